From an optimization exercise on the open Yosys and OpenROAD flow, aimed at small area; shortcuts taken in it are not production practice.
RTL that was checked went through simulation tests only; none was proved equivalent to the original.
Order is by start time. A run may have started before the one above it ended, and the first run may already hold edits.
Some runs may be left out. An edit can pass the tests and still lose a function that they never use.
Only the layout flow was run in runs 2, 7 and 21 to 23; the RTL was not checked for function there.
The clock port is modelled as an ideal driver; clocking choices that lean on that would not hold on a real chip.

==> flow/run.sh <==
#!/bin/bash
# synth_recipe.tcl (not shown) runs the flow's synth.tcl, then flattens the netlist and writes it again
# the make line also repeats each setting of config.mk as NAME=value (left out here)
make -C /OpenROAD-flow-scripts/flow DESIGN_CONFIG=/design/flow/config.mk WORK_HOME=/design/flow/orfs CLKGATE_MAP_FILE= SYNTH_SCRIPT=/design/flow/synth_recipe.tcl finish
==> flow/config.mk <==
export PLATFORM = sky130hd
export DESIGN_NAME = hyper_bus
export DESIGN_NICKNAME = hyper_bus
export VERILOG_FILES = /design/flow/design.v
export SDC_FILE = /design/flow/constraint.sdc
export NUM_CORES = 4
export LEC_CHECK = 0
export CAP_MARGIN = 20
export CORE_MARGIN = 2
export CORE_UTILIZATION = 40
export PLACE_DENSITY = 0.6
export SLEW_MARGIN = 20
==> flow/constraint.sdc <==
create_clock -name core_clock -period 5.0 [get_ports {ram_clock}]
set_input_delay 1.0000 -clock core_clock [delete_from_list [all_inputs] [get_ports {ram_clock}]]
set_output_delay 1.0000 -clock core_clock [all_outputs]
set_load 0.01 [all_outputs]
==> flow/design.v <==
`timescale 1 ns / 1 ns
module hyper_bus #(
    parameter HBRAM_FRE   = 200_000_000,
    parameter BIT_WIDTH   = 16,
    parameter INIT_NUM    = 256,
    parameter LATENCY     = 7,
    parameter STRENGTH    = "34_ohms",
    parameter BURST_MODE  = "legacy",
    parameter BURST_LEN   = 16,
    parameter REFRESH     = "Full_Array",
    parameter CLOCK_TYPE  = "Single_Ended",
    parameter MASK_WIDTH  = 4
) (
    input                              ram_clock,
    input                              ram_reset,
    input                              ram_en,
    input                              rw_ctrl,
    input      [31:0]                  ram_addr,
    input      [31:0]                  ram_burst_len,
    output                             ram_wr_valid,
    input      [BIT_WIDTH * 2 - 1 : 0] ram_wr_data,
    output reg                         ram_rd_valid,
    output reg [BIT_WIDTH * 2 - 1 : 0] ram_rd_data,
    input      [MASK_WIDTH - 1 : 0]    ram_data_mask,
    output  reg                        hbc_cal_pass,
    output  reg                        ctrl_idle,
    output  reg                        hbc_ck_p_hi,
    output                             hbc_ck_p_lo,
    output                             hbc_ck_n_hi,
    output                             hbc_ck_n_lo,
    output  reg                        hbc_cs_n,
    output  reg                        hbc_rst_n,
    output reg [BIT_WIDTH - 1 : 0]     hbc_dq_en,
    output reg [BIT_WIDTH - 1 : 0]     hbc_dq_out_hi,
    output reg [BIT_WIDTH - 1 : 0]     hbc_dq_out_lo,
    input      [BIT_WIDTH - 1 : 0]     hbc_dq_in_hi,
    input      [BIT_WIDTH - 1 : 0]     hbc_dq_in_lo,
    output reg [BIT_WIDTH/8 - 1 : 0]   hbc_rwds_en,
    output reg [BIT_WIDTH/8 - 1 : 0]   hbc_rwds_out_hi,
    output reg [BIT_WIDTH/8 - 1 : 0]   hbc_rwds_out_lo,
    input      [BIT_WIDTH/8 - 1 : 0]   hbc_rwds_in_hi,
    input      [BIT_WIDTH/8 - 1 : 0]   hbc_rwds_in_lo
);
localparam                TVCS = ((HBRAM_FRE / 1000) * 160) / 1000;             
localparam                TRP  = (((HBRAM_FRE / 1000) / 1000) * 200) / 1000;    
localparam                TRPH = (((HBRAM_FRE / 1000) / 1000) * 400) / 1000;    
localparam                TRST = ((HBRAM_FRE / 1000) * 3) / 1000;               
localparam                TCPH = ((HBRAM_FRE / 1000) * 2) / 1000;               
localparam                IDLE        = 4'd0;
localparam                RESET       = 4'd1;
localparam                RESET_WAIT  = 4'd2;
localparam                CONFIG_PRE  = 4'd3;
localparam                CONFIG      = 4'd4;
localparam                CONFIG_DONE = 4'd5;
localparam                CONFIG_WAIT = 4'd6;
localparam                WAIT        = 4'd7;
localparam                INIT_PRE    = 4'd8;
localparam                INIT        = 4'd9;
localparam                WRITE       = 4'd10;
localparam                READ        = 4'd11;
localparam                DONE        = 4'd12;
reg                       flag;                
reg  [15:0]               init_cnt;            
reg  [6:0]                rst_cnt;             
reg  [15:0]               rst_wait_cnt;        
reg  [3:0]                clk_cnt;             
reg  [9:0]                cph_cnt;             
reg  [1:0]                cr_cnt;              
reg  [31:0]               data_cnt;            
wire [3:0]                latency_config;      
wire [2:0]                str_config;          
wire                      mode_config;         
wire [1:0]                len_config;          
wire [2:0]                refresh_config;      
wire                      clock_config;        
wire [7:0]                command_config;
wire [15:0]               cr0_config;          
wire [15:0]               cr1_config;          
reg  [31:0]               r_ram_addr;
reg                       r_rw_ctrl;
reg  [MASK_WIDTH - 1 : 0] r_data_mask;
wire [MASK_WIDTH - 1 : 0] read_data_mask;
reg  [BIT_WIDTH/8 - 1 : 0]r_hbc_rwds_in_hi;
reg  [BIT_WIDTH - 1 : 0]  r_hbc_dq_in_hi;
reg  [3:0]                state_now;
reg  [3:0]                state_next;
assign                    command_config = {r_rw_ctrl,1'b0,mode_config,r_ram_addr[31:27]};
assign                    cr0_config     = {1'b1,str_config,4'hf,latency_config,1'b1,mode_config,len_config};
assign                    cr1_config     = {8'hff,1'b1,clock_config,1'b0,refresh_config,2'b01};
assign                    read_data_mask = ~r_data_mask;
always @(posedge ram_clock or posedge ram_reset) begin
    if(ram_reset == 1'b1)begin
        flag <= 1'b0;
    end
    else if(state_now == DONE)begin
        flag <= 1'b1;
    end
    else begin
        flag <= flag;
    end
end
always @(posedge ram_clock or posedge ram_reset) begin
    if(ram_reset == 1'b1)begin
        r_rw_ctrl <= 1'b0;
    end
    else if(ram_en)begin
        r_rw_ctrl <= rw_ctrl;
    end
    else begin
        r_rw_ctrl <= r_rw_ctrl;
    end
end
always @(posedge ram_clock or posedge ram_reset) begin
    if(ram_reset == 1'b1)begin
        r_ram_addr <= 1'b0;
    end
    else if(ram_en)begin
        r_ram_addr <= ram_addr;
    end
    else begin
        r_ram_addr <= r_ram_addr;
    end
end
generate
    case (LATENCY)
        3 : begin : three_delay
            assign latency_config = 4'b1110;
        end
        4 : begin : four_delay
            assign latency_config = 4'b1111;
        end
        5 : begin : five_delay
            assign latency_config = 4'b0000;
        end
        6 : begin : six_delay
            assign latency_config = 4'b0001;
        end
        7 : begin : seven_delay
            assign latency_config = 4'b0010;
        end
        default : begin
            assign latency_config = 4'b0010;
        end
endcase
endgenerate
generate
    case (STRENGTH)
        "34_ohms"  : begin : Drive_34_ohms
            assign str_config = 3'b000;
        end
        "115_ohms" : begin : Drive_115_ohms
            assign str_config = 3'b001;
        end
        "67_ohms"  : begin : Drive_67_ohms
            assign str_config = 3'b010;
        end
        "46_ohms"  : begin : Drive_46_ohms
            assign str_config = 3'b011;
        end
        "27_ohms"  : begin : Drive_27_ohms
            assign str_config = 3'b101;
        end
        "22_ohms"  : begin : Drive_22_ohms
            assign str_config = 3'b110;
        end
        "19_ohms"  : begin : Drive_19_ohms
            assign str_config = 3'b111;
        end
        default    : begin
            assign str_config = 3'b000;
        end
endcase
endgenerate
generate
    case (BURST_MODE)
        "legacy" : begin : legacy_burst_mode
            assign mode_config = 1'b1;
        end
        "hybrid" : begin : hybrid_burst_mode
            assign mode_config = 1'b0;
        end
        default : begin
            assign mode_config = 1'b1;
        end
    endcase
endgenerate
generate
    case (BURST_LEN)
        16  : begin : length_16
            assign len_config = 2'b10;
        end
        32  : begin : length_32
            assign len_config = 2'b11;
        end
        64  : begin : length_64
            assign len_config = 2'b01;
        end
        128 : begin : length_128
            assign len_config = 2'b00;
        end
        default : begin : NOP end
endcase
endgenerate
generate
    case (REFRESH)
        "Full_Array" : begin : FULL_ARRAY
            assign refresh_config = 3'b000;
        end
        "Bottom_1_2_Array" : begin : BOTTOM_1_2_ARRAY
            assign refresh_config = 3'b001;
        end
        "Bottom_1_4_Array" : begin : BOTTOM_1_4_ARRAY
            assign refresh_config = 3'b010;
        end
        "Bottom_1_8_Arrray" : begin : BOTTOM_1_8_ARRAY
            assign refresh_config = 3'b011;
        end
        "None" : begin : NONE
            assign refresh_config = 3'b100;
        end
        "Top_1_2_Array" : begin : TOP_1_2_ARRAY
            assign refresh_config = 3'b101;
        end
        "Top_1_4_Array" : begin : TOP_1_4_ARRAY
            assign refresh_config = 3'b110;
        end
        "Top_1_8_Array" : begin : TOP_1_8_ARRAY
            assign refresh_config = 3'b111;
        end
        default : begin
            assign refresh_config = 3'b000;
        end
endcase
endgenerate
generate
    case (CLOCK_TYPE)
        "legacy" : begin : Singal_Ended_Config
            assign clock_config = 1'b1;
        end
        "hybrid" : begin : Different_Config
            assign clock_config = 1'b0;
        end
        default : begin
            assign clock_config = 1'b1;
        end
    endcase
endgenerate
always @(posedge ram_clock or posedge ram_reset) begin
    if(ram_reset == 1'b1)begin
        init_cnt <= 16'd0;
    end
    else if(init_cnt < 16'd1000)begin
        init_cnt <= init_cnt + 1'b1;
    end
    else begin
        init_cnt <= init_cnt;
    end
end
always @(posedge ram_clock or posedge ram_reset) begin
    if(ram_reset == 1'b1)begin
        rst_cnt <= 7'd0;
    end
    else if(state_now == RESET)begin
        if(rst_cnt < TRPH - 1)begin
            rst_cnt <= rst_cnt + 1'b1;
        end
        else begin
            rst_cnt <= rst_cnt;
        end
    end
    else begin
        rst_cnt <= rst_cnt;
    end
end
always @(posedge ram_clock or posedge ram_reset) begin
    if(ram_reset == 1'b1)begin
        rst_wait_cnt <= 10'd0;
    end
    else if(state_now == RESET_WAIT)begin
        if(rst_wait_cnt < TVCS - 1)begin
            rst_wait_cnt <= rst_wait_cnt + 1'b1;
        end
        else begin
            rst_wait_cnt <= rst_wait_cnt;
        end
    end
    else begin
        rst_wait_cnt <= rst_wait_cnt;
    end
end
always @(posedge ram_clock or posedge ram_reset) begin
    if(ram_reset == 1'b1)begin
        clk_cnt <= 4'd0;
    end
    else if(state_now == CONFIG || state_now == INIT)begin
        clk_cnt <= clk_cnt + 1'b1;
    end
    else begin
        clk_cnt <= 4'd0;
    end
end
always @(posedge ram_clock or posedge ram_reset) begin
    if(ram_reset == 1'b1)begin
        cph_cnt <= 4'd0;
    end
    else if(state_now == CONFIG_WAIT || state_now == DONE)begin
        if(cph_cnt < TCPH - 1'b1)begin
            cph_cnt <= cph_cnt + 1'b1;
        end
        else begin
            cph_cnt <= cph_cnt;
        end
    end
    else begin
        cph_cnt <= 3'd0;
    end
end
always @(posedge ram_clock or posedge ram_reset) begin
    if(ram_reset == 1'b1)begin
        cr_cnt <= 2'd0;
    end
    else if(state_now == CONFIG_DONE)begin
        cr_cnt <= cr_cnt + 1'b1;
    end
    else begin
        cr_cnt <= cr_cnt;
    end
end
always @(posedge ram_clock or posedge ram_reset) begin
    if(ram_reset == 1'b1)begin
        data_cnt <= 12'd0;
    end
    else if(state_now == WRITE)begin
        data_cnt <= data_cnt + 2'd2;
    end
    else if(state_now == READ)begin
        if(r_hbc_rwds_in_hi[0] ^ hbc_rwds_in_lo[0])begin
            data_cnt <= data_cnt + 2'd2;
        end
        else begin
            data_cnt <= data_cnt;
        end
    end
    else begin
        data_cnt <= 12'd0;
    end
end
always @(posedge ram_clock or posedge ram_reset) begin
    if(ram_reset == 1'b1)begin
        state_now <= IDLE;
    end
    else begin
        state_now <= state_next;
    end
end
always @(*) begin
    if(ram_reset == 1'b1)begin
        state_next <= IDLE;
    end
    else begin
        case(state_now)
            IDLE:begin
                if(init_cnt == 16'd1000)begin
                    state_next <= RESET;
                end
                else begin
                    state_next <= IDLE;
                end
            end
            RESET:begin
                if(rst_cnt == TRPH - 1)begin
                    state_next <= RESET_WAIT;
                end
                else begin
                    state_next <= RESET;
                end
            end
            RESET_WAIT:begin
                if(rst_wait_cnt == TVCS - 1)begin
                    state_next <= CONFIG_PRE;
                end
                else begin
                    state_next <= RESET_WAIT;
                end
            end
            CONFIG_PRE:begin
                state_next <= CONFIG;
            end
            CONFIG:begin
                if(clk_cnt == 4'd3)begin
                    state_next <= CONFIG_DONE;
                end
                else begin
                    state_next <= CONFIG;
                end
            end
            CONFIG_DONE:begin
                state_next <= CONFIG_WAIT;
            end
            CONFIG_WAIT:begin
                if(cr_cnt == 2'd2)begin
                    if(cph_cnt == TCPH - 1)begin
                        state_next <= WAIT;
                    end
                    else begin
                        state_next <= CONFIG_WAIT;
                    end
                end
                else begin
                    if(cph_cnt == TCPH - 1)begin
                        state_next <= CONFIG_PRE;
                    end
                    else begin
                        state_next <= CONFIG_WAIT;
                    end
                end
            end
            WAIT:begin
                if(flag == 1'b0)begin
                    state_next <= INIT_PRE;
                end
                else begin
                    if(ram_en)begin
                        state_next <= INIT_PRE;
                    end
                    else begin
                        state_next <= WAIT;
                    end
                end
            end
            INIT_PRE:begin
                state_next <= INIT;
            end
            INIT:begin
                if(flag == 1'b0)begin
                    if(clk_cnt == LATENCY * 2 + 1)begin
                        state_next <= WRITE;
                    end
                    else begin
                        state_next <= INIT;
                    end
                end
                else begin
                    if(clk_cnt == LATENCY * 2 + 1)begin
                        if(r_rw_ctrl)begin
                            state_next <= READ;
                        end
                        else begin
                            state_next <= WRITE;
                        end
                    end
                    else begin
                        state_next <= INIT;
                    end
                end
            end
            WRITE:begin
                if(flag == 1'b0)begin
                    if(data_cnt == INIT_NUM - 2)begin
                        state_next <= DONE;
                    end
                    else begin
                        state_next <= WRITE;
                    end
                end
                else begin
                    if(data_cnt == ram_burst_len - 2)begin
                        state_next <= DONE;
                    end
                    else begin
                        state_next <= WRITE;
                    end
                end
            end
            READ:begin
                if(data_cnt == ram_burst_len - 2)begin
                    state_next <= DONE;
                end
                else begin
                    state_next <= READ;
                end
            end
            DONE:begin
                if(cph_cnt == TCPH - 1'b1)begin
                    state_next <= WAIT;
                end
                else begin
                    state_next <= DONE;
                end
            end
            default:begin
                state_next <= IDLE;
            end
        endcase
    end
end
assign hbc_ck_p_lo = 1'b0;
assign hbc_ck_n_lo = 1'b0;
always @(posedge ram_clock or posedge ram_reset) begin
        if(ram_reset == 1'b1)begin
            hbc_ck_p_hi <= 1'b0;
        end
        else begin
            case(state_now)
                IDLE:begin
                    hbc_ck_p_hi <= 1'b0;
                end
                RESET:begin
                    hbc_ck_p_hi <= 1'b0;
                end
                RESET_WAIT:begin
                    hbc_ck_p_hi <= 1'b0;
                end
                CONFIG_PRE:begin
                    hbc_ck_p_hi <= 1'b0;
                end
                CONFIG_DONE:begin
                    hbc_ck_p_hi <= 1'b0;
                end
                CONFIG_WAIT:begin
                    hbc_ck_p_hi <= 1'b0;
                end
                WAIT:begin
                    hbc_ck_p_hi <= 1'b0;
                end
                INIT_PRE:begin
                    hbc_ck_p_hi <= 1'b0;
                end
                DONE:begin
                    hbc_ck_p_hi <= 1'b0;
                end
                default:begin
                    hbc_ck_p_hi <= 1'b1;
                end
            endcase
        end
    end
generate if(CLOCK_TYPE == "Single_Ended") begin : Single_Ended_Clock
    assign hbc_ck_n_hi = 1'b0;
end
endgenerate
generate if(CLOCK_TYPE == "Different") begin : Different_Clock
    assign hbc_ck_n_hi = ~hbc_ck_p_hi;
end
endgenerate
always @(posedge ram_clock or posedge ram_reset) begin
    if(ram_reset == 1'b1)begin
        hbc_cs_n <= 1'b1;
    end
    else begin
        case(state_now)
            IDLE:begin
                hbc_cs_n <= 1'b1;
            end
            RESET:begin
                hbc_cs_n <= 1'b1;
            end
            RESET_WAIT:begin
                hbc_cs_n <= 1'b1;
            end
            CONFIG_PRE:begin
                hbc_cs_n <= 1'b0;
            end
            CONFIG:begin
                hbc_cs_n <= 1'b0;
            end
            CONFIG_DONE:begin
                hbc_cs_n <= 1'b1;
            end
            CONFIG_WAIT:begin
                hbc_cs_n <= 1'b1;
            end
            WAIT:begin
                hbc_cs_n <= 1'b1;
            end
            INIT_PRE:begin
                hbc_cs_n <= 1'b0;
            end
            INIT:begin
                hbc_cs_n <= 1'b0;
            end
            WRITE:begin
                hbc_cs_n <= 1'b0;
            end
            READ:begin
                hbc_cs_n <= 1'b0;
            end
            DONE:begin
                hbc_cs_n <= 1'b1;
            end
            default:begin
                hbc_cs_n <= 1'b1;
            end
        endcase
    end
end
always @(posedge ram_clock or posedge ram_reset) begin
    if(ram_reset == 1'b1)begin
        hbc_rst_n <= 1'b1;
    end
    else if(state_now == RESET)begin
        if(rst_cnt <= TRP - 1)begin
            hbc_rst_n <= 1'b0;
        end
        else begin
            hbc_rst_n <= 1'b1;
        end
    end
    else begin
        hbc_rst_n <= 1'b1;
    end
end
always @(posedge ram_clock or posedge ram_reset) begin
    if(ram_reset == 1'b1)begin
        hbc_dq_en <= {(BIT_WIDTH){1'b0}};
    end
    else begin
        case(state_now)
            RESET:begin
                if(rst_cnt <= TRP - 1)begin
                    hbc_dq_en <= {(BIT_WIDTH){1'b0}};
                end
                else begin
                    hbc_dq_en <= {(BIT_WIDTH){1'b1}};
                end
            end
            INIT:begin
                if(clk_cnt <= 4'd2)begin
                    hbc_dq_en <= {(BIT_WIDTH){1'b1}};
                end
                else begin
                    hbc_dq_en <= {(BIT_WIDTH){1'b0}};
                end
            end
            READ:begin
                hbc_dq_en <= {(BIT_WIDTH){1'b0}};
            end
            DONE:begin
                hbc_dq_en <= {(BIT_WIDTH){1'b0}};
            end
            default:begin
                hbc_dq_en <= {(BIT_WIDTH){1'b1}};
            end
        endcase
    end
end
always @(posedge ram_clock or posedge ram_reset) begin
    if(ram_reset == 1'b1)begin
        hbc_dq_out_hi <= 0;
        hbc_dq_out_lo <= 0;
    end
    else begin
        case(state_now)
            IDLE:begin
                hbc_dq_out_hi <= 0;
                hbc_dq_out_lo <= 0;
            end
            RESET:begin
                hbc_dq_out_hi <= 0;
                hbc_dq_out_lo <= 0;
            end
            RESET_WAIT:begin
                hbc_dq_out_hi <= 0;
                hbc_dq_out_lo <= 0;
            end
            CONFIG:begin
                case(clk_cnt)
                    4'd0:begin
                        hbc_dq_out_hi <= (BIT_WIDTH == 16) ? 16'h6060 : 8'h60;
                        hbc_dq_out_lo <= 0;
                    end
                    4'd1:begin
                        hbc_dq_out_hi <= (BIT_WIDTH == 16) ? 16'h0101 : 8'h01;
                        hbc_dq_out_lo <= 0;
                    end
                    4'd2:begin
                        hbc_dq_out_hi <= 0;
                        case(cr_cnt)
                            2'd0:begin
                                hbc_dq_out_lo <= 0;
                            end
                            2'd1:begin
                                hbc_dq_out_lo <= (BIT_WIDTH == 16) ? 16'h0101 : 8'h01;
                            end
                            default:begin
                                hbc_dq_out_lo <= 0;
                            end
                        endcase
                    end
                    4'd3:begin
                        case(cr_cnt)
                            2'd0:begin
                                hbc_dq_out_hi <= (BIT_WIDTH == 16) ? {cr0_config[15:8],cr0_config[15:8]} : cr0_config[15:8];
                                hbc_dq_out_lo <= (BIT_WIDTH == 16) ? {cr0_config[7:0],cr0_config[7:0]}  : cr0_config[7:0];
                            end
                            2'd1:begin
                                hbc_dq_out_hi <= (BIT_WIDTH == 16) ? {cr1_config[15:8],cr1_config[15:8]} : cr1_config[15:8];
                                hbc_dq_out_lo <= (BIT_WIDTH == 16) ? {cr1_config[7:0],cr1_config[7:0]}  : cr1_config[7:0];
                            end
                            default:begin
                                hbc_dq_out_lo <= 0;
                            end
                        endcase
                    end
                    default:begin
                        hbc_dq_out_hi <= 0;
                        hbc_dq_out_lo <= 0;
                    end
                endcase
            end
            CONFIG_DONE:begin
                hbc_dq_out_hi <= 0;
                hbc_dq_out_lo <= 0;
            end
            CONFIG_WAIT:begin
                hbc_dq_out_hi <= 0;
                hbc_dq_out_lo <= 0;
            end
            WAIT:begin
                hbc_dq_out_hi <= 0;
                hbc_dq_out_lo <= 0;
            end
            INIT:begin
                case(clk_cnt)
                    4'd0:begin
                        hbc_dq_out_hi <= (BIT_WIDTH == 16) ? {command_config,command_config}       : command_config;
                        hbc_dq_out_lo <= (BIT_WIDTH == 16) ? {r_ram_addr[26:19],r_ram_addr[26:19]} : r_ram_addr[26:19];
                    end
                    4'd1:begin
                        hbc_dq_out_hi <= (BIT_WIDTH == 16) ? {r_ram_addr[18:11],r_ram_addr[18:11]} : r_ram_addr[18:11];
                        hbc_dq_out_lo <= (BIT_WIDTH == 16) ? {r_ram_addr[10:3],r_ram_addr[10:3]}   : r_ram_addr[10:3];
                    end
                    4'd2:begin
                        hbc_dq_out_hi <= (BIT_WIDTH == 16) ? 16'h0000 : 8'h00;
                        hbc_dq_out_lo <= (BIT_WIDTH == 16) ? {5'd0,r_ram_addr[2:0],5'd0,r_ram_addr[2:0]} : {5'd0,r_ram_addr[2:0]};
                    end
                    default:begin
                        hbc_dq_out_hi <= 0;
                        hbc_dq_out_lo <= 0;
                    end
                endcase
            end
            WRITE:begin
                if(flag == 1'b0)begin
                    hbc_dq_out_hi <= 0;
                    hbc_dq_out_lo <= 0;
                end
                else begin
                    hbc_dq_out_hi <= ram_wr_data[BIT_WIDTH * 2 - 1 : BIT_WIDTH];
                    hbc_dq_out_lo <= ram_wr_data[BIT_WIDTH - 1 : 0];
                end
            end
            READ:begin
                hbc_dq_out_hi <= 0;
                hbc_dq_out_lo <= 0;
            end
            DONE:begin
                hbc_dq_out_hi <= 0;
                hbc_dq_out_lo <= 0;
            end
            default:begin
                hbc_dq_out_hi <= 0;
                hbc_dq_out_lo <= 0;
            end
        endcase
    end
end
always @(posedge ram_clock or posedge ram_reset) begin
    if(ram_reset == 1'b1)begin
        hbc_rwds_en <= 0;
    end
    else begin
        case(state_now)
            CONFIG_PRE:begin
                hbc_rwds_en <= (BIT_WIDTH == 16) ? 2'b11 : 1'b1;
            end
            CONFIG:begin
                hbc_rwds_en <= (BIT_WIDTH == 16) ? 2'b11 : 1'b1;
            end
            INIT_PRE:begin
                hbc_rwds_en <= (BIT_WIDTH == 16) ? 2'b11 : 1'b1;
            end
            INIT:begin
                if(clk_cnt <= 4'd2)begin
                    hbc_rwds_en <= (BIT_WIDTH == 16) ? 2'b11 : 1'b1;
                end
                else if(clk_cnt == LATENCY * 2 + 1)begin
                    if(r_rw_ctrl)begin
                        hbc_rwds_en <= (BIT_WIDTH == 16) ? 2'b00 : 1'b0;
                    end
                    else begin
                        hbc_rwds_en <= (BIT_WIDTH == 16) ? 2'b11 : 1'b1;
                    end
                end
                else begin
                    hbc_rwds_en <= 0;
                end
            end
            WRITE:begin
                hbc_rwds_en <= (BIT_WIDTH == 16) ? 2'b11 : 1'b1;
            end
            default:begin
                hbc_rwds_en <= 0;
            end
        endcase
    end
end
generate if(MASK_WIDTH >= 4) begin : BIG_TO_SMALL
    case(BIT_WIDTH)
        8 : begin
            always @(posedge ram_clock or posedge ram_reset) begin
                if(ram_reset == 1'b1)begin
                    r_data_mask <= 0;
                end
                else if(ram_en)begin
                    r_data_mask <= ram_data_mask;
                end
                else if(state_now == WRITE)begin
                    r_data_mask <= {r_data_mask[MASK_WIDTH - 3 : 0],r_data_mask[MASK_WIDTH - 1 : MASK_WIDTH - 2]};
                end
                else begin
                    r_data_mask <= r_data_mask;
                end
            end
            always @(posedge ram_clock or posedge ram_reset) begin
                if(ram_reset == 1'b1)begin
                    hbc_rwds_out_hi <= 1'b0;
                    hbc_rwds_out_lo <= 1'b0;
                end
                else if(state_now == INIT)begin
                    if(clk_cnt <= 4'd3)begin
                        hbc_rwds_out_hi <= 1'b1;
                        hbc_rwds_out_lo <= 1'b1;
                    end
                    else begin
                        hbc_rwds_out_hi <= 1'b0;
                        hbc_rwds_out_lo <= 1'b0;
                    end
                end
                else if(state_now == CONFIG_PRE || state_now == CONFIG || state_now == INIT_PRE)begin
                    hbc_rwds_out_hi <= 1'b1;
                    hbc_rwds_out_lo <= 1'b1;
                end
                else if(state_now == WRITE)begin
                    if(flag == 1'b0)begin
                        hbc_rwds_out_hi <= 1'b0;
                        hbc_rwds_out_lo <= 1'b0;
                    end
                    else begin
                        hbc_rwds_out_hi <= ~r_data_mask[MASK_WIDTH - 1];
                        hbc_rwds_out_lo <= ~r_data_mask[MASK_WIDTH - 2];
                    end
                end
                else begin
                    hbc_rwds_out_hi <= 1'b0;
                    hbc_rwds_out_lo <= 1'b0;
                end
            end
        end
        16 : begin
            if(MASK_WIDTH == 4)begin
                always @(posedge ram_clock or posedge ram_reset) begin
                    if(ram_reset == 1'b1)begin
                        r_data_mask <= 0;
                    end
                    else if(ram_en)begin
                        r_data_mask <= ram_data_mask;
                    end
                    else begin
                        r_data_mask <= r_data_mask;
                    end
                end
            end
            else begin
                always @(posedge ram_clock or posedge ram_reset) begin
                    if(ram_reset == 1'b1)begin
                        r_data_mask <= 0;
                    end
                    else if(ram_en)begin
                        r_data_mask <= ram_data_mask;
                    end
                    else if(state_now == WRITE)begin
                        r_data_mask <= {r_data_mask[MASK_WIDTH - 5 : 0],r_data_mask[MASK_WIDTH - 1 : MASK_WIDTH - 4]};
                    end
                    else begin
                        r_data_mask <= r_data_mask;
                    end
                end
            end
            always @(posedge ram_clock or posedge ram_reset) begin
                if(ram_reset == 1'b1)begin
                    hbc_rwds_out_hi <= 2'b00;
                    hbc_rwds_out_lo <= 2'b00;
                end
                else if(state_now == INIT)begin
                    if(clk_cnt <= 4'd3)begin
                        hbc_rwds_out_hi <= 2'b11;
                        hbc_rwds_out_lo <= 2'b11;
                    end
                    else begin
                        hbc_rwds_out_hi <= 2'b00;
                        hbc_rwds_out_lo <= 2'b00;
                    end
                end
                else if(state_now == CONFIG_PRE || state_now == CONFIG || state_now == INIT_PRE)begin
                    hbc_rwds_out_hi <= 2'b11;
                    hbc_rwds_out_lo <= 2'b11;
                end
                else if(state_now == WRITE)begin
                    if(flag == 1'b0)begin
                        hbc_rwds_out_hi <= 2'b00;
                        hbc_rwds_out_lo <= 2'b00;
                    end
                    else begin
                        hbc_rwds_out_hi <= ~r_data_mask[MASK_WIDTH - 3 : MASK_WIDTH - 4];
                        hbc_rwds_out_lo <= ~r_data_mask[MASK_WIDTH - 1 : MASK_WIDTH - 2];
                    end
                end
                else begin
                    hbc_rwds_out_hi <= 2'b00;
                    hbc_rwds_out_lo <= 2'b00;
                end
            end
        end
        default : begin
            always @(posedge ram_clock) begin
                hbc_rwds_out_hi <= 0;
                hbc_rwds_out_lo <= 0;
            end
        end
    endcase
end
endgenerate
generate if(MASK_WIDTH < 4) begin : SMALL_TO_BIG
    always @(posedge ram_clock or posedge ram_reset) begin
        if(ram_reset == 1'b1)begin
            r_data_mask <= 0;
        end
        else if(ram_en)begin
            r_data_mask <= ram_data_mask;
        end
        else begin
            r_data_mask <= r_data_mask;
        end
    end
    if(MASK_WIDTH <= 1)begin
        always @(posedge ram_clock or posedge ram_reset) begin
            if(ram_reset == 1'b1)begin
                hbc_rwds_out_hi <= 0;
                hbc_rwds_out_lo <= 0;
            end
            else if(state_now == INIT)begin
                if(clk_cnt <= 4'd3)begin
                    hbc_rwds_out_hi <= (BIT_WIDTH == 16) ? 2'b11 : 1'b1;
                    hbc_rwds_out_lo <= (BIT_WIDTH == 16) ? 2'b11 : 1'b1;
                end
                else begin
                    hbc_rwds_out_hi <= 0;
                    hbc_rwds_out_lo <= 0;
                end
            end
            else if(state_now == CONFIG_PRE || state_now == CONFIG || state_now == INIT_PRE)begin
                hbc_rwds_out_hi <= (BIT_WIDTH == 16) ? 2'b11 : 1'b1;
                hbc_rwds_out_lo <= (BIT_WIDTH == 16) ? 2'b11 : 1'b1;
            end
            else if(state_now == WRITE)begin
                if(flag == 1'b0)begin
                    hbc_rwds_out_hi <= 0;
                    hbc_rwds_out_lo <= 0;
                end
                else begin
                    hbc_rwds_out_hi <= ~r_data_mask;
                    hbc_rwds_out_lo <= ~r_data_mask;
                end
            end
            else begin
                hbc_rwds_out_hi <= 0;
                hbc_rwds_out_lo <= 0;
            end
        end
    end
    else begin
        always @(posedge ram_clock or posedge ram_reset) begin
            if(ram_reset == 1'b1)begin
                hbc_rwds_out_hi <= 0;
                hbc_rwds_out_lo <= 0;
            end
            else if(state_now == INIT)begin
                if(clk_cnt <= 4'd3)begin
                    hbc_rwds_out_hi <= (BIT_WIDTH == 16) ? 2'b11 : 1'b1;
                    hbc_rwds_out_lo <= (BIT_WIDTH == 16) ? 2'b11 : 1'b1;
                end
                else begin
                    hbc_rwds_out_hi <= 0;
                    hbc_rwds_out_lo <= 0;
                end
            end
            else if(state_now == CONFIG_PRE || state_now == CONFIG || state_now == INIT_PRE)begin
                hbc_rwds_out_hi <= (BIT_WIDTH == 16) ? 2'b11 : 1'b1;
                hbc_rwds_out_lo <= (BIT_WIDTH == 16) ? 2'b11 : 1'b1;
            end
            else if(state_now == WRITE)begin
                if(flag == 1'b0)begin
                    hbc_rwds_out_hi <= 0;
                    hbc_rwds_out_lo <= 0;
                end
                else begin
                    hbc_rwds_out_hi <= (BIT_WIDTH == 16) ? ~r_data_mask : ~r_data_mask[MASK_WIDTH - 1];
                    hbc_rwds_out_lo <= (BIT_WIDTH == 16) ? ~r_data_mask : ~r_data_mask[MASK_WIDTH - 2];
                end
            end
            else begin
                hbc_rwds_out_hi <= 0;
                hbc_rwds_out_lo <= 0;
            end
        end
    end
end
endgenerate
always @(posedge ram_clock or posedge ram_reset) begin
    if(ram_reset == 1'b1)begin
        hbc_cal_pass <= 1'b0;
    end
    else if(state_now == WAIT && flag)begin
        hbc_cal_pass <= 1'b1;
    end
    else begin
        hbc_cal_pass <= hbc_cal_pass;
    end
end
always @(posedge ram_clock or posedge ram_reset) begin
    if(ram_reset == 1'b1)begin
        r_hbc_rwds_in_hi <= 0;
    end
    else begin
        r_hbc_rwds_in_hi <= hbc_rwds_in_hi;
    end
end
always @(posedge ram_clock or posedge ram_reset) begin
    if(ram_reset == 1'b1)begin
        ram_rd_valid <= 1'b0;
    end
    else if(state_now == READ)begin
        if(r_hbc_rwds_in_hi[0] ^ hbc_rwds_in_lo[0])begin
            ram_rd_valid <= 1'b1;
        end
        else begin
            ram_rd_valid <= 1'b0;
        end
    end
    else begin
        ram_rd_valid <= 1'b0;
    end
end
always @(posedge ram_clock or posedge ram_reset) begin
    if(ram_reset == 1'b1)begin
        r_hbc_dq_in_hi <= 0;
    end
    else begin
        r_hbc_dq_in_hi <= hbc_dq_in_hi;
    end
end
always @(posedge ram_clock or posedge ram_reset) begin
    if(ram_reset == 1'b1)begin
        ram_rd_data <= 0;
    end
    else if(state_now == READ)begin
        if(r_hbc_rwds_in_hi[0] ^ hbc_rwds_in_lo[0])begin
            ram_rd_data <= {r_hbc_dq_in_hi,hbc_dq_in_lo};
        end
        else begin
            ram_rd_data <= ram_rd_data;
        end
    end
    else begin
        ram_rd_data <= ram_rd_data;
    end
end
assign ram_wr_valid = (state_now == WRITE && flag) ? 1'b1 : 1'b0;
always @(posedge ram_clock or posedge ram_reset) begin
    if(ram_reset == 1'b1)begin
        ctrl_idle <= 1'b1;
    end
    else if(flag && (state_now == INIT || state_now == WRITE || state_now == READ || state_now == DONE))begin
        ctrl_idle <= 1'b0;
    end
    else begin
        ctrl_idle <= 1'b1;
    end
end
endmodule   
==> impl_metrics.json, run 1 <==
{
  "cts-resized-gates": 0,
  "clockBufferDepth": 3,
  "worst-slew-pin-transition_ns": 0.8426,
  "maxSlewHeadroom_pct": 43.35,
  "final-hold-violation-count": 0,
  "dp_hpwl_um": 19050,
  "antenna_found_initial": 0,
  "start_util_pct": 40.48,
  "post_synth.cell_area_avg_um2": 10.46,
  "layout_common_cells": "sky130_fd_sc_hd__clkdlybuf4s50_1, sky130_fd_sc_hd__dfrtp_1, sky130_fd_sc_hd__nor2_1, sky130_fd_sc_hd__nand2_1, sky130_fd_sc_hd__mux2_2",
  "fillCellCount": 2430,
  "drv_slew": 0,
  "hold_path_class": "register to register",
  "antenna_left": 0,
  "max_stage_delay_ns": 0.72,
  "routed_via_density": 5.273,
  "dpl_cell_area_mm2": 0.01333,
  "clk_root_buffer_cell": "sky130_fd_sc_hd__clkbuf_16",
  "cts-htree-levels": 1,
  "startpoint_type": "register",
  "num_io_pins": 236,
  "grt_max_degree": 139,
  "area_growth_syn_to_layout_pct": 30.50,
  "portBuffers": 230,
  "cp_num_buf_inv": 2,
  "num_vias": 8426,
  "grt_setup_unrepaired": "no",
  "synth_ff_type": "sky130_fd_sc_hd__dfrtp_1",
  "drt-pass1-iter-count": 8,
  "design_area_mm2": 0.01416,
  "worstSetupPathType": "register to primary output",
  "grt_use_total_pct": 18.61,
  "required_ns": 4.00,
  "critPathMaxFanout": 19,
  "ys.warnings.count": 1,
  "gp_routability_congestion": 0.8734,
  "drc": 0,
  "synthDistinctLibCells": 76,
  "finalNetCount": 1393,
  "row_cnt": 60,
  "worst_clock_skew_ns": 0.01800,
  "final_common_cell": "sky130_fd_sc_hd__clkdlybuf4s50_1",
  "timing.critical_path.max_delay_family": "simple AND/OR/NAND/NOR gates",
  "timing.critical_path.arrival_ns": 2.93,
  "cap_violations": 0,
  "grt_overflow": 0,
  "synth_sequential_area_ratio_pct": 51.01,
  "detail_route.wl_per_cell_um": 16.55,
  "finalWirelength_um": 26450,
  "worstPathCellList": "nor2b_1 > nand2_1 > nor2_1 > nand2_1 > clkinv_1 > clkdlybuf4s50_1",
  "fp.dieArea_mm2": 0.02846,
  "die_h_um": 168.7,
  "post_cts_buffers": 0,
  "diodes": 0,
  "drive_gt1_share_pct": 11.46,
  "cts_buffers": 25,
  "synth-edff-count": 0,
  "core_region_area_mm2": 0.02680,
  "crit_slowest_cell": "sky130_fd_sc_hd__dfrtp_1",
  "post_cts_hold_buffer_count": 0,
  "worstSetupEndpointType": "primary output",
  "drt_iter0_markers": 477,
  "layout_min_cycle_time_ns": 3.935,
  "worst_skew_pair.late_latency_ns": 0.52,
  "cts_tree": "yes",
  "fp.dieW_um": 168.7,
  "clock-sinks": 221,
  "grt_first_pass_wirelength_um": 43640,
  "ys_ff_latch": 221,
  "max_freq_mhz": 254.1,
  "setup-violations-final": 0,
  "outcome": "finished clean",
  "post_synth_instance_area_mm2": 0.01085,
  "first_global_vias": 8436,
  "min_period_over_period_pct": 78.69,
  "asyncSetResetFlopFracSynth_pct": 100.0,
  "syn_inst_count": 1037,
  "cpMostUsedCell": "sky130_fd_sc_hd__nand2_1",
  "cts.reportedPaths.clkPinSlew_ns": 0.06
}
==> per-layer routing <==
metal | vias up | wire length [µm] | global-route usage [%]
met3 | 37 | 1536 | 3.718
met1 | 4092 | 12220 | 26.03
met4 | 0 | 524 | 4.648
met5 | - | 0 | 0
met2 | 237 | 12160 | 29.83
li1 | 4060 | - | -
==> sequential cells by signal (all words and copies together), names as in the netlist, 4 cells and up <==
signal,cells
r_ram_addr,32
ram_rd_data,32
data_cnt,31
hbc_dq_out_hi,16
hbc_dq_out_lo,16
init_cnt,16
r_hbc_dq_in_hi,16
rst_wait_cnt,16
cph_cnt,10
rst_cnt,7
clk_cnt,4
r_data_mask,4
state_now,4
==> stage by stage <==
stage               setup TNS (ns)  cells  hold WS, ns  util (%)  setup slack [ns]
floorplan                 -0.03596   1039       0.4276         -          -0.03596
global placement                 0   1553       0.3651     49.75            0.7720
detailed placement               0   1553       0.3659     49.75            0.7001
CTS                              0   1598       0.3807     52.82            0.9987
global route                     0   1598       0.3984     52.83            0.8456
finish                           0   1598       0.3763     52.83             1.065
==> worst register-to-register path, cell delays in order (launching register included) <==
cell and delay [ns]:
sky130_fd_sc_hd__dfrtp_1 0.71, sky130_fd_sc_hd__nand2b_1 0.32, sky130_fd_sc_hd__or2_2 0.42, sky130_fd_sc_hd__nor3_2 0.24, sky130_fd_sc_hd__nand2_1 0.27, sky130_fd_sc_hd__nor3_2 0.18
sky130_fd_sc_hd__buf_4 0.26, sky130_fd_sc_hd__nand2b_1 0.46, sky130_fd_sc_hd__a21oi_1 0.10, sky130_fd_sc_hd__a21o_1 0.17
==> synthesized netlist by cell type (3+ instances only) <==
| cell type | count | share of area (%) |
|---|---|---|
| sky130_fd_sc_hd__nand2b_1 | 12 | 0.69 |
| sky130_fd_sc_hd__xnor2_1 | 62 | 5.0 |
| sky130_fd_sc_hd__buf_4 | 19 | 1.3 |
| sky130_fd_sc_hd__nand3_1 | 43 | 2.0 |
| sky130_fd_sc_hd__a21o_1 | 22 | 1.5 |
| sky130_fd_sc_hd__a21oi_1 | 34 | 1.6 |
| sky130_fd_sc_hd__and2_1 | 5 | 0.29 |
| sky130_fd_sc_hd__xor2_1 | 34 | 2.7 |
| sky130_fd_sc_hd__nand4_1 | 20 | 1.2 |
| sky130_fd_sc_hd__or3_1 | 8 | 0.46 |
| sky130_fd_sc_hd__dfstp_2 | 3 | 0.73 |
| sky130_fd_sc_hd__o2111ai_1 | 3 | 0.24 |
| sky130_fd_sc_hd__nor2_1 | 94 | 3.3 |
| sky130_fd_sc_hd__o21ai_0 | 46 | 2.1 |
| sky130_fd_sc_hd__nor4_1 | 21 | 1.2 |
| sky130_fd_sc_hd__o31ai_1 | 4 | 0.28 |
| sky130_fd_sc_hd__mux2_2 | 73 | 7.6 |
| sky130_fd_sc_hd__and4b_1 | 3 | 0.28 |
| sky130_fd_sc_hd__and4_1 | 6 | 0.48 |
| sky130_fd_sc_hd__nand3b_1 | 6 | 0.42 |
| sky130_fd_sc_hd__and3_1 | 8 | 0.46 |
| sky130_fd_sc_hd__clkbuf_1 | 39 | 1.3 |
| sky130_fd_sc_hd__nor3_2 | 3 | 0.28 |
| sky130_fd_sc_hd__or2_2 | 4 | 0.23 |
| sky130_fd_sc_hd__nand2_1 | 81 | 2.8 |
| sky130_fd_sc_hd__ha_1 | 14 | 1.6 |
| sky130_fd_sc_hd__a211oi_1 | 4 | 0.28 |
| sky130_fd_sc_hd__nor4b_1 | 3 | 0.24 |
| sky130_fd_sc_hd__or4_1 | 4 | 0.28 |
| sky130_fd_sc_hd__a22oi_1 | 13 | 0.90 |
| sky130_fd_sc_hd__inv_1 | 26 | 0.90 |
| sky130_fd_sc_hd__nor2b_1 | 4 | 0.23 |
| sky130_fd_sc_hd__dfrtp_1 | 218 | 50 |
| sky130_fd_sc_hd__a31oi_1 | 8 | 0.46 |
| sky130_fd_sc_hd__nor3_1 | 33 | 1.5 |
==> worst paths after layout <==
path | start | end | slack (ns) | cells past startpoint
min in group asynchronous | ram_reset | rst_wait_cnt[10] | 1.17 | 3
max in group asynchronous | ram_reset | data_cnt[24] | 3.23 | 3
hold reg to reg | init_cnt[13] | init_cnt[13] | 0.38 | 0
hold / removal | init_cnt[13] | init_cnt[13] | 0.38 | 0
setup / recovery | state_now[3] | ram_wr_valid | 1.07 | 6
setup reg to reg | state_now[2] | hbc_dq_out_hi[13] | 1.77 | 9
==> cell families (layout without fill, tap and decap cells) <==
family | count (synthesis) | after routing | synth area share, %
AO/OA/AOI/OAI | 164 | 164 | 9.803
XOR/XNOR | 96 | 96 | 7.750
adder cells (fa/ha/maj) | 14 | 14 | 1.615
buffers and inverters | 92 | 310 | 3.956
flip-flops | 221 | 221 | 51.01
multiplexers | 76 | 76 | 7.865
other | 1 | 3 | 0.03456
AND/OR/NAND/NOR | 373 | 373 | 17.97
==> layout make-up <==
class | count | area, µm² | area share, %
flip-flops and latches | 221 | 5534 | 39.09
multi-input cells | 726 | 4898 | 34.60
repair buffers | 238 | 2374 | 16.76
clock buffers | 40 | 742.0 | 5.240
well taps | 341 | 426.7 | 3.013
inverters | 27 | 105.1 | 0.7423
clock inverters | 5 | 78.83 | 0.5567
Power of run 1 is not shown: the default activity estimate is doubtful for this run.
==> run 2, diff against run 1 <==
==> flow/design.v (replaced) <==
`timescale 1 ns / 1 ns
module hyper_bus #(
    parameter HBRAM_FRE   = 200_000_000,
    parameter BIT_WIDTH   = 16,
    parameter INIT_NUM    = 256,
    parameter LATENCY     = 7,
    parameter STRENGTH    = "34_ohms",
    parameter BURST_MODE  = "legacy",
    parameter BURST_LEN   = 16,
    parameter REFRESH     = "Full_Array",
    parameter CLOCK_TYPE  = "Single_Ended",
    parameter MASK_WIDTH  = 4
) (
    input                              ram_clock,
    input                              ram_reset,
    input                              ram_en,
    input                              rw_ctrl,
    input      [31:0]                  ram_addr,
    input      [31:0]                  ram_burst_len,
    output                             ram_wr_valid,
    input      [BIT_WIDTH * 2 - 1 : 0] ram_wr_data,
    output reg                         ram_rd_valid,
    output reg [BIT_WIDTH * 2 - 1 : 0] ram_rd_data,
    input      [MASK_WIDTH - 1 : 0]    ram_data_mask,
    output reg                         hbc_cal_pass,
    output reg                         ctrl_idle,
    output reg                         hbc_ck_p_hi,
    output                             hbc_ck_p_lo,
    output                             hbc_ck_n_hi,
    output                             hbc_ck_n_lo,
    output reg                         hbc_cs_n,
    output reg                         hbc_rst_n,
    output     [BIT_WIDTH - 1 : 0]     hbc_dq_en,
    output     [BIT_WIDTH - 1 : 0]     hbc_dq_out_hi,
    output     [BIT_WIDTH - 1 : 0]     hbc_dq_out_lo,
    input      [BIT_WIDTH - 1 : 0]     hbc_dq_in_hi,
    input      [BIT_WIDTH - 1 : 0]     hbc_dq_in_lo,
    output     [BIT_WIDTH/8 - 1 : 0]   hbc_rwds_en,
    output     [BIT_WIDTH/8 - 1 : 0]   hbc_rwds_out_hi,
    output     [BIT_WIDTH/8 - 1 : 0]   hbc_rwds_out_lo,
    input      [BIT_WIDTH/8 - 1 : 0]   hbc_rwds_in_hi,
    input      [BIT_WIDTH/8 - 1 : 0]   hbc_rwds_in_lo
);
localparam IDLE        = 4'd0;
localparam RESET       = 4'd1;
localparam RESET_WAIT  = 4'd2;
localparam CONFIG_PRE  = 4'd3;
localparam CONFIG      = 4'd4;
localparam CONFIG_DONE = 4'd5;
localparam CONFIG_WAIT = 4'd6;
localparam WAIT        = 4'd7;
localparam INIT_PRE    = 4'd8;
localparam INIT        = 4'd9;
localparam WRITE       = 4'd10;
localparam READ        = 4'd11;
localparam DONE        = 4'd12;
reg  [3:0]  state;
reg  [3:0]  state_next;
reg  [14:0] cnt;             
reg         flag;            
reg         cr_sel;          
reg         dq_en_r;
reg         rwds_en_r;
reg         r_rw_ctrl;
reg  [3:0]  r_data_mask;
reg  [2:0]  r_addr_lo;       
reg         r_rwds_hi0;
reg  [15:0] r_dq_in_hi;
reg  [15:0] dq_hi;           
reg  [15:0] dq_lo;           
reg         dq_on;           
reg         dq_dup;          
reg         rwds_wr;         
reg         rwds_one;        
wire strobe = r_rwds_hi0 ^ hbc_rwds_in_lo[0];
wire rw_rd  = r_rw_ctrl & flag;
wire [14:0] cnt_inc = cnt + 1'b1;
wire t1000  = cnt[9] & cnt[8] & cnt[7] & cnt[6] & cnt[5] & cnt[3];
wire t79    = cnt[6] & cnt[3] & cnt[2] & cnt[1] & cnt[0];
wire t31999 = cnt[14] & cnt[13] & cnt[12] & cnt[11] & cnt[10] & cnt[7] & cnt[6] &
              cnt[5] & cnt[4] & cnt[3] & cnt[2] & cnt[1] & cnt[0];
wire t3     = cnt[1] & cnt[0];
wire t399   = cnt[8] & cnt[7] & cnt[3] & cnt[2] & cnt[1] & cnt[0];
wire t15    = cnt[3] & cnt[2] & cnt[1] & cnt[0];
wire t127   = cnt[6] & cnt[5] & cnt[4] & cnt[3] & cnt[2] & cnt[1] & cnt[0];
wire tlen   = (cnt_inc[10:0] == ram_burst_len[11:1]);
wire ge40   = cnt[6] | (cnt[5] & (cnt[4] | cnt[3]));    
wire le2    = !(cnt[3] | cnt[2] | (cnt[1] & cnt[0]));    
always @(*) begin
    case (state)
        IDLE:        state_next = t1000 ? RESET : IDLE;
        RESET:       state_next = t79 ? RESET_WAIT : RESET;
        RESET_WAIT:  state_next = t31999 ? CONFIG_PRE : RESET_WAIT;
        CONFIG_PRE:  state_next = CONFIG;
        CONFIG:      state_next = t3 ? CONFIG_DONE : CONFIG;
        CONFIG_DONE: state_next = CONFIG_WAIT;
        CONFIG_WAIT: state_next = t399 ? (cr_sel ? CONFIG_PRE : WAIT) : CONFIG_WAIT;
        WAIT:        state_next = (!flag || ram_en) ? INIT_PRE : WAIT;
        INIT_PRE:    state_next = INIT;
        INIT:        state_next = t15 ? (rw_rd ? READ : WRITE) : INIT;
        WRITE:       state_next = (flag ? tlen : t127) ? DONE : WRITE;
        READ:        state_next = tlen ? DONE : READ;
        DONE:        state_next = t399 ? WAIT : DONE;
        default:     state_next = IDLE;
    endcase
end
always @(posedge ram_clock or posedge ram_reset) begin
    if (ram_reset) begin
        state <= IDLE;
        cnt   <= 15'd0;
    end else begin
        state <= state_next;
        if (state_next != state)
            cnt <= 15'd0;
        else if (state != READ || strobe)
            cnt <= cnt_inc;
    end
end
always @(posedge ram_clock or posedge ram_reset) begin
    if (ram_reset) begin
        flag   <= 1'b0;
        cr_sel <= 1'b0;
    end else begin
        if (state == DONE)
            flag <= 1'b1;
        if (state == CONFIG_DONE)
            cr_sel <= ~cr_sel;
    end
end
always @(posedge ram_clock) begin
    if (ram_en) begin
        r_rw_ctrl   <= rw_ctrl;
        r_data_mask <= ram_data_mask;
    end
    r_rwds_hi0 <= hbc_rwds_in_hi[0];
    r_dq_in_hi <= hbc_dq_in_hi;
end
always @(posedge ram_clock) begin
    case (state)
        WAIT: begin
            dq_hi     <= {ram_addr[18:11] & {8{flag}}, rw_ctrl & flag, 1'b0, 1'b1, ram_addr[31:27] & {5{flag}}};
            dq_lo     <= {ram_addr[10:3] & {8{flag}}, ram_addr[26:19] & {8{flag}}};
            r_addr_lo <= ram_addr[2:0] & {3{flag}};
        end
        INIT: case (cnt[1:0])
            2'd0: ;
            2'd1: begin
                dq_hi[7:0] <= dq_hi[15:8];
                dq_lo[7:0] <= dq_lo[15:8];
            end
            2'd2: begin
                dq_hi[7:0] <= 8'd0;
                dq_lo[7:0] <= {5'd0, r_addr_lo};
            end
            default: ;
        endcase
        INIT_PRE: ;
        CONFIG: case (cnt[1:0])
            2'd0: begin dq_hi[7:0] <= 8'h60; dq_lo[7:0] <= 8'h00; end
            2'd1: begin dq_hi[7:0] <= 8'h01; dq_lo[7:0] <= 8'h00; end
            2'd2: begin dq_hi[7:0] <= 8'h00; dq_lo[7:0] <= cr_sel ? 8'h01 : 8'h00; end
            2'd3: begin
                dq_hi[7:0] <= cr_sel ? 8'hff : 8'h8f;
                dq_lo[7:0] <= cr_sel ? 8'hc1 : 8'h2e;
            end
        endcase
        default: begin
            dq_hi <= ram_wr_data[31:16];
            dq_lo <= ram_wr_data[15:0];
        end
    endcase
end
assign hbc_dq_out_hi = {dq_dup ? dq_hi[7:0] : dq_hi[15:8], dq_hi[7:0]} & {16{dq_on}};
assign hbc_dq_out_lo = {dq_dup ? dq_lo[7:0] : dq_lo[15:8], dq_lo[7:0]} & {16{dq_on}};
assign hbc_rwds_out_hi = ({2{rwds_wr}} & ~r_data_mask[1:0]) | {2{rwds_one}};
assign hbc_rwds_out_lo = ({2{rwds_wr}} & ~r_data_mask[3:2]) | {2{rwds_one}};
assign hbc_ck_p_lo = 1'b0;
assign hbc_ck_n_lo = 1'b0;
assign hbc_ck_n_hi = 1'b0;
assign hbc_dq_en   = {BIT_WIDTH{dq_en_r}};
assign hbc_rwds_en = {2{rwds_en_r}};
assign ram_wr_valid = (state == WRITE) & flag;
always @(posedge ram_clock or posedge ram_reset) begin
    if (ram_reset) begin
        hbc_ck_p_hi     <= 1'b0;
        hbc_cs_n        <= 1'b1;
        hbc_rst_n       <= 1'b1;
        dq_en_r         <= 1'b0;
        rwds_en_r       <= 1'b0;
        dq_on           <= 1'b0;
        dq_dup          <= 1'b0;
        rwds_wr         <= 1'b0;
        rwds_one        <= 1'b0;
        hbc_cal_pass    <= 1'b0;
        ctrl_idle       <= 1'b1;
        ram_rd_valid    <= 1'b0;
        ram_rd_data     <= 32'd0;
    end else begin
        hbc_ck_p_hi <= (state == CONFIG) | (state == INIT) | (state == WRITE) | (state == READ);
        hbc_cs_n    <= !((state == CONFIG_PRE) | (state == CONFIG) | (state == INIT_PRE) |
                         (state == INIT) | (state == WRITE) | (state == READ));
        hbc_rst_n   <= !((state == RESET) & !ge40);
        case (state)
            RESET:   dq_en_r <= ge40;
            INIT:    dq_en_r <= le2;
            READ:    dq_en_r <= 1'b0;
            DONE:    dq_en_r <= 1'b0;
            default: dq_en_r <= 1'b1;
        endcase
        case (state)
            CONFIG_PRE, CONFIG, INIT_PRE: rwds_en_r <= 1'b1;
            INIT:    rwds_en_r <= le2 | (t15 & !rw_rd);
            WRITE:   rwds_en_r <= 1'b1;
            default: rwds_en_r <= 1'b0;
        endcase
        rwds_one <= (state == CONFIG_PRE) | (state == CONFIG) | (state == INIT_PRE) |
                    ((state == INIT) & !(cnt[3] | cnt[2]));
        rwds_wr  <= (state == WRITE) & flag;
        dq_on    <= (state == CONFIG) | ((state == INIT) & le2) | ((state == WRITE) & flag);
        dq_dup   <= (state == CONFIG) | (state == INIT);
        if (state == WAIT && flag)
            hbc_cal_pass <= 1'b1;
        ctrl_idle    <= !(flag & ((state == INIT) | (state == WRITE) | (state == READ) | (state == DONE)));
        ram_rd_valid <= (state == READ) & strobe;
        if ((state == READ) & strobe)
            ram_rd_data <= {r_dq_in_hi, hbc_dq_in_lo};
    end
end
endmodule
==> flow/flow/run.sh (new file) <==
#!/bin/bash
# Standard ORFS layout (standard.sh, unchanged synthesis) with two
# area-related overrides:
#  - port buffers use the smallest buffer cell (every port still gets one)
#  - clock tree synthesis uses small clock buffers and no dummy loads
set -uo pipefail
export BUFFER_PORTS_ARGS="-buffer_cell sky130_fd_sc_hd__buf_1"
export CTS_ARGS="-sink_clustering_enable -repair_clock_nets -dont_use_dummy_load -buf_list {sky130_fd_sc_hd__clkbuf_2 sky130_fd_sc_hd__clkbuf_4 sky130_fd_sc_hd__clkbuf_8}"
bash standard.sh > make_finish.log 2>&1
st=$?
cp -r orfs/logs orfs_logs 2>/dev/null || true
exit $st
==> flow/standard.sh (new file) <==
#!/bin/bash
# synth_recipe.tcl (not shown) runs the flow's synth.tcl, then flattens the netlist and writes it again
# the make line also repeats each setting of config.mk as NAME=value (left out here)
make -C /OpenROAD-flow-scripts/flow DESIGN_CONFIG=/design/flow/config.mk WORK_HOME=/design/flow/orfs CLKGATE_MAP_FILE= SYNTH_SCRIPT=/design/flow/synth_recipe.tcl "${@:-finish}"
--- a/flow/config.mk
+++ b/flow/config.mk
@@ -7,2 +7,3 @@
 export LEC_CHECK = 0
+export ABC_AREA = 1
 export CAP_MARGIN = 20
removed: flow/run.sh
==> impl_metrics.json, run 2 <==
{
  "clock-sinks": 122,
  "syn_inst_count": 731,
  "largest_reg_flops": 32,
  "finalWirelength_um": 15910,
  "drive_gt1_share_pct": 7.367,
  "setup-violations-final": 0,
  "layout_common_cells": "sky130_fd_sc_hd__nand2_1, sky130_fd_sc_hd__buf_1, sky130_fd_sc_hd__nor2_1, sky130_fd_sc_hd__inv_1, sky130_fd_sc_hd__dfrtp_1",
  "grt_overflow": 0,
  "startpoint_type": "register",
  "synth_sequential_area_ratio_pct": 51.40,
  "drc": 0,
  "post_cts_buffers": 0,
  "grt_setup_unrepaired": "no",
  "ys.warnings.count": 1,
  "required_ns": 4.00,
  "hold_path_class": "register to register",
  "antenna_left": 0,
  "min_period_over_period_pct": 61.10,
  "outcome": "finished clean",
  "post_synth.cell_area_avg_um2": 8.442,
  "worst-slew-pin-transition_ns": 0.9819,
  "synth.area.top_cells": "sky130_fd_sc_hd__dfrtp_1, sky130_fd_sc_hd__edfxtp_1, sky130_fd_sc_hd__nand2_1",
  "fp.dieArea_mm2": 0.01644,
  "portBuffers": 209,
  "fp.dieW_um": 128.2,
  "worstSetupPathType": "register to primary output",
  "tns_ns": 0,
  "yosysTopAreaCell": "sky130_fd_sc_hd__dfrtp_1",
  "grt_max_degree": 35,
  "dp_hpwl_um": 12000,
  "post_cts_hold_buffer_count": 0,
  "routed_via_density": 4.847,
  "critPathMaxFanout": 17,
  "num_io_pins": 236,
  "clk_root_buffer_cell": "sky130_fd_sc_hd__clkbuf_8",
  "first_global_vias": 4999,
  "ff2ff_setup_slack_ns": 2.19,
  "cts-resized-gates": 0,
  "cts.reportedPaths.clkPinSlew_ns": 0.08,
  "fillCellCount": 1533,
  "synth-edff-count": 40,
  "ys_top_cells_by_count": "sky130_fd_sc_hd__nand2_1, sky130_fd_sc_hd__nor2_1, sky130_fd_sc_hd__inv_1",
  "maxSlewHeadroom_pct": 34.30,
  "grt_first_pass_wirelength_um": 24920,
  "worst_skew_pair.late_latency_ns": 0.44,
  "core_region_area_mm2": 0.01515,
  "drt-pass1-iter-count": 5,
  "synth_ff_type": "sky130_fd_sc_hd__dfrtp_1",
  "gp_routability_congestion": 0.9098,
  "layout_min_cycle_time_ns": 3.055,
  "ys_ff_latch": 122,
  "synthDistinctLibCells": 43,
  "post_synth_instance_area_mm2": 0.006171,
  "max_flop_register": "ram_rd_data",
  "grt_use_total_pct": 19.60,
  "final-hold-violation-count": 0,
  "finalNetCount": 1069,
  "cts_tree": "yes",
  "timing.critical_path.arrival_ns": 2.05,
  "cts_buffers": 17,
  "final-seq-area_mm2": 0.003172,
  "die_h_um": 128.2,
  "start_util_pct": 40.74,
  "antenna_found_initial": 0,
  "synth.top_cell.area_share_pct": 25.14,
  "num_vias": 5385,
  "area_growth_syn_to_layout_pct": 17.13,
  "cts-htree-levels": 4,
  "detail_route.wl_per_cell_um": 14.32,
  "clockBufferDepth": 2,
  "max_freq_mhz": 327.4,
  "drt_iter0_markers": 307,
  "yosysMostFrequentCell": "sky130_fd_sc_hd__nand2_1",
  "diodes": 0,
  "drv_slew": 0,
  "final_common_cell": "sky130_fd_sc_hd__nand2_1",
  "cap_violations": 0,
  "row_cnt": 45,
  "worst_clock_skew_ns": 0.03132,
  "multi_input_area_mm2": 0.002469,
  "asyncSetResetFlopFracSynth_pct": 53.28,
  "worstSetupEndpointType": "primary output"
}
## run 2: worst paths after layout
check	to	cells past startpoint	start
worst max-delay path	hbc_dq_out_lo[8]	4	dq_dup
worst min-delay path	ram_rd_data[16]	2	r_dq_in_hi[0]
min in group asynchronous	ram_rd_data[17]	2	ram_reset
worst max register to register	cnt[13]	15	cnt[0]
worst min register to register	ram_rd_data[16]	2	r_dq_in_hi[0]
max in group asynchronous	hbc_rst_n	3	ram_reset
## run 2: logic make-up (layout without fill, tap and decap cells)
logic type	count (synthesis)	in the layout	synth area share, %
AND/OR/NAND/NOR	394	394	28.69
flip-flops	122	122	51.40
buffers and inverters	119	309	8.800
AO/OA/AOI/OAI	81	81	8.597
XOR/XNOR	10	10	1.642
adder cells (fa/ha/maj)	4	4	0.8111
other	1	3	0.06077
## run 2: final cells by class
cell class                      instances  area share, %
Clock buffer                           17          3.237
Inverter                               77          3.999
Multi-Input combinational cell        492          34.15
Sequential cell                       122          43.88
Tap cell                              188          3.254
Timing Repair Buffer                  215          11.48
## run 2: worst max-delay path, cell delays in order, from the launching register on
cell                       delay, ns
sky130_fd_sc_hd__dfrtp_1        0.62
sky130_fd_sc_hd__clkinv_1       0.51
sky130_fd_sc_hd__o21ai_0        0.29
sky130_fd_sc_hd__a21oi_1        0.07
sky130_fd_sc_hd__buf_1          0.15
## run 2: per-stage QoR
step	worst slack, ns	cell area (µm²)	std cells	util [%]	hold slack (ns)
floorplan	2.379	6178	733	-	0.4096
global placement	2.153	6987	1093	46.13	0.4121
detailed placement	2.119	6994	1094	46.18	0.4151
CTS	1.860	7228	1111	47.72	0.4095
global route	1.694	7228	1111	47.72	0.4276
finish	1.945	7228	1111	47.72	0.4075
## run 2: layer usage
metal / up-vias / wire length [µm] / track usage (%)
li1: 2707 / - / -
met1: 2444 / 7076 / 25.83
met2: 216 / 7479 / 31.38
met3: 18 / 1090 / 5.008
met4: 0 / 262 / 6.981
met5: - / 0 / 0
Power of run 2 is not shown: the default activity estimate is doubtful for this run.
==> run 3, diff against run 2 <==
--- a/flow/design.v
+++ b/flow/design.v
@@ -33,4 +33,4 @@
     output     [BIT_WIDTH - 1 : 0]     hbc_dq_en,
-    output     [BIT_WIDTH - 1 : 0]     hbc_dq_out_hi,
-    output     [BIT_WIDTH - 1 : 0]     hbc_dq_out_lo,
+    output reg [BIT_WIDTH - 1 : 0]     hbc_dq_out_hi,
+    output reg [BIT_WIDTH - 1 : 0]     hbc_dq_out_lo,
     input      [BIT_WIDTH - 1 : 0]     hbc_dq_in_hi,
@@ -38,4 +38,4 @@
     output     [BIT_WIDTH/8 - 1 : 0]   hbc_rwds_en,
-    output     [BIT_WIDTH/8 - 1 : 0]   hbc_rwds_out_hi,
-    output     [BIT_WIDTH/8 - 1 : 0]   hbc_rwds_out_lo,
+    output reg [BIT_WIDTH/8 - 1 : 0]   hbc_rwds_out_hi,
+    output reg [BIT_WIDTH/8 - 1 : 0]   hbc_rwds_out_lo,
     input      [BIT_WIDTH/8 - 1 : 0]   hbc_rwds_in_hi,
@@ -63,13 +63,7 @@
 reg         rwds_en_r;
+reg  [31:0] r_ram_addr;
 reg         r_rw_ctrl;
 reg  [3:0]  r_data_mask;
-reg  [2:0]  r_addr_lo;       
 reg         r_rwds_hi0;
 reg  [15:0] r_dq_in_hi;
-reg  [15:0] dq_hi;           
-reg  [15:0] dq_lo;           
-reg         dq_on;           
-reg         dq_dup;          
-reg         rwds_wr;         
-reg         rwds_one;        
 wire strobe = r_rwds_hi0 ^ hbc_rwds_in_lo[0];
@@ -87,3 +81,2 @@
 wire ge40   = cnt[6] | (cnt[5] & (cnt[4] | cnt[3]));    
-wire le2    = !(cnt[3] | cnt[2] | (cnt[1] & cnt[0]));    
 always @(*) begin
@@ -131,2 +124,3 @@
     if (ram_en) begin
+        r_ram_addr  <= ram_addr;
         r_rw_ctrl   <= rw_ctrl;
@@ -137,41 +131,2 @@
 end
-always @(posedge ram_clock) begin
-    case (state)
-        WAIT: begin
-            dq_hi     <= {ram_addr[18:11] & {8{flag}}, rw_ctrl & flag, 1'b0, 1'b1, ram_addr[31:27] & {5{flag}}};
-            dq_lo     <= {ram_addr[10:3] & {8{flag}}, ram_addr[26:19] & {8{flag}}};
-            r_addr_lo <= ram_addr[2:0] & {3{flag}};
-        end
-        INIT: case (cnt[1:0])
-            2'd0: ;
-            2'd1: begin
-                dq_hi[7:0] <= dq_hi[15:8];
-                dq_lo[7:0] <= dq_lo[15:8];
-            end
-            2'd2: begin
-                dq_hi[7:0] <= 8'd0;
-                dq_lo[7:0] <= {5'd0, r_addr_lo};
-            end
-            default: ;
-        endcase
-        INIT_PRE: ;
-        CONFIG: case (cnt[1:0])
-            2'd0: begin dq_hi[7:0] <= 8'h60; dq_lo[7:0] <= 8'h00; end
-            2'd1: begin dq_hi[7:0] <= 8'h01; dq_lo[7:0] <= 8'h00; end
-            2'd2: begin dq_hi[7:0] <= 8'h00; dq_lo[7:0] <= cr_sel ? 8'h01 : 8'h00; end
-            2'd3: begin
-                dq_hi[7:0] <= cr_sel ? 8'hff : 8'h8f;
-                dq_lo[7:0] <= cr_sel ? 8'hc1 : 8'h2e;
-            end
-        endcase
-        default: begin
-            dq_hi <= ram_wr_data[31:16];
-            dq_lo <= ram_wr_data[15:0];
-        end
-    endcase
-end
-assign hbc_dq_out_hi = {dq_dup ? dq_hi[7:0] : dq_hi[15:8], dq_hi[7:0]} & {16{dq_on}};
-assign hbc_dq_out_lo = {dq_dup ? dq_lo[7:0] : dq_lo[15:8], dq_lo[7:0]} & {16{dq_on}};
-assign hbc_rwds_out_hi = ({2{rwds_wr}} & ~r_data_mask[1:0]) | {2{rwds_one}};
-assign hbc_rwds_out_lo = ({2{rwds_wr}} & ~r_data_mask[3:2]) | {2{rwds_one}};
 assign hbc_ck_p_lo = 1'b0;
@@ -182,2 +137,4 @@
 assign ram_wr_valid = (state == WRITE) & flag;
+wire [7:0] cmd = {rw_rd, 1'b0, 1'b1, r_ram_addr[31:27] & {5{flag}}};
+wire [31:0] a = r_ram_addr & {32{flag}};
 always @(posedge ram_clock or posedge ram_reset) begin
@@ -189,6 +146,6 @@
         rwds_en_r       <= 1'b0;
-        dq_on           <= 1'b0;
-        dq_dup          <= 1'b0;
-        rwds_wr         <= 1'b0;
-        rwds_one        <= 1'b0;
+        hbc_rwds_out_hi <= 2'b00;
+        hbc_rwds_out_lo <= 2'b00;
+        hbc_dq_out_hi   <= 16'd0;
+        hbc_dq_out_lo   <= 16'd0;
         hbc_cal_pass    <= 1'b0;
@@ -204,3 +161,3 @@
             RESET:   dq_en_r <= ge40;
-            INIT:    dq_en_r <= le2;
+            INIT:    dq_en_r <= !(cnt[3] | cnt[2] | (cnt[1] & cnt[0]));
             READ:    dq_en_r <= 1'b0;
@@ -211,3 +168,3 @@
             CONFIG_PRE, CONFIG, INIT_PRE: rwds_en_r <= 1'b1;
-            INIT:    rwds_en_r <= le2 | (t15 & !rw_rd);
+            INIT:    rwds_en_r <= !(cnt[3] | cnt[2] | (cnt[1] & cnt[0])) | (t15 & !rw_rd);
             WRITE:   rwds_en_r <= 1'b1;
@@ -215,7 +172,50 @@
         endcase
-        rwds_one <= (state == CONFIG_PRE) | (state == CONFIG) | (state == INIT_PRE) |
-                    ((state == INIT) & !(cnt[3] | cnt[2]));
-        rwds_wr  <= (state == WRITE) & flag;
-        dq_on    <= (state == CONFIG) | ((state == INIT) & le2) | ((state == WRITE) & flag);
-        dq_dup   <= (state == CONFIG) | (state == INIT);
+        case (state)
+            CONFIG_PRE, CONFIG, INIT_PRE: begin
+                hbc_rwds_out_hi <= 2'b11;
+                hbc_rwds_out_lo <= 2'b11;
+            end
+            INIT: begin
+                hbc_rwds_out_hi <= {2{!(cnt[3] | cnt[2])}};
+                hbc_rwds_out_lo <= {2{!(cnt[3] | cnt[2])}};
+            end
+            WRITE: begin
+                hbc_rwds_out_hi <= ~r_data_mask[1:0] & {2{flag}};
+                hbc_rwds_out_lo <= ~r_data_mask[3:2] & {2{flag}};
+            end
+            default: begin
+                hbc_rwds_out_hi <= 2'b00;
+                hbc_rwds_out_lo <= 2'b00;
+            end
+        endcase
+        hbc_dq_out_hi <= 16'd0;
+        hbc_dq_out_lo <= 16'd0;
+        case (state)
+            CONFIG: case (cnt[1:0])
+                2'd0: hbc_dq_out_hi <= 16'h6060;
+                2'd1: hbc_dq_out_hi <= 16'h0101;
+                2'd2: hbc_dq_out_lo <= cr_sel ? 16'h0101 : 16'h0000;
+                2'd3: begin
+                    hbc_dq_out_hi <= cr_sel ? 16'hffff : 16'h8f8f;
+                    hbc_dq_out_lo <= cr_sel ? 16'hc1c1 : 16'h2e2e;
+                end
+            endcase
+            INIT: if (cnt[3:2] == 2'd0) case (cnt[1:0])
+                2'd0: begin
+                    hbc_dq_out_hi <= {cmd, cmd};
+                    hbc_dq_out_lo <= {a[26:19], a[26:19]};
+                end
+                2'd1: begin
+                    hbc_dq_out_hi <= {a[18:11], a[18:11]};
+                    hbc_dq_out_lo <= {a[10:3], a[10:3]};
+                end
+                2'd2: hbc_dq_out_lo <= {5'd0, a[2:0], 5'd0, a[2:0]};
+                default: ;
+            endcase
+            WRITE: if (flag) begin
+                hbc_dq_out_hi <= ram_wr_data[31:16];
+                hbc_dq_out_lo <= ram_wr_data[15:0];
+            end
+            default: ;
+        endcase
         if (state == WAIT && flag)
==> impl_metrics.json, run 3 <==
{
  "portBuffers": 209,
  "grt_setup_unrepaired": "no",
  "clock-sinks": 151,
  "yosysTopAreaCell": "sky130_fd_sc_hd__dfrtp_1",
  "worstReg2RegEnd": "cnt[7]",
  "first_global_vias": 4667,
  "cap_violations": 0,
  "ys_top_cells_by_count": "sky130_fd_sc_hd__nand2_1, sky130_fd_sc_hd__dfrtp_1, sky130_fd_sc_hd__inv_1",
  "start_util_pct": 40.77,
  "finalHoldWorstSlack_ns": 0.4205,
  "r2r_cells": 15,
  "clk_root_buffer_cell": "sky130_fd_sc_hd__clkbuf_8",
  "critical_path.endpoint": "ram_wr_valid",
  "finalWirelength_um": 15320,
  "fp.dieArea_mm2": 0.01717,
  "design_area_mm2": 0.007560,
  "finalNetCount": 1045,
  "post_synth_instance_area_mm2": 0.006454,
  "top_layer_used": "met4",
  "area_growth_syn_to_layout_pct": 17.14,
  "layout_common_cells": "sky130_fd_sc_hd__nand2_1, sky130_fd_sc_hd__buf_1, sky130_fd_sc_hd__dfrtp_1, sky130_fd_sc_hd__inv_1, sky130_fd_sc_hd__nand3_1",
  "grt_first_pass_wirelength_um": 23320,
  "synth-edff-count": 37,
  "timing.critical_path.arrival_ns": 2.42,
  "worstPathCellList": "inv_1 > nor2_1 > inv_1 > nor2_1 > nand2_1 > inv_1 > buf_4 > buf_1",
  "synth.top_cell.area_share_pct": 36.45,
  "critical_path.reg2reg.startpoint": "cnt[0]",
  "ys.warnings.count": 1,
  "ys_ff_latch": 151,
  "maxSlewHeadroom_pct": 31.10,
  "route.met2.wl_um": 6932,
  "post_cts_hold_buffer_count": 0,
  "asyncSetResetFlopFracSynth_pct": 64.24,
  "cts-htree-levels": 4,
  "die_h_um": 131.0,
  "max_stage_delay_ns": 0.39,
  "worstSetupPathType": "register to primary output",
  "outcome": "finished clean",
  "antenna_left": 0,
  "core_region_area_mm2": 0.01583,
  "worstSetupEndpointType": "primary output",
  "dpl_cell_area_mm2": 0.007326,
  "largestRegisters": "r_ram_addr (32), ram_rd_data (32)",
  "clockBufferDepth": 2,
  "cts_tree": "yes",
  "routed_via_density": 4.583,
  "setup-violations-final": 0,
  "startpoint_type": "register",
  "post_cts_buffers": 0,
  "post_synth.cell_area_avg_um2": 9.180,
  "worst-slew-pin-transition_ns": 1.032,
  "hold_path_class": "register to register",
  "tns_ns": 0,
  "synth_ff_type": "sky130_fd_sc_hd__dfrtp_1",
  "final-hold-violation-count": 0,
  "min_period_over_period_pct": 68.34,
  "drt_iter0_markers": 275,
  "grt_overflow": 0,
  "drive_gt1_share_pct": 7.461,
  "worst_clock_skew_ns": 0.03133,
  "syn_inst_count": 703,
  "worst_setup_path_startpoint": "state[3]",
  "crit_slowest_cell": "sky130_fd_sc_hd__dfrtp_1",
  "cts-resized-gates": 0,
  "dp_hpwl_um": 11140,
  "diodes": 0,
  "cts_buffers": 17,
  "max_freq_mhz": 292.7,
  "final_common_cell": "sky130_fd_sc_hd__nand2_1",
  "layout_min_cycle_time_ns": 3.417,
  "dr_wl_met3_um": 1510,
  "final-instance-count-excl-fill": 1114,
  "row_cnt": 46,
  "num_io_pins": 236,
  "place_inst": 1097,
  "fp.dieW_um": 131.0,
  "yosysMostFrequentCell": "sky130_fd_sc_hd__nand2_1",
  "m1WireLength_um": 6669,
  "drc": 0,
  "gp_routability_congestion": 0.8477,
  "worst_skew_pair.late_latency_ns": 0.45,
  "drt-pass1-iter-count": 5,
  "required_ns": 4.00,
  "drv_slew": 0,
  "num_vias": 5106,
  "grt_max_degree": 68,
  "cts.reportedPaths.clkPinSlew_ns": 0.07,
  "detail_route.wl_per_cell_um": 13.75,
  "synth.area.top_cells": "sky130_fd_sc_hd__dfrtp_1, sky130_fd_sc_hd__edfxtp_1, sky130_fd_sc_hd__nand2_1",
  "cpMostUsedCell": "sky130_fd_sc_hd__inv_1",
  "critPathMaxFanout": 33,
  "grt_use_total_pct": 18.05,
  "synth_sequential_area_ratio_pct": 60.16,
  "ff2ff_setup_slack_ns": 2.17,
  "antenna_found_initial": 0,
  "synthDistinctLibCells": 37
}
run 3: changes by cell type after synthesis, sizes merged, moves of 7 or more:
| cell | before | now |
|---|---|---|
| a22o | 16 | 9 |
| clkbuf | 19 | 11 |
| dfrtp | 62 | 94 |
| inv | 74 | 64 |
| nand2 | 244 | 269 |
| nand3 | 33 | 42 |
| nor2 | 93 | 56 |
| o21ai | 39 | 21 |
run 3: cell type report:
class / instances / area, µm²
tap: 216 / 270.3
timing repair buffer: 214 / 823.3
clock buffer: 17 / 234.0
fill: 1532 / 8268
sequential: 151 / 3882
inverter: 64 / 242.7
multi-input combinational: 452 / 2107
run 3: metal layers:
| metal | vias to the layer above | track usage [%] |
|---|---|---|
| met2 | 190 | 27.74 |
| li1 | 2594 | - |
| met5 | - | 0 |
| met4 | 0 | 5.194 |
| met3 | 13 | 7.125 |
| met1 | 2309 | 23.77 |
run 3: through the flow:
step                      utilization (%)  setup slack [ns]
after floorplan                         -             1.471
after global placement              46.28             1.956
after detailed placement            46.28             1.912
after CTS                           47.76             1.529
after global routing                47.76             1.314
final                               47.76             1.583
run 3: worst min-delay path by stage:
stage,start,end,cells past startpoint
floorplan,r_dq_in_hi[0],ram_rd_data[16],2
global placement,r_dq_in_hi[2],ram_rd_data[18],2
detailed placement,r_dq_in_hi[14],ram_rd_data[30],2
CTS,r_data_mask[2],hbc_rwds_out_lo[0],1
global route,r_data_mask[1],hbc_rwds_out_hi[1],1
finish,r_data_mask[2],hbc_rwds_out_lo[0],1
run 3: cells by family after synthesis:
kind of cell               count (synthesis)  share of synthesized area (%)
adders and majority gates                  5                         0.9694
other                                      1                        0.05811
AOI/OAI and AO/OA                         52                          4.963
buffers and inverters                    102                          7.348
xor gates and xnor gates                   8                          1.086
and+or+nand+nor                          384                          25.42
DFF                                      151                          60.16
run 3: worst max-delay path: cells and delay by family, from the launching register on:
family	cells	cell delay, ns
buf+inv	5	0.84
simple gates	3	0.75
flops	1	0.39
Power of run 3 is not shown: the default activity estimate is doubtful for this run.
==> run 4, diff against run 3 <==
==> flow/design.v (replaced) <==
`timescale 1 ns / 1 ns
module hyper_bus #(
    parameter HBRAM_FRE   = 200_000_000,
    parameter BIT_WIDTH   = 16,
    parameter INIT_NUM    = 256,
    parameter LATENCY     = 7,
    parameter STRENGTH    = "34_ohms",
    parameter BURST_MODE  = "legacy",
    parameter BURST_LEN   = 16,
    parameter REFRESH     = "Full_Array",
    parameter CLOCK_TYPE  = "Single_Ended",
    parameter MASK_WIDTH  = 4
) (
    input                              ram_clock,
    input                              ram_reset,
    input                              ram_en,
    input                              rw_ctrl,
    input      [31:0]                  ram_addr,
    input      [31:0]                  ram_burst_len,
    output                             ram_wr_valid,
    input      [BIT_WIDTH * 2 - 1 : 0] ram_wr_data,
    output reg                         ram_rd_valid,
    output reg [BIT_WIDTH * 2 - 1 : 0] ram_rd_data,
    input      [MASK_WIDTH - 1 : 0]    ram_data_mask,
    output reg                         hbc_cal_pass,
    output reg                         ctrl_idle,
    output reg                         hbc_ck_p_hi,
    output                             hbc_ck_p_lo,
    output                             hbc_ck_n_hi,
    output                             hbc_ck_n_lo,
    output reg                         hbc_cs_n,
    output reg                         hbc_rst_n,
    output     [BIT_WIDTH - 1 : 0]     hbc_dq_en,
    output     [BIT_WIDTH - 1 : 0]     hbc_dq_out_hi,
    output     [BIT_WIDTH - 1 : 0]     hbc_dq_out_lo,
    input      [BIT_WIDTH - 1 : 0]     hbc_dq_in_hi,
    input      [BIT_WIDTH - 1 : 0]     hbc_dq_in_lo,
    output     [BIT_WIDTH/8 - 1 : 0]   hbc_rwds_en,
    output     [BIT_WIDTH/8 - 1 : 0]   hbc_rwds_out_hi,
    output     [BIT_WIDTH/8 - 1 : 0]   hbc_rwds_out_lo,
    input      [BIT_WIDTH/8 - 1 : 0]   hbc_rwds_in_hi,
    input      [BIT_WIDTH/8 - 1 : 0]   hbc_rwds_in_lo
);
localparam IDLE  = 4'd0;
localparam RESET = 4'd1;
localparam RWAIT = 4'd2;
localparam CFG   = 4'd3;
localparam CW    = 4'd4;
localparam WAIT  = 4'd5;
localparam INIT  = 4'd6;
localparam XFER  = 4'd7;
localparam DONE  = 4'd8;
reg  [3:0]  state;
reg  [3:0]  state_next;
reg  [14:0] cnt;             
reg         flag;            
reg         cr_sel;          
reg         dq_en_r;
reg         rwds_en_r;
reg         r_rw_ctrl;
reg  [3:0]  r_data_mask;
reg  [2:0]  r_addr_lo;       
reg         r_rwds_hi0;
reg  [15:0] r_dq_in_hi;
reg  [15:0] dq_hi;           
reg  [15:0] dq_lo;           
reg         dq_on;           
reg         rwds_wr;         
reg         rwds_one;        
wire s_idle  = state == IDLE;
wire s_reset = state == RESET;
wire s_rwait = state == RWAIT;
wire s_cfg   = state == CFG;
wire s_cw    = state == CW;
wire s_wait  = state == WAIT;
wire s_init  = state == INIT;
wire s_xfer  = state == XFER;
wire s_done  = state == DONE;
wire strobe = r_rwds_hi0 ^ hbc_rwds_in_lo[0];
wire rw_rd  = r_rw_ctrl & flag;             
wire wr_on  = flag & ~r_rw_ctrl;            
wire [14:0] cnt_inc = cnt + 1'b1;
wire t1000  = cnt[9] & cnt[8] & cnt[7] & cnt[6] & cnt[5] & cnt[3];
wire t79    = cnt[6] & cnt[3] & cnt[2] & cnt[1] & cnt[0];
wire t31999 = cnt[14] & cnt[13] & cnt[12] & cnt[11] & cnt[10] & cnt[7] & cnt[6] &
              cnt[5] & cnt[4] & cnt[3] & cnt[2] & cnt[1] & cnt[0];
wire t400   = cnt[8] & cnt[7] & cnt[4];
wire t399   = cnt[8] & cnt[7] & cnt[3] & cnt[2] & cnt[1] & cnt[0];
wire t127   = cnt[6] & cnt[5] & cnt[4] & cnt[3] & cnt[2] & cnt[1] & cnt[0];
wire tlen   = (cnt_inc[10:0] == ram_burst_len[11:1]);
wire ge40   = cnt[6] | (cnt[5] & (cnt[4] | cnt[3]));    
wire nz     = |cnt[4:0];                                 
wire le3    = ~(cnt[4] | cnt[3] | cnt[2]);              
wire le4    = le3 | (cnt[2] & ~cnt[1] & ~cnt[0] & ~cnt[4] & ~cnt[3]);
wire adv = (s_idle & t1000) | (s_reset & t79) | (s_rwait & t31999) | (s_cfg & cnt[2]) |
           (s_cw & t400) | (s_wait & (~flag | ram_en)) | (s_init & cnt[4]) |
           (s_xfer & (flag ? tlen : t127)) | (s_done & t399);
always @(*) begin
    case (state)
        IDLE:    state_next = RESET;
        RESET:   state_next = RWAIT;
        RWAIT:   state_next = CFG;
        CFG:     state_next = CW;
        CW:      state_next = cr_sel ? CFG : WAIT;
        WAIT:    state_next = INIT;
        INIT:    state_next = XFER;
        XFER:    state_next = DONE;
        DONE:    state_next = WAIT;
        default: state_next = IDLE;
    endcase
end
always @(posedge ram_clock or posedge ram_reset) begin
    if (ram_reset) begin
        state <= IDLE;
        cnt   <= 15'd0;
    end else begin
        if (adv) begin
            state <= state_next;
            cnt   <= 15'd0;
        end else if (!(s_xfer & rw_rd & ~strobe)) begin
            cnt   <= cnt_inc;
        end
    end
end
always @(posedge ram_clock or posedge ram_reset) begin
    if (ram_reset) begin
        flag   <= 1'b0;
        cr_sel <= 1'b0;
    end else begin
        if (s_done)
            flag <= 1'b1;
        if (s_cfg & adv)
            cr_sel <= ~cr_sel;
    end
end
always @(posedge ram_clock) begin
    if (ram_en) begin
        r_rw_ctrl   <= rw_ctrl;
        r_data_mask <= ram_data_mask;
    end
    r_rwds_hi0 <= hbc_rwds_in_hi[0];
    r_dq_in_hi <= hbc_dq_in_hi;
end
always @(posedge ram_clock) begin
    if (s_wait) begin
        dq_hi     <= {ram_addr[18:11] & {8{flag}}, rw_ctrl & flag, 1'b0, 1'b1, ram_addr[31:27] & {5{flag}}};
        dq_lo     <= {ram_addr[10:3] & {8{flag}}, ram_addr[26:19] & {8{flag}}};
        r_addr_lo <= ram_addr[2:0] & {3{flag}};
    end else if (s_init) begin
        if (cnt[1:0] == 2'd2) begin
            dq_hi[7:0] <= dq_hi[15:8];
            dq_lo[7:0] <= dq_lo[15:8];
        end else if (cnt[1:0] == 2'd3) begin
            dq_hi[7:0] <= 8'd0;
            dq_lo[7:0] <= {5'd0, r_addr_lo};
        end
    end else if (s_cfg) begin
        case (cnt[2:0])
            3'd1: begin dq_hi[7:0] <= 8'h60; dq_lo[7:0] <= 8'h00; end
            3'd2: begin dq_hi[7:0] <= 8'h01; dq_lo[7:0] <= 8'h00; end
            3'd3: begin dq_hi[7:0] <= 8'h00; dq_lo[7:0] <= cr_sel ? 8'h01 : 8'h00; end
            default: begin
                dq_hi[7:0] <= cr_sel ? 8'hff : 8'h8f;
                dq_lo[7:0] <= cr_sel ? 8'hc1 : 8'h2e;
            end
        endcase
    end else begin
        dq_hi <= ram_wr_data[31:16];
        dq_lo <= ram_wr_data[15:0];
    end
end
assign hbc_dq_out_hi = {rwds_wr ? dq_hi[15:8] : dq_hi[7:0], dq_hi[7:0]} & {16{dq_on}};
assign hbc_dq_out_lo = {rwds_wr ? dq_lo[15:8] : dq_lo[7:0], dq_lo[7:0]} & {16{dq_on}};
assign hbc_rwds_out_hi = ({2{rwds_wr}} & ~r_data_mask[1:0]) | {2{rwds_one}};
assign hbc_rwds_out_lo = ({2{rwds_wr}} & ~r_data_mask[3:2]) | {2{rwds_one}};
assign hbc_ck_p_lo = 1'b0;
assign hbc_ck_n_lo = 1'b0;
assign hbc_ck_n_hi = 1'b0;
assign hbc_dq_en   = {BIT_WIDTH{dq_en_r}};
assign hbc_rwds_en = {2{rwds_en_r}};
assign ram_wr_valid = s_xfer & wr_on;
always @(posedge ram_clock or posedge ram_reset) begin
    if (ram_reset) begin
        hbc_ck_p_hi     <= 1'b0;
        hbc_cs_n        <= 1'b1;
        hbc_rst_n       <= 1'b1;
        dq_en_r         <= 1'b0;
        rwds_en_r       <= 1'b0;
        dq_on           <= 1'b0;
        rwds_wr         <= 1'b0;
        rwds_one        <= 1'b0;
        hbc_cal_pass    <= 1'b0;
        ctrl_idle       <= 1'b1;
        ram_rd_valid    <= 1'b0;
        ram_rd_data     <= 32'd0;
    end else begin
        hbc_ck_p_hi <= ((s_cfg | s_init) & nz) | s_xfer;
        hbc_cs_n    <= ~(s_cfg | s_init | s_xfer);
        hbc_rst_n   <= ~(s_reset & ~ge40);
        dq_en_r     <= ~((s_reset & ~ge40) | (s_init & ~le3) | (s_xfer & rw_rd) | s_done);
        rwds_en_r   <= s_cfg | (s_init & (le3 | (cnt[4] & ~rw_rd))) | (s_xfer & ~rw_rd);
        rwds_one    <= s_cfg | (s_init & le4);
        rwds_wr     <= s_xfer & wr_on;
        dq_on       <= (s_cfg & nz) | (s_init & le3 & nz) | (s_xfer & wr_on);
        if (s_wait & flag)
            hbc_cal_pass <= 1'b1;
        ctrl_idle    <= ~(flag & ((s_init & nz) | s_xfer | s_done));
        ram_rd_valid <= s_xfer & rw_rd & strobe;
        if (s_xfer & rw_rd & strobe)
            ram_rd_data <= {r_dq_in_hi, hbc_dq_in_lo};
    end
end
endmodule
==> impl_metrics.json, run 4 <==
{
  "hold_path_class": "register to register",
  "drt_iter0_markers": 306,
  "antenna_found_initial": 1,
  "finalNetCount": 1045,
  "antenna_left": 0,
  "timing.critical_path.arrival_ns": 2.03,
  "crit_slowest_cell": "sky130_fd_sc_hd__inv_1",
  "portBuffers": 209,
  "critPathMaxFanout": 20,
  "startpoint_type": "register",
  "finalWirelength_um": 15420,
  "min_period_over_period_pct": 60.67,
  "start_util_pct": 40.85,
  "timing.critical_path.max_delay_family": "buffers and inverters",
  "worst_clock_skew_ns": 0.02051,
  "synth_sequential_area_ratio_pct": 52.67,
  "met3_usage_pct": 6.075,
  "max_flop_register": "ram_rd_data",
  "cts.reportedPaths.clkPinSlew_ns": 0.07,
  "drt-pass1-iter-count": 7,
  "grt_setup_unrepaired": "no",
  "fp.dieW_um": 125.8,
  "first_global_vias": 4989,
  "synth-edff-count": 38,
  "synth_ff_type": "sky130_fd_sc_hd__dfrtp_1",
  "worstSetupPathType": "register to primary output",
  "ys_ff_latch": 121,
  "syn_inst_count": 709,
  "worst_skew_pair.late_latency_ns": 0.44,
  "met1_usage_pct": 26.63,
  "max_freq_mhz": 329.7,
  "cp_num_buf_inv": 2,
  "num_io_pins": 236,
  "cts_buffers": 17,
  "grt_use_total_pct": 20.26,
  "core_region_area_mm2": 0.01453,
  "dp_hpwl_um": 11570,
  "tns_ns": 0,
  "finalHoldWorstSlack_ns": 0.4102,
  "routed_via_density": 4.853,
  "cts-resized-gates": 0,
  "cts_tree": "yes",
  "post_cts_buffers": 0,
  "globalRoute.busiestLayer": "met2",
  "maxSlewHeadroom_pct": 29.65,
  "grt_first_pass_wirelength_um": 25360,
  "ys_top_cells_by_count": "sky130_fd_sc_hd__nand2_1, sky130_fd_sc_hd__nor2_1, sky130_fd_sc_hd__inv_1",
  "required_ns": 4.00,
  "grt_max_degree": 36,
  "drv_slew": 0,
  "cpMostUsedCell": "sky130_fd_sc_hd__nor2_1",
  "synthDistinctLibCells": 47,
  "setup_slack_ns": 1.967,
  "row_cnt": 44,
  "fillCellCount": 1487,
  "clockBufferDepth": 2,
  "num_vias": 5256,
  "drc": 0,
  "grt_overflow": 0,
  "final-hold-violation-count": 0,
  "area_growth_syn_to_layout_pct": 17.43,
  "cts-htree-levels": 4,
  "largest_reg_flops": 32,
  "worstSetupEndpointType": "primary output",
  "post_synth.cell_area_avg_um2": 8.374,
  "post_synth_instance_area_mm2": 0.005937,
  "die_h_um": 125.8,
  "fp.dieArea_mm2": 0.01583,
  "layout_min_cycle_time_ns": 3.033,
  "worst-slew-pin-transition_ns": 1.051,
  "gr-usage-met2_pct": 32.18,
  "synth.area.top_cells": "sky130_fd_sc_hd__dfrtp_1, sky130_fd_sc_hd__edfxtp_1, sky130_fd_sc_hd__nand2_1",
  "post_cts_hold_buffer_count": 0,
  "max_stage_delay_ns": 0.58,
  "worstPathCellList": "inv_1 > nor2_1 > nor2_1 > buf_1",
  "layout_common_cells": "sky130_fd_sc_hd__nand2_1, sky130_fd_sc_hd__buf_1, sky130_fd_sc_hd__nor2_1, sky130_fd_sc_hd__inv_1, sky130_fd_sc_hd__dfrtp_1",
  "yosysMostFrequentCell": "sky130_fd_sc_hd__nand2_1",
  "outcome": "finished clean",
  "post_placement_setup_slack_ns": 2.413,
  "gp_routability_congestion": 0.8727,
  "synth.top_cell.area_share_pct": 25.71,
  "clk_root_buffer_cell": "sky130_fd_sc_hd__clkbuf_8",
  "asyncSetResetFlopFracSynth_pct": 52.89,
  "ys.warnings.count": 1,
  "clock-sinks": 121,
  "final_common_cell": "sky130_fd_sc_hd__nand2_1",
  "yosysTopAreaCell": "sky130_fd_sc_hd__dfrtp_1",
  "cap_violations": 0,
  "setup-violations-final": 0,
  "detail_route.wl_per_cell_um": 14.24,
  "drive_gt1_share_pct": 6.013,
  "finalCoreUtilization_pct": 47.97
}
## run 4: changes by cell type in the layout (fill, tap and decap cells not counted), moves of 6 or more
| cell | change |
|---|---|
| sky130_fd_sc_hd__a21oi_1 | -6 |
| sky130_fd_sc_hd__a22o_1 | +8 |
| sky130_fd_sc_hd__dfrtp_1 | -33 |
| sky130_fd_sc_hd__inv_1 | +6 |
| sky130_fd_sc_hd__nand2_1 | -39 |
| sky130_fd_sc_hd__nand4_1 | +6 |
| sky130_fd_sc_hd__nor2_1 | +37 |
| sky130_fd_sc_hd__nor2_2 | -7 |
| sky130_fd_sc_hd__o21ai_0 | +20 |
## run 4: cell families (layout without fill, tap and decap cells)
family / count (synthesis) / count (layout) / synth area share [%]
other cells: 1 / 4 / 0.06316
buf+inv: 115 / 302 / 8.999
fa+ha+maj: 5 / 5 / 1.054
simple gates: 374 / 374 / 26.95
compound gates: 85 / 85 / 9.083
flops: 121 / 121 / 52.67
xor+xnor: 8 / 8 / 1.180
## run 4: area by class of cell
| type | count | area (µm²) | area share [%] |
|---|---|---|---|
| multi-input combinational | 475 | 2291 | 32.86 |
| antenna | 1 | 2.502 | 0.03589 |
| inverter | 72 | 272.8 | 3.912 |
| clock buffer | 17 | 234.0 | 3.356 |
| tap | 184 | 230.2 | 3.302 |
| timing repair buffer | 213 | 814.5 | 11.68 |
| sequential | 121 | 3127 | 44.85 |
## run 4: metrics by stage
step           std cells  cell area, µm²
4_1_cts             1082            6969
3_5_place_dp        1065            6735
5_1_grt             1082            6969
2_1_floorplan        711            5944
3_3_place_gp        1065            6730
6_report            1083            6972
## run 4: metal layers
metal  vias up  share of wire (%)  wire length (µm)
li1       2639                  -                 -
met1      2383                 45              6961
met2       214                 45              6926
met3        20                8.3              1275
met4         0                1.7               259
met5         -                  0                 0
## run 4: worst paths after layout
| path | startpoint | endpoint | slack, ns | cells after the start |
|---|---|---|---|---|
| setup / recovery | rwds_wr | hbc_dq_out_hi[14] | 1.97 | 4 |
| hold / removal | r_dq_in_hi[3] | ram_rd_data[19] | 0.41 | 2 |
| setup reg to reg | state[0] | state[2] | 2.54 | 12 |
| hold reg to reg | r_dq_in_hi[3] | ram_rd_data[19] | 0.41 | 2 |
| max in group asynchronous | ram_reset | flag | 3.42 | 3 |
| min in group asynchronous | ram_reset | ram_rd_valid | 0.67 | 2 |
## run 4: worst register-to-register path: stages, from the launching register on
cell                      delay, ns
sky130_fd_sc_hd__dfrtp_1       0.42
sky130_fd_sc_hd__inv_1         0.11
sky130_fd_sc_hd__nor2_1        0.08
sky130_fd_sc_hd__nand2_2       0.38
sky130_fd_sc_hd__inv_2         0.18
sky130_fd_sc_hd__o21ai_0       0.11
sky130_fd_sc_hd__o21ai_1       0.10
sky130_fd_sc_hd__a31oi_1       0.15
sky130_fd_sc_hd__nand2_1       0.09
sky130_fd_sc_hd__nor2_1        0.31
sky130_fd_sc_hd__nand2_4       0.25
sky130_fd_sc_hd__nand2_1       0.13
sky130_fd_sc_hd__nand2_1       0.05
Power of run 4 is not shown: the default activity estimate is doubtful for this run.
==> run 5, diff against run 4 <==
==> flow/flow/run.sh (replaced) <==
#!/bin/bash
# Standard ORFS layout (standard.sh, unchanged synthesis) with
# area-related overrides:
#  - port buffers use the smallest buffer cell (every port still gets one)
#  - clock tree synthesis uses no dummy loads
#  - after global routing, cells with timing slack are downsized (RECOVER_POWER)
set -uo pipefail
export BUFFER_PORTS_ARGS="-buffer_cell sky130_fd_sc_hd__buf_1"
export CTS_ARGS="-sink_clustering_enable -repair_clock_nets -dont_use_dummy_load -buf_list {sky130_fd_sc_hd__clkbuf_2 sky130_fd_sc_hd__clkbuf_4 sky130_fd_sc_hd__clkbuf_8}"
export RECOVER_POWER=100
bash standard.sh > make_finish.log 2>&1
st=$?
cp -r orfs/logs orfs_logs 2>/dev/null || true
exit $st
==> impl_metrics.json, run 5 <==
{
  "antenna_left": 0,
  "multi_input_area_mm2": 0.002261,
  "fp.dieArea_mm2": 0.01583,
  "grt_max_degree": 36,
  "max_stage_delay_ns": 1.60,
  "worst-slew-pin-transition_ns": 1.900,
  "hold_path.startpoint": "r_dq_in_hi[3]",
  "max_flop_register": "ram_rd_data",
  "critPathMaxFanout": 29,
  "gr-usage-met2_pct": 32.18,
  "synth.top_cell.area_share_pct": 25.71,
  "finalHoldWorstSlack_ns": 0.4102,
  "routed_via_density": 4.848,
  "final-hold-violation-count": 0,
  "setup-violations-final": 0,
  "required_ns": 5.27,
  "finalNetCount": 1045,
  "post_synth_instance_area_mm2": 0.005937,
  "clk_root_buffer_cell": "sky130_fd_sc_hd__clkbuf_8",
  "gp_routability_congestion": 0.8727,
  "detail_route.wl_per_cell_um": 14.31,
  "grt_use_total_pct": 20.26,
  "post_cts_buffers": 0,
  "drive_gt1_share_pct": 4.677,
  "timing.critical_path.arrival_ns": 3.59,
  "drc": 0,
  "post_cts_hold_buffer_count": 0,
  "worstPathCellList": "inv_1 > nor2_1 > nand2_1 > nor2_1 > a22oi_1 > o2111ai_1",
  "dp_hpwl_um": 11570,
  "fp.dieW_um": 125.8,
  "worst_skew_pair.late_latency_ns": 0.44,
  "num_io_pins": 236,
  "asyncSetResetFlopFracSynth_pct": 52.89,
  "start_util_pct": 40.85,
  "worstSetupPathType": "register to register",
  "largest_reg_flops": 32,
  "die_h_um": 125.8,
  "cts-htree-levels": 4,
  "drt_iter0_markers": 325,
  "cp_num_buf_inv": 1,
  "portBuffers": 209,
  "hold_path_class": "register to register",
  "outcome": "failed layout checks",
  "maxSlewHeadroom_pct": -27.12,
  "row_cnt": 44,
  "cts.reportedPaths.clkPinSlew_ns": 0.07,
  "synth_sequential_area_ratio_pct": 52.67,
  "fillCellCount": 1494,
  "cap_violations": 2,
  "grt_setup_unrepaired": "no",
  "startpoint_type": "register",
  "clock-sinks": 121,
  "syn_inst_count": 709,
  "first_global_vias": 4989,
  "layout_min_cycle_time_ns": 3.322,
  "finalWirelength_um": 15500,
  "failed_layout_checks": "capacitance limit, slew limit",
  "synth.area.top_cells": "sky130_fd_sc_hd__dfrtp_1, sky130_fd_sc_hd__edfxtp_1, sky130_fd_sc_hd__nand2_1",
  "grt_first_pass_wirelength_um": 25360,
  "antenna_found_initial": 1,
  "post_synth.cell_area_avg_um2": 8.374,
  "worst_clock_skew_ns": 0.02000,
  "ys_top_cells_by_count": "sky130_fd_sc_hd__nand2_1, sky130_fd_sc_hd__nor2_1, sky130_fd_sc_hd__inv_1",
  "met3_usage_pct": 6.075,
  "drt-pass1-iter-count": 5,
  "cts_buffers": 17,
  "met1_usage_pct": 26.63,
  "ys.warnings.count": 1,
  "worstSetupEndpointType": "register",
  "tns_ns": 0,
  "synthDistinctLibCells": 47,
  "min_period_over_period_pct": 66.44,
  "synth-edff-count": 38,
  "timing.critical_path.max_delay_family": "simple AND/OR/NAND/NOR gates",
  "core_region_area_mm2": 0.01453,
  "clockBufferDepth": 2,
  "cts_tree": "yes",
  "yosysMostFrequentCell": "sky130_fd_sc_hd__nand2_1",
  "grt_overflow": 0,
  "area_growth_syn_to_layout_pct": 16.73,
  "final_common_cell": "sky130_fd_sc_hd__nand2_1",
  "drv_slew": 61,
  "num_vias": 5250,
  "max_freq_mhz": 301.0,
  "cts-resized-gates": 0,
  "layout_common_cells": "sky130_fd_sc_hd__nand2_1, sky130_fd_sc_hd__buf_1, sky130_fd_sc_hd__nor2_1, sky130_fd_sc_hd__inv_1, sky130_fd_sc_hd__dfrtp_1",
  "globalRoute.busiestLayer": "met2",
  "final-seq-area_mm2": 0.003127,
  "synth_ff_type": "sky130_fd_sc_hd__dfrtp_1",
  "critical_path.reg2reg.startpoint": "state[0]",
  "finalCoreUtilization_pct": 47.68,
  "worst_setup_path_startpoint": "state[0]",
  "cpMostUsedCell": "sky130_fd_sc_hd__nor2_1",
  "ys_ff_latch": 121,
  "yosysTopAreaCell": "sky130_fd_sc_hd__dfrtp_1",
  "crit_slowest_cell": "sky130_fd_sc_hd__nor2_1"
}
run 5: cell counts after synthesis:
No cell type changed its count.
run 5: tightest hold or removal path, delay by kind of cell, from the launching register on:
kind,cells,cell delay [ns]
flops,1,0.29
simple gates,2,0.10
run 5: logic make-up after synthesis:
group | share of synthesized area, %
xor gates and xnor gates | 1.180
other | 0.06316
adders and majority gates | 1.054
AOI/OAI and AO/OA | 9.083
DFF | 52.67
buffers and inverters | 8.999
and+or+nand+nor | 26.95
run 5: metal layers:
metal  share of wire, %  vias up
li1                   -     2634
met1                 45     2370
met2                 45      224
met3                8.5       22
met4                1.8        0
met5                  0        -
run 5: worst paths after layout:
kind | to | slack (ns) | cells past startpoint
min in group asynchronous | ram_rd_valid | 0.92 | 2
worst min-delay path | ram_rd_data[19] | 0.41 | 2
worst max register to register | dq_lo[0] | 1.68 | 6
worst max-delay path | dq_lo[0] | 1.68 | 6
max in group asynchronous | ram_rd_data[24] | 1.91 | 3
worst min register to register | ram_rd_data[19] | 0.41 | 2
run 5: through the flow:
step,std cells,instance area [µm²],setup WS (ns)
after global placement,1065,6730,2.403
final,1083,6930,1.678
after floorplan,711,5944,2.407
after CTS,1082,6969,1.964
after global routing,1082,6928,1.198
after detailed placement,1065,6735,2.413
run 5: layout make-up:
| cell class | count | area share, % |
|---|---|---|
| flip-flops and latches | 121 | 45.12 |
| multi-input cells | 475 | 32.62 |
| repair buffers | 213 | 11.59 |
| inverters | 72 | 3.936 |
| clock buffers | 17 | 3.376 |
| well taps | 184 | 3.322 |
| diodes | 1 | 0.03611 |
Power of run 5 is not shown: the default activity estimate is doubtful for this run.
==> run 6, diff against run 5 <==
==> flow/flow/run.sh (replaced) <==
#!/bin/bash
# The standard layout (standard.sh, with synth_recipe.tcl as the synthesis
# script, so the same Yosys passes and registers) with area-related changes:
#  - ABC maps the combinational logic with an area-oriented script
#    (flow/abc_area.script: deepsyn + choice-based area mapping); ORFS reads it
#    from a copy of its scripts folder, otherwise unchanged
#  - port buffers use the smallest buffer cell (every port still gets one)
#  - clock tree synthesis uses no dummy loads
# Each tool's log stays under orfs/logs/; make's own output goes to make_finish.log.
set -uo pipefail
here=$(pwd)
rm -rf "$here/orfs_scripts"
cp -r "$FLOW_HOME/scripts" "$here/orfs_scripts"
cp "$here/flow/abc_area.script" "$here/orfs_scripts/abc_area.script"
export SCRIPTS_DIR="$here/orfs_scripts"
export BUFFER_PORTS_ARGS="-buffer_cell sky130_fd_sc_hd__buf_1"
export CTS_ARGS="-sink_clustering_enable -repair_clock_nets -dont_use_dummy_load -buf_list {sky130_fd_sc_hd__clkbuf_2 sky130_fd_sc_hd__clkbuf_4 sky130_fd_sc_hd__clkbuf_8}"
bash standard.sh > make_finish.log 2>&1
st=$?
cp -r orfs/logs orfs_logs 2>/dev/null || true
exit $st
==> flow/flow/abc_area.script (new file) <==
strash
&get -n
&deepsyn -T 20
&put
dch -f
amap
topo
==> impl_metrics.json, run 6 <==
{
  "syn_inst_count": 475,
  "drt-pass1-iter-count": 4,
  "maxSlewHeadroom_pct": 27.35,
  "max_flop_register": "ram_rd_data",
  "min_period_over_period_pct": 84.44,
  "post_synth_instance_area_mm2": 0.005244,
  "layout_min_cycle_time_ns": 4.222,
  "final_common_cell": "sky130_fd_sc_hd__buf_1",
  "asyncSetResetFlopFracSynth_pct": 52.89,
  "fp.dieArea_mm2": 0.01404,
  "gp_routability_congestion": 0.8658,
  "worstPathCellList": "clkinv_1 > ha_1 > nor2_1 > a21oi_1 > or4_1 > a2111oi_0 > o211ai_1 > a2111oi_0 > o2111ai_1 > o21ai_0 > nor2b_1 > clkinv_1 > or2_0 > o22ai_1",
  "crit_slowest_cell": "sky130_fd_sc_hd__or4_1",
  "num_vias": 4546,
  "tns_ns": 0,
  "synth_sequential_area_ratio_pct": 59.63,
  "cts_tree": "yes",
  "diodes": 0,
  "drive_gt1_share_pct": 4.354,
  "setup-violations-final": 0,
  "cts-htree-levels": 4,
  "core_region_area_mm2": 0.01272,
  "yosysMostFrequentCell": "sky130_fd_sc_hd__dfrtp_1",
  "antenna_found_initial": 1,
  "worst-slew-pin-transition_ns": 1.086,
  "dpl_cell_area_mm2": 0.006151,
  "required_ns": 5.26,
  "drv_slew": 0,
  "num_io_pins": 236,
  "cts.reportedPaths.clkPinSlew_ns": 0.07,
  "cts-resized-gates": 0,
  "critPathMaxFanout": 11,
  "dp_hpwl_um": 10300,
  "fp.dieW_um": 118.5,
  "worst_skew_pair.late_latency_ns": 0.43,
  "finalNetCount": 836,
  "antenna_left": 0,
  "grt_max_degree": 52,
  "ys_ff_latch": 121,
  "clk_root_buffer_cell": "sky130_fd_sc_hd__clkbuf_8",
  "final-hold-violation-count": 0,
  "timing.critical_path.arrival_ns": 4.48,
  "worstSetupPathType": "register to register",
  "outcome": "finished clean",
  "start_util_pct": 41.22,
  "synth.area.top_cells": "sky130_fd_sc_hd__dfrtp_1, sky130_fd_sc_hd__edfxtp_1, sky130_fd_sc_hd__dfxtp_1",
  "finalCoreUtilization_pct": 50.19,
  "grt_overflow": 0,
  "max_freq_mhz": 236.8,
  "largest_reg_flops": 32,
  "synth.top_cell.area_share_pct": 29.11,
  "first_global_vias": 4412,
  "fillCellCount": 1219,
  "timing.critical_path.max_delay_family": "compound AO/OA/AOI/OAI gates",
  "startpoint_type": "register",
  "drc": 0,
  "post_cts_hold_buffer_count": 0,
  "ys.warnings.count": 1,
  "design_area_mm2": 0.006385,
  "die_h_um": 118.5,
  "cp_num_buf_inv": 2,
  "drt_iter0_markers": 295,
  "finalHoldWorstSlack_ns": 0.4540,
  "grt_first_pass_wirelength_um": 22270,
  "synth-edff-count": 38,
  "yosysTopAreaCell": "sky130_fd_sc_hd__dfrtp_1",
  "grt_use_total_pct": 20.03,
  "synthDistinctLibCells": 38,
  "grt_setup_unrepaired": "no",
  "hold_path_class": "register to register",
  "max_stage_delay_ns": 0.52,
  "clock-sinks": 121,
  "cts_buffers": 17,
  "post_cts_buffers": 0,
  "ys_top_cells_by_count": "sky130_fd_sc_hd__dfrtp_1, sky130_fd_sc_hd__nor2_1, sky130_fd_sc_hd__clkinv_1",
  "cap_violations": 0,
  "worst_clock_skew_ns": 0.01964,
  "layout_common_cells": "sky130_fd_sc_hd__buf_1, sky130_fd_sc_hd__dfrtp_1, sky130_fd_sc_hd__clkinv_1, sky130_fd_sc_hd__nor2_1, sky130_fd_sc_hd__edfxtp_1",
  "area_growth_syn_to_layout_pct": 21.76,
  "post_synth.cell_area_avg_um2": 11.04,
  "synth_ff_type": "sky130_fd_sc_hd__dfrtp_1",
  "portBuffers": 209,
  "detail_route.wl_per_cell_um": 16.28,
  "worstSetupEndpointType": "register",
  "finalWirelength_um": 14010,
  "routed_via_density": 5.280,
  "row_cnt": 41,
  "clockBufferDepth": 2
}
## run 6: changes by cell type after synthesis, sizes merged, moves of 22 or more
cell / delta
nor2: -35
o22a: +32
o21ai: -22
inv: -71
clkinv: +51
nand3: -32
nand2: -193
## run 6: worst reg2reg max path: cells and delay by family, from the launching register on
kind                     cells  cell delay, ns
flip-flops                   1            0.41
adder cells (fa/ha/maj)      1            0.38
AND/OR/NAND/NOR              4            1.31
buffers and inverters        2            0.35
AO/OA/AOI/OAI                7            1.61
## run 6: cell families after synthesis
| logic type | Yosys count | synth area share, % |
|---|---|---|
| XOR/XNOR | 1 | 0.1671 |
| other | 1 | 0.07151 |
| AND/OR/NAND/NOR | 121 | 10.12 |
| flip-flops | 121 | 59.63 |
| adder cells (fa/ha/maj) | 5 | 1.193 |
| AO/OA/AOI/OAI | 153 | 22.10 |
| buffers and inverters | 73 | 6.729 |
## run 6: stage by stage
step	setup WS [ns]	cells
after floorplan	1.472	477
after global placement	0.8061	844
after detailed placement	0.6475	844
after CTS	0.7155	861
after global routing	0.3975	861
final	0.7778	861
## run 6: per-layer routing
metal / up-vias / global-route usage [%] / share of wire [%]
li1: 2162 / - / -
met1: 2145 / 23.89 / 41
met2: 223 / 34.39 / 48
met3: 14 / 7.529 / 9.2
met4: 2 / 4.613 / 0.88
met5: - / 0 / 0.093
## run 6: final timing paths
path	start	endpoint	slack [ns]	cells past startpoint
max in group asynchronous	ram_reset	cr_sel	3.54	3
hold reg to reg	r_dq_in_hi[6]	ram_rd_data[22]	0.45	1
min in group asynchronous	ram_reset	ram_rd_data[20]	0.50	2
setup reg to reg	cnt[0]	cnt[10]	0.78	14
setup / recovery	cnt[0]	cnt[10]	0.78	14
hold / removal	r_dq_in_hi[6]	ram_rd_data[22]	0.45	1
## run 6: cell type report
type                            count  area, µm²  area share [%]
Sequential cell                   121       3127           48.97
Multi-Input combinational cell    283       1777           27.83
Timing Repair Buffer              216      837.1           13.11
Clock buffer                       17      234.0           3.665
Tap cell                          172      215.2           3.371
Inverter                           52      195.2           3.057
Power of run 6 is not shown: the default activity estimate is doubtful for this run.
==> run 7, diff against run 6 <==
--- a/flow/design.v
+++ b/flow/design.v
@@ -26,3 +26,3 @@
     output reg                         ctrl_idle,
-    output reg                         hbc_ck_p_hi,
+    output                             hbc_ck_p_hi,
     output                             hbc_ck_p_lo,
@@ -30,4 +30,4 @@
     output                             hbc_ck_n_lo,
-    output reg                         hbc_cs_n,
-    output reg                         hbc_rst_n,
+    output                             hbc_cs_n,
+    output                             hbc_rst_n,
     output     [BIT_WIDTH - 1 : 0]     hbc_dq_en,
@@ -66,5 +66,3 @@
 reg  [15:0] dq_lo;           
-reg         dq_on;           
-reg         rwds_wr;         
-reg         rwds_one;        
+reg         fst;             
 wire s_idle  = state == IDLE;
@@ -94,2 +92,10 @@
 wire le4    = le3 | (cnt[2] & ~cnt[1] & ~cnt[0] & ~cnt[4] & ~cnt[3]);
+wire ge2     = |cnt[4:1];                                
+wire done_f  = (s_cw | s_done) & fst;                    
+wire rwds_wr = (s_xfer & ~fst | s_done & fst) & wr_on;   
+wire rwds_one = (s_cfg & ~fst) | (s_cw & fst) | (s_init & ~fst & ~(cnt[4] | cnt[3] | (cnt[2] & cnt[1])));
+wire dq_on   = (s_cfg & ge2) | (s_cw & fst) | (s_init & ge2 & ~(cnt[4] | cnt[3] | (cnt[2] & (cnt[1] | cnt[0])))) | rwds_wr;
+assign hbc_ck_p_hi = ((s_cfg | s_init) & ge2) | s_xfer | done_f;
+assign hbc_cs_n    = ~(((s_cfg | s_init) & ~fst) | s_xfer | done_f);
+assign hbc_rst_n   = ~(s_reset & ~fst & ~(cnt[6] | (cnt[5] & (cnt[4] | cnt[3] & (|cnt[2:0])))));
 wire adv = (s_idle & t1000) | (s_reset & t79) | (s_rwait & t31999) | (s_cfg & cnt[2]) |
@@ -115,3 +121,5 @@
         cnt   <= 15'd0;
-    end else begin
+        fst   <= 1'b1;
+    end else begin
+        fst <= adv;
         if (adv) begin
@@ -183,10 +191,4 @@
     if (ram_reset) begin
-        hbc_ck_p_hi     <= 1'b0;
-        hbc_cs_n        <= 1'b1;
-        hbc_rst_n       <= 1'b1;
         dq_en_r         <= 1'b0;
         rwds_en_r       <= 1'b0;
-        dq_on           <= 1'b0;
-        rwds_wr         <= 1'b0;
-        rwds_one        <= 1'b0;
         hbc_cal_pass    <= 1'b0;
@@ -196,10 +198,4 @@
     end else begin
-        hbc_ck_p_hi <= ((s_cfg | s_init) & nz) | s_xfer;
-        hbc_cs_n    <= ~(s_cfg | s_init | s_xfer);
-        hbc_rst_n   <= ~(s_reset & ~ge40);
         dq_en_r     <= ~((s_reset & ~ge40) | (s_init & ~le3) | (s_xfer & rw_rd) | s_done);
         rwds_en_r   <= s_cfg | (s_init & (le3 | (cnt[4] & ~rw_rd))) | (s_xfer & ~rw_rd);
-        rwds_one    <= s_cfg | (s_init & le4);
-        rwds_wr     <= s_xfer & wr_on;
-        dq_on       <= (s_cfg & nz) | (s_init & le3 & nz) | (s_xfer & wr_on);
         if (s_wait & flag)
==> impl_metrics.json, run 7 <==
{
  "outcome": "finished clean",
  "worstSetupEndpointType": "primary output",
  "drt_iter0_markers": 196,
  "post_synth.cell_area_avg_um2": 10.46,
  "drv_slew": 0,
  "area_growth_syn_to_layout_pct": 22.06,
  "layout_min_cycle_time_ns": 4.437,
  "fp.dieArea_mm2": 0.01397,
  "worst_clock_skew_ns": 0.02349,
  "min_period_over_period_pct": 88.74,
  "grt_first_pass_wirelength_um": 22830,
  "detail_route.wl_per_cell_um": 15.99,
  "grt_setup_unrepaired": "no",
  "cts-resized-gates": 0,
  "timing.critical_path.arrival_ns": 3.44,
  "grt_overflow": 0,
  "final-hold-violation-count": 0,
  "drt-pass1-iter-count": 4,
  "post_synth_instance_area_mm2": 0.005218,
  "final_common_cell": "sky130_fd_sc_hd__buf_1",
  "worst_skew_pair.late_latency_ns": 0.44,
  "synth_sequential_area_ratio_pct": 57.51,
  "grt_use_total_pct": 20.74,
  "die_h_um": 118.2,
  "clk_root_buffer_cell": "sky130_fd_sc_hd__clkbuf_8",
  "max_freq_mhz": 225.4,
  "ys_ff_latch": 116,
  "synth.area.top_cells": "sky130_fd_sc_hd__dfrtp_1, sky130_fd_sc_hd__edfxtp_1, sky130_fd_sc_hd__dfxtp_1",
  "drive_gt1_share_pct": 4.213,
  "antenna_found_initial": 0,
  "setup-violations-final": 0,
  "hold_path_class": "register to register",
  "grt_max_degree": 60,
  "max_flop_register": "ram_rd_data",
  "core_region_area_mm2": 0.01267,
  "dp_hpwl_um": 10490,
  "asyncSetResetFlopFracSynth_pct": 50.86,
  "ys_top_cells_by_count": "sky130_fd_sc_hd__clkinv_1, sky130_fd_sc_hd__dfrtp_1, sky130_fd_sc_hd__nor2_1",
  "cts-htree-levels": 4,
  "post_cts_buffers": 0,
  "tns_ns": 0,
  "portBuffers": 209,
  "largest_reg_flops": 32,
  "start_util_pct": 41.18,
  "yosysTopAreaCell": "sky130_fd_sc_hd__dfrtp_1",
  "cts_tree": "yes",
  "synth.top_cell.area_share_pct": 27.34,
  "yosysMostFrequentCell": "sky130_fd_sc_hd__clkinv_1",
  "gp_routability_congestion": 0.8772,
  "post_cts_hold_buffer_count": 0,
  "required_ns": 4.00,
  "finalNetCount": 859,
  "drc": 0,
  "synthDistinctLibCells": 33,
  "clockBufferDepth": 2,
  "first_global_vias": 4550,
  "num_vias": 4571,
  "syn_inst_count": 499,
  "row_cnt": 41,
  "worstSetupPathType": "register to primary output",
  "routed_via_density": 5.171,
  "critPathMaxFanout": 26,
  "antenna_left": 0,
  "synth-edff-count": 38,
  "cap_violations": 0,
  "finalWirelength_um": 14130,
  "num_io_pins": 236,
  "clock-sinks": 116,
  "cts.reportedPaths.clkPinSlew_ns": 0.06,
  "layout_common_cells": "sky130_fd_sc_hd__buf_1, sky130_fd_sc_hd__clkinv_1, sky130_fd_sc_hd__dfrtp_1, sky130_fd_sc_hd__nor2_1, sky130_fd_sc_hd__edfxtp_1",
  "startpoint_type": "register",
  "diodes": 0,
  "synth_ff_type": "sky130_fd_sc_hd__dfrtp_1",
  "maxSlewHeadroom_pct": 32.37,
  "ys.warnings.count": 1,
  "cts_buffers": 17,
  "fp.dieW_um": 118.2,
  "worst-slew-pin-transition_ns": 1.011
}
run 7: cell types whose count changed in the layout (fill, tap and decap cells not counted), moves of 4 or more:
| cell | change |
|---|---|
| sky130_fd_sc_hd__a22o_1 | +9 |
| sky130_fd_sc_hd__a32o_1 | -13 |
| sky130_fd_sc_hd__clkinv_1 | +9 |
| sky130_fd_sc_hd__dfrtp_1 | -4 |
| sky130_fd_sc_hd__nor3_1 | +12 |
| sky130_fd_sc_hd__o21ai_0 | +7 |
| sky130_fd_sc_hd__o22ai_1 | -4 |
run 7: kinds of logic after synthesis:
logic type | synth area share (%)
compound gates | 22.69
simple gates | 11.13
flops | 57.51
buf+inv | 7.410
fa+ha+maj | 1.199
other cells | 0.07187
run 7: worst paths after layout:
| check | slack, ns | start | cells past startpoint | to |
|---|---|---|---|---|
| hold / removal | 0.45 | r_dq_in_hi[4] | 1 | ram_rd_data[20] |
| max in group asynchronous | 3.74 | ram_reset | 3 | cnt[3] |
| setup reg to reg | 1.03 | cnt[2] | 17 | cnt[9] |
| hold reg to reg | 0.45 | r_dq_in_hi[4] | 1 | ram_rd_data[20] |
| setup / recovery | 0.56 | state[2] | 9 | hbc_dq_out_lo[11] |
| min in group asynchronous | 0.75 | ram_reset | 3 | ram_rd_data[8] |
run 7: metrics by stage:
stage / hold slack [ns] / utilization [%] / instances / setup slack, ns / instance area [µm²]
final: 0.4500 / 50.26 / 884 / 0.5630 / 6369
after global placement: 0.4343 / 48.30 / 866 / 1.066 / 6120
after floorplan: 0.4333 / - / 501 / 0.8225 / 5225
after detailed placement: 0.4399 / 48.30 / 866 / 1.001 / 6120
after global routing: 0.4680 / 50.26 / 884 / 0.3346 / 6369
after CTS: 0.4478 / 50.14 / 883 / 0.6060 / 6354
run 7: worst max-delay path: stages, from the launching register on:
cell	delay, ns
sky130_fd_sc_hd__dfrtp_1	0.43
sky130_fd_sc_hd__clkinv_1	0.12
sky130_fd_sc_hd__nand2_1	0.09
sky130_fd_sc_hd__nor3_1	0.46
sky130_fd_sc_hd__a211oi_1	0.21
sky130_fd_sc_hd__nor3_2	0.21
sky130_fd_sc_hd__buf_4	0.24
sky130_fd_sc_hd__clkinv_1	0.60
sky130_fd_sc_hd__o21ai_0	0.46
sky130_fd_sc_hd__buf_1	0.19
run 7: area by class of cell:
cell class	instances	area, µm²
inverters	61	229.0
flip-flops and latches	116	3000
fillers	1243	6302
clock buffers	17	234.0
repair buffers	215	837.1
well taps	172	215.2
multi-input cells	303	1853
run 7: routing by layer:
metal	share of wire, %	wire length, µm	global-route usage, %
met5	0	0	0
met4	1.9	269	7.756
met3	8.1	1146	7.819
met2	47	6608	32.77
met1	43	6109	25.86
Power of run 7 is not shown: the default activity estimate is doubtful for this run.
==> run 8, diff against run 7 <==
==> flow/design.v: back to that of run 4 <==
--- a/flow/flow/run.sh
+++ b/flow/flow/run.sh
@@ -16,3 +16,3 @@
 export BUFFER_PORTS_ARGS="-buffer_cell sky130_fd_sc_hd__buf_1"
-export CTS_ARGS="-sink_clustering_enable -repair_clock_nets -dont_use_dummy_load -buf_list {sky130_fd_sc_hd__clkbuf_2 sky130_fd_sc_hd__clkbuf_4 sky130_fd_sc_hd__clkbuf_8}"
+export CTS_ARGS="-sink_clustering_enable -sink_clustering_size 10 -sink_clustering_max_diameter 60 -repair_clock_nets -dont_use_dummy_load -buf_list {sky130_fd_sc_hd__clkbuf_2 sky130_fd_sc_hd__clkbuf_4} -root_buf sky130_fd_sc_hd__clkbuf_4 -sink_clustering_buffer sky130_fd_sc_hd__clkbuf_4"
 bash standard.sh > make_finish.log 2>&1
==> impl_metrics.json, run 8 <==
{
  "dp_hpwl_um": 10300,
  "die_h_um": 118.5,
  "synth.top_cell.area_share_pct": 29.11,
  "worst-slew-pin-transition_ns": 1.086,
  "final_common_cell": "sky130_fd_sc_hd__buf_1",
  "grt_overflow": 0,
  "cts_tree": "yes",
  "synth-edff-count": 38,
  "grt_setup_unrepaired": "no",
  "maxSlewHeadroom_pct": 27.34,
  "finalWirelength_um": 14040,
  "layout_min_cycle_time_ns": 4.285,
  "fillCellCount": 1240,
  "setup-violations-final": 0,
  "cts-resized-gates": 0,
  "cts_buffers": 17,
  "gp_routability_congestion": 0.8658,
  "largest_reg_flops": 32,
  "required_ns": 5.34,
  "synth.area.top_cells": "sky130_fd_sc_hd__dfrtp_1, sky130_fd_sc_hd__edfxtp_1, sky130_fd_sc_hd__dfxtp_1",
  "diodes": 0,
  "timing.critical_path.arrival_ns": 4.63,
  "antenna_left": 0,
  "worst_clock_skew_ns": 0.03210,
  "ys_top_cells_by_count": "sky130_fd_sc_hd__dfrtp_1, sky130_fd_sc_hd__nor2_1, sky130_fd_sc_hd__clkinv_1",
  "startpoint_type": "register",
  "layout_common_cells": "sky130_fd_sc_hd__buf_1, sky130_fd_sc_hd__dfrtp_1, sky130_fd_sc_hd__clkinv_1, sky130_fd_sc_hd__nor2_1, sky130_fd_sc_hd__edfxtp_1",
  "drc": 0,
  "yosysMostFrequentCell": "sky130_fd_sc_hd__dfrtp_1",
  "drv_slew": 0,
  "drive_gt1_share_pct": 4.354,
  "start_util_pct": 41.22,
  "detail_route.wl_per_cell_um": 16.30,
  "core_region_area_mm2": 0.01272,
  "grt_use_total_pct": 20.05,
  "row_cnt": 41,
  "setup_slack_ns": 0.7146,
  "grt_first_pass_wirelength_um": 22200,
  "drt_iter0_markers": 267,
  "post_cts_buffers": 0,
  "tns_ns": 0,
  "syn_inst_count": 475,
  "fp.dieW_um": 118.5,
  "area_growth_syn_to_layout_pct": 19.73,
  "asyncSetResetFlopFracSynth_pct": 52.89,
  "routed_via_density": 5.305,
  "clk_root_buffer_cell": "sky130_fd_sc_hd__clkbuf_4",
  "ys.warnings.count": 1,
  "yosysTopAreaCell": "sky130_fd_sc_hd__dfrtp_1",
  "ys_ff_latch": 121,
  "critPathMaxFanout": 11,
  "clockBufferDepth": 2,
  "synthDistinctLibCells": 38,
  "cts.reportedPaths.clkPinSlew_ns": 0.11,
  "worst_skew_pair.late_latency_ns": 0.52,
  "post_synth_instance_area_mm2": 0.005244,
  "worstSetupPathType": "register to register",
  "drt-pass1-iter-count": 5,
  "finalNetCount": 836,
  "synth_sequential_area_ratio_pct": 59.63,
  "synth_ff_type": "sky130_fd_sc_hd__dfrtp_1",
  "num_io_pins": 236,
  "grt_max_degree": 52,
  "num_vias": 4568,
  "clock-sinks": 121,
  "cap_violations": 0,
  "post_cts_hold_buffer_count": 0,
  "max_flop_register": "ram_rd_data",
  "finalCoreUtilization_pct": 49.35,
  "cts-htree-levels": 4,
  "worstSetupEndpointType": "register",
  "min_period_over_period_pct": 85.71,
  "outcome": "finished clean",
  "fp.dieArea_mm2": 0.01404,
  "max_freq_mhz": 233.4,
  "hold_path_class": "input pin to asynchronous set/reset pin",
  "first_global_vias": 4400,
  "final-hold-violation-count": 0,
  "antenna_found_initial": 1,
  "portBuffers": 209,
  "post_synth.cell_area_avg_um2": 11.04,
  "post_placement_setup_slack_ns": 0.6475
}
-- run 8: cell type report --
| class | instances | area, µm² | area share (%) |
|---|---|---|---|
| Tap cell | 172 | 215.2 | 3.428 |
| Clock buffer | 17 | 127.6 | 2.033 |
| Multi-Input combinational cell | 283 | 1777 | 28.30 |
| Sequential cell | 121 | 3127 | 49.80 |
| Inverter | 52 | 195.2 | 3.109 |
| Timing Repair Buffer | 216 | 837.1 | 13.33 |
-- run 8: final timing paths --
| kind | slack, ns | startpoint | depth (start not counted) | end |
|---|---|---|---|---|
| setup / recovery | 0.71 | cnt[0] | 14 | cnt[10] |
| hold / removal | 0.39 | ram_reset | 2 | ram_rd_data[20] |
| setup reg to reg | 0.71 | cnt[0] | 14 | cnt[10] |
| hold reg to reg | 0.46 | r_dq_in_hi[14] | 1 | ram_rd_data[30] |
| max in group asynchronous | 3.63 | ram_reset | 3 | dq_on |
| min in group core_clock | 0.46 | r_dq_in_hi[14] | 1 | ram_rd_data[30] |
-- run 8: kinds of logic (layout without fill, tap and decap cells) --
family	after synthesis	in the layout	synth area share, %
and+or+nand+nor	121	121	10.12
xor gates and xnor gates	1	1	0.1671
other	1	3	0.07151
AOI/OAI and AO/OA	153	153	22.10
DFF	121	121	59.63
adders and majority gates	5	5	1.193
buffers and inverters	73	285	6.729
-- run 8: metrics by stage --
step | std cells | area (µm²) | hold WS (ns)
finish | 861 | 6279 | 0.3940
global route | 861 | 6279 | 0.3706
CTS | 861 | 6279 | 0.3526
detailed placement | 844 | 6151 | 0.4416
global placement | 844 | 6151 | 0.4353
floorplan | 477 | 5251 | 0.4333
-- run 8: layer usage --
layer | part of all wire (%) | track usage [%]
met1 | 40 | 23.76
met2 | 49 | 34.32
met3 | 10 | 7.384
met4 | 1.1 | 5.432
met5 | 0.093 | 0
-- run 8: worst max-delay path, cell delays in order (launching register included) --
cell,delay (ns)
sky130_fd_sc_hd__dfrtp_1,0.42
sky130_fd_sc_hd__clkinv_1,0.20
sky130_fd_sc_hd__ha_1,0.38
sky130_fd_sc_hd__nor2_1,0.11
sky130_fd_sc_hd__a21oi_1,0.04
sky130_fd_sc_hd__or4_1,0.52
sky130_fd_sc_hd__a2111oi_0,0.45
sky130_fd_sc_hd__o211ai_1,0.16
sky130_fd_sc_hd__a2111oi_0,0.34
sky130_fd_sc_hd__o2111ai_1,0.19
sky130_fd_sc_hd__o21ai_0,0.26
sky130_fd_sc_hd__nor2b_1,0.16
sky130_fd_sc_hd__clkinv_1,0.15
sky130_fd_sc_hd__or2_0,0.56
sky130_fd_sc_hd__o22ai_1,0.17
Power of run 8 is not shown: the default activity estimate is doubtful for this run.
==> run 9, diff against run 8 <==
--- a/flow/design.v
+++ b/flow/design.v
@@ -26,3 +26,3 @@
     output reg                         ctrl_idle,
-    output reg                         hbc_ck_p_hi,
+    output                             hbc_ck_p_hi,
     output                             hbc_ck_p_lo,
@@ -30,4 +30,4 @@
     output                             hbc_ck_n_lo,
-    output reg                         hbc_cs_n,
-    output reg                         hbc_rst_n,
+    output                             hbc_cs_n,
+    output                             hbc_rst_n,
     output     [BIT_WIDTH - 1 : 0]     hbc_dq_en,
@@ -57,7 +57,4 @@
 reg         cr_sel;          
-reg         dq_en_r;
-reg         rwds_en_r;
 reg         r_rw_ctrl;
 reg  [3:0]  r_data_mask;
-reg  [2:0]  r_addr_lo;       
 reg         r_rwds_hi0;
@@ -66,5 +63,3 @@
 reg  [15:0] dq_lo;           
-reg         dq_on;           
-reg         rwds_wr;         
-reg         rwds_one;        
+reg         fst;             
 wire s_idle  = state == IDLE;
@@ -88,5 +83,6 @@
 wire t399   = cnt[8] & cnt[7] & cnt[3] & cnt[2] & cnt[1] & cnt[0];
-wire t127   = cnt[6] & cnt[5] & cnt[4] & cnt[3] & cnt[2] & cnt[1] & cnt[0];
-wire tlen   = (cnt_inc[10:0] == ram_burst_len[11:1]);
+wire [10:0] xfer_start = flag ? ~ram_burst_len[11:1] : 11'd1919;
+wire tlast  = &cnt[10:1];
 wire ge40   = cnt[6] | (cnt[5] & (cnt[4] | cnt[3]));    
+wire ge41   = cnt[6] | (cnt[5] & (cnt[4] | cnt[3] & (|cnt[2:0])));    
 wire nz     = |cnt[4:0];                                 
@@ -94,5 +90,13 @@
 wire le4    = le3 | (cnt[2] & ~cnt[1] & ~cnt[0] & ~cnt[4] & ~cnt[3]);
+wire ge2     = |cnt[4:1];                                
+wire done_f  = (s_cw | s_done) & fst;                    
+wire rwds_wr = (s_xfer & ~fst | s_done & fst) & wr_on;   
+wire rwds_one = (s_cfg & ~fst) | (s_cw & fst) | (s_init & ~fst & ~(cnt[4] | cnt[3] | (cnt[2] & cnt[1])));
+wire dq_on   = (s_cfg & ge2) | (s_cw & fst) | (s_init & ge2 & ~(cnt[4] | cnt[3] | (cnt[2] & (cnt[1] | cnt[0])))) | rwds_wr;
+assign hbc_ck_p_hi = ((s_cfg | s_init) & ge2) | s_xfer | done_f;
+assign hbc_cs_n    = ~(((s_cfg | s_init) & ~fst) | s_xfer | done_f);
+assign hbc_rst_n   = ~(s_reset & ~fst & ~(cnt[6] | (cnt[5] & (cnt[4] | cnt[3] & (|cnt[2:0])))));
 wire adv = (s_idle & t1000) | (s_reset & t79) | (s_rwait & t31999) | (s_cfg & cnt[2]) |
            (s_cw & t400) | (s_wait & (~flag | ram_en)) | (s_init & cnt[4]) |
-           (s_xfer & (flag ? tlen : t127)) | (s_done & t399);
+           (s_xfer & tlast) | (s_done & t399);
 always @(*) begin
@@ -115,6 +119,8 @@
         cnt   <= 15'd0;
-    end else begin
+        fst   <= 1'b1;
+    end else begin
+        fst <= adv;
         if (adv) begin
             state <= state_next;
-            cnt   <= 15'd0;
+            cnt   <= s_init ? {4'd0, xfer_start} : 15'd0;
         end else if (!(s_xfer & rw_rd & ~strobe)) begin
@@ -145,12 +151,12 @@
     if (s_wait) begin
-        dq_hi     <= {ram_addr[18:11] & {8{flag}}, rw_ctrl & flag, 1'b0, 1'b1, ram_addr[31:27] & {5{flag}}};
-        dq_lo     <= {ram_addr[10:3] & {8{flag}}, ram_addr[26:19] & {8{flag}}};
-        r_addr_lo <= ram_addr[2:0] & {3{flag}};
+        dq_hi <= {ram_addr[18:11], ram_addr[2:0], ram_addr[31:27]} & {16{flag}};
+        dq_lo <= {ram_addr[10:3], ram_addr[26:19]} & {16{flag}};
     end else if (s_init) begin
         if (cnt[1:0] == 2'd2) begin
-            dq_hi[7:0] <= dq_hi[15:8];
-            dq_lo[7:0] <= dq_lo[15:8];
+            dq_hi[7:0]   <= dq_hi[15:8];
+            dq_lo[7:0]   <= dq_lo[15:8];
+            dq_lo[15:13] <= dq_hi[7:5];
         end else if (cnt[1:0] == 2'd3) begin
             dq_hi[7:0] <= 8'd0;
-            dq_lo[7:0] <= {5'd0, r_addr_lo};
+            dq_lo[7:0] <= {5'd0, dq_lo[15:13]};
         end
@@ -171,3 +177,5 @@
 end
-assign hbc_dq_out_hi = {rwds_wr ? dq_hi[15:8] : dq_hi[7:0], dq_hi[7:0]} & {16{dq_on}};
+wire cmd_beat = s_init & (cnt[4:0] == 5'd2);
+wire [7:0] dq_hi_b0 = {cmd_beat ? rw_rd : dq_hi[7], dq_hi[6] & ~cmd_beat, dq_hi[5] | cmd_beat, dq_hi[4:0]};
+assign hbc_dq_out_hi = {rwds_wr ? dq_hi[15:8] : dq_hi_b0, dq_hi_b0} & {16{dq_on}};
 assign hbc_dq_out_lo = {rwds_wr ? dq_lo[15:8] : dq_lo[7:0], dq_lo[7:0]} & {16{dq_on}};
@@ -178,4 +186,7 @@
 assign hbc_ck_n_hi = 1'b0;
-assign hbc_dq_en   = {BIT_WIDTH{dq_en_r}};
-assign hbc_rwds_en = {2{rwds_en_r}};
+wire dq_en_c   = ~((s_idle & fst) | (s_reset & ~fst & ~ge41) | (s_wait & fst & flag) |
+                    (s_init & ~fst & ~le4) | (s_xfer & (fst | rw_rd)) | (s_done & (~fst | rw_rd)));
+wire rwds_en_c = (s_cfg & ~fst) | ((s_cw | s_done & ~rw_rd) & fst) | (s_init & ~fst & le4) | (s_xfer & ~rw_rd);
+assign hbc_dq_en   = {BIT_WIDTH{dq_en_c}};
+assign hbc_rwds_en = {2{rwds_en_c}};
 assign ram_wr_valid = s_xfer & wr_on;
@@ -183,10 +194,2 @@
     if (ram_reset) begin
-        hbc_ck_p_hi     <= 1'b0;
-        hbc_cs_n        <= 1'b1;
-        hbc_rst_n       <= 1'b1;
-        dq_en_r         <= 1'b0;
-        rwds_en_r       <= 1'b0;
-        dq_on           <= 1'b0;
-        rwds_wr         <= 1'b0;
-        rwds_one        <= 1'b0;
         hbc_cal_pass    <= 1'b0;
@@ -196,10 +199,2 @@
     end else begin
-        hbc_ck_p_hi <= ((s_cfg | s_init) & nz) | s_xfer;
-        hbc_cs_n    <= ~(s_cfg | s_init | s_xfer);
-        hbc_rst_n   <= ~(s_reset & ~ge40);
-        dq_en_r     <= ~((s_reset & ~ge40) | (s_init & ~le3) | (s_xfer & rw_rd) | s_done);
-        rwds_en_r   <= s_cfg | (s_init & (le3 | (cnt[4] & ~rw_rd))) | (s_xfer & ~rw_rd);
-        rwds_one    <= s_cfg | (s_init & le4);
-        rwds_wr     <= s_xfer & wr_on;
-        dq_on       <= (s_cfg & nz) | (s_init & le3 & nz) | (s_xfer & wr_on);
         if (s_wait & flag)
--- a/flow/flow/run.sh
+++ b/flow/flow/run.sh
@@ -16,3 +16,3 @@
 export BUFFER_PORTS_ARGS="-buffer_cell sky130_fd_sc_hd__buf_1"
-export CTS_ARGS="-sink_clustering_enable -sink_clustering_size 10 -sink_clustering_max_diameter 60 -repair_clock_nets -dont_use_dummy_load -buf_list {sky130_fd_sc_hd__clkbuf_2 sky130_fd_sc_hd__clkbuf_4} -root_buf sky130_fd_sc_hd__clkbuf_4 -sink_clustering_buffer sky130_fd_sc_hd__clkbuf_4"
+export CTS_ARGS="-sink_clustering_enable -sink_clustering_size 20 -sink_clustering_max_diameter 100 -repair_clock_nets -dont_use_dummy_load -buf_list {sky130_fd_sc_hd__clkbuf_8} -root_buf sky130_fd_sc_hd__clkbuf_8 -sink_clustering_buffer sky130_fd_sc_hd__clkbuf_8"
 bash standard.sh > make_finish.log 2>&1
==> impl_metrics.json, run 9 <==
{
  "worst_skew_pair.late_latency_ns": 0.37,
  "min_period_over_period_pct": 91.17,
  "asyncSetResetFlopFracSynth_pct": 51.35,
  "outcome": "finished clean",
  "max_freq_mhz": 219.4,
  "ys_ff_latch": 111,
  "cts_buffers": 9,
  "cts-htree-levels": 3,
  "finalCoreUtilization_pct": 50.36,
  "cpMostUsedCell": "sky130_fd_sc_hd__nand2_1",
  "synth-edff-count": 37,
  "design_area_mm2": 0.006125,
  "drc": 0,
  "hold_path_class": "register to register",
  "post_cts_hold_buffer_count": 0,
  "diodes": 0,
  "area_growth_syn_to_layout_pct": 21.65,
  "dpl_cell_area_mm2": 0.005982,
  "final-hold-violation-count": 0,
  "yosysTopAreaCell": "sky130_fd_sc_hd__dfrtp_1",
  "yosysMostFrequentCell": "sky130_fd_sc_hd__dfrtp_1",
  "worstSetupPathType": "register to primary output",
  "cts_tree": "yes",
  "final_common_cell": "sky130_fd_sc_hd__buf_1",
  "clockBufferDepth": 2,
  "drt_iter0_markers": 372,
  "num_io_pins": 236,
  "num_vias": 4562,
  "drv_slew": 0,
  "clk_root_buffer_cell": "sky130_fd_sc_hd__clkbuf_8",
  "grt_overflow": 0,
  "detail_route.wl_per_cell_um": 17.26,
  "start_util_pct": 41.40,
  "synth_sequential_area_ratio_pct": 57.21,
  "required_ns": 4.00,
  "row_cnt": 40,
  "worstSetupEndpointType": "primary output",
  "timing.critical_path.arrival_ns": 3.56,
  "grt_first_pass_wirelength_um": 22350,
  "fp.dieArea_mm2": 0.01350,
  "synth.area.top_cells": "sky130_fd_sc_hd__dfrtp_1, sky130_fd_sc_hd__edfxtp_1, sky130_fd_sc_hd__o22a_1",
  "antenna_left": 0,
  "syn_inst_count": 454,
  "ys_top_cells_by_count": "sky130_fd_sc_hd__dfrtp_1, sky130_fd_sc_hd__nor2_1, sky130_fd_sc_hd__o22a_1",
  "cts.reportedPaths.clkPinSlew_ns": 0.09,
  "max_stage_delay_ns": 0.58,
  "grt_use_total_pct": 21.37,
  "portBuffers": 209,
  "critPathMaxFanout": 20,
  "worst-slew-pin-transition_ns": 0.9917,
  "finalWirelength_um": 14380,
  "synth.top_cell.area_share_pct": 27.34,
  "synth_ff_type": "sky130_fd_sc_hd__dfrtp_1",
  "post_synth.cell_area_avg_um2": 11.09,
  "cts-resized-gates": 0,
  "grt_max_degree": 58,
  "grt_setup_unrepaired": "no",
  "worst_clock_skew_ns": 0.01696,
  "die_h_um": 116.2,
  "ys.warnings.count": 1,
  "routed_via_density": 5.477,
  "critical_path.reg2reg.startpoint": "state[0]",
  "cap_violations": 0,
  "max_flop_register": "ram_rd_data",
  "layout_common_cells": "sky130_fd_sc_hd__buf_1, sky130_fd_sc_hd__dfrtp_1, sky130_fd_sc_hd__o22a_1, sky130_fd_sc_hd__nor2_1",
  "dp_hpwl_um": 10630,
  "drive_gt1_share_pct": 4.511,
  "crit_slowest_cell": "sky130_fd_sc_hd__nor3_1",
  "fp.dieW_um": 116.2,
  "post_cts_buffers": 0,
  "antenna_found_initial": 0,
  "clock-sinks": 111,
  "worst_setup_path_startpoint": "state[0]",
  "finalNetCount": 812,
  "maxSlewHeadroom_pct": 32.18,
  "timing.critical_path.max_delay_family": "simple AND/OR/NAND/NOR gates",
  "synthDistinctLibCells": 39,
  "layout_min_cycle_time_ns": 4.559,
  "gp_routability_congestion": 0.9279,
  "first_global_vias": 4491,
  "post_synth_instance_area_mm2": 0.005035,
  "core_region_area_mm2": 0.01216,
  "startpoint_type": "register",
  "tns_ns": 0,
  "worstPathCellList": "clkinv_1 > nand2_1 > nor3_1 > nand2_1 > nand2_1 > clkinv_1 > nor3_2 > buf_4 > clkinvlp_4 > o21ai_0 > buf_1",
  "cp_num_buf_inv": 5,
  "fillCellCount": 1190,
  "hold_path.startpoint": "r_dq_in_hi[8]",
  "drt-pass1-iter-count": 5,
  "largest_reg_flops": 32,
  "setup-violations-final": 0
}
==> run 9: per-layer routing <==
layer	vias to the layer above	GRT usage [%]	wire [µm]
li1	2132	-	-
met1	2182	28.00	6079
met2	227	34.85	6813
met3	21	4.722	1260
met4	0	8.333	226
met5	-	0	0
==> run 9: stage by stage <==
stage / hold WS, ns / setup WS [ns] / cells
after floorplan: 0.4333 / 0.2802 / 456
after global placement: 0.4350 / 0.6523 / 824
after detailed placement: 0.4398 / 0.6329 / 824
after CTS: 0.4619 / 0.1935 / 833
after global routing: 0.4809 / 0.07074 / 833
final: 0.4568 / 0.4413 / 833
==> run 9: final timing paths <==
check	end	slack [ns]	cells after the start
max in group asynchronous	ram_rd_data[26]	3.70	3
worst min-delay path	ram_rd_data[24]	0.46	1
worst max register to register	dq_hi[5]	1.71	12
worst max-delay path	hbc_rwds_out_hi[0]	0.44	11
worst min register to register	ram_rd_data[24]	0.46	1
min in group asynchronous	ram_rd_data[4]	0.79	3
==> run 9: final cells by class <==
cell class              instances  area (µm²)  share of cell area (%)
multi-input cells             285        1886                   30.79
well taps                     168       210.2                   3.432
inverters                      39       150.1                   2.451
repair buffers                221       874.6                   14.28
clock buffers                   9       123.9                   2.022
flip-flops and latches        111        2880                   47.03
==> run 9: cells by family after synthesis <==
group / count (synthesis) / synth area share, %
compound gates: 146 / 23.43
fa+ha+maj: 5 / 1.243
buf+inv: 60 / 6.039
flops: 111 / 57.21
other cells: 1 / 0.07448
simple gates: 131 / 12.00
==> run 9: worst reg2reg max path, delay by kind of cell, from the launching register on <==
kind / cells / cell delay (ns)
buffers and inverters: 3 / 0.60
AND/OR/NAND/NOR: 8 / 1.79
flip-flops: 1 / 0.52
AO/OA/AOI/OAI: 1 / 0.14
Power of run 9 is not shown: the default activity estimate is doubtful for this run.
==> run 10, diff against run 9 <==
--- a/flow/design.v
+++ b/flow/design.v
@@ -61,4 +61,6 @@
 reg  [15:0] r_dq_in_hi;
-reg  [15:0] dq_hi;           
-reg  [15:0] dq_lo;           
+reg  [15:0] ndq_hi;          
+reg  [15:0] ndq_lo;          
+wire [15:0] dq_hi = ~ndq_hi;
+wire [15:0] dq_lo = ~ndq_lo;
 reg         fst;             
@@ -76,13 +78,11 @@
 wire wr_on  = flag & ~r_rw_ctrl;            
-wire [14:0] cnt_inc = cnt + 1'b1;
-wire t1000  = cnt[9] & cnt[8] & cnt[7] & cnt[6] & cnt[5] & cnt[3];
-wire t79    = cnt[6] & cnt[3] & cnt[2] & cnt[1] & cnt[0];
-wire t31999 = cnt[14] & cnt[13] & cnt[12] & cnt[11] & cnt[10] & cnt[7] & cnt[6] &
-              cnt[5] & cnt[4] & cnt[3] & cnt[2] & cnt[1] & cnt[0];
-wire t400   = cnt[8] & cnt[7] & cnt[4];
-wire t399   = cnt[8] & cnt[7] & cnt[3] & cnt[2] & cnt[1] & cnt[0];
+wire        cnt_up  = ~(s_xfer & rw_rd & ~strobe);       
+wire [14:0] cnt_inc = cnt + {14'd0, cnt_up};
+wire t1024  = cnt[10];                                                   
+wire t80    = cnt[6] & cnt[4];                                           
+wire t32000 = cnt[14] & cnt[13] & cnt[12] & cnt[11] & cnt[10] & cnt[8];  
+wire t400   = cnt[8] & cnt[7] & cnt[4];                                  
 wire [10:0] xfer_start = flag ? ~ram_burst_len[11:1] : 11'd1919;
 wire tlast  = &cnt[10:1];
-wire ge40   = cnt[6] | (cnt[5] & (cnt[4] | cnt[3]));    
-wire ge41   = cnt[6] | (cnt[5] & (cnt[4] | cnt[3] & (|cnt[2:0])));    
+wire ge42   = cnt[6] | (cnt[5] & (cnt[4] | cnt[3] & (cnt[2] | cnt[1])));    
 wire nz     = |cnt[4:0];                                 
@@ -94,9 +94,15 @@
 wire rwds_one = (s_cfg & ~fst) | (s_cw & fst) | (s_init & ~fst & ~(cnt[4] | cnt[3] | (cnt[2] & cnt[1])));
-wire dq_on   = (s_cfg & ge2) | (s_cw & fst) | (s_init & ge2 & ~(cnt[4] | cnt[3] | (cnt[2] & (cnt[1] | cnt[0])))) | rwds_wr;
+wire init_b   = s_init & ~cnt[4] & ~cnt[3];
+wire beat1    = init_b & (cnt[2:0] == 3'd2);
+wire beat2    = init_b & (cnt[2:0] == 3'd3);
+wire beat3    = init_b & (cnt[2:0] == 3'd4);
+wire cfg_on   = (s_cfg & ge2) | (s_cw & fst);
+wire dq_on_hi = cfg_on | beat1 | beat2 | rwds_wr;
+wire dq_on_lo = dq_on_hi | beat3;
 assign hbc_ck_p_hi = ((s_cfg | s_init) & ge2) | s_xfer | done_f;
 assign hbc_cs_n    = ~(((s_cfg | s_init) & ~fst) | s_xfer | done_f);
-assign hbc_rst_n   = ~(s_reset & ~fst & ~(cnt[6] | (cnt[5] & (cnt[4] | cnt[3] & (|cnt[2:0])))));
-wire adv = (s_idle & t1000) | (s_reset & t79) | (s_rwait & t31999) | (s_cfg & cnt[2]) |
-           (s_cw & t400) | (s_wait & (~flag | ram_en)) | (s_init & cnt[4]) |
-           (s_xfer & tlast) | (s_done & t399);
+assign hbc_rst_n   = ~(s_reset & ~fst & ~ge42);
+wire adv = (s_idle & t1024) | (s_reset & t80) | (s_rwait & t32000) | (s_cfg & cnt[2]) |
+           ((s_cw | s_done) & t400) | (s_wait & (~flag | ram_en)) | (s_init & cnt[4]) |
+           (s_xfer & tlast);
 always @(*) begin
@@ -118,3 +124,3 @@
         state <= IDLE;
-        cnt   <= 15'd0;
+        cnt   <= 15'd24;
         fst   <= 1'b1;
@@ -124,4 +130,4 @@
             state <= state_next;
-            cnt   <= s_init ? {4'd0, xfer_start} : 15'd0;
-        end else if (!(s_xfer & rw_rd & ~strobe)) begin
+            cnt   <= s_init ? {4'd0, xfer_start} : {14'd0, s_idle | s_reset | s_xfer};
+        end else begin
             cnt   <= cnt_inc;
@@ -151,21 +157,15 @@
     if (s_wait) begin
-        dq_hi <= {ram_addr[18:11], ram_addr[2:0], ram_addr[31:27]} & {16{flag}};
-        dq_lo <= {ram_addr[10:3], ram_addr[26:19]} & {16{flag}};
+        ndq_hi <= ~({ram_addr[18:11], ram_addr[2:0], ram_addr[31:27]} & {16{flag}});
+        ndq_lo <= ~({ram_addr[10:3], ram_addr[26:19]} & {16{flag}});
     end else if (s_init) begin
-        if (cnt[1:0] == 2'd2) begin
-            dq_hi[7:0]   <= dq_hi[15:8];
-            dq_lo[7:0]   <= dq_lo[15:8];
-            dq_lo[15:13] <= dq_hi[7:5];
-        end else if (cnt[1:0] == 2'd3) begin
-            dq_hi[7:0] <= 8'd0;
-            dq_lo[7:0] <= {5'd0, dq_lo[15:13]};
-        end
+        if (cnt[1:0] == 2'd2)
+            ndq_lo[7:0] <= ~({5'd0, dq_hi[7:5]});
     end else if (s_cfg) begin
         case (cnt[2:0])
-            3'd1: begin dq_hi[7:0] <= 8'h60; dq_lo[7:0] <= 8'h00; end
-            3'd2: begin dq_hi[7:0] <= 8'h01; dq_lo[7:0] <= 8'h00; end
-            3'd3: begin dq_hi[7:0] <= 8'h00; dq_lo[7:0] <= cr_sel ? 8'h01 : 8'h00; end
+            3'd1: begin ndq_hi[7:0] <= ~(8'h60); ndq_lo[7:0] <= ~(8'h00); end
+            3'd2: begin ndq_hi[7:0] <= ~(8'h01); ndq_lo[7:0] <= ~(8'h00); end
+            3'd3: begin ndq_hi[7:0] <= ~(8'h00); ndq_lo[7:0] <= ~(cr_sel ? 8'h01 : 8'h00); end
             default: begin
-                dq_hi[7:0] <= cr_sel ? 8'hff : 8'h8f;
-                dq_lo[7:0] <= cr_sel ? 8'hc1 : 8'h2e;
+                ndq_hi[7:0] <= ~(cr_sel ? 8'hff : 8'h8f);
+                ndq_lo[7:0] <= ~(cr_sel ? 8'hc1 : 8'h2e);
             end
@@ -173,10 +173,9 @@
     end else begin
-        dq_hi <= ram_wr_data[31:16];
-        dq_lo <= ram_wr_data[15:0];
-    end
-end
-wire cmd_beat = s_init & (cnt[4:0] == 5'd2);
-wire [7:0] dq_hi_b0 = {cmd_beat ? rw_rd : dq_hi[7], dq_hi[6] & ~cmd_beat, dq_hi[5] | cmd_beat, dq_hi[4:0]};
-assign hbc_dq_out_hi = {rwds_wr ? dq_hi[15:8] : dq_hi_b0, dq_hi_b0} & {16{dq_on}};
-assign hbc_dq_out_lo = {rwds_wr ? dq_lo[15:8] : dq_lo[7:0], dq_lo[7:0]} & {16{dq_on}};
+        ndq_hi <= ~(ram_wr_data[31:16]);
+        ndq_lo <= ~(ram_wr_data[15:0]);
+    end
+end
+wire [7:0] dq_hi_b0 = {beat1 ? rw_rd : dq_hi[7], dq_hi[6] & ~beat1, dq_hi[5] | beat1, dq_hi[4:0]};
+assign hbc_dq_out_hi = {(rwds_wr | beat2) ? dq_hi[15:8] : dq_hi_b0, beat2 ? dq_hi[15:8] : dq_hi_b0} & {16{dq_on_hi}};
+assign hbc_dq_out_lo = {(rwds_wr | beat2) ? dq_lo[15:8] : dq_lo[7:0], beat2 ? dq_lo[15:8] : dq_lo[7:0]} & {16{dq_on_lo}};
 assign hbc_rwds_out_hi = ({2{rwds_wr}} & ~r_data_mask[1:0]) | {2{rwds_one}};
@@ -186,3 +185,3 @@
 assign hbc_ck_n_hi = 1'b0;
-wire dq_en_c   = ~((s_idle & fst) | (s_reset & ~fst & ~ge41) | (s_wait & fst & flag) |
+wire dq_en_c   = ~((s_idle & fst) | (s_reset & ~fst & ~ge42) | (s_wait & fst & flag) |
                     (s_init & ~fst & ~le4) | (s_xfer & (fst | rw_rd)) | (s_done & (~fst | rw_rd)));
--- a/flow/flow/run.sh
+++ b/flow/flow/run.sh
@@ -16,3 +16,3 @@
 export BUFFER_PORTS_ARGS="-buffer_cell sky130_fd_sc_hd__buf_1"
-export CTS_ARGS="-sink_clustering_enable -sink_clustering_size 20 -sink_clustering_max_diameter 100 -repair_clock_nets -dont_use_dummy_load -buf_list {sky130_fd_sc_hd__clkbuf_8} -root_buf sky130_fd_sc_hd__clkbuf_8 -sink_clustering_buffer sky130_fd_sc_hd__clkbuf_8"
+export CTS_ARGS="-sink_clustering_enable -sink_clustering_size 16 -sink_clustering_max_diameter 80 -repair_clock_nets -dont_use_dummy_load -buf_list {sky130_fd_sc_hd__clkbuf_8} -root_buf sky130_fd_sc_hd__clkbuf_8 -sink_clustering_buffer sky130_fd_sc_hd__clkbuf_8"
 bash standard.sh > make_finish.log 2>&1
==> impl_metrics.json, run 10 <==
{
  "setup-violations-final": 0,
  "dr_wl_met3_um": 863,
  "ff2ff_setup_slack_ns": 1.10,
  "ys_ff_latch": 111,
  "hold_path_class": "register to register",
  "clk_root_buffer_cell": "sky130_fd_sc_hd__clkbuf_8",
  "finalWirelength_um": 13240,
  "tns_ns": 0,
  "whs_endpoint": "ram_rd_data[17]",
  "required_ns": 4.00,
  "cts-htree-levels": 3,
  "grt_overflow": 0,
  "num_io_pins": 236,
  "synth_ff_type": "sky130_fd_sc_hd__dfrtp_1",
  "first_global_vias": 4120,
  "yosysMostFrequentCell": "sky130_fd_sc_hd__dfrtp_1",
  "antenna_found_initial": 0,
  "worstPathCellList": "clkinv_1 > nor2_1 > nand2_1 > nor2_2 > clkinv_1 > nor2_1 > clkinv_1 > nor2_1 > nand2_1 > nor2_1 > nor2_1 > or2_0 > a222oi_1 > clkinv_1 > o21ai_0 > buf_1",
  "post_cts_buffers": 0,
  "synth-edff-count": 37,
  "cap_violations": 0,
  "worst_clock_skew_ns": 0.03886,
  "worstSetupPathType": "register to primary output",
  "area_growth_syn_to_layout_pct": 21.22,
  "critical_path.reg2reg.startpoint": "state[1]",
  "cts_tree": "yes",
  "routed_via_density": 5.294,
  "row_cnt": 40,
  "clock-sinks": 111,
  "grt_max_degree": 58,
  "max_freq_mhz": 223.3,
  "diodes": 0,
  "fp.dieW_um": 114.4,
  "max_flop_register": "ram_rd_data",
  "drt_iter0_markers": 222,
  "maxSlewHeadroom_pct": 34.27,
  "synth.area.top_cells": "sky130_fd_sc_hd__dfrtp_1, sky130_fd_sc_hd__edfxtp_1, sky130_fd_sc_hd__dfxtp_1",
  "worst_skew_pair.late_latency_ns": 0.38,
  "cts.reportedPaths.clkPinSlew_ns": 0.12,
  "post_cts_hold_buffer_count": 0,
  "start_util_pct": 40.76,
  "grt_first_pass_wirelength_um": 20510,
  "drc": 0,
  "die_h_um": 114.4,
  "top_layer_used": "met4",
  "synth_sequential_area_ratio_pct": 59.12,
  "yosysTopAreaCell": "sky130_fd_sc_hd__dfrtp_1",
  "layout_min_cycle_time_ns": 4.478,
  "asyncSetResetFlopFracSynth_pct": 51.35,
  "route.met2.wl_um": 6413,
  "portBuffers": 209,
  "cpMostUsedCell": "sky130_fd_sc_hd__nor2_1",
  "synth.top_cell.area_share_pct": 27.20,
  "critPathMaxFanout": 6,
  "cts-resized-gates": 0,
  "antenna_left": 0,
  "worstHoldPathCells": 1,
  "detail_route.wl_per_cell_um": 16.25,
  "worst-slew-pin-transition_ns": 0.9860,
  "cp_num_buf_inv": 5,
  "clockBufferDepth": 2,
  "worstReg2RegEnd": "state[1]",
  "dp_hpwl_um": 9813,
  "max_stage_delay_ns": 0.37,
  "num_vias": 4315,
  "cts_buffers": 9,
  "m1WireLength_um": 5768,
  "worstSetupEndpointType": "primary output",
  "final_common_cell": "sky130_fd_sc_hd__buf_1",
  "timing.critical_path.max_delay_family": "simple AND/OR/NAND/NOR gates",
  "min_period_over_period_pct": 89.57,
  "synthDistinctLibCells": 34,
  "grt_setup_unrepaired": "no",
  "finalNetCount": 812,
  "post_synth.cell_area_avg_um2": 10.65,
  "timing.critical_path.arrival_ns": 3.48,
  "layout_common_cells": "sky130_fd_sc_hd__buf_1, sky130_fd_sc_hd__dfrtp_1, sky130_fd_sc_hd__o21ai_0, sky130_fd_sc_hd__nor2_1, sky130_fd_sc_hd__clkinv_1",
  "final-hold-violation-count": 0,
  "hold_path.startpoint": "r_dq_in_hi[1]",
  "core_region_area_mm2": 0.01196,
  "r2r_cells": 12,
  "drv_slew": 0,
  "gp_routability_congestion": 0.8561,
  "largest_reg_flops": 32,
  "ys_top_cells_by_count": "sky130_fd_sc_hd__dfrtp_1, sky130_fd_sc_hd__nor2_1, sky130_fd_sc_hd__o21ai_0",
  "drive_gt1_share_pct": 4.341,
  "fp.dieArea_mm2": 0.01309,
  "grt_use_total_pct": 20.18,
  "syn_inst_count": 458,
  "ys.warnings.count": 1,
  "post_synth_instance_area_mm2": 0.004876,
  "crit_slowest_cell": "sky130_fd_sc_hd__dfrtp_1",
  "outcome": "finished clean",
  "drt-pass1-iter-count": 4,
  "startpoint_type": "register"
}
-- run 10: cell count changes after synthesis, moves of 13 or more --
cell / before / now
sky130_fd_sc_hd__or2_0: 4 / 19
sky130_fd_sc_hd__o22ai_1: 6 / 19
sky130_fd_sc_hd__o21ai_0: 13 / 47
sky130_fd_sc_hd__a22o_1: 13 / 0
sky130_fd_sc_hd__o22a_1: 48 / 32
sky130_fd_sc_hd__a22oi_1: 3 / 17
-- run 10: worst register-to-register path: stages (launching register included) --
cell	delay, ns
sky130_fd_sc_hd__dfrtp_1	0.40
sky130_fd_sc_hd__clkinv_1	0.13
sky130_fd_sc_hd__nor2_1	0.10
sky130_fd_sc_hd__a21oi_1	0.22
sky130_fd_sc_hd__nand3_1	0.36
sky130_fd_sc_hd__nor2_1	0.25
sky130_fd_sc_hd__clkinv_1	0.59
sky130_fd_sc_hd__o32ai_1	0.31
sky130_fd_sc_hd__nor3_1	0.10
sky130_fd_sc_hd__o21ai_0	0.14
sky130_fd_sc_hd__or2_0	0.80
sky130_fd_sc_hd__o21ai_0	0.22
sky130_fd_sc_hd__a32oi_1	0.21
-- run 10: per-layer routing --
| layer | vias to the layer above | GRT usage (%) |
|---|---|---|
| met3 | 13 | 4.182 |
| li1 | 2109 | - |
| met1 | 2030 | 25.15 |
| met4 | 0 | 7.236 |
| met5 | - | 0 |
| met2 | 163 | 34.71 |
-- run 10: area by class of cell --
type / count / area, µm²
clock buffers: 9 / 123.9
fillers: 1171 / 6051
inverters: 40 / 150.1
multi-input cells: 288 / 1703
flip-flops and latches: 111 / 2883
well taps: 147 / 183.9
repair buffers: 220 / 867.1
-- run 10: per-stage QoR --
stage | cell area [µm²] | hold slack [ns] | worst slack (ns) | cells | util, %
6_report | 5911 | 0.4374 | 0.5216 | 815 | 49.41
5_1_grt | 5911 | 0.4451 | 0.1176 | 815 | 49.41
4_1_cts | 5908 | 0.4457 | 0.3878 | 815 | 49.39
3_5_place_dp | 5784 | 0.4391 | 0.8072 | 806 | 48.36
3_3_place_gp | 5784 | 0.4353 | 0.8275 | 806 | 48.36
2_1_floorplan | 4883 | 0.4333 | 0.6005 | 460 | -
-- run 10: cell families (layout without fill, tap and decap cells) --
logic type	Yosys count	after routing	share of synthesized area, %
other cells	1	3	0.07691
flops	111	111	59.12
fa+ha+maj	2	2	0.5131
compound gates	159	159	22.48
buf+inv	61	269	6.312
simple gates	124	124	11.50
-- run 10: how the worst max path moves through the flow --
stage                             end     start  depth (start not counted)  slack, ns
finish              hbc_dq_out_hi[15]  state[1]                         16       0.52
global route         hbc_dq_out_lo[1]  state[2]                         15       0.12
CTS                  hbc_dq_out_lo[1]  state[2]                         15       0.39
detailed placement   hbc_dq_out_lo[1]  state[1]                         15       0.81
global placement    hbc_dq_out_hi[15]  state[1]                         16       0.83
floorplan           hbc_dq_out_hi[15]  state[1]                         15       0.60
Power of run 10 is not shown: the default activity estimate is doubtful for this run.
==> run 11, diff against run 10 <==
--- a/flow/flow/run.sh
+++ b/flow/flow/run.sh
@@ -16,3 +16,3 @@
 export BUFFER_PORTS_ARGS="-buffer_cell sky130_fd_sc_hd__buf_1"
-export CTS_ARGS="-sink_clustering_enable -sink_clustering_size 16 -sink_clustering_max_diameter 80 -repair_clock_nets -dont_use_dummy_load -buf_list {sky130_fd_sc_hd__clkbuf_8} -root_buf sky130_fd_sc_hd__clkbuf_8 -sink_clustering_buffer sky130_fd_sc_hd__clkbuf_8"
+export CTS_ARGS="-sink_clustering_enable -sink_clustering_size 12 -sink_clustering_max_diameter 60 -repair_clock_nets -dont_use_dummy_load -buf_list {sky130_fd_sc_hd__clkbuf_8} -root_buf sky130_fd_sc_hd__clkbuf_8 -sink_clustering_buffer sky130_fd_sc_hd__clkbuf_8"
 bash standard.sh > make_finish.log 2>&1
==> impl_metrics.json, run 11 <==
{
  "outcome": "finished clean",
  "gp_routability_congestion": 0.8561,
  "num_vias": 4315,
  "layout_min_cycle_time_ns": 4.478,
  "portBuffers": 209,
  "post_synth_instance_area_mm2": 0.004876,
  "required_ns": 4.00,
  "cts_buffers": 9,
  "post_cts_hold_buffer_count": 0,
  "cp_num_buf_inv": 5,
  "worst_skew_pair.late_latency_ns": 0.38,
  "hold_path_class": "register to register",
  "post_synth.cell_area_avg_um2": 10.65,
  "routed_via_density": 5.294,
  "grt_max_degree": 58,
  "asyncSetResetFlopFracSynth_pct": 51.35,
  "antenna_left": 0,
  "yosysTopAreaCell": "sky130_fd_sc_hd__dfrtp_1",
  "synth.top_cell.area_share_pct": 27.20,
  "clk_root_buffer_cell": "sky130_fd_sc_hd__clkbuf_8",
  "drc": 0,
  "finalWirelength_um": 13240,
  "post_cts_buffers": 0,
  "dp_hpwl_um": 9813,
  "grt_setup_unrepaired": "no",
  "largest_reg_flops": 32,
  "grt_use_total_pct": 20.18,
  "max_freq_mhz": 223.3,
  "synth_sequential_area_ratio_pct": 59.12,
  "max_flop_register": "ram_rd_data",
  "fp.dieArea_mm2": 0.01309,
  "synthDistinctLibCells": 34,
  "fillCellCount": 1171,
  "setup-violations-final": 0,
  "diodes": 0,
  "detail_route.wl_per_cell_um": 16.25,
  "clockBufferDepth": 2,
  "ys.warnings.count": 1,
  "synth.area.top_cells": "sky130_fd_sc_hd__dfrtp_1, sky130_fd_sc_hd__edfxtp_1, sky130_fd_sc_hd__dfxtp_1",
  "cts_tree": "yes",
  "cts-htree-levels": 3,
  "drive_gt1_share_pct": 4.341,
  "cts-resized-gates": 0,
  "drt-pass1-iter-count": 4,
  "yosysMostFrequentCell": "sky130_fd_sc_hd__dfrtp_1",
  "worst-slew-pin-transition_ns": 0.9860,
  "final-seq-area_mm2": 0.002883,
  "fp.dieW_um": 114.4,
  "synth-edff-count": 37,
  "syn_inst_count": 458,
  "final-hold-violation-count": 0,
  "cpMostUsedCell": "sky130_fd_sc_hd__nor2_1",
  "timing.critical_path.max_delay_family": "simple AND/OR/NAND/NOR gates",
  "area_growth_syn_to_layout_pct": 21.22,
  "drt_iter0_markers": 222,
  "multi_input_area_mm2": 0.001703,
  "ys_ff_latch": 111,
  "worstSetupPathType": "register to primary output",
  "timing.critical_path.arrival_ns": 3.48,
  "num_io_pins": 236,
  "grt_overflow": 0,
  "die_h_um": 114.4,
  "start_util_pct": 40.76,
  "maxSlewHeadroom_pct": 34.27,
  "worst_clock_skew_ns": 0.03886,
  "startpoint_type": "register",
  "critPathMaxFanout": 6,
  "drv_slew": 0,
  "core_region_area_mm2": 0.01196,
  "layout_common_cells": "sky130_fd_sc_hd__buf_1, sky130_fd_sc_hd__dfrtp_1, sky130_fd_sc_hd__o21ai_0, sky130_fd_sc_hd__nor2_1, sky130_fd_sc_hd__clkinv_1",
  "clock-sinks": 111,
  "crit_slowest_cell": "sky130_fd_sc_hd__dfrtp_1",
  "antenna_found_initial": 0,
  "tns_ns": 0,
  "ys_top_cells_by_count": "sky130_fd_sc_hd__dfrtp_1, sky130_fd_sc_hd__nor2_1, sky130_fd_sc_hd__o21ai_0",
  "max_stage_delay_ns": 0.37,
  "grt_first_pass_wirelength_um": 20510,
  "row_cnt": 40,
  "worstPathCellList": "clkinv_1 > nor2_1 > nand2_1 > nor2_2 > clkinv_1 > nor2_1 > clkinv_1 > nor2_1 > nand2_1 > nor2_1 > nor2_1 > or2_0 > a222oi_1 > clkinv_1 > o21ai_0 > buf_1",
  "first_global_vias": 4120,
  "worstSetupEndpointType": "primary output",
  "cap_violations": 0,
  "final_common_cell": "sky130_fd_sc_hd__buf_1",
  "synth_ff_type": "sky130_fd_sc_hd__dfrtp_1",
  "cts.reportedPaths.clkPinSlew_ns": 0.12,
  "min_period_over_period_pct": 89.57,
  "finalNetCount": 812
}
==> run 11: area by class of cell <==
class                      instances  share of cell area (%)
multi-input combinational        288                   28.81
timing repair buffer             220                   14.67
sequential                       111                   48.77
clock buffer                       9                   2.096
inverter                          40                   2.540
tap                              147                   3.112
==> run 11: path summary, 6_finish.rpt <==
kind / startpoint / to / slack (ns) / depth (start not counted)
worst min register to register: r_dq_in_hi[1] / ram_rd_data[17] / 0.44 / 1
max in group asynchronous: ram_reset / hbc_cal_pass / 3.69 / 3
worst min-delay path: r_dq_in_hi[1] / ram_rd_data[17] / 0.44 / 1
worst max-delay path: state[1] / hbc_dq_out_hi[15] / 0.52 / 16
worst max register to register: state[1] / state[1] / 1.10 / 12
min in group asynchronous: ram_reset / ram_rd_data[17] / 0.79 / 3
==> run 11: kinds of logic (layout without fill, tap and decap cells) <==
kind of cell / Yosys count / count (layout) / synth area share, %
compound gates: 159 / 159 / 22.48
fa+ha+maj: 2 / 2 / 0.5131
buf+inv: 61 / 269 / 6.312
flops: 111 / 111 / 59.12
simple gates: 124 / 124 / 11.50
other cells: 1 / 3 / 0.07691
==> run 11: worst register-to-register path, cell delays in order, from the launching register on <==
cell	delay (ns)
sky130_fd_sc_hd__dfrtp_1	0.40
sky130_fd_sc_hd__clkinv_1	0.13
sky130_fd_sc_hd__nor2_1	0.10
sky130_fd_sc_hd__a21oi_1	0.22
sky130_fd_sc_hd__nand3_1	0.36
sky130_fd_sc_hd__nor2_1	0.25
sky130_fd_sc_hd__clkinv_1	0.59
sky130_fd_sc_hd__o32ai_1	0.31
sky130_fd_sc_hd__nor3_1	0.10
sky130_fd_sc_hd__o21ai_0	0.14
sky130_fd_sc_hd__or2_0	0.80
sky130_fd_sc_hd__o21ai_0	0.22
sky130_fd_sc_hd__a32oi_1	0.21
==> run 11: per-layer routing <==
layer	track usage, %	wire, µm	vias up
li1	-	-	2109
met1	25.15	5768	2030
met2	34.71	6413	163
met3	4.182	863	13
met4	7.236	197	0
met5	0	0	-
==> run 11: stage by stage <==
step | setup WS (ns) | hold WS (ns) | instances | utilization, % | cell area, µm²
floorplan | 0.6005 | 0.4333 | 460 | - | 4883
global placement | 0.8275 | 0.4353 | 806 | 48.36 | 5784
detailed placement | 0.8072 | 0.4391 | 806 | 48.36 | 5784
CTS | 0.3878 | 0.4457 | 815 | 49.39 | 5908
global route | 0.1176 | 0.4451 | 815 | 49.41 | 5911
finish | 0.5216 | 0.4374 | 815 | 49.41 | 5911
Power of run 11 is not shown: the default activity estimate is doubtful for this run.
==> run 12, diff against run 11 <==
--- a/flow/design.v
+++ b/flow/design.v
@@ -43,10 +43,10 @@
 );
-localparam IDLE  = 4'd0;
+localparam IDLE  = 4'd2;
 localparam RESET = 4'd1;
-localparam RWAIT = 4'd2;
-localparam CFG   = 4'd3;
-localparam CW    = 4'd4;
-localparam WAIT  = 4'd5;
-localparam INIT  = 4'd6;
-localparam XFER  = 4'd7;
+localparam RWAIT = 4'd3;
+localparam CFG   = 4'd9;
+localparam CW    = 4'd10;
+localparam WAIT  = 4'd13;
+localparam INIT  = 4'd0;
+localparam XFER  = 4'd5;
 localparam DONE  = 4'd8;
--- a/flow/config.mk
+++ b/flow/config.mk
@@ -8,3 +8,3 @@
 export ABC_AREA = 1
-export CAP_MARGIN = 20
+export CAP_MARGIN = 0
 export CORE_MARGIN = 2
@@ -12,2 +12,2 @@
 export PLACE_DENSITY = 0.6
-export SLEW_MARGIN = 20
+export SLEW_MARGIN = 0
==> impl_metrics.json, run 12 <==
{
  "outcome": "finished clean",
  "diodes": 0,
  "layout_min_cycle_time_ns": 4.674,
  "ys.warnings.count": 1,
  "finalNetCount": 793,
  "drc": 0,
  "ys_ff_latch": 111,
  "timing.critical_path.arrival_ns": 3.67,
  "routed_via_density": 5.435,
  "drt-pass1-iter-count": 6,
  "area_growth_syn_to_layout_pct": 22.05,
  "post_cts_buffers": 0,
  "worstSetupPathType": "register to primary output",
  "start_util_pct": 40.53,
  "worst_clock_skew_ns": 0.03672,
  "portBuffers": 209,
  "finalWirelength_um": 13370,
  "max_flop_register": "ram_rd_data",
  "num_io_pins": 236,
  "synth.area.top_cells": "sky130_fd_sc_hd__dfrtp_1, sky130_fd_sc_hd__edfxtp_1, sky130_fd_sc_hd__dfxtp_1",
  "ff2ff_setup_slack_ns": 1.59,
  "dp_hpwl_um": 10060,
  "critPathMaxFanout": 15,
  "die_h_um": 113.6,
  "post_synth.cell_area_avg_um2": 11.00,
  "synthDistinctLibCells": 33,
  "cts.reportedPaths.clkPinSlew_ns": 0.10,
  "grt_max_degree": 58,
  "worstSetupEndpointType": "primary output",
  "num_vias": 4326,
  "final_common_cell": "sky130_fd_sc_hd__buf_1",
  "grt_overflow": 0,
  "final-hold-violation-count": 0,
  "grt_first_pass_wirelength_um": 20600,
  "synth_sequential_area_ratio_pct": 59.99,
  "min_period_over_period_pct": 93.48,
  "largest_reg_flops": 32,
  "fp.dieW_um": 113.6,
  "setup-violations-final": 0,
  "cap_violations": 0,
  "antenna_left": 0,
  "post_synth_instance_area_mm2": 0.004807,
  "yosysMostFrequentCell": "sky130_fd_sc_hd__nor2_1",
  "finalCoreUtilization_pct": 49.46,
  "clock-sinks": 111,
  "gp_routability_congestion": 0.9389,
  "synth_ff_type": "sky130_fd_sc_hd__dfrtp_1",
  "fillCellCount": 1162,
  "drive_gt1_share_pct": 5.085,
  "startpoint_type": "register",
  "required_ns": 4.00,
  "worst-slew-pin-transition_ns": 1.231,
  "drv_slew": 0,
  "clk_root_buffer_cell": "sky130_fd_sc_hd__clkbuf_8",
  "fp.dieArea_mm2": 0.01291,
  "syn_inst_count": 437,
  "grt_use_total_pct": 20.56,
  "synth-edff-count": 37,
  "first_global_vias": 4094,
  "hold_path_class": "register to register",
  "cts_buffers": 9,
  "ys_top_cells_by_count": "sky130_fd_sc_hd__nor2_1, sky130_fd_sc_hd__dfrtp_1, sky130_fd_sc_hd__clkinv_1",
  "yosysTopAreaCell": "sky130_fd_sc_hd__dfrtp_1",
  "antenna_found_initial": 0,
  "synth.top_cell.area_share_pct": 27.07,
  "layout_common_cells": "sky130_fd_sc_hd__buf_1, sky130_fd_sc_hd__nor2_1, sky130_fd_sc_hd__dfrtp_1, sky130_fd_sc_hd__clkinv_1, sky130_fd_sc_hd__edfxtp_1",
  "detail_route.wl_per_cell_um": 16.79,
  "tns_ns": 0,
  "finalHoldWorstSlack_ns": 0.4427,
  "asyncSetResetFlopFracSynth_pct": 51.35,
  "cts_tree": "yes",
  "drt_iter0_markers": 176,
  "post_cts_hold_buffer_count": 0,
  "max_freq_mhz": 214.0,
  "core_region_area_mm2": 0.01186,
  "clockBufferDepth": 2,
  "maxSlewHeadroom_pct": 17.07,
  "row_cnt": 40,
  "cts-resized-gates": 1,
  "cts-htree-levels": 3,
  "worst_skew_pair.late_latency_ns": 0.38
}
==> run 12: final timing paths <==
kind                       cells after the start     startpoint                 to
hold / removal                                 1  r_dq_in_hi[7]    ram_rd_data[23]
setup reg to reg                              10       state[1]            cnt[11]
max in group asynchronous                      3      ram_reset           state[0]
setup / recovery                              16       state[0]  hbc_dq_out_lo[15]
hold reg to reg                                1  r_dq_in_hi[7]    ram_rd_data[23]
min in group asynchronous                      3      ram_reset             cnt[9]
==> run 12: stage by stage <==
step	std cells	worst slack (ns)	cell area (µm²)
finish	796	0.3262	5867
global route	796	-0.03176	5867
CTS	796	0.1034	5861
detailed placement	787	0.4051	5737
global placement	787	0.4872	5737
floorplan	439	0.01180	4820
==> run 12: kinds of logic (layout without fill, tap and decap cells) <==
kind of cell             count (synthesis)  count (layout)  synth area share [%]
AO/OA/AOI/OAI                          160             160                 23.66
XOR/XNOR                                 1               1                0.1822
adder cells (fa/ha/maj)                  2               2                0.5205
buffers and inverters                   59             269                 6.247
flip-flops                             111             111                 60.00
other                                    1               3               0.07801
AND/OR/NAND/NOR                        103             103                 9.318
==> run 12: layer usage <==
layer,up-vias,wire [µm],GRT usage (%),part of all wire (%)
li1,2070,-,-,-
met1,2026,5608,25.45,42
met2,203,6183,33.77,46
met3,27,1208,6.482,9.0
met4,0,365,8.049,2.7
met5,-,0,0,0
==> run 12: critical path: stages (launching register included) <==
cell,delay (ns)
sky130_fd_sc_hd__dfrtp_1,0.46
sky130_fd_sc_hd__nor2_1,0.31
sky130_fd_sc_hd__clkinv_1,0.14
sky130_fd_sc_hd__nor2_1,0.16
sky130_fd_sc_hd__clkinv_1,0.12
sky130_fd_sc_hd__nor3_2,0.22
sky130_fd_sc_hd__clkinv_1,0.16
sky130_fd_sc_hd__nor2_1,0.17
sky130_fd_sc_hd__nand2_1,0.12
sky130_fd_sc_hd__nor2_1,0.17
sky130_fd_sc_hd__clkinv_1,0.08
sky130_fd_sc_hd__buf_4,0.19
sky130_fd_sc_hd__nand2_1,0.19
sky130_fd_sc_hd__o21a_2,0.29
sky130_fd_sc_hd__or2_1,0.29
sky130_fd_sc_hd__o22ai_1,0.11
sky130_fd_sc_hd__buf_1,0.14
==> run 12: final cells by class <==
type,count,area (µm²),area share [%]
Clock buffer,9,123.9,2.111
Sequential cell,111,2884,49.16
Timing Repair Buffer,222,882.1,15.04
Tap cell,147,183.9,3.135
Inverter,38,142.6,2.431
Multi-Input combinational cell,269,1650,28.13
Power of run 12 is not shown: the default activity estimate is doubtful for this run.
==> run 13, diff against run 12 <==
--- a/flow/config.mk
+++ b/flow/config.mk
@@ -8,3 +8,3 @@
 export ABC_AREA = 1
-export CAP_MARGIN = 0
+export CAP_MARGIN = 20
 export CORE_MARGIN = 2
@@ -12,2 +12,2 @@
 export PLACE_DENSITY = 0.6
-export SLEW_MARGIN = 0
+export SLEW_MARGIN = 20
==> impl_metrics.json, run 13 <==
{
  "synth_ff_type": "sky130_fd_sc_hd__dfrtp_1",
  "syn_inst_count": 437,
  "clock-sinks": 111,
  "num_io_pins": 236,
  "drv_slew": 0,
  "finalNetCount": 793,
  "worstPathCellList": "nor2_1 > clkinv_1 > nor2_1 > clkinv_1 > nor3_2 > clkinv_1 > nor2_1 > nand2_1 > nor2_1 > clkinv_1 > buf_4 > nand2_1 > o21a_2 > or2_1 > o22ai_1 > buf_1",
  "layout_common_cells": "sky130_fd_sc_hd__buf_1, sky130_fd_sc_hd__nor2_1, sky130_fd_sc_hd__dfrtp_1, sky130_fd_sc_hd__clkinv_1, sky130_fd_sc_hd__edfxtp_1",
  "worstSetupPathType": "register to primary output",
  "ys_top_cells_by_count": "sky130_fd_sc_hd__nor2_1, sky130_fd_sc_hd__dfrtp_1, sky130_fd_sc_hd__clkinv_1",
  "clockBufferDepth": 2,
  "row_cnt": 40,
  "yosysTopAreaCell": "sky130_fd_sc_hd__dfrtp_1",
  "fillCellCount": 1162,
  "drive_gt1_share_pct": 5.085,
  "start_util_pct": 40.53,
  "fp.dieW_um": 113.6,
  "max_flop_register": "ram_rd_data",
  "core_region_area_mm2": 0.01186,
  "drt_iter0_markers": 176,
  "cts.reportedPaths.clkPinSlew_ns": 0.10,
  "synthDistinctLibCells": 33,
  "routed_via_density": 5.454,
  "diodes": 0,
  "finalWirelength_um": 13360,
  "setup-violations-final": 0,
  "finalHoldWorstSlack_ns": 0.4428,
  "maxSlewHeadroom_pct": 40.03,
  "antenna_found_initial": 0,
  "clk_root_buffer_cell": "sky130_fd_sc_hd__clkbuf_8",
  "ys.warnings.count": 1,
  "num_vias": 4341,
  "grt_overflow": 0,
  "gp_routability_congestion": 0.9389,
  "final-instance-count-excl-fill": 796,
  "required_ns": 4.00,
  "worst-slew-pin-transition_ns": 0.8940,
  "drc": 0,
  "synth.area.top_cells": "sky130_fd_sc_hd__dfrtp_1, sky130_fd_sc_hd__edfxtp_1, sky130_fd_sc_hd__dfxtp_1",
  "worst_skew_pair.late_latency_ns": 0.38,
  "grt_use_total_pct": 20.56,
  "min_period_over_period_pct": 93.53,
  "ys_ff_latch": 111,
  "max_stage_delay_ns": 0.46,
  "worst_clock_skew_ns": 0.03673,
  "post_cts_hold_buffer_count": 0,
  "post_placement_setup_slack_ns": 0.4051,
  "die_h_um": 113.6,
  "cts_buffers": 9,
  "final-hold-violation-count": 0,
  "synth.top_cell.area_share_pct": 27.07,
  "antenna_left": 0,
  "synth-edff-count": 37,
  "cap_violations": 0,
  "first_global_vias": 4094,
  "detail_route.wl_per_cell_um": 16.78,
  "asyncSetResetFlopFracSynth_pct": 51.35,
  "portBuffers": 209,
  "final_common_cell": "sky130_fd_sc_hd__buf_1",
  "hold_path_class": "register to register",
  "yosysMostFrequentCell": "sky130_fd_sc_hd__nor2_1",
  "outcome": "finished clean",
  "worstSetupEndpointType": "primary output",
  "setup_slack_ns": 0.3237,
  "layout_min_cycle_time_ns": 4.676,
  "dp_hpwl_um": 10060,
  "place_inst": 787,
  "grt_max_degree": 58,
  "post_synth.cell_area_avg_um2": 11.00,
  "synth_sequential_area_ratio_pct": 59.99,
  "largest_reg_flops": 32,
  "drt-pass1-iter-count": 5,
  "post_synth_instance_area_mm2": 0.004807,
  "critPathMaxFanout": 15,
  "crit_slowest_cell": "sky130_fd_sc_hd__dfrtp_1",
  "finalCoreUtilization_pct": 49.46,
  "cts_tree": "yes",
  "area_growth_syn_to_layout_pct": 22.05,
  "fp.dieArea_mm2": 0.01291,
  "grt_first_pass_wirelength_um": 20600,
  "max_freq_mhz": 213.8,
  "cts-htree-levels": 3,
  "startpoint_type": "register",
  "timing.critical_path.arrival_ns": 3.68
}
-- run 13: what timing repair did --
item / CTS / global route
hold endpoints to repair: 0 / 0
setup buffers: 0 / 0
endpoints found under the setup margin: 8 / 9
resized for setup: 1 / 2
-- run 13: final cells by class --
| cell class | count | area [µm²] | share of cell area, % |
|---|---|---|---|
| clock buffers | 9 | 123.9 | 2.111 |
| repair buffers | 222 | 882.1 | 15.04 |
| well taps | 147 | 183.9 | 3.135 |
| multi-input cells | 269 | 1650 | 28.13 |
| inverters | 38 | 142.6 | 2.431 |
| flip-flops and latches | 111 | 2884 | 49.16 |
-- run 13: final timing paths --
path | start | slack (ns) | cells past startpoint | endpoint
max | state[0] | 0.32 | 16 | hbc_dq_out_lo[15]
min | r_dq_in_hi[7] | 0.44 | 1 | ram_rd_data[23]
max reg2reg | state[1] | 1.57 | 10 | cnt[11]
min reg2reg | r_dq_in_hi[7] | 0.44 | 1 | ram_rd_data[23]
max in group asynchronous | ram_reset | 3.68 | 3 | state[0]
min in group asynchronous | ram_reset | 0.81 | 3 | cnt[9]
-- run 13: cell families after synthesis --
| group | after synthesis | synth area share [%] |
|---|---|---|
| compound gates | 160 | 23.66 |
| xor+xnor | 1 | 0.1822 |
| fa+ha+maj | 2 | 0.5205 |
| buf+inv | 59 | 6.247 |
| flops | 111 | 60.00 |
| other cells | 1 | 0.07801 |
| simple gates | 103 | 9.318 |
-- run 13: layer usage --
layer	vias up	GRT usage (%)	part of all wire (%)
met5	-	0	0
met4	0	8.049	2.8
met3	28	6.482	9.2
met2	208	33.77	46
met1	2033	25.45	42
li1	2072	-	-
-- run 13: per-stage QoR --
step / setup TNS (ns) / cell area (µm²)
6_report: 0 / 5867
5_1_grt: -0.2010 / 5867
4_1_cts: 0 / 5861
3_5_place_dp: 0 / 5737
3_3_place_gp: 0 / 5737
2_1_floorplan: 0 / 4820
-- run 13: worst max-delay path: cells and delay by family (launching register included) --
family                 cells  cell delay (ns)
AO/OA/AOI/OAI              2             0.40
buffers and inverters      6             0.83
flip-flops                 1             0.46
AND/OR/NAND/NOR            8             1.64
Power of run 13 is not shown: the default activity estimate is doubtful for this run.
==> run 14, diff against run 13 <==
--- a/flow/flow/run.sh
+++ b/flow/flow/run.sh
@@ -16,2 +16,3 @@
 export BUFFER_PORTS_ARGS="-buffer_cell sky130_fd_sc_hd__buf_1"
+export REMOVE_ABC_BUFFERS=1
 export CTS_ARGS="-sink_clustering_enable -sink_clustering_size 12 -sink_clustering_max_diameter 60 -repair_clock_nets -dont_use_dummy_load -buf_list {sky130_fd_sc_hd__clkbuf_8} -root_buf sky130_fd_sc_hd__clkbuf_8 -sink_clustering_buffer sky130_fd_sc_hd__clkbuf_8"
--- a/flow/config.mk
+++ b/flow/config.mk
@@ -11,2 +11,3 @@
 export CORE_UTILIZATION = 40
+export GPL_TIMING_DRIVEN = 0
 export PLACE_DENSITY = 0.6
==> impl_metrics.json, run 14 <==
{
  "synth-edff-count": 37,
  "synth.top_cell.area_share_pct": 27.07,
  "routed_via_density": 5.400,
  "cap_violations": 0,
  "core_region_area_mm2": 0.01186,
  "finalNetCount": 792,
  "start_util_pct": 40.53,
  "antenna_left": 0,
  "dp_hpwl_um": 10110,
  "post_synth_instance_area_mm2": 0.004807,
  "synth.area.top_cells": "sky130_fd_sc_hd__dfrtp_1, sky130_fd_sc_hd__edfxtp_1, sky130_fd_sc_hd__dfxtp_1",
  "startpoint_type": "register",
  "required_ns": 4.00,
  "finalHoldWorstSlack_ns": 0.4268,
  "diodes": 0,
  "cts_buffers": 9,
  "grt_first_pass_wirelength_um": 21360,
  "hold_path_class": "register to register",
  "design_area_mm2": 0.005946,
  "drv_slew": 0,
  "worst_clock_skew_ns": 0.03407,
  "drive_gt1_share_pct": 6.790,
  "final_common_cell": "sky130_fd_sc_hd__buf_1",
  "min_period_over_period_pct": 93.74,
  "yosysTopAreaCell": "sky130_fd_sc_hd__dfrtp_1",
  "antenna_found_initial": 0,
  "ys.warnings.count": 1,
  "post_synth.cell_area_avg_um2": 11.00,
  "outcome": "finished clean",
  "finalWirelength_um": 13640,
  "synth_sequential_area_ratio_pct": 59.99,
  "clk_root_buffer_cell": "sky130_fd_sc_hd__clkbuf_8",
  "drc": 0,
  "portBuffers": 209,
  "worstSetupPathType": "register to primary output",
  "grt_max_degree": 39,
  "yosysMostFrequentCell": "sky130_fd_sc_hd__nor2_1",
  "grt_setup_unrepaired": "no",
  "timing.critical_path.arrival_ns": 3.69,
  "final-instance-count-excl-fill": 795,
  "dpl_cell_area_mm2": 0.005703,
  "layout_min_cycle_time_ns": 4.687,
  "synthDistinctLibCells": 33,
  "max_freq_mhz": 213.3,
  "max_flop_register": "ram_rd_data",
  "fp.dieW_um": 113.6,
  "grt_overflow": 0,
  "final-hold-violation-count": 0,
  "worstSetupEndpointType": "primary output",
  "gp_routability_congestion": 0.9341,
  "grt_use_total_pct": 21.16,
  "maxSlewHeadroom_pct": 38.80,
  "die_h_um": 113.6,
  "synth_ff_type": "sky130_fd_sc_hd__dfrtp_1",
  "cts.reportedPaths.clkPinSlew_ns": 0.11,
  "syn_inst_count": 437,
  "drt-pass1-iter-count": 5,
  "clockBufferDepth": 2,
  "first_global_vias": 4317,
  "row_cnt": 40,
  "detail_route.wl_per_cell_um": 17.15,
  "clock-sinks": 111,
  "num_vias": 4293,
  "area_growth_syn_to_layout_pct": 23.69,
  "post_cts_hold_buffer_count": 0,
  "ys_ff_latch": 111,
  "setup-violations-final": 0,
  "fp.dieArea_mm2": 0.01291,
  "layout_common_cells": "sky130_fd_sc_hd__buf_1, sky130_fd_sc_hd__dfrtp_1, sky130_fd_sc_hd__nor2_1, sky130_fd_sc_hd__edfxtp_1, sky130_fd_sc_hd__clkinv_1",
  "cts-htree-levels": 3,
  "worst_skew_pair.late_latency_ns": 0.37,
  "worst-slew-pin-transition_ns": 0.9124,
  "place_inst": 778,
  "drt_iter0_markers": 160,
  "num_io_pins": 236,
  "tns_ns": 0,
  "cts_tree": "yes",
  "ys_top_cells_by_count": "sky130_fd_sc_hd__nor2_1, sky130_fd_sc_hd__dfrtp_1, sky130_fd_sc_hd__clkinv_1",
  "largest_reg_flops": 32,
  "asyncSetResetFlopFracSynth_pct": 51.35,
  "critPathMaxFanout": 12
}
-- run 14: layout make-up --
| class | instances | area [µm²] |
|---|---|---|
| multi-input cells | 270 | 1719 |
| flip-flops and latches | 111 | 2884 |
| well taps | 147 | 183.9 |
| clock buffers | 9 | 123.9 |
| fillers | 1185 | 5916 |
| repair buffers | 220 | 884.6 |
| inverters | 38 | 150.1 |
-- run 14: critical path, stage by stage (launching register included) --
cell and delay [ns]:
sky130_fd_sc_hd__dfstp_2 0.57, sky130_fd_sc_hd__clkinv_1 0.16, sky130_fd_sc_hd__nand3_2 0.29, sky130_fd_sc_hd__nor2_1 0.15, sky130_fd_sc_hd__nor2_4 0.27, sky130_fd_sc_hd__buf_8 0.20
sky130_fd_sc_hd__clkinv_1 0.14, sky130_fd_sc_hd__a21o_1 0.20, sky130_fd_sc_hd__a21oi_1 0.27, sky130_fd_sc_hd__nand2_1 0.09, sky130_fd_sc_hd__nand2_1 0.20, sky130_fd_sc_hd__o21a_2 0.32
sky130_fd_sc_hd__or2_4 0.21, sky130_fd_sc_hd__o22ai_1 0.11, sky130_fd_sc_hd__buf_1 0.16
-- run 14: cell families (layout without fill, tap and decap cells) --
family | after synthesis | in the layout | synth area share, %
adder cells (fa/ha/maj) | 2 | 2 | 0.5205
buffers and inverters | 59 | 267 | 6.247
AO/OA/AOI/OAI | 160 | 160 | 23.66
AND/OR/NAND/NOR | 103 | 104 | 9.318
flip-flops | 111 | 111 | 60.00
XOR/XNOR | 1 | 1 | 0.1822
other | 1 | 3 | 0.07801
-- run 14: stage by stage --
| stage | setup WS [ns] | utilization (%) |
|---|---|---|
| after global placement | -2.158 | 47.43 |
| after floorplan | -3.000 | - |
| final | 0.3128 | 50.13 |
| after global routing | 0.006825 | 50.13 |
| after detailed placement | -1.026 | 48.08 |
| after CTS | 0.009173 | 49.59 |
-- run 14: layer usage --
layer	part of all wire [%]	vias to the layer above	track usage (%)
met5	0	-	0
met4	1.6	0	6.504
met3	8.3	17	6.217
met2	48	181	36.09
met1	42	2041	26.08
li1	-	2054	-
-- run 14: final timing paths --
check,slack (ns),end,cells after the start,startpoint
min,0.43,ram_rd_data[24],1,r_dq_in_hi[8]
max in group asynchronous,3.88,ram_rd_data[20],3,ram_reset
max,0.31,hbc_dq_out_lo[10],14,state[1]
max reg2reg,1.62,ram_rd_data[27],8,state[1]
min in group asynchronous,0.57,cnt[2],2,ram_reset
min reg2reg,0.43,ram_rd_data[24],1,r_dq_in_hi[8]
-- run 14: timing repair --
action / CTS / global route
gates cloned: 1 / 0
setup buffers: 1 / 6
pin swaps: 1 / 4
resized for setup: 14 / 4
endpoints found under the setup margin: 52 / 10
endpoints found under the hold margin: 0 / 0
Power of run 14 is not shown: the default activity estimate is doubtful for this run.
==> run 15, diff against run 14 <==
--- a/flow/flow/run.sh
+++ b/flow/flow/run.sh
@@ -16,3 +16,2 @@
 export BUFFER_PORTS_ARGS="-buffer_cell sky130_fd_sc_hd__buf_1"
-export REMOVE_ABC_BUFFERS=1
 export CTS_ARGS="-sink_clustering_enable -sink_clustering_size 12 -sink_clustering_max_diameter 60 -repair_clock_nets -dont_use_dummy_load -buf_list {sky130_fd_sc_hd__clkbuf_8} -root_buf sky130_fd_sc_hd__clkbuf_8 -sink_clustering_buffer sky130_fd_sc_hd__clkbuf_8"
--- a/flow/config.mk
+++ b/flow/config.mk
@@ -10,5 +10,4 @@
 export CORE_MARGIN = 2
-export CORE_UTILIZATION = 40
-export GPL_TIMING_DRIVEN = 0
-export PLACE_DENSITY = 0.6
+export CORE_UTILIZATION = 70
+export PLACE_DENSITY = 0.85
 export SLEW_MARGIN = 20
==> impl_metrics.json, run 15 <==
{
  "outcome": "finished clean",
  "grt_first_pass_wirelength_um": 20080,
  "grt_setup_unrepaired": "no",
  "cts_tree": "yes",
  "worstSetupPathType": "register to primary output",
  "dpl_cell_area_mm2": 0.005653,
  "yosysTopAreaCell": "sky130_fd_sc_hd__dfrtp_1",
  "finalWirelength_um": 13340,
  "synth.top_cell.area_share_pct": 27.07,
  "synth_sequential_area_ratio_pct": 59.99,
  "final_common_cell": "sky130_fd_sc_hd__buf_1",
  "max_freq_mhz": 214.8,
  "grt_overflow": 0,
  "synth_ff_type": "sky130_fd_sc_hd__dfrtp_1",
  "min_period_over_period_pct": 93.12,
  "synthDistinctLibCells": 33,
  "drc": 0,
  "worst_skew_pair.late_latency_ns": 0.39,
  "ys_ff_latch": 111,
  "timing.critical_path.max_delay_family": "simple AND/OR/NAND/NOR gates",
  "clock-sinks": 111,
  "first_global_vias": 4302,
  "post_cts_hold_buffer_count": 0,
  "synth-edff-count": 37,
  "core_region_area_mm2": 0.006719,
  "setup_slack_ns": 0.3438,
  "cts.reportedPaths.clkPinSlew_ns": 0.10,
  "clk_root_buffer_cell": "sky130_fd_sc_hd__clkbuf_8",
  "setup-violations-final": 0,
  "area_growth_syn_to_layout_pct": 20.35,
  "drt_iter0_markers": 405,
  "fp.dieW_um": 86.87,
  "num_vias": 4541,
  "die_h_um": 86.87,
  "asyncSetResetFlopFracSynth_pct": 51.35,
  "grt_use_total_pct": 35.12,
  "routed_via_density": 6.229,
  "ys.warnings.count": 1,
  "worst_clock_skew_ns": 0.04382,
  "syn_inst_count": 437,
  "drv_slew": 0,
  "ys_top_cells_by_count": "sky130_fd_sc_hd__nor2_1, sky130_fd_sc_hd__dfrtp_1, sky130_fd_sc_hd__clkinv_1",
  "cp_num_buf_inv": 5,
  "maxSlewHeadroom_pct": 43.01,
  "final-hold-violation-count": 0,
  "detail_route.wl_per_cell_um": 18.30,
  "dp_hpwl_um": 9675,
  "drt-pass1-iter-count": 5,
  "layout_min_cycle_time_ns": 4.656,
  "clockBufferDepth": 2,
  "gp_routability_congestion": 0.9014,
  "num_io_pins": 236,
  "crit_slowest_cell": "sky130_fd_sc_hd__dfrtp_1",
  "post_synth_instance_area_mm2": 0.004807,
  "finalNetCount": 793,
  "worst-slew-pin-transition_ns": 0.8497,
  "drive_gt1_share_pct": 5.239,
  "yosysMostFrequentCell": "sky130_fd_sc_hd__nor2_1",
  "layout_common_cells": "sky130_fd_sc_hd__buf_1, sky130_fd_sc_hd__dfrtp_1, sky130_fd_sc_hd__nor2_1, sky130_fd_sc_hd__clkinv_1, sky130_fd_sc_hd__edfxtp_1",
  "grt_max_degree": 58,
  "antenna_found_initial": 0,
  "tns_ns": 0,
  "diodes": 0,
  "cap_violations": 0,
  "design_area_mm2": 0.005786,
  "hold_path_class": "register to register",
  "max_stage_delay_ns": 0.47,
  "portBuffers": 209,
  "largest_reg_flops": 32,
  "max_flop_register": "ram_rd_data",
  "post_placement_setup_slack_ns": 0.4390,
  "timing.critical_path.arrival_ns": 3.66,
  "row_cnt": 30,
  "cts-htree-levels": 3,
  "worstPathCellList": "nor2_1 > clkinv_1 > nor2_1 > clkinv_1 > nor3_2 > clkinv_1 > nor2_1 > nand2_1 > nor2_1 > nor2_1 > or2_0 > a222oi_1 > clkinv_1 > o21ai_0 > buf_1",
  "cts_buffers": 9,
  "required_ns": 4.00,
  "start_util_pct": 71.55,
  "startpoint_type": "register",
  "post_synth.cell_area_avg_um2": 11.00,
  "synth.area.top_cells": "sky130_fd_sc_hd__dfrtp_1, sky130_fd_sc_hd__edfxtp_1, sky130_fd_sc_hd__dfxtp_1",
  "worstSetupEndpointType": "primary output",
  "fp.dieArea_mm2": 0.007546,
  "antenna_left": 0,
  "critPathMaxFanout": 6,
  "cpMostUsedCell": "sky130_fd_sc_hd__nor2_1"
}
## run 15: changes by cell type in the layout (fill, tap and decap cells not counted), sizes merged
cell    change
buf         +2
clkinv      -1
inv         +1
nor2        -1
## run 15: timing repair
action                     4_1_cts  5_1_grt
setup endpoints to repair        2        9
buffers inserted                 0        0
gates resized for setup          1        3
cloned                           0        0
## run 15: cell families (layout without fill, tap and decap cells)
kind of cell	after synthesis	after routing	synth area share [%]
XOR/XNOR	1	1	0.1822
buffers and inverters	59	269	6.247
adder cells (fa/ha/maj)	2	2	0.5205
flip-flops	111	111	60.00
AND/OR/NAND/NOR	103	103	9.318
AO/OA/AOI/OAI	160	160	23.66
other	1	3	0.07801
## run 15: area by class of cell
cell class / count / area (µm²)
clock buffer: 9 / 123.9
sequential: 111 / 2884
multi-input combinational: 269 / 1653
timing repair buffer: 222 / 882.1
tap: 80 / 100.1
fill: 396 / 933.4
inverter: 38 / 142.6
## run 15: path summary, 6_finish.rpt
| path | start | end | slack [ns] | cells past startpoint |
|---|---|---|---|---|
| setup / recovery | state[2] | hbc_dq_out_hi[15] | 0.34 | 15 |
| hold / removal | r_dq_in_hi[8] | ram_rd_data[24] | 0.45 | 1 |
| setup reg to reg | state[1] | cnt[6] | 1.82 | 12 |
| hold reg to reg | r_dq_in_hi[8] | ram_rd_data[24] | 0.45 | 1 |
| max in group asynchronous | ram_reset | flag | 3.70 | 3 |
| min in group asynchronous | ram_reset | ram_rd_data[10] | 0.79 | 3 |
## run 15: routing by layer
metal | vias to the layer above | wire, µm | global-route usage, %
met5 | - | 0 | 0
met4 | 0 | 473 | 16.62
met3 | 52 | 1340 | 8.720
met1 | 2122 | 4778 | 41.60
met2 | 308 | 6750 | 60.17
li1 | 2059 | - | -
## run 15: metrics by stage
stage	hold slack [ns]	utilization, %	instances
finish	0.4519	86.11	729
global route	0.4631	86.11	729
CTS	0.4501	85.98	729
detailed placement	0.4422	84.13	720
global placement	0.4348	84.13	720
floorplan	0.4333	-	439
## run 15: worst reg2reg max path, stage by stage (launching register included)
cell and delay, ns:
sky130_fd_sc_hd__dfstp_2 0.58, sky130_fd_sc_hd__clkinv_1 0.17, sky130_fd_sc_hd__o21ai_0 0.27, sky130_fd_sc_hd__nor2_1 0.10, sky130_fd_sc_hd__clkinv_1 0.13, sky130_fd_sc_hd__nor3_1 0.06, sky130_fd_sc_hd__o21ai_0 0.24, sky130_fd_sc_hd__o21ai_0 0.20
sky130_fd_sc_hd__nor3_1 0.34, sky130_fd_sc_hd__buf_4 0.27, sky130_fd_sc_hd__clkinv_1 0.36, sky130_fd_sc_hd__nor2_1 0.25, sky130_fd_sc_hd__a211oi_1 0.07
Power of run 15 is not shown: the default activity estimate is doubtful for this run.
==> run 16, diff against run 15 <==
--- a/flow/config.mk
+++ b/flow/config.mk
@@ -10,4 +10,4 @@
 export CORE_MARGIN = 2
-export CORE_UTILIZATION = 70
-export PLACE_DENSITY = 0.85
+export CORE_UTILIZATION = 60
+export PLACE_DENSITY = 0.75
 export SLEW_MARGIN = 20
==> impl_metrics.json, run 16 <==
{
  "largest_reg_flops": 32,
  "routed_via_density": 5.836,
  "hold_path_class": "register to register",
  "drive_gt1_share_pct": 5.247,
  "drv_slew": 0,
  "ys.warnings.count": 1,
  "setup_slack_ns": 0.3559,
  "worstPathCellList": "clkinv_1 > o21ai_0 > nor2_1 > clkinv_1 > o21ai_0 > nand2_1 > nor3_4 > a21oi_1 > nand2_1 > nand2_1 > o21a_2 > or2_1 > o22ai_1 > buf_1",
  "cp_num_buf_inv": 3,
  "synth_ff_type": "sky130_fd_sc_hd__dfrtp_1",
  "fp.dieArea_mm2": 0.008744,
  "die_h_um": 93.51,
  "area_growth_syn_to_layout_pct": 21.00,
  "detail_route.wl_per_cell_um": 17.49,
  "synth.area.top_cells": "sky130_fd_sc_hd__dfrtp_1, sky130_fd_sc_hd__edfxtp_1, sky130_fd_sc_hd__dfxtp_1",
  "antenna_found_initial": 0,
  "start_util_pct": 62.21,
  "synth-edff-count": 37,
  "cpMostUsedCell": "sky130_fd_sc_hd__nand2_1",
  "max_stage_delay_ns": 0.47,
  "tns_ns": 0,
  "worst_clock_skew_ns": 0.03560,
  "worst_skew_pair.late_latency_ns": 0.37,
  "min_period_over_period_pct": 92.88,
  "critPathMaxFanout": 9,
  "synthDistinctLibCells": 33,
  "drc": 0,
  "cts-htree-levels": 3,
  "finalWirelength_um": 13120,
  "outcome": "finished clean",
  "cts.reportedPaths.clkPinSlew_ns": 0.11,
  "num_io_pins": 236,
  "timing.critical_path.arrival_ns": 3.64,
  "grt_max_degree": 58,
  "yosysMostFrequentCell": "sky130_fd_sc_hd__nor2_1",
  "maxSlewHeadroom_pct": 23.65,
  "row_cnt": 32,
  "num_vias": 4377,
  "yosysTopAreaCell": "sky130_fd_sc_hd__dfrtp_1",
  "layout_common_cells": "sky130_fd_sc_hd__buf_1, sky130_fd_sc_hd__dfrtp_1, sky130_fd_sc_hd__nor2_1, sky130_fd_sc_hd__clkinv_1, sky130_fd_sc_hd__edfxtp_1",
  "final-hold-violation-count": 0,
  "final_common_cell": "sky130_fd_sc_hd__buf_1",
  "asyncSetResetFlopFracSynth_pct": 51.35,
  "post_synth_instance_area_mm2": 0.004807,
  "timing.critical_path.max_delay_family": "simple AND/OR/NAND/NOR gates",
  "clockBufferDepth": 2,
  "ys_ff_latch": 111,
  "drt_iter0_markers": 265,
  "dp_hpwl_um": 9761,
  "core_region_area_mm2": 0.007727,
  "worst-slew-pin-transition_ns": 1.133,
  "cts_tree": "yes",
  "finalHoldWorstSlack_ns": 0.4483,
  "clock-sinks": 111,
  "antenna_left": 0,
  "setup-violations-final": 0,
  "diodes": 0,
  "synth_sequential_area_ratio_pct": 59.99,
  "max_freq_mhz": 215.3,
  "finalNetCount": 792,
  "post_placement_setup_slack_ns": 0.3796,
  "grt_first_pass_wirelength_um": 20410,
  "fillCellCount": 609,
  "worstSetupEndpointType": "primary output",
  "post_cts_buffers": 0,
  "worstSetupPathType": "register to primary output",
  "syn_inst_count": 437,
  "startpoint_type": "register",
  "max_flop_register": "ram_rd_data",
  "cap_violations": 0,
  "layout_min_cycle_time_ns": 4.644,
  "cts_buffers": 9,
  "clk_root_buffer_cell": "sky130_fd_sc_hd__clkbuf_8",
  "ys_top_cells_by_count": "sky130_fd_sc_hd__nor2_1, sky130_fd_sc_hd__dfrtp_1, sky130_fd_sc_hd__clkinv_1",
  "fp.dieW_um": 93.51,
  "crit_slowest_cell": "sky130_fd_sc_hd__dfrtp_1",
  "post_synth.cell_area_avg_um2": 11.00,
  "gp_routability_congestion": 0.8911,
  "synth.top_cell.area_share_pct": 27.07,
  "grt_setup_unrepaired": "no",
  "portBuffers": 209,
  "first_global_vias": 4210,
  "drt-pass1-iter-count": 7,
  "grt_use_total_pct": 30.23,
  "required_ns": 4.00,
  "grt_overflow": 0
}
[run 16: layer usage]
metal  part of all wire (%)  vias up  global-route usage [%]  routed length (µm)
met5                      0        -                       0                   0
met4                    1.4        0                   8.211                 187
met3                    7.9       17                   5.963                1042
met2                     51      208                   54.26                6725
met1                     39     2095                   37.28                5160
li1                       -     2057                       -                   -
[run 16: layout make-up]
cell class | instances | area, µm² | share of cell area, %
multi-input cells | 269 | 1664 | 28.61
clock buffers | 9 | 123.9 | 2.129
flip-flops and latches | 111 | 2884 | 49.58
well taps | 102 | 127.6 | 2.194
repair buffers | 221 | 874.6 | 15.04
inverters | 38 | 142.6 | 2.452
[run 16: cells by family (layout without fill, tap and decap cells)]
| group | count (synthesis) | after routing | share of synthesized area (%) |
|---|---|---|---|
| AO/OA/AOI/OAI | 160 | 160 | 23.66 |
| XOR/XNOR | 1 | 1 | 0.1822 |
| adder cells (fa/ha/maj) | 2 | 2 | 0.5205 |
| buffers and inverters | 59 | 268 | 6.247 |
| flip-flops | 111 | 111 | 60.00 |
| other | 1 | 3 | 0.07801 |
| AND/OR/NAND/NOR | 103 | 103 | 9.318 |
[run 16: worst paths after layout]
kind,from,endpoint,slack (ns),cells past startpoint
max in group asynchronous,ram_reset,cnt[0],3.70,3
worst min-delay path,r_dq_in_hi[3],ram_rd_data[19],0.45,1
worst max register to register,state[1],cnt[13],1.85,11
min in group asynchronous,ram_reset,ram_rd_data[10],0.80,3
worst max-delay path,state[0],hbc_dq_out_lo[13],0.36,14
worst min register to register,r_dq_in_hi[3],ram_rd_data[19],0.45,1
[run 16: timing repair]
item / 4_1_cts / 5_1_grt
resized for setup: 1 / 5
setup endpoints to repair: 8 / 9
hold buffers: 0 / 0
endpoints found under the hold margin: 0 / 0
[run 16: per-stage QoR]
step           instances  instance area, µm²  utilization [%]
2_1_floorplan        439                4820                -
3_3_place_gp         741                5673            73.41
3_5_place_dp         741                5673            73.41
4_1_cts              750                5797            75.02
5_1_grt              750                5817            75.28
6_report             750                5817            75.28
Power of run 16 is not shown: the default activity estimate is doubtful for this run.
==> run 17, diff against run 16 <==
--- a/flow/flow/run.sh
+++ b/flow/flow/run.sh
@@ -16,2 +16,3 @@
 export BUFFER_PORTS_ARGS="-buffer_cell sky130_fd_sc_hd__buf_1"
+export DONT_USE_CELLS="sky130_fd_sc_hd__buf_4 sky130_fd_sc_hd__buf_6 sky130_fd_sc_hd__buf_8 sky130_fd_sc_hd__buf_12 sky130_fd_sc_hd__buf_16"
 export CTS_ARGS="-sink_clustering_enable -sink_clustering_size 12 -sink_clustering_max_diameter 60 -repair_clock_nets -dont_use_dummy_load -buf_list {sky130_fd_sc_hd__clkbuf_8} -root_buf sky130_fd_sc_hd__clkbuf_8 -sink_clustering_buffer sky130_fd_sc_hd__clkbuf_8"
--- a/flow/config.mk
+++ b/flow/config.mk
@@ -10,4 +10,4 @@
 export CORE_MARGIN = 2
-export CORE_UTILIZATION = 60
-export PLACE_DENSITY = 0.75
+export CORE_UTILIZATION = 40
+export PLACE_DENSITY = 0.6
 export SLEW_MARGIN = 20
==> impl_metrics.json, run 17 <==
{
  "start_util_pct": 40.53,
  "post_synth.cell_area_avg_um2": 11.00,
  "synthDistinctLibCells": 33,
  "maxSlewHeadroom_pct": 40.03,
  "finalNetCount": 793,
  "timing.critical_path.max_delay_family": "simple AND/OR/NAND/NOR gates",
  "final_common_cell": "sky130_fd_sc_hd__buf_1",
  "clock-sinks": 111,
  "top_layer_used": "met4",
  "cap_violations": 0,
  "worst-slew-pin-transition_ns": 0.8940,
  "cp_num_buf_inv": 6,
  "grt_first_pass_wirelength_um": 20600,
  "ys_top_cells_by_count": "sky130_fd_sc_hd__nor2_1, sky130_fd_sc_hd__dfrtp_1, sky130_fd_sc_hd__clkinv_1",
  "antenna_found_initial": 0,
  "drt-pass1-iter-count": 5,
  "detail_route.wl_per_cell_um": 16.78,
  "synth.top_cell.area_share_pct": 27.07,
  "grt_max_degree": 58,
  "layout_min_cycle_time_ns": 4.676,
  "ys_ff_latch": 111,
  "post_cts_hold_buffer_count": 0,
  "worstSetupPathType": "register to primary output",
  "fp.dieW_um": 113.6,
  "final-hold-violation-count": 0,
  "setup-violations-final": 0,
  "syn_inst_count": 437,
  "clk_root_buffer_cell": "sky130_fd_sc_hd__clkbuf_8",
  "critPathMaxFanout": 15,
  "grt_overflow": 0,
  "final-instance-count-excl-fill": 796,
  "max_freq_mhz": 213.8,
  "core_region_area_mm2": 0.01186,
  "fp.dieArea_mm2": 0.01291,
  "drc": 0,
  "first_global_vias": 4094,
  "hold_path_class": "register to register",
  "drive_gt1_share_pct": 5.085,
  "cts_buffers": 9,
  "diodes": 0,
  "worst_clock_skew_ns": 0.03673,
  "post_cts_buffers": 0,
  "asyncSetResetFlopFracSynth_pct": 51.35,
  "required_ns": 4.00,
  "place_inst": 787,
  "max_flop_register": "ram_rd_data",
  "ff2ff_setup_slack_ns": 1.57,
  "finalHoldWorstSlack_ns": 0.4428,
  "synth.area.top_cells": "sky130_fd_sc_hd__dfrtp_1, sky130_fd_sc_hd__edfxtp_1, sky130_fd_sc_hd__dfxtp_1",
  "dp_hpwl_um": 10060,
  "area_growth_syn_to_layout_pct": 22.05,
  "finalWirelength_um": 13360,
  "route.met2.wl_um": 6152,
  "m1WireLength_um": 5602,
  "tns_ns": 0,
  "row_cnt": 40,
  "drv_slew": 0,
  "clockBufferDepth": 2,
  "dr_wl_met3_um": 1231,
  "gp_routability_congestion": 0.9389,
  "num_vias": 4341,
  "ys.warnings.count": 1,
  "drt_iter0_markers": 176,
  "routed_via_density": 5.454,
  "post_synth_instance_area_mm2": 0.004807,
  "finalCoreUtilization_pct": 49.46,
  "worst_skew_pair.late_latency_ns": 0.38,
  "layout_common_cells": "sky130_fd_sc_hd__buf_1, sky130_fd_sc_hd__nor2_1, sky130_fd_sc_hd__dfrtp_1, sky130_fd_sc_hd__clkinv_1, sky130_fd_sc_hd__edfxtp_1",
  "synth_ff_type": "sky130_fd_sc_hd__dfrtp_1",
  "startpoint_type": "register",
  "yosysMostFrequentCell": "sky130_fd_sc_hd__nor2_1",
  "min_period_over_period_pct": 93.53,
  "worstPathCellList": "nor2_1 > clkinv_1 > nor2_1 > clkinv_1 > nor3_2 > clkinv_1 > nor2_1 > nand2_1 > nor2_1 > clkinv_1 > buf_4 > nand2_1 > o21a_2 > or2_1 > o22ai_1 > buf_1",
  "timing.critical_path.arrival_ns": 3.68,
  "synth_sequential_area_ratio_pct": 59.99,
  "cts_tree": "yes",
  "cts-htree-levels": 3,
  "max_stage_delay_ns": 0.46,
  "synth-edff-count": 37,
  "portBuffers": 209,
  "grt_use_total_pct": 20.56,
  "antenna_left": 0,
  "largest_reg_flops": 32,
  "num_io_pins": 236,
  "die_h_um": 113.6,
  "cts.reportedPaths.clkPinSlew_ns": 0.10,
  "crit_slowest_cell": "sky130_fd_sc_hd__dfrtp_1",
  "outcome": "finished clean",
  "yosysTopAreaCell": "sky130_fd_sc_hd__dfrtp_1",
  "worstSetupEndpointType": "primary output"
}
run 17: cell counts after synthesis:
No cell type changed its count.
run 17: cell type report:
type	instances	area, µm²
flip-flops and latches	111	2884
clock buffers	9	123.9
well taps	147	183.9
multi-input cells	269	1650
fillers	1162	5995
inverters	38	142.6
repair buffers	222	882.1
run 17: worst paths after layout:
path / from / cells after the start / end
worst max-delay path: state[0] / 16 / hbc_dq_out_lo[15]
worst min-delay path: r_dq_in_hi[7] / 1 / ram_rd_data[23]
worst max register to register: state[1] / 10 / cnt[11]
worst min register to register: r_dq_in_hi[7] / 1 / ram_rd_data[23]
max in group asynchronous: ram_reset / 3 / state[0]
min in group asynchronous: ram_reset / 3 / cnt[9]
run 17: repair_timing:
item,4_1_cts,5_1_grt
resized for setup,1,2
setup endpoints to repair,8,9
pin swaps,0,0
endpoints found under the hold margin,0,0
run 17: logic make-up after synthesis:
logic type      after synthesis  share of synthesized area [%]
xor+xnor                      1                         0.1822
compound gates              160                          23.66
other cells                   1                        0.07801
fa+ha+maj                     2                         0.5205
buf+inv                      59                          6.247
flops                       111                          60.00
simple gates                103                          9.318
run 17: through the flow:
| stage | area (µm²) | setup WS (ns) |
|---|---|---|
| after floorplan | 4820 | 0.01180 |
| after global placement | 5737 | 0.4872 |
| after detailed placement | 5737 | 0.4051 |
| after CTS | 5861 | 0.1034 |
| after global routing | 5867 | -0.03176 |
| final | 5867 | 0.3237 |
run 17: layer usage:
metal / global-route usage (%) / vias to the layer above
met1: 25.45 / 2033
met5: 0 / -
met2: 33.77 / 208
met3: 6.482 / 28
li1: - / 2072
met4: 8.049 / 0
Power of run 17 is not shown: the default activity estimate is doubtful for this run.
==> run 18, diff against run 17 <==
--- a/flow/design.v
+++ b/flow/design.v
@@ -89,3 +89,3 @@
 wire le3    = ~(cnt[4] | cnt[3] | cnt[2]);              
-wire le4    = le3 | (cnt[2] & ~cnt[1] & ~cnt[0] & ~cnt[4] & ~cnt[3]);
+wire le4    = le3 | (cnt[2] & ~cnt[1] & ~cnt[0] & ~cnt[4] & ~cnt[3]);    
 wire ge2     = |cnt[4:1];                                
--- a/flow/flow/run.sh
+++ b/flow/flow/run.sh
@@ -16,3 +16,2 @@
 export BUFFER_PORTS_ARGS="-buffer_cell sky130_fd_sc_hd__buf_1"
-export DONT_USE_CELLS="sky130_fd_sc_hd__buf_4 sky130_fd_sc_hd__buf_6 sky130_fd_sc_hd__buf_8 sky130_fd_sc_hd__buf_12 sky130_fd_sc_hd__buf_16"
 export CTS_ARGS="-sink_clustering_enable -sink_clustering_size 12 -sink_clustering_max_diameter 60 -repair_clock_nets -dont_use_dummy_load -buf_list {sky130_fd_sc_hd__clkbuf_8} -root_buf sky130_fd_sc_hd__clkbuf_8 -sink_clustering_buffer sky130_fd_sc_hd__clkbuf_8"
==> flow/flow/abc_area.script (replaced) <==
strash
&get -n
&deepsyn -T 20
&put
dc2
dch -f
amap
strash
dc2
dch -f
amap
topo
==> impl_metrics.json, run 18 <==
{
  "fillCellCount": 1192,
  "yosysMostFrequentCell": "sky130_fd_sc_hd__nor2_1",
  "worst_skew_pair.late_latency_ns": 0.37,
  "layout_min_cycle_time_ns": 4.533,
  "worst_setup_path_startpoint": "state[3]",
  "startpoint_type": "register",
  "fp.dieArea_mm2": 0.01292,
  "m1WireLength_um": 5688,
  "dr_wl_met3_um": 953,
  "finalWirelength_um": 13230,
  "synth.area.top_cells": "sky130_fd_sc_hd__dfrtp_1, sky130_fd_sc_hd__edfxtp_1, sky130_fd_sc_hd__dfxtp_1",
  "synthDistinctLibCells": 37,
  "row_cnt": 40,
  "r2r_cells": 14,
  "critical_path.reg2reg.startpoint": "state[3]",
  "synth_ff_type": "sky130_fd_sc_hd__dfrtp_1",
  "drv_slew": 0,
  "gp_routability_congestion": 0.8717,
  "core_region_area_mm2": 0.01186,
  "top_layer_used": "met4",
  "area_growth_syn_to_layout_pct": 22.74,
  "max_freq_mhz": 220.6,
  "required_ns": 4.00,
  "grt_use_total_pct": 20.51,
  "grt_setup_unrepaired": "no",
  "routed_via_density": 5.310,
  "first_global_vias": 4099,
  "clock-sinks": 111,
  "worstSetupEndpointType": "primary output",
  "num_io_pins": 236,
  "tns_ns": 0,
  "worst-slew-pin-transition_ns": 0.7338,
  "cap_violations": 0,
  "antenna_found_initial": 0,
  "portBuffers": 209,
  "drc": 0,
  "grt_overflow": 0,
  "yosysTopAreaCell": "sky130_fd_sc_hd__dfrtp_1",
  "maxSlewHeadroom_pct": 51.08,
  "cts.reportedPaths.clkPinSlew_ns": 0.09,
  "layout_common_cells": "sky130_fd_sc_hd__buf_1, sky130_fd_sc_hd__nor2_1, sky130_fd_sc_hd__dfrtp_1, sky130_fd_sc_hd__edfxtp_1, sky130_fd_sc_hd__clkinv_1",
  "finalNetCount": 798,
  "outcome": "finished clean",
  "diodes": 0,
  "ys.warnings.count": 1,
  "final-hold-violation-count": 0,
  "timing.critical_path.arrival_ns": 3.53,
  "synth_sequential_area_ratio_pct": 59.96,
  "asyncSetResetFlopFracSynth_pct": 51.35,
  "synth.top_cell.area_share_pct": 27.06,
  "drt-pass1-iter-count": 5,
  "finalHoldWorstSlack_ns": 0.4606,
  "post_synth_instance_area_mm2": 0.004810,
  "synth-edff-count": 37,
  "critPathMaxFanout": 9,
  "hold_path.startpoint": "r_dq_in_hi[15]",
  "setup-violations-final": 0,
  "cts_buffers": 9,
  "cts_tree": "yes",
  "grt_first_pass_wirelength_um": 20470,
  "largest_reg_flops": 32,
  "min_period_over_period_pct": 90.65,
  "cts-htree-levels": 3,
  "antenna_left": 0,
  "clockBufferDepth": 2,
  "post_cts_buffers": 0,
  "ys_ff_latch": 111,
  "max_flop_register": "ram_rd_data",
  "ys_top_cells_by_count": "sky130_fd_sc_hd__nor2_1, sky130_fd_sc_hd__dfrtp_1, sky130_fd_sc_hd__edfxtp_1",
  "syn_inst_count": 440,
  "final_common_cell": "sky130_fd_sc_hd__buf_1",
  "fp.dieW_um": 113.7,
  "drt_iter0_markers": 148,
  "hold_path_class": "register to register",
  "post_synth.cell_area_avg_um2": 10.93,
  "die_h_um": 113.7,
  "route.met2.wl_um": 6418,
  "num_vias": 4253,
  "worstSetupPathType": "register to primary output",
  "drive_gt1_share_pct": 5.505,
  "detail_route.wl_per_cell_um": 16.52,
  "worstHoldPathCells": 1,
  "clk_root_buffer_cell": "sky130_fd_sc_hd__clkbuf_8",
  "grt_max_degree": 58,
  "dp_hpwl_um": 9713,
  "start_util_pct": 40.55,
  "worst_clock_skew_ns": 0.02172
}
==> run 18: final cells by class <==
type / instances / area (µm²) / area share, %
Tap cell: 147 / 183.9 / 3.116
Sequential cell: 111 / 2884 / 48.86
Inverter: 36 / 135.1 / 2.289
Multi-Input combinational cell: 274 / 1662 / 28.15
Timing Repair Buffer: 224 / 914.6 / 15.49
Clock buffer: 9 / 123.9 / 2.098
==> run 18: path summary, 6_finish.rpt <==
kind                       slack, ns          endpoint
setup reg to reg                1.68            cnt[7]
setup / recovery                0.47  hbc_dq_out_lo[9]
min in group asynchronous       0.79   ram_rd_data[11]
hold reg to reg                 0.46   ram_rd_data[31]
hold / removal                  0.46   ram_rd_data[31]
max in group asynchronous       3.69              flag
==> run 18: through the flow <==
step / worst slack [ns] / instance area [µm²] / util (%) / instances
2_1_floorplan: 0.04014 / 4826 / - / 442
3_3_place_gp: 0.5175 / 5751 / 48.48 / 791
3_5_place_dp: 0.4718 / 5751 / 48.48 / 791
4_1_cts: 0.04605 / 5874 / 49.53 / 800
5_1_grt: 0.1298 / 5903 / 49.77 / 801
6_report: 0.4673 / 5903 / 49.77 / 801
==> run 18: cells by family (layout without fill, tap and decap cells) <==
kind of cell             Yosys count  after routing  share of synthesized area [%]
AO/OA/AOI/OAI                    153            153                          22.79
XOR/XNOR                           1              1                         0.1821
adder cells (fa/ha/maj)            2              2                         0.5202
buffers and inverters             57            269                          6.087
flip-flops                       111            111                          59.96
other                              1              3                        0.07797
AND/OR/NAND/NOR                  115            115                          10.38
==> run 18: worst max-delay path: stages, from the launching register on <==
cell and delay, ns:
sky130_fd_sc_hd__dfrtp_1 0.46, sky130_fd_sc_hd__nor2_1 0.11, sky130_fd_sc_hd__clkinv_1 0.10, sky130_fd_sc_hd__nand2_1 0.08
sky130_fd_sc_hd__nor2_1 0.17, sky130_fd_sc_hd__clkinv_1 0.21, sky130_fd_sc_hd__o21ai_0 0.24, sky130_fd_sc_hd__clkinv_1 0.17
sky130_fd_sc_hd__nor4_2 0.36, sky130_fd_sc_hd__a21oi_1 0.16, sky130_fd_sc_hd__nand2_1 0.10, sky130_fd_sc_hd__nand2_1 0.14
sky130_fd_sc_hd__o21a_2 0.25, sky130_fd_sc_hd__or2_4 0.30, sky130_fd_sc_hd__o22ai_1 0.14, sky130_fd_sc_hd__buf_1 0.17
==> run 18: routing by layer <==
| layer | global-route usage, % | vias to the layer above |
|---|---|---|
| met2 | 36.05 | 169 |
| met3 | 5.101 | 16 |
| met4 | 5.366 | 0 |
| li1 | - | 2066 |
| met5 | 0 | - |
| met1 | 25.35 | 2002 |
==> run 18: timing repair <==
action,CTS,global route
hold buffers,0,0
setup endpoints to repair,0,8
resized for setup,0,3
Power of run 18 is not shown: the default activity estimate is doubtful for this run.
==> run 19, diff against run 18 <==
--- a/flow/flow/run.sh
+++ b/flow/flow/run.sh
@@ -16,2 +16,3 @@
 export BUFFER_PORTS_ARGS="-buffer_cell sky130_fd_sc_hd__buf_1"
+export PRE_GLOBAL_PLACE_TCL="$here/flow/pre_gpl.tcl"
 export CTS_ARGS="-sink_clustering_enable -sink_clustering_size 12 -sink_clustering_max_diameter 60 -repair_clock_nets -dont_use_dummy_load -buf_list {sky130_fd_sc_hd__clkbuf_8} -root_buf sky130_fd_sc_hd__clkbuf_8 -sink_clustering_buffer sky130_fd_sc_hd__clkbuf_8"
==> flow/flow/abc_area.script (replaced) <==
strash
&get -n
&deepsyn -T 20
&put
dch -f
amap
topo
==> flow/flow/pre_gpl.tcl (new file) <==
# keep the timing-driven placement's repair buffers small
set_dont_use [get_lib_cells {sky130_fd_sc_hd__buf_4 sky130_fd_sc_hd__buf_6 sky130_fd_sc_hd__buf_8 sky130_fd_sc_hd__buf_12 sky130_fd_sc_hd__buf_16}]
==> impl_metrics.json, run 19 <==
{
  "outcome": "finished clean",
  "hold_path_class": "register to register",
  "layout_min_cycle_time_ns": 4.601,
  "gp_routability_congestion": 0.9411,
  "synthDistinctLibCells": 33,
  "cap_violations": 0,
  "setup-violations-final": 0,
  "clk_root_buffer_cell": "sky130_fd_sc_hd__clkbuf_8",
  "multi_input_area_mm2": 0.001650,
  "cts.reportedPaths.clkPinSlew_ns": 0.11,
  "clockBufferDepth": 2,
  "fp.dieW_um": 113.6,
  "drv_slew": 0,
  "startpoint_type": "register",
  "post_cts_hold_buffer_count": 0,
  "ys.warnings.count": 1,
  "syn_inst_count": 437,
  "final-seq-area_mm2": 0.002884,
  "finalHoldWorstSlack_ns": 0.4558,
  "yosys.area_share.simple_pct": 9.318,
  "required_ns": 4.00,
  "synth.area.top_cells": "sky130_fd_sc_hd__dfrtp_1, sky130_fd_sc_hd__edfxtp_1, sky130_fd_sc_hd__dfxtp_1",
  "worstSetupEndpointType": "primary output",
  "synth_top_family_by_area": "compound AO/OA/AOI/OAI gates",
  "post_cts_buffers": 0,
  "cts-htree-levels": 3,
  "worstSetupPathType": "register to primary output",
  "cts_buffers": 9,
  "post_synth_instance_area_mm2": 0.004807,
  "grt_first_pass_wirelength_um": 21190,
  "ys_top_cells_by_count": "sky130_fd_sc_hd__nor2_1, sky130_fd_sc_hd__dfrtp_1, sky130_fd_sc_hd__clkinv_1",
  "num_vias": 4334,
  "yosysMostFrequentCell": "sky130_fd_sc_hd__nor2_1",
  "drive_gt1_share_pct": 3.538,
  "grt_overflow": 0,
  "num_io_pins": 236,
  "synth_sequential_area_ratio_pct": 59.99,
  "final_common_cell": "sky130_fd_sc_hd__buf_1",
  "max_freq_mhz": 217.4,
  "synth-edff-count": 37,
  "cts-resized-gates": 0,
  "core_region_area_mm2": 0.01186,
  "critPathMaxFanout": 8,
  "row_cnt": 40,
  "antenna_left": 0,
  "portBuffers": 209,
  "drc": 0,
  "drt_iter0_markers": 191,
  "start_util_pct": 40.53,
  "largest_reg_flops": 32,
  "dp_hpwl_um": 10290,
  "ys_ff_latch": 111,
  "final-hold-violation-count": 0,
  "synth-adder-area-share_pct": 0.5206,
  "place_inst": 788,
  "final-instance-count-excl-fill": 797,
  "worst_clock_skew_ns": 0.03263,
  "clock-sinks": 111,
  "detail_route.wl_per_cell_um": 16.99,
  "tns_ns": 0,
  "area_growth_syn_to_layout_pct": 22.44,
  "routed_via_density": 5.438,
  "synth.top_cell.area_share_pct": 27.07,
  "timing.critical_path.arrival_ns": 3.60,
  "finalNetCount": 794,
  "yosys.area_share.xor_xnor_pct": 0.1822,
  "diodes": 0,
  "worst-slew-pin-transition_ns": 0.8952,
  "synth_ff_type": "sky130_fd_sc_hd__dfrtp_1",
  "worst_skew_pair.late_latency_ns": 0.37,
  "synth-compound-area-share_pct": 23.66,
  "die_h_um": 113.6,
  "maxSlewHeadroom_pct": 39.95,
  "layout_common_cells": "sky130_fd_sc_hd__buf_1, sky130_fd_sc_hd__nor2_1, sky130_fd_sc_hd__dfrtp_1, sky130_fd_sc_hd__clkinv_1, sky130_fd_sc_hd__edfxtp_1",
  "dpl_cell_area_mm2": 0.005763,
  "grt_use_total_pct": 21.00,
  "grt_setup_unrepaired": "no",
  "fillCellCount": 1165,
  "antenna_found_initial": 0,
  "max_flop_register": "ram_rd_data",
  "cts_tree": "yes",
  "grt_max_degree": 42,
  "post_synth.cell_area_avg_um2": 11.00,
  "asyncSetResetFlopFracSynth_pct": 51.35,
  "yosysTopAreaCell": "sky130_fd_sc_hd__dfrtp_1",
  "mux_cell_area_share_after_synthesis_pct": 0,
  "design_area_mm2": 0.005886,
  "fp.dieArea_mm2": 0.01291,
  "finalWirelength_um": 13540,
  "drt-pass1-iter-count": 5,
  "first_global_vias": 4263,
  "min_period_over_period_pct": 92.01
}
==> run 19: changes by cell type after synthesis, moves of 3 or more <==
cell	previous run	this run
sky130_fd_sc_hd__nand2_1	23	19
sky130_fd_sc_hd__a21o_1	0	3
sky130_fd_sc_hd__nor3_1	6	9
sky130_fd_sc_hd__o22a_1	1	33
sky130_fd_sc_hd__a22o_1	32	0
sky130_fd_sc_hd__o21ai_0	22	27
sky130_fd_sc_hd__nor2_1	61	53
==> run 19: worst paths after layout <==
check	slack (ns)	from	to	depth (start not counted)
max in group asynchronous	3.20	ram_reset	ram_rd_data[10]	3
worst min-delay path	0.46	r_dq_in_hi[9]	ram_rd_data[25]	1
worst max-delay path	0.40	state[0]	hbc_dq_out_hi[15]	15
min in group asynchronous	0.79	ram_reset	ram_rd_data[25]	2
worst min register to register	0.46	r_dq_in_hi[9]	ram_rd_data[25]	1
worst max register to register	1.25	state[1]	cnt[11]	8
==> run 19: worst max-delay path: stages, from the launching register on <==
cell and delay (ns):
sky130_fd_sc_hd__dfrtp_1 0.44, sky130_fd_sc_hd__nor2_1 0.30, sky130_fd_sc_hd__clkinv_1 0.14, sky130_fd_sc_hd__nor2_1 0.16, sky130_fd_sc_hd__clkinv_1 0.11, sky130_fd_sc_hd__nor3_2 0.22, sky130_fd_sc_hd__clkinv_1 0.17, sky130_fd_sc_hd__nor2_1 0.16
sky130_fd_sc_hd__nand2_1 0.12, sky130_fd_sc_hd__nor2_1 0.15, sky130_fd_sc_hd__nor2_1 0.15, sky130_fd_sc_hd__or2_0 0.27, sky130_fd_sc_hd__a222oi_1 0.36, sky130_fd_sc_hd__clkinv_1 0.11, sky130_fd_sc_hd__o21ai_0 0.22, sky130_fd_sc_hd__buf_1 0.18
==> run 19: cell type report <==
type / instances / share of cell area (%)
inverters: 38 / 2.423
clock buffers: 9 / 2.105
well taps: 147 / 3.125
multi-input cells: 269 / 28.04
flip-flops and latches: 111 / 49.00
repair buffers: 223 / 15.31
==> run 19: logic make-up after synthesis <==
family,after synthesis
flip-flops,111
buffers and inverters,59
AO/OA/AOI/OAI,160
AND/OR/NAND/NOR,103
other,1
adder cells (fa/ha/maj),2
XOR/XNOR,1
==> run 19: layer usage <==
| layer | GRT usage [%] | vias up | wire length [µm] |
|---|---|---|---|
| met4 | 6.992 | 0 | 238 |
| met3 | 4.516 | 19 | 1064 |
| met2 | 36.25 | 192 | 6562 |
| li1 | - | 2059 | - |
| met5 | 0 | - | 0 |
| met1 | 26.36 | 2064 | 5677 |
==> run 19: stage by stage <==
step | utilization [%] | setup WS [ns]
2_1_floorplan | - | 0.01180
3_3_place_gp | 48.59 | 0.6054
3_5_place_dp | 48.59 | 0.5281
4_1_cts | 49.63 | 0.1153
5_1_grt | 49.62 | 0.008839
6_report | 49.62 | 0.3994
Power of run 19 is not shown: the default activity estimate is doubtful for this run.
==> run 20, diff against run 19 <==
--- a/flow/flow/run.sh
+++ b/flow/flow/run.sh
@@ -16,3 +16,2 @@
 export BUFFER_PORTS_ARGS="-buffer_cell sky130_fd_sc_hd__buf_1"
-export PRE_GLOBAL_PLACE_TCL="$here/flow/pre_gpl.tcl"
 export CTS_ARGS="-sink_clustering_enable -sink_clustering_size 12 -sink_clustering_max_diameter 60 -repair_clock_nets -dont_use_dummy_load -buf_list {sky130_fd_sc_hd__clkbuf_8} -root_buf sky130_fd_sc_hd__clkbuf_8 -sink_clustering_buffer sky130_fd_sc_hd__clkbuf_8"
removed: flow/flow/pre_gpl.tcl
==> impl_metrics.json, run 20 <==
{
  "layout_min_cycle_time_ns": 4.676,
  "worstReg2RegEnd": "cnt[11]",
  "globalRoute.busiestLayer": "met2",
  "portBuffers": 209,
  "tns_ns": 0,
  "finalWirelength_um": 13360,
  "gp_routability_congestion": 0.9389,
  "drive_gt1_share_pct": 5.085,
  "layout_common_cells": "sky130_fd_sc_hd__buf_1, sky130_fd_sc_hd__nor2_1, sky130_fd_sc_hd__dfrtp_1, sky130_fd_sc_hd__clkinv_1, sky130_fd_sc_hd__edfxtp_1",
  "core_region_area_mm2": 0.01186,
  "worst-slew-pin-transition_ns": 0.8940,
  "grt_max_degree": 58,
  "clk_root_buffer_cell": "sky130_fd_sc_hd__clkbuf_8",
  "ys.warnings.count": 1,
  "fp.dieW_um": 113.6,
  "synthDistinctLibCells": 33,
  "cap_violations": 0,
  "met3_usage_pct": 6.482,
  "final-instance-count-excl-fill": 796,
  "asyncSetResetFlopFracSynth_pct": 51.35,
  "post_synth_instance_area_mm2": 0.004807,
  "drv_slew": 0,
  "clock-sinks": 111,
  "final-hold-violation-count": 0,
  "grt_first_pass_wirelength_um": 20600,
  "row_cnt": 40,
  "clockBufferDepth": 2,
  "diodes": 0,
  "min_period_over_period_pct": 93.53,
  "setup-violations-final": 0,
  "worstHoldPathCells": 1,
  "antenna_found_initial": 0,
  "fillCellCount": 1162,
  "cts.reportedPaths.clkPinSlew_ns": 0.10,
  "outcome": "finished clean",
  "synth.top_cell.area_share_pct": 27.07,
  "final-seq-area_mm2": 0.002884,
  "num_vias": 4341,
  "ys_ff_latch": 111,
  "gr-usage-met2_pct": 33.77,
  "start_util_pct": 40.53,
  "max_stage_delay_ns": 0.46,
  "synth_ff_type": "sky130_fd_sc_hd__dfrtp_1",
  "cts_tree": "yes",
  "synth-edff-count": 37,
  "antenna_left": 0,
  "multi_input_area_mm2": 0.001650,
  "worst_skew_pair.late_latency_ns": 0.38,
  "grt_overflow": 0,
  "startpoint_type": "register",
  "syn_inst_count": 437,
  "worstSetupPathType": "register to primary output",
  "timing.critical_path.arrival_ns": 3.68,
  "max_flop_register": "ram_rd_data",
  "yosysMostFrequentCell": "sky130_fd_sc_hd__nor2_1",
  "num_io_pins": 236,
  "drt_iter0_markers": 176,
  "max_freq_mhz": 213.8,
  "finalNetCount": 793,
  "synth_sequential_area_ratio_pct": 59.99,
  "final_common_cell": "sky130_fd_sc_hd__buf_1",
  "drc": 0,
  "post_synth.cell_area_avg_um2": 11.00,
  "dp_hpwl_um": 10060,
  "worstPathCellList": "nor2_1 > clkinv_1 > nor2_1 > clkinv_1 > nor3_2 > clkinv_1 > nor2_1 > nand2_1 > nor2_1 > clkinv_1 > buf_4 > nand2_1 > o21a_2 > or2_1 > o22ai_1 > buf_1",
  "area_growth_syn_to_layout_pct": 22.05,
  "cts-htree-levels": 3,
  "ff2ff_setup_slack_ns": 1.57,
  "die_h_um": 113.6,
  "yosysTopAreaCell": "sky130_fd_sc_hd__dfrtp_1",
  "grt_use_total_pct": 20.56,
  "detail_route.wl_per_cell_um": 16.78,
  "worstSetupEndpointType": "primary output",
  "drt-pass1-iter-count": 5,
  "fp.dieArea_mm2": 0.01291,
  "r2r_cells": 10,
  "place_inst": 787,
  "first_global_vias": 4094,
  "post_cts_hold_buffer_count": 0,
  "synth.area.top_cells": "sky130_fd_sc_hd__dfrtp_1, sky130_fd_sc_hd__edfxtp_1, sky130_fd_sc_hd__dfxtp_1",
  "hold_path_class": "register to register",
  "routed_via_density": 5.454,
  "critPathMaxFanout": 15,
  "maxSlewHeadroom_pct": 40.03,
  "finalHoldWorstSlack_ns": 0.4428,
  "largest_reg_flops": 32,
  "hold_path.startpoint": "r_dq_in_hi[7]",
  "worst_clock_skew_ns": 0.03673,
  "cts-resized-gates": 1,
  "post_cts_buffers": 0,
  "critical_path.reg2reg.startpoint": "state[1]",
  "ys_top_cells_by_count": "sky130_fd_sc_hd__nor2_1, sky130_fd_sc_hd__dfrtp_1, sky130_fd_sc_hd__clkinv_1",
  "whs_endpoint": "ram_rd_data[23]",
  "cts_buffers": 9,
  "met1_usage_pct": 25.45,
  "worst_setup_path_startpoint": "state[0]",
  "crit_slowest_cell": "sky130_fd_sc_hd__dfrtp_1",
  "required_ns": 4.00
}
## run 20: cell types whose count changed in the layout (fill, tap and decap cells not counted), sizes merged
cell,previous run,this run
dlygate4sd1,11,0
clkbuf,10,9
buf,210,222
clkdlybuf4s18,1,0
## run 20: through the flow
stage	cell area [µm²]	setup WS, ns	util [%]
2_1_floorplan	4820	0.01180	-
3_3_place_gp	5737	0.4872	48.37
3_5_place_dp	5737	0.4051	48.37
4_1_cts	5861	0.1034	49.41
5_1_grt	5867	-0.03176	49.46
6_report	5867	0.3237	49.46
## run 20: worst max path at each step
stage	endpoint	depth (start not counted)	slack [ns]
after floorplan	hbc_dq_out_lo[10]	11	0.01
after global placement	hbc_dq_out_lo[13]	16	0.49
after detailed placement	hbc_dq_out_lo[8]	16	0.41
after CTS	hbc_dq_out_lo[11]	16	0.10
after global routing	hbc_dq_out_lo[14]	16	-0.03
final	hbc_dq_out_lo[15]	16	0.32
## run 20: cell families (layout without fill, tap and decap cells)
kind of cell               count (synthesis)  count (layout)  share of synthesized area (%)
AOI/OAI and AO/OA                        160             160                          23.66
adders and majority gates                  2               2                         0.5205
buffers and inverters                     59             269                          6.247
xor gates and xnor gates                   1               1                         0.1822
and+or+nand+nor                          103             103                          9.318
DFF                                      111             111                          60.00
other                                      1               3                        0.07801
## run 20: worst max-delay path: cells and delay by family, from the launching register on
kind / cells / cell delay, ns
buffers and inverters: 6 / 0.83
DFF: 1 / 0.46
and+or+nand+nor: 8 / 1.64
AOI/OAI and AO/OA: 2 / 0.40
## run 20: area by class of cell
type / count / share of cell area (%)
Timing Repair Buffer: 222 / 15.04
Inverter: 38 / 2.431
Tap cell: 147 / 3.135
Sequential cell: 111 / 49.16
Multi-Input combinational cell: 269 / 28.13
Clock buffer: 9 / 2.111
## run 20: routing by layer
metal	vias to the layer above	wire, µm
met5	-	0
met4	0	369
met3	28	1231
met2	208	6152
met1	2033	5602
li1	2072	-
Power of run 20 is not shown: the default activity estimate is doubtful for this run.
==> run 21, diff against run 20 <==
--- a/flow/design.v
+++ b/flow/design.v
@@ -43,11 +43,11 @@
 );
-localparam IDLE  = 4'd2;
-localparam RESET = 4'd1;
-localparam RWAIT = 4'd3;
-localparam CFG   = 4'd9;
-localparam CW    = 4'd10;
-localparam WAIT  = 4'd13;
-localparam INIT  = 4'd0;
-localparam XFER  = 4'd5;
-localparam DONE  = 4'd8;
+localparam IDLE  = 4'd8;
+localparam RESET = 4'd14;
+localparam RWAIT = 4'd1;
+localparam CFG   = 4'd3;
+localparam CW    = 4'd0;
+localparam WAIT  = 4'd7;
+localparam INIT  = 4'd6;
+localparam XFER  = 4'd11;
+localparam DONE  = 4'd10;
 reg  [3:0]  state;
@@ -56,3 +56,2 @@
 reg         flag;            
-reg         cr_sel;          
 reg         r_rw_ctrl;
@@ -75,2 +74,3 @@
 wire s_done  = state == DONE;
+wire cr_sel  = cnt[14];
 wire strobe = r_rwds_hi0 ^ hbc_rwds_in_lo[0];
@@ -130,3 +130,3 @@
             state <= state_next;
-            cnt   <= s_init ? {4'd0, xfer_start} : {14'd0, s_idle | s_reset | s_xfer};
+            cnt   <= s_init ? {4'd0, xfer_start} : {(s_cfg & ~cnt[14]) | (s_cw & cnt[14]), 13'd0, s_idle | s_reset | s_xfer};
         end else begin
@@ -139,3 +139,2 @@
         flag   <= 1'b0;
-        cr_sel <= 1'b0;
     end else begin
@@ -143,4 +142,2 @@
             flag <= 1'b1;
-        if (s_cfg & adv)
-            cr_sel <= ~cr_sel;
     end
==> impl_metrics.json, run 21 <==
{
  "outcome": "finished clean",
  "tns_ns": 0,
  "timing.critical_path.arrival_ns": 3.53,
  "post_cts_buffers": 0,
  "asyncSetResetFlopFracSynth_pct": 50.91,
  "worst_setup_path_startpoint": "state[1]",
  "hold_path_class": "register to register",
  "routed_via_density": 5.244,
  "critical_path.endpoint": "hbc_dq_out_lo[8]",
  "startpoint_type": "register",
  "drc": 0,
  "drive_gt1_share_pct": 5.473,
  "max_flop_register": "ram_rd_data",
  "grt_use_total_pct": 20.93,
  "yosysMostFrequentCell": "sky130_fd_sc_hd__dfrtp_1",
  "drt-pass1-iter-count": 4,
  "required_ns": 4.00,
  "largest_reg_flops": 32,
  "antenna_left": 0,
  "clk_root_buffer_cell": "sky130_fd_sc_hd__clkbuf_8",
  "grt_max_degree": 57,
  "max_freq_mhz": 220.7,
  "ys_top_cells_by_count": "sky130_fd_sc_hd__dfrtp_1, sky130_fd_sc_hd__nor2_1, sky130_fd_sc_hd__o21ai_0",
  "num_io_pins": 236,
  "cap_violations": 0,
  "antenna_found_initial": 0,
  "worstSetupEndpointType": "primary output",
  "portBuffers": 209,
  "yosysTopAreaCell": "sky130_fd_sc_hd__dfrtp_1",
  "start_util_pct": 40.79,
  "critPathMaxFanout": 8,
  "layout_min_cycle_time_ns": 4.532,
  "fp.dieW_um": 114.5,
  "gp_routability_congestion": 0.9242,
  "post_synth.cell_area_avg_um2": 10.54,
  "cts-htree-levels": 3,
  "core_region_area_mm2": 0.01196,
  "ys_ff_latch": 110,
  "finalNetCount": 820,
  "final_common_cell": "sky130_fd_sc_hd__buf_1",
  "dp_hpwl_um": 10420,
  "num_vias": 4316,
  "post_synth_instance_area_mm2": 0.004880,
  "grt_first_pass_wirelength_um": 21470,
  "worstSetupPathType": "register to primary output",
  "cts_buffers": 9,
  "syn_inst_count": 463,
  "r2r_cells": 19,
  "synth.area.top_cells": "sky130_fd_sc_hd__dfrtp_1, sky130_fd_sc_hd__edfxtp_1, sky130_fd_sc_hd__dfxtp_1",
  "area_growth_syn_to_layout_pct": 22.28,
  "setup-violations-final": 0,
  "maxSlewHeadroom_pct": 48.60,
  "finalHoldWorstSlack_ns": 0.4597,
  "diodes": 0,
  "final-hold-violation-count": 0,
  "worstReg2RegEnd": "cnt[3]",
  "detail_route.wl_per_cell_um": 16.52,
  "clock-sinks": 110,
  "clockBufferDepth": 2,
  "fp.dieArea_mm2": 0.01310,
  "grt_setup_unrepaired": "no",
  "worst_skew_pair.late_latency_ns": 0.37,
  "worst-slew-pin-transition_ns": 0.7658,
  "synthDistinctLibCells": 36,
  "synth-edff-count": 37,
  "synth.top_cell.area_share_pct": 26.15,
  "ff2ff_setup_slack_ns": 1.45,
  "grt_overflow": 0,
  "synth_ff_type": "sky130_fd_sc_hd__dfrtp_1",
  "synth_sequential_area_ratio_pct": 58.59,
  "cts.reportedPaths.clkPinSlew_ns": 0.11,
  "finalWirelength_um": 13600,
  "cts_tree": "yes",
  "drt_iter0_markers": 211,
  "min_period_over_period_pct": 90.64,
  "worst_clock_skew_ns": 0.03363,
  "die_h_um": 114.5,
  "ys.warnings.count": 1,
  "drv_slew": 0,
  "layout_common_cells": "sky130_fd_sc_hd__buf_1, sky130_fd_sc_hd__dfrtp_1, sky130_fd_sc_hd__nor2_1, sky130_fd_sc_hd__o21ai_0, sky130_fd_sc_hd__clkinv_1",
  "first_global_vias": 4291,
  "row_cnt": 40,
  "critical_path.reg2reg.startpoint": "state[3]"
}
run 21: changes by cell type after synthesis, moves of 6 or more:
cell,previous run,this run
sky130_fd_sc_hd__a211oi_1,10,2
sky130_fd_sc_hd__a21oi_1,13,20
sky130_fd_sc_hd__o21ai_0,27,45
sky130_fd_sc_hd__or2_0,11,18
sky130_fd_sc_hd__o22ai_1,27,16
sky130_fd_sc_hd__nand2_1,19,26
sky130_fd_sc_hd__a21boi_0,0,6
sky130_fd_sc_hd__a221oi_1,18,5
sky130_fd_sc_hd__a31o_1,0,7
run 21: worst min-delay path by stage:
stage	to	depth (start not counted)	start	slack (ns)
CTS	ram_rd_data[21]	1	r_dq_in_hi[5]	0.46
detailed placement	ram_rd_data[21]	1	r_dq_in_hi[5]	0.44
finish	ram_rd_data[20]	1	r_dq_in_hi[4]	0.46
global placement	ram_rd_data[27]	1	r_dq_in_hi[11]	0.44
global route	ram_rd_data[21]	1	r_dq_in_hi[5]	0.48
floorplan	ram_rd_data[16]	1	r_dq_in_hi[0]	0.43
run 21: logic make-up (layout without fill, tap and decap cells):
family	after synthesis	count (layout)	synth area share [%]
other	1	3	0.07685
AO/OA/AOI/OAI	170	170	23.64
buffers and inverters	63	274	6.461
flip-flops	110	110	58.59
AND/OR/NAND/NOR	117	117	10.72
adder cells (fa/ha/maj)	2	2	0.5127
run 21: cell type report:
class / instances / area, µm²
clock buffer: 9 / 123.9
fill: 1207 / 5995
inverter: 42 / 161.4
multi-input combinational: 292 / 1749
sequential: 110 / 2859
tap: 147 / 183.9
timing repair buffer: 223 / 889.6
run 21: critical path: stages, from the launching register on:
cell and delay [ns]:
sky130_fd_sc_hd__dfrtp_1 0.39, sky130_fd_sc_hd__clkinv_1 0.19, sky130_fd_sc_hd__nor3_1 0.33, sky130_fd_sc_hd__clkinv_1 0.18, sky130_fd_sc_hd__nor2_2 0.24, sky130_fd_sc_hd__clkinv_1 0.13
sky130_fd_sc_hd__nor2_1 0.23, sky130_fd_sc_hd__nand2_1 0.12, sky130_fd_sc_hd__nor2_1 0.18, sky130_fd_sc_hd__clkinv_1 0.16, sky130_fd_sc_hd__nor2_2 0.22, sky130_fd_sc_hd__a21oi_2 0.10
sky130_fd_sc_hd__a31oi_4 0.26, sky130_fd_sc_hd__or2_0 0.18, sky130_fd_sc_hd__o22ai_1 0.11, sky130_fd_sc_hd__buf_1 0.15
run 21: per-stage QoR:
step	util [%]	cell area [µm²]	cells	setup slack, ns
floorplan	-	4887	465	0.07636
global placement	48.54	5806	814	0.6249
detailed placement	48.54	5806	814	0.5480
CTS	49.57	5929	823	0.1620
global route	49.88	5967	823	0.07579
finish	49.88	5967	823	0.4682
run 21: layer usage:
| metal | wire length [µm] | vias to the layer above | global-route usage, % |
|---|---|---|---|
| met5 | 0 | - | 0 |
| met4 | 163 | 0 | 6.504 |
| met3 | 976 | 15 | 4.288 |
| met2 | 6710 | 176 | 36.61 |
| met1 | 5747 | 2010 | 26.03 |
| li1 | - | 2115 | - |
run 21: what timing repair did:
action / in CTS / in global routing
resized for setup: 0 / 7
hold buffers: 0 / 0
setup endpoints to repair: 0 / 26
Power of run 21 is not shown: the default activity estimate is doubtful for this run.
==> run 22, diff against run 21 <==
--- a/flow/design.v
+++ b/flow/design.v
@@ -43,11 +43,11 @@
 );
-localparam IDLE  = 4'd8;
-localparam RESET = 4'd14;
-localparam RWAIT = 4'd1;
-localparam CFG   = 4'd3;
-localparam CW    = 4'd0;
-localparam WAIT  = 4'd7;
-localparam INIT  = 4'd6;
-localparam XFER  = 4'd11;
-localparam DONE  = 4'd10;
+localparam IDLE  = 4'd2;
+localparam RESET = 4'd1;
+localparam RWAIT = 4'd3;
+localparam CFG   = 4'd9;
+localparam CW    = 4'd10;
+localparam WAIT  = 4'd13;
+localparam INIT  = 4'd0;
+localparam XFER  = 4'd5;
+localparam DONE  = 4'd8;
 reg  [3:0]  state;
==> impl_metrics.json, run 22 <==
{
  "post_synth_instance_area_mm2": 0.004853,
  "row_cnt": 40,
  "start_util_pct": 40.75,
  "gp_routability_congestion": 0.9245,
  "layout_common_cells": "sky130_fd_sc_hd__buf_1, sky130_fd_sc_hd__dfrtp_1, sky130_fd_sc_hd__nor2_1, sky130_fd_sc_hd__edfxtp_1, sky130_fd_sc_hd__clkinv_1",
  "ys_ff_latch": 110,
  "syn_inst_count": 444,
  "post_cts_hold_buffer_count": 0,
  "setup-violations-final": 0,
  "synthDistinctLibCells": 41,
  "cts_tree": "yes",
  "cts-htree-levels": 3,
  "ys.warnings.count": 1,
  "synth-edff-count": 37,
  "final_common_cell": "sky130_fd_sc_hd__buf_1",
  "finalCoreUtilization_pct": 49.47,
  "diodes": 0,
  "max_flop_register": "ram_rd_data",
  "synth_ff_type": "sky130_fd_sc_hd__dfrtp_1",
  "tns_ns": 0,
  "startpoint_type": "register",
  "antenna_found_initial": 0,
  "ys_top_cells_by_count": "sky130_fd_sc_hd__dfrtp_1, sky130_fd_sc_hd__nor2_1, sky130_fd_sc_hd__clkinv_1",
  "routed_via_density": 5.404,
  "gr-usage-met2_pct": 34.68,
  "timing.critical_path.arrival_ns": 3.63,
  "antenna_left": 0,
  "drt-pass1-iter-count": 5,
  "largest_reg_flops": 32,
  "cts_buffers": 9,
  "worstSetupEndpointType": "primary output",
  "area_growth_syn_to_layout_pct": 21.42,
  "post_synth.cell_area_avg_um2": 10.93,
  "outcome": "finished clean",
  "hold_path_class": "register to register",
  "worstPathCellList": "clkinv_1 > nor3_1 > buf_4 > clkinv_1 > nor2_1 > nor2_1 > o21bai_1 > o21ai_0 > nand2_1 > nand2_1 > o21a_1 > or2_0 > o21ai_0 > buf_1",
  "yosysMostFrequentCell": "sky130_fd_sc_hd__dfrtp_1",
  "drive_gt1_share_pct": 4.587,
  "grt_max_degree": 57,
  "grt_setup_unrepaired": "no",
  "grt_first_pass_wirelength_um": 20710,
  "final-hold-violation-count": 0,
  "detail_route.wl_per_cell_um": 16.71,
  "met3_usage_pct": 5.717,
  "synth.area.top_cells": "sky130_fd_sc_hd__dfrtp_1, sky130_fd_sc_hd__edfxtp_1, sky130_fd_sc_hd__dfxtp_1",
  "drv_slew": 0,
  "asyncSetResetFlopFracSynth_pct": 50.91,
  "finalWirelength_um": 13380,
  "num_vias": 4329,
  "fp.dieW_um": 114.2,
  "dp_hpwl_um": 10080,
  "core_region_area_mm2": 0.01191,
  "synth.top_cell.area_share_pct": 26.30,
  "layout_min_cycle_time_ns": 4.629,
  "cp_num_buf_inv": 4,
  "clk_root_buffer_cell": "sky130_fd_sc_hd__clkbuf_8",
  "drc": 0,
  "clock-sinks": 110,
  "portBuffers": 209,
  "worst_skew_pair.late_latency_ns": 0.39,
  "min_period_over_period_pct": 92.59,
  "critPathMaxFanout": 10,
  "worstSetupPathType": "register to primary output",
  "worst_clock_skew_ns": 0.04726,
  "timing.critical_path.max_delay_family": "simple AND/OR/NAND/NOR gates",
  "first_global_vias": 4208,
  "finalNetCount": 798,
  "yosysTopAreaCell": "sky130_fd_sc_hd__dfrtp_1",
  "cap_violations": 0,
  "cts.reportedPaths.clkPinSlew_ns": 0.12,
  "maxSlewHeadroom_pct": 37.31,
  "synth_sequential_area_ratio_pct": 58.91,
  "fp.dieArea_mm2": 0.01303,
  "worst-slew-pin-transition_ns": 0.9345,
  "num_io_pins": 236,
  "max_stage_delay_ns": 0.49,
  "met1_usage_pct": 25.04,
  "clockBufferDepth": 2,
  "globalRoute.busiestLayer": "met2",
  "max_freq_mhz": 216.0,
  "grt_use_total_pct": 20.35,
  "ff2ff_setup_slack_ns": 1.18,
  "drt_iter0_markers": 203,
  "grt_overflow": 0,
  "die_h_um": 114.2,
  "required_ns": 4.00,
  "crit_slowest_cell": "sky130_fd_sc_hd__dfrtp_1"
}
==> run 22: changes by cell type in the layout (fill, tap and decap cells not counted), sizes merged, moves of 4 or more <==
cell    previous run  this run
a21oi             20         9
a211oi             2        10
a31oi              6         2
o21ai             45        31
a221oi             5        15
nand2             26        17
clkinv            40        36
a31o               7         0
==> run 22: cells by family after synthesis <==
kind of cell,after synthesis,synth area share [%]
buffers and inverters,59,6.187
and+or+nand+nor,114,10.83
DFF,110,58.91
other,1,0.07727
adders and majority gates,2,0.5155
AOI/OAI and AO/OA,158,23.49
==> run 22: layout make-up <==
class	instances	area, µm²
clock buffer	9	123.9
fill	1190	6018
inverter	38	146.4
multi-input combinational	277	1713
sequential	110	2859
tap	147	183.9
timing repair buffer	220	867.1
==> run 22: worst paths after layout <==
check,cells after the start,start,to
min,1,r_dq_in_hi[12],ram_rd_data[28]
max,14,state[0],hbc_dq_out_lo[0]
min in group asynchronous,3,ram_reset,ram_rd_data[18]
max in group asynchronous,3,ram_reset,cnt[9]
min reg2reg,1,r_dq_in_hi[12],ram_rd_data[28]
max reg2reg,19,state[1],cnt[14]
==> run 22: layer usage <==
layer	part of all wire, %	vias up
met5	0	-
met3	7.9	18
li1	-	2084
met1	42	2033
met2	49	194
met4	1.3	0
==> run 22: what timing repair did <==
| item | in CTS | in global routing |
|---|---|---|
| gates cloned | 0 | 0 |
| setup buffers | 0 | 0 |
| endpoints found under the setup margin | 11 | 17 |
| resized for setup | 1 | 2 |
==> run 22: per-stage QoR <==
step                      cells  setup WS [ns]  hold WS (ns)  instance area, µm²
after floorplan             446         0.1613        0.4075                4863
after global placement      792         0.4741        0.4350                5757
after detailed placement    792         0.3648        0.4415                5757
after CTS                   801         0.2632        0.4479                5883
after global routing        801       0.009402        0.4543                5893
final                       801         0.3707        0.4411                5893
Power of run 22 is not shown: the default activity estimate is doubtful for this run.
==> run 23, diff against run 22 <==
--- a/flow/design.v
+++ b/flow/design.v
@@ -54,4 +54,5 @@
 reg  [3:0]  state_next;
-reg  [14:0] cnt;             
+reg  [13:0] cnt;             
 reg         flag;            
+reg         cr_sel;          
 reg         r_rw_ctrl;
@@ -74,3 +75,2 @@
 wire s_done  = state == DONE;
-wire cr_sel  = cnt[14];
 wire strobe = r_rwds_hi0 ^ hbc_rwds_in_lo[0];
@@ -78,7 +78,7 @@
 wire wr_on  = flag & ~r_rw_ctrl;            
-wire        cnt_up  = ~(s_xfer & rw_rd & ~strobe);       
-wire [14:0] cnt_inc = cnt + {14'd0, cnt_up};
+wire        cnt_up  = ~(s_xfer & rw_rd & ~strobe) & ~(s_rwait & ~cr_sel);
+wire [13:0] cnt_inc = cnt + {13'd0, cnt_up};
 wire t1024  = cnt[10];                                                   
 wire t80    = cnt[6] & cnt[4];                                           
-wire t32000 = cnt[14] & cnt[13] & cnt[12] & cnt[11] & cnt[10] & cnt[8];  
+wire t32000 = cnt[13] & cnt[12] & cnt[11] & cnt[10] & cnt[9] & cnt[7] & cr_sel;  
 wire t400   = cnt[8] & cnt[7] & cnt[4];                                  
@@ -89,3 +89,3 @@
 wire le3    = ~(cnt[4] | cnt[3] | cnt[2]);              
-wire le4    = le3 | (cnt[2] & ~cnt[1] & ~cnt[0] & ~cnt[4] & ~cnt[3]);    
+wire le4    = le3 | (cnt[2] & ~cnt[1] & ~cnt[0] & ~cnt[4] & ~cnt[3]);
 wire ge2     = |cnt[4:1];                                
@@ -124,3 +124,3 @@
         state <= IDLE;
-        cnt   <= 15'd24;
+        cnt   <= 14'd24;
         fst   <= 1'b1;
@@ -130,3 +130,3 @@
             state <= state_next;
-            cnt   <= s_init ? {4'd0, xfer_start} : {(s_cfg & ~cnt[14]) | (s_cw & cnt[14]), 13'd0, s_idle | s_reset | s_xfer};
+            cnt   <= s_init ? {3'd0, xfer_start} : {13'd0, s_idle | s_reset | s_xfer};
         end else begin
@@ -139,2 +139,3 @@
         flag   <= 1'b0;
+        cr_sel <= 1'b0;
     end else begin
@@ -142,2 +143,4 @@
             flag <= 1'b1;
+        if ((s_cfg & adv) | s_rwait)
+            cr_sel <= ~cr_sel;
     end
==> impl_metrics.json, run 23 <==
{
  "design_area_mm2": 0.005886,
  "layout_min_cycle_time_ns": 4.675,
  "detail_route.wl_per_cell_um": 16.92,
  "drv_slew": 0,
  "final_common_cell": "sky130_fd_sc_hd__buf_1",
  "first_global_vias": 4310,
  "grt_overflow": 0,
  "post_placement_setup_slack_ns": 0.5758,
  "worst-slew-pin-transition_ns": 0.9515,
  "num_io_pins": 236,
  "dp_hpwl_um": 10020,
  "diodes": 0,
  "fp.dieArea_mm2": 0.01290,
  "ys.warnings.count": 1,
  "startpoint_type": "register",
  "num_vias": 4354,
  "setup_slack_ns": 0.3250,
  "min_period_over_period_pct": 93.50,
  "grt_max_degree": 57,
  "area_growth_syn_to_layout_pct": 22.53,
  "routed_via_density": 5.422,
  "asyncSetResetFlopFracSynth_pct": 50.91,
  "synth.top_cell.area_share_pct": 26.57,
  "clockBufferDepth": 2,
  "yosysMostFrequentCell": "sky130_fd_sc_hd__dfrtp_1",
  "start_util_pct": 40.50,
  "layout_common_cells": "sky130_fd_sc_hd__buf_1, sky130_fd_sc_hd__dfrtp_1, sky130_fd_sc_hd__nor2_1, sky130_fd_sc_hd__clkinv_1, sky130_fd_sc_hd__edfxtp_1",
  "synth_sequential_area_ratio_pct": 59.52,
  "antenna_left": 0,
  "finalWirelength_um": 13590,
  "fp.dieW_um": 113.6,
  "cts_tree": "yes",
  "grt_use_total_pct": 20.45,
  "synth.area.top_cells": "sky130_fd_sc_hd__dfrtp_1, sky130_fd_sc_hd__edfxtp_1, sky130_fd_sc_hd__dfxtp_1",
  "worstSetupEndpointType": "primary output",
  "cts-htree-levels": 3,
  "maxSlewHeadroom_pct": 36.17,
  "syn_inst_count": 442,
  "hold_path_class": "register to register",
  "finalNetCount": 800,
  "outcome": "finished clean",
  "core_region_area_mm2": 0.01186,
  "row_cnt": 40,
  "timing.critical_path.arrival_ns": 3.67,
  "setup-violations-final": 0,
  "worstSetupPathType": "register to primary output",
  "max_flop_register": "ram_rd_data",
  "grt_first_pass_wirelength_um": 20860,
  "yosysTopAreaCell": "sky130_fd_sc_hd__dfrtp_1",
  "ys_top_cells_by_count": "sky130_fd_sc_hd__dfrtp_1, sky130_fd_sc_hd__nor2_1, sky130_fd_sc_hd__clkinv_1",
  "synth-edff-count": 37,
  "cts.reportedPaths.clkPinSlew_ns": 0.10,
  "required_ns": 4.00,
  "clk_root_buffer_cell": "sky130_fd_sc_hd__clkbuf_8",
  "synthDistinctLibCells": 35,
  "critPathMaxFanout": 9,
  "max_freq_mhz": 213.9,
  "clock-sinks": 110,
  "synth_ff_type": "sky130_fd_sc_hd__dfrtp_1",
  "cap_violations": 0,
  "portBuffers": 209,
  "finalCoreUtilization_pct": 49.62,
  "worst_clock_skew_ns": 0.03077,
  "drive_gt1_share_pct": 5.488,
  "drt-pass1-iter-count": 4,
  "drc": 0,
  "dpl_cell_area_mm2": 0.005746,
  "gp_routability_congestion": 0.9301,
  "largest_reg_flops": 32,
  "antenna_found_initial": 0,
  "die_h_um": 113.6,
  "post_synth_instance_area_mm2": 0.004803,
  "worst_skew_pair.late_latency_ns": 0.37,
  "ys_ff_latch": 110,
  "drt_iter0_markers": 255,
  "final-hold-violation-count": 0,
  "post_synth.cell_area_avg_um2": 10.87,
  "cts_buffers": 9
}
-- run 23: changes by cell type after synthesis, moves of 5 or more --
| cell | change |
|---|---|
| sky130_fd_sc_hd__a211oi_1 | -6 |
| sky130_fd_sc_hd__a32o_1 | +6 |
| sky130_fd_sc_hd__clkinv_1 | +5 |
| sky130_fd_sc_hd__nand2_1 | +11 |
| sky130_fd_sc_hd__nand3_1 | -5 |
| sky130_fd_sc_hd__o22ai_1 | +7 |
| sky130_fd_sc_hd__or2_0 | -15 |
| sky130_fd_sc_hd__or3_1 | +7 |
-- run 23: kinds of logic after synthesis --
kind of cell             share of synthesized area, %
AO/OA/AOI/OAI                                   23.76
flip-flops                                      59.52
AND/OR/NAND/NOR                                 9.481
buffers and inverters                           6.642
adder cells (fa/ha/maj)                        0.5209
other                                         0.07807
-- run 23: worst max-delay path: stages (launching register included) --
cell and delay [ns]:
sky130_fd_sc_hd__dfrtp_1 0.48, sky130_fd_sc_hd__clkinv_1 0.21, sky130_fd_sc_hd__nor3_2 0.24, sky130_fd_sc_hd__nand2_1 0.16
sky130_fd_sc_hd__o21ai_0 0.15, sky130_fd_sc_hd__clkinv_1 0.16, sky130_fd_sc_hd__nor2_1 0.16, sky130_fd_sc_hd__clkinv_1 0.12
sky130_fd_sc_hd__nor4_2 0.26, sky130_fd_sc_hd__a31oi_1 0.07, sky130_fd_sc_hd__buf_4 0.17, sky130_fd_sc_hd__nor2_1 0.15
sky130_fd_sc_hd__a31oi_2 0.14, sky130_fd_sc_hd__or3_4 0.48, sky130_fd_sc_hd__o22ai_1 0.16, sky130_fd_sc_hd__buf_1 0.19
-- run 23: worst paths after layout --
check | start | endpoint | slack, ns | cells after the start
max | state[0] | hbc_dq_out_lo[12] | 0.33 | 15
min | r_dq_in_hi[2] | ram_rd_data[18] | 0.44 | 1
max reg2reg | state[1] | cnt[11] | 1.66 | 14
min reg2reg | r_dq_in_hi[2] | ram_rd_data[18] | 0.44 | 1
max in group asynchronous | ram_reset | cr_sel | 3.70 | 3
min in group asynchronous | ram_reset | cnt[1] | 0.81 | 3
-- run 23: final cells by class --
| type | count | area [µm²] |
|---|---|---|
| clock buffers | 9 | 123.9 |
| fillers | 1183 | 5976 |
| inverters | 43 | 161.4 |
| multi-input cells | 270 | 1660 |
| flip-flops and latches | 110 | 2859 |
| well taps | 147 | 183.9 |
| repair buffers | 224 | 897.1 |
-- run 23: what timing repair did --
action / CTS / global route
gates resized for setup: 0 / 3
setup endpoints to repair: 0 / 8
hold buffers: 0 / 0
setup buffers: 0 / 0
-- run 23: per-stage QoR --
stage,hold slack (ns),instances,setup TNS [ns]
floorplan,0.4333,444,0
global placement,0.4351,793,0
detailed placement,0.4399,794,0
CTS,0.4458,803,0
global route,0.4668,803,-0.004431
finish,0.4387,803,0
-- run 23: routing by layer --
metal,track usage (%),wire (µm),up-vias
met1,25.70,5740,2050
li1,-,-,2088
met3,4.623,1093,19
met5,0,0,-
met4,6.341,234,0
met2,35.33,6517,197
Power of run 23 is not shown: the default activity estimate is doubtful for this run.
==> run 24, diff against run 23 <==
--- a/flow/design.v
+++ b/flow/design.v
@@ -54,3 +54,3 @@
 reg  [3:0]  state_next;
-reg  [13:0] cnt;             
+reg  [14:0] cnt;             
 reg         flag;            
@@ -78,7 +78,7 @@
 wire wr_on  = flag & ~r_rw_ctrl;            
-wire        cnt_up  = ~(s_xfer & rw_rd & ~strobe) & ~(s_rwait & ~cr_sel);
-wire [13:0] cnt_inc = cnt + {13'd0, cnt_up};
+wire        cnt_up  = ~(s_xfer & rw_rd & ~strobe);       
+wire [14:0] cnt_inc = cnt + {14'd0, cnt_up};
 wire t1024  = cnt[10];                                                   
 wire t80    = cnt[6] & cnt[4];                                           
-wire t32000 = cnt[13] & cnt[12] & cnt[11] & cnt[10] & cnt[9] & cnt[7] & cr_sel;  
+wire t32000 = cnt[14] & cnt[13] & cnt[12] & cnt[11] & cnt[10] & cnt[8];  
 wire t400   = cnt[8] & cnt[7] & cnt[4];                                  
@@ -89,3 +89,3 @@
 wire le3    = ~(cnt[4] | cnt[3] | cnt[2]);              
-wire le4    = le3 | (cnt[2] & ~cnt[1] & ~cnt[0] & ~cnt[4] & ~cnt[3]);
+wire le4    = le3 | (cnt[2] & ~cnt[1] & ~cnt[0] & ~cnt[4] & ~cnt[3]);    
 wire ge2     = |cnt[4:1];                                
@@ -124,3 +124,3 @@
         state <= IDLE;
-        cnt   <= 14'd24;
+        cnt   <= 15'd24;
         fst   <= 1'b1;
@@ -130,3 +130,3 @@
             state <= state_next;
-            cnt   <= s_init ? {3'd0, xfer_start} : {13'd0, s_idle | s_reset | s_xfer};
+            cnt   <= s_init ? {4'd0, xfer_start} : {14'd0, s_idle | s_reset | s_xfer};
         end else begin
@@ -143,3 +143,3 @@
             flag <= 1'b1;
-        if ((s_cfg & adv) | s_rwait)
+        if (s_cfg & adv)
             cr_sel <= ~cr_sel;
--- a/flow/flow/run.sh
+++ b/flow/flow/run.sh
@@ -16,2 +16,4 @@
 export BUFFER_PORTS_ARGS="-buffer_cell sky130_fd_sc_hd__buf_1"
+export POST_CTS_TCL="$here/flow/post_cts.tcl"
+export SKIP_REPAIR_TIE_FANOUT=1
 export CTS_ARGS="-sink_clustering_enable -sink_clustering_size 12 -sink_clustering_max_diameter 60 -repair_clock_nets -dont_use_dummy_load -buf_list {sky130_fd_sc_hd__clkbuf_8} -root_buf sky130_fd_sc_hd__clkbuf_8 -sink_clustering_buffer sky130_fd_sc_hd__clkbuf_8"
==> flow/flow/post_cts.tcl (new file) <==
# The clock tree's root buffer only drives the leaf buffers' inputs: use a
# smaller clock buffer there (the leaves keep clkbuf_8).
set clk_net [get_nets -of_objects [get_ports ram_clock]]
foreach pin [get_pins -of_objects $clk_net] {
  if {[get_property $pin direction] != "input"} { continue }
  set inst [get_cells -of_objects $pin]
  if {[get_property $inst ref_name] == "sky130_fd_sc_hd__clkbuf_8"} {
    puts "post_cts: root clock buffer [get_property $inst name] -> clkbuf_4"
    replace_cell $inst sky130_fd_sc_hd__clkbuf_4
  }
}
==> impl_metrics.json, run 24 <==
{
  "outcome": "aborted with a tool error",
  "stop_stage": "clock tree synthesis",
  "stop_error": "[ERROR STA-0100] unsupported object type Port.",
  "synth.top_cell.area_share_pct": 27.07,
  "dp_hpwl_um": 9717,
  "place_inst": 786,
  "asyncSetResetFlopFracSynth_pct": 51.35,
  "synth.area.top_cells": "sky130_fd_sc_hd__dfrtp_1, sky130_fd_sc_hd__edfxtp_1, sky130_fd_sc_hd__dfxtp_1",
  "num_io_pins": 236,
  "gp_routability_congestion": 0.9063,
  "ys.warnings.count": 1,
  "yosysMostFrequentCell": "sky130_fd_sc_hd__nor2_1",
  "die_h_um": 113.6,
  "post_synth_instance_area_mm2": 0.004807,
  "post_synth.cell_area_avg_um2": 11.00,
  "synth-edff-count": 37,
  "ys_ff_latch": 111,
  "clock-sinks": 111,
  "yosysTopAreaCell": "sky130_fd_sc_hd__dfrtp_1",
  "fp.dieW_um": 113.6,
  "row_cnt": 40,
  "syn_inst_count": 437,
  "portBuffers": 209,
  "synthDistinctLibCells": 33,
  "ys_top_cells_by_count": "sky130_fd_sc_hd__nor2_1, sky130_fd_sc_hd__dfrtp_1, sky130_fd_sc_hd__clkinv_1",
  "synth_sequential_area_ratio_pct": 59.99,
  "synth_ff_type": "sky130_fd_sc_hd__dfrtp_1",
  "start_util_pct": 40.53
}
[run 24: cells by family after synthesis]
| logic type | after synthesis | share of synthesized area, % |
|---|---|---|
| xor gates and xnor gates | 1 | 0.1822 |
| buffers and inverters | 59 | 6.247 |
| AOI/OAI and AO/OA | 160 | 23.66 |
| and+or+nand+nor | 103 | 9.318 |
| adders and majority gates | 2 | 0.5205 |
| other | 1 | 0.07801 |
| DFF | 111 | 60.00 |
[run 24: metrics by stage]
step                      setup WS, ns  utilization, %  area (µm²)
after floorplan                0.01180               -        4812
after global placement          0.4488           48.39        5739
after detailed placement        0.3881           48.39        5739
[run 24: how the worst max path moves through the flow]
| stage | start | endpoint | slack [ns] |
|---|---|---|---|
| after floorplan | state[1] | hbc_dq_out_lo[10] | 0.01 |
| after global placement | state[0] | hbc_dq_out_lo[9] | 0.45 |
| after detailed placement | state[0] | hbc_dq_out_lo[9] | 0.39 |
==> run 25, diff against run 24 <==
--- a/flow/flow/post_cts.tcl
+++ b/flow/flow/post_cts.tcl
@@ -2,3 +2,3 @@
 # smaller clock buffer there (the leaves keep clkbuf_8).
-set clk_net [get_nets -of_objects [get_ports ram_clock]]
+set clk_net [get_nets ram_clock]
 foreach pin [get_pins -of_objects $clk_net] {
==> impl_metrics.json, run 25 <==
{
  "drv_slew": 0,
  "num_io_pins": 236,
  "first_global_vias": 4069,
  "grt_use_total_pct": 20.04,
  "synth_ff_type": "sky130_fd_sc_hd__dfrtp_1",
  "gp_routability_congestion": 0.9063,
  "num_vias": 4239,
  "yosysMostFrequentCell": "sky130_fd_sc_hd__nor2_1",
  "routed_via_density": 5.325,
  "required_ns": 4.00,
  "area_growth_syn_to_layout_pct": 22.36,
  "finalWirelength_um": 13040,
  "fp.dieW_um": 113.6,
  "worstSetupPathType": "register to primary output",
  "yosysTopAreaCell": "sky130_fd_sc_hd__dfrtp_1",
  "critPathMaxFanout": 9,
  "outcome": "finished clean",
  "drt-pass1-iter-count": 4,
  "synth.area.top_cells": "sky130_fd_sc_hd__dfrtp_1, sky130_fd_sc_hd__edfxtp_1, sky130_fd_sc_hd__dfxtp_1",
  "synthDistinctLibCells": 33,
  "min_period_over_period_pct": 90.31,
  "synth.top_cell.area_share_pct": 27.07,
  "grt_first_pass_wirelength_um": 20110,
  "diodes": 0,
  "detail_route.wl_per_cell_um": 16.38,
  "cts.reportedPaths.clkPinSlew_ns": 0.09,
  "layout_min_cycle_time_ns": 4.516,
  "syn_inst_count": 437,
  "ys_ff_latch": 111,
  "layout_common_cells": "sky130_fd_sc_hd__buf_1, sky130_fd_sc_hd__dfrtp_1, sky130_fd_sc_hd__nor2_1, sky130_fd_sc_hd__clkinv_1, sky130_fd_sc_hd__edfxtp_1",
  "timing.critical_path.arrival_ns": 3.52,
  "antenna_found_initial": 0,
  "worst_skew_pair.late_latency_ns": 0.46,
  "drc": 0,
  "ys_top_cells_by_count": "sky130_fd_sc_hd__nor2_1, sky130_fd_sc_hd__dfrtp_1, sky130_fd_sc_hd__clkinv_1",
  "finalNetCount": 793,
  "post_synth.cell_area_avg_um2": 11.00,
  "final-hold-violation-count": 0,
  "synth_sequential_area_ratio_pct": 59.99,
  "drt_iter0_markers": 162,
  "asyncSetResetFlopFracSynth_pct": 51.35,
  "antenna_left": 0,
  "portBuffers": 209,
  "worst-slew-pin-transition_ns": 0.8894,
  "cap_violations": 0,
  "post_synth_instance_area_mm2": 0.004807,
  "grt_setup_unrepaired": "no",
  "synth-edff-count": 37,
  "fp.dieArea_mm2": 0.01291,
  "worst_clock_skew_ns": 0.03301,
  "finalHoldWorstSlack_ns": 0.4600,
  "dp_hpwl_um": 9717,
  "ys.warnings.count": 1,
  "max_flop_register": "ram_rd_data",
  "core_region_area_mm2": 0.01186,
  "final-instance-count-excl-fill": 796,
  "startpoint_type": "register",
  "start_util_pct": 40.53,
  "tns_ns": 0,
  "largest_reg_flops": 32,
  "cts_tree": "yes",
  "maxSlewHeadroom_pct": 40.34,
  "drive_gt1_share_pct": 5.855,
  "final_common_cell": "sky130_fd_sc_hd__buf_1",
  "clock-sinks": 111,
  "grt_max_degree": 58,
  "grt_overflow": 0,
  "fillCellCount": 1181,
  "worstSetupEndpointType": "primary output",
  "setup-violations-final": 0,
  "hold_path_class": "register to register",
  "place_inst": 786,
  "row_cnt": 40,
  "die_h_um": 113.6,
  "max_freq_mhz": 221.5
}
## run 25: through the flow
step	utilization [%]	setup slack, ns	area [µm²]
2_1_floorplan	-	0.01180	4812
3_3_place_gp	48.39	0.4488	5739
3_5_place_dp	48.39	0.3881	5739
5_1_grt	49.59	0.05621	5882
6_report	49.59	0.4844	5882
## run 25: per-layer routing
metal,vias to the layer above,GRT usage [%],wire length [µm]
met4,0,8.618,256
li1,2061,-,-
met5,-,0,0
met3,18,4.251,952
met1,1991,25.24,5645
met2,169,33.61,6182
## run 25: logic make-up after synthesis
logic type	Yosys count	share of synthesized area, %
compound gates	160	23.66
xor+xnor	1	0.1822
fa+ha+maj	2	0.5205
buf+inv	59	6.247
flops	111	60.00
other cells	1	0.07801
simple gates	103	9.318
## run 25: critical path, cell delays in order (launching register included)
cell and delay [ns]:
sky130_fd_sc_hd__dfrtp_1 0.49, sky130_fd_sc_hd__clkinv_1 0.20, sky130_fd_sc_hd__o21ai_0 0.27, sky130_fd_sc_hd__nor2_1 0.10
sky130_fd_sc_hd__clkinv_1 0.12, sky130_fd_sc_hd__o21ai_0 0.22, sky130_fd_sc_hd__nand2_1 0.16, sky130_fd_sc_hd__nor3_2 0.05
sky130_fd_sc_hd__buf_4 0.17, sky130_fd_sc_hd__a21oi_1 0.24, sky130_fd_sc_hd__nand2_1 0.08, sky130_fd_sc_hd__nand2_1 0.19
sky130_fd_sc_hd__o21a_2 0.31, sky130_fd_sc_hd__or2_4 0.23, sky130_fd_sc_hd__o22ai_1 0.11, sky130_fd_sc_hd__buf_1 0.14
## run 25: worst paths after layout
path,start,end,slack (ns),cells past startpoint
min,r_dq_in_hi[14],ram_rd_data[30],0.46,1
max,state[0],hbc_dq_out_lo[9],0.48,15
max reg2reg,state[0],ram_rd_data[16],1.87,9
min in group asynchronous,ram_reset,cnt[14],0.72,3
min reg2reg,r_dq_in_hi[14],ram_rd_data[30],0.46,1
max in group asynchronous,ram_reset,state[2],3.77,3
## run 25: cell type report
| cell class | count | area [µm²] | share of cell area (%) |
|---|---|---|---|
| Clock buffer | 9 | 117.6 | 2.000 |
| Inverter | 38 | 142.6 | 2.425 |
| Multi-Input combinational cell | 267 | 1657 | 28.16 |
| Timing Repair Buffer | 224 | 897.1 | 15.25 |
| Sequential cell | 111 | 2884 | 49.03 |
| Tap cell | 147 | 183.9 | 3.127 |
Power of run 25 is not shown: the default activity estimate is doubtful for this run.
==> run 26, diff against run 25 <==
--- a/flow/design.v
+++ b/flow/design.v
@@ -104,3 +104,3 @@
 assign hbc_rst_n   = ~(s_reset & ~fst & ~ge42);
-wire adv = (s_idle & t1024) | (s_reset & t80) | (s_rwait & t32000) | (s_cfg & cnt[2]) |
+wire adv = (s_idle & ~fst & t1024) | (s_reset & t80) | (s_rwait & t32000) | (s_cfg & cnt[2]) |
            ((s_cw | s_done) & t400) | (s_wait & (~flag | ram_en)) | (s_init & cnt[4]) |
@@ -124,3 +124,2 @@
         state <= IDLE;
-        cnt   <= 15'd24;
         fst   <= 1'b1;
@@ -128,20 +127,23 @@
         fst <= adv;
-        if (adv) begin
+        if (adv)
             state <= state_next;
-            cnt   <= s_init ? {4'd0, xfer_start} : {14'd0, s_idle | s_reset | s_xfer};
-        end else begin
-            cnt   <= cnt_inc;
-        end
-    end
+    end
+end
+always @(posedge ram_clock) begin
+    if (s_idle & fst)
+        cnt <= 15'd25;
+    else if (adv)
+        cnt <= s_init ? {4'd0, xfer_start} : {14'd0, s_idle | s_reset | s_xfer};
+    else
+        cnt <= cnt_inc;
+    if (s_idle)
+        cr_sel <= 1'b0;
+    else if (s_cfg & adv)
+        cr_sel <= ~cr_sel;
 end
 always @(posedge ram_clock or posedge ram_reset) begin
-    if (ram_reset) begin
-        flag   <= 1'b0;
-        cr_sel <= 1'b0;
-    end else begin
-        if (s_done)
-            flag <= 1'b1;
-        if (s_cfg & adv)
-            cr_sel <= ~cr_sel;
-    end
+    if (ram_reset)
+        flag <= 1'b0;
+    else if (s_done)
+        flag <= 1'b1;
 end
==> impl_metrics.json, run 26 <==
{
  "outcome": "finished clean",
  "asyncSetResetFlopFracSynth_pct": 36.94,
  "finalWirelength_um": 13620,
  "required_ns": 4.00,
  "cts_tree": "yes",
  "dpl_cell_area_mm2": 0.005713,
  "globalRoute.busiestLayer": "met2",
  "synth-edff-count": 37,
  "final-hold-violation-count": 0,
  "hold_path_class": "register to register",
  "synth_ff_type": "sky130_fd_sc_hd__dfrtp_1",
  "worstSetupPathType": "register to primary output",
  "timing.critical_path.arrival_ns": 3.74,
  "worst-slew-pin-transition_ns": 0.8996,
  "worstSetupEndpointType": "primary output",
  "num_vias": 4324,
  "finalNetCount": 808,
  "core_region_area_mm2": 0.01186,
  "ys_ff_latch": 111,
  "met3_usage_pct": 6.589,
  "layout_min_cycle_time_ns": 4.743,
  "die_h_um": 113.7,
  "synthDistinctLibCells": 39,
  "ff2ff_setup_slack_ns": 1.56,
  "post_synth.cell_area_avg_um2": 10.53,
  "drt-pass1-iter-count": 4,
  "diodes": 0,
  "start_util_pct": 40.56,
  "critPathMaxFanout": 8,
  "gr-usage-met2_pct": 38.16,
  "cap_violations": 0,
  "fp.dieArea_mm2": 0.01292,
  "ys.warnings.count": 1,
  "grt_overflow": 0,
  "layout_common_cells": "sky130_fd_sc_hd__buf_1, sky130_fd_sc_hd__clkinv_1, sky130_fd_sc_hd__o21ai_0, sky130_fd_sc_hd__nor2_1",
  "antenna_found_initial": 0,
  "ys_top_cells_by_count": "sky130_fd_sc_hd__nor2_1, sky130_fd_sc_hd__clkinv_1, sky130_fd_sc_hd__o21ai_0",
  "clock-sinks": 111,
  "drt_iter0_markers": 318,
  "drive_gt1_share_pct": 5.120,
  "max_freq_mhz": 210.8,
  "drc": 0,
  "worst_clock_skew_ns": 0.03298,
  "drv_slew": 0,
  "synth_sequential_area_ratio_pct": 58.23,
  "routed_via_density": 5.332,
  "yosysTopAreaCell": "sky130_fd_sc_hd__edfxtp_1",
  "setup-violations-final": 0,
  "num_io_pins": 236,
  "min_period_over_period_pct": 94.86,
  "detail_route.wl_per_cell_um": 16.79,
  "synth.area.top_cells": "sky130_fd_sc_hd__edfxtp_1, sky130_fd_sc_hd__dfrtp_1, sky130_fd_sc_hd__dfxtp_1",
  "area_growth_syn_to_layout_pct": 21.95,
  "startpoint_type": "register",
  "maxSlewHeadroom_pct": 39.66,
  "final_common_cell": "sky130_fd_sc_hd__buf_1",
  "gp_routability_congestion": 0.9319,
  "worst_skew_pair.late_latency_ns": 0.45,
  "post_synth_instance_area_mm2": 0.004811,
  "dp_hpwl_um": 10600,
  "max_flop_register": "ram_rd_data",
  "portBuffers": 209,
  "synth.top_cell.area_share_pct": 23.09,
  "design_area_mm2": 0.005867,
  "largest_reg_flops": 32,
  "cts.reportedPaths.clkPinSlew_ns": 0.10,
  "grt_setup_unrepaired": "no",
  "row_cnt": 40,
  "grt_use_total_pct": 21.06,
  "tns_ns": 0,
  "first_global_vias": 4369,
  "yosysMostFrequentCell": "sky130_fd_sc_hd__nor2_1",
  "fp.dieW_um": 113.7,
  "grt_first_pass_wirelength_um": 21290,
  "met1_usage_pct": 23.70,
  "grt_max_degree": 42,
  "syn_inst_count": 457,
  "antenna_left": 0
}
[run 26: cell count changes after synthesis, sizes merged, moves of 3 or more]
cell    delta
nor2       -6
o31ai      +3
clkinv     +8
nor2b      +3
a31oi      +3
dfrtp     -14
a221oi     -6
a211oi     -7
nand2      +6
a21o       -3
a21oi      -4
o21ai     +16
dfxtp     +16
[run 26: layer usage]
| metal | wire (µm) | vias up | share of wire, % |
|---|---|---|---|
| li1 | - | 2100 | - |
| met1 | 5511 | 2042 | 40 |
| met2 | 6835 | 167 | 50 |
| met3 | 1058 | 15 | 7.8 |
| met4 | 210 | 0 | 1.5 |
| met5 | 0 | - | 0 |
[run 26: final timing paths]
kind / depth (start not counted) / start / endpoint
worst max-delay path: 14 / state[1] / hbc_dq_out_lo[8]
worst min-delay path: 1 / r_dq_in_hi[3] / ram_rd_data[19]
worst max register to register: 18 / state[1] / cnt[12]
worst min register to register: 1 / r_dq_in_hi[3] / ram_rd_data[19]
max in group asynchronous: 3 / ram_reset / ram_rd_data[21]
min in group asynchronous: 3 / ram_reset / ram_rd_data[11]
[run 26: critical path: stages, from the launching register on]
cell                       delay (ns)
sky130_fd_sc_hd__dfstp_2         0.60
sky130_fd_sc_hd__clkinv_1        0.21
sky130_fd_sc_hd__nand2_1         0.21
sky130_fd_sc_hd__o22ai_1         0.17
sky130_fd_sc_hd__nor2_2          0.22
sky130_fd_sc_hd__buf_4           0.18
sky130_fd_sc_hd__nor2_1          0.06
sky130_fd_sc_hd__o21ai_0         0.36
sky130_fd_sc_hd__a21oi_1         0.15
sky130_fd_sc_hd__nor2b_1         0.19
sky130_fd_sc_hd__nor2_2          0.22
sky130_fd_sc_hd__a31oi_2         0.11
sky130_fd_sc_hd__or2_0           0.26
sky130_fd_sc_hd__o22ai_1         0.18
sky130_fd_sc_hd__buf_1           0.18
[run 26: cells by family (layout without fill, tap and decap cells)]
group | after synthesis | after routing | synth area share (%)
compound gates | 169 | 169 | 24.42
simple gates | 107 | 107 | 9.883
other cells | 1 | 1 | 0.07795
flops | 111 | 111 | 58.23
buf+inv | 67 | 274 | 6.866
fa+ha+maj | 2 | 2 | 0.5201
[run 26: cell type report]
| class | count | area (µm²) |
|---|---|---|
| multi-input combinational | 279 | 1727 |
| timing repair buffer | 219 | 859.6 |
| tap | 147 | 183.9 |
| clock buffer | 9 | 117.6 |
| sequential | 111 | 2803 |
| fill | 1178 | 5995 |
| inverter | 46 | 176.4 |
[run 26: per-stage QoR]
step | std cells | hold slack [ns] | setup slack (ns) | util, %
after floorplan | 457 | 0.4333 | 0.2767 | -
after global placement | 802 | 0.4348 | 0.4302 | 48.16
after detailed placement | 802 | 0.4423 | 0.3217 | 48.16
after global routing | 811 | 0.4883 | 0.03882 | 49.46
final | 811 | 0.4636 | 0.2569 | 49.46
Power of run 26 is not shown: the default activity estimate is doubtful for this run.
==> run 27, diff against run 26 <==
--- a/flow/flow/run.sh
+++ b/flow/flow/run.sh
@@ -16,4 +16,2 @@
 export BUFFER_PORTS_ARGS="-buffer_cell sky130_fd_sc_hd__buf_1"
-export POST_CTS_TCL="$here/flow/post_cts.tcl"
-export SKIP_REPAIR_TIE_FANOUT=1
 export CTS_ARGS="-sink_clustering_enable -sink_clustering_size 12 -sink_clustering_max_diameter 60 -repair_clock_nets -dont_use_dummy_load -buf_list {sky130_fd_sc_hd__clkbuf_8} -root_buf sky130_fd_sc_hd__clkbuf_8 -sink_clustering_buffer sky130_fd_sc_hd__clkbuf_8"
removed: flow/flow/post_cts.tcl
==> impl_metrics.json, run 27 <==
{
  "final-hold-violation-count": 0,
  "maxSlewHeadroom_pct": 37.99,
  "drt_iter0_markers": 282,
  "synthDistinctLibCells": 39,
  "setup_slack_ns": 0.2877,
  "max_flop_register": "ram_rd_data",
  "grt_use_total_pct": 20.45,
  "gp_routability_congestion": 0.8843,
  "ys_ff_latch": 111,
  "drt-pass1-iter-count": 4,
  "detail_route.wl_per_cell_um": 16.60,
  "fp.dieW_um": 113.7,
  "critical_path.reg2reg.startpoint": "state[3]",
  "cts_tree": "yes",
  "antenna_found_initial": 0,
  "grt_overflow": 0,
  "worstSetupEndpointType": "primary output",
  "yosysTopAreaCell": "sky130_fd_sc_hd__edfxtp_1",
  "worst_skew_pair.late_latency_ns": 0.40,
  "finalCoreUtilization_pct": 49.41,
  "ys_top_cells_by_count": "sky130_fd_sc_hd__nor2_1, sky130_fd_sc_hd__clkinv_1, sky130_fd_sc_hd__o21ai_0",
  "die_h_um": 113.7,
  "finalNetCount": 810,
  "cts.reportedPaths.clkPinSlew_ns": 0.12,
  "startpoint_type": "register",
  "yosysMostFrequentCell": "sky130_fd_sc_hd__nor2_1",
  "diodes": 0,
  "asyncSetResetFlopFracSynth_pct": 36.94,
  "design_area_mm2": 0.005861,
  "ys.warnings.count": 1,
  "cap_violations": 0,
  "clk_root_buffer_cell": "sky130_fd_sc_hd__clkbuf_8",
  "max_stage_delay_ns": 0.59,
  "dpl_cell_area_mm2": 0.005720,
  "grt_max_degree": 42,
  "syn_inst_count": 457,
  "dp_hpwl_um": 10260,
  "cts-htree-levels": 3,
  "row_cnt": 40,
  "synth_sequential_area_ratio_pct": 58.23,
  "first_global_vias": 4130,
  "post_cts_buffers": 0,
  "synth-edff-count": 37,
  "drc": 0,
  "layout_min_cycle_time_ns": 4.712,
  "hold_path.startpoint": "r_dq_in_hi[2]",
  "portBuffers": 209,
  "post_synth.cell_area_avg_um2": 10.53,
  "clockBufferDepth": 2,
  "worst_clock_skew_ns": 0.03870,
  "required_ns": 4.00,
  "routed_via_density": 5.315,
  "layout_common_cells": "sky130_fd_sc_hd__buf_1, sky130_fd_sc_hd__clkinv_1, sky130_fd_sc_hd__nor2_1, sky130_fd_sc_hd__o21ai_0, sky130_fd_sc_hd__dfrtp_1",
  "grt_setup_unrepaired": "yes",
  "core_region_area_mm2": 0.01186,
  "synth_ff_type": "sky130_fd_sc_hd__dfrtp_1",
  "cts_buffers": 9,
  "finalWirelength_um": 13490,
  "min_period_over_period_pct": 94.25,
  "fp.dieArea_mm2": 0.01292,
  "worstPathCellList": "clkinv_1 > nand2_1 > o22ai_1 > nor2_1 > clkinv_1 > nor2_1 > nand3_1 > clkinv_1 > a21oi_1 > nor2b_1 > nor2_1 > a31oi_2 > or2_0 > o22ai_1 > buf_1",
  "start_util_pct": 40.56,
  "outcome": "finished clean",
  "num_vias": 4321,
  "critPathMaxFanout": 8,
  "synth.top_cell.area_share_pct": 23.09,
  "antenna_left": 0,
  "drv_slew": 0,
  "max_freq_mhz": 212.2,
  "area_growth_syn_to_layout_pct": 21.82,
  "crit_slowest_cell": "sky130_fd_sc_hd__dfstp_2",
  "worst-slew-pin-transition_ns": 0.9245,
  "drive_gt1_share_pct": 4.354,
  "synth.area.top_cells": "sky130_fd_sc_hd__edfxtp_1, sky130_fd_sc_hd__dfrtp_1, sky130_fd_sc_hd__dfxtp_1",
  "grt_first_pass_wirelength_um": 20490,
  "final_common_cell": "sky130_fd_sc_hd__buf_1",
  "clock-sinks": 111,
  "post_placement_setup_slack_ns": 0.2793,
  "hold_path_class": "register to register",
  "timing.critical_path.arrival_ns": 3.71,
  "post_synth_instance_area_mm2": 0.004811,
  "worstSetupPathType": "register to primary output",
  "num_io_pins": 236,
  "setup-violations-final": 0,
  "worst_setup_path_startpoint": "state[1]",
  "largest_reg_flops": 32
}
-- run 27: cell types whose count changed in the layout (fill, tap and decap cells not counted), sizes merged --
cell,delta
clkinvlp,-1
conb,+2
inv,-1
clkinv,+2
-- run 27: what timing repair did --
item / 4_1_cts / 5_1_grt
gates resized for setup: 3 / 2
endpoints found under the setup margin: 21 / 19
hold buffers: 0 / 0
-- run 27: worst max-delay path: cells and delay by family (launching register included) --
kind | cells | cell delay, ns
compound gates | 4 | 0.55
buf+inv | 4 | 0.60
flops | 1 | 0.59
simple gates | 7 | 1.59
-- run 27: through the flow --
step	instances	hold slack, ns	setup TNS, ns
2_1_floorplan	459	0.4333	0
3_3_place_gp	804	0.4348	0
3_5_place_dp	804	0.4414	0
4_1_cts	813	0.4420	0
5_1_grt	813	0.4740	-0.1213
6_report	813	0.4421	0
-- run 27: per-layer routing --
layer / part of all wire [%] / vias to the layer above / global-route usage, %
met4: 1.4 / 0 / 6.260
met3: 8.5 / 16 / 5.739
met5: 0 / - / 0
met1: 42 / 2002 / 24.78
li1: - / 2109 / -
met2: 48 / 194 / 35.53
-- run 27: final timing paths --
check / cells past startpoint / end / slack (ns)
min in group asynchronous: 3 / ram_rd_data[11] / 0.68
max reg2reg: 11 / ndq_lo[6] / 1.57
max in group asynchronous: 3 / ctrl_idle / 3.90
min: 1 / ram_rd_data[18] / 0.44
min reg2reg: 1 / ram_rd_data[18] / 0.44
max: 15 / hbc_dq_out_lo[12] / 0.29
-- run 27: cell families (layout without fill, tap and decap cells) --
family,after synthesis,count (layout),synth area share [%]
compound gates,169,169,24.42
simple gates,107,107,9.883
other cells,1,3,0.07795
flops,111,111,58.23
buf+inv,67,274,6.866
fa+ha+maj,2,2,0.5201
-- run 27: final cells by class --
class	instances	area, µm²
inverter	46	173.9
fill	1168	6001
sequential	111	2801
multi-input combinational	281	1718
timing repair buffer	219	859.6
clock buffer	9	123.9
tap	147	183.9
Power of run 27 is not shown: the default activity estimate is doubtful for this run.

-- afterwards: timing with drivers on the ports --
Ports are ideal in the flow. The routed layouts listed here were re-timed in OpenROAD.
Step 1 (the two cells are an assumption about what drives the block):
set clk [get_ports {ram_clock}]
set_driving_cell -lib_cell sky130_fd_sc_hd__clkbuf_16 $clk
set_driving_cell -lib_cell sky130_fd_sc_hd__buf_2 [delete_from_list [all_inputs] $clk]
Step 2 adds t to the input delays and takes it off the output delays; t is the mean of the earliest and latest rising clock arrival at the registers after step 1. Input paths then give back, and output paths get back, about the clock's delay inside the block.
Three values: ideal ports, drivers, drivers and shift; two values: the first two.
| run | shift t [ns] | setup slack, ns | slew at the worst register clock pin (ns) |
|---|---|---|---|
| run 1 | 0.552 | 1.065 / 1.021 / 0.662 | 0.06 / 0.06 |
| run 2 | 0.461 | 1.945 / 1.908 / 2.154 | 0.08 / 0.08 |
| run 3 | 0.467 | 1.583 / 1.549 / 1.918 | 0.09 / 0.09 |
| run 4 | 0.461 | 1.967 / 1.933 / 2.373 | 0.08 / 0.08 |
| run 5 | 0.463 | 1.678 / 1.678 / 1.459 | 0.08 / 0.08 |
| run 6 | 0.449 | 0.778 / 0.778 / 0.700 | 0.07 / 0.07 |
| run 7 | 0.458 | 0.563 / 0.531 / 0.989 | 0.08 / 0.08 |
| run 8 | 0.536 | 0.715 / 0.715 / 0.659 | 0.11 / 0.11 |
| run 9 | 0.391 | 0.441 / 0.407 / 0.798 | 0.10 / 0.10 |
| run 10 | 0.396 | 0.522 / 0.487 / 0.883 | 0.12 / 0.12 |
| run 11 | 0.396 | 0.522 / 0.487 / 0.883 | 0.12 / 0.12 |
| run 12 | 0.397 | 0.326 / 0.294 / 0.691 | 0.11 / 0.11 |
| run 13 | 0.397 | 0.324 / 0.291 / 0.689 | 0.11 / 0.11 |
| run 14 | 0.387 | 0.313 / 0.281 / 0.668 | 0.11 / 0.11 |
| run 15 | 0.398 | 0.344 / 0.311 / 0.709 | 0.12 / 0.12 |
| run 16 | 0.386 | 0.356 / 0.323 / 0.709 | 0.11 / 0.11 |
| run 17 | 0.397 | 0.324 / 0.291 / 0.689 | 0.11 / 0.11 |
| run 18 | 0.393 | 0.467 / 0.434 / 0.827 | 0.10 / 0.10 |
| run 19 | 0.385 | 0.399 / 0.367 / 0.752 | 0.11 / 0.11 |
| run 20 | 0.397 | 0.324 / 0.291 / 0.689 | 0.11 / 0.11 |
| run 21 | 0.386 | 0.468 / 0.436 / 0.822 | 0.11 / 0.11 |
| run 22 | 0.395 | 0.371 / 0.338 / 0.733 | 0.12 / 0.12 |
| run 23 | 0.386 | 0.325 / 0.293 / 0.678 | 0.10 / 0.10 |
| run 25 | 0.473 | 0.484 / 0.453 / 0.926 | 0.11 / 0.11 |
| run 26 | 0.464 | 0.257 / 0.227 / 0.691 | 0.11 / 0.11 |
| run 27 | 0.408 | 0.288 / 0.256 / 0.664 | 0.12 / 0.12 |
For run 1, which loses most, drivers alone change the setup slack by -0.044 ns; drivers and shift together by -0.403 ns. The worst setup slack also covers recovery checks on asynchronous resets.
